From an optimization exercise on the open Yosys and OpenROAD flow, aimed at small area and a short achievable clock period; shortcuts taken in it are not production practice.
RTL that was checked went through simulation tests only; none was proved equivalent to the original.
The runs stand in the order in which they began. Some may have run side by side, so a run need not build on the results above it, and the first need not be the original design.
Not every run is shown, and edits may drop behaviour that the tests do not exercise.
No functional check of the RTL was part of runs 2 to 4, 7, 8, 10, 11, 14 to 17, 20, 25 to 27, 34 and 36.
Power is estimated from default activity; no workload was simulated.

==> design.v <==
module softplus8_pla #(
    parameter WIDTH = 16,
    parameter SLICES = 8,
    parameter FP = 8
) (
    input wire clk,
    input wire rst,
    input wire signed [WIDTH - 1:0] x,
    output wire [WIDTH - 1:0] y
);
    localparam signed [(WIDTH * SLICES - 1):0] SLOPES = {
        16'sd255,
        16'sd250,
        16'sd230,
        16'sd172,
        16'sd84,
        16'sd26,
        16'sd6,
        16'sd1
    };
    localparam signed [(WIDTH * SLICES - 1):0] INTERCEPTS = {
        16'sd9,
        16'sd32,
        16'sd91,
        16'sd177,
        16'sd177,
        16'sd91,
        16'sd32,
        16'sd9
    };
    localparam signed [(WIDTH * (SLICES + 1) - 1):0] BREAKPOINTS = {
        16'sd1536,
        16'sd1152,
        16'sd768,
        16'sd384,
        16'sd0,
        -16'sd384,
        -16'sd768,
        -16'sd1152,
        -16'sd1536
    };
    reg [SLICES:0] sel;  
    reg signed [(2 * WIDTH - 1):0] segmult [SLICES - 1:0];  
    reg [WIDTH - 1:0] segres [SLICES - 1:0];  
    reg [WIDTH - 1:0] mux;  
    integer i;
    always @(*) begin
        for (i = 0; i < SLICES + 1; i = i + 1) begin
            sel[i] = (x_reg > $signed(BREAKPOINTS[WIDTH * i +: WIDTH]));
        end
        for (i = 0; i < SLICES; i = i + 1) begin
            segmult[i] = x_reg * $signed(SLOPES[WIDTH * i +: WIDTH]);
        end
        for (i = 0; i < SLICES; i = i + 1) begin
            segres[i] = (segmult_reg[i] >> FP) + $signed(INTERCEPTS[WIDTH * i +: WIDTH]);
        end
        mux = {WIDTH{1'b0}};
        if (sel_reg2 == {(SLICES+1){1'b0}}) begin
            mux = {WIDTH{1'b0}};
        end else if (sel_reg2 == {(SLICES+1){1'b1}}) begin
            mux = segres_reg[SLICES - 1];
        end else begin
            for (i = 0; i < SLICES; i = i + 1) begin
                if (sel_reg2 == ((1 << (i + 1)) - 1)) begin
                    mux = segres_reg[i];
                end
            end
        end
    end
    reg signed [WIDTH - 1:0] x_reg;
    reg [SLICES:0] sel_reg1;
    reg signed [2 * WIDTH - 1:0] segmult_reg [SLICES - 1:0];
    reg [SLICES:0] sel_reg2;
    reg [WIDTH - 1:0] segres_reg [SLICES - 1:0];
    reg [WIDTH - 1:0] mux_reg;
    always @(posedge clk or posedge rst) begin
        if (rst) begin
            x_reg <= {WIDTH{1'b0}};
            sel_reg1 <= {(SLICES + 1){1'b0}};
            for (i = 0; i < SLICES; i = i + 1) begin
                segmult_reg[i] <= {(WIDTH * 2){1'b0}};
            end
            sel_reg2 <= {(SLICES + 1){1'b0}};
            for (i = 0; i < SLICES; i = i + 1) begin
                segres_reg[i] <= {WIDTH{1'b0}};
            end
            mux_reg <= {WIDTH{1'b0}};
        end else begin
            x_reg <= x;
            sel_reg1 <= sel;
            for (i = 0; i < SLICES; i = i + 1) begin
                segmult_reg[i] <= segmult[i];
            end
            sel_reg2 <= sel_reg1;
            for (i = 0; i < SLICES; i = i + 1) begin
                segres_reg[i] <= segres[i];
            end
            mux_reg <= mux;
        end
    end
    assign y = mux_reg;
endmodule
==> run.sh <==
#!/bin/bash
# synth_recipe.tcl (not shown) runs the flow's synth.tcl, then flattens the netlist and writes it again
# the make line also repeats each setting of config.mk as NAME=value (left out here)
make -C /OpenROAD-flow-scripts/flow DESIGN_CONFIG=/design/flow/config.mk WORK_HOME=/design/flow/orfs CLKGATE_MAP_FILE= SYNTH_SCRIPT=/design/flow/synth_recipe.tcl finish
==> config.mk <==
export PLATFORM = sky130hd
export DESIGN_NAME = softplus8_pla
export DESIGN_NICKNAME = softplus8_pla
export VERILOG_FILES = /design/flow/design.v
export SDC_FILE = /design/flow/constraint.sdc
export NUM_CORES = 4
export LEC_CHECK = 0
export CAP_MARGIN = 20
export CORE_MARGIN = 2
export CORE_UTILIZATION = 40
export SLEW_MARGIN = 20
==> constraint.sdc <==
create_clock -name core_clock -period 5.5 [get_ports {clk}]
set_input_delay 1.1000 -clock core_clock [delete_from_list [all_inputs] [get_ports {clk}]]
set_output_delay 1.1000 -clock core_clock [all_outputs]
set_load 0.01 [all_outputs]
==> results.py, run 1 <==
metrics = {
    "clocking": {
        "insertion_delay_ps": 560,
        "cts_tree": "done",
        "hold_buffers": 0,
        "path_clk_slew_ps": 60,
        "clk_root_buffer_cell": "clkbuf_16",
        "post_cts_buffers": 0,
        "clk_path_buf_depth": 3,
        "cts_inserted_buffers": 35,
        "cts_num_sinks": 292,
        "htreeDepth": 2,
    },
    "final_layout": {
        "final_cell_area_um2": 23800,
        "nNetsFinal": 2519,
        "area_growth_pct": 13.0,
        "largest_register_ffs": 128,
        "drive_gt1_frac": 0.0622,
        "num_antenna_cells": 0,
        "fill_cells": 4919,
        "utilization": 0.455,
    },
    "worst_setup_path": {
        "r2r_cells": 15,
        "crit_family": "adder cells",
        "cpPeakStageDelay_ps": 550,
        "start_kind": "flop",
        "required_ps": 5970,
        "worstReg2RegStart": "x_reg[7]$_DFF_PP0_",
        "slowest_stage": "fa_1",
        "critPathBufInv": 2,
        "rrSetupSlack_ps": 380,
        "rr_endpoint": "segmult_reg[6][22]$_DFF_PP0_",
        "worstPathMaxFanout": 6,
        "end_kind": "flop",
        "worstPathCellList": "inv_1 > fa_1 > fa_1 > fa_1 > fa_1 > inv_1 > ha_1 > a21o_1 > a2111oi_0 > o21ai_1 > a41o_1 > o221a_2 > o21a_1 > nor2_1 > xnor2_1",
        "cp.arrival_ps": 5600,
        "crit_type": "flop to flop",
        "critPathMostFrequentCell": "fa_1",
    },
    "pwr": {
        "pwr-share-comb": 0.508,
        "p_int_mw": 7.33,
        "switchingPower_mw": 5.09,
        "peakVddDrop_v": 0.000282,
        "p_sw_frac": 0.410,
        "powerDensity_nw_per_um2": 522,
        "p_clk_frac": 0.208,
        "power_frac_seq": 0.285,
        "leakagePower_nw": 11.8,
    },
    "routing": {
        "final_antenna_net_count": 0,
        "num_vias": 13900,
        "wl_per_cell_um": 19.7,
        "drcViolationCount": 0,
        "vias_per_cell": 5.00,
        "first_pass_iters": 6,
        "drtIter0Drc": 1085,
        "wl_um": 54700,
    },
    "global_route": {
        "grt_pass1_vias": 14800,
        "grt_use_total": 0.211,
        "grt_max_degree": 133,
        "grt_pass1_wl_um": 86200,
        "antenna_found_initial": 4,
        "grt_overflow": 0,
    },
    "synth": {
        "ys_ff_latch": 292,
        "synth_area_leaders": "dfrtp_1, fa_1, ha_1",
        "synth_xor_area_frac": 0.0836,
        "synth.distinct_cells": 70,
        "syn-num-nets": 2430,
        "synth_edf_count": 0,
        "synth.most_common_cell": "inv_1",
        "synth_top_area_frac": 0.347,
        "ys_async_sr_fraction": 1.00,
        "synthFlopType": "dfrtp_1",
        "syn_inst": 1976,
        "muxShareOfSynthArea": 0.00196,
        "synth-compound-area-share": 0.0785,
        "yosysWarnings": 5,
        "synth-simple-area-share": 0.0932,
        "yosysTopAreaCell": "dfrtp_1",
        "synth-seq-area-share": 0.347,
        "synthTopCellsByCount": "inv_1, dfrtp_1, ha_1",
        "synth_adder_area_share": 0.321,
        "synth.cell_area_um2": 21100,
        "synth.avg_cell_area_um2": 10.7,
        "synth_top_family_by_area": "adder cells",
    },
    "timing": {
        "setup_tns_ps": 0,
        "fmax_ghz": 0.195,
        "setup_viol": 0,
        "drv_slew": 0,
        "rsz0062_at_grt": "false",
        "setup_slack_ps": 376,
        "worstMarginPinSlew_ps": 1060,
        "fin_skew_ps": 13.8,
        "hold_viol": 0,
        "slew_headroom": 0.288,
        "post-route-min-period_ps": 5120,
        "period_share": 0.932,
    },
    "place": {
        "io_buffers": 33,
        "globalplace.congestion": 0.938,
        "post-place-ws_ps": 360,
        "dpl-instance-area_um2": 22500,
        "dp_hpwl_um": 43700,
    },
    "status": {
        "outcome": "timing/DRC/antenna clean",
    },
    "min_path": {
        "worstHoldPathCells": 0,
        "hp-class": "flop to flop",
        "hp-start": "sel_reg1[7]$_DFF_PP0_",
        "hold_end": "sel_reg2[7]$_DFF_PP0_",
    },
    "floorplan": {
        "core_um2": 52300,
        "die_height_um": 233,
        "dieArea_um2": 54500,
        "initial_core_util": 0.402,
        "die_width_um": 233,
        "io_pins": 34,
        "row_count": 84,
    },
    "run": {
        "maxCapViolations": 0,
    },
}
kinds of logic after synthesis:
| kind of cell | Yosys count |
|---|---|
| adders and majority gates | 437 |
| buffers and inverters | 419 |
| and+or+nand+nor | 393 |
| DFF | 292 |
| AOI/OAI and AO/OA | 230 |
| xor gates and xnor gates | 201 |
| muxes | 4 |
metrics by stage:
step / hold WS, ps / cells / power, mW
final: 344 / 2778 / 12.4
after global routing: 348 / 2778 / 13.5
after CTS: 347 / 2778 / 12.5
after detailed placement: 336 / 2716 / 9.79
after global placement: 334 / 2716 / 9.63
after floorplan: 331 / 1976 / 8.07
cells in the final DEF (no fill, tap or decap), types with 10 or more instances in the layout:
| master | Yosys | routed |
|---|---|---|
| a21o_1 | 14 | 14 |
| a21oi_1 | 61 | 61 |
| a222oi_1 | 31 | 31 |
| a31oi_1 | 13 | 13 |
| and2_1 | 10 | 10 |
| and3_1 | 19 | 19 |
| and4_1 | 11 | 11 |
| buf_4 | 0 | 34 |
| clkbuf_16 | 0 | 36 |
| clkdlybuf4s50_1 | 0 | 33 |
| dfrtp_1 | 292 | 290 |
| fa_1 | 173 | 173 |
| ha_1 | 263 | 263 |
| inv_1 | 401 | 399 |
| nand2_1 | 111 | 111 |
| nand2b_1 | 18 | 18 |
| nand3_1 | 35 | 35 |
| nand4_1 | 29 | 29 |
| nor2_1 | 85 | 84 |
| nor2b_1 | 15 | 15 |
| nor3_1 | 25 | 23 |
| o21a_1 | 23 | 23 |
| o21ai_0 | 27 | 27 |
| or2_2 | 10 | 10 |
| xnor2_1 | 129 | 129 |
| xor2_1 | 72 | 72 |
final cells by class:
type / count / area [um^2] / area share
multi-input cells: 1265 / 12200 / 0.513
inverters: 402 / 1520 / 0.0637
well taps: 688 / 861 / 0.0362
clock buffers: 45 / 985 / 0.0414
clock inverters: 17 / 300 / 0.0126
repair buffers: 69 / 626 / 0.0263
flip-flops and latches: 292 / 7310 / 0.307
layer usage:
metal	part of all wire	up-vias	global-route usage
li1	-	6589	-
met1	0.45	6968	0.283
met2	0.48	274	0.354
met3	0.037	71	0.0210
met4	0.034	0	0.0785
met5	0	-	0
timing repair:
item / in CTS / in global routing
endpoints found under the setup margin: 0 / 2
hold endpoints to repair: 0 / 0
resized for setup: 0 / 3
power by group through the flow:
stage	registers (mW)	logic, mW	clock network [mW]
final	3.54	6.31	2.58
after global placement	3.54	6.09	0
after floorplan	3.39	4.68	0
after detailed placement	3.56	6.23	0
after global routing	3.62	7.15	2.72
after CTS	3.53	6.30	2.62
worst max path at each step:
stage,from,end,slack (ps),cells past startpoint
6_report,x_reg[7]$_DFF_PP0_,segmult_reg[6][22]$_DFF_PP0_,380,15
5_1_grt,x_reg[7]$_DFF_PP0_,segmult_reg[6][22]$_DFF_PP0_,30,15
4_1_cts,x_reg[9]$_DFF_PP0_,segmult_reg[7][22]$_DFF_PP0_,330,17
3_5_place_dp,x_reg[7]$_DFF_PP0_,segmult_reg[6][22]$_DFF_PP0_,360,15
3_3_place_gp,x_reg[6]$_DFF_PP0_,segmult_reg[6][22]$_DFF_PP0_,500,15
2_1_floorplan,x_reg[15]$_DFF_PP0_,segmult_reg[7][23]$_DFF_PP0_,70,16
==> run 2: changes to the inputs <==
==> design.v (replaced) <==
module softplus8_pla (input wire clk, input wire rst, input wire signed [15:0] x, output wire [15:0] y);
  reg [15:0] x1;
  wire neg = x1[15];
  wire pos = ~neg;
  wire [14:0] m = x1[14:0] ^ {15{neg}};
  wire [7:0] a7 = m[14:7];
  wire [6:0] t = m[6:0];
  wire hi = |m[14:11];
  wire [10:0] ml = m[10:0];
  wire j3 = ~hi & (neg ? ml <= 11'd382 : ml <= 11'd384);
  wire j2 = ~hi & (neg ? ml <= 11'd766 : ml <= 11'd768);
  wire j1 = ~hi & (neg ? ml <= 11'd1150 : ml <= 11'd1152);
  wire zero = neg & ~(~hi & (ml <= 11'd1534));
  wire seg7 = pos & ~j1;
  wire jn0 = neg & ~j1;  
  wire [8:0] s = {2'b0, t} + {1'b0, t, 1'b0};
  reg [13:0] X, Y, K;
  reg [10:0] L;
  always @(*) begin
    if (j3) begin X = {s, 5'b0}; Y = {3'b0, s, 2'b0}; K = neg ? 14'd339 : 14'd255; end
    else if (j2) begin X = {2'b0, t, 5'b0}; Y = {4'b0, s, 1'b0}; K = neg ? 14'd281 : 14'd255; end
    else begin X = {4'b0, s, 1'b0}; Y = 14'd0; K = neg ? 14'd261 : 14'd255; end
  end
  wire [13:0] N = X - Y + K;
  wire [5:0] E = N[13:8];
  always @(*) begin
    if (jn0) L = 11'd8 - {7'd0, a7[3:1]};
    else if (j3) L = pos ? 11'd177 + 11'd86 * a7[3:0] : 11'd177 - 11'd42 * a7[3:0];
    else if (j2) L = pos ? 11'd91 + 11'd115 * a7[3:0] : 11'd91 - 11'd13 * a7[3:0];
    else L = pos ? 11'd32 + 11'd125 * a7[3:0] : 11'd32 - 11'd3 * a7[3:0];
  end
  wire [6:0] U = seg7 ? 7'd9 - {6'd0, |x1[7:0]} : (jn0 ? 7'd0 : (pos ? t : 7'd0));
  wire [6:0] V = seg7 ? x1[14:8] : (jn0 ? 7'd0 : {1'b0, E});
  wire [7:0] Q = {1'b0, U} - {1'b0, V};
  wire [14:0] P = seg7 ? x1[14:0] : {4'd0, L};
  wire [14:0] f = zero ? 15'd0 : P + {{7{Q[7]}}, Q};
  reg [14:0] f2, f3, f4;
  always @(posedge clk) begin x1 <= x; f2 <= f; f3 <= f2; end
  always @(posedge clk or posedge rst) if (rst) f4 <= 15'd0; else f4 <= f3;
  assign y = {1'b0, f4};
endmodule
==> results.py, run 2 <==
metrics = {
    "final_layout": {
        "final_cell_mix": "buf_4, ha_1, inv_1",
        "largest_register_ffs": 16,
        "nNetsFinal": 1109,
        "area_growth_pct": 40.8,
        "mostFrequentLayoutCell": "buf_4",
        "final_cell_area_um2": 9410,
        "utilization": 0.571,
        "final_cells": 1189,
        "drive_gt1_frac": 0.320,
        "num_antenna_cells": 0,
        "fill_cells": 1438,
    },
    "routing": {
        "first_pass_iters": 4,
        "vias_per_cell": 5.30,
        "wl_um": 20000,
        "final_antenna_net_count": 0,
        "wl_per_cell_um": 16.9,
        "num_vias": 6298,
        "drcViolationCount": 0,
        "drtIter0Drc": 422,
    },
    "worst_setup_path": {
        "crit_type": "flop to flop",
        "cp.arrival_ps": 7000,
        "required_ps": 5760,
        "cpPeakStageDelay_ps": 530,
        "slowest_stage": "fa_1",
        "start_kind": "flop",
        "worstPathMaxFanout": 6,
        "end_kind": "flop",
    },
    "synth": {
        "synth_top_area_frac": 0.197,
        "synth-seq-area-share": 0.194,
        "synth_top_family_by_area": "adder cells",
        "synth.most_common_cell": "ha_1",
        "synth-compound-area-share": 0.203,
        "synth_edf_count": 0,
        "yosysTopAreaCell": "ha_1",
        "synth_xor_area_frac": 0.0985,
        "syn_inst": 793,
        "muxShareOfSynthArea": 0.0169,
        "synth.cell_area_um2": 6680,
        "yosysWarnings": 1,
        "syn-num-nets": 938,
        "synth_area_leaders": "ha_1, dfxtp_1, fa_1",
        "synth-simple-area-share": 0.157,
        "synth_adder_area_share": 0.263,
        "synthTopCellsByCount": "ha_1, inv_1, a21oi_1",
        "synth.avg_cell_area_um2": 8.42,
        "ys_async_sr_fraction": 0.246,
        "ys_ff_latch": 61,
        "synth.distinct_cells": 79,
        "synthFlopType": "dfxtp_1",
    },
    "timing": {
        "drv_slew": 0,
        "hold_viol": 0,
        "setup_slack_ps": -1240,
        "fin_skew_ps": 21.8,
        "fmax_ghz": 0.148,
        "setup_tns_ps": -12180,
        "period_share": 1.23,
        "rsz0062_at_grt": "true",
        "worstMarginPinSlew_ps": 891,
        "setup_viol": 14,
        "slew_headroom": 0.404,
        "post-route-min-period_ps": 6740,
        "hold-worst-slack_ps": 308,
    },
    "clocking": {
        "cts_tree": "done",
        "cts_inserted_buffers": 9,
        "cts_num_sinks": 61,
        "htreeDepth": 3,
        "hold_buffers": 0,
        "insertion_delay_ps": 340,
        "clk_root_buffer_cell": "clkbuf_16",
        "clk_path_buf_depth": 2,
        "path_clk_slew_ps": 70,
    },
    "floorplan": {
        "core_um2": 16500,
        "io_pins": 34,
        "die_height_um": 133,
        "initial_core_util": 0.406,
        "row_count": 47,
        "die_width_um": 133,
        "dieArea_um2": 17800,
    },
    "status": {
        "outcome": "complete, but fails checks",
        "so_faults": "setup timing",
    },
    "place": {
        "dpl-instance-area_um2": 8320,
        "dp_cells": 1152,
        "globalplace.congestion": 0.914,
        "io_buffers": 32,
        "dp_hpwl_um": 14900,
    },
    "global_route": {
        "grt_overflow": 0,
        "antenna_found_initial": 0,
        "grt_use_total": 0.222,
        "grtUsageMet3": 0.0285,
        "busiest_layer": "met2",
        "grt_pass1_wl_um": 31300,
        "use_met2": 0.377,
        "met1_usage": 0.301,
        "grt_max_degree": 29,
        "grt_pass1_vias": 6121,
    },
    "pwr": {
        "leakagePower_nw": 4.21,
        "peakVddDrop_v": 0.000188,
        "powerDensity_nw_per_um2": 355,
    },
    "min_path": {
        "hp-class": "flop to flop",
    },
    "run": {
        "maxCapViolations": 0,
    },
}
## run 2: per-layer routing
layer | up-vias | wire (um)
met5 | - | 0
met4 | 0 | 367
met3 | 30 | 953
met2 | 175 | 9710
met1 | 2977 | 9010
li1 | 3116 | -
## run 2: final timing paths
check | startpoint | endpoint | slack [ps] | cells after the start
max | x1[15]$_DFF_P_ | f2[14]$_SDFF_PP0_ | -1240 | 34
min | f2[9]$_SDFF_PP0_ | f3[9]$_DFF_P_ | 310 | 0
max reg2reg | x1[15]$_DFF_P_ | f2[14]$_SDFF_PP0_ | -1240 | 34
min reg2reg | f2[9]$_SDFF_PP0_ | f3[9]$_DFF_P_ | 310 | 0
max in group asynchronous | rst | f4[7]$_DFF_PP0_ | 4020 | 2
min in group asynchronous | rst | f4[6]$_DFF_PP0_ | 1120 | 2
## run 2: through the flow
stage,setup slack [ps],power (mW)
floorplan,-1570,1.87
global placement,-1520,2.48
detailed placement,-1560,2.50
CTS,-1340,3.19
global route,-1570,3.61
finish,-1240,3.34
## run 2: final cells by class
cell class,instances,area [um^2],share of cell area
timing repair buffer,197,1600,0.170
tap,220,275,0.0293
clock inverter,3,17.5,0.00186
multi-input combinational,625,5670,0.603
inverter,70,263,0.0279
sequential,61,1300,0.138
clock buffer,13,282,0.0299
## run 2: cells by family after synthesis
group / after synthesis
flops: 61
buf+inv: 107
simple gates: 210
xor+xnor: 73
fa+ha+maj: 127
mux: 11
other cells: 1
compound gates: 203
## run 2: repair_timing
action                     in CTS  in global routing
hold endpoints to repair        0                  0
pin swaps                      39                 41
setup endpoints to repair      14                 14
setup buffers                   9                 12
resized for setup              52                 71
## run 2: power by group
part / switching [mW] / internal [mW]
Combinational: 1.11 / 1.04
Sequential: 0.0374 / 0.577
Clock: 0.221 / 0.356
## run 2: worst max-delay path, delay by kind of cell (launching register included)
kind / cells / cell delay, ps
XOR/XNOR: 2 / 270
AND/OR/NAND/NOR: 6 / 1050
adder cells (fa/ha/maj): 5 / 1650
flip-flops: 1 / 340
buffers and inverters: 5 / 480
AO/OA/AOI/OAI: 16 / 2860
==> run 3: changes to the inputs <==
==> design.v (replaced) <==
module softplus8_pla (input wire clk, input wire rst, input wire signed [15:0] x, output wire [15:0] y);
  wire x0tz = ~|x[6:0];
  wire big0 = x[15] ? ~&x[14:11] : |x[14:11];
  wire [5:0] li0 = {x[15], x[10:7], x0tz};
  wire [4:0] cl0;
  assign cl0[0] = (li0 == 6'd0) | (li0 == 6'd1) | (li0 == 6'd2) | (li0 == 6'd3) | (li0 == 6'd4) | (li0 == 6'd5) | (li0 == 6'd7) | (li0 == 6'd12) | (li0 == 6'd14) | (li0 == 6'd15) | (li0 == 6'd16) | (li0 == 6'd17) | (li0 == 6'd19) | (li0 == 6'd46) | (li0 == 6'd48) | (li0 == 6'd49) | (li0 == 6'd50) | (li0 == 6'd51) | (li0 == 6'd53) | (li0 == 6'd58) | (li0 == 6'd60) | (li0 == 6'd61) | (li0 == 6'd62) | (li0 == 6'd63);
  assign cl0[1] = (li0 == 6'd0) | (li0 == 6'd1) | (li0 == 6'd2) | (li0 == 6'd3) | (li0 == 6'd4) | (li0 == 6'd5) | (li0 == 6'd6) | (li0 == 6'd7) | (li0 == 6'd8) | (li0 == 6'd9) | (li0 == 6'd10) | (li0 == 6'd11) | (li0 == 6'd13) | (li0 == 6'd52) | (li0 == 6'd54) | (li0 == 6'd55) | (li0 == 6'd56) | (li0 == 6'd57) | (li0 == 6'd58) | (li0 == 6'd59) | (li0 == 6'd60) | (li0 == 6'd61) | (li0 == 6'd62) | (li0 == 6'd63);
  assign cl0[2] = (li0 == 6'd0) | (li0 == 6'd2) | (li0 == 6'd3) | (li0 == 6'd4) | (li0 == 6'd5) | (li0 == 6'd6) | (li0 == 6'd7) | (li0 == 6'd8) | (li0 == 6'd9) | (li0 == 6'd10) | (li0 == 6'd11) | (li0 == 6'd12) | (li0 == 6'd13) | (li0 == 6'd14) | (li0 == 6'd15) | (li0 == 6'd16) | (li0 == 6'd17) | (li0 == 6'd18) | (li0 == 6'd19) | (li0 == 6'd20) | (li0 == 6'd21) | (li0 == 6'd22) | (li0 == 6'd23) | (li0 == 6'd24) | (li0 == 6'd25) | (li0 == 6'd26) | (li0 == 6'd27) | (li0 == 6'd28) | (li0 == 6'd29) | (li0 == 6'd30) | (li0 == 6'd31);
  assign cl0[3] = (li0 == 6'd18) | (li0 == 6'd20) | (li0 == 6'd21) | (li0 == 6'd22) | (li0 == 6'd23) | (li0 == 6'd24) | (li0 == 6'd25) | (li0 == 6'd26) | (li0 == 6'd27) | (li0 == 6'd28) | (li0 == 6'd29) | (li0 == 6'd30) | (li0 == 6'd31);
  assign cl0[4] = (li0 == 6'd32) | (li0 == 6'd33) | (li0 == 6'd34) | (li0 == 6'd35) | (li0 == 6'd36) | (li0 == 6'd37) | (li0 == 6'd38) | (li0 == 6'd39) | (li0 == 6'd41);
  wire zero0 = big0 ? x[15] : cl0[4];
  wire seg70 = big0 ? ~x[15] : cl0[3];
  wire pos0 = ~big0 & cl0[2];
  reg [15:0] x1; reg [1:0] j1; reg pos1, zero1, seg71;
  wire [6:0] t = x1[6:0];
  wire [6:0] v = t ^ {7{pos1}};
  wire [11:0] r1 = j1[1] ? {3'd0, v, 2'b0} : 12'd0;
  wire [11:0] r2 = (j1 == 2'd3) ? {1'b0, v, 4'b0} : (j1 == 2'd2) ? {2'b0, v, 3'b0} : (j1 == 2'd1) ? {4'b0, v, 1'b0} : 12'd0;
  wire [11:0] kl = pos1 ? ((j1 == 2'd3) ? 12'd21 : (j1 == 2'd2) ? 12'd13 : 12'd3) : 12'd0;
  wire [11:0] sm = {5'd0, v} + r1 + r2 + kl;
  wire [5:0] E = (j1 == 2'd3) ? sm[11:6] : {1'b0, sm[11:7]};
  wire [7:0] q7 = 8'd9 - ({1'b0, x1[14:8]} + {7'd0, |x1[7:0]});
  wire [7:0] Ew = zero1 ? 8'd0 : seg71 ? q7 : (j1 == 2'd0 ? 8'd0 : {2'd0, E});
  reg [15:0] x2; reg [7:0] E2; reg pos2, seg72, zero2;
  wire [5:0] li2 = {x2[15], x2[10:7], ~|x2[6:0]};
  wire [7:0] K2;
  assign K2[0] = (li2 == 6'd0) | (li2 == 6'd1) | (li2 == 6'd2) | (li2 == 6'd3) | (li2 == 6'd4) | (li2 == 6'd5) | (li2 == 6'd6) | (li2 == 6'd7) | (li2 == 6'd10) | (li2 == 6'd11) | (li2 == 6'd12) | (li2 == 6'd16) | (li2 == 6'd17) | (li2 == 6'd40) | (li2 == 6'd42) | (li2 == 6'd43) | (li2 == 6'd46) | (li2 == 6'd50) | (li2 == 6'd51) | (li2 == 6'd52) | (li2 == 6'd56) | (li2 == 6'd57) | (li2 == 6'd58) | (li2 == 6'd60) | (li2 == 6'd61) | (li2 == 6'd62) | (li2 == 6'd63);
  assign K2[1] = (li2 == 6'd0) | (li2 == 6'd4) | (li2 == 6'd5) | (li2 == 6'd6) | (li2 == 6'd8) | (li2 == 6'd9) | (li2 == 6'd12) | (li2 == 6'd19) | (li2 == 6'd40) | (li2 == 6'd42) | (li2 == 6'd43) | (li2 == 6'd50) | (li2 == 6'd51) | (li2 == 6'd53) | (li2 == 6'd54) | (li2 == 6'd55) | (li2 == 6'd56) | (li2 == 6'd57) | (li2 == 6'd58) | (li2 == 6'd62) | (li2 == 6'd63);
  assign K2[2] = (li2 == 6'd0) | (li2 == 6'd2) | (li2 == 6'd3) | (li2 == 6'd6) | (li2 == 6'd10) | (li2 == 6'd11) | (li2 == 6'd16) | (li2 == 6'd17) | (li2 == 6'd44) | (li2 == 6'd45) | (li2 == 6'd46) | (li2 == 6'd47) | (li2 == 6'd52) | (li2 == 6'd53) | (li2 == 6'd56) | (li2 == 6'd57) | (li2 == 6'd59) | (li2 == 6'd60) | (li2 == 6'd61) | (li2 == 6'd62) | (li2 == 6'd63);
  assign K2[3] = (li2 == 6'd2) | (li2 == 6'd3) | (li2 == 6'd7) | (li2 == 6'd8) | (li2 == 6'd9) | (li2 == 6'd10) | (li2 == 6'd11) | (li2 == 6'd12) | (li2 == 6'd14) | (li2 == 6'd15) | (li2 == 6'd48) | (li2 == 6'd49) | (li2 == 6'd50) | (li2 == 6'd51) | (li2 == 6'd52) | (li2 == 6'd53) | (li2 == 6'd54) | (li2 == 6'd55) | (li2 == 6'd60) | (li2 == 6'd61);
  assign K2[4] = (li2 == 6'd1) | (li2 == 6'd2) | (li2 == 6'd3) | (li2 == 6'd4) | (li2 == 6'd5) | (li2 == 6'd8) | (li2 == 6'd9) | (li2 == 6'd54) | (li2 == 6'd55) | (li2 == 6'd58) | (li2 == 6'd59) | (li2 == 6'd60) | (li2 == 6'd61);
  assign K2[5] = (li2 == 6'd1) | (li2 == 6'd4) | (li2 == 6'd5) | (li2 == 6'd6) | (li2 == 6'd56) | (li2 == 6'd57) | (li2 == 6'd58) | (li2 == 6'd59);
  assign K2[6] = (li2 == 6'd2) | (li2 == 6'd3) | (li2 == 6'd60) | (li2 == 6'd61);
  assign K2[7] = (li2 == 6'd0) | (li2 == 6'd1) | (li2 == 6'd62) | (li2 == 6'd63);
  wire [7:0] Kw = (seg72 | zero2) ? 8'd0 : K2;
  wire [7:0] Pl = (pos2 | seg72) ? x2[7:0] : 8'd0;
  wire [9:0] sl = {2'b0, Pl} + {2'b0, Kw} + {{2{E2[7] & seg72}}, E2};
  reg [7:0] fl3; reg [6:0] ph3; reg [1:0] d3;
  wire [6:0] fh = ph3 + {{5{d3[1]}}, d3};
  reg [14:0] f4;
  always @(posedge clk) begin
    x1 <= x; j1 <= cl0[1:0]; pos1 <= pos0; zero1 <= zero0; seg71 <= seg70;
    x2 <= x1; E2 <= Ew; pos2 <= pos1; seg72 <= seg71; zero2 <= zero1;
    fl3 <= sl[7:0]; ph3 <= (pos2 | seg72) ? x2[14:8] : 7'd0; d3 <= sl[9:8];
  end
  always @(posedge clk or posedge rst) if (rst) f4 <= 15'd0; else f4 <= {fh, fl3};
  assign y = {1'b0, f4};
endmodule
--- a/config.mk
+++ b/config.mk
@@ -7,5 +7,5 @@
 export LEC_CHECK = 0
 export CAP_MARGIN = 20
 export CORE_MARGIN = 2
-export CORE_UTILIZATION = 40
+export CORE_UTILIZATION = 65
 export SLEW_MARGIN = 20
==> results.py, run 3 <==
metrics = {
    "pwr": {
        "peakVddDrop_v": 0.000157,
        "p_clk_frac": 0.323,
        "power_frac_seq": 0.449,
        "p_int_mw": 1.12,
        "power_mw": 1.54,
        "leakagePower_nw": 2.25,
        "switchingPower_uw": 415,
        "p_sw_frac": 0.270,
        "pwr-share-comb": 0.228,
        "powerDensity_nw_per_um2": 310,
    },
    "timing": {
        "fmax_ghz": 0.253,
        "fin_skew_ps": 10.3,
        "worstMarginPinSlew_ps": 955,
        "setup_tns_ps": 0,
        "hold_viol": 0,
        "rsz0062_at_grt": "false",
        "drv_slew": 0,
        "setup_viol": 0,
        "post-route-min-period_ps": 3950,
        "period_share": 0.718,
        "hold-worst-slack_ps": 323,
        "slew_headroom": 0.361,
    },
    "routing": {
        "num_vias": 3096,
        "vias_per_cell": 5.61,
        "first_pass_iters": 4,
        "met2WireLength_um": 3960,
        "dr.max_layer_used": "met4",
        "wl_um": 7810,
        "drtIter0Drc": 153,
        "drcViolationCount": 0,
        "final_antenna_net_count": 0,
        "route.met3.wl_um": 306,
        "m1WireLength_um": 3370,
        "wl_per_cell_um": 14.1,
    },
    "clocking": {
        "cts_tree": "done",
        "post_cts_resized": 0,
        "post_cts_buffers": 0,
        "htreeDepth": 3,
        "cts_inserted_buffers": 9,
        "insertion_delay_ps": 340,
        "cts_num_sinks": 80,
        "hold_buffers": 0,
        "path_clk_slew_ps": 80,
        "clk_root_buffer_cell": "clkbuf_8",
        "clk_path_buf_depth": 2,
    },
    "place": {
        "dpl-instance-area_um2": 4720,
        "io_buffers": 32,
        "globalplace.congestion": 0.914,
        "dp_hpwl_um": 6200,
    },
    "floorplan": {
        "row_count": 30,
        "die_height_um": 86.4,
        "die_width_um": 86.4,
        "core_um2": 6680,
        "dieArea_um2": 7470,
        "initial_core_util": 0.661,
        "io_pins": 34,
    },
    "global_route": {
        "grt_pass1_wl_um": 13300,
        "grt_pass1_vias": 2987,
        "grt_overflow": 0,
        "grt_use_total": 0.227,
        "antenna_found_initial": 0,
        "grt_max_degree": 23,
    },
    "worst_setup_path": {
        "end_kind": "flop",
        "cp.arrival_ps": 4160,
        "crit_type": "flop to flop",
        "worstPathMaxFanout": 11,
        "required_ps": 5710,
        "start_kind": "flop",
    },
    "synth": {
        "ys_async_sr_fraction": 0.188,
        "synthFlopType": "dfxtp_1",
        "synth.avg_cell_area_um2": 9.88,
        "syn_inst": 447,
        "syn-num-nets": 524,
        "synth_edf_count": 0,
        "synth.distinct_cells": 61,
        "ys_ff_latch": 80,
        "synth-seq-area-share": 0.380,
        "synthTopCellsByCount": "dfxtp_1, ha_1, inv_1",
        "synth_top_area_frac": 0.295,
        "synth_area_leaders": "dfxtp_1, ha_1, fa_1",
        "synth.most_common_cell": "dfxtp_1",
        "yosysWarnings": 1,
        "synth.cell_area_um2": 4420,
        "yosysTopAreaCell": "dfxtp_1",
    },
    "final_layout": {
        "area_growth_pct": 12.2,
        "fill_cells": 499,
        "multi_input_area_um2": 2490,
        "seq_area_um2": 1680,
        "final_cell_area_um2": 4950,
        "drive_gt1_frac": 0.0508,
        "mostFrequentLayoutCell": "dfxtp_1",
        "num_antenna_cells": 0,
        "final_cell_mix": "dfxtp_1, ha_1, inv_1",
        "nNetsFinal": 544,
    },
    "status": {
        "outcome": "timing/DRC/antenna clean",
    },
    "run": {
        "maxCapViolations": 0,
    },
    "min_path": {
        "hp-class": "flop to flop",
    },
}
## run 3: cell types whose count changed in the layout (fill, tap and decap cells not counted), sizes merged, moves of 12 or more
cell,before,now
ha,105,40
buf,165,0
xnor2,50,19
nand2,61,22
nand3,20,2
a21oi,65,27
inv,70,35
a21o,19,7
nor2,51,28
o21ai,37,15
xor2,23,10
dfxtp,46,65
## run 3: cells by family after synthesis
kind of cell | share of synthesized area
xor gates and xnor gates | 0.0575
buffers and inverters | 0.0564
muxes | 0.00907
other | 0.000849
adders and majority gates | 0.204
and+or+nand+nor | 0.137
DFF | 0.380
AOI/OAI and AO/OA | 0.156
## run 3: power groups by stage
stage	registers, mW	clock network, mW	logic [mW]
after detailed placement	0.704	0	0.350
after global routing	0.697	0.531	0.395
after global placement	0.700	0	0.342
after CTS	0.691	0.506	0.353
after floorplan	0.696	0	0.247
final	0.689	0.496	0.350
## run 3: critical path, cell delays in order (launching register included)
cell and delay (ps):
dfxtp_1 590, ha_1 330, nand2b_1 190, nor2_1 120
a21oi_1 60, fa_1 500, inv_1 50, fa_1 470
ha_1 200, nor3_1 300, a22oi_4 140, a221oi_4 350
xnor2_1 130, a221oi_2 250, o22ai_1 120
## run 3: routing by layer
| metal | up-vias | track usage |
|---|---|---|
| li1 | 1574 | - |
| met1 | 1424 | 0.274 |
| met2 | 82 | 0.395 |
| met3 | 16 | 0.0562 |
| met4 | 0 | 0.0810 |
| met5 | - | 0 |
## run 3: layout make-up
type                    instances  area share
repair buffers                 32      0.0646
multi-input cells             309       0.503
well taps                      80      0.0202
clock inverters                 6      0.0217
clock buffers                  10      0.0258
inverters                      35      0.0265
flip-flops and latches         80       0.338
## run 3: worst paths after layout
kind                           startpoint          endpoint  slack [ps]  depth (start not counted)
max reg2reg                  pos1$_DFF_P_  E2[4]$_SDFF_PP0_        1550                         14
min reg2reg                fl3[5]$_DFF_P_   f4[5]$_DFF_PP0_         320                          0
max in group asynchronous             rst   f4[7]$_DFF_PP0_        4050                          2
min                        fl3[5]$_DFF_P_   f4[5]$_DFF_PP0_         320                          0
max                          pos1$_DFF_P_  E2[4]$_SDFF_PP0_        1550                         14
min in group asynchronous             rst   f4[4]$_DFF_PP0_        1090                          2
## run 3: through the flow
step	util	instances	setup WS, ps
after floorplan	-	447	1890
after global placement	0.706	536	1670
after detailed placement	0.706	536	1510
after CTS	0.742	552	1550
after global routing	0.742	552	1240
final	0.742	552	1550
==> run 4: changes to the inputs <==
--- a/config.mk
+++ b/config.mk
@@ -8,4 +8,5 @@
 export CAP_MARGIN = 20
 export CORE_MARGIN = 2
 export CORE_UTILIZATION = 65
+export SETUP_SLACK_MARGIN = 3.2
 export SLEW_MARGIN = 20
==> results.py, run 4 <==
metrics = {
    "timing": {
        "setup_viol": 0,
        "setup_tns_ps": 0,
        "period_share": 0.649,
        "post-route-min-period_ps": 3570,
        "hold_viol": 0,
        "rsz0062_at_grt": "true",
        "drv_slew": 0,
        "fin_skew_ps": 7.73,
        "slew_headroom": 0.405,
        "fmax_ghz": 0.280,
        "hold-worst-slack_ps": 326,
        "worstMarginPinSlew_ps": 889,
    },
    "routing": {
        "drcViolationCount": 0,
        "wl_um": 10300,
        "drtIter0Drc": 252,
        "vias_per_cell": 5.88,
        "num_vias": 3413,
        "first_pass_iters": 6,
        "wl_per_cell_um": 17.7,
        "final_antenna_net_count": 0,
    },
    "run": {
        "maxCapViolations": 0,
    },
    "global_route": {
        "antenna_found_initial": 0,
        "grt_overflow": 0,
        "grt_use_total": 0.272,
        "grt_pass1_wl_um": 15600,
        "grt_max_degree": 23,
        "grt_pass1_vias": 3374,
    },
    "pwr": {
        "peakVddDrop_v": 0.000211,
        "leakagePower_nw": 2.54,
        "powerDensity_nw_per_um2": 286,
    },
    "synth": {
        "synth_top_area_frac": 0.295,
        "synthTopCellsByCount": "dfxtp_1, ha_1, inv_1",
        "synth-simple-area-share": 0.137,
        "yosysTopAreaCell": "dfxtp_1",
        "synth.distinct_cells": 61,
        "synth_edf_count": 0,
        "syn_inst": 447,
        "synth.cell_area_um2": 4420,
        "synth.avg_cell_area_um2": 9.88,
        "synth_top_family_by_area": "adder cells",
        "syn-num-nets": 524,
        "yosysWarnings": 1,
        "synth_area_leaders": "dfxtp_1, ha_1, fa_1",
        "ys_async_sr_fraction": 0.188,
        "ys_ff_latch": 80,
        "synth_adder_area_share": 0.204,
        "synth.most_common_cell": "dfxtp_1",
        "synthFlopType": "dfxtp_1",
        "muxShareOfSynthArea": 0.00907,
        "synth-seq-area-share": 0.380,
        "synth_xor_area_frac": 0.0575,
        "synth-compound-area-share": 0.156,
    },
    "final_layout": {
        "final_cell_mix": "dfxtp_1, inv_1, ha_1",
        "mostFrequentLayoutCell": "dfxtp_1",
        "area_growth_pct": 26.6,
        "drive_gt1_frac": 0.256,
        "num_antenna_cells": 0,
        "nNetsFinal": 572,
    },
    "worst_setup_path": {
        "crit_type": "flop to flop",
        "critPathLaunch": "pos1$_DFF_P_",
        "worstPathMaxFanout": 10,
        "r2r_cells": 15,
        "cp-endpoint": "E2[3]$_SDFF_PP0_",
        "rrSetupSlack_ps": 1930,
        "rr_endpoint": "E2[3]$_SDFF_PP0_",
        "end_kind": "flop",
        "start_kind": "flop",
        "cp.arrival_ps": 3780,
        "worstReg2RegStart": "pos1$_DFF_P_",
        "required_ps": 5720,
    },
    "floorplan": {
        "dieArea_um2": 7470,
        "initial_core_util": 0.661,
        "row_count": 30,
        "io_pins": 34,
        "die_width_um": 86.4,
        "core_um2": 6680,
        "die_height_um": 86.4,
    },
    "place": {
        "dp_hpwl_um": 6520,
        "io_buffers": 32,
        "globalplace.congestion": 0.919,
    },
    "clocking": {
        "cts_num_sinks": 80,
        "cts_inserted_buffers": 9,
        "hold_buffers": 0,
        "insertion_delay_ps": 350,
        "cts_tree": "done",
        "clk_path_buf_depth": 2,
        "path_clk_slew_ps": 80,
        "clk_root_buffer_cell": "clkbuf_8",
        "htreeDepth": 3,
    },
    "min_path": {
        "hp-start": "x1[15]$_DFF_P_",
        "hp-class": "flop to flop",
    },
    "status": {
        "outcome": "timing/DRC/antenna clean",
    },
}
[run 4: cell types whose count changed in the layout (fill, tap and decap cells not counted), sizes merged]
cell	before	now
buf	0	28
bufinv	3	2
clkdlybuf4s15	0	2
clkdlybuf4s50	32	10
clkinv	2	1
dlygate4sd2	0	20
inv	35	37
[run 4: layout make-up]
class                           instances  area, um^2
Clock buffer                           10         128
Clock inverter                          6        91.3
Fill cell                             396        1090
Inverter                               35         131
Multi-Input combinational cell        309        2880
Sequential cell                        80        1710
Tap cell                               80         100
Timing Repair Buffer                   60         552
[run 4: kinds of logic after synthesis]
| kind of cell | Yosys count |
|---|---|
| fa+ha+maj | 61 |
| other cells | 1 |
| xor+xnor | 29 |
| flops | 80 |
| simple gates | 116 |
| mux | 4 |
| compound gates | 98 |
| buf+inv | 58 |
[run 4: per-stage QoR]
step	power [mW]	util	cells	worst slack, ps	cell area, um^2
global route	1.67	0.837	580	1800	5590
detailed placement	1.08	0.723	536	1810	4830
global placement	1.06	0.723	536	1810	4830
finish	1.60	0.837	580	1930	5590
CTS	1.57	0.801	569	2080	5360
floorplan	0.959	-	447	2240	4560
[run 4: routing by layer]
| layer | vias to the layer above | track usage | wire length (um) |
|---|---|---|---|
| li1 | 1632 | - | - |
| met1 | 1625 | 0.299 | 3910 |
| met2 | 119 | 0.493 | 5520 |
| met3 | 37 | 0.0638 | 438 |
| met4 | 0 | 0.129 | 407 |
| met5 | - | 0 | 0 |
[run 4: report_power, final]
group | switching, mW | internal [mW]
combinational | 0.225 | 0.207
sequential | 0.0467 | 0.649
clock | 0.215 | 0.258
total | 0.486 | 1.11
[run 4: worst max-delay path, stage by stage, from the launching register on]
cell	delay, ps
dfxtp_4	410
buf_4	130
xor2_2	260
inv_1	130
a21oi_1	170
a22o_1	160
fa_1	420
ha_2	210
ha_4	280
a21o_1	200
a21o_1	200
a221oi_4	360
buf_4	180
xnor2_2	60
mux2i_1	160
o22ai_1	90
[run 4: worst min path at each step]
stage,end,cells past startpoint
2_1_floorplan,x2[15]$_DFF_P_,0
3_3_place_gp,x2[15]$_DFF_P_,0
3_5_place_dp,x2[15]$_DFF_P_,0
4_1_cts,x2[15]$_DFF_P_,0
5_1_grt,f4[2]$_DFF_PP0_,0
6_report,x2[15]$_DFF_P_,0
[run 4: repair_timing]
action	in CTS	in global routing
pin swaps	30	11
cloned	0	0
endpoints found under the hold margin	0	0
buffers inserted	17	11
resized for setup	67	38
setup endpoints to repair	32	17
==> run 5: changes to the inputs <==
==> design.v (replaced) <==
module softplus8_pla (input wire clk, input wire rst, input wire signed [15:0] x, output wire [15:0] y);
  wire tz0 = ~|x[6:0];
  wire big0 = x[15] ? ~&x[14:11] : |x[14:11];
  wire [5:0] li0 = {x[15], x[10:7], tz0};
  wire [4:0] cl0;
  assign cl0[0] = (li0 == 6'd12) | (li0 == 6'd14) | (li0 == 6'd15) | (li0 == 6'd16) | (li0 == 6'd17) | (li0 == 6'd19) | (li0 == 6'd46) | (li0 == 6'd48) | (li0 == 6'd49) | (li0 == 6'd50) | (li0 == 6'd51) | (li0 == 6'd53);
  assign cl0[1] = (li0 == 6'd6) | (li0 == 6'd8) | (li0 == 6'd9) | (li0 == 6'd10) | (li0 == 6'd11) | (li0 == 6'd13) | (li0 == 6'd52) | (li0 == 6'd54) | (li0 == 6'd55) | (li0 == 6'd56) | (li0 == 6'd57) | (li0 == 6'd59);
  assign cl0[2] = (li0 == 6'd0) | (li0 == 6'd1) | (li0 == 6'd2) | (li0 == 6'd3) | (li0 == 6'd4) | (li0 == 6'd5) | (li0 == 6'd7) | (li0 == 6'd58) | (li0 == 6'd60) | (li0 == 6'd61) | (li0 == 6'd62) | (li0 == 6'd63);
  assign cl0[3] = (li0 == 6'd18) | (li0 == 6'd20) | (li0 == 6'd21) | (li0 == 6'd22) | (li0 == 6'd23) | (li0 == 6'd24) | (li0 == 6'd25) | (li0 == 6'd26) | (li0 == 6'd27) | (li0 == 6'd28) | (li0 == 6'd29) | (li0 == 6'd30) | (li0 == 6'd31);
  assign cl0[4] = (li0 == 6'd32) | (li0 == 6'd33) | (li0 == 6'd34) | (li0 == 6'd35) | (li0 == 6'd36) | (li0 == 6'd37) | (li0 == 6'd38) | (li0 == 6'd39) | (li0 == 6'd41);
  wire pos0 = ~x[15] & ~(tz0 & ~|x[14:7]);        
  wire zero0 = big0 ? x[15] : cl0[4];
  wire seg70 = big0 ? ~x[15] : cl0[3];
  wire [2:0] jh0 = big0 ? 3'd0 : cl0[2:0];          
  reg [15:7] xh1; reg [6:0] v1; reg [2:0] jh1; reg pos1, zero1, seg71;
  wire [6:0] t1 = v1 ^ {7{pos1}};
  wire [12:0] w = {6'd0, v1};
  wire [12:0] rA = jh1[2] ? w << 5 : jh1[1] ? w << 3 : jh1[0] ? w << 1 : 13'd0;
  wire [12:0] rB = jh1[2] ? w << 3 : jh1[1] ? w << 2 : jh1[0] ? w : 13'd0;
  wire [12:0] rC = jh1[2] ? w << 1 : jh1[1] ? w : 13'd0;
  wire [12:0] kc = pos1 ? (jh1[2] ? 13'd42 : jh1[1] ? 13'd13 : jh1[0] ? 13'd3 : 13'd0) : 13'd0;
  wire [12:0] s1 = rA ^ rB ^ rC;
  wire [12:0] c1 = ((rA & rB) | (rA & rC) | (rB & rC)) << 1;
  wire [12:0] s2 = s1 ^ c1 ^ kc;
  wire [12:0] c2 = ((s1 & c1) | (s1 & kc) | (c1 & kc)) << 1;
  wire [7:0] lo = {1'b0, s2[6:0]} + {1'b0, c2[6:0]};
  wire c7 = lo[7];
  wire [5:0] li1 = {xh1[15], xh1[10:7], ~|t1};
  wire [7:0] K1;
  assign K1[0] = (li1 == 6'd0) | (li1 == 6'd1) | (li1 == 6'd2) | (li1 == 6'd3) | (li1 == 6'd4) | (li1 == 6'd5) | (li1 == 6'd6) | (li1 == 6'd7) | (li1 == 6'd10) | (li1 == 6'd11) | (li1 == 6'd12) | (li1 == 6'd16) | (li1 == 6'd17) | (li1 == 6'd40) | (li1 == 6'd42) | (li1 == 6'd43) | (li1 == 6'd46) | (li1 == 6'd50) | (li1 == 6'd51) | (li1 == 6'd52) | (li1 == 6'd56) | (li1 == 6'd57) | (li1 == 6'd58) | (li1 == 6'd60) | (li1 == 6'd61) | (li1 == 6'd62) | (li1 == 6'd63);
  assign K1[1] = (li1 == 6'd0) | (li1 == 6'd4) | (li1 == 6'd5) | (li1 == 6'd6) | (li1 == 6'd8) | (li1 == 6'd9) | (li1 == 6'd12) | (li1 == 6'd19) | (li1 == 6'd40) | (li1 == 6'd42) | (li1 == 6'd43) | (li1 == 6'd50) | (li1 == 6'd51) | (li1 == 6'd53) | (li1 == 6'd54) | (li1 == 6'd55) | (li1 == 6'd56) | (li1 == 6'd57) | (li1 == 6'd58) | (li1 == 6'd62) | (li1 == 6'd63);
  assign K1[2] = (li1 == 6'd0) | (li1 == 6'd2) | (li1 == 6'd3) | (li1 == 6'd6) | (li1 == 6'd10) | (li1 == 6'd11) | (li1 == 6'd16) | (li1 == 6'd17) | (li1 == 6'd44) | (li1 == 6'd45) | (li1 == 6'd46) | (li1 == 6'd47) | (li1 == 6'd52) | (li1 == 6'd53) | (li1 == 6'd56) | (li1 == 6'd57) | (li1 == 6'd59) | (li1 == 6'd60) | (li1 == 6'd61) | (li1 == 6'd62) | (li1 == 6'd63);
  assign K1[3] = (li1 == 6'd2) | (li1 == 6'd3) | (li1 == 6'd7) | (li1 == 6'd8) | (li1 == 6'd9) | (li1 == 6'd10) | (li1 == 6'd11) | (li1 == 6'd12) | (li1 == 6'd14) | (li1 == 6'd15) | (li1 == 6'd48) | (li1 == 6'd49) | (li1 == 6'd50) | (li1 == 6'd51) | (li1 == 6'd52) | (li1 == 6'd53) | (li1 == 6'd54) | (li1 == 6'd55) | (li1 == 6'd60) | (li1 == 6'd61);
  assign K1[4] = (li1 == 6'd1) | (li1 == 6'd2) | (li1 == 6'd3) | (li1 == 6'd4) | (li1 == 6'd5) | (li1 == 6'd8) | (li1 == 6'd9) | (li1 == 6'd54) | (li1 == 6'd55) | (li1 == 6'd58) | (li1 == 6'd59) | (li1 == 6'd60) | (li1 == 6'd61);
  assign K1[5] = (li1 == 6'd1) | (li1 == 6'd4) | (li1 == 6'd5) | (li1 == 6'd6) | (li1 == 6'd56) | (li1 == 6'd57) | (li1 == 6'd58) | (li1 == 6'd59);
  assign K1[6] = (li1 == 6'd2) | (li1 == 6'd3) | (li1 == 6'd60) | (li1 == 6'd61);
  assign K1[7] = (li1 == 6'd0) | (li1 == 6'd1) | (li1 == 6'd62) | (li1 == 6'd63);
  wire [7:0] q7 = 8'd9 - ({1'b0, xh1[14:8]} + {7'd0, xh1[7] | (|t1)});  
  wire [7:0] Kq = zero1 ? 8'd0 : seg71 ? q7 : K1;
  wire [7:0] Pl1 = (pos1 | seg71) ? {xh1[7], t1} : 8'd0;
  wire [9:0] PK = {2'b0, Pl1} + {{2{Kq[7] & seg71}}, Kq};
  reg [6:0] ph2; reg [9:0] PK2; reg [5:0] S2, C2; reg c72;
  wire [9:0] sl = PK2 + {4'd0, S2} + {4'd0, C2} + {9'd0, c72};
  reg [7:0] fl3; reg [6:0] ph3; reg [1:0] d3;
  wire [6:0] fh = ph3 + {{5{d3[1]}}, d3};
  reg [14:0] f4;
  always @(posedge clk) begin
    xh1 <= x[15:7]; v1 <= x[6:0] ^ {7{pos0}}; jh1 <= jh0; pos1 <= pos0; zero1 <= zero0; seg71 <= seg70;
    ph2 <= (pos1 | seg71) ? xh1[14:8] : 7'd0; PK2 <= PK; S2 <= s2[12:7]; C2 <= c2[12:7]; c72 <= c7;
    fl3 <= sl[7:0]; ph3 <= ph2; d3 <= sl[9:8];
  end
  always @(posedge clk or posedge rst) if (rst) f4 <= 15'd0; else f4 <= {fh, fl3};
  assign y = {1'b0, f4};
endmodule
--- a/config.mk
+++ b/config.mk
@@ -8,5 +8,4 @@
 export CAP_MARGIN = 20
 export CORE_MARGIN = 2
 export CORE_UTILIZATION = 65
-export SETUP_SLACK_MARGIN = 3.2
 export SLEW_MARGIN = 20
==> results.py, run 5 <==
metrics = {
    "status": {
        "outcome": "timing/DRC/antenna clean",
    },
    "timing": {
        "fin_skew_ps": 11.6,
        "rsz0062_at_grt": "false",
        "post-route-min-period_ps": 3920,
        "setup_tns_ps": 0,
        "period_share": 0.713,
        "fmax_ghz": 0.255,
        "setup_viol": 0,
        "drv_slew": 0,
        "slew_headroom": 0.484,
        "hold_viol": 0,
        "hold-worst-slack_ps": 327,
        "worstMarginPinSlew_ps": 773,
    },
    "synth": {
        "syn_inst": 515,
        "synth.avg_cell_area_um2": 9.34,
        "syn-num-nets": 596,
        "synth.distinct_cells": 66,
        "synthTopCellsByCount": "dfxtp_1, inv_1, ha_1",
        "yosysWarnings": 1,
        "ys_ff_latch": 82,
        "synth.cell_area_um2": 4810,
        "synthFlopType": "dfxtp_1",
        "synth_top_area_frac": 0.279,
        "ys_async_sr_fraction": 0.183,
        "synth_edf_count": 0,
        "synth.most_common_cell": "dfxtp_1",
        "synth_area_leaders": "dfxtp_1, ha_1, fa_1",
        "yosysTopAreaCell": "dfxtp_1",
        "synth-seq-area-share": 0.357,
    },
    "final_layout": {
        "multi_input_area_um2": 2790,
        "final_cell_mix": "dfxtp_1, inv_1, ha_1",
        "drive_gt1_frac": 0.0649,
        "largest_register_ffs": 15,
        "seq_area_um2": 1720,
        "num_antenna_cells": 0,
        "fill_cells": 560,
        "mostFrequentLayoutCell": "dfxtp_1",
        "nNetsFinal": 615,
        "utilization": 0.740,
        "area_growth_pct": 11.0,
    },
    "place": {
        "globalplace.congestion": 0.872,
        "io_buffers": 32,
        "dp_hpwl_um": 6720,
    },
    "clocking": {
        "htreeDepth": 3,
        "post_cts_resized": 0,
        "cts_inserted_buffers": 9,
        "cts_num_sinks": 82,
        "cts_tree": "done",
        "post_cts_buffers": 0,
        "hold_buffers": 0,
        "clk_root_buffer_cell": "clkbuf_8",
        "insertion_delay_ps": 360,
        "path_clk_slew_ps": 90,
        "clk_path_buf_depth": 2,
    },
    "routing": {
        "num_vias": 3592,
        "wl_um": 8900,
        "drtIter0Drc": 127,
        "final_antenna_net_count": 0,
        "vias_per_cell": 5.63,
        "drcViolationCount": 0,
        "first_pass_iters": 4,
        "wl_per_cell_um": 14.0,
    },
    "pwr": {
        "leakagePower_nw": 2.43,
        "power_mw": 1.50,
        "powerDensity_nw_per_um2": 281,
        "peakVddDrop_v": 0.000172,
    },
    "floorplan": {
        "core_um2": 7210,
        "io_pins": 34,
        "die_width_um": 90.0,
        "dieArea_um2": 8100,
        "row_count": 31,
        "initial_core_util": 0.667,
        "die_height_um": 90.0,
    },
    "min_path": {
        "hp-class": "flop to flop",
    },
    "global_route": {
        "grt_use_total": 0.234,
        "grt_overflow": 0,
        "grt_max_degree": 24,
        "grt_pass1_wl_um": 15600,
        "antenna_found_initial": 0,
        "grt_pass1_vias": 3493,
    },
    "worst_setup_path": {
        "end_kind": "flop",
        "rrSetupSlack_ps": 1580,
        "required_ps": 5740,
        "cp.arrival_ps": 4160,
        "start_kind": "flop",
        "worstPathMaxFanout": 18,
        "crit_type": "flop to flop",
    },
    "run": {
        "maxCapViolations": 0,
    },
}
-- run 5: cell count changes after synthesis, sizes merged, moves of 6 or more --
cell / delta
mux2: +7
xor2: +7
nor2: +10
a211oi: +6
nor2b: -9
inv: +14
nand2: +21
nand3: +6
nor3: -6
o21ai: +9
-- run 5: critical path, stage by stage (launching register included) --
cell	delay, ps
dfxtp_1	470
nor4_1	500
mux2i_4	140
a21oi_4	330
nand2b_1	110
ha_1	190
inv_1	50
ha_1	160
inv_1	50
ha_1	260
a21oi_1	140
o31a_1	160
ha_1	270
a21o_1	200
a21oi_1	230
o21bai_1	120
a21boi_0	200
o21bai_1	100
xnor2_1	120
-- run 5: cells by family (layout without fill, tap and decap cells) --
family | Yosys count | after routing | synth area share
and+or+nand+nor | 141 | 141 | 0.143
AOI/OAI and AO/OA | 113 | 113 | 0.159
DFF | 82 | 82 | 0.357
buffers and inverters | 73 | 97 | 0.0632
adders and majority gates | 63 | 63 | 0.194
xor gates and xnor gates | 32 | 32 | 0.0583
muxes | 10 | 10 | 0.0252
other | 1 | 1 | 0.000780
-- run 5: metal layers --
| layer | wire length (um) | vias to the layer above | GRT usage | part of all wire |
|---|---|---|---|---|
| li1 | - | 1798 | - | - |
| met1 | 3930 | 1700 | 0.294 | 0.44 |
| met2 | 4520 | 83 | 0.413 | 0.51 |
| met3 | 334 | 11 | 0.0461 | 0.038 |
| met4 | 113 | 0 | 0.0628 | 0.013 |
| met5 | 0 | - | 0 | 0 |
-- run 5: worst paths after layout --
check / from / depth (start not counted) / end
setup reg to reg: pos1$_DFF_P_ / 18 / PK2[8]$_DFF_P_
min in group asynchronous: rst / 2 / f4[1]$_DFF_PP0_
max in group asynchronous: rst / 2 / f4[10]$_DFF_PP0_
hold reg to reg: ph2[0]$_SDFF_PP0_ / 0 / ph3[0]$_DFF_P_
hold / removal: ph2[0]$_SDFF_PP0_ / 0 / ph3[0]$_DFF_P_
setup / recovery: pos1$_DFF_P_ / 18 / PK2[8]$_DFF_P_
-- run 5: power by group --
group | total [mW] | switching, mW | internal, mW
Combinational | 0.312 | 0.148 | 0.164
Clock | 0.447 | 0.230 | 0.217
Sequential | 0.742 | 0.0569 | 0.685
Total | 1.50 | 0.435 | 1.07
-- run 5: final cells by class --
class | instances | share of cell area
Timing Repair Buffer | 32 | 0.0600
Sequential cell | 82 | 0.322
Tap cell | 99 | 0.0232
Clock inverter | 7 | 0.0150
Clock buffer | 9 | 0.0232
Multi-Input combinational cell | 360 | 0.523
Inverter | 49 | 0.0345
-- run 5: metrics by stage --
stage	cell area, um^2	std cells	setup slack (ps)
final	5340	638	1580
after global routing	5340	638	1370
after CTS	5340	638	1620
after detailed placement	5130	622	1650
after global placement	5130	622	1790
after floorplan	4810	515	2050
==> run 6: changes to the inputs <==
==> design.v (replaced) <==
module softplus8_pla (
    input  wire clk,
    input  wire rst,
    input  wire signed [15:0] x,
    output wire [15:0] y
);
  wire tz0 = ~|x[6:0];
  wire nz0 = ~tz0 | x[7];
  wire big0 = x[15] ? ~&x[14:11] : |x[14:11];
  wire [4:0] cl0;
  assign cl0[0] = (~tz0 & x[8] & x[9] & ~x[10] & ~x[15]) | (~tz0 & x[7] & x[8] & x[9] & ~x[10]) | (x[7] & x[8] & x[9] & ~x[10] & ~x[15]) | (~x[7] & ~x[8] & ~x[9] & x[10]) | (~x[8] & ~x[9] & x[10] & x[15]) | (tz0 & ~x[8] & ~x[9] & x[10]) | (tz0 & ~x[7] & ~x[9] & x[10] & x[15]);
  assign cl0[1] = (~tz0 & x[7] & x[8] & ~x[9] & ~x[10] & ~x[15]) | (~x[8] & x[9] & ~x[10] & ~x[15]) | (tz0 & ~x[7] & x[9] & ~x[10] & ~x[15]) | (~tz0 & x[8] & ~x[9] & x[10] & x[15]) | (~x[7] & ~x[8] & x[9] & x[10] & x[15]) | (tz0 & ~x[8] & x[9] & x[10] & x[15]) | (x[7] & x[8] & ~x[9] & x[10] & x[15]);
  assign cl0[2] = (~x[8] & ~x[9] & ~x[10] & ~x[15]) | (~x[7] & ~x[9] & ~x[10] & ~x[15]) | (tz0 & ~x[9] & ~x[10] & ~x[15]) | (~tz0 & x[7] & x[9] & x[10] & x[15]) | (x[8] & x[9] & x[10] & x[15]);
  assign cl0[3] = (~tz0 & x[7] & x[10] & ~x[15]) | (x[8] & x[10] & ~x[15]) | (x[9] & x[10] & ~x[15]);
  assign cl0[4] = (~x[9] & ~x[10] & x[15]) | (tz0 & ~x[7] & ~x[8] & ~x[10] & x[15]);
  wire pos0 = ~x[15] & ~(tz0 & ~|x[14:7]);       
  wire zero0 = big0 ? x[15] : cl0[4];
  wire seg70 = big0 ? ~x[15] : cl0[3];
  wire [2:0] jh0 = big0 ? 3'd0 : cl0[2:0];         
  reg [15:7] xh1;
  reg [6:0] v1;
  reg [2:0] jh1;
  reg pos1, zero1, seg71, tz1, nz1;
  wire [6:0] t1 = v1 ^ {7{pos1}};
  wire [12:0] w = {6'd0, v1};
  wire [12:0] rA = jh1[2] ? w << 5 : jh1[1] ? w << 3 : jh1[0] ? w << 1 : 13'd0;
  wire [12:0] rB = jh1[2] ? w << 3 : jh1[1] ? w << 2 : jh1[0] ? w : 13'd0;
  wire [12:0] rC = jh1[2] ? w << 1 : jh1[1] ? w : 13'd0;
  wire [12:0] kc = pos1 ? (jh1[2] ? 13'd42 : jh1[1] ? 13'd13 : jh1[0] ? 13'd3 : 13'd0) : 13'd0;
  wire [12:0] s1 = rA ^ rB ^ rC;
  wire [12:0] c1 = ((rA & rB) | (rA & rC) | (rB & rC)) << 1;
  wire [12:0] s2 = s1 ^ c1 ^ kc;
  wire [12:0] c2 = ((s1 & c1) | (s1 & kc) | (c1 & kc)) << 1;
  wire [7:0] lo = {1'b0, s2[6:0]} + {1'b0, c2[6:0]};
  wire [7:0] K1;
  assign K1[0] = (~tz1 & ~xh1[7] & xh1[8] & ~xh1[15]) | (xh1[7] & ~xh1[8] & ~xh1[9] & xh1[15]) | (xh1[8] & xh1[9] & xh1[10]) | (~xh1[9] & ~xh1[10]) | (xh1[7] & ~xh1[8] & ~xh1[10]) | (~xh1[7] & ~xh1[8] & xh1[9] & xh1[15]) | (~xh1[7] & xh1[10] & ~xh1[15]) | (~tz1 & xh1[7] & xh1[9] & xh1[15]) | (~tz1 & ~xh1[7] & xh1[8] & xh1[10]);
  assign K1[1] = (~xh1[7] & ~xh1[8] & xh1[9]) | (~xh1[8] & ~xh1[10] & xh1[15]) | (xh1[7] & xh1[8] & xh1[10]) | (xh1[7] & ~xh1[9] & xh1[10]) | (~tz1 & ~xh1[7] & ~xh1[10] & ~xh1[15]) | (tz1 & ~xh1[7] & xh1[8] & ~xh1[9]) | (~tz1 & xh1[7] & xh1[10]) | (~tz1 & xh1[8] & ~xh1[9] & ~xh1[15]);
  assign K1[2] = (~xh1[7] & xh1[10] & ~xh1[15]) | (~xh1[7] & xh1[9] & xh1[10]) | (tz1 & xh1[9] & xh1[10]) | (xh1[8] & xh1[9] & xh1[15]) | (xh1[7] & ~xh1[8] & ~xh1[10] & ~xh1[15]) | (~xh1[7] & xh1[8] & xh1[15]) | (~tz1 & xh1[7] & ~xh1[9] & ~xh1[10]) | (~tz1 & ~xh1[8] & ~xh1[9] & ~xh1[10]);
  assign K1[3] = (~tz1 & xh1[9] & ~xh1[15]) | (~xh1[9] & xh1[15]) | (~xh1[7] & xh1[8] & xh1[10]) | (tz1 & xh1[7] & ~xh1[10] & ~xh1[15]) | (~xh1[8] & xh1[9] & ~xh1[15]) | (xh1[7] & ~xh1[8] & ~xh1[9] & ~xh1[10]);
  assign K1[4] = (~xh1[7] & ~xh1[8] & xh1[9] & ~xh1[15]) | (xh1[7] & ~xh1[8] & xh1[9] & xh1[10]) | (~xh1[7] & xh1[8] & xh1[9] & xh1[10]) | (xh1[7] & ~xh1[8] & ~xh1[9] & ~xh1[10]) | (xh1[7] & xh1[8] & ~xh1[9] & xh1[10]) | (tz1 & ~xh1[7] & ~xh1[9] & ~xh1[10]) | (~xh1[7] & xh1[8] & ~xh1[9] & ~xh1[10]);
  assign K1[5] = (tz1 & ~xh1[7] & ~xh1[9] & ~xh1[10]) | (~xh1[8] & xh1[9] & xh1[10]) | (~tz1 & xh1[8] & ~xh1[9] & ~xh1[15]);
  assign K1[6] = (xh1[7] & ~xh1[8] & ~xh1[9] & ~xh1[10]) | (~xh1[7] & xh1[8] & xh1[9] & xh1[10]);
  assign K1[7] = (~xh1[7] & ~xh1[8] & ~xh1[9] & ~xh1[10]) | (xh1[7] & xh1[8] & xh1[9] & xh1[10]);
  wire usep = pos1 | seg71;
  wire [9:0] Pl = usep ? {2'b0, xh1[7], t1} : 10'd0;
  wire [9:0] Kc = zero1 ? 10'd0 : seg71 ? 10'd9 : {2'b0, K1};
  wire [9:0] An = seg71 ? {3'b111, ~xh1[14:8]} : 10'd0;
  wire [9:0] PK = Pl + Kc + An + {9'd0, seg71 & ~nz1};
  reg [6:0] ph2;
  reg [9:0] PK2;
  reg [5:0] S2, C2;
  reg c72;
  wire [9:0] sl = PK2 + {4'd0, S2} + {4'd0, C2} + {9'd0, c72};
  reg [7:0] fl3;
  reg [6:0] ph3;
  reg [1:0] d3;
  wire [6:0] fh = ph3 + {{5{d3[1]}}, d3};
  reg [14:0] f4;
  always @(posedge clk) begin
    xh1 <= x[15:7]; v1 <= x[6:0] ^ {7{pos0}}; jh1 <= jh0;
    pos1 <= pos0; zero1 <= zero0; seg71 <= seg70; tz1 <= tz0; nz1 <= nz0;
    ph2 <= usep ? xh1[14:8] : 7'd0; PK2 <= PK; S2 <= s2[12:7]; C2 <= c2[12:7]; c72 <= lo[7];
    fl3 <= sl[7:0]; ph3 <= ph2; d3 <= sl[9:8];
  end
  always @(posedge clk or posedge rst)
    if (rst) f4 <= 15'd0;
    else f4 <= {fh, fl3};
  assign y = {1'b0, f4};
endmodule
==> results.py, run 6 <==
metrics = {
    "status": {
        "outcome": "timing/DRC/antenna clean",
    },
    "place": {
        "globalplace.congestion": 0.928,
        "dp_cells": 615,
        "dpl-instance-area_um2": 5190,
        "io_buffers": 32,
        "dp_hpwl_um": 6940,
    },
    "final_layout": {
        "final_cell_area_um2": 5410,
        "drive_gt1_frac": 0.0508,
        "nNetsFinal": 607,
        "area_growth_pct": 12.0,
        "mostFrequentLayoutCell": "dfxtp_1",
        "num_antenna_cells": 0,
        "fill_cells": 550,
        "final_cell_mix": "dfxtp_1, inv_1, nand2_1, ha_1, clkdlybuf4s50_1",
        "final_cells": 631,
        "largest_register_ffs": 15,
    },
    "min_path": {
        "hp-class": "flop to flop",
    },
    "worst_setup_path": {
        "end_kind": "flop",
        "cp-endpoint": "PK2[9]$_DFF_P_",
        "crit_type": "flop to flop",
        "cpPeakStageDelay_ps": 830,
        "crit_family": "simple AND/OR/NAND/NOR gates",
        "worstPathMaxFanout": 12,
        "slowest_stage": "a2111oi_0",
        "rrSetupSlack_ps": 1740,
        "cp.arrival_ps": 4010,
        "worstReg2RegStart": "seg71$_DFF_P_",
        "worstPathCellList": "inv_1 > nor2_1 > mux2i_1 > fa_1 > inv_1 > ha_1 > and3_1 > a2111oi_0 > nor4b_1 > nand4b_1",
        "start_kind": "flop",
        "path_depth": 10,
        "rr_endpoint": "PK2[9]$_DFF_P_",
        "required_ps": 5740,
        "r2r_cells": 10,
        "critPathLaunch": "seg71$_DFF_P_",
        "critPathMostFrequentCell": "inv_1",
        "critPathBufInv": 2,
    },
    "synth": {
        "syn_inst": 506,
        "yosysWarnings": 1,
        "synth.cell_area_um2": 4830,
        "synth.avg_cell_area_um2": 9.54,
        "synth_edf_count": 0,
        "synth_top_area_frac": 0.286,
        "syn-num-nets": 586,
        "synth.distinct_cells": 60,
        "yosysTopAreaCell": "dfxtp_1",
        "synth-seq-area-share": 0.364,
        "ys_ff_latch": 84,
        "ys_async_sr_fraction": 0.179,
        "synth_area_leaders": "dfxtp_1, fa_1, ha_1",
        "synthFlopType": "dfxtp_1",
        "synthTopCellsByCount": "dfxtp_1, inv_1, ha_1, nand2_1, fa_1",
        "synth.most_common_cell": "dfxtp_1",
    },
    "pwr": {
        "p_clk_frac": 0.268,
        "p_sw_frac": 0.297,
        "switchingPower_uw": 536,
        "peakVddDrop_v": 0.000146,
        "p_int_mw": 1.27,
        "pwr-share-comb": 0.283,
        "powerDensity_nw_per_um2": 333,
        "leakagePower_nw": 2.45,
        "power_frac_seq": 0.449,
    },
    "clocking": {
        "path_clk_slew_ps": 90,
        "clk_root_buffer_cell": "clkbuf_8",
        "post_cts_resized": 0,
        "insertion_delay_ps": 350,
        "hold_buffers": 0,
        "cts_inserted_buffers": 9,
        "htreeDepth": 3,
        "clk_path_buf_depth": 2,
        "post_cts_buffers": 0,
        "cts_tree": "done",
        "cts_num_sinks": 84,
    },
    "timing": {
        "hold-worst-slack_ps": 331,
        "fmax_ghz": 0.266,
        "slew_headroom": 0.360,
        "post-route-min-period_ps": 3760,
        "setup_viol": 0,
        "setup_tns_ps": 0,
        "worstMarginPinSlew_ps": 935,
        "rsz0062_at_grt": "false",
        "fin_skew_ps": 12.5,
        "drv_slew": 0,
        "hold_viol": 0,
        "period_share": 0.684,
    },
    "routing": {
        "final_antenna_net_count": 0,
        "wl_um": 8840,
        "num_vias": 3546,
        "first_pass_iters": 5,
        "vias_per_cell": 5.62,
        "wl_per_cell_um": 14.0,
        "drcViolationCount": 0,
        "drtIter0Drc": 136,
    },
    "floorplan": {
        "die_width_um": 90.2,
        "io_pins": 34,
        "row_count": 31,
        "dieArea_um2": 8140,
        "initial_core_util": 0.669,
        "core_um2": 7210,
        "die_height_um": 90.2,
    },
    "global_route": {
        "grt_use_total": 0.239,
        "grt_pass1_vias": 3646,
        "grt_pass1_wl_um": 16000,
        "grt_overflow": 0,
        "antenna_found_initial": 0,
        "grt_max_degree": 22,
    },
    "run": {
        "maxCapViolations": 0,
    },
}
## run 6: metrics by stage
| step | util | total power, mW | setup WS [ps] |
|---|---|---|---|
| after global placement | 0.719 | 1.31 | 1940 |
| final | 0.750 | 1.80 | 1740 |
| after CTS | 0.750 | 1.82 | 1760 |
| after detailed placement | 0.719 | 1.34 | 1790 |
| after global routing | 0.750 | 1.92 | 1460 |
| after floorplan | - | 1.14 | 2070 |
## run 6: area by class of cell
class | instances | area [um^2] | share of cell area
inverters | 50 | 188 | 0.0347
repair buffers | 32 | 320 | 0.0592
multi-input cells | 350 | 2800 | 0.517
flip-flops and latches | 84 | 1760 | 0.325
well taps | 99 | 124 | 0.0229
clock inverters | 6 | 95.1 | 0.0176
clock buffers | 10 | 128 | 0.0236
## run 6: power by group through the flow
stage | registers (mW) | clock network [mW] | logic [mW]
after floorplan | 0.831 | 0 | 0.305
after global placement | 0.820 | 0 | 0.494
after detailed placement | 0.827 | 0 | 0.512
after CTS | 0.813 | 0.489 | 0.513
after global routing | 0.830 | 0.522 | 0.572
final | 0.810 | 0.482 | 0.511
## run 6: kinds of logic (layout without fill, tap and decap cells)
family	count (synthesis)	count (layout)	synth area share
AO/OA/AOI/OAI	113	113	0.161
XOR/XNOR	22	22	0.0399
adder cells (fa/ha/maj)	62	62	0.203
buffers and inverters	72	98	0.0567
flip-flops	84	84	0.364
multiplexers	9	9	0.0194
other	1	1	0.000776
AND/OR/NAND/NOR	143	143	0.155
## run 6: how the worst min path moves through the flow
stage                            from         endpoint  slack [ps]  cells past startpoint
global placement    ph2[5]$_SDFF_PP0_   ph3[5]$_DFF_P_         310                      0
global route        ph2[2]$_SDFF_PP0_   ph3[2]$_DFF_P_         340                      0
CTS                    fl3[1]$_DFF_P_  f4[1]$_DFF_PP0_         330                      0
detailed placement  ph2[6]$_SDFF_PP0_   ph3[6]$_DFF_P_         320                      0
finish                 fl3[1]$_DFF_P_  f4[1]$_DFF_PP0_         330                      0
floorplan           ph2[0]$_SDFF_PP0_   ph3[0]$_DFF_P_         310                      0
## run 6: routing by layer
layer  part of all wire  wire length, um  global-route usage
met3              0.034              297              0.0444
met2               0.51             4520               0.426
met4              0.016              140              0.0885
met1               0.44             3880               0.288
met5                  0                0                   0
==> run 7: changes to the inputs <==
==> design.v (replaced) <==
module softplus8_pla (
    input  wire clk,
    input  wire rst,
    input  wire signed [15:0] x,
    output wire [15:0] y
);
  wire tz0 = ~|x[6:0];
  wire big0 = x[15] ? ~&x[14:11] : |x[14:11];
  wire [4:0] cl0;
  assign cl0[0] = (~tz0 & x[8] & x[9] & ~x[10] & ~x[15]) | (~tz0 & x[7] & x[8] & x[9] & ~x[10]) | (x[7] & x[8] & x[9] & ~x[10] & ~x[15]) | (~x[7] & ~x[8] & ~x[9] & x[10]) | (~x[8] & ~x[9] & x[10] & x[15]) | (tz0 & ~x[8] & ~x[9] & x[10]) | (tz0 & ~x[7] & ~x[9] & x[10] & x[15]);
  assign cl0[1] = (~tz0 & x[7] & x[8] & ~x[9] & ~x[10] & ~x[15]) | (~x[8] & x[9] & ~x[10] & ~x[15]) | (tz0 & ~x[7] & x[9] & ~x[10] & ~x[15]) | (~tz0 & x[8] & ~x[9] & x[10] & x[15]) | (~x[7] & ~x[8] & x[9] & x[10] & x[15]) | (tz0 & ~x[8] & x[9] & x[10] & x[15]) | (x[7] & x[8] & ~x[9] & x[10] & x[15]);
  assign cl0[2] = (~x[8] & ~x[9] & ~x[10] & ~x[15]) | (~x[7] & ~x[9] & ~x[10] & ~x[15]) | (tz0 & ~x[9] & ~x[10] & ~x[15]) | (~tz0 & x[7] & x[9] & x[10] & x[15]) | (x[8] & x[9] & x[10] & x[15]);
  assign cl0[3] = (~tz0 & x[7] & x[10] & ~x[15]) | (x[8] & x[10] & ~x[15]) | (x[9] & x[10] & ~x[15]);
  assign cl0[4] = (~x[9] & ~x[10] & x[15]) | (tz0 & ~x[7] & ~x[8] & ~x[10] & x[15]);
  wire [7:0] K0;
  assign K0[0] = (~tz0 & ~x[7] & x[8] & ~x[15]) | (x[7] & ~x[8] & ~x[9] & x[15]) | (x[8] & x[9] & x[10]) | (~x[9] & ~x[10]) | (x[7] & ~x[8] & ~x[10]) | (~x[7] & ~x[8] & x[9] & x[15]) | (~x[7] & x[10] & ~x[15]) | (~tz0 & x[7] & x[9] & x[15]) | (~tz0 & ~x[7] & x[8] & x[10]);
  assign K0[1] = (~x[7] & ~x[8] & x[9]) | (~x[8] & ~x[10] & x[15]) | (x[7] & x[8] & x[10]) | (x[7] & ~x[9] & x[10]) | (~tz0 & ~x[7] & ~x[10] & ~x[15]) | (tz0 & ~x[7] & x[8] & ~x[9]) | (~tz0 & x[7] & x[10]) | (~tz0 & x[8] & ~x[9] & ~x[15]);
  assign K0[2] = (~x[7] & x[10] & ~x[15]) | (~x[7] & x[9] & x[10]) | (tz0 & x[9] & x[10]) | (x[8] & x[9] & x[15]) | (x[7] & ~x[8] & ~x[10] & ~x[15]) | (~x[7] & x[8] & x[15]) | (~tz0 & x[7] & ~x[9] & ~x[10]) | (~tz0 & ~x[8] & ~x[9] & ~x[10]);
  assign K0[3] = (~tz0 & x[9] & ~x[15]) | (~x[9] & x[15]) | (~x[7] & x[8] & x[10]) | (tz0 & x[7] & ~x[10] & ~x[15]) | (~x[8] & x[9] & ~x[15]) | (x[7] & ~x[8] & ~x[9] & ~x[10]);
  assign K0[4] = (~x[7] & ~x[8] & x[9] & ~x[15]) | (x[7] & ~x[8] & x[9] & x[10]) | (~x[7] & x[8] & x[9] & x[10]) | (x[7] & ~x[8] & ~x[9] & ~x[10]) | (x[7] & x[8] & ~x[9] & x[10]) | (tz0 & ~x[7] & ~x[9] & ~x[10]) | (~x[7] & x[8] & ~x[9] & ~x[10]);
  assign K0[5] = (tz0 & ~x[7] & ~x[9] & ~x[10]) | (~x[8] & x[9] & x[10]) | (~tz0 & x[8] & ~x[9] & ~x[15]);
  assign K0[6] = (x[7] & ~x[8] & ~x[9] & ~x[10]) | (~x[7] & x[8] & x[9] & x[10]);
  assign K0[7] = (~x[7] & ~x[8] & ~x[9] & ~x[10]) | (x[7] & x[8] & x[9] & x[10]);
  wire pos0 = ~x[15] & ~(tz0 & ~|x[14:7]);       
  wire zero0 = big0 ? x[15] : cl0[4];
  wire seg70 = big0 ? ~x[15] : cl0[3];
  wire [2:0] jh0 = big0 ? 3'd0 : cl0[2:0];         
  wire [7:0] Ke0 = zero0 ? 8'd0 : seg70 ? 8'd9 : K0;
  reg [14:7] xh1;
  reg [6:0] v1;
  reg [2:0] jh1;
  reg [7:0] K1;
  reg pos1, seg71, ci1;
  wire [6:0] t1 = v1 ^ {7{pos1}};
  wire [12:0] w = {6'd0, v1};
  wire [12:0] rA = jh1[2] ? w << 5 : jh1[1] ? w << 3 : jh1[0] ? w << 1 : 13'd0;
  wire [12:0] rB = jh1[2] ? w << 3 : jh1[1] ? w << 2 : jh1[0] ? w : 13'd0;
  wire [12:0] rC = jh1[2] ? w << 1 : jh1[1] ? w : 13'd0;
  wire [6:0] kc = pos1 ? (jh1[2] ? 7'd42 : jh1[1] ? 7'd13 : jh1[0] ? 7'd3 : 7'd0) : 7'd0;
  wire [12:0] s1 = rA ^ rB ^ rC;
  wire [12:0] c1 = ((rA & rB) | (rA & rC) | (rB & rC)) << 1;
  wire [8:0] lo = {2'b0, s1[6:0]} + {2'b0, c1[6:0]} + {2'b0, kc};
  wire usep = pos1 | seg71;
  wire [9:0] Pl = usep ? {2'b0, xh1[7], t1} : 10'd0;
  wire [9:0] An = seg71 ? {3'b111, ~xh1[14:8]} : 10'd0;
  wire [9:0] PK = Pl + {2'b0, K1} + An + {9'd0, ci1};
  reg [6:0] ph2;
  reg [9:0] PK2;
  reg [5:0] S2, C2;
  reg [1:0] c72;
  wire [9:0] sl = PK2 + {4'd0, S2} + {4'd0, C2} + {8'd0, c72};
  reg [7:0] fl3;
  reg [6:0] ph3;
  reg [1:0] d3;
  wire [6:0] fh = ph3 + {{5{d3[1]}}, d3};
  reg [14:0] f4;
  always @(posedge clk) begin
    xh1 <= x[14:7]; v1 <= x[6:0] ^ {7{pos0}}; jh1 <= jh0; K1 <= Ke0;
    pos1 <= pos0; seg71 <= seg70; ci1 <= seg70 & tz0 & ~x[7];
    ph2 <= usep ? xh1[14:8] : 7'd0; PK2 <= PK; S2 <= s1[12:7]; C2 <= c1[12:7]; c72 <= lo[8:7];
    fl3 <= sl[7:0]; ph3 <= ph2; d3 <= sl[9:8];
  end
  always @(posedge clk or posedge rst)
    if (rst) f4 <= 15'd0;
    else f4 <= {fh, fl3};
  assign y = {1'b0, f4};
endmodule
--- a/config.mk
+++ b/config.mk
@@ -8,4 +8,5 @@
 export CAP_MARGIN = 20
 export CORE_MARGIN = 2
 export CORE_UTILIZATION = 65
+export SETUP_SLACK_MARGIN = 2.9
 export SLEW_MARGIN = 20
==> results.py, run 7 <==
metrics = {
    "worst_setup_path": {
        "start_kind": "flop",
        "critPathMostFrequentCell": "fa_1",
        "end_kind": "flop",
        "cp.arrival_ps": 3170,
        "cpPeakStageDelay_ps": 510,
        "crit_type": "flop to flop",
        "worstReg2RegStart": "jh1[1]$_SDFF_PP0_",
        "worstPathCellList": "nor2b_4 > nand2_2 > a21o_1 > fa_1 > fa_1 > inv_2 > ha_4 > o211ai_1 > o21a_1 > o21ai_2 > a21oi_2 > xnor2_1",
        "slowest_stage": "fa_1",
        "worstPathMaxFanout": 7,
        "rrSetupSlack_ps": 2580,
        "required_ps": 5750,
        "rr_endpoint": "c72[0]$_DFF_P_",
        "r2r_cells": 12,
    },
    "routing": {
        "vias_per_cell": 5.80,
        "drtIter0Drc": 167,
        "num_vias": 3862,
        "final_antenna_net_count": 0,
        "wl_per_cell_um": 16.2,
        "drcViolationCount": 0,
        "first_pass_iters": 4,
        "wl_um": 10800,
    },
    "clocking": {
        "htreeDepth": 3,
        "cts_tree": "done",
        "insertion_delay_ps": 360,
        "clk_root_buffer_cell": "clkbuf_8",
        "clk_path_buf_depth": 2,
        "cts_inserted_buffers": 9,
        "cts_num_sinks": 89,
        "path_clk_slew_ps": 100,
        "hold_buffers": 0,
    },
    "synth": {
        "synth.cell_area_um2": 4970,
        "syn-num-nets": 594,
        "synth.avg_cell_area_um2": 9.67,
        "ys_async_sr_fraction": 0.169,
        "yosysWarnings": 1,
        "syn_inst": 514,
        "synthFlopType": "dfxtp_1",
        "synth_edf_count": 0,
        "synth-seq-area-share": 0.374,
        "yosysTopAreaCell": "dfxtp_1",
        "ys_ff_latch": 89,
        "synth.distinct_cells": 66,
        "synth_area_leaders": "dfxtp_1, fa_1, ha_1",
        "synth_top_area_frac": 0.298,
        "synthTopCellsByCount": "dfxtp_1, inv_1, nor2_1",
        "synth.most_common_cell": "dfxtp_1",
    },
    "pwr": {
        "power_mw": 1.98,
        "leakagePower_nw": 2.61,
        "peakVddDrop_v": 0.000155,
        "powerDensity_nw_per_um2": 334,
    },
    "final_layout": {
        "nNetsFinal": 642,
        "largest_register_ffs": 15,
        "num_antenna_cells": 0,
        "final_cells": 666,
        "utilization": 0.808,
        "drive_gt1_frac": 0.198,
        "final_cell_area_um2": 5920,
        "area_growth_pct": 19.2,
        "mostFrequentLayoutCell": "dfxtp_1",
        "final_cell_mix": "dfxtp_1, inv_1, nor2_1",
    },
    "floorplan": {
        "core_um2": 7330,
        "die_width_um": 91.5,
        "io_pins": 34,
        "dieArea_um2": 8360,
        "die_height_um": 91.5,
        "row_count": 31,
        "initial_core_util": 0.678,
    },
    "place": {
        "globalplace.congestion": 0.874,
        "dpl-instance-area_um2": 5350,
        "dp_hpwl_um": 7160,
        "dp_cells": 624,
        "io_buffers": 32,
    },
    "timing": {
        "fin_skew_ps": 16.7,
        "period_share": 0.531,
        "post-route-min-period_ps": 2920,
        "slew_headroom": 0.542,
        "setup_tns_ps": 0,
        "setup_viol": 0,
        "rsz0062_at_grt": "true",
        "drv_slew": 0,
        "hold_viol": 0,
        "worstMarginPinSlew_ps": 687,
        "fmax_ghz": 0.343,
    },
    "min_path": {
        "hp-start": "ph2[3]$_SDFF_PP0_",
        "worstHoldPathCells": 0,
        "hp-class": "flop to flop",
        "hold_end": "ph3[3]$_DFF_P_",
    },
    "run": {
        "maxCapViolations": 0,
    },
    "global_route": {
        "met1_usage": 0.307,
        "busiest_layer": "met2",
        "grt_use_total": 0.264,
        "grt_pass1_vias": 3865,
        "antenna_found_initial": 0,
        "grtUsageMet3": 0.0556,
        "grt_max_degree": 28,
        "grt_pass1_wl_um": 17800,
        "grt_overflow": 0,
        "use_met2": 0.474,
    },
    "status": {
        "outcome": "timing/DRC/antenna clean",
    },
}
## run 7: final cells by class
type | count | area, um^2
timing repair buffer | 58 | 520
multi-input combinational | 354 | 3000
tap | 99 | 124
clock buffer | 10 | 128
inverter | 50 | 191
fill | 443 | 1410
clock inverter | 6 | 75.1
sequential | 89 | 1890
## run 7: worst max path at each step
stage          slack (ps)              start                 to  cells past startpoint
6_report             2580  jh1[1]$_SDFF_PP0_     c72[0]$_DFF_P_                     12
5_1_grt              2450  jh1[0]$_SDFF_PP0_     c72[0]$_DFF_P_                     11
4_1_cts              2600  jh1[0]$_SDFF_PP0_     c72[0]$_DFF_P_                     13
3_5_place_dp         2160  jh1[2]$_SDFF_PP0_     c72[0]$_DFF_P_                     10
3_3_place_gp         2240               x[7]  jh1[1]$_SDFF_PP0_                      6
2_1_floorplan        2700  jh1[1]$_SDFF_PP0_     c72[0]$_DFF_P_                     12
## run 7: power by group
group          switching (mW)  internal (mW)  total, mW  leakage, nW
Clock                   0.243          0.217      0.460       0.0994
Sequential             0.0645          0.790      0.855        0.794
Combinational           0.334          0.331      0.666         1.72
Total                   0.642           1.34       1.98         2.61
## run 7: what timing repair did
| item | 4_1_cts | 5_1_grt |
|---|---|---|
| gates resized for setup | 38 | 33 |
| buffers inserted | 13 | 13 |
| pin swaps | 11 | 19 |
| setup endpoints to repair | 29 | 20 |
## run 7: per-layer routing
metal  part of all wire  vias to the layer above
met2               0.52                      132
met3              0.046                       38
met1               0.40                     1826
met5                  0                        -
met4              0.032                        0
li1                   -                     1866
## run 7: cells by family after synthesis
logic type      after synthesis  synth area share
fa+ha+maj                    63             0.196
compound gates              119             0.164
xor+xnor                     24            0.0423
other cells                   1          0.000754
buf+inv                      71            0.0569
simple gates                138             0.147
flops                        89             0.374
mux                           9            0.0199
## run 7: through the flow
stage | setup WS [ps] | hold slack, ps
after floorplan | 2700 | 310
after global placement | 2240 | 310
after detailed placement | 2160 | 312
after CTS | 2600 | 321
after global routing | 2450 | 322
final | 2580 | 320
## run 7: critical path: cells and delay by family, from the launching register on
family | cells | cell delay, ps
and+or+nand+nor | 2 | 260
xor gates and xnor gates | 1 | 120
adders and majority gates | 3 | 1270
AOI/OAI and AO/OA | 5 | 720
DFF | 1 | 390
buffers and inverters | 1 | 50
==> run 8: changes to the inputs <==
--- a/config.mk
+++ b/config.mk
@@ -8,5 +8,4 @@
 export CAP_MARGIN = 20
 export CORE_MARGIN = 2
 export CORE_UTILIZATION = 65
-export SETUP_SLACK_MARGIN = 2.9
 export SLEW_MARGIN = 20
==> results.py, run 8 <==
metrics = {
    "run": {
        "maxCapViolations": 0,
    },
    "timing": {
        "period_share": 0.626,
        "setup_slack_ps": 2060,
        "post-route-min-period_ps": 3440,
        "fmax_ghz": 0.291,
        "hold_viol": 0,
        "slew_headroom": 0.371,
        "rsz0062_at_grt": "false",
        "drv_slew": 0,
        "setup_viol": 0,
        "fin_skew_ps": 8.61,
        "worstMarginPinSlew_ps": 940,
        "setup_tns_ps": 0,
    },
    "worst_setup_path": {
        "crit_type": "flop to flop",
        "critPathMostFrequentCell": "fa_1",
        "worstPathCellList": "mux2_2 > fa_1 > fa_1 > inv_1 > ha_1 > o211ai_1 > o21a_1 > o21ai_0 > a21oi_1 > xnor2_1",
        "critPathBufInv": 1,
        "slowest_stage": "dfxtp_1",
        "start_kind": "flop",
        "cp.arrival_ps": 3690,
        "worstPathMaxFanout": 29,
        "cpPeakStageDelay_ps": 860,
        "required_ps": 5750,
        "crit_family": "adder cells",
        "end_kind": "flop",
    },
    "clocking": {
        "cts_tree": "done",
        "post_cts_buffers": 0,
        "cts_inserted_buffers": 9,
        "htreeDepth": 3,
        "hold_buffers": 0,
        "clk_path_buf_depth": 2,
        "insertion_delay_ps": 360,
        "cts_num_sinks": 89,
        "path_clk_slew_ps": 90,
        "post_cts_resized": 0,
        "clk_root_buffer_cell": "clkbuf_8",
    },
    "synth": {
        "synth.most_common_cell": "dfxtp_1",
        "synth_edf_count": 0,
        "synth.avg_cell_area_um2": 9.67,
        "synth-seq-area-share": 0.374,
        "synth_top_area_frac": 0.298,
        "synth.cell_area_um2": 4970,
        "synthFlopType": "dfxtp_1",
        "synthTopCellsByCount": "dfxtp_1, inv_1, nor2_1",
        "syn_inst": 514,
        "yosysWarnings": 1,
        "synth_area_leaders": "dfxtp_1, fa_1, ha_1",
        "ys_async_sr_fraction": 0.169,
        "synth.distinct_cells": 66,
        "yosysTopAreaCell": "dfxtp_1",
        "ys_ff_latch": 89,
        "syn-num-nets": 594,
    },
    "final_layout": {
        "final_cell_mix": "dfxtp_1, inv_1, nor2_1",
        "mostFrequentLayoutCell": "dfxtp_1",
        "area_growth_pct": 11.0,
        "nNetsFinal": 616,
        "num_antenna_cells": 0,
        "largest_register_ffs": 15,
        "drive_gt1_frac": 0.0647,
    },
    "floorplan": {
        "row_count": 31,
        "dieArea_um2": 8360,
        "io_pins": 34,
        "core_um2": 7330,
        "die_height_um": 91.5,
        "die_width_um": 91.5,
        "initial_core_util": 0.678,
    },
    "routing": {
        "drcViolationCount": 0,
        "num_vias": 3634,
        "route.met3.wl_um": 434,
        "drtIter0Drc": 129,
        "wl_per_cell_um": 14.2,
        "dr.max_layer_used": "met4",
        "wl_um": 9060,
        "first_pass_iters": 4,
        "final_antenna_net_count": 0,
        "m1WireLength_um": 4060,
        "vias_per_cell": 5.68,
        "met2WireLength_um": 4340,
    },
    "place": {
        "dp_hpwl_um": 6870,
        "io_buffers": 32,
        "globalplace.congestion": 0.915,
        "post-place-ws_ps": 2090,
    },
    "min_path": {
        "hp-class": "flop to flop",
    },
    "global_route": {
        "grt_pass1_vias": 3516,
        "antenna_found_initial": 0,
        "grt_use_total": 0.239,
        "grt_pass1_wl_um": 16000,
        "grt_max_degree": 30,
        "grt_overflow": 0,
    },
    "status": {
        "outcome": "timing/DRC/antenna clean",
    },
    "pwr": {
        "peakVddDrop_v": 0.000155,
        "leakagePower_nw": 2.46,
        "powerDensity_nw_per_um2": 342,
    },
}
run 8: cell types whose count changed in the layout (fill, tap and decap cells not counted), moves of 4 or more:
cell / change
a21oi_1: +4
a21oi_2: -4
buf_4: -23
clkdlybuf4s50_1: +5
dfxtp_1: +11
dfxtp_2: -4
dfxtp_4: -7
ha_1: +6
inv_1: +4
nor2_1: +5
nor2b_1: +4
o21ai_0: +4
run 8: final cells by class:
cell class	instances	area (um^2)
multi-input cells	354	2830
flip-flops and latches	89	1860
fillers	514	1810
repair buffers	32	320
inverters	50	188
clock buffers	10	128
well taps	99	124
clock inverters	6	72.6
run 8: path summary, 6_finish.rpt:
kind,startpoint,end,slack (ps),cells after the start
max,jh1[2]$_SDFF_PP0_,c72[0]$_DFF_P_,2060,10
min,fl3[4]$_DFF_P_,f4[4]$_DFF_PP0_,330,0
max reg2reg,jh1[2]$_SDFF_PP0_,c72[0]$_DFF_P_,2060,10
min reg2reg,fl3[4]$_DFF_P_,f4[4]$_DFF_PP0_,330,0
max in group asynchronous,rst,f4[5]$_DFF_PP0_,4060,2
min in group asynchronous,rst,f4[1]$_DFF_PP0_,1080,2
run 8: stage by stage:
step / area (um^2) / cells / total power, mW / utilization / hold slack (ps)
global route: 5520 / 640 / 2.02 / 0.753 / 334
global placement: 5320 / 624 / 1.43 / 0.726 / 311
finish: 5520 / 640 / 1.89 / 0.753 / 326
floorplan: 4970 / 514 / 1.25 / - / 310
CTS: 5520 / 640 / 1.90 / 0.753 / 326
detailed placement: 5320 / 624 / 1.45 / 0.726 / 312
run 8: logic make-up after synthesis:
logic type / Yosys count / synth area share
flops: 89 / 0.374
buf+inv: 71 / 0.0569
compound gates: 119 / 0.164
fa+ha+maj: 63 / 0.196
mux: 9 / 0.0199
simple gates: 138 / 0.147
other cells: 1 / 0.000754
xor+xnor: 24 / 0.0423
run 8: report_power, final:
group	switching [mW]	leakage, nW	internal [mW]	total (mW)
clock	0.232	0.0983	0.216	0.449
combinational	0.290	1.57	0.296	0.586
sequential	0.0609	0.790	0.790	0.851
run 8: metal layers:
| layer | GRT usage | up-vias |
|---|---|---|
| met3 | 0.0639 | 22 |
| met1 | 0.298 | 1683 |
| met4 | 0.104 | 0 |
| li1 | - | 1812 |
| met2 | 0.391 | 117 |
| met5 | 0 | - |
==> run 9: changes to the inputs <==
--- a/design.v
+++ b/design.v
@@ -25,39 +25,39 @@
   wire zero0 = big0 ? x[15] : cl0[4];
   wire seg70 = big0 ? ~x[15] : cl0[3];
   wire [2:0] jh0 = big0 ? 3'd0 : cl0[2:0];         
-  wire [7:0] Ke0 = zero0 ? 8'd0 : seg70 ? 8'd9 : K0;
+  wire [7:0] u0 = pos0 ? 8'd128 - {1'b0, x[6:0]} : {1'b0, x[6:0]};
   reg [14:7] xh1;
-  reg [6:0] v1;
+  reg [7:0] u1;
   reg [2:0] jh1;
   reg [7:0] K1;
-  reg pos1, seg71, ci1;
-  wire [6:0] t1 = v1 ^ {7{pos1}};
-  wire [12:0] w = {6'd0, v1};
+  reg pos1, seg71, zero1, ci1;
+  wire [12:0] w = {5'd0, u1};
   wire [12:0] rA = jh1[2] ? w << 5 : jh1[1] ? w << 3 : jh1[0] ? w << 1 : 13'd0;
   wire [12:0] rB = jh1[2] ? w << 3 : jh1[1] ? w << 2 : jh1[0] ? w : 13'd0;
   wire [12:0] rC = jh1[2] ? w << 1 : jh1[1] ? w : 13'd0;
-  wire [6:0] kc = pos1 ? (jh1[2] ? 7'd42 : jh1[1] ? 7'd13 : jh1[0] ? 7'd3 : 7'd0) : 7'd0;
   wire [12:0] s1 = rA ^ rB ^ rC;
   wire [12:0] c1 = ((rA & rB) | (rA & rC) | (rB & rC)) << 1;
-  wire [8:0] lo = {2'b0, s1[6:0]} + {2'b0, c1[6:0]} + {2'b0, kc};
+  wire [7:0] lo = {1'b0, s1[6:0]} + {1'b0, c1[6:0]};
   wire usep = pos1 | seg71;
-  wire [9:0] Pl = usep ? {2'b0, xh1[7], t1} : 10'd0;
+  wire [9:0] Pl = usep ? {2'b0, xh1[7], ~u1[6:0] & {7{~u1[7]}}} : 10'd0;
+  wire [7:0] Ke = zero1 ? 8'd0 : seg71 ? 8'd9 : K1;
   wire [9:0] An = seg71 ? {3'b111, ~xh1[14:8]} : 10'd0;
-  wire [9:0] PK = Pl + {2'b0, K1} + An + {9'd0, ci1};
+  wire [9:0] PK = Pl + {2'b0, Ke} + An + {9'd0, ci1};
   reg [6:0] ph2;
   reg [9:0] PK2;
   reg [5:0] S2, C2;
-  reg [1:0] c72;
-  wire [9:0] sl = PK2 + {4'd0, S2} + {4'd0, C2} + {8'd0, c72};
+  reg c72;
+  wire [9:0] sl = PK2 + {4'd0, S2} + {4'd0, C2} + {9'd0, c72};
   reg [7:0] fl3;
   reg [6:0] ph3;
   reg [1:0] d3;
   wire [6:0] fh = ph3 + {{5{d3[1]}}, d3};
   reg [14:0] f4;
   always @(posedge clk) begin
-    xh1 <= x[14:7]; v1 <= x[6:0] ^ {7{pos0}}; jh1 <= jh0; K1 <= Ke0;
-    pos1 <= pos0; seg71 <= seg70; ci1 <= seg70 & tz0 & ~x[7];
-    ph2 <= usep ? xh1[14:8] : 7'd0; PK2 <= PK; S2 <= s1[12:7]; C2 <= c1[12:7]; c72 <= lo[8:7];
+    xh1 <= x[14:7]; u1 <= u0; jh1 <= jh0; K1 <= K0;
+    pos1 <= pos0; seg71 <= seg70; zero1 <= zero0;
+    ci1 <= tz0 ? (seg70 & ~x[7]) : pos0;
+    ph2 <= usep ? xh1[14:8] : 7'd0; PK2 <= PK; S2 <= s1[12:7]; C2 <= c1[12:7]; c72 <= lo[7];
     fl3 <= sl[7:0]; ph3 <= ph2; d3 <= sl[9:8];
   end
   always @(posedge clk or posedge rst)
--- a/config.mk
+++ b/config.mk
@@ -7,5 +7,6 @@
 export LEC_CHECK = 0
 export CAP_MARGIN = 20
 export CORE_MARGIN = 2
-export CORE_UTILIZATION = 65
+export CORE_UTILIZATION = 75
+export SETUP_SLACK_MARGIN = 3.2
 export SLEW_MARGIN = 20
==> results.py, run 9 <==
metrics = {
    "place": {
        "io_buffers": 32,
        "globalplace.congestion": 0.879,
        "dpl-instance-area_um2": 5160,
        "dp_hpwl_um": 8020,
    },
    "clocking": {
        "post_cts_buffers": 27,
        "cts_num_sinks": 92,
        "htreeDepth": 3,
        "cts_inserted_buffers": 9,
        "clk_root_buffer_cell": "clkbuf_8",
        "post_cts_resized": 123,
        "hold_buffers": 0,
        "clk_path_buf_depth": 2,
    },
    "synth": {
        "syn_inst": 488,
        "synth.avg_cell_area_um2": 9.54,
        "synth_top_area_frac": 0.331,
        "synth.most_common_cell": "dfxtp_1",
        "ys_async_sr_fraction": 0.163,
        "ys_ff_latch": 92,
        "synth-seq-area-share": 0.412,
        "synthTopCellsByCount": "dfxtp_1, inv_1, nand2_1",
        "synth.cell_area_um2": 4650,
        "synth_edf_count": 0,
        "syn-num-nets": 561,
        "synthFlopType": "dfxtp_1",
        "yosysTopAreaCell": "dfxtp_1",
        "synth_area_leaders": "dfxtp_1, fa_1, ha_1",
        "yosysWarnings": 1,
        "synth.distinct_cells": 54,
    },
    "status": {
        "stop_error": "[ERROR DPL-0033] detailed placement checks failed during check placement.",
        "stop_stage": "clock tree synthesis (4_1_cts)",
        "outcome": "aborted with a tool error",
    },
    "floorplan": {
        "initial_core_util": 0.781,
        "io_pins": 34,
        "die_width_um": 82.8,
        "die_height_um": 82.8,
        "row_count": 28,
    },
}
-- run 9: kinds of logic after synthesis --
family,Yosys count,synth area share
adder cells (fa/ha/maj),55,0.187
AO/OA/AOI/OAI,107,0.148
other,1,0.000806
flip-flops,92,0.412
multiplexers,1,0.00215
AND/OR/NAND/NOR,141,0.148
XOR/XNOR,24,0.0452
buffers and inverters,67,0.0565
-- run 9: per-stage QoR --
stage                     cells  setup WS [ps]  hold slack [ps]  utilization
after global placement      576           2190              310        0.867
after floorplan             488           2920              310            -
after detailed placement    576           2140              313        0.867
-- run 9: power groups by stage --
stage	registers [mW]	logic, mW	clock network, mW
floorplan	0.889	0.320	0
global placement	0.870	0.499	0
detailed placement	0.889	0.548	0
-- run 9: how the worst min path moves through the flow --
stage / to / slack (ps) / cells past startpoint
after floorplan: ph3[0]$_DFF_P_ / 310 / 0
after detailed placement: ph3[1]$_DFF_P_ / 310 / 0
after global placement: ph3[6]$_DFF_P_ / 310 / 0
==> run 10: changes to the inputs <==
==> design.v (replaced) <==
module softplus8_pla (
    input  wire clk,
    input  wire rst,
    input  wire signed [15:0] x,
    output wire [15:0] y
);
  wire neg0 = x[15];
  wire tz0 = ~|x[6:0];
  wire [3:0] am0 = x[10:7] ^ {4{neg0}};
  wire big0 = neg0 ? ~&x[14:11] : |x[14:11];
  wire pos0 = ~neg0;                                         
  wire ge9 = am0[3] & (am0[2] | am0[1] | am0[0]);
  wire seg70 = ~neg0 & (big0 | ge9);                         
  wire zero0 = neg0 & (big0 | (am0[3] & am0[2]) | (am0 == 4'd11 & tz0));   
  wire [2:0] jh0 = (big0 | ge9) ? 3'd0 :
                   {am0 <= 4'd2, am0 >= 4'd3 & am0 <= 4'd5, am0 >= 4'd6};    
  wire inc0 = tz0 & ~big0 & (neg0 ? (am0 == 4'd2 | am0 == 4'd5) : am0 == 4'd9);
  wire dec0 = tz0 & ~big0 & (neg0 ? am0 == 4'd8 : (am0 == 4'd3 | am0 == 4'd6));
  wire [7:0] u0 = pos0 ? 8'd128 - {1'b0, x[6:0]} : {1'b0, x[6:0]};
  reg [15:7] xh1;
  reg [7:0] u1;
  reg [2:0] jh1;
  reg pos1, seg71, zero1, ci1, dec1;
  wire [12:0] w = {5'd0, u1};
  wire [12:0] rA = jh1[2] ? w << 5 : jh1[1] ? w << 3 : jh1[0] ? w << 1 : 13'd0;
  wire [12:0] rB = jh1[2] ? w << 3 : jh1[1] ? w << 2 : jh1[0] ? w : 13'd0;
  wire [12:0] rC = jh1[2] ? w << 1 : jh1[1] ? w : 13'd0;
  wire [12:0] s1 = rA ^ rB ^ rC;
  wire [12:0] c1 = ((rA & rB) | (rA & rC) | (rB & rC)) << 1;
  wire [7:0] lo = {1'b0, s1[6:0]} + {1'b0, c1[6:0]};
  wire [5:0] hi = s1[12:7] + c1[12:7];    
  wire [3:0] am1 = xh1[10:7] ^ {4{xh1[15]}};
  wire [7:0] K1;
  assign K1[0] = (~am1[0] & am1[1]) | (~am1[2] & ~am1[3]) | (am1[1] & am1[3]) | (~am1[0] & ~am1[2]) | (am1[0] & ~am1[1] & am1[2]);
  assign K1[1] = (~am1[0] & ~am1[3]) | (am1[1] & ~am1[2]);
  assign K1[2] = (~am1[1] & ~am1[2]) | (am1[0] & ~am1[2] & ~am1[3]) | (am1[0] & ~am1[1]);
  assign K1[3] = (am1[0] & ~am1[1] & ~am1[3]) | (am1[2]);
  assign K1[4] = (am1[0] & ~am1[1] & ~am1[2] & ~am1[3]) | (~am1[0] & am1[1] & ~am1[2] & ~am1[3]) | (~am1[0] & ~am1[1] & am1[2]);
  assign K1[5] = (am1[1] & ~am1[2] & ~am1[3]);
  assign K1[6] = (am1[0] & ~am1[1] & ~am1[2] & ~am1[3]);
  assign K1[7] = (~am1[0] & ~am1[1] & ~am1[2] & ~am1[3]);
  wire usep = pos1 | seg71;
  wire [9:0] Pl = usep ? {2'b0, xh1[7], ~u1[6:0] & {7{~u1[7]}}} : 10'd0;
  wire [7:0] Ke = zero1 ? 8'd0 : seg71 ? 8'd9 : K1;
  wire [9:0] An = seg71 ? {3'b111, ~xh1[14:8]} : {10{dec1}};
  wire [9:0] PK = Pl + {2'b0, Ke} + An + {9'd0, ci1};
  reg [6:0] ph2;
  reg [9:0] PK2;
  reg [5:0] H2;
  reg c72;
  wire [9:0] sl = PK2 + {4'd0, H2} + {9'd0, c72};
  reg [7:0] fl3;
  reg [6:0] ph3;
  reg [1:0] d3;
  wire [6:0] fh = ph3 + {{5{d3[1]}}, d3};
  reg [14:0] f4;
  always @(posedge clk) begin
    xh1 <= x[15:7]; u1 <= u0; jh1 <= jh0;
    pos1 <= pos0; seg71 <= seg70; zero1 <= zero0; dec1 <= dec0;
    ci1 <= tz0 ? ((seg70 & ~x[7]) | inc0) : pos0;
    ph2 <= usep ? xh1[14:8] : 7'd0; PK2 <= PK; H2 <= hi; c72 <= lo[7];
    fl3 <= sl[7:0]; ph3 <= ph2; d3 <= sl[9:8];
  end
  always @(posedge clk or posedge rst)
    if (rst) f4 <= 15'd0;
    else f4 <= {fh, fl3};
  assign y = {1'b0, f4};
endmodule
--- a/config.mk
+++ b/config.mk
@@ -7,6 +7,6 @@
 export LEC_CHECK = 0
 export CAP_MARGIN = 20
 export CORE_MARGIN = 2
-export CORE_UTILIZATION = 75
-export SETUP_SLACK_MARGIN = 3.2
+export CORE_UTILIZATION = 70
+export SETUP_SLACK_MARGIN = 2.9
 export SLEW_MARGIN = 20
==> results.py, run 10 <==
metrics = {
    "status": {
        "outcome": "timing/DRC/antenna clean",
    },
    "place": {
        "io_buffers": 32,
        "post-place-ws_ps": 2270,
        "globalplace.congestion": 0.851,
        "dpl-instance-area_um2": 4900,
        "dp_hpwl_um": 6180,
    },
    "synth": {
        "synth.most_common_cell": "dfxtp_1",
        "syn-num-nets": 547,
        "ys_async_sr_fraction": 0.185,
        "synthFlopType": "dfxtp_1",
        "synth.cell_area_um2": 4490,
        "synth-seq-area-share": 0.378,
        "synth.distinct_cells": 61,
        "yosysWarnings": 1,
        "synth_edf_count": 0,
        "synth_top_area_frac": 0.294,
        "synthTopCellsByCount": "dfxtp_1, inv_1, nand2_1",
        "syn_inst": 475,
        "yosysTopAreaCell": "dfxtp_1",
        "ys_ff_latch": 81,
        "synth.avg_cell_area_um2": 9.46,
        "synth_area_leaders": "dfxtp_1, fa_1, ha_1",
    },
    "timing": {
        "slew_headroom": 0.506,
        "fin_skew_ps": 11.2,
        "worstMarginPinSlew_ps": 741,
        "fmax_ghz": 0.326,
        "drv_slew": 0,
        "hold-worst-slack_ps": 322,
        "setup_tns_ps": 0,
        "rsz0062_at_grt": "true",
        "setup_viol": 0,
        "post-route-min-period_ps": 3060,
        "period_share": 0.557,
        "hold_viol": 0,
        "setup_slack_ps": 2440,
    },
    "final_layout": {
        "fill_cells": 292,
        "multi_input_area_um2": 2740,
        "drive_gt1_frac": 0.202,
        "mostFrequentLayoutCell": "dfxtp_1",
        "nNetsFinal": 598,
        "num_antenna_cells": 0,
        "final_cell_area_um2": 5490,
        "final_cell_mix": "dfxtp_1, inv_1, nand2_1",
        "seq_area_um2": 1730,
        "largest_register_ffs": 15,
        "area_growth_pct": 22.3,
    },
    "floorplan": {
        "io_pins": 34,
        "die_width_um": 84.1,
        "row_count": 29,
        "initial_core_util": 0.716,
        "core_um2": 6280,
        "dieArea_um2": 7080,
        "die_height_um": 84.1,
    },
    "routing": {
        "num_vias": 3626,
        "drcViolationCount": 0,
        "wl_per_cell_um": 17.1,
        "final_antenna_net_count": 0,
        "first_pass_iters": 4,
        "wl_um": 10400,
        "drtIter0Drc": 226,
        "vias_per_cell": 5.96,
    },
    "worst_setup_path": {
        "critPathMostFrequentCell": "nor3_1",
        "worstPathCellList": "or3_4 > buf_4 > nor3_1 > a41oi_1 > nor3_1 > fa_1 > ha_1 > a21oi_1 > o21ai_2 > a21oi_2 > xnor2_1",
        "required_ps": 5780,
        "critPathBufInv": 1,
        "end_kind": "flop",
        "cpPeakStageDelay_ps": 500,
        "r2r_cells": 11,
        "slowest_stage": "fa_1",
        "start_kind": "flop",
        "crit_type": "flop to flop",
        "crit_family": "simple AND/OR/NAND/NOR gates",
        "cp.arrival_ps": 3340,
        "worstPathMaxFanout": 4,
        "path_depth": 11,
    },
    "min_path": {
        "worstHoldPathCells": 0,
        "hp-class": "flop to flop",
    },
    "pwr": {
        "peakVddDrop_v": 0.000347,
        "powerDensity_nw_per_um2": 321,
        "power_mw": 1.76,
        "leakagePower_nw": 2.53,
    },
    "global_route": {
        "grt_max_degree": 21,
        "antenna_found_initial": 0,
        "grt_overflow": 0,
        "grt_use_total": 0.259,
        "grt_pass1_vias": 3269,
        "grt_pass1_wl_um": 14700,
    },
    "clocking": {
        "clk_path_buf_depth": 2,
        "hold_buffers": 0,
        "clk_root_buffer_cell": "clkbuf_8",
        "path_clk_slew_ps": 90,
        "insertion_delay_ps": 370,
        "cts_tree": "done",
        "htreeDepth": 3,
        "cts_num_sinks": 81,
        "cts_inserted_buffers": 9,
    },
    "run": {
        "maxCapViolations": 0,
    },
}
## run 10: changes by cell type after synthesis, sizes merged, moves of 4 or more
cell,change
a21o,+5
a21oi,-4
a221oi,-4
and3,+6
dfxtp,-11
inv,+6
nand2,-4
nand3,-4
nor2,-6
o21ai,-4
o22ai,-4
o31ai,-5
xor2,+8
## run 10: stage by stage
stage | util | instances
2_1_floorplan | - | 475
3_3_place_gp | 0.780 | 565
3_5_place_dp | 0.780 | 565
4_1_cts | 0.832 | 592
5_1_grt | 0.875 | 608
6_report | 0.875 | 608
## run 10: layout make-up
class | instances | share of cell area
Timing Repair Buffer | 59 | 0.0991
Clock inverter | 6 | 0.00911
Multi-Input combinational cell | 322 | 0.498
Tap cell | 77 | 0.0175
Clock buffer | 10 | 0.0251
Inverter | 53 | 0.0362
Sequential cell | 81 | 0.315
## run 10: metal layers
layer | part of all wire | GRT usage | up-vias | wire length [um]
met5 | 0 | 0 | - | 0
met4 | 0.030 | 0.101 | 0 | 308
met3 | 0.053 | 0.0465 | 35 | 549
met2 | 0.53 | 0.469 | 162 | 5450
met1 | 0.39 | 0.303 | 1719 | 4070
li1 | - | - | 1710 | -
## run 10: path summary, 6_finish.rpt
check / slack [ps] / startpoint / to
min reg2reg: 320 / fl3[5]$_DFF_P_ / f4[5]$_DFF_PP0_
max reg2reg: 2440 / xh1[15]$_DFF_P_ / PK2[9]$_DFF_P_
max in group asynchronous: 4070 / rst / f4[7]$_DFF_PP0_
min in group asynchronous: 1070 / rst / f4[5]$_DFF_PP0_
max: 2440 / xh1[15]$_DFF_P_ / PK2[9]$_DFF_P_
min: 320 / fl3[5]$_DFF_P_ / f4[5]$_DFF_PP0_
## run 10: report_power, final
group          total [mW]  switching, mW  internal, mW
Sequential          0.790         0.0669         0.723
Clock               0.405          0.225         0.181
Combinational       0.567          0.266         0.301
## run 10: what timing repair did
action | in CTS | in global routing
buffers inserted | 11 | 16
setup endpoints to repair | 13 | 9
cloned | 0 | 0
gates resized for setup | 25 | 42
pin swaps | 5 | 33
## run 10: kinds of logic (layout without fill, tap and decap cells)
group                    Yosys count  in the layout  synth area share
AO/OA/AOI/OAI                     99             99             0.148
adder cells (fa/ha/maj)           54             54             0.185
buffers and inverters             72            128            0.0613
XOR/XNOR                          29             29            0.0565
flip-flops                        81             81             0.378
other                              1              1          0.000835
AND/OR/NAND/NOR                  133            133             0.152
multiplexers                       6              6            0.0178
## run 10: worst register-to-register path, delay by kind of cell (launching register included)
kind                       cells  cell delay [ps]
AOI/OAI and AO/OA              4              560
xor gates and xnor gates       1              150
adders and majority gates      2              870
buffers and inverters          1              140
DFF                            1              360
and+or+nand+nor                3              900
==> run 11: changes to the inputs <==
==> design.v (replaced) <==
module softplus8_pla (
    input  wire clk,
    input  wire rst,
    input  wire signed [15:0] x,
    output wire [15:0] y
);
  wire neg0 = x[15];
  wire tz0 = ~|x[6:0];
  wire [3:0] am0 = x[10:7] ^ {4{neg0}};
  wire big0 = neg0 ? ~&x[14:11] : |x[14:11];
  wire pos0 = ~neg0;                                         
  wire ge9 = am0[3] & (am0[2] | am0[1] | am0[0]);
  wire seg70 = ~neg0 & (big0 | ge9);                         
  wire zero0 = neg0 & (big0 | (am0[3] & am0[2]) | (am0 == 4'd11 & tz0));   
  wire [2:0] jh0 = (big0 | ge9) ? 3'd0 :
                   {am0 <= 4'd2, am0 >= 4'd3 & am0 <= 4'd5, am0 >= 4'd6};    
  wire inc0 = tz0 & ~big0 & (neg0 ? (am0 == 4'd2 | am0 == 4'd5) : am0 == 4'd9);
  wire dec0 = tz0 & ~big0 & (neg0 ? am0 == 4'd8 : (am0 == 4'd3 | am0 == 4'd6));
  wire [7:0] u0 = pos0 ? 8'd128 - {1'b0, x[6:0]} : {1'b0, x[6:0]};
  wire [7:0] K0;
  assign K0[0] = (~am0[0] & am0[1]) | (~am0[2] & ~am0[3]) | (am0[1] & am0[3]) | (~am0[0] & ~am0[2]) | (am0[0] & ~am0[1] & am0[2]);
  assign K0[1] = (~am0[0] & ~am0[3]) | (am0[1] & ~am0[2]);
  assign K0[2] = (~am0[1] & ~am0[2]) | (am0[0] & ~am0[2] & ~am0[3]) | (am0[0] & ~am0[1]);
  assign K0[3] = (am0[0] & ~am0[1] & ~am0[3]) | (am0[2]);
  assign K0[4] = (am0[0] & ~am0[1] & ~am0[2] & ~am0[3]) | (~am0[0] & am0[1] & ~am0[2] & ~am0[3]) | (~am0[0] & ~am0[1] & am0[2]);
  assign K0[5] = (am0[1] & ~am0[2] & ~am0[3]);
  assign K0[6] = (am0[0] & ~am0[1] & ~am0[2] & ~am0[3]);
  assign K0[7] = (~am0[0] & ~am0[1] & ~am0[2] & ~am0[3]);
  wire [7:0] Ke0 = zero0 ? 8'd0 : seg70 ? 8'd9 : K0;
  reg [14:7] xh1;
  reg [7:0] u1, Ke1;
  reg [2:0] jh1;
  reg pos1, seg71, ci1, dec1;
  wire [12:0] w = {5'd0, u1};
  wire [12:0] rA = jh1[2] ? w << 5 : jh1[1] ? w << 3 : jh1[0] ? w << 1 : 13'd0;
  wire [12:0] rB = jh1[2] ? w << 3 : jh1[1] ? w << 2 : jh1[0] ? w : 13'd0;
  wire [12:0] rC = jh1[2] ? w << 1 : jh1[1] ? w : 13'd0;
  wire [12:0] s1 = rA ^ rB ^ rC;
  wire [12:0] c1 = ((rA & rB) | (rA & rC) | (rB & rC)) << 1;
  wire [7:0] lo = {1'b0, s1[6:0]} + {1'b0, c1[6:0]};
  wire [5:0] hi = s1[12:7] + c1[12:7];    
  wire usep = pos1 | seg71;
  wire [9:0] Pl = usep ? {2'b0, xh1[7], ~u1[6:0] & {7{~u1[7]}}} : 10'd0;
  wire [9:0] An = seg71 ? {3'b111, ~xh1[14:8]} : {10{dec1}};
  wire [9:0] PK = Pl + {2'b0, Ke1} + An + {9'd0, ci1};
  reg [6:0] ph2;
  reg [9:0] PK2;
  reg [5:0] H2;
  reg c72;
  wire [9:0] sl = PK2 + {4'd0, H2} + {9'd0, c72};
  reg [7:0] fl3;
  reg [6:0] ph3;
  reg [1:0] d3;
  wire [6:0] fh = ph3 + {{5{d3[1]}}, d3};
  reg [14:0] f4;
  always @(posedge clk) begin
    xh1 <= x[14:7]; u1 <= u0; jh1 <= jh0; Ke1 <= Ke0;
    pos1 <= pos0; seg71 <= seg70; dec1 <= dec0;
    ci1 <= tz0 ? ((seg70 & ~x[7]) | inc0) : pos0;
    ph2 <= usep ? xh1[14:8] : 7'd0; PK2 <= PK; H2 <= hi; c72 <= lo[7];
    fl3 <= sl[7:0]; ph3 <= ph2; d3 <= sl[9:8];
  end
  always @(posedge clk or posedge rst)
    if (rst) f4 <= 15'd0;
    else f4 <= {fh, fl3};
  assign y = {1'b0, f4};
endmodule
==> results.py, run 11 <==
metrics = {
    "timing": {
        "period_share": 0.500,
        "fin_skew_ps": 12.9,
        "setup_tns_ps": 0,
        "rsz0062_at_grt": "true",
        "post-route-min-period_ps": 2750,
        "fmax_ghz": 0.364,
        "worstMarginPinSlew_ps": 756,
        "slew_headroom": 0.496,
        "setup_slack_ps": 2750,
        "setup_viol": 0,
        "drv_slew": 0,
        "hold_viol": 0,
        "hold-worst-slack_ps": 325,
    },
    "final_layout": {
        "num_antenna_cells": 0,
        "final_cell_mix": "dfxtp_1, inv_1, nand2_1",
        "utilization": 0.865,
        "nNetsFinal": 601,
        "largest_register_ffs": 15,
        "drive_gt1_frac": 0.165,
        "mostFrequentLayoutCell": "dfxtp_1",
        "area_growth_pct": 19.3,
    },
    "routing": {
        "vias_per_cell": 6.00,
        "num_vias": 3669,
        "drcViolationCount": 0,
        "wl_per_cell_um": 17.2,
        "wl_um": 10500,
        "drtIter0Drc": 230,
        "final_antenna_net_count": 0,
        "first_pass_iters": 5,
    },
    "synth": {
        "synth_area_leaders": "dfxtp_1, fa_1, ha_1",
        "synth.most_common_cell": "dfxtp_1",
        "synth_top_family_by_area": "adder cells",
        "synth.cell_area_um2": 4600,
        "synth-compound-area-share": 0.153,
        "yosysWarnings": 1,
        "synth_top_area_frac": 0.313,
        "syn_inst": 481,
        "synthFlopType": "dfxtp_1",
        "synth_adder_area_share": 0.181,
        "synth_edf_count": 0,
        "ys_async_sr_fraction": 0.172,
        "yosysTopAreaCell": "dfxtp_1",
        "synth.distinct_cells": 63,
        "synthTopCellsByCount": "dfxtp_1, inv_1, a21oi_1",
        "ys_ff_latch": 87,
        "muxShareOfSynthArea": 0.00788,
        "synth_xor_area_frac": 0.0552,
        "syn-num-nets": 553,
        "synth-seq-area-share": 0.395,
        "synth.avg_cell_area_um2": 9.57,
        "synth-simple-area-share": 0.154,
    },
    "floorplan": {
        "initial_core_util": 0.725,
        "io_pins": 34,
        "dieArea_um2": 7240,
        "core_um2": 6350,
        "die_width_um": 85.1,
        "die_height_um": 85.1,
        "row_count": 29,
    },
    "global_route": {
        "grt_overflow": 0,
        "grt_pass1_wl_um": 15700,
        "grt_use_total": 0.275,
        "antenna_found_initial": 0,
        "grt_pass1_vias": 3457,
        "grt_max_degree": 36,
    },
    "worst_setup_path": {
        "cp.arrival_ps": 2990,
        "start_kind": "flop",
        "crit_family": "compound AO/OA/AOI/OAI gates",
        "worstPathMaxFanout": 6,
        "worstPathCellList": "or2_4 > nor2_4 > fa_1 > ha_1 > a21o_1 > a2111oi_4 > o21ai_1 > a21oi_1 > xnor2_1",
        "required_ps": 5740,
        "crit_type": "flop to flop",
        "rrSetupSlack_ps": 2750,
        "end_kind": "flop",
        "critPathBufInv": 0,
        "slowest_stage": "fa_1",
        "cpPeakStageDelay_ps": 570,
    },
    "min_path": {
        "hp-class": "flop to flop",
    },
    "clocking": {
        "insertion_delay_ps": 360,
        "cts_num_sinks": 87,
        "htreeDepth": 3,
        "cts_tree": "done",
        "hold_buffers": 0,
        "clk_root_buffer_cell": "clkbuf_8",
        "cts_inserted_buffers": 9,
        "clk_path_buf_depth": 2,
        "path_clk_slew_ps": 90,
    },
    "pwr": {
        "power_mw": 1.77,
        "powerDensity_nw_per_um2": 321,
        "leakagePower_nw": 2.45,
        "peakVddDrop_v": 0.000372,
    },
    "place": {
        "dp_hpwl_um": 6400,
        "globalplace.congestion": 0.946,
        "io_buffers": 32,
        "post-place-ws_ps": 2360,
    },
    "run": {
        "maxCapViolations": 0,
    },
    "status": {
        "outcome": "timing/DRC/antenna clean",
    },
}
run 11: through the flow:
step | cells | instance area (um^2)
after floorplan | 481 | 4700
after global placement | 573 | 5020
after detailed placement | 573 | 5020
after CTS | 600 | 5380
after global routing | 611 | 5500
final | 611 | 5500
run 11: path summary, 6_finish.rpt:
kind,startpoint,end,cells past startpoint
max,u1[7]$_SDFF_PP0_,PK2[9]$_DFF_P_,9
min,ph2[1]$_SDFF_PP0_,ph3[1]$_DFF_P_,0
max reg2reg,u1[7]$_SDFF_PP0_,PK2[9]$_DFF_P_,9
min reg2reg,ph2[1]$_SDFF_PP0_,ph3[1]$_DFF_P_,0
max in group asynchronous,rst,f4[8]$_DFF_PP0_,2
min in group asynchronous,rst,f4[7]$_DFF_PP0_,2
run 11: final cells by class:
type | count | area (um^2)
multi-input combinational | 333 | 2740
inverter | 43 | 161
fill | 328 | 855
clock inverter | 6 | 45.0
tap | 77 | 96.3
sequential | 87 | 1830
clock buffer | 10 | 128
timing repair buffer | 55 | 492
run 11: per-layer routing:
metal,global-route usage,part of all wire,vias to the layer above
li1,-,-,1730
met1,0.310,0.39,1720
met2,0.487,0.51,180
met3,0.0710,0.057,39
met4,0.123,0.044,0
met5,0,0,-
run 11: logic make-up (layout without fill, tap and decap cells):
kind of cell | Yosys count | after routing
and+or+nand+nor | 140 | 140
xor gates and xnor gates | 29 | 29
adders and majority gates | 54 | 54
muxes | 3 | 3
buffers and inverters | 61 | 114
other | 1 | 1
DFF | 87 | 87
AOI/OAI and AO/OA | 106 | 106
run 11: report_power, final:
part	internal, mW	switching (mW)
Sequential	0.765	0.0631
Clock	0.167	0.234
Combinational	0.273	0.264
run 11: worst register-to-register path, stage by stage, from the launching register on:
cell	delay, ps
dfxtp_1	450
or2_4	240
nor2_4	50
fa_1	570
ha_1	250
a21o_1	210
a2111oi_4	430
o21ai_1	130
a21oi_1	210
xnor2_1	90
run 11: what timing repair did:
item / 4_1_cts / 5_1_grt
endpoints found under the setup margin: 19 / 15
gates cloned: 0 / 0
resized for setup: 41 / 15
pin swaps: 21 / 19
setup buffers: 11 / 11
==> run 12: changes to the inputs <==
==> design.v: back to that of run 9 <==
--- a/config.mk
+++ b/config.mk
@@ -7,6 +7,6 @@
 export LEC_CHECK = 0
 export CAP_MARGIN = 20
 export CORE_MARGIN = 2
-export CORE_UTILIZATION = 70
+export CORE_UTILIZATION = 65
 export SETUP_SLACK_MARGIN = 2.9
 export SLEW_MARGIN = 20
==> results.py, run 12 <==
metrics = {
    "place": {
        "io_buffers": 32,
        "globalplace.congestion": 0.839,
        "dp_cells": 597,
        "dp_hpwl_um": 6640,
    },
    "pwr": {
        "peakVddDrop_v": 0.000168,
        "power_mw": 1.93,
        "powerDensity_nw_per_um2": 346,
        "leakagePower_nw": 2.51,
    },
    "synth": {
        "ys_ff_latch": 92,
        "synth.distinct_cells": 54,
        "synth.most_common_cell": "dfxtp_1",
        "synthTopCellsByCount": "dfxtp_1, inv_1, nand2_1",
        "synth.cell_area_um2": 4650,
        "synth_adder_area_share": 0.187,
        "ys_async_sr_fraction": 0.163,
        "synth-compound-area-share": 0.148,
        "syn_inst": 488,
        "yosysWarnings": 1,
        "synthFlopType": "dfxtp_1",
        "synth_top_family_by_area": "adder cells",
        "synth_edf_count": 0,
        "synth-simple-area-share": 0.148,
        "synth.avg_cell_area_um2": 9.54,
        "synth_xor_area_frac": 0.0452,
        "synth_top_area_frac": 0.331,
        "synth-seq-area-share": 0.412,
        "syn-num-nets": 561,
        "yosysTopAreaCell": "dfxtp_1",
        "muxShareOfSynthArea": 0.00215,
        "synth_area_leaders": "dfxtp_1, fa_1, ha_1",
    },
    "timing": {
        "rsz0062_at_grt": "true",
        "fmax_ghz": 0.379,
        "worstMarginPinSlew_ps": 794,
        "slew_headroom": 0.471,
        "post-route-min-period_ps": 2640,
        "setup_tns_ps": 0,
        "period_share": 0.479,
        "hold_viol": 0,
        "setup_viol": 0,
        "drv_slew": 0,
        "fin_skew_ps": 17.7,
    },
    "worst_setup_path": {
        "rrSetupSlack_ps": 2860,
        "path_depth": 10,
        "start_kind": "flop",
        "crit_family": "adder cells",
        "cp.arrival_ps": 2930,
        "worstPathMaxFanout": 8,
        "end_kind": "flop",
        "cpPeakStageDelay_ps": 550,
        "r2r_cells": 10,
        "slowest_stage": "fa_1",
        "worstPathCellList": "nor2_4 > or3_1 > fa_1 > inv_1 > ha_1 > nand3_2 > and2_4 > o21a_1 > o21ai_2 > xnor2_1",
        "crit_type": "flop to flop",
        "worstReg2RegStart": "seg71$_DFF_P_",
        "required_ps": 5790,
        "rr_endpoint": "PK2[7]$_DFF_P_",
        "critPathBufInv": 1,
    },
    "final_layout": {
        "num_antenna_cells": 0,
        "drive_gt1_frac": 0.144,
        "mostFrequentLayoutCell": "dfxtp_1",
        "final_cells": 623,
        "area_growth_pct": 19.8,
        "nNetsFinal": 596,
        "largest_register_ffs": 15,
        "final_cell_mix": "dfxtp_1, inv_1, nand2_1",
    },
    "floorplan": {
        "row_count": 30,
        "dieArea_um2": 7850,
        "io_pins": 34,
        "die_width_um": 88.6,
        "core_um2": 6870,
        "die_height_um": 88.6,
        "initial_core_util": 0.677,
    },
    "routing": {
        "drcViolationCount": 0,
        "first_pass_iters": 5,
        "vias_per_cell": 5.83,
        "drtIter0Drc": 128,
        "wl_um": 10200,
        "num_vias": 3630,
        "wl_per_cell_um": 16.4,
        "final_antenna_net_count": 0,
    },
    "run": {
        "maxCapViolations": 0,
    },
    "clocking": {
        "insertion_delay_ps": 360,
        "cts_num_sinks": 92,
        "clk_root_buffer_cell": "clkbuf_8",
        "htreeDepth": 3,
        "clk_path_buf_depth": 2,
        "cts_tree": "done",
        "path_clk_slew_ps": 100,
        "cts_inserted_buffers": 9,
    },
    "global_route": {
        "grt_pass1_vias": 3411,
        "grt_overflow": 0,
        "grt_use_total": 0.258,
        "antenna_found_initial": 0,
        "grt_pass1_wl_um": 15600,
        "grt_max_degree": 26,
    },
    "min_path": {
        "hp-start": "fl3[7]$_DFF_P_",
        "hp-class": "flop to flop",
        "hold_end": "f4[7]$_DFF_PP0_",
        "worstHoldPathCells": 0,
    },
    "status": {
        "outcome": "timing/DRC/antenna clean",
    },
}
## run 12: changes by cell type after synthesis, moves of 4 or more
cell and delta:
nor2_1 -6, a21oi_1 -7, or3_1 +7, o22ai_1 +5, dfxtp_1 +5, nand2_1 +6, xor2_1 -8, inv_1 +4
o31ai_1 +4
## run 12: how the worst max path moves through the flow
stage,start,to
final,seg71$_DFF_P_,PK2[7]$_DFF_P_
after global routing,seg71$_DFF_P_,PK2[7]$_DFF_P_
after CTS,seg71$_DFF_P_,PK2[7]$_DFF_P_
after detailed placement,x[1],K1[2]$_DFF_P_
after global placement,x[1],K1[2]$_DFF_P_
after floorplan,seg71$_DFF_P_,PK2[9]$_DFF_P_
## run 12: final cells by class
cell class,instances,area (um^2)
multi-input cells,329,2730
flip-flops and latches,92,1930
fillers,437,1300
repair buffers,43,394
inverters,48,183
clock buffers,9,124
well taps,96,120
clock inverters,6,96.3
## run 12: timing repair
action | in CTS | in global routing
hold buffers | 0 | 0
pin swaps | 5 | 18
resized for setup | 33 | 38
endpoints found under the setup margin | 27 | 20
hold endpoints to repair | 0 | 0
buffers inserted | 6 | 5
## run 12: per-layer routing
layer	up-vias	track usage	wire (um)
met1	1734	0.307	4050
li1	1726	-	-
met4	0	0.120	401
met5	-	0	0
met3	38	0.0541	473
met2	132	0.448	5320
## run 12: cell families after synthesis
logic type | after synthesis
AOI/OAI and AO/OA | 107
muxes | 1
other | 1
buffers and inverters | 67
xor gates and xnor gates | 24
adders and majority gates | 55
DFF | 92
and+or+nand+nor | 141
## run 12: per-stage QoR
stage | utilization | hold WS (ps) | setup WS [ps] | cell area, um^2
3_5_place_dp | 0.736 | 312 | 2250 | 5060
3_3_place_gp | 0.736 | 310 | 2310 | 5060
6_report | 0.811 | 324 | 2860 | 5570
2_1_floorplan | - | 310 | 2890 | 4700
4_1_cts | 0.789 | 334 | 2860 | 5420
5_1_grt | 0.811 | 337 | 2770 | 5570
## run 12: report_power, final
| group | leakage (nW) | internal [mW] | switching (mW) |
|---|---|---|---|
| clock network | 0.108 | 0.259 | 0.241 |
| registers | 0.820 | 0.803 | 0.0570 |
| logic | 1.59 | 0.284 | 0.282 |
| total | 2.51 | 1.35 | 0.581 |
==> run 13: changes to the inputs <==
--- a/config.mk
+++ b/config.mk
@@ -7,6 +7,6 @@
 export LEC_CHECK = 0
 export CAP_MARGIN = 20
 export CORE_MARGIN = 2
-export CORE_UTILIZATION = 65
-export SETUP_SLACK_MARGIN = 2.9
+export CORE_UTILIZATION = 70
+export SETUP_SLACK_MARGIN = 3.1
 export SLEW_MARGIN = 20
==> results.py, run 13 <==
metrics = {
    "status": {
        "outcome": "timing/DRC/antenna clean",
    },
    "clocking": {
        "path_clk_slew_ps": 100,
        "clk_root_buffer_cell": "clkbuf_8",
        "hold_buffers": 0,
        "htreeDepth": 3,
        "cts_tree": "done",
        "cts_num_sinks": 92,
        "cts_inserted_buffers": 9,
        "clk_path_buf_depth": 2,
        "insertion_delay_ps": 380,
    },
    "worst_setup_path": {
        "cp.arrival_ps": 2960,
        "worstReg2RegStart": "u1[7]$_SDFF_PN0_",
        "r2r_cells": 9,
        "rrSetupSlack_ps": 2840,
        "crit_type": "flop to flop",
        "required_ps": 5800,
        "slowest_stage": "fa_1",
        "rr_endpoint": "PK2[9]$_DFF_P_",
        "worstPathCellList": "or3_4 > fa_1 > inv_1 > ha_4 > nand2_2 > nor3_4 > a211o_1 > a21oi_2 > xnor2_1",
        "worstPathMaxFanout": 12,
        "end_kind": "flop",
        "start_kind": "flop",
        "cpPeakStageDelay_ps": 580,
    },
    "place": {
        "dp_hpwl_um": 7060,
        "dpl-instance-area_um2": 5110,
        "globalplace.congestion": 0.870,
        "io_buffers": 32,
    },
    "routing": {
        "final_antenna_net_count": 0,
        "wl_per_cell_um": 23.1,
        "drcViolationCount": 0,
        "drtIter0Drc": 355,
        "vias_per_cell": 6.69,
        "wl_um": 14400,
        "num_vias": 4153,
        "first_pass_iters": 8,
    },
    "pwr": {
        "powerDensity_nw_per_um2": 348,
        "peakVddDrop_v": 0.000324,
        "leakagePower_nw": 2.60,
    },
    "final_layout": {
        "final_cell_mix": "dfxtp_1, inv_1, nand2_1",
        "fill_cells": 234,
        "mostFrequentLayoutCell": "dfxtp_1",
        "largest_register_ffs": 15,
        "nNetsFinal": 612,
        "drive_gt1_frac": 0.237,
        "num_antenna_cells": 0,
        "final_cell_area_um2": 5840,
        "area_growth_pct": 25.6,
    },
    "floorplan": {
        "die_height_um": 85.5,
        "io_pins": 34,
        "dieArea_um2": 7320,
        "row_count": 29,
        "die_width_um": 85.5,
        "core_um2": 6390,
        "initial_core_util": 0.729,
    },
    "timing": {
        "setup_tns_ps": 0,
        "drv_slew": 0,
        "fin_skew_ps": 17.3,
        "fmax_ghz": 0.377,
        "worstMarginPinSlew_ps": 563,
        "slew_headroom": 0.625,
        "rsz0062_at_grt": "true",
        "hold_viol": 0,
        "setup_viol": 0,
        "period_share": 0.483,
        "post-route-min-period_ps": 2660,
    },
    "synth": {
        "synthFlopType": "dfxtp_1",
        "synth_top_area_frac": 0.331,
        "synth.most_common_cell": "dfxtp_1",
        "ys_async_sr_fraction": 0.163,
        "syn-num-nets": 561,
        "yosysTopAreaCell": "dfxtp_1",
        "synth_edf_count": 0,
        "yosysWarnings": 1,
        "syn_inst": 488,
        "synth.distinct_cells": 54,
        "ys_ff_latch": 92,
        "synthTopCellsByCount": "dfxtp_1, inv_1, nand2_1",
        "synth.cell_area_um2": 4650,
        "synth_area_leaders": "dfxtp_1, fa_1, ha_1",
        "synth-seq-area-share": 0.412,
        "synth.avg_cell_area_um2": 9.54,
    },
    "min_path": {
        "hp-class": "flop to flop",
        "worstHoldPathCells": 0,
        "hold_end": "ph3[4]$_DFF_P_",
        "hp-start": "ph2[4]$_SDFF_PP0_",
    },
    "run": {
        "maxCapViolations": 0,
    },
    "global_route": {
        "grt_use_total": 0.334,
        "antenna_found_initial": 1,
        "grt_overflow": 0,
        "grt_pass1_vias": 3966,
        "grt_max_degree": 26,
        "grt_pass1_wl_um": 18900,
    },
}
-- run 13: cell counts after synthesis --
Identical to the previous run, type by type.
-- run 13: worst max-delay path by stage --
stage	start	to	slack (ps)	cells after the start
2_1_floorplan	x[1]	K1[0]$_DFF_P_	2920	7
3_3_place_gp	x[1]	K1[2]$_DFF_P_	2190	8
3_5_place_dp	x[1]	K1[2]$_DFF_P_	2120	8
4_1_cts	seg71$_DFF_P_	PK2[8]$_DFF_P_	2970	10
5_1_grt	seg71$_DFF_P_	PK2[9]$_DFF_P_	2790	10
6_report	u1[7]$_SDFF_PN0_	PK2[9]$_DFF_P_	2840	9
-- run 13: routing by layer --
layer | part of all wire | global-route usage
met1 | 0.34 | 0.374
met2 | 0.49 | 0.582
met5 | 0.0011 | 0
met3 | 0.091 | 0.0529
met4 | 0.083 | 0.229
-- run 13: worst max-delay path: cells and delay by family, from the launching register on --
kind | cells | cell delay (ps)
flip-flops | 1 | 410
buffers and inverters | 1 | 80
adder cells (fa/ha/maj) | 2 | 860
XOR/XNOR | 1 | 140
AO/OA/AOI/OAI | 2 | 490
AND/OR/NAND/NOR | 3 | 600
-- run 13: logic make-up (layout without fill, tap and decap cells) --
logic type | Yosys count | count (layout) | synth area share
DFF | 92 | 92 | 0.412
xor gates and xnor gates | 24 | 24 | 0.0452
and+or+nand+nor | 141 | 141 | 0.148
other | 1 | 1 | 0.000806
buffers and inverters | 67 | 123 | 0.0565
adders and majority gates | 55 | 55 | 0.187
AOI/OAI and AO/OA | 107 | 107 | 0.148
muxes | 1 | 1 | 0.00215
-- run 13: report_power, final --
part           leakage (nW)  total, mW  internal, mW  switching (mW)
Sequential            0.821      0.877         0.804          0.0732
Combinational          1.67      0.682         0.322           0.360
Clock                 0.104      0.476         0.191           0.284
-- run 13: stage by stage --
stage / hold slack, ps / power [mW] / cells / utilization / setup WS, ps
floorplan: 310 / 1.19 / 488 / - / 2920
global placement: 310 / 1.36 / 578 / 0.800 / 2190
detailed placement: 312 / 1.40 / 578 / 0.800 / 2120
CTS: 330 / 1.88 / 610 / 0.881 / 2970
global route: 343 / 2.10 / 621 / 0.915 / 2790
finish: 336 / 2.03 / 621 / 0.915 / 2840
-- run 13: final cells by class --
class / count / area (um^2) / area share
multi-input combinational: 329 / 2870 / 0.491
sequential: 92 / 1940 / 0.332
timing repair buffer: 59 / 544 / 0.0931
inverter: 48 / 195 / 0.0334
clock buffer: 10 / 138 / 0.0236
tap: 77 / 96.3 / 0.0165
clock inverter: 6 / 62.6 / 0.0107
-- run 13: timing repair --
item                                   CTS  global route
endpoints found under the hold margin    0             0
pin swaps                               25            23
setup endpoints to repair               29            21
resized for setup                       82            45
setup buffers                           16            11
==> run 14: changes to the inputs <==
==> design.v (replaced) <==
module softplus8_pla (
    input  wire clk,
    input  wire rst,
    input  wire signed [15:0] x,
    output wire [15:0] y
);
  wire neg0 = x[15];
  wire tz0 = ~|x[6:0];
  wire [3:0] am0 = x[10:7] ^ {4{neg0}};
  wire big0 = neg0 ? ~&x[14:11] : |x[14:11];
  wire pos0 = ~neg0;                                         
  wire ge9 = am0[3] & (am0[2] | am0[1] | am0[0]);
  wire seg70 = ~neg0 & (big0 | ge9);                         
  wire zero0 = neg0 & (big0 | (am0[3] & am0[2]) | (am0 == 4'd11 & tz0));   
  wire [2:0] jh0 = (big0 | ge9) ? 3'd0 :
                   {am0 <= 4'd2, am0 >= 4'd3 & am0 <= 4'd5, am0 >= 4'd6};    
  wire inc0 = tz0 & ~big0 & (neg0 ? (am0 == 4'd2 | am0 == 4'd5) : am0 == 4'd9);
  wire dec0 = tz0 & ~big0 & (neg0 ? am0 == 4'd8 : (am0 == 4'd3 | am0 == 4'd6));
  wire [7:0] u0 = pos0 ? 8'd128 - {1'b0, x[6:0]} : {1'b0, x[6:0]};
  wire [7:0] K0;
  assign K0[0] = (~am0[0] & am0[1]) | (~am0[2] & ~am0[3]) | (am0[1] & am0[3]) | (~am0[0] & ~am0[2]) | (am0[0] & ~am0[1] & am0[2]);
  assign K0[1] = (~am0[0] & ~am0[3]) | (am0[1] & ~am0[2]);
  assign K0[2] = (~am0[1] & ~am0[2]) | (am0[0] & ~am0[2] & ~am0[3]) | (am0[0] & ~am0[1]);
  assign K0[3] = (am0[0] & ~am0[1] & ~am0[3]) | (am0[2]);
  assign K0[4] = (am0[0] & ~am0[1] & ~am0[2] & ~am0[3]) | (~am0[0] & am0[1] & ~am0[2] & ~am0[3]) | (~am0[0] & ~am0[1] & am0[2]);
  assign K0[5] = (am0[1] & ~am0[2] & ~am0[3]);
  assign K0[6] = (am0[0] & ~am0[1] & ~am0[2] & ~am0[3]);
  assign K0[7] = (~am0[0] & ~am0[1] & ~am0[2] & ~am0[3]);
  wire [8:0] q70 = {2'b11, ~x[14:8]} + 9'd9 + {8'd0, tz0 & ~x[7]};
  wire [8:0] Ke0 = zero0 ? 9'd0 : seg70 ? q70 : {1'b0, K0};
  reg [14:7] xh1;
  reg [7:0] u1;
  reg [8:0] Ke1;
  reg [2:0] jh1;
  reg pos1, seg71, ci1, dec1;
  wire [12:0] w = {5'd0, u1};
  wire [12:0] rA = jh1[2] ? w << 5 : jh1[1] ? w << 3 : jh1[0] ? w << 1 : 13'd0;
  wire [12:0] rB = jh1[2] ? w << 3 : jh1[1] ? w << 2 : jh1[0] ? w : 13'd0;
  wire [12:0] rC = jh1[2] ? w << 1 : jh1[1] ? w : 13'd0;
  wire [12:0] s1 = rA ^ rB ^ rC;
  wire [12:0] c1 = ((rA & rB) | (rA & rC) | (rB & rC)) << 1;
  wire [7:0] lo = {1'b0, s1[6:0]} + {1'b0, c1[6:0]};
  wire [5:0] hi = s1[12:7] + c1[12:7];    
  wire usep = pos1 | seg71;
  wire [9:0] Pl = dec1 ? {{3{~(usep & xh1[7])}}, 7'h7f} :
                  usep ? {2'b0, xh1[7], ~u1[6:0] & {7{~u1[7]}}} : 10'd0;
  wire [9:0] PK = Pl + {Ke1[8], Ke1} + {9'd0, ci1};
  reg [6:0] ph2;
  reg [9:0] PK2;
  reg [5:0] H2;
  reg c72;
  wire [9:0] sl = PK2 + {4'd0, H2} + {9'd0, c72};
  reg [7:0] fl3;
  reg [6:0] ph3;
  reg [1:0] d3;
  wire [6:0] fh = ph3 + {{5{d3[1]}}, d3};
  reg [14:0] f4;
  always @(posedge clk) begin
    xh1 <= x[14:7]; u1 <= u0; jh1 <= jh0; Ke1 <= Ke0;
    pos1 <= pos0; seg71 <= seg70; dec1 <= dec0;
    ci1 <= tz0 ? inc0 : pos0;
    ph2 <= usep ? xh1[14:8] : 7'd0; PK2 <= PK; H2 <= hi; c72 <= lo[7];
    fl3 <= sl[7:0]; ph3 <= ph2; d3 <= sl[9:8];
  end
  always @(posedge clk or posedge rst)
    if (rst) f4 <= 15'd0;
    else f4 <= {fh, fl3};
  assign y = {1'b0, f4};
endmodule
==> results.py, run 14 <==
metrics = {
    "synth": {
        "synth_area_leaders": "dfxtp_1, ha_1, dfrtp_1",
        "ys_async_sr_fraction": 0.170,
        "synth.most_common_cell": "dfxtp_1",
        "yosysTopAreaCell": "dfxtp_1",
        "synth.cell_area_um2": 4540,
        "synth-seq-area-share": 0.404,
        "syn_inst": 470,
        "synth.distinct_cells": 61,
        "ys_ff_latch": 88,
        "synth_top_area_frac": 0.322,
        "synthFlopType": "dfxtp_1",
        "syn-num-nets": 537,
        "yosysWarnings": 1,
        "synth.avg_cell_area_um2": 9.67,
        "synth_edf_count": 0,
        "synthTopCellsByCount": "dfxtp_1, inv_1, nor2_1",
    },
    "final_layout": {
        "num_antenna_cells": 0,
        "final_cells": 612,
        "largest_register_ffs": 15,
        "final_cell_mix": "dfxtp_1, nor2_1, inv_1",
        "nNetsFinal": 597,
        "mostFrequentLayoutCell": "dfxtp_1",
        "drive_gt1_frac": 0.206,
        "area_growth_pct": 22.4,
    },
    "place": {
        "post-place-ws_ps": 1690,
        "globalplace.congestion": 0.912,
        "io_buffers": 32,
        "dp_cells": 562,
        "dp_hpwl_um": 6220,
    },
    "clocking": {
        "hold_buffers": 0,
        "cts_inserted_buffers": 9,
        "cts_tree": "done",
        "cts_num_sinks": 88,
        "htreeDepth": 3,
        "insertion_delay_ps": 360,
        "clk_root_buffer_cell": "clkbuf_8",
        "path_clk_slew_ps": 100,
        "clk_path_buf_depth": 2,
    },
    "global_route": {
        "grt_overflow": 0,
        "grt_pass1_vias": 3426,
        "grt_use_total": 0.266,
        "grt_pass1_wl_um": 15400,
        "antenna_found_initial": 0,
        "grt_max_degree": 23,
    },
    "worst_setup_path": {
        "crit_type": "primary input to flop",
        "required_ps": 5760,
        "cp.arrival_ps": 3180,
        "worstPathMaxFanout": 3,
        "start_kind": "primary input",
        "end_kind": "flop",
    },
    "timing": {
        "rsz0062_at_grt": "true",
        "setup_slack_ps": 2580,
        "hold_viol": 0,
        "setup_tns_ps": 0,
        "period_share": 0.530,
        "fmax_ghz": 0.343,
        "worstMarginPinSlew_ps": 520,
        "drv_slew": 0,
        "post-route-min-period_ps": 2920,
        "fin_skew_ps": 10.7,
        "slew_headroom": 0.653,
        "setup_viol": 0,
    },
    "floorplan": {
        "die_width_um": 84.6,
        "core_um2": 6310,
        "dieArea_um2": 7150,
        "initial_core_util": 0.720,
        "die_height_um": 84.6,
        "row_count": 29,
        "io_pins": 34,
    },
    "routing": {
        "first_pass_iters": 5,
        "wl_um": 11200,
        "wl_per_cell_um": 18.2,
        "vias_per_cell": 6.17,
        "num_vias": 3774,
        "final_antenna_net_count": 0,
        "drcViolationCount": 0,
        "drtIter0Drc": 303,
    },
    "pwr": {
        "leakagePower_nw": 2.51,
        "powerDensity_nw_per_um2": 295,
        "peakVddDrop_v": 0.000222,
        "power_mw": 1.64,
    },
    "run": {
        "maxCapViolations": 0,
    },
    "min_path": {
        "hp-class": "flop to flop",
    },
    "status": {
        "outcome": "timing/DRC/antenna clean",
    },
}
-- run 14: cell count changes after synthesis, moves of 7 or more --
| cell | before | now |
|---|---|---|
| o21bai_1 | 2 | 10 |
| or3_1 | 8 | 1 |
| xor2_1 | 4 | 13 |
| nand2_1 | 42 | 27 |
| buf_2 | 0 | 7 |
| clkbuf_1 | 16 | 7 |
| inv_1 | 47 | 38 |
| fa_1 | 24 | 13 |
-- run 14: worst max-delay path, cell delays in order --
cell	delay [ps]
buf_12	110
inv_12	40
ha_4	110
or3b_4	400
nor4_4	190
nand2_1	100
ha_2	190
inv_2	70
ha_4	130
inv_2	40
o21ai_2	140
nand2_1	130
xnor2_1	150
a211oi_1	260
-- run 14: logic make-up after synthesis --
group	count (synthesis)	share of synthesized area
AND/OR/NAND/NOR	133	0.159
AO/OA/AOI/OAI	111	0.166
flip-flops	88	0.404
buffers and inverters	55	0.0490
adder cells (fa/ha/maj)	49	0.156
XOR/XNOR	31	0.0597
multiplexers	2	0.00496
other	1	0.000825
-- run 14: through the flow --
stage | util | hold WS (ps) | instance area, um^2
6_report | 0.881 | 321 | 5560
5_1_grt | 0.881 | 323 | 5560
4_1_cts | 0.851 | 328 | 5370
3_5_place_dp | 0.783 | 312 | 4940
3_3_place_gp | 0.783 | 310 | 4940
2_1_floorplan | - | 310 | 4610
-- run 14: repair_timing --
item / CTS / global route
setup buffers: 20 / 14
pin swaps: 25 / 25
gates resized for setup: 60 / 36
endpoints found under the setup margin: 27 / 20
-- run 14: final timing paths --
check	start	endpoint	slack [ps]	depth (start not counted)
setup / recovery	x[0]	Ke1[6]$_SDFF_PP0_	2580	14
hold / removal	fl3[3]$_DFF_P_	f4[3]$_DFF_PP0_	320	0
setup reg to reg	jh1[1]$_SDFF_PN0_	H2[4]$_DFF_P_	2930	11
hold reg to reg	fl3[3]$_DFF_P_	f4[3]$_DFF_PP0_	320	0
max in group asynchronous	rst	f4[7]$_DFF_PP0_	4090	2
min in group asynchronous	rst	f4[0]$_DFF_PP0_	1060	2
-- run 14: final cells by class --
cell class	count	area, um^2
Clock inverter	5	40.0
Timing Repair Buffer	66	609
Sequential cell	88	1850
Multi-Input combinational cell	327	2670
Inverter	38	164
Tap cell	77	96.3
Clock buffer	11	141
Fill cell	304	749
-- run 14: metal layers --
layer  wire length (um)  up-vias  share of wire  GRT usage
met2               5830      208           0.52      0.484
met3                715       34          0.064     0.0501
li1                   -     1742              -          -
met1               4310     1790           0.39      0.313
met5                  0        -              0          0
met4                301        0          0.027     0.0880
-- run 14: power by group --
group | switching [mW] | internal (mW)
Combinational | 0.210 | 0.204
Clock | 0.241 | 0.179
Sequential | 0.0552 | 0.751
==> run 15: changes to the inputs <==
--- a/design.v
+++ b/design.v
@@ -26,30 +26,29 @@
   assign K0[5] = (am0[1] & ~am0[2] & ~am0[3]);
   assign K0[6] = (am0[0] & ~am0[1] & ~am0[2] & ~am0[3]);
   assign K0[7] = (~am0[0] & ~am0[1] & ~am0[2] & ~am0[3]);
-  wire [8:0] q70 = {2'b11, ~x[14:8]} + 9'd9 + {8'd0, tz0 & ~x[7]};
-  wire [8:0] Ke0 = zero0 ? 9'd0 : seg70 ? q70 : {1'b0, K0};
+  wire nz0 = ~tz0 | x[7];
+  wire [8:0] Ke0 = zero0 ? 9'd0 : seg70 ? (nz0 ? -9'sd119 : -9'sd118) : {1'b0, K0};
   reg [14:7] xh1;
   reg [7:0] u1;
   reg [8:0] Ke1;
   reg [2:0] jh1;
   reg pos1, seg71, ci1, dec1;
-  wire [12:0] w = {5'd0, u1};
-  wire [12:0] rA = jh1[2] ? w << 5 : jh1[1] ? w << 3 : jh1[0] ? w << 1 : 13'd0;
-  wire [12:0] rB = jh1[2] ? w << 3 : jh1[1] ? w << 2 : jh1[0] ? w : 13'd0;
-  wire [12:0] rC = jh1[2] ? w << 1 : jh1[1] ? w : 13'd0;
-  wire [12:0] s1 = rA ^ rB ^ rC;
-  wire [12:0] c1 = ((rA & rB) | (rA & rC) | (rB & rC)) << 1;
+  wire [13:0] w = {6'd0, u1};
+  wire [13:0] rA = jh1[2] ? w << 5 : jh1[1] ? w << 3 : jh1[0] ? w << 1 : seg71 ? {~xh1[14:8], 7'd0} : 14'd0;
+  wire [13:0] rB = jh1[2] ? w << 3 : jh1[1] ? w << 2 : jh1[0] ? w : 14'd0;
+  wire [13:0] rC = jh1[2] ? w << 1 : jh1[1] ? w : 14'd0;
+  wire [13:0] s1 = rA ^ rB ^ rC;
+  wire [13:0] c1 = ((rA & rB) | (rA & rC) | (rB & rC)) << 1;
   wire [7:0] lo = {1'b0, s1[6:0]} + {1'b0, c1[6:0]};
-  wire [5:0] hi = s1[12:7] + c1[12:7];    
   wire usep = pos1 | seg71;
   wire [9:0] Pl = dec1 ? {{3{~(usep & xh1[7])}}, 7'h7f} :
                   usep ? {2'b0, xh1[7], ~u1[6:0] & {7{~u1[7]}}} : 10'd0;
   wire [9:0] PK = Pl + {Ke1[8], Ke1} + {9'd0, ci1};
   reg [6:0] ph2;
   reg [9:0] PK2;
-  reg [5:0] H2;
+  reg [6:0] S2, C2;
   reg c72;
-  wire [9:0] sl = PK2 + {4'd0, H2} + {9'd0, c72};
+  wire [9:0] sl = PK2 + {3'd0, S2} + {3'd0, C2} + {9'd0, c72};
   reg [7:0] fl3;
   reg [6:0] ph3;
   reg [1:0] d3;
@@ -59,7 +58,7 @@
     xh1 <= x[14:7]; u1 <= u0; jh1 <= jh0; Ke1 <= Ke0;
     pos1 <= pos0; seg71 <= seg70; dec1 <= dec0;
     ci1 <= tz0 ? inc0 : pos0;
-    ph2 <= usep ? xh1[14:8] : 7'd0; PK2 <= PK; H2 <= hi; c72 <= lo[7];
+    ph2 <= usep ? xh1[14:8] : 7'd0; PK2 <= PK; S2 <= s1[13:7]; C2 <= c1[13:7]; c72 <= lo[7];
     fl3 <= sl[7:0]; ph3 <= ph2; d3 <= sl[9:8];
   end
   always @(posedge clk or posedge rst)
--- a/config.mk
+++ b/config.mk
@@ -8,5 +8,5 @@
 export CAP_MARGIN = 20
 export CORE_MARGIN = 2
 export CORE_UTILIZATION = 70
-export SETUP_SLACK_MARGIN = 3.1
+export SETUP_SLACK_MARGIN = 2.9
 export SLEW_MARGIN = 20
==> results.py, run 15 <==
metrics = {
    "synth": {
        "ys_async_sr_fraction": 0.160,
        "synth_edf_count": 0,
        "synth-seq-area-share": 0.414,
        "yosysWarnings": 1,
        "synth.avg_cell_area_um2": 9.87,
        "syn-num-nets": 547,
        "synth.most_common_cell": "dfxtp_1",
        "synth.cell_area_um2": 4730,
        "ys_ff_latch": 94,
        "synth_top_area_frac": 0.335,
        "syn_inst": 479,
        "synth.distinct_cells": 66,
        "yosysTopAreaCell": "dfxtp_1",
        "synth_area_leaders": "dfxtp_1, ha_1, dfrtp_1",
        "synthFlopType": "dfxtp_1",
        "synthTopCellsByCount": "dfxtp_1, nor2_1, nand2_1",
    },
    "final_layout": {
        "num_antenna_cells": 0,
        "area_growth_pct": 13.2,
        "mostFrequentLayoutCell": "dfxtp_1",
        "drive_gt1_frac": 0.0973,
        "final_cell_area_um2": 5350,
        "largest_register_ffs": 15,
        "nNetsFinal": 577,
        "final_cell_mix": "dfxtp_1, nor2_1, nand2_1",
    },
    "global_route": {
        "grt_overflow": 0,
        "grt_pass1_wl_um": 16200,
        "busiest_layer": "met2",
        "met1_usage": 0.319,
        "grt_max_degree": 34,
        "antenna_found_initial": 0,
        "grt_pass1_vias": 3570,
        "use_met2": 0.491,
        "grt_use_total": 0.276,
        "grtUsageMet3": 0.0495,
    },
    "routing": {
        "drtIter0Drc": 202,
        "first_pass_iters": 7,
        "num_vias": 3616,
        "final_antenna_net_count": 0,
        "drcViolationCount": 0,
        "vias_per_cell": 6.12,
        "wl_um": 9740,
        "wl_per_cell_um": 16.5,
    },
    "worst_setup_path": {
        "required_ps": 5740,
        "end_kind": "flop",
        "cp-endpoint": "Ke1[3]$_SDFF_PP0_",
        "cp.arrival_ps": 2890,
        "worstPathMaxFanout": 5,
        "crit_type": "primary input to flop",
        "rr_endpoint": "PK2[8]$_DFF_P_",
        "worstReg2RegStart": "seg71$_DFF_P_",
        "rrSetupSlack_ps": 2970,
        "critPathLaunch": "x[12]",
        "r2r_cells": 9,
        "start_kind": "primary input",
    },
    "status": {
        "outcome": "timing/DRC/antenna clean",
    },
    "timing": {
        "setup_viol": 0,
        "rsz0062_at_grt": "true",
        "slew_headroom": 0.550,
        "fin_skew_ps": 10.0,
        "fmax_ghz": 0.377,
        "worstMarginPinSlew_ps": 676,
        "hold_viol": 0,
        "post-route-min-period_ps": 2650,
        "setup_tns_ps": 0,
        "drv_slew": 0,
        "period_share": 0.482,
    },
    "min_path": {
        "hp-class": "flop to flop",
        "worstHoldPathCells": 0,
    },
    "clocking": {
        "insertion_delay_ps": 350,
        "cts_num_sinks": 94,
        "cts_tree": "done",
        "hold_buffers": 0,
        "cts_inserted_buffers": 9,
        "htreeDepth": 3,
        "clk_root_buffer_cell": "clkbuf_8",
        "path_clk_slew_ps": 90,
        "clk_path_buf_depth": 2,
    },
    "floorplan": {
        "dieArea_um2": 7430,
        "die_width_um": 86.2,
        "die_height_um": 86.2,
        "core_um2": 6420,
        "io_pins": 34,
        "row_count": 29,
        "initial_core_util": 0.736,
    },
    "pwr": {
        "peakVddDrop_v": 0.000163,
        "leakagePower_nw": 2.43,
        "powerDensity_nw_per_um2": 315,
    },
    "place": {
        "io_buffers": 32,
        "dp_hpwl_um": 6560,
        "dpl-instance-area_um2": 5020,
        "globalplace.congestion": 0.947,
    },
    "run": {
        "maxCapViolations": 0,
    },
}
## run 15: cell count changes after synthesis, moves of 4 or more
| cell | delta |
|---|---|
| a21oi_1 | -5 |
| a2bb2oi_1 | +4 |
| buf_2 | -6 |
| clkbuf_8 | +5 |
| dfxtp_1 | +6 |
| inv_1 | -8 |
| nand2_1 | +8 |
| nor3_1 | +7 |
| nor3b_1 | -4 |
| o41ai_1 | +4 |
| xnor2_1 | -5 |
## run 15: worst min path at each step
| stage | from | end | slack (ps) |
|---|---|---|---|
| 4_1_cts | fl3[4]$_DFF_P_ | f4[4]$_DFF_PP0_ | 320 |
| 2_1_floorplan | ph2[0]$_SDFF_PN0_ | ph3[0]$_DFF_P_ | 310 |
| 3_3_place_gp | ph2[4]$_SDFF_PN0_ | ph3[4]$_DFF_P_ | 310 |
| 5_1_grt | fl3[4]$_DFF_P_ | f4[4]$_DFF_PP0_ | 330 |
| 3_5_place_dp | ph2[1]$_SDFF_PN0_ | ph3[1]$_DFF_P_ | 310 |
| 6_report | fl3[4]$_DFF_P_ | f4[4]$_DFF_PP0_ | 320 |
## run 15: cells by family (layout without fill, tap and decap cells)
family	Yosys count	in the layout	synth area share
xor gates and xnor gates	26	26	0.0482
and+or+nand+nor	140	140	0.152
AOI/OAI and AO/OA	118	118	0.172
buffers and inverters	49	84	0.0521
other	1	1	0.000793
DFF	94	94	0.414
muxes	1	1	0.00238
adders and majority gates	50	50	0.158
## run 15: report_power, final
group / leakage, nW / internal [mW] / switching [mW]
sequential: 0.836 / 0.799 / 0.0492
combinational: 1.51 / 0.223 / 0.219
clock: 0.0835 / 0.166 / 0.230
total: 2.43 / 1.19 / 0.498
## run 15: layout make-up
type / instances / area, um^2
timing repair buffer: 38 / 394
sequential: 94 / 1960
multi-input combinational: 336 / 2620
inverter: 30 / 113
fill: 391 / 1070
clock inverter: 5 / 38.8
clock buffer: 11 / 131
tap: 77 / 96.3
## run 15: worst max-delay path, stage by stage
cell             delay, ps
clkdlybuf4s50_1        490
nor4_4                 370
a2bb2oi_1              220
o31a_2                 430
a311oi_1               280
## run 15: what timing repair did
item	in CTS	in global routing
gates resized for setup	21	19
setup buffers	0	4
setup endpoints to repair	12	14
pin swaps	2	5
endpoints found under the hold margin	0	0
cloned	1	0
## run 15: per-stage QoR
| stage | std cells | hold WS [ps] | total power [mW] | worst slack (ps) | util |
|---|---|---|---|---|---|
| 3_3_place_gp | 570 | 310 | 1.26 | 2170 | 0.782 |
| 6_report | 591 | 320 | 1.69 | 2850 | 0.833 |
| 4_1_cts | 587 | 320 | 1.68 | 2910 | 0.822 |
| 3_5_place_dp | 570 | 312 | 1.29 | 2120 | 0.782 |
| 5_1_grt | 591 | 332 | 1.77 | 2830 | 0.833 |
| 2_1_floorplan | 479 | 310 | 1.11 | 2920 | - |
## run 15: per-layer routing
layer	part of all wire	vias to the layer above
met4	0.051	0
li1	-	1736
met2	0.50	159
met1	0.40	1673
met5	0	-
met3	0.057	48
==> run 16: changes to the inputs <==
--- a/config.mk
+++ b/config.mk
@@ -8,5 +8,7 @@
 export CAP_MARGIN = 20
 export CORE_MARGIN = 2
 export CORE_UTILIZATION = 70
+export CTS_CLUSTER_DIAMETER = 100
+export CTS_CLUSTER_SIZE = 40
 export SETUP_SLACK_MARGIN = 2.9
 export SLEW_MARGIN = 20
==> results.py, run 16 <==
metrics = {
    "place": {
        "io_buffers": 32,
        "globalplace.congestion": 0.947,
        "dp_hpwl_um": 6560,
        "post-place-ws_ps": 2120,
    },
    "final_layout": {
        "mostFrequentLayoutCell": "dfxtp_1",
        "nNetsFinal": 577,
        "largest_register_ffs": 15,
        "final_cell_mix": "dfxtp_1, nor2_1, nand2_1",
        "area_growth_pct": 13.2,
        "drive_gt1_frac": 0.0973,
        "num_antenna_cells": 0,
    },
    "routing": {
        "final_antenna_net_count": 0,
        "wl_per_cell_um": 16.5,
        "num_vias": 3616,
        "first_pass_iters": 7,
        "drcViolationCount": 0,
        "vias_per_cell": 6.12,
        "wl_um": 9740,
        "drtIter0Drc": 202,
    },
    "global_route": {
        "grt_max_degree": 34,
        "grt_overflow": 0,
        "grt_pass1_vias": 3570,
        "grt_use_total": 0.276,
        "grtUsageMet3": 0.0495,
        "grt_pass1_wl_um": 16200,
        "met1_usage": 0.319,
        "use_met2": 0.491,
        "antenna_found_initial": 0,
        "busiest_layer": "met2",
    },
    "pwr": {
        "leakagePower_nw": 2.43,
        "power_frac_seq": 0.503,
        "powerDensity_nw_per_um2": 315,
        "p_sw_frac": 0.295,
        "p_int_mw": 1.19,
        "p_clk_frac": 0.235,
        "switchingPower_uw": 498,
        "pwr-share-comb": 0.262,
        "peakVddDrop_v": 0.000163,
    },
    "synth": {
        "yosysWarnings": 1,
        "synth.most_common_cell": "dfxtp_1",
        "synthTopCellsByCount": "dfxtp_1, nor2_1, nand2_1",
        "syn-num-nets": 547,
        "synthFlopType": "dfxtp_1",
        "yosysTopAreaCell": "dfxtp_1",
        "synth-seq-area-share": 0.414,
        "synth_edf_count": 0,
        "ys_ff_latch": 94,
        "synth_area_leaders": "dfxtp_1, ha_1, dfrtp_1",
        "synth_top_area_frac": 0.335,
        "synth.avg_cell_area_um2": 9.87,
        "syn_inst": 479,
        "synth.distinct_cells": 66,
        "ys_async_sr_fraction": 0.160,
        "synth.cell_area_um2": 4730,
    },
    "floorplan": {
        "row_count": 29,
        "core_um2": 6420,
        "initial_core_util": 0.736,
        "die_width_um": 86.2,
        "die_height_um": 86.2,
        "dieArea_um2": 7430,
        "io_pins": 34,
    },
    "worst_setup_path": {
        "rr_endpoint": "PK2[8]$_DFF_P_",
        "cp-endpoint": "Ke1[3]$_SDFF_PP0_",
        "crit_type": "primary input to flop",
        "worstReg2RegStart": "seg71$_DFF_P_",
        "required_ps": 5740,
        "start_kind": "primary input",
        "worstPathMaxFanout": 5,
        "r2r_cells": 9,
        "cp.arrival_ps": 2890,
        "rrSetupSlack_ps": 2970,
        "critPathLaunch": "x[12]",
        "end_kind": "flop",
    },
    "clocking": {
        "clk_path_buf_depth": 2,
        "cts_tree": "done",
        "hold_buffers": 0,
        "insertion_delay_ps": 350,
        "htreeDepth": 3,
        "path_clk_slew_ps": 90,
        "cts_inserted_buffers": 9,
        "cts_num_sinks": 94,
        "clk_root_buffer_cell": "clkbuf_8",
    },
    "timing": {
        "period_share": 0.482,
        "rsz0062_at_grt": "true",
        "worstMarginPinSlew_ps": 676,
        "fin_skew_ps": 10.0,
        "post-route-min-period_ps": 2650,
        "setup_tns_ps": 0,
        "setup_viol": 0,
        "slew_headroom": 0.550,
        "setup_slack_ps": 2850,
        "hold_viol": 0,
        "drv_slew": 0,
        "fmax_ghz": 0.377,
    },
    "run": {
        "maxCapViolations": 0,
    },
    "min_path": {
        "hp-start": "fl3[4]$_DFF_P_",
        "hp-class": "flop to flop",
    },
    "status": {
        "outcome": "timing/DRC/antenna clean",
    },
}
run 16: cell counts after synthesis:
No cell type changed its count.
run 16: worst min path at each step:
stage	slack, ps	endpoint	depth (start not counted)
2_1_floorplan	310	ph3[0]$_DFF_P_	0
3_3_place_gp	310	ph3[4]$_DFF_P_	0
3_5_place_dp	310	ph3[1]$_DFF_P_	0
4_1_cts	320	f4[4]$_DFF_PP0_	0
5_1_grt	330	f4[4]$_DFF_PP0_	0
6_report	320	f4[4]$_DFF_PP0_	0
run 16: final cells by class:
cell class	instances	area (um^2)
Multi-Input combinational cell	336	2620
Timing Repair Buffer	38	394
Clock inverter	5	38.8
Sequential cell	94	1960
Inverter	30	113
Fill cell	391	1070
Tap cell	77	96.3
Clock buffer	11	131
run 16: power groups by stage:
stage               clock network [mW]  logic (mW)  registers [mW]
global placement                     0       0.403           0.860
finish                           0.396       0.442           0.848
global route                     0.425       0.487           0.861
CTS                              0.399       0.433           0.849
floorplan                            0       0.237           0.878
detailed placement                   0       0.422           0.865
run 16: routing by layer:
metal  vias up  routed length [um]
met5         -                   0
met4         0                 493
met3        48                 553
met2       159                4830
met1      1673                3860
li1       1736                   -
run 16: critical path, cell delays in order:
cell	delay (ps)
clkdlybuf4s50_1	490
nor4_4	370
a2bb2oi_1	220
o31a_2	430
a311oi_1	280
run 16: cell families after synthesis:
logic type	share of synthesized area
buffers and inverters	0.0521
other	0.000793
AOI/OAI and AO/OA	0.172
muxes	0.00238
adders and majority gates	0.158
DFF	0.414
and+or+nand+nor	0.152
xor gates and xnor gates	0.0482
run 16: what timing repair did:
item	in CTS	in global routing
pin swaps	2	5
gates cloned	1	0
gates resized for setup	21	19
setup buffers	0	4
endpoints found under the setup margin	12	14
run 16: through the flow:
step	std cells	power [mW]	hold slack (ps)	util	instance area, um^2
after floorplan	479	1.11	310	-	4730
after global placement	570	1.26	310	0.782	5020
after detailed placement	570	1.29	312	0.782	5020
after CTS	587	1.68	320	0.822	5280
after global routing	591	1.77	332	0.833	5350
final	591	1.69	320	0.833	5350
==> run 17: changes to the inputs <==
--- a/config.mk
+++ b/config.mk
@@ -8,7 +8,5 @@
 export CAP_MARGIN = 20
 export CORE_MARGIN = 2
 export CORE_UTILIZATION = 70
-export CTS_CLUSTER_DIAMETER = 100
-export CTS_CLUSTER_SIZE = 40
-export SETUP_SLACK_MARGIN = 2.9
+export SETUP_SLACK_MARGIN = 2.7
 export SLEW_MARGIN = 20
==> results.py, run 17 <==
metrics = {
    "status": {
        "outcome": "timing/DRC/antenna clean",
    },
    "global_route": {
        "grt_max_degree": 37,
        "grt_pass1_vias": 3486,
        "grt_use_total": 0.267,
        "grt_overflow": 0,
        "antenna_found_initial": 0,
        "grt_pass1_wl_um": 15500,
    },
    "routing": {
        "drtIter0Drc": 185,
        "m1WireLength_um": 3790,
        "wl_per_cell_um": 15.6,
        "route.met3.wl_um": 435,
        "final_antenna_net_count": 0,
        "met2WireLength_um": 4520,
        "vias_per_cell": 6.04,
        "dr.max_layer_used": "met4",
        "drcViolationCount": 0,
        "wl_um": 9150,
        "num_vias": 3553,
        "first_pass_iters": 5,
    },
    "synth": {
        "yosysWarnings": 1,
        "synthTopCellsByCount": "dfxtp_1, nor2_1, nand2_1",
        "ys_async_sr_fraction": 0.160,
        "synth.cell_area_um2": 4730,
        "synth_top_area_frac": 0.335,
        "synth.distinct_cells": 66,
        "synth_edf_count": 0,
        "yosysTopAreaCell": "dfxtp_1",
        "syn-num-nets": 547,
        "synth.avg_cell_area_um2": 9.87,
        "ys_ff_latch": 94,
        "synth-seq-area-share": 0.414,
        "synth.most_common_cell": "dfxtp_1",
        "syn_inst": 479,
        "synth_area_leaders": "dfxtp_1, ha_1, dfrtp_1",
        "synthFlopType": "dfxtp_1",
    },
    "floorplan": {
        "dieArea_um2": 7430,
        "io_pins": 34,
        "core_um2": 6420,
        "die_height_um": 86.2,
        "row_count": 29,
        "initial_core_util": 0.736,
        "die_width_um": 86.2,
    },
    "timing": {
        "rsz0062_at_grt": "true",
        "period_share": 0.498,
        "fin_skew_ps": 5.09,
        "setup_viol": 0,
        "setup_tns_ps": 0,
        "worstMarginPinSlew_ps": 744,
        "hold-worst-slack_ps": 329,
        "slew_headroom": 0.491,
        "hold_viol": 0,
        "fmax_ghz": 0.365,
        "post-route-min-period_ps": 2740,
        "drv_slew": 0,
    },
    "clocking": {
        "cts_tree": "done",
        "htreeDepth": 3,
        "insertion_delay_ps": 370,
        "clk_root_buffer_cell": "clkbuf_8",
        "cts_inserted_buffers": 9,
        "path_clk_slew_ps": 100,
        "clk_path_buf_depth": 2,
        "cts_num_sinks": 94,
        "hold_buffers": 0,
    },
    "worst_setup_path": {
        "start_kind": "primary input",
        "required_ps": 5720,
        "worstPathCellList": "clkdlybuf4s50_1 > buf_12 > or3b_2 > a2111oi_2 > o31a_2 > a311oi_1",
        "critPathBufInv": 2,
        "end_kind": "flop",
        "cpPeakStageDelay_ps": 500,
        "slowest_stage": "clkdlybuf4s50_1",
        "worstPathMaxFanout": 36,
        "cp.arrival_ps": 2960,
        "crit_type": "primary input to flop",
        "crit_family": "buffers and inverters",
    },
    "run": {
        "maxCapViolations": 0,
    },
    "pwr": {
        "p_clk_frac": 0.260,
        "peakVddDrop_v": 0.000142,
        "p_sw_frac": 0.304,
        "p_int_mw": 1.21,
        "power_mw": 1.74,
        "switchingPower_uw": 528,
        "pwr-share-comb": 0.251,
        "powerDensity_nw_per_um2": 329,
        "power_frac_seq": 0.489,
        "leakagePower_nw": 2.37,
    },
    "final_layout": {
        "final_cell_area_um2": 5270,
        "nNetsFinal": 574,
        "final_cell_mix": "dfxtp_1, nor2_1, nand2_1",
        "mostFrequentLayoutCell": "dfxtp_1",
        "area_growth_pct": 11.5,
        "utilization": 0.821,
        "drive_gt1_frac": 0.0802,
        "largest_register_ffs": 15,
        "num_antenna_cells": 0,
    },
    "place": {
        "io_buffers": 32,
        "dp_hpwl_um": 6640,
        "dpl-instance-area_um2": 5020,
        "globalplace.congestion": 0.925,
    },
    "min_path": {
        "hp-class": "flop to flop",
    },
}
run 17: cell counts after synthesis:
No cell type changed its count.
run 17: what timing repair did:
action / in CTS / in global routing
setup buffers: 0 / 2
cloned: 0 / 0
resized for setup: 8 / 8
endpoints found under the setup margin: 6 / 11
pin swaps: 0 / 2
run 17: stage by stage:
stage                     setup WS [ps]  instances
after floorplan                    2850        479
after global placement             2160        570
after detailed placement           2040        570
after CTS                          2700        586
after global routing               2660        588
final                              2760        588
run 17: per-layer routing:
layer	global-route usage	up-vias
li1	-	1730
met2	0.458	130
met3	0.0486	38
met4	0.156	0
met1	0.313	1655
met5	0	-
run 17: logic make-up after synthesis:
logic type	after synthesis	synth area share
xor gates and xnor gates	26	0.0482
DFF	94	0.414
muxes	1	0.00238
buffers and inverters	49	0.0521
and+or+nand+nor	140	0.152
adders and majority gates	50	0.158
AOI/OAI and AO/OA	118	0.172
other	1	0.000793
run 17: area by class of cell:
cell class / instances / area [um^2]
Clock inverter: 6 / 57.6
Timing Repair Buffer: 35 / 355
Fill cell: 424 / 1150
Tap cell: 77 / 96.3
Sequential cell: 94 / 1960
Multi-Input combinational cell: 336 / 2550
Inverter: 30 / 113
Clock buffer: 10 / 138
run 17: path summary, 6_finish.rpt:
kind	startpoint	endpoint	slack, ps	cells past startpoint
worst max-delay path	x[15]	Ke1[3]$_SDFF_PP0_	2760	6
worst min-delay path	fl3[4]$_DFF_P_	f4[4]$_DFF_PP0_	330	0
worst max register to register	jh1[1]$_SDFF_PN0_	c72$_DFF_P_	2820	10
worst min register to register	fl3[4]$_DFF_P_	f4[4]$_DFF_PP0_	330	0
max in group asynchronous	rst	f4[8]$_DFF_PP0_	4100	2
min in group asynchronous	rst	f4[10]$_DFF_PP0_	1060	2
run 17: power by group through the flow:
stage / Sequential (mW) / Clock [mW] / Combinational [mW]
6_report: 0.849 / 0.451 / 0.435
3_5_place_dp: 0.866 / 0 / 0.424
5_1_grt: 0.861 / 0.481 / 0.482
2_1_floorplan: 0.877 / 0 / 0.237
3_3_place_gp: 0.860 / 0 / 0.403
4_1_cts: 0.850 / 0.459 / 0.429
==> run 18: changes to the inputs <==
--- a/design.v
+++ b/design.v
@@ -27,12 +27,11 @@
   assign K0[6] = (am0[0] & ~am0[1] & ~am0[2] & ~am0[3]);
   assign K0[7] = (~am0[0] & ~am0[1] & ~am0[2] & ~am0[3]);
   wire nz0 = ~tz0 | x[7];
-  wire [8:0] Ke0 = zero0 ? 9'd0 : seg70 ? (nz0 ? -9'sd119 : -9'sd118) : {1'b0, K0};
   reg [14:7] xh1;
   reg [7:0] u1;
-  reg [8:0] Ke1;
+  reg [7:0] K1;
   reg [2:0] jh1;
-  reg pos1, seg71, ci1, dec1;
+  reg pos1, seg71, zero1, nz1, ci1, dec1;
   wire [13:0] w = {6'd0, u1};
   wire [13:0] rA = jh1[2] ? w << 5 : jh1[1] ? w << 3 : jh1[0] ? w << 1 : seg71 ? {~xh1[14:8], 7'd0} : 14'd0;
   wire [13:0] rB = jh1[2] ? w << 3 : jh1[1] ? w << 2 : jh1[0] ? w : 14'd0;
@@ -43,7 +42,8 @@
   wire usep = pos1 | seg71;
   wire [9:0] Pl = dec1 ? {{3{~(usep & xh1[7])}}, 7'h7f} :
                   usep ? {2'b0, xh1[7], ~u1[6:0] & {7{~u1[7]}}} : 10'd0;
-  wire [9:0] PK = Pl + {Ke1[8], Ke1} + {9'd0, ci1};
+  wire [9:0] Ke = zero1 ? 10'd0 : seg71 ? (nz1 ? -10'sd119 : -10'sd118) : {2'b0, K1};
+  wire [9:0] PK = Pl + Ke + {9'd0, ci1};
   reg [6:0] ph2;
   reg [9:0] PK2;
   reg [6:0] S2, C2;
@@ -55,8 +55,8 @@
   wire [6:0] fh = ph3 + {{5{d3[1]}}, d3};
   reg [14:0] f4;
   always @(posedge clk) begin
-    xh1 <= x[14:7]; u1 <= u0; jh1 <= jh0; Ke1 <= Ke0;
-    pos1 <= pos0; seg71 <= seg70; dec1 <= dec0;
+    xh1 <= x[14:7]; u1 <= u0; jh1 <= jh0; K1 <= K0;
+    pos1 <= pos0; seg71 <= seg70; zero1 <= zero0; nz1 <= nz0; dec1 <= dec0;
     ci1 <= tz0 ? inc0 : pos0;
     ph2 <= usep ? xh1[14:8] : 7'd0; PK2 <= PK; S2 <= s1[13:7]; C2 <= c1[13:7]; c72 <= lo[7];
     fl3 <= sl[7:0]; ph3 <= ph2; d3 <= sl[9:8];
--- a/config.mk
+++ b/config.mk
@@ -8,5 +8,5 @@
 export CAP_MARGIN = 20
 export CORE_MARGIN = 2
 export CORE_UTILIZATION = 70
-export SETUP_SLACK_MARGIN = 2.7
+export SETUP_SLACK_MARGIN = 2.9
 export SLEW_MARGIN = 20
==> results.py, run 18 <==
metrics = {
    "status": {
        "outcome": "timing/DRC/antenna clean",
    },
    "routing": {
        "wl_per_cell_um": 14.4,
        "num_vias": 3441,
        "first_pass_iters": 5,
        "final_antenna_net_count": 0,
        "drtIter0Drc": 142,
        "vias_per_cell": 5.83,
        "wl_um": 8470,
        "drcViolationCount": 0,
    },
    "final_layout": {
        "final_cell_area_um2": 5270,
        "multi_input_area_um2": 2490,
        "mostFrequentLayoutCell": "dfxtp_1",
        "drive_gt1_frac": 0.0799,
        "largest_register_ffs": 15,
        "nNetsFinal": 576,
        "final_cell_mix": "dfxtp_1, nor2_1, ha_1",
        "num_antenna_cells": 0,
        "fill_cells": 375,
        "seq_area_um2": 1990,
        "area_growth_pct": 13.7,
        "final_cells": 590,
    },
    "synth": {
        "syn_inst": 477,
        "ys_ff_latch": 95,
        "synth_area_leaders": "dfxtp_1, ha_1, dfrtp_1",
        "synth.cell_area_um2": 4640,
        "syn-num-nets": 545,
        "synth-seq-area-share": 0.426,
        "synth.most_common_cell": "dfxtp_1",
        "yosysWarnings": 1,
        "yosysTopAreaCell": "dfxtp_1",
        "synth_edf_count": 0,
        "ys_async_sr_fraction": 0.158,
        "synthTopCellsByCount": "dfxtp_1, nor2_1, ha_1",
        "synth.avg_cell_area_um2": 9.72,
        "synthFlopType": "dfxtp_1",
        "synth.distinct_cells": 61,
        "synth_top_area_frac": 0.345,
    },
    "timing": {
        "slew_headroom": 0.566,
        "rsz0062_at_grt": "false",
        "drv_slew": 0,
        "fmax_ghz": 0.393,
        "setup_viol": 0,
        "setup_tns_ps": 0,
        "worstMarginPinSlew_ps": 649,
        "period_share": 0.463,
        "fin_skew_ps": 6.86,
        "post-route-min-period_ps": 2550,
        "hold_viol": 0,
    },
    "worst_setup_path": {
        "cp.arrival_ps": 2800,
        "critPathLaunch": "x[15]",
        "required_ps": 5750,
        "end_kind": "flop",
        "rrSetupSlack_ps": 2980,
        "worstPathMaxFanout": 31,
        "r2r_cells": 9,
        "worstReg2RegStart": "jh1[1]$_SDFF_PN0_",
        "rr_endpoint": "c72$_DFF_P_",
        "start_kind": "primary input",
        "crit_type": "primary input to flop",
    },
    "min_path": {
        "hp-class": "flop to flop",
        "hold_end": "f4[7]$_DFF_PP0_",
        "worstHoldPathCells": 0,
        "hp-start": "fl3[7]$_DFF_P_",
    },
    "floorplan": {
        "die_width_um": 85.4,
        "core_um2": 6390,
        "die_height_um": 85.4,
        "dieArea_um2": 7290,
        "row_count": 29,
        "initial_core_util": 0.726,
        "io_pins": 34,
    },
    "clocking": {
        "htreeDepth": 3,
        "hold_buffers": 0,
        "cts_num_sinks": 95,
        "path_clk_slew_ps": 90,
        "cts_tree": "done",
        "clk_path_buf_depth": 2,
        "insertion_delay_ps": 350,
        "cts_inserted_buffers": 9,
        "clk_root_buffer_cell": "clkbuf_8",
    },
    "global_route": {
        "antenna_found_initial": 0,
        "grt_pass1_vias": 3374,
        "grt_pass1_wl_um": 14400,
        "grt_max_degree": 32,
        "grt_use_total": 0.249,
        "grt_overflow": 0,
    },
    "run": {
        "maxCapViolations": 0,
    },
    "place": {
        "dp_hpwl_um": 6510,
        "dpl-instance-area_um2": 4990,
        "dp_cells": 570,
        "globalplace.congestion": 0.926,
        "io_buffers": 32,
    },
    "pwr": {
        "powerDensity_nw_per_um2": 335,
        "peakVddDrop_v": 0.000379,
        "power_mw": 1.77,
        "leakagePower_nw": 2.38,
    },
}
## run 18: worst max path at each step
stage,to,cells past startpoint
after global placement,zero1$_DFF_P_,5
after CTS,c72$_DFF_P_,9
after global routing,ci1$_DFF_P_,6
after detailed placement,ci1$_DFF_P_,6
after floorplan,c72$_DFF_P_,10
final,zero1$_DFF_P_,5
## run 18: timing repair
item,CTS,global route
gates resized for setup,4,11
setup endpoints to repair,7,9
pin swaps,0,1
setup buffers,0,4
## run 18: cell type report
cell class / count / area share
repair buffers: 37 / 0.0686
clock buffers: 9 / 0.0235
inverters: 33 / 0.0242
flip-flops and latches: 95 / 0.377
well taps: 77 / 0.0183
clock inverters: 7 / 0.0152
multi-input cells: 332 / 0.473
## run 18: kinds of logic (layout without fill, tap and decap cells)
| group | count (synthesis) | after routing | share of synthesized area |
|---|---|---|---|
| compound gates | 107 | 107 | 0.152 |
| xor+xnor | 25 | 25 | 0.0472 |
| fa+ha+maj | 50 | 50 | 0.161 |
| buf+inv | 50 | 86 | 0.0424 |
| flops | 95 | 95 | 0.426 |
| mux | 5 | 5 | 0.0132 |
| other cells | 1 | 1 | 0.000809 |
| simple gates | 144 | 144 | 0.157 |
## run 18: per-layer routing
metal / track usage / share of wire / routed length [um] / up-vias
met1: 0.280 / 0.41 / 3480 / 1613
met5: 0 / 0 / 0 / -
li1: - / - / - / 1704
met2: 0.452 / 0.51 / 4360 / 101
met3: 0.0399 / 0.047 / 402 / 23
met4: 0.127 / 0.027 / 227 / 0
## run 18: power breakdown
group	total (mW)	internal [mW]	switching [mW]
clock	0.459	0.215	0.244
combinational	0.444	0.228	0.215
sequential	0.863	0.810	0.0526
## run 18: per-stage QoR
step                hold slack, ps  worst slack [ps]   util
finish                         332              2950  0.826
global route                   339              2890  0.826
CTS                            333              2810  0.814
detailed placement             312              2570  0.781
global placement               310              2590  0.781
floorplan                      310              2980      -
## run 18: critical path, cell delays in order
cell             delay (ps)
clkdlybuf4s50_1         410
buf_6                   180
or4_4                   570
mux2_4                  300
a22o_1                  220
==> run 19: changes to the inputs <==
==> flow/run.sh (new file) <==
#!/bin/bash
set -o pipefail
cp standard.sh standard_copy.log
export BUFFER_PORTS_ARGS="-buffer_cell sky130_fd_sc_hd__buf_2"
bash standard.sh > standard.log 2>&1
==> standard.sh (new file) <==
#!/bin/bash
# synth_recipe.tcl (not shown) runs the flow's synth.tcl, then flattens the netlist and writes it again
# the make line also repeats each setting of config.mk as NAME=value (left out here)
make -C /OpenROAD-flow-scripts/flow DESIGN_CONFIG=/design/flow/config.mk WORK_HOME=/design/flow/orfs CLKGATE_MAP_FILE= SYNTH_SCRIPT=/design/flow/synth_recipe.tcl "${@:-finish}"
removed: run.sh
==> results.py, run 19 <==
metrics = {
    "status": {
        "outcome": "timing/DRC/antenna clean",
    },
    "global_route": {
        "grt_max_degree": 32,
        "met1_usage": 0.274,
        "grt_pass1_wl_um": 14300,
        "grtUsageMet3": 0.0379,
        "use_met2": 0.469,
        "grt_overflow": 0,
        "busiest_layer": "met2",
        "grt_use_total": 0.250,
        "antenna_found_initial": 0,
        "grt_pass1_vias": 3285,
    },
    "synth": {
        "synth_edf_count": 0,
        "synthFlopType": "dfxtp_1",
        "ys_async_sr_fraction": 0.158,
        "synth-seq-area-share": 0.426,
        "synth_area_leaders": "dfxtp_1, ha_1, dfrtp_1",
        "synth.cell_area_um2": 4640,
        "synth.distinct_cells": 61,
        "yosysTopAreaCell": "dfxtp_1",
        "syn-num-nets": 545,
        "synth.avg_cell_area_um2": 9.72,
        "syn_inst": 477,
        "synthTopCellsByCount": "dfxtp_1, nor2_1, ha_1",
        "yosysWarnings": 1,
        "synth.most_common_cell": "dfxtp_1",
        "synth_top_area_frac": 0.345,
        "ys_ff_latch": 95,
    },
    "worst_setup_path": {
        "worstPathMaxFanout": 8,
        "end_kind": "flop",
        "required_ps": 5790,
        "crit_type": "flop to flop",
        "start_kind": "flop",
        "cp.arrival_ps": 2740,
        "r2r_cells": 10,
    },
    "final_layout": {
        "nNetsFinal": 579,
        "multi_input_area_um2": 2480,
        "final_cell_mix": "dfxtp_1, nor2_1, ha_1",
        "final_cell_area_um2": 5110,
        "utilization": 0.800,
        "fill_cells": 420,
        "drive_gt1_frac": 0.145,
        "largest_register_ffs": 15,
        "area_growth_pct": 10.1,
        "num_antenna_cells": 0,
        "seq_area_um2": 1990,
        "mostFrequentLayoutCell": "dfxtp_1",
    },
    "clocking": {
        "clk_root_buffer_cell": "clkbuf_8",
        "hold_buffers": 0,
        "insertion_delay_ps": 350,
        "clk_path_buf_depth": 2,
        "path_clk_slew_ps": 80,
        "cts_inserted_buffers": 9,
        "htreeDepth": 3,
        "cts_num_sinks": 95,
        "cts_tree": "done",
    },
    "place": {
        "post-place-ws_ps": 2580,
        "io_buffers": 32,
        "dpl-instance-area_um2": 4820,
        "dp_hpwl_um": 6460,
        "globalplace.congestion": 0.970,
    },
    "timing": {
        "setup_slack_ps": 3040,
        "rsz0062_at_grt": "false",
        "worstMarginPinSlew_ps": 526,
        "period_share": 0.447,
        "fmax_ghz": 0.407,
        "hold_viol": 0,
        "fin_skew_ps": 8.39,
        "setup_tns_ps": 0,
        "slew_headroom": 0.649,
        "setup_viol": 0,
        "drv_slew": 0,
        "post-route-min-period_ps": 2460,
    },
    "routing": {
        "wl_um": 8410,
        "drtIter0Drc": 117,
        "final_antenna_net_count": 0,
        "wl_per_cell_um": 14.2,
        "vias_per_cell": 5.74,
        "drcViolationCount": 0,
        "num_vias": 3404,
        "first_pass_iters": 5,
    },
    "floorplan": {
        "die_height_um": 85.4,
        "core_um2": 6390,
        "row_count": 29,
        "initial_core_util": 0.726,
        "io_pins": 34,
        "dieArea_um2": 7290,
        "die_width_um": 85.4,
    },
    "run": {
        "maxCapViolations": 0,
    },
    "min_path": {
        "hp-class": "flop to flop",
        "worstHoldPathCells": 0,
    },
    "pwr": {
        "leakagePower_nw": 2.39,
        "power_mw": 1.69,
        "peakVddDrop_v": 0.000250,
        "powerDensity_nw_per_um2": 330,
    },
}
[run 19: cell counts after synthesis]
No cell type changed its count.
[run 19: critical path, cell delays in order, from the launching register on]
cell	delay [ps]
dfxtp_4	380
nor2_4	60
or2_1	290
o21bai_1	230
fa_2	250
inv_1	50
fa_1	410
nor2b_2	140
o2111ai_1	160
a31oi_1	260
xor2_1	160
[run 19: metal layers]
layer	share of wire	routed length, um	vias to the layer above
met5	0	0	-
met4	0.025	213	0
met3	0.050	417	24
met2	0.53	4420	124
met1	0.40	3360	1552
li1	-	-	1704
[run 19: per-stage QoR]
step / instances / hold slack (ps)
finish: 593 / 333
global route: 593 / 338
CTS: 585 / 332
global placement: 569 / 310
detailed placement: 569 / 313
floorplan: 477 / 310
[run 19: report_power, final]
group / switching (mW) / internal [mW] / total [mW] / leakage [nW]
clock: 0.226 / 0.212 / 0.438 / 0.0981
sequential: 0.0474 / 0.810 / 0.857 / 0.846
combinational: 0.216 / 0.175 / 0.391 / 1.44
[run 19: layout make-up]
| cell class | count | share of cell area |
|---|---|---|
| Inverter | 33 | 0.0250 |
| Clock inverter | 5 | 0.0113 |
| Sequential cell | 95 | 0.390 |
| Timing Repair Buffer | 40 | 0.0431 |
| Clock buffer | 11 | 0.0257 |
| Multi-Input combinational cell | 332 | 0.487 |
| Tap cell | 77 | 0.0189 |
[run 19: repair_timing]
item | in CTS | in global routing
resized for setup | 6 | 8
setup buffers | 0 | 8
setup endpoints to repair | 4 | 5
gates cloned | 0 | 0
pin swaps | 0 | 2
[run 19: cell families after synthesis]
| group | count (synthesis) | synth area share |
|---|---|---|
| AOI/OAI and AO/OA | 107 | 0.152 |
| xor gates and xnor gates | 25 | 0.0472 |
| adders and majority gates | 50 | 0.161 |
| buffers and inverters | 50 | 0.0424 |
| DFF | 95 | 0.426 |
| muxes | 5 | 0.0132 |
| other | 1 | 0.000809 |
| and+or+nand+nor | 144 | 0.157 |
[run 19: worst paths after layout]
kind | end | startpoint | slack, ps
hold / removal | ph3[0]$_DFF_P_ | ph2[0]$_SDFF_PN0_ | 330
min in group asynchronous | f4[14]$_DFF_PP0_ | rst | 760
setup / recovery | PK2[8]$_DFF_P_ | seg71$_DFF_P_ | 3040
setup reg to reg | PK2[8]$_DFF_P_ | seg71$_DFF_P_ | 3040
max in group asynchronous | f4[8]$_DFF_PP0_ | rst | 4380
hold reg to reg | ph3[0]$_DFF_P_ | ph2[0]$_SDFF_PN0_ | 330
==> run 20: changes to the inputs <==
--- a/design.v
+++ b/design.v
@@ -29,9 +29,13 @@
   wire nz0 = ~tz0 | x[7];
   reg [14:7] xh1;
   reg [7:0] u1;
-  reg [7:0] K1;
+  wire [8:0] Pl0 = dec0 ? (pos0 & x[7] ? 9'd127 : 9'h1ff) :
+                   inc0 ? {1'b0, pos0 & x[7], 7'd1} :
+                   pos0 ? {1'b0, x[7:0]} : 9'd0;
+  wire [8:0] Ke0 = zero0 ? 9'd0 : seg70 ? (nz0 ? -9'sd119 : -9'sd118) : {1'b0, K0};
+  reg [8:0] Pl1, Ke1;
   reg [2:0] jh1;
-  reg pos1, seg71, zero1, nz1, ci1, dec1;
+  reg pos1, seg71;
   wire [13:0] w = {6'd0, u1};
   wire [13:0] rA = jh1[2] ? w << 5 : jh1[1] ? w << 3 : jh1[0] ? w << 1 : seg71 ? {~xh1[14:8], 7'd0} : 14'd0;
   wire [13:0] rB = jh1[2] ? w << 3 : jh1[1] ? w << 2 : jh1[0] ? w : 14'd0;
@@ -40,10 +44,7 @@
   wire [13:0] c1 = ((rA & rB) | (rA & rC) | (rB & rC)) << 1;
   wire [7:0] lo = {1'b0, s1[6:0]} + {1'b0, c1[6:0]};
   wire usep = pos1 | seg71;
-  wire [9:0] Pl = dec1 ? {{3{~(usep & xh1[7])}}, 7'h7f} :
-                  usep ? {2'b0, xh1[7], ~u1[6:0] & {7{~u1[7]}}} : 10'd0;
-  wire [9:0] Ke = zero1 ? 10'd0 : seg71 ? (nz1 ? -10'sd119 : -10'sd118) : {2'b0, K1};
-  wire [9:0] PK = Pl + Ke + {9'd0, ci1};
+  wire [9:0] PK = {Pl1[8], Pl1} + {Ke1[8], Ke1};
   reg [6:0] ph2;
   reg [9:0] PK2;
   reg [6:0] S2, C2;
@@ -55,9 +56,8 @@
   wire [6:0] fh = ph3 + {{5{d3[1]}}, d3};
   reg [14:0] f4;
   always @(posedge clk) begin
-    xh1 <= x[14:7]; u1 <= u0; jh1 <= jh0; K1 <= K0;
-    pos1 <= pos0; seg71 <= seg70; zero1 <= zero0; nz1 <= nz0; dec1 <= dec0;
-    ci1 <= tz0 ? inc0 : pos0;
+    xh1 <= x[14:7]; u1 <= u0; jh1 <= jh0; 
+    pos1 <= pos0; seg71 <= seg70; Pl1 <= Pl0; Ke1 <= Ke0;
     ph2 <= usep ? xh1[14:8] : 7'd0; PK2 <= PK; S2 <= s1[13:7]; C2 <= c1[13:7]; c72 <= lo[7];
     fl3 <= sl[7:0]; ph3 <= ph2; d3 <= sl[9:8];
   end
--- a/config.mk
+++ b/config.mk
@@ -8,5 +8,5 @@
 export CAP_MARGIN = 20
 export CORE_MARGIN = 2
 export CORE_UTILIZATION = 70
-export SETUP_SLACK_MARGIN = 2.9
+export SETUP_SLACK_MARGIN = 3.1
 export SLEW_MARGIN = 20
==> results.py, run 20 <==
metrics = {
    "clocking": {
        "htreeDepth": 3,
        "clk_path_buf_depth": 2,
        "cts_num_sinks": 100,
        "clk_root_buffer_cell": "clkbuf_8",
        "hold_buffers": 0,
        "path_clk_slew_ps": 100,
        "insertion_delay_ps": 370,
        "cts_inserted_buffers": 9,
        "cts_tree": "done",
    },
    "synth": {
        "yosysTopAreaCell": "dfxtp_1",
        "synth_edf_count": 0,
        "yosysWarnings": 1,
        "ys_ff_latch": 100,
        "synth.avg_cell_area_um2": 9.89,
        "synth-seq-area-share": 0.441,
        "synth.most_common_cell": "dfxtp_1",
        "syn_inst": 476,
        "syn-num-nets": 543,
        "synth.distinct_cells": 60,
        "synth_area_leaders": "dfxtp_1, ha_1, dfrtp_1",
        "synthTopCellsByCount": "dfxtp_1, nor2_1, ha_1",
        "synthFlopType": "dfxtp_1",
        "synth.cell_area_um2": 4710,
        "ys_async_sr_fraction": 0.150,
        "synth_top_area_frac": 0.362,
    },
    "timing": {
        "setup_tns_ps": 0,
        "worstMarginPinSlew_ps": 526,
        "drv_slew": 0,
        "rsz0062_at_grt": "true",
        "setup_viol": 0,
        "slew_headroom": 0.649,
        "fin_skew_ps": 14.8,
        "hold_viol": 0,
        "post-route-min-period_ps": 2550,
        "fmax_ghz": 0.393,
        "period_share": 0.463,
        "hold-worst-slack_ps": 333,
        "setup_slack_ps": 2950,
    },
    "global_route": {
        "grt_pass1_wl_um": 16600,
        "grt_use_total": 0.289,
        "use_met2": 0.516,
        "grt_overflow": 0,
        "busiest_layer": "met2",
        "grtUsageMet3": 0.0491,
        "met1_usage": 0.342,
        "antenna_found_initial": 0,
        "grt_pass1_vias": 3620,
        "grt_max_degree": 36,
    },
    "final_layout": {
        "num_antenna_cells": 0,
        "final_cell_mix": "dfxtp_1, nor2_1, ha_1",
        "largest_register_ffs": 15,
        "nNetsFinal": 586,
        "drive_gt1_frac": 0.202,
        "area_growth_pct": 15.8,
        "mostFrequentLayoutCell": "dfxtp_1",
        "utilization": 0.849,
    },
    "status": {
        "outcome": "timing/DRC/antenna clean",
    },
    "worst_setup_path": {
        "critPathLaunch": "x[13]",
        "worstReg2RegStart": "c72$_DFF_P_",
        "rrSetupSlack_ps": 3100,
        "crit_type": "primary input to flop",
        "required_ps": 5810,
        "cp.arrival_ps": 2860,
        "start_kind": "primary input",
        "worstPathMaxFanout": 5,
        "end_kind": "flop",
        "r2r_cells": 7,
        "cp-endpoint": "Pl1[0]$_SDFF_PP1_",
        "rr_endpoint": "d3[0]$_DFF_P_",
    },
    "routing": {
        "wl_um": 10300,
        "drtIter0Drc": 178,
        "final_antenna_net_count": 0,
        "vias_per_cell": 6.12,
        "wl_per_cell_um": 17.2,
        "first_pass_iters": 4,
        "drcViolationCount": 0,
        "num_vias": 3678,
    },
    "floorplan": {
        "row_count": 29,
        "die_width_um": 86,
        "core_um2": 6420,
        "dieArea_um2": 7400,
        "io_pins": 34,
        "die_height_um": 86,
        "initial_core_util": 0.733,
    },
    "place": {
        "io_buffers": 32,
        "dp_hpwl_um": 6910,
        "globalplace.congestion": 0.912,
        "post-place-ws_ps": 2030,
    },
    "pwr": {
        "powerDensity_nw_per_um2": 306,
        "power_mw": 1.67,
        "leakagePower_nw": 2.53,
        "peakVddDrop_v": 0.000183,
    },
    "run": {
        "maxCapViolations": 0,
    },
    "min_path": {
        "hp-class": "flop to flop",
    },
}
## run 20: logic make-up after synthesis
group | count (synthesis) | synth area share
xor gates and xnor gates | 25 | 0.0481
adders and majority gates | 49 | 0.153
and+or+nand+nor | 132 | 0.143
AOI/OAI and AO/OA | 118 | 0.166
other | 1 | 0.000797
buffers and inverters | 48 | 0.0407
muxes | 3 | 0.00771
DFF | 100 | 0.441
## run 20: repair_timing
item                                    CTS  global route
endpoints found under the setup margin   22            16
cloned                                    1             0
setup buffers                            13             6
gates resized for setup                  20            21
pin swaps                                 6            17
## run 20: where the power goes
part           internal [mW]  switching, mW  total, mW
Sequential             0.812         0.0370      0.849
Clock                  0.228          0.279      0.507
Combinational          0.135          0.178      0.313
Total                   1.18          0.494       1.67
## run 20: worst min path at each step
stage / start / endpoint / slack [ps] / depth (start not counted)
detailed placement: ph2[6]$_SDFF_PN0_ / ph3[6]$_DFF_P_ / 310 / 0
global route: ph2[6]$_SDFF_PN0_ / ph3[6]$_DFF_P_ / 340 / 0
finish: fl3[3]$_DFF_P_ / f4[3]$_DFF_PP0_ / 330 / 0
floorplan: ph2[0]$_SDFF_PN0_ / ph3[0]$_DFF_P_ / 310 / 0
global placement: ph2[5]$_SDFF_PN0_ / ph3[5]$_DFF_P_ / 310 / 0
CTS: fl3[5]$_DFF_P_ / f4[5]$_DFF_PP0_ / 330 / 0
## run 20: worst max-delay path, cell delays in order
cell	delay (ps)
buf_6	90
or4_4	560
mux2_4	320
or4b_4	570
a21bo_1	220
## run 20: layout make-up
| type | instances | area (um^2) |
|---|---|---|
| clock buffer | 9 | 124 |
| clock inverter | 7 | 103 |
| fill | 339 | 972 |
| inverter | 28 | 114 |
| multi-input combinational | 329 | 2590 |
| sequential | 100 | 2090 |
| tap | 77 | 96.3 |
| timing repair buffer | 51 | 335 |
## run 20: metal layers
| metal | wire length, um | part of all wire |
|---|---|---|
| met3 | 532 | 0.051 |
| met5 | 0 | 0 |
| met4 | 259 | 0.025 |
| met2 | 5410 | 0.52 |
| met1 | 4150 | 0.40 |
## run 20: through the flow
stage	area (um^2)	std cells
after floorplan	4790	476
after CTS	5320	595
final	5450	601
after global routing	5450	601
after global placement	4920	565
after detailed placement	4920	565
==> run 21: changes to the inputs <==
--- a/design.v
+++ b/design.v
@@ -29,13 +29,9 @@
   wire nz0 = ~tz0 | x[7];
   reg [14:7] xh1;
   reg [7:0] u1;
-  wire [8:0] Pl0 = dec0 ? (pos0 & x[7] ? 9'd127 : 9'h1ff) :
-                   inc0 ? {1'b0, pos0 & x[7], 7'd1} :
-                   pos0 ? {1'b0, x[7:0]} : 9'd0;
-  wire [8:0] Ke0 = zero0 ? 9'd0 : seg70 ? (nz0 ? -9'sd119 : -9'sd118) : {1'b0, K0};
-  reg [8:0] Pl1, Ke1;
+  reg [7:0] K1;
   reg [2:0] jh1;
-  reg pos1, seg71;
+  reg pos1, seg71, zero1, nz1, ci1, dec1;
   wire [13:0] w = {6'd0, u1};
   wire [13:0] rA = jh1[2] ? w << 5 : jh1[1] ? w << 3 : jh1[0] ? w << 1 : seg71 ? {~xh1[14:8], 7'd0} : 14'd0;
   wire [13:0] rB = jh1[2] ? w << 3 : jh1[1] ? w << 2 : jh1[0] ? w : 14'd0;
@@ -44,7 +40,10 @@
   wire [13:0] c1 = ((rA & rB) | (rA & rC) | (rB & rC)) << 1;
   wire [7:0] lo = {1'b0, s1[6:0]} + {1'b0, c1[6:0]};
   wire usep = pos1 | seg71;
-  wire [9:0] PK = {Pl1[8], Pl1} + {Ke1[8], Ke1};
+  wire [9:0] Pl = dec1 ? {{3{~(usep & xh1[7])}}, 7'h7f} :
+                  usep ? {2'b0, xh1[7], ~u1[6:0] & {7{~u1[7]}}} : 10'd0;
+  wire [9:0] Ke = zero1 ? 10'd0 : seg71 ? (nz1 ? -10'sd119 : -10'sd118) : {2'b0, K1};
+  wire [9:0] PK = Pl + Ke + {9'd0, ci1};
   reg [6:0] ph2;
   reg [9:0] PK2;
   reg [6:0] S2, C2;
@@ -56,8 +55,9 @@
   wire [6:0] fh = ph3 + {{5{d3[1]}}, d3};
   reg [14:0] f4;
   always @(posedge clk) begin
-    xh1 <= x[14:7]; u1 <= u0; jh1 <= jh0; 
-    pos1 <= pos0; seg71 <= seg70; Pl1 <= Pl0; Ke1 <= Ke0;
+    xh1 <= x[14:7]; u1 <= u0; jh1 <= jh0; K1 <= K0;
+    pos1 <= pos0; seg71 <= seg70; zero1 <= zero0; nz1 <= nz0; dec1 <= dec0;
+    ci1 <= tz0 ? inc0 : pos0;
     ph2 <= usep ? xh1[14:8] : 7'd0; PK2 <= PK; S2 <= s1[13:7]; C2 <= c1[13:7]; c72 <= lo[7];
     fl3 <= sl[7:0]; ph3 <= ph2; d3 <= sl[9:8];
   end
--- a/config.mk
+++ b/config.mk
@@ -8,5 +8,5 @@
 export CAP_MARGIN = 20
 export CORE_MARGIN = 2
 export CORE_UTILIZATION = 70
-export SETUP_SLACK_MARGIN = 3.1
+export SETUP_SLACK_MARGIN = 3.3
 export SLEW_MARGIN = 20
==> results.py, run 21 <==
metrics = {
    "status": {
        "outcome": "timing/DRC/antenna clean",
    },
    "final_layout": {
        "area_growth_pct": 15.1,
        "largest_register_ffs": 15,
        "final_cell_mix": "dfxtp_1, nor2_1, ha_1, buf_2, inv_1",
        "num_antenna_cells": 0,
        "nNetsFinal": 591,
        "utilization": 0.836,
        "fill_cells": 398,
        "drive_gt1_frac": 0.201,
        "final_cell_area_um2": 5340,
        "mostFrequentLayoutCell": "dfxtp_1",
    },
    "pwr": {
        "leakagePower_nw": 2.48,
        "power_mw": 1.76,
        "powerDensity_nw_per_um2": 330,
        "peakVddDrop_v": 0.000277,
    },
    "timing": {
        "fmax_ghz": 0.422,
        "period_share": 0.431,
        "hold-worst-slack_ps": 331,
        "worstMarginPinSlew_ps": 529,
        "drv_slew": 0,
        "rsz0062_at_grt": "true",
        "hold_viol": 0,
        "setup_viol": 0,
        "fin_skew_ps": 9.41,
        "post-route-min-period_ps": 2370,
        "setup_tns_ps": 0,
        "slew_headroom": 0.647,
    },
    "synth": {
        "synth.avg_cell_area_um2": 9.72,
        "ys_async_sr_fraction": 0.158,
        "synthFlopType": "dfxtp_1",
        "yosysWarnings": 1,
        "yosysTopAreaCell": "dfxtp_1",
        "synth.most_common_cell": "dfxtp_1",
        "synth_area_leaders": "dfxtp_1, ha_1, dfrtp_1",
        "ys_ff_latch": 95,
        "synth_edf_count": 0,
        "synth.distinct_cells": 61,
        "syn-num-nets": 545,
        "synthTopCellsByCount": "dfxtp_1, nor2_1, ha_1",
        "synth_top_area_frac": 0.345,
        "synth-seq-area-share": 0.426,
        "syn_inst": 477,
        "synth.cell_area_um2": 4640,
    },
    "clocking": {
        "htreeDepth": 3,
        "cts_tree": "done",
        "path_clk_slew_ps": 90,
        "cts_inserted_buffers": 9,
        "insertion_delay_ps": 360,
        "clk_path_buf_depth": 2,
        "clk_root_buffer_cell": "clkbuf_8",
        "cts_num_sinks": 95,
    },
    "worst_setup_path": {
        "end_kind": "flop",
        "cpPeakStageDelay_ps": 440,
        "rr_endpoint": "c72$_DFF_P_",
        "start_kind": "flop",
        "required_ps": 5760,
        "worstPathCellList": "nor2b_4 > a22o_1 > mux2_4 > fa_1 > ha_1 > a21o_1 > a21o_1 > a21o_1 > a21o_1",
        "slowest_stage": "fa_1",
        "crit_family": "compound AO/OA/AOI/OAI gates",
        "r2r_cells": 9,
        "critPathBufInv": 0,
        "critPathLaunch": "jh1[0]$_SDFF_PN0_",
        "cp.arrival_ps": 2630,
        "crit_type": "flop to flop",
        "path_depth": 9,
        "worstPathMaxFanout": 8,
        "cp-endpoint": "c72$_DFF_P_",
        "worstReg2RegStart": "jh1[0]$_SDFF_PN0_",
        "critPathMostFrequentCell": "a21o_1",
        "rrSetupSlack_ps": 3130,
    },
    "place": {
        "globalplace.congestion": 0.940,
        "dp_hpwl_um": 6320,
        "io_buffers": 32,
        "dpl-instance-area_um2": 4840,
    },
    "global_route": {
        "antenna_found_initial": 0,
        "grt_pass1_wl_um": 15000,
        "grt_use_total": 0.260,
        "grt_overflow": 0,
        "grt_max_degree": 32,
        "grt_pass1_vias": 3387,
    },
    "floorplan": {
        "row_count": 29,
        "initial_core_util": 0.726,
        "die_height_um": 85.4,
        "die_width_um": 85.4,
        "dieArea_um2": 7290,
        "io_pins": 34,
        "core_um2": 6390,
    },
    "routing": {
        "num_vias": 3560,
        "drtIter0Drc": 142,
        "vias_per_cell": 5.88,
        "first_pass_iters": 5,
        "drcViolationCount": 0,
        "wl_um": 9280,
        "wl_per_cell_um": 15.3,
        "final_antenna_net_count": 0,
    },
    "min_path": {
        "hp-class": "flop to flop",
    },
    "run": {
        "maxCapViolations": 0,
    },
}
==> run 21: per-layer routing <==
metal,global-route usage,share of wire,up-vias,wire [um]
li1,-,-,1723,-
met1,0.306,0.40,1655,3710
met2,0.461,0.50,145,4680
met3,0.0379,0.056,37,520
met4,0.127,0.039,0,366
met5,0,0,-,0
==> run 21: kinds of logic (layout without fill, tap and decap cells) <==
logic type	Yosys count	after routing	synth area share
DFF	95	95	0.426
muxes	5	5	0.0132
xor gates and xnor gates	25	25	0.0472
buffers and inverters	50	101	0.0424
adders and majority gates	50	50	0.161
other	1	1	0.000809
and+or+nand+nor	144	144	0.157
AOI/OAI and AO/OA	107	107	0.152
==> run 21: worst min path at each step <==
stage / from / to / depth (start not counted)
6_report: fl3[0]$_DFF_P_ / f4[0]$_DFF_PP0_ / 0
3_3_place_gp: ph2[2]$_SDFF_PN0_ / ph3[2]$_DFF_P_ / 0
4_1_cts: fl3[0]$_DFF_P_ / f4[0]$_DFF_PP0_ / 0
5_1_grt: fl3[0]$_DFF_P_ / f4[0]$_DFF_PP0_ / 0
3_5_place_dp: ph2[0]$_SDFF_PN0_ / ph3[0]$_DFF_P_ / 0
2_1_floorplan: ph2[0]$_SDFF_PN0_ / ph3[0]$_DFF_P_ / 0
==> run 21: through the flow <==
stage	std cells	setup WS (ps)
4_1_cts	598	3140
3_5_place_dp	569	2630
5_1_grt	605	3050
6_report	605	3130
3_3_place_gp	569	2700
2_1_floorplan	477	3100
==> run 21: cell type report <==
class / instances / area [um^2] / area share
Clock buffer: 9 / 124 / 0.0232
Clock inverter: 7 / 81.3 / 0.0152
Inverter: 33 / 128 / 0.0239
Multi-Input combinational cell: 332 / 2580 / 0.484
Sequential cell: 95 / 1990 / 0.373
Tap cell: 77 / 96.3 / 0.0180
Timing Repair Buffer: 52 / 333 / 0.0623
==> run 21: timing repair <==
item | 4_1_cts | 5_1_grt
setup buffers | 13 | 7
resized for setup | 18 | 20
endpoints found under the setup margin | 12 | 12
pin swaps | 9 | 11
hold buffers | 0 | 0
==> run 21: power breakdown <==
part | switching (mW) | internal (mW) | total (mW) | leakage, nW
clock network | 0.246 | 0.216 | 0.462 | 0.0993
logic | 0.241 | 0.199 | 0.439 | 1.53
registers | 0.0477 | 0.810 | 0.858 | 0.848
==> run 22: changes to the inputs <==
--- a/config.mk
+++ b/config.mk
@@ -8,5 +8,5 @@
 export CAP_MARGIN = 20
 export CORE_MARGIN = 2
 export CORE_UTILIZATION = 70
-export SETUP_SLACK_MARGIN = 3.3
+export SETUP_SLACK_MARGIN = 3.1
 export SLEW_MARGIN = 20
==> results.py, run 22 <==
metrics = {
    "final_layout": {
        "mostFrequentLayoutCell": "dfxtp_1",
        "final_cell_mix": "dfxtp_1, nor2_1, ha_1",
        "nNetsFinal": 580,
        "drive_gt1_frac": 0.159,
        "num_antenna_cells": 0,
        "area_growth_pct": 10.8,
        "largest_register_ffs": 15,
    },
    "status": {
        "outcome": "timing/DRC/antenna clean",
    },
    "routing": {
        "final_antenna_net_count": 0,
        "drcViolationCount": 0,
        "wl_per_cell_um": 14.6,
        "drtIter0Drc": 152,
        "vias_per_cell": 5.78,
        "num_vias": 3433,
        "wl_um": 8700,
        "first_pass_iters": 5,
    },
    "timing": {
        "setup_slack_ps": 3140,
        "slew_headroom": 0.658,
        "hold_viol": 0,
        "worstMarginPinSlew_ps": 512,
        "drv_slew": 0,
        "fmax_ghz": 0.423,
        "fin_skew_ps": 7.74,
        "period_share": 0.430,
        "rsz0062_at_grt": "true",
        "setup_tns_ps": 0,
        "setup_viol": 0,
        "post-route-min-period_ps": 2360,
    },
    "synth": {
        "synth-seq-area-share": 0.426,
        "synth.cell_area_um2": 4640,
        "synthFlopType": "dfxtp_1",
        "synth_top_family_by_area": "adder cells",
        "synth-compound-area-share": 0.152,
        "synth_top_area_frac": 0.345,
        "synth.most_common_cell": "dfxtp_1",
        "syn-num-nets": 545,
        "yosysWarnings": 1,
        "synth.avg_cell_area_um2": 9.72,
        "synth_area_leaders": "dfxtp_1, ha_1, dfrtp_1",
        "ys_async_sr_fraction": 0.158,
        "synthTopCellsByCount": "dfxtp_1, nor2_1, ha_1",
        "synth_edf_count": 0,
        "syn_inst": 477,
        "synth_xor_area_frac": 0.0472,
        "ys_ff_latch": 95,
        "synth_adder_area_share": 0.161,
        "synth-simple-area-share": 0.157,
        "synth.distinct_cells": 61,
        "yosysTopAreaCell": "dfxtp_1",
        "muxShareOfSynthArea": 0.0132,
    },
    "worst_setup_path": {
        "worstPathMaxFanout": 8,
        "critPathMostFrequentCell": "a21o_1",
        "cp.arrival_ps": 2620,
        "start_kind": "flop",
        "crit_family": "compound AO/OA/AOI/OAI gates",
        "end_kind": "flop",
        "required_ps": 5760,
        "slowest_stage": "fa_1",
        "cpPeakStageDelay_ps": 440,
        "crit_type": "flop to flop",
        "worstPathCellList": "nor2b_4 > a22o_1 > mux2_4 > fa_1 > ha_1 > a21o_1 > a21o_1 > a21o_1 > a21o_1",
        "critPathBufInv": 0,
    },
    "clocking": {
        "clk_root_buffer_cell": "clkbuf_8",
        "clk_path_buf_depth": 2,
        "cts_inserted_buffers": 9,
        "path_clk_slew_ps": 90,
        "htreeDepth": 3,
        "insertion_delay_ps": 360,
        "hold_buffers": 0,
        "cts_tree": "done",
        "cts_num_sinks": 95,
    },
    "floorplan": {
        "dieArea_um2": 7290,
        "core_um2": 6390,
        "row_count": 29,
        "die_height_um": 85.4,
        "initial_core_util": 0.726,
        "die_width_um": 85.4,
        "io_pins": 34,
    },
    "global_route": {
        "grt_use_total": 0.253,
        "grt_max_degree": 32,
        "grt_overflow": 0,
        "grt_pass1_vias": 3320,
        "grt_pass1_wl_um": 14400,
        "antenna_found_initial": 0,
    },
    "run": {
        "maxCapViolations": 0,
    },
    "pwr": {
        "peakVddDrop_v": 0.000288,
        "power_mw": 1.70,
        "powerDensity_nw_per_um2": 331,
        "leakagePower_nw": 2.40,
    },
    "min_path": {
        "hp-class": "flop to flop",
    },
    "place": {
        "dp_hpwl_um": 6490,
        "io_buffers": 32,
        "post-place-ws_ps": 2630,
        "globalplace.congestion": 0.962,
    },
}
[run 22: cell type report]
cell class	count	area, um^2
Clock buffer	10	128
Inverter	33	128
Sequential cell	95	1990
Tap cell	77	96.3
Fill cell	413	1250
Timing Repair Buffer	41	225
Clock inverter	6	67.6
Multi-Input combinational cell	332	2500
[run 22: layer usage]
metal,up-vias,track usage,wire length (um)
met4,0,0.104,244
met5,-,0,0
met3,25,0.0506,483
li1,1703,-,-
met1,1592,0.270,3440
met2,113,0.479,4530
[run 22: path summary, 6_finish.rpt]
check | slack, ps | start | to | cells past startpoint
max | 3140 | jh1[0]$_SDFF_PN0_ | c72$_DFF_P_ | 9
min | 330 | fl3[5]$_DFF_P_ | f4[5]$_DFF_PP0_ | 0
max reg2reg | 3140 | jh1[0]$_SDFF_PN0_ | c72$_DFF_P_ | 9
min reg2reg | 330 | fl3[5]$_DFF_P_ | f4[5]$_DFF_PP0_ | 0
max in group asynchronous | 4400 | rst | f4[8]$_DFF_PP0_ | 2
min in group asynchronous | 750 | rst | f4[0]$_DFF_PP0_ | 2
[run 22: metrics by stage]
stage | hold slack (ps) | cell area [um^2] | utilization | cells
6_report | 331 | 5140 | 0.805 | 594
5_1_grt | 335 | 5140 | 0.805 | 594
2_1_floorplan | 310 | 4650 | - | 477
4_1_cts | 332 | 5110 | 0.800 | 591
3_5_place_dp | 313 | 4830 | 0.756 | 569
3_3_place_gp | 311 | 4830 | 0.756 | 569
[run 22: where the power goes]
group | switching (mW) | total, mW | internal (mW)
Sequential | 0.0467 | 0.857 | 0.810
Clock | 0.237 | 0.450 | 0.213
Combinational | 0.219 | 0.395 | 0.176
Total | 0.503 | 1.70 | 1.20
[run 22: logic make-up (layout without fill, tap and decap cells)]
kind of cell | after synthesis | count (layout)
AND/OR/NAND/NOR | 144 | 144
buffers and inverters | 50 | 90
other | 1 | 1
XOR/XNOR | 25 | 25
adder cells (fa/ha/maj) | 50 | 50
multiplexers | 5 | 5
AO/OA/AOI/OAI | 107 | 107
flip-flops | 95 | 95
[run 22: timing repair]
action	CTS	global route
pin swaps	3	5
buffers inserted	6	3
setup endpoints to repair	7	5
resized for setup	14	5
gates cloned	0	0
==> run 23: changes to the inputs <==
==> flow/run.sh (replaced) <==
#!/bin/bash
set -o pipefail
cp standard.sh standard_copy.log
export BUFFER_PORTS_ARGS="-buffer_cell sky130_fd_sc_hd__buf_2"
export RECOVER_POWER=100
bash standard.sh > standard.log 2>&1
==> results.py, run 23 <==
metrics = {
    "worst_setup_path": {
        "end_kind": "flop",
        "start_kind": "flop",
        "required_ps": 5780,
        "cp.arrival_ps": 3140,
        "cpPeakStageDelay_ps": 450,
        "rrSetupSlack_ps": 2640,
        "path_depth": 9,
        "worstPathCellList": "nor2_1 > or2_0 > o21bai_2 > fa_1 > clkbuf_1 > a211oi_1 > o211ai_1 > and3_1 > o22ai_1",
        "slowest_stage": "fa_1",
        "r2r_cells": 9,
        "crit_type": "flop to flop",
        "crit_family": "simple AND/OR/NAND/NOR gates",
        "worstPathMaxFanout": 8,
        "critPathBufInv": 1,
    },
    "clocking": {
        "htreeDepth": 3,
        "hold_buffers": 0,
        "path_clk_slew_ps": 90,
        "clk_path_buf_depth": 2,
        "cts_num_sinks": 95,
        "clk_root_buffer_cell": "clkbuf_8",
        "insertion_delay_ps": 360,
        "cts_tree": "done",
        "cts_inserted_buffers": 9,
    },
    "synth": {
        "synthTopCellsByCount": "dfxtp_1, nor2_1, ha_1",
        "synth.distinct_cells": 61,
        "synth_area_leaders": "dfxtp_1, ha_1, dfrtp_1",
        "ys_ff_latch": 95,
        "yosysTopAreaCell": "dfxtp_1",
        "syn-num-nets": 545,
        "synth.cell_area_um2": 4640,
        "synth.most_common_cell": "dfxtp_1",
        "syn_inst": 477,
        "yosysWarnings": 1,
        "synthFlopType": "dfxtp_1",
        "synth_top_area_frac": 0.345,
        "synth.avg_cell_area_um2": 9.72,
        "ys_async_sr_fraction": 0.158,
        "synth_edf_count": 0,
        "synth-seq-area-share": 0.426,
    },
    "run": {
        "maxCapViolations": 0,
    },
    "place": {
        "globalplace.congestion": 0.962,
        "dp_hpwl_um": 6490,
        "dpl-instance-area_um2": 4830,
        "dp_cells": 569,
        "io_buffers": 32,
    },
    "pwr": {
        "switchingPower_uw": 500,
        "peakVddDrop_v": 0.000283,
        "p_sw_frac": 0.297,
        "powerDensity_nw_per_um2": 333,
        "power_frac_seq": 0.510,
        "p_clk_frac": 0.267,
        "leakagePower_nw": 2.30,
        "p_int_mw": 1.18,
        "pwr-share-comb": 0.223,
    },
    "global_route": {
        "grt_overflow": 0,
        "grt_use_total": 0.253,
        "grt_pass1_vias": 3320,
        "grt_pass1_wl_um": 14400,
        "grt_max_degree": 32,
        "antenna_found_initial": 0,
    },
    "timing": {
        "post-route-min-period_ps": 2860,
        "period_share": 0.520,
        "setup_viol": 0,
        "rsz0062_at_grt": "true",
        "fin_skew_ps": 6.44,
        "slew_headroom": 0.210,
        "setup_tns_ps": 0,
        "hold-worst-slack_ps": 331,
        "drv_slew": 0,
        "hold_viol": 0,
        "worstMarginPinSlew_ps": 1190,
        "fmax_ghz": 0.350,
    },
    "final_layout": {
        "area_growth_pct": 8.88,
        "final_cell_mix": "dfxtp_1, nor2_1, ha_1",
        "mostFrequentLayoutCell": "dfxtp_1",
        "nNetsFinal": 580,
        "largest_register_ffs": 15,
        "num_antenna_cells": 0,
        "final_cells": 594,
        "final_cell_area_um2": 5050,
        "drive_gt1_frac": 0.0812,
    },
    "routing": {
        "first_pass_iters": 5,
        "wl_um": 8690,
        "wl_per_cell_um": 14.6,
        "num_vias": 3444,
        "drcViolationCount": 0,
        "vias_per_cell": 5.80,
        "drtIter0Drc": 164,
        "final_antenna_net_count": 0,
    },
    "min_path": {
        "hp-class": "flop to flop",
        "worstHoldPathCells": 0,
    },
    "floorplan": {
        "initial_core_util": 0.726,
        "die_width_um": 85.4,
        "core_um2": 6390,
        "die_height_um": 85.4,
        "row_count": 29,
        "io_pins": 34,
        "dieArea_um2": 7290,
    },
    "status": {
        "outcome": "timing/DRC/antenna clean",
    },
}
## run 23: power by group through the flow
stage / combinational (mW) / clock (mW) / sequential (mW)
final: 0.375 / 0.448 / 0.858
after global routing: 0.420 / 0.479 / 0.873
after CTS: 0.392 / 0.455 / 0.859
after detailed placement: 0.381 / 0 / 0.875
after global placement: 0.365 / 0 / 0.871
after floorplan: 0.247 / 0 / 0.890
## run 23: routing by layer
layer  vias to the layer above  part of all wire  GRT usage
li1                       1706                 -          -
met1                      1598              0.40      0.270
met2                       112              0.52      0.479
met3                        28             0.054     0.0506
met4                         0             0.031      0.104
met5                         -                 0          0
## run 23: final timing paths
path                                 from          endpoint
min                        fl3[0]$_DFF_P_   f4[0]$_DFF_PP0_
max reg2reg                 seg71$_DFF_P_    PK2[9]$_DFF_P_
max                         seg71$_DFF_P_    PK2[9]$_DFF_P_
max in group asynchronous             rst   f4[8]$_DFF_PP0_
min in group asynchronous             rst  f4[12]$_DFF_PP0_
min reg2reg                fl3[0]$_DFF_P_   f4[0]$_DFF_PP0_
## run 23: layout make-up
type	instances	area [um^2]
Multi-Input combinational cell	332	2460
Sequential cell	95	1980
Fill cell	450	1340
Timing Repair Buffer	41	185
Clock buffer	10	128
Inverter	33	128
Tap cell	77	96.3
Clock inverter	6	67.6
## run 23: repair_timing
action,in CTS,in global routing
buffers inserted,6,3
endpoints found under the setup margin,7,5
pin swaps,3,5
resized for setup,14,5
## run 23: per-stage QoR
step                      power [mW]  setup slack (ps)   util
after floorplan                 1.14              3100      -
after global placement          1.24              2710  0.756
after detailed placement        1.26              2630  0.756
after CTS                       1.71              3090  0.800
after global routing            1.77              2460  0.791
final                           1.68              2640  0.791
## run 23: logic make-up (layout without fill, tap and decap cells)
family          after synthesis  count (layout)  share of synthesized area
mux                           5               5                     0.0132
flops                        95              95                      0.426
xor+xnor                     25              25                     0.0472
fa+ha+maj                    50              50                      0.161
buf+inv                      50              90                     0.0424
simple gates                144             144                      0.157
other cells                   1               1                   0.000809
compound gates              107             107                      0.152
==> run 24: changes to the inputs <==
==> flow/run.sh (replaced) <==
#!/bin/bash
set -o pipefail
cp standard.sh standard_copy.log
export BUFFER_PORTS_ARGS="-buffer_cell sky130_fd_sc_hd__buf_2"
bash standard.sh > standard.log 2>&1
--- a/config.mk
+++ b/config.mk
@@ -8,5 +8,5 @@
 export CAP_MARGIN = 20
 export CORE_MARGIN = 2
 export CORE_UTILIZATION = 70
-export SETUP_SLACK_MARGIN = 3.1
+export SETUP_SLACK_MARGIN = 3.0
 export SLEW_MARGIN = 20
==> results.py, run 24 <==
metrics = {
    "status": {
        "outcome": "timing/DRC/antenna clean",
    },
    "timing": {
        "worstMarginPinSlew_ps": 521,
        "post-route-min-period_ps": 2440,
        "setup_viol": 0,
        "fin_skew_ps": 9.01,
        "hold_viol": 0,
        "rsz0062_at_grt": "true",
        "hold-worst-slack_ps": 333,
        "fmax_ghz": 0.411,
        "drv_slew": 0,
        "period_share": 0.443,
        "slew_headroom": 0.652,
        "setup_tns_ps": 0,
        "setup_slack_ps": 3060,
    },
    "synth": {
        "synth.most_common_cell": "dfxtp_1",
        "ys_ff_latch": 95,
        "synth-seq-area-share": 0.426,
        "yosysTopAreaCell": "dfxtp_1",
        "synth-compound-area-share": 0.152,
        "muxShareOfSynthArea": 0.0132,
        "synth_area_leaders": "dfxtp_1, ha_1, dfrtp_1",
        "synth_top_family_by_area": "adder cells",
        "synth.distinct_cells": 61,
        "syn_inst": 477,
        "synth_adder_area_share": 0.161,
        "synth.avg_cell_area_um2": 9.72,
        "synth_xor_area_frac": 0.0472,
        "synth_top_area_frac": 0.345,
        "syn-num-nets": 545,
        "ys_async_sr_fraction": 0.158,
        "synth_edf_count": 0,
        "synthFlopType": "dfxtp_1",
        "synthTopCellsByCount": "dfxtp_1, nor2_1, ha_1",
        "synth.cell_area_um2": 4640,
        "yosysWarnings": 1,
        "synth-simple-area-share": 0.157,
    },
    "worst_setup_path": {
        "required_ps": 5760,
        "end_kind": "flop",
        "start_kind": "flop",
        "r2r_cells": 9,
        "worstPathMaxFanout": 8,
        "crit_type": "flop to flop",
        "cp.arrival_ps": 2700,
    },
    "routing": {
        "first_pass_iters": 5,
        "vias_per_cell": 5.76,
        "final_antenna_net_count": 0,
        "wl_per_cell_um": 14.3,
        "num_vias": 3404,
        "drtIter0Drc": 147,
        "drcViolationCount": 0,
        "wl_um": 8430,
    },
    "floorplan": {
        "die_width_um": 85.4,
        "core_um2": 6390,
        "row_count": 29,
        "io_pins": 34,
        "initial_core_util": 0.726,
        "dieArea_um2": 7290,
        "die_height_um": 85.4,
    },
    "final_layout": {
        "drive_gt1_frac": 0.150,
        "final_cell_mix": "dfxtp_1, nor2_1, ha_1",
        "seq_area_um2": 1990,
        "multi_input_area_um2": 2490,
        "fill_cells": 439,
        "nNetsFinal": 577,
        "utilization": 0.802,
        "largest_register_ffs": 15,
        "num_antenna_cells": 0,
        "mostFrequentLayoutCell": "dfxtp_1",
        "area_growth_pct": 10.4,
        "final_cell_area_um2": 5120,
        "final_cells": 591,
    },
    "global_route": {
        "grt_pass1_wl_um": 14300,
        "grt_pass1_vias": 3292,
        "grt_overflow": 0,
        "antenna_found_initial": 0,
        "grt_use_total": 0.250,
        "grt_max_degree": 32,
    },
    "clocking": {
        "clk_root_buffer_cell": "clkbuf_8",
        "clk_path_buf_depth": 2,
        "cts_num_sinks": 95,
        "htreeDepth": 3,
        "cts_tree": "done",
        "path_clk_slew_ps": 90,
        "cts_inserted_buffers": 9,
        "insertion_delay_ps": 360,
    },
    "min_path": {
        "worstHoldPathCells": 0,
        "hp-class": "flop to flop",
    },
    "run": {
        "maxCapViolations": 0,
    },
    "pwr": {
        "pwr-share-comb": 0.229,
        "power_mw": 1.71,
        "power_frac_seq": 0.502,
        "leakagePower_nw": 2.39,
        "powerDensity_nw_per_um2": 334,
        "p_sw_frac": 0.297,
        "switchingPower_uw": 507,
        "p_clk_frac": 0.270,
        "peakVddDrop_v": 0.000296,
        "p_int_mw": 1.20,
    },
    "place": {
        "post-place-ws_ps": 2590,
        "globalplace.congestion": 0.956,
        "dp_cells": 569,
        "io_buffers": 32,
        "dp_hpwl_um": 6440,
        "dpl-instance-area_um2": 4820,
    },
}
-- run 24: worst paths after layout --
| kind | startpoint | endpoint | slack (ps) |
|---|---|---|---|
| worst max-delay path | jh1[0]$_SDFF_PN0_ | c72$_DFF_P_ | 3060 |
| worst min-delay path | fl3[1]$_DFF_P_ | f4[1]$_DFF_PP0_ | 330 |
| worst max register to register | jh1[0]$_SDFF_PN0_ | c72$_DFF_P_ | 3060 |
| worst min register to register | fl3[1]$_DFF_P_ | f4[1]$_DFF_PP0_ | 330 |
| max in group asynchronous | rst | f4[8]$_DFF_PP0_ | 4390 |
| min in group asynchronous | rst | f4[12]$_DFF_PP0_ | 750 |
-- run 24: layout make-up --
cell class / instances / area share
Inverter: 33 / 0.0249
Clock buffer: 9 / 0.0242
Tap cell: 77 / 0.0188
Clock inverter: 7 / 0.0159
Sequential cell: 95 / 0.389
Multi-Input combinational cell: 332 / 0.487
Timing Repair Buffer: 38 / 0.0401
-- run 24: routing by layer --
| layer | GRT usage | wire length, um | share of wire |
|---|---|---|---|
| met2 | 0.455 | 4250 | 0.50 |
| met3 | 0.0428 | 463 | 0.055 |
| met5 | 0 | 0 | 0 |
| met1 | 0.273 | 3420 | 0.41 |
| met4 | 0.137 | 297 | 0.035 |
-- run 24: timing repair --
action,4_1_cts,5_1_grt
pin swaps,0,9
setup buffers,3,3
resized for setup,9,8
setup endpoints to repair,7,7
hold buffers,0,0
-- run 24: cell families after synthesis --
group | count (synthesis)
multiplexers | 5
AO/OA/AOI/OAI | 107
AND/OR/NAND/NOR | 144
buffers and inverters | 50
XOR/XNOR | 25
flip-flops | 95
other | 1
adder cells (fa/ha/maj) | 50
-- run 24: power by group through the flow --
stage | clock network (mW) | registers, mW | logic [mW]
floorplan | 0 | 0.890 | 0.246
global placement | 0 | 0.871 | 0.366
detailed placement | 0 | 0.875 | 0.384
CTS | 0.468 | 0.859 | 0.387
global route | 0.492 | 0.871 | 0.438
finish | 0.461 | 0.856 | 0.390
-- run 24: worst max-delay path: stages, from the launching register on --
cell and delay [ps]:
dfxtp_2 340, nor2b_4 140, a22o_1 210, mux2_4 270, fa_1 470, ha_1 300
a21o_1 160, a21o_1 150, a21o_1 150, a21o_1 150
==> run 25: changes to the inputs <==
--- a/design.v
+++ b/design.v
@@ -38,7 +38,7 @@
   wire [13:0] rC = jh1[2] ? w << 1 : jh1[1] ? w : 14'd0;
   wire [13:0] s1 = rA ^ rB ^ rC;
   wire [13:0] c1 = ((rA & rB) | (rA & rC) | (rB & rC)) << 1;
-  wire [7:0] lo = {1'b0, s1[6:0]} + {1'b0, c1[6:0]};
+  wire [13:0] sc = s1 + c1;    
   wire usep = pos1 | seg71;
   wire [9:0] Pl = dec1 ? {{3{~(usep & xh1[7])}}, 7'h7f} :
                   usep ? {2'b0, xh1[7], ~u1[6:0] & {7{~u1[7]}}} : 10'd0;
@@ -46,9 +46,8 @@
   wire [9:0] PK = Pl + Ke + {9'd0, ci1};
   reg [6:0] ph2;
   reg [9:0] PK2;
-  reg [6:0] S2, C2;
-  reg c72;
-  wire [9:0] sl = PK2 + {3'd0, S2} + {3'd0, C2} + {9'd0, c72};
+  reg [6:0] E2;
+  wire [9:0] sl = PK2 + {3'd0, E2};
   reg [7:0] fl3;
   reg [6:0] ph3;
   reg [1:0] d3;
@@ -58,7 +57,7 @@
     xh1 <= x[14:7]; u1 <= u0; jh1 <= jh0; K1 <= K0;
     pos1 <= pos0; seg71 <= seg70; zero1 <= zero0; nz1 <= nz0; dec1 <= dec0;
     ci1 <= tz0 ? inc0 : pos0;
-    ph2 <= usep ? xh1[14:8] : 7'd0; PK2 <= PK; S2 <= s1[13:7]; C2 <= c1[13:7]; c72 <= lo[7];
+    ph2 <= usep ? xh1[14:8] : 7'd0; PK2 <= PK; E2 <= sc[13:7];
     fl3 <= sl[7:0]; ph3 <= ph2; d3 <= sl[9:8];
   end
   always @(posedge clk or posedge rst)
--- a/config.mk
+++ b/config.mk
@@ -8,5 +8,5 @@
 export CAP_MARGIN = 20
 export CORE_MARGIN = 2
 export CORE_UTILIZATION = 70
-export SETUP_SLACK_MARGIN = 3.0
+export SETUP_SLACK_MARGIN = 3.1
 export SLEW_MARGIN = 20
==> results.py, run 25 <==
metrics = {
    "global_route": {
        "grt_use_total": 0.295,
        "grt_overflow": 0,
        "grt_pass1_wl_um": 16500,
        "grt_pass1_vias": 3593,
        "antenna_found_initial": 0,
        "grt_max_degree": 30,
    },
    "status": {
        "outcome": "timing/DRC/antenna clean",
    },
    "final_layout": {
        "mostFrequentLayoutCell": "dfxtp_1",
        "multi_input_area_um2": 2700,
        "seq_area_um2": 1870,
        "fill_cells": 354,
        "num_antenna_cells": 0,
        "area_growth_pct": 19.4,
        "largest_register_ffs": 15,
        "drive_gt1_frac": 0.220,
        "final_cell_mix": "dfxtp_1, nor2_1, nand2_1",
        "nNetsFinal": 600,
    },
    "worst_setup_path": {
        "end_kind": "flop",
        "start_kind": "flop",
        "critPathLaunch": "jh1[1]$_SDFF_PN0_",
        "crit_type": "flop to flop",
        "cp.arrival_ps": 3160,
        "required_ps": 5750,
        "worstPathMaxFanout": 6,
        "rrSetupSlack_ps": 2590,
        "cp-endpoint": "E2[6]$_DFF_P_",
        "rr_endpoint": "E2[6]$_DFF_P_",
        "r2r_cells": 11,
        "worstReg2RegStart": "jh1[1]$_SDFF_PN0_",
    },
    "clocking": {
        "cts_tree": "done",
        "htreeDepth": 3,
        "path_clk_slew_ps": 80,
        "clk_path_buf_depth": 2,
        "cts_num_sinks": 89,
        "clk_root_buffer_cell": "clkbuf_8",
        "cts_inserted_buffers": 9,
        "insertion_delay_ps": 360,
    },
    "run": {
        "maxCapViolations": 0,
    },
    "pwr": {
        "power_mw": 1.68,
        "power_frac_seq": 0.484,
        "peakVddDrop_v": 0.000304,
        "p_int_mw": 1.19,
        "p_sw_frac": 0.292,
        "switchingPower_uw": 490,
        "p_clk_frac": 0.302,
        "powerDensity_nw_per_um2": 312,
        "pwr-share-comb": 0.214,
        "leakagePower_nw": 2.46,
    },
    "timing": {
        "setup_viol": 0,
        "setup_tns_ps": 0,
        "setup_slack_ps": 2590,
        "hold_viol": 0,
        "slew_headroom": 0.479,
        "period_share": 0.529,
        "fmax_ghz": 0.344,
        "rsz0062_at_grt": "true",
        "drv_slew": 0,
        "worstMarginPinSlew_ps": 775,
        "fin_skew_ps": 7.13,
        "post-route-min-period_ps": 2910,
    },
    "synth": {
        "synth_edf_count": 0,
        "ys_ff_latch": 89,
        "ys_async_sr_fraction": 0.169,
        "synth_top_area_frac": 0.329,
        "synth-seq-area-share": 0.413,
        "synth.most_common_cell": "dfxtp_1",
        "synth.cell_area_um2": 4500,
        "synthTopCellsByCount": "dfxtp_1, nor2_1, nand2_1",
        "synth.avg_cell_area_um2": 9.26,
        "syn_inst": 486,
        "syn-num-nets": 551,
        "synth.distinct_cells": 55,
        "yosysTopAreaCell": "dfxtp_1",
        "yosysWarnings": 1,
        "synth_area_leaders": "dfxtp_1, ha_1, dfrtp_1",
        "synthFlopType": "dfxtp_1",
    },
    "floorplan": {
        "dieArea_um2": 7090,
        "die_height_um": 84.2,
        "core_um2": 6280,
        "io_pins": 34,
        "die_width_um": 84.2,
        "initial_core_util": 0.717,
        "row_count": 29,
    },
    "routing": {
        "first_pass_iters": 5,
        "final_antenna_net_count": 0,
        "drcViolationCount": 0,
        "drtIter0Drc": 325,
        "vias_per_cell": 6.21,
        "wl_per_cell_um": 19.0,
        "num_vias": 3834,
        "wl_um": 11700,
    },
    "place": {
        "post-place-ws_ps": 2380,
        "dp_hpwl_um": 6860,
        "io_buffers": 32,
        "globalplace.congestion": 0.906,
    },
    "min_path": {
        "hp-class": "flop to flop",
    },
}
==> run 25: cell families (layout without fill, tap and decap cells) <==
logic type	after synthesis	after routing	share of synthesized area
compound gates	116	116	0.164
xor+xnor	29	29	0.0564
fa+ha+maj	47	47	0.151
buf+inv	47	101	0.0417
flops	89	89	0.413
mux	5	5	0.0117
other cells	1	1	0.000833
simple gates	152	152	0.162
==> run 25: what timing repair did <==
action,4_1_cts,5_1_grt
hold buffers,0,0
gates resized for setup,21,28
pin swaps,14,21
setup endpoints to repair,13,7
setup buffers,11,13
cloned,0,0
==> run 25: routing by layer <==
layer / share of wire / GRT usage / routed length (um) / vias to the layer above
met2: 0.50 / 0.529 / 5900 / 208
met4: 0.058 / 0.120 / 675 / 0
met3: 0.069 / 0.0619 / 812 / 75
met1: 0.37 / 0.341 / 4300 / 1789
li1: - / - / - / 1762
met5: 0 / 0 / 0 / -
==> run 25: cell type report <==
cell class,count,share of cell area
Sequential cell,89,0.349
Multi-Input combinational cell,350,0.502
Inverter,29,0.0203
Tap cell,77,0.0179
Timing Repair Buffer,56,0.0691
Clock buffer,11,0.0263
Clock inverter,5,0.0161
==> run 25: worst min-delay path by stage <==
| stage | start | to | slack [ps] | cells after the start |
|---|---|---|---|---|
| finish | fl3[0]$_DFF_P_ | f4[0]$_DFF_PP0_ | 330 | 0 |
| global route | fl3[5]$_DFF_P_ | f4[5]$_DFF_PP0_ | 330 | 0 |
| CTS | fl3[0]$_DFF_P_ | f4[0]$_DFF_PP0_ | 330 | 0 |
| detailed placement | ph2[2]$_SDFF_PN0_ | ph3[2]$_DFF_P_ | 310 | 0 |
| global placement | ph2[6]$_SDFF_PN0_ | ph3[6]$_DFF_P_ | 310 | 0 |
| floorplan | ph2[0]$_SDFF_PN0_ | ph3[0]$_DFF_P_ | 310 | 0 |
==> run 25: power by group through the flow <==
stage	registers, mW	logic (mW)	clock network (mW)
after global placement	0.819	0.304	0
after CTS	0.809	0.338	0.504
after detailed placement	0.824	0.324	0
after floorplan	0.832	0.206	0
final	0.811	0.359	0.507
after global routing	0.821	0.393	0.531
==> run 25: critical path, stage by stage, from the launching register on <==
cell	delay (ps)
dfxtp_4	390
buf_8	140
buf_4	150
nor3_1	270
a21oi_1	100
o21ai_0	280
ha_1	300
ha_1	380
a21o_1	200
a21oi_1	290
a21oi_1	130
xor2_1	170
==> run 25: through the flow <==
stage                     std cells  hold WS, ps  utilization  area (um^2)
after floorplan                 486          310            -         4630
after global placement          577          310        0.758         4760
final                           617          331        0.856         5380
after detailed placement        577          312        0.758         4760
after global routing            617          333        0.856         5380
after CTS                       604          332        0.818         5130
==> run 26: changes to the inputs <==
--- a/config.mk
+++ b/config.mk
@@ -8,5 +8,5 @@
 export CAP_MARGIN = 20
 export CORE_MARGIN = 2
 export CORE_UTILIZATION = 70
-export SETUP_SLACK_MARGIN = 3.1
+export SETUP_SLACK_MARGIN = 3.2
 export SLEW_MARGIN = 20
==> results.py, run 26 <==
metrics = {
    "synth": {
        "syn-num-nets": 551,
        "synth.most_common_cell": "dfxtp_1",
        "muxShareOfSynthArea": 0.0117,
        "synthFlopType": "dfxtp_1",
        "synth_edf_count": 0,
        "synth_adder_area_share": 0.151,
        "synth.avg_cell_area_um2": 9.26,
        "yosysWarnings": 1,
        "synthTopCellsByCount": "dfxtp_1, nor2_1, nand2_1",
        "synth_xor_area_frac": 0.0564,
        "ys_async_sr_fraction": 0.169,
        "yosysTopAreaCell": "dfxtp_1",
        "synth_top_area_frac": 0.329,
        "synth-seq-area-share": 0.413,
        "synth_top_family_by_area": "compound AO/OA/AOI/OAI gates",
        "ys_ff_latch": 89,
        "syn_inst": 486,
        "synth-simple-area-share": 0.162,
        "synth-compound-area-share": 0.164,
        "synth_area_leaders": "dfxtp_1, ha_1, dfrtp_1",
        "synth.distinct_cells": 55,
        "synth.cell_area_um2": 4500,
    },
    "global_route": {
        "grt_use_total": 0.293,
        "grtUsageMet3": 0.0521,
        "met1_usage": 0.327,
        "grt_max_degree": 29,
        "grt_overflow": 0,
        "use_met2": 0.553,
        "busiest_layer": "met2",
        "antenna_found_initial": 0,
        "grt_pass1_vias": 3688,
        "grt_pass1_wl_um": 16600,
    },
    "clocking": {
        "cts_num_sinks": 89,
        "clk_path_buf_depth": 2,
        "cts_inserted_buffers": 9,
        "insertion_delay_ps": 360,
        "cts_tree": "done",
        "htreeDepth": 3,
        "clk_root_buffer_cell": "clkbuf_8",
        "hold_buffers": 0,
        "path_clk_slew_ps": 90,
    },
    "timing": {
        "fmax_ghz": 0.357,
        "setup_tns_ps": 0,
        "setup_viol": 0,
        "hold-worst-slack_ps": 331,
        "setup_slack_ps": 2700,
        "fin_skew_ps": 13.7,
        "worstMarginPinSlew_ps": 523,
        "drv_slew": 0,
        "rsz0062_at_grt": "true",
        "post-route-min-period_ps": 2800,
        "period_share": 0.510,
        "hold_viol": 0,
        "slew_headroom": 0.651,
    },
    "routing": {
        "first_pass_iters": 5,
        "vias_per_cell": 6.10,
        "drcViolationCount": 0,
        "wl_um": 10900,
        "num_vias": 3768,
        "drtIter0Drc": 256,
        "wl_per_cell_um": 17.7,
        "final_antenna_net_count": 0,
    },
    "run": {
        "maxCapViolations": 0,
    },
    "place": {
        "dpl-instance-area_um2": 4760,
        "globalplace.congestion": 0.897,
        "dp_hpwl_um": 6790,
        "dp_cells": 577,
        "post-place-ws_ps": 2310,
        "io_buffers": 32,
    },
    "floorplan": {
        "core_um2": 6280,
        "die_height_um": 84.2,
        "die_width_um": 84.2,
        "row_count": 29,
        "initial_core_util": 0.717,
        "dieArea_um2": 7090,
        "io_pins": 34,
    },
    "pwr": {
        "leakagePower_nw": 2.46,
        "power_frac_seq": 0.510,
        "powerDensity_nw_per_um2": 294,
        "power_mw": 1.59,
        "switchingPower_uw": 483,
        "pwr-share-comb": 0.230,
        "p_clk_frac": 0.260,
        "peakVddDrop_v": 0.000288,
        "p_sw_frac": 0.304,
        "p_int_mw": 1.10,
    },
    "worst_setup_path": {
        "end_kind": "flop",
        "worstPathMaxFanout": 7,
        "cp.arrival_ps": 3100,
        "rrSetupSlack_ps": 2700,
        "cpPeakStageDelay_ps": 510,
        "critPathMostFrequentCell": "buf_6",
        "rr_endpoint": "E2[4]$_DFF_P_",
        "required_ps": 5790,
        "slowest_stage": "fa_2",
        "crit_type": "flop to flop",
        "start_kind": "flop",
        "worstReg2RegStart": "jh1[1]$_SDFF_PN0_",
        "worstPathCellList": "buf_6 > buf_6 > mux2i_1 > o21ai_1 > fa_2 > ha_4 > a21o_1 > o2bb2ai_2 > or3_4 > a21oi_4 > xnor2_2",
        "r2r_cells": 11,
    },
    "min_path": {
        "worstHoldPathCells": 0,
        "hold_end": "f4[2]$_DFF_PP0_",
        "hp-class": "flop to flop",
        "hp-start": "fl3[2]$_DFF_P_",
    },
    "final_layout": {
        "mostFrequentLayoutCell": "dfxtp_1",
        "num_antenna_cells": 0,
        "area_growth_pct": 19.9,
        "final_cell_mix": "dfxtp_1, nor2_1, nand2_1",
        "drive_gt1_frac": 0.240,
        "final_cells": 618,
        "final_cell_area_um2": 5400,
        "nNetsFinal": 601,
        "largest_register_ffs": 15,
        "utilization": 0.860,
    },
    "status": {
        "outcome": "timing/DRC/antenna clean",
    },
}
==> run 26: power by group through the flow <==
stage | logic (mW) | registers [mW] | clock network, mW
2_1_floorplan | 0.207 | 0.832 | 0
3_3_place_gp | 0.304 | 0.820 | 0
3_5_place_dp | 0.321 | 0.824 | 0
4_1_cts | 0.340 | 0.808 | 0.409
5_1_grt | 0.404 | 0.819 | 0.438
6_report | 0.365 | 0.809 | 0.412
==> run 26: layout make-up <==
class | instances | area [um^2]
Timing Repair Buffer | 57 | 392
Clock buffer | 11 | 141
Fill cell | 343 | 880
Inverter | 29 | 109
Tap cell | 77 | 96.3
Sequential cell | 89 | 1870
Clock inverter | 5 | 38.8
Multi-Input combinational cell | 350 | 2750
==> run 26: timing repair <==
| action | in CTS | in global routing |
|---|---|---|
| hold endpoints to repair | 0 | 0 |
| pin swaps | 15 | 19 |
| setup endpoints to repair | 14 | 13 |
| gates cloned | 1 | 0 |
| setup buffers | 17 | 7 |
| resized for setup | 37 | 22 |
==> run 26: worst max path at each step <==
stage / end / from / slack (ps) / cells after the start
2_1_floorplan: E2[4]$_DFF_P_ / jh1[0]$_SDFF_PN0_ / 2860 / 14
3_3_place_gp: E2[4]$_DFF_P_ / jh1[2]$_SDFF_PN0_ / 2420 / 10
3_5_place_dp: E2[4]$_DFF_P_ / jh1[2]$_SDFF_PN0_ / 2310 / 10
4_1_cts: E2[4]$_DFF_P_ / jh1[1]$_SDFF_PN0_ / 2810 / 10
5_1_grt: E2[6]$_DFF_P_ / jh1[0]$_SDFF_PN0_ / 2590 / 14
6_report: E2[4]$_DFF_P_ / jh1[1]$_SDFF_PN0_ / 2700 / 11
==> run 26: critical path: cells and delay by family (launching register included) <==
kind / cells / cell delay (ps)
buffers and inverters: 2 / 230
AOI/OAI and AO/OA: 4 / 650
xor gates and xnor gates: 1 / 110
and+or+nand+nor: 1 / 400
DFF: 1 / 430
adders and majority gates: 2 / 690
muxes: 1 / 240
==> run 26: cells by family (layout without fill, tap and decap cells) <==
| logic type | Yosys count | count (layout) |
|---|---|---|
| and+or+nand+nor | 152 | 152 |
| AOI/OAI and AO/OA | 116 | 116 |
| DFF | 89 | 89 |
| adders and majority gates | 47 | 47 |
| buffers and inverters | 47 | 102 |
| xor gates and xnor gates | 29 | 29 |
| muxes | 5 | 5 |
| other | 1 | 1 |
==> run 26: routing by layer <==
metal | share of wire | wire length, um
met1 | 0.37 | 4080
met5 | 0 | 0
met3 | 0.060 | 659
met2 | 0.54 | 5860
met4 | 0.031 | 342
==> run 27: changes to the inputs <==
--- a/design.v
+++ b/design.v
@@ -38,7 +38,8 @@
   wire [13:0] rC = jh1[2] ? w << 1 : jh1[1] ? w : 14'd0;
   wire [13:0] s1 = rA ^ rB ^ rC;
   wire [13:0] c1 = ((rA & rB) | (rA & rC) | (rB & rC)) << 1;
-  wire [13:0] sc = s1 + c1;    
+  wire [7:0] lo = {1'b0, s1[6:0]} + {1'b0, c1[6:0]};
+  wire [6:0] hi = s1[13:7] + c1[13:7];    
   wire usep = pos1 | seg71;
   wire [9:0] Pl = dec1 ? {{3{~(usep & xh1[7])}}, 7'h7f} :
                   usep ? {2'b0, xh1[7], ~u1[6:0] & {7{~u1[7]}}} : 10'd0;
@@ -47,7 +48,8 @@
   reg [6:0] ph2;
   reg [9:0] PK2;
   reg [6:0] E2;
-  wire [9:0] sl = PK2 + {3'd0, E2};
+  reg c72;
+  wire [9:0] sl = PK2 + {3'd0, E2} + {9'd0, c72};
   reg [7:0] fl3;
   reg [6:0] ph3;
   reg [1:0] d3;
@@ -57,7 +59,7 @@
     xh1 <= x[14:7]; u1 <= u0; jh1 <= jh0; K1 <= K0;
     pos1 <= pos0; seg71 <= seg70; zero1 <= zero0; nz1 <= nz0; dec1 <= dec0;
     ci1 <= tz0 ? inc0 : pos0;
-    ph2 <= usep ? xh1[14:8] : 7'd0; PK2 <= PK; E2 <= sc[13:7];
+    ph2 <= usep ? xh1[14:8] : 7'd0; PK2 <= PK; E2 <= hi; c72 <= lo[7];
     fl3 <= sl[7:0]; ph3 <= ph2; d3 <= sl[9:8];
   end
   always @(posedge clk or posedge rst)
==> results.py, run 27 <==
metrics = {
    "final_layout": {
        "final_cell_mix": "dfxtp_1, nor2_1, nand2_1",
        "drive_gt1_frac": 0.224,
        "final_cell_area_um2": 5280,
        "num_antenna_cells": 0,
        "nNetsFinal": 596,
        "largest_register_ffs": 15,
        "final_cells": 612,
        "mostFrequentLayoutCell": "dfxtp_1",
        "area_growth_pct": 17.9,
        "fill_cells": 359,
    },
    "clocking": {
        "cts_num_sinks": 90,
        "clk_root_buffer_cell": "clkbuf_8",
        "insertion_delay_ps": 350,
        "cts_inserted_buffers": 9,
        "cts_tree": "done",
        "htreeDepth": 3,
        "clk_path_buf_depth": 2,
        "path_clk_slew_ps": 90,
    },
    "worst_setup_path": {
        "start_kind": "flop",
        "cp-endpoint": "E2[6]$_DFF_P_",
        "cp.arrival_ps": 3130,
        "worstReg2RegStart": "jh1[0]$_SDFF_PN0_",
        "worstPathMaxFanout": 5,
        "end_kind": "flop",
        "critPathBufInv": 1,
        "crit_family": "adder cells",
        "required_ps": 5740,
        "critPathLaunch": "jh1[0]$_SDFF_PN0_",
        "cpPeakStageDelay_ps": 530,
        "path_depth": 12,
        "slowest_stage": "fa_1",
        "r2r_cells": 12,
        "worstPathCellList": "nor2b_4 > a221oi_4 > nor2_1 > fa_1 > ha_2 > inv_2 > fa_2 > nor2b_2 > o21ai_1 > a21boi_1 > o21ai_1 > xnor2_1",
        "rr_endpoint": "E2[6]$_DFF_P_",
        "crit_type": "flop to flop",
        "rrSetupSlack_ps": 2610,
        "critPathMostFrequentCell": "o21ai_1",
    },
    "pwr": {
        "leakagePower_nw": 2.45,
        "powerDensity_nw_per_um2": 308,
        "peakVddDrop_v": 0.000296,
    },
    "routing": {
        "final_antenna_net_count": 0,
        "drcViolationCount": 0,
        "wl_per_cell_um": 15.7,
        "wl_um": 9580,
        "drtIter0Drc": 158,
        "first_pass_iters": 5,
        "num_vias": 3579,
        "vias_per_cell": 5.85,
    },
    "floorplan": {
        "row_count": 29,
        "initial_core_util": 0.714,
        "io_pins": 34,
        "die_height_um": 84.0,
        "die_width_um": 84.0,
        "core_um2": 6280,
        "dieArea_um2": 7060,
    },
    "timing": {
        "drv_slew": 0,
        "setup_slack_ps": 2610,
        "worstMarginPinSlew_ps": 519,
        "slew_headroom": 0.654,
        "setup_viol": 0,
        "rsz0062_at_grt": "true",
        "setup_tns_ps": 0,
        "period_share": 0.526,
        "fmax_ghz": 0.346,
        "fin_skew_ps": 8.34,
        "post-route-min-period_ps": 2890,
        "hold_viol": 0,
    },
    "synth": {
        "syn-num-nets": 551,
        "synthTopCellsByCount": "dfxtp_1, nor2_1, inv_1, nand2_1, o21ai_0",
        "synth.avg_cell_area_um2": 9.24,
        "ys_ff_latch": 90,
        "ys_async_sr_fraction": 0.167,
        "synth.most_common_cell": "dfxtp_1",
        "syn_inst": 485,
        "synth_top_area_frac": 0.335,
        "yosysTopAreaCell": "dfxtp_1",
        "synth.distinct_cells": 48,
        "synthFlopType": "dfxtp_1",
        "synth-seq-area-share": 0.419,
        "synth_area_leaders": "dfxtp_1, ha_1, dfrtp_1",
        "synth_edf_count": 0,
        "synth.cell_area_um2": 4480,
        "yosysWarnings": 1,
    },
    "global_route": {
        "grt_max_degree": 31,
        "grt_use_total": 0.254,
        "grt_pass1_wl_um": 14400,
        "grt_pass1_vias": 3295,
        "antenna_found_initial": 0,
        "grt_overflow": 0,
    },
    "run": {
        "maxCapViolations": 0,
    },
    "place": {
        "dp_cells": 575,
        "post-place-ws_ps": 2390,
        "dpl-instance-area_um2": 4690,
        "io_buffers": 32,
        "dp_hpwl_um": 6300,
        "globalplace.congestion": 0.915,
    },
    "status": {
        "outcome": "timing/DRC/antenna clean",
    },
    "min_path": {
        "hp-class": "flop to flop",
    },
}
-- run 27: cell type report --
cell class / count / area, um^2 / area share
Clock buffer: 10 / 138 / 0.0261
Clock inverter: 6 / 72.6 / 0.0137
Inverter: 38 / 143 / 0.0270
Multi-Input combinational cell: 338 / 2610 / 0.494
Timing Repair Buffer: 53 / 332 / 0.0628
Sequential cell: 90 / 1890 / 0.359
Tap cell: 77 / 96.3 / 0.0182
-- run 27: worst register-to-register path, stage by stage, from the launching register on --
cell and delay [ps]:
dfxtp_4 370, nor2b_4 140, a221oi_4 290, nor2_1 110, fa_1 530, ha_2 190, inv_2 40, fa_2 360
nor2b_2 140, o21ai_1 120, a21boi_1 240, o21ai_1 130, xnor2_1 150
-- run 27: kinds of logic (layout without fill, tap and decap cells) --
group,count (synthesis),after routing,share of synthesized area
compound gates,121,121,0.169
xor+xnor,26,26,0.0508
fa+ha+maj,48,48,0.158
buf+inv,57,107,0.0486
flops,90,90,0.419
mux,2,2,0.00475
other cells,1,1,0.000837
simple gates,140,140,0.149
-- run 27: per-layer routing --
layer  vias up  track usage  routed length, um
met2       156        0.446               4810
li1       1728            -                  -
met1      1652        0.297               3740
met3        43       0.0564                604
met5         -            0                  0
met4         0        0.113                422
-- run 27: worst min-delay path by stage --
stage	startpoint	endpoint	slack, ps	cells after the start
final	ph2[2]$_SDFF_PN0_	ph3[2]$_DFF_P_	330	0
after global routing	fl3[5]$_DFF_P_	f4[5]$_DFF_PP0_	330	0
after CTS	fl3[0]$_DFF_P_	f4[0]$_DFF_PP0_	330	0
after detailed placement	ph2[1]$_SDFF_PN0_	ph3[1]$_DFF_P_	310	0
after global placement	ph2[5]$_SDFF_PN0_	ph3[5]$_DFF_P_	310	0
after floorplan	ph2[0]$_SDFF_PN0_	ph3[0]$_DFF_P_	310	0
-- run 27: what timing repair did --
item | CTS | global route
hold buffers | 0 | 0
endpoints found under the setup margin | 13 | 15
buffers inserted | 11 | 10
resized for setup | 31 | 25
pin swaps | 20 | 16
gates cloned | 0 | 0
-- run 27: per-stage QoR --
step | hold WS [ps] | power (mW) | utilization
6_report | 330 | 1.63 | 0.841
5_1_grt | 334 | 1.70 | 0.841
4_1_cts | 331 | 1.60 | 0.808
3_5_place_dp | 312 | 1.14 | 0.748
3_3_place_gp | 310 | 1.12 | 0.748
2_1_floorplan | 310 | 1.04 | -
-- run 27: power by group --
group	total, mW	internal [mW]	switching [mW]
logic	0.352	0.158	0.194
registers	0.814	0.765	0.0493
clock network	0.462	0.228	0.234
total	1.63	1.15	0.477
==> run 28: changes to the inputs <==
--- a/design.v
+++ b/design.v
@@ -39,7 +39,6 @@
   wire [13:0] s1 = rA ^ rB ^ rC;
   wire [13:0] c1 = ((rA & rB) | (rA & rC) | (rB & rC)) << 1;
   wire [7:0] lo = {1'b0, s1[6:0]} + {1'b0, c1[6:0]};
-  wire [6:0] hi = s1[13:7] + c1[13:7];    
   wire usep = pos1 | seg71;
   wire [9:0] Pl = dec1 ? {{3{~(usep & xh1[7])}}, 7'h7f} :
                   usep ? {2'b0, xh1[7], ~u1[6:0] & {7{~u1[7]}}} : 10'd0;
@@ -47,9 +46,9 @@
   wire [9:0] PK = Pl + Ke + {9'd0, ci1};
   reg [6:0] ph2;
   reg [9:0] PK2;
-  reg [6:0] E2;
+  reg [6:0] S2, C2;
   reg c72;
-  wire [9:0] sl = PK2 + {3'd0, E2} + {9'd0, c72};
+  wire [9:0] sl = PK2 + {3'd0, S2} + {3'd0, C2} + {9'd0, c72};
   reg [7:0] fl3;
   reg [6:0] ph3;
   reg [1:0] d3;
@@ -59,7 +58,7 @@
     xh1 <= x[14:7]; u1 <= u0; jh1 <= jh0; K1 <= K0;
     pos1 <= pos0; seg71 <= seg70; zero1 <= zero0; nz1 <= nz0; dec1 <= dec0;
     ci1 <= tz0 ? inc0 : pos0;
-    ph2 <= usep ? xh1[14:8] : 7'd0; PK2 <= PK; E2 <= hi; c72 <= lo[7];
+    ph2 <= usep ? xh1[14:8] : 7'd0; PK2 <= PK; S2 <= s1[13:7]; C2 <= c1[13:7]; c72 <= lo[7];
     fl3 <= sl[7:0]; ph3 <= ph2; d3 <= sl[9:8];
   end
   always @(posedge clk or posedge rst)
--- a/config.mk
+++ b/config.mk
@@ -8,5 +8,7 @@
 export CAP_MARGIN = 20
 export CORE_MARGIN = 2
 export CORE_UTILIZATION = 70
+export CTS_BUF_LIST = sky130_fd_sc_hd__clkbuf_4 sky130_fd_sc_hd__clkbuf_8
+export CTS_CLUSTER_SIZE = 12
 export SETUP_SLACK_MARGIN = 3.2
 export SLEW_MARGIN = 20
==> results.py, run 28 <==
metrics = {
    "routing": {
        "wl_um": 8930,
        "drtIter0Drc": 182,
        "vias_per_cell": 5.74,
        "first_pass_iters": 5,
        "num_vias": 3427,
        "wl_per_cell_um": 15.0,
        "drcViolationCount": 0,
        "final_antenna_net_count": 0,
    },
    "synth": {
        "synth_edf_count": 0,
        "synth_top_area_frac": 0.345,
        "synth.avg_cell_area_um2": 9.72,
        "synthFlopType": "dfxtp_1",
        "synth-seq-area-share": 0.426,
        "synth.cell_area_um2": 4640,
        "synth.distinct_cells": 61,
        "yosysWarnings": 1,
        "synth.most_common_cell": "dfxtp_1",
        "synthTopCellsByCount": "dfxtp_1, nor2_1, ha_1",
        "ys_async_sr_fraction": 0.158,
        "ys_ff_latch": 95,
        "yosysTopAreaCell": "dfxtp_1",
        "syn_inst": 477,
        "syn-num-nets": 545,
        "synth_area_leaders": "dfxtp_1, ha_1, dfrtp_1",
    },
    "worst_setup_path": {
        "crit_type": "flop to flop",
        "worstReg2RegStart": "u1[1]$_DFF_P_",
        "crit_family": "compound AO/OA/AOI/OAI gates",
        "critPathMostFrequentCell": "a21o_1",
        "slowest_stage": "fa_1",
        "required_ps": 5750,
        "rr_endpoint": "c72$_DFF_P_",
        "start_kind": "flop",
        "worstPathMaxFanout": 6,
        "rrSetupSlack_ps": 3180,
        "end_kind": "flop",
        "cp.arrival_ps": 2580,
        "cpPeakStageDelay_ps": 430,
        "critPathBufInv": 0,
        "worstPathCellList": "a22o_1 > mux2_4 > fa_1 > ha_1 > a21o_1 > a21o_1 > a21o_1 > a21o_1",
        "r2r_cells": 8,
    },
    "min_path": {
        "hp-class": "flop to flop",
        "hp-start": "fl3[0]$_DFF_P_",
        "worstHoldPathCells": 0,
        "hold_end": "f4[0]$_DFF_PP0_",
    },
    "clocking": {
        "cts_inserted_buffers": 9,
        "hold_buffers": 0,
        "cts_num_sinks": 95,
        "htreeDepth": 3,
        "cts_tree": "done",
        "clk_root_buffer_cell": "clkbuf_8",
        "clk_path_buf_depth": 2,
        "insertion_delay_ps": 350,
        "path_clk_slew_ps": 90,
    },
    "global_route": {
        "grt_pass1_vias": 3305,
        "grt_overflow": 0,
        "grt_pass1_wl_um": 14600,
        "grt_max_degree": 32,
        "antenna_found_initial": 0,
        "grt_use_total": 0.255,
    },
    "pwr": {
        "power_mw": 1.67,
        "peakVddDrop_v": 0.000289,
        "powerDensity_nw_per_um2": 322,
        "leakagePower_nw": 2.42,
    },
    "final_layout": {
        "nNetsFinal": 583,
        "largest_register_ffs": 15,
        "seq_area_um2": 1990,
        "drive_gt1_frac": 0.183,
        "final_cell_mix": "dfxtp_1, nor2_1, ha_1",
        "num_antenna_cells": 0,
        "fill_cells": 419,
        "mostFrequentLayoutCell": "dfxtp_1",
        "area_growth_pct": 12.1,
        "final_cell_area_um2": 5200,
        "multi_input_area_um2": 2560,
    },
    "floorplan": {
        "die_width_um": 85.4,
        "core_um2": 6390,
        "io_pins": 34,
        "row_count": 29,
        "die_height_um": 85.4,
        "dieArea_um2": 7290,
        "initial_core_util": 0.726,
    },
    "place": {
        "globalplace.congestion": 0.899,
        "dpl-instance-area_um2": 4830,
        "io_buffers": 32,
        "dp_hpwl_um": 6530,
    },
    "timing": {
        "drv_slew": 0,
        "fmax_ghz": 0.430,
        "slew_headroom": 0.655,
        "setup_tns_ps": 0,
        "period_share": 0.423,
        "worstMarginPinSlew_ps": 518,
        "rsz0062_at_grt": "true",
        "post-route-min-period_ps": 2320,
        "fin_skew_ps": 11.5,
        "setup_viol": 0,
        "hold_viol": 0,
    },
    "run": {
        "maxCapViolations": 0,
    },
    "status": {
        "outcome": "timing/DRC/antenna clean",
    },
}
-- run 28: cell count changes in the layout (fill, tap and decap cells not counted), sizes merged, moves of 5 or more --
cell / delta
dfxtp: +5
inv: -8
nand2: -7
a21oi: -9
o21ai: -11
buf: -10
-- run 28: cell type report --
type / count / area share
clock buffer: 11 / 0.0267
clock inverter: 5 / 0.00674
inverter: 33 / 0.0246
multi-input combinational: 332 / 0.492
sequential: 95 / 0.383
tap: 77 / 0.0185
timing repair buffer: 44 / 0.0481
-- run 28: cells by family (layout without fill, tap and decap cells) --
group                      Yosys count  count (layout)  share of synthesized area
adders and majority gates           50              50                      0.161
and+or+nand+nor                    144             144                      0.157
AOI/OAI and AO/OA                  107             107                      0.152
DFF                                 95              95                      0.426
xor gates and xnor gates            25              25                     0.0472
buffers and inverters               50              93                     0.0424
other                                1               1                   0.000809
muxes                                5               5                     0.0132
-- run 28: stage by stage --
step	hold WS [ps]	setup WS (ps)	instances	utilization
finish	331	3180	597	0.814
global route	334	3110	597	0.814
CTS	331	3180	595	0.805
detailed placement	313	2620	569	0.756
global placement	310	2700	569	0.756
floorplan	310	3100	477	-
-- run 28: timing repair --
item | in CTS | in global routing
pin swaps | 7 | 5
resized for setup | 20 | 10
buffers inserted | 10 | 2
endpoints found under the setup margin | 8 | 8
-- run 28: worst max-delay path by stage --
stage | start | to | slack [ps] | cells after the start
CTS | jh1[0]$_SDFF_PN0_ | c72$_DFF_P_ | 3180 | 9
floorplan | jh1[0]$_SDFF_PN0_ | c72$_DFF_P_ | 3100 | 10
global placement | jh1[2]$_SDFF_PN0_ | c72$_DFF_P_ | 2700 | 8
detailed placement | jh1[2]$_SDFF_PN0_ | c72$_DFF_P_ | 2620 | 8
global route | jh1[0]$_SDFF_PN0_ | c72$_DFF_P_ | 3110 | 9
finish | u1[1]$_DFF_P_ | c72$_DFF_P_ | 3180 | 8
-- run 28: routing by layer --
layer	global-route usage	part of all wire
met2	0.491	0.53
met1	0.275	0.41
met5	0	0
met3	0.0428	0.042
met4	0.0938	0.018
-- run 28: power breakdown --
group          total, mW  leakage (nW)  internal [mW]  switching [mW]
logic              0.410          1.48          0.181           0.229
registers          0.859         0.847          0.810          0.0486
clock network      0.403        0.0905          0.175           0.228
==> run 29: changes to the inputs <==
--- a/config.mk
+++ b/config.mk
@@ -8,7 +8,5 @@
 export CAP_MARGIN = 20
 export CORE_MARGIN = 2
 export CORE_UTILIZATION = 70
-export CTS_BUF_LIST = sky130_fd_sc_hd__clkbuf_4 sky130_fd_sc_hd__clkbuf_8
-export CTS_CLUSTER_SIZE = 12
 export SETUP_SLACK_MARGIN = 3.2
 export SLEW_MARGIN = 20
==> results.py, run 29 <==
metrics = {
    "worst_setup_path": {
        "critPathMostFrequentCell": "a21o_1",
        "slowest_stage": "fa_1",
        "cp.arrival_ps": 2580,
        "required_ps": 5750,
        "r2r_cells": 9,
        "worstPathMaxFanout": 6,
        "start_kind": "flop",
        "rrSetupSlack_ps": 3180,
        "worstPathCellList": "nor2b_4 > a22o_1 > mux2_4 > fa_1 > ha_1 > a21o_1 > a21o_1 > a21o_1 > a21o_1",
        "crit_type": "flop to flop",
        "cpPeakStageDelay_ps": 430,
        "end_kind": "flop",
    },
    "final_layout": {
        "final_cell_mix": "dfxtp_1, nor2_1, ha_1",
        "mostFrequentLayoutCell": "dfxtp_1",
        "nNetsFinal": 583,
        "area_growth_pct": 11.9,
        "drive_gt1_frac": 0.179,
        "num_antenna_cells": 0,
        "utilization": 0.813,
        "largest_register_ffs": 15,
        "final_cell_area_um2": 5190,
        "final_cells": 597,
    },
    "pwr": {
        "peakVddDrop_v": 0.000289,
        "powerDensity_nw_per_um2": 320,
        "leakagePower_nw": 2.41,
        "p_clk_frac": 0.236,
        "pwr-share-comb": 0.247,
        "power_frac_seq": 0.518,
        "power_mw": 1.66,
        "switchingPower_uw": 502,
        "p_sw_frac": 0.303,
        "p_int_mw": 1.16,
    },
    "routing": {
        "vias_per_cell": 5.76,
        "drcViolationCount": 0,
        "final_antenna_net_count": 0,
        "first_pass_iters": 5,
        "num_vias": 3439,
        "drtIter0Drc": 213,
        "wl_per_cell_um": 14.8,
        "wl_um": 8850,
    },
    "synth": {
        "synthFlopType": "dfxtp_1",
        "synth.cell_area_um2": 4640,
        "synth_top_area_frac": 0.345,
        "synth_area_leaders": "dfxtp_1, ha_1, dfrtp_1",
        "synth.avg_cell_area_um2": 9.72,
        "synth-seq-area-share": 0.426,
        "syn_inst": 477,
        "ys_ff_latch": 95,
        "yosysTopAreaCell": "dfxtp_1",
        "synth.distinct_cells": 61,
        "synth.most_common_cell": "dfxtp_1",
        "ys_async_sr_fraction": 0.158,
        "synth_edf_count": 0,
        "synthTopCellsByCount": "dfxtp_1, nor2_1, ha_1",
        "yosysWarnings": 1,
        "syn-num-nets": 545,
    },
    "floorplan": {
        "initial_core_util": 0.726,
        "row_count": 29,
        "io_pins": 34,
        "die_height_um": 85.4,
        "core_um2": 6390,
        "dieArea_um2": 7290,
        "die_width_um": 85.4,
    },
    "clocking": {
        "cts_num_sinks": 95,
        "hold_buffers": 0,
        "cts_tree": "done",
        "path_clk_slew_ps": 90,
        "cts_inserted_buffers": 9,
        "htreeDepth": 3,
        "insertion_delay_ps": 350,
        "clk_root_buffer_cell": "clkbuf_8",
        "clk_path_buf_depth": 2,
    },
    "timing": {
        "slew_headroom": 0.654,
        "fmax_ghz": 0.430,
        "setup_viol": 0,
        "rsz0062_at_grt": "true",
        "worstMarginPinSlew_ps": 519,
        "hold_viol": 0,
        "fin_skew_ps": 10.2,
        "post-route-min-period_ps": 2320,
        "drv_slew": 0,
        "period_share": 0.423,
        "setup_tns_ps": 0,
    },
    "status": {
        "outcome": "timing/DRC/antenna clean",
    },
    "min_path": {
        "hp-class": "flop to flop",
        "worstHoldPathCells": 0,
    },
    "global_route": {
        "grt_pass1_vias": 3303,
        "antenna_found_initial": 0,
        "grt_max_degree": 32,
        "grt_overflow": 0,
        "grt_use_total": 0.254,
        "grt_pass1_wl_um": 14600,
    },
    "run": {
        "maxCapViolations": 0,
    },
    "place": {
        "globalplace.congestion": 0.899,
        "dp_cells": 569,
        "dpl-instance-area_um2": 4830,
        "io_buffers": 32,
        "dp_hpwl_um": 6530,
    },
}
## run 29: cell counts after synthesis
No cell type changed its count.
## run 29: worst paths after layout
check / from / to
worst max-delay path: jh1[0]$_SDFF_PN0_ / c72$_DFF_P_
worst min-delay path: fl3[0]$_DFF_P_ / f4[0]$_DFF_PP0_
worst max register to register: jh1[0]$_SDFF_PN0_ / c72$_DFF_P_
worst min register to register: fl3[0]$_DFF_P_ / f4[0]$_DFF_PP0_
max in group asynchronous: rst / f4[8]$_DFF_PP0_
min in group asynchronous: rst / f4[4]$_DFF_PP0_
## run 29: layout make-up
type                    count  area (um^2)
multi-input cells         332         2560
flip-flops and latches     95         1990
fillers                   418         1200
repair buffers             44          250
clock buffers              11          131
inverters                  33          128
well taps                  77         96.3
clock inverters             5         35.0
## run 29: timing repair
action	in CTS	in global routing
setup buffers	10	2
gates resized for setup	20	10
pin swaps	7	5
setup endpoints to repair	8	8
## run 29: cell families (layout without fill, tap and decap cells)
family,Yosys count,in the layout,share of synthesized area
buf+inv,50,93,0.0424
simple gates,144,144,0.157
flops,95,95,0.426
fa+ha+maj,50,50,0.161
other cells,1,1,0.000809
xor+xnor,25,25,0.0472
compound gates,107,107,0.152
mux,5,5,0.0132
## run 29: worst max-delay path: cells and delay by family (launching register included)
family	cells	cell delay [ps]
and+or+nand+nor	1	140
DFF	1	330
adders and majority gates	2	710
AOI/OAI and AO/OA	5	800
muxes	1	260
## run 29: stage by stage
step / hold WS, ps / setup WS, ps
global placement: 310 / 2700
CTS: 331 / 3180
finish: 331 / 3180
detailed placement: 313 / 2620
global route: 334 / 3110
floorplan: 310 / 3100
## run 29: routing by layer
metal | GRT usage | vias to the layer above | share of wire
met5 | 0 | - | 0
met4 | 0.0938 | 0 | 0.015
met3 | 0.0428 | 12 | 0.050
met2 | 0.491 | 114 | 0.54
met1 | 0.274 | 1602 | 0.40
li1 | - | 1711 | -
## run 29: power groups by stage
stage,clock network [mW],registers [mW],logic (mW)
final,0.391,0.859,0.409
after CTS,0.397,0.859,0.397
after global routing,0.421,0.872,0.456
after global placement,0,0.872,0.365
after detailed placement,0,0.876,0.386
after floorplan,0,0.890,0.247
==> run 30: changes to the inputs <==
--- a/config.mk
+++ b/config.mk
@@ -7,6 +7,6 @@
 export LEC_CHECK = 0
 export CAP_MARGIN = 20
 export CORE_MARGIN = 2
-export CORE_UTILIZATION = 70
+export CORE_UTILIZATION = 75
 export SETUP_SLACK_MARGIN = 3.2
 export SLEW_MARGIN = 20
==> results.py, run 30 <==
metrics = {
    "pwr": {
        "switchingPower_uw": 538,
        "peakVddDrop_v": 0.000286,
        "power_frac_seq": 0.506,
        "power_mw": 1.71,
        "p_sw_frac": 0.315,
        "p_int_mw": 1.17,
        "leakagePower_nw": 2.43,
        "p_clk_frac": 0.249,
        "powerDensity_nw_per_um2": 328,
        "pwr-share-comb": 0.246,
    },
    "final_layout": {
        "final_cell_mix": "dfxtp_1, nor2_1, ha_1",
        "final_cell_area_um2": 5200,
        "largest_register_ffs": 15,
        "seq_area_um2": 1990,
        "num_antenna_cells": 0,
        "fill_cells": 308,
        "final_cells": 598,
        "multi_input_area_um2": 2530,
        "nNetsFinal": 586,
        "area_growth_pct": 12.2,
        "drive_gt1_frac": 0.182,
        "mostFrequentLayoutCell": "dfxtp_1",
    },
    "routing": {
        "vias_per_cell": 5.96,
        "drcViolationCount": 0,
        "num_vias": 3566,
        "drtIter0Drc": 186,
        "wl_um": 9340,
        "first_pass_iters": 7,
        "wl_per_cell_um": 15.6,
        "final_antenna_net_count": 0,
    },
    "floorplan": {
        "core_um2": 5960,
        "initial_core_util": 0.779,
        "dieArea_um2": 6830,
        "die_height_um": 82.6,
        "io_pins": 34,
        "die_width_um": 82.6,
        "row_count": 28,
    },
    "timing": {
        "drv_slew": 0,
        "fmax_ghz": 0.421,
        "period_share": 0.432,
        "setup_viol": 0,
        "slew_headroom": 0.642,
        "setup_tns_ps": 0,
        "rsz0062_at_grt": "true",
        "fin_skew_ps": 12.7,
        "post-route-min-period_ps": 2380,
        "hold_viol": 0,
        "worstMarginPinSlew_ps": 536,
    },
    "min_path": {
        "hold_end": "f4[4]$_DFF_PP0_",
        "worstHoldPathCells": 0,
        "hp-start": "fl3[4]$_DFF_P_",
        "hp-class": "flop to flop",
    },
    "synth": {
        "synth_top_area_frac": 0.345,
        "synth.cell_area_um2": 4640,
        "syn-num-nets": 545,
        "synth.most_common_cell": "dfxtp_1",
        "synth-seq-area-share": 0.426,
        "yosysTopAreaCell": "dfxtp_1",
        "yosysWarnings": 1,
        "synthFlopType": "dfxtp_1",
        "synth_edf_count": 0,
        "synth.avg_cell_area_um2": 9.72,
        "synth.distinct_cells": 61,
        "synth_area_leaders": "dfxtp_1, ha_1, dfrtp_1",
        "synthTopCellsByCount": "dfxtp_1, nor2_1, ha_1",
        "syn_inst": 477,
        "ys_ff_latch": 95,
        "ys_async_sr_fraction": 0.158,
    },
    "clocking": {
        "insertion_delay_ps": 360,
        "hold_buffers": 0,
        "clk_path_buf_depth": 2,
        "htreeDepth": 3,
        "cts_tree": "done",
        "cts_num_sinks": 95,
        "path_clk_slew_ps": 100,
        "cts_inserted_buffers": 9,
        "clk_root_buffer_cell": "clkbuf_8",
    },
    "worst_setup_path": {
        "critPathBufInv": 0,
        "rr_endpoint": "c72$_DFF_P_",
        "worstPathMaxFanout": 7,
        "end_kind": "flop",
        "cpPeakStageDelay_ps": 450,
        "worstPathCellList": "nor2b_4 > a22o_1 > mux2_4 > fa_1 > ha_1 > a21o_1 > a21o_1 > a21o_1 > a21o_1",
        "critPathMostFrequentCell": "a21o_1",
        "start_kind": "flop",
        "slowest_stage": "fa_1",
        "worstReg2RegStart": "jh1[0]$_SDFF_PN0_",
        "crit_type": "flop to flop",
        "cp.arrival_ps": 2640,
        "required_ps": 5760,
        "path_depth": 9,
        "rrSetupSlack_ps": 3120,
        "r2r_cells": 9,
        "crit_family": "compound AO/OA/AOI/OAI gates",
    },
    "global_route": {
        "busiest_layer": "met2",
        "grt_max_degree": 32,
        "antenna_found_initial": 0,
        "grtUsageMet3": 0.0435,
        "use_met2": 0.520,
        "grt_use_total": 0.286,
        "grt_pass1_wl_um": 14700,
        "grt_pass1_vias": 3339,
        "met1_usage": 0.321,
        "grt_overflow": 0,
    },
    "status": {
        "outcome": "timing/DRC/antenna clean",
    },
    "place": {
        "globalplace.congestion": 0.929,
        "dp_hpwl_um": 6760,
        "io_buffers": 32,
        "dpl-instance-area_um2": 4830,
        "dp_cells": 567,
    },
    "run": {
        "maxCapViolations": 0,
    },
}
## run 30: changes by cell type in the layout (fill, tap and decap cells not counted), sizes merged
cell,before,now
inv,33,34
buf,43,46
clkbuf,12,10
clkinv,3,4
## run 30: stage by stage
stage                     worst slack, ps  hold WS [ps]  utilization
after CTS                            3110           334        0.861
after global routing                 3060           336        0.874
after floorplan                      3100           310            -
final                                3120           333        0.874
after global placement               2710           311        0.811
after detailed placement             2600           312        0.811
## run 30: area by class of cell
cell class	count	share of cell area
repair buffers	47	0.0524
clock buffers	9	0.0238
flip-flops and latches	95	0.383
clock inverters	7	0.0125
inverters	33	0.0245
multi-input cells	332	0.486
well taps	75	0.0180
## run 30: how the worst max path moves through the flow
stage	from	to	slack, ps
global placement	jh1[2]$_SDFF_PN0_	c72$_DFF_P_	2710
global route	jh1[0]$_SDFF_PN0_	c72$_DFF_P_	3060
finish	jh1[0]$_SDFF_PN0_	c72$_DFF_P_	3120
detailed placement	jh1[2]$_SDFF_PN0_	c72$_DFF_P_	2600
CTS	jh1[0]$_SDFF_PN0_	c72$_DFF_P_	3110
floorplan	jh1[0]$_SDFF_PN0_	c72$_DFF_P_	3100
## run 30: cells by family after synthesis
| group | count (synthesis) | share of synthesized area |
|---|---|---|
| AND/OR/NAND/NOR | 144 | 0.157 |
| AO/OA/AOI/OAI | 107 | 0.152 |
| flip-flops | 95 | 0.426 |
| adder cells (fa/ha/maj) | 50 | 0.161 |
| buffers and inverters | 50 | 0.0424 |
| XOR/XNOR | 25 | 0.0472 |
| multiplexers | 5 | 0.0132 |
| other | 1 | 0.000809 |
## run 30: per-layer routing
metal	wire (um)	vias up
met4	431	0
met1	3650	1641
li1	-	1719
met3	556	45
met5	0	-
met2	4710	161
## run 30: power by group through the flow
stage                     sequential (mW)  clock, mW  combinational, mW
after floorplan                     0.890          0              0.247
after global placement              0.871          0              0.364
after detailed placement            0.883          0              0.391
after CTS                           0.866      0.428              0.402
after global routing                0.878      0.458              0.469
final                               0.864      0.424              0.419
## run 30: what timing repair did
action / CTS / global route
pin swaps: 6 / 6
setup endpoints to repair: 8 / 10
resized for setup: 17 / 9
setup buffers: 9 / 6
==> run 31: changes to the inputs <==
--- a/config.mk
+++ b/config.mk
@@ -7,6 +7,6 @@
 export LEC_CHECK = 0
 export CAP_MARGIN = 20
 export CORE_MARGIN = 2
-export CORE_UTILIZATION = 75
+export CORE_UTILIZATION = 60
 export SETUP_SLACK_MARGIN = 3.2
 export SLEW_MARGIN = 20
==> results.py, run 31 <==
metrics = {
    "status": {
        "outcome": "timing/DRC/antenna clean",
    },
    "final_layout": {
        "final_cell_mix": "dfxtp_1, nor2_1, ha_1",
        "final_cells": 623,
        "drive_gt1_frac": 0.175,
        "largest_register_ffs": 15,
        "area_growth_pct": 13.0,
        "num_antenna_cells": 0,
        "utilization": 0.689,
        "mostFrequentLayoutCell": "dfxtp_1",
        "nNetsFinal": 584,
    },
    "floorplan": {
        "initial_core_util": 0.610,
        "die_height_um": 91.9,
        "core_um2": 7610,
        "die_width_um": 91.9,
        "dieArea_um2": 8450,
        "row_count": 32,
        "io_pins": 34,
    },
    "routing": {
        "drcViolationCount": 0,
        "wl_um": 8380,
        "final_antenna_net_count": 0,
        "dr.max_layer_used": "met4",
        "vias_per_cell": 5.44,
        "m1WireLength_um": 3680,
        "drtIter0Drc": 105,
        "wl_per_cell_um": 13.4,
        "met2WireLength_um": 4270,
        "num_vias": 3391,
        "route.met3.wl_um": 311,
        "first_pass_iters": 4,
    },
    "synth": {
        "syn-num-nets": 545,
        "synth_top_area_frac": 0.345,
        "synth_edf_count": 0,
        "synthTopCellsByCount": "dfxtp_1, nor2_1, ha_1",
        "synthFlopType": "dfxtp_1",
        "synth.distinct_cells": 61,
        "synth.avg_cell_area_um2": 9.72,
        "synth.most_common_cell": "dfxtp_1",
        "synth.cell_area_um2": 4640,
        "ys_async_sr_fraction": 0.158,
        "ys_ff_latch": 95,
        "yosysWarnings": 1,
        "syn_inst": 477,
        "synth_area_leaders": "dfxtp_1, ha_1, dfrtp_1",
        "synth-seq-area-share": 0.426,
        "yosysTopAreaCell": "dfxtp_1",
    },
    "global_route": {
        "grt_use_total": 0.214,
        "antenna_found_initial": 0,
        "grt_overflow": 0,
        "grt_pass1_vias": 3180,
        "grt_max_degree": 32,
        "grt_pass1_wl_um": 14300,
    },
    "min_path": {
        "hp-class": "flop to flop",
    },
    "clocking": {
        "cts_num_sinks": 95,
        "cts_inserted_buffers": 9,
        "insertion_delay_ps": 350,
        "clk_path_buf_depth": 2,
        "path_clk_slew_ps": 90,
        "clk_root_buffer_cell": "clkbuf_8",
        "cts_tree": "done",
        "htreeDepth": 3,
        "hold_buffers": 0,
    },
    "timing": {
        "hold_viol": 0,
        "setup_tns_ps": 0,
        "fmax_ghz": 0.428,
        "worstMarginPinSlew_ps": 546,
        "post-route-min-period_ps": 2340,
        "setup_viol": 0,
        "fin_skew_ps": 8.16,
        "setup_slack_ps": 3160,
        "slew_headroom": 0.636,
        "period_share": 0.425,
        "rsz0062_at_grt": "true",
        "drv_slew": 0,
    },
    "pwr": {
        "leakagePower_nw": 2.43,
        "powerDensity_nw_per_um2": 328,
        "peakVddDrop_v": 0.000156,
    },
    "place": {
        "post-place-ws_ps": 2620,
        "globalplace.congestion": 0.947,
        "dp_cells": 594,
        "io_buffers": 32,
        "dp_hpwl_um": 6340,
    },
    "worst_setup_path": {
        "crit_type": "flop to flop",
        "required_ps": 5760,
        "worstPathMaxFanout": 8,
        "cp.arrival_ps": 2590,
        "start_kind": "flop",
        "end_kind": "flop",
    },
    "run": {
        "maxCapViolations": 0,
    },
}
-- run 31: cell counts after synthesis --
No cell type changed its count.
-- run 31: logic make-up after synthesis --
family,share of synthesized area
other,0.000809
XOR/XNOR,0.0472
multiplexers,0.0132
buffers and inverters,0.0424
AO/OA/AOI/OAI,0.152
AND/OR/NAND/NOR,0.157
adder cells (fa/ha/maj),0.161
flip-flops,0.426
-- run 31: area by class of cell --
type / instances / area [um^2]
flip-flops and latches: 95 / 1990
well taps: 102 / 128
multi-input cells: 332 / 2520
clock inverters: 6 / 73.8
clock buffers: 10 / 138
repair buffers: 45 / 258
inverters: 33 / 128
fillers: 619 / 2370
-- run 31: worst max-delay path, stage by stage, from the launching register on --
cell and delay, ps:
dfxtp_2 330, nor2b_4 140, a22o_1 190, mux2_4 260
fa_1 440, ha_1 280, a21o_1 150, a21o_1 150
a21o_1 150, a21o_1 140
-- run 31: worst paths after layout --
kind | startpoint | to | slack, ps | cells past startpoint
setup reg to reg | jh1[0]$_SDFF_PN0_ | c72$_DFF_P_ | 3160 | 9
max in group asynchronous | rst | f4[2]$_DFF_PP0_ | 4360 | 2
setup / recovery | jh1[0]$_SDFF_PN0_ | c72$_DFF_P_ | 3160 | 9
hold / removal | fl3[2]$_DFF_P_ | f4[2]$_DFF_PP0_ | 330 | 0
hold reg to reg | fl3[2]$_DFF_P_ | f4[2]$_DFF_PP0_ | 330 | 0
min in group asynchronous | rst | f4[12]$_DFF_PP0_ | 770 | 2
-- run 31: where the power goes --
part           leakage, nW  switching, mW  internal, mW  total [mW]
sequential           0.847         0.0455         0.810       0.855
clock                0.108          0.243         0.229       0.472
combinational         1.48          0.211         0.178       0.389
-- run 31: layer usage --
| layer | track usage | vias to the layer above |
|---|---|---|
| li1 | - | 1715 |
| met1 | 0.258 | 1575 |
| met2 | 0.382 | 88 |
| met3 | 0.0485 | 13 |
| met4 | 0.0622 | 0 |
| met5 | 0 | - |
-- run 31: repair_timing --
item,4_1_cts,5_1_grt
gates resized for setup,15,8
endpoints found under the setup margin,7,8
hold endpoints to repair,0,0
pin swaps,4,5
buffers inserted,9,4
-- run 31: per-stage QoR --
step	hold slack (ps)	area (um^2)	total power [mW]
2_1_floorplan	310	4650	1.14
3_3_place_gp	311	4860	1.24
3_5_place_dp	312	4860	1.25
4_1_cts	333	5180	1.73
5_1_grt	337	5240	1.83
6_report	331	5240	1.72
==> run 32: changes to the inputs <==
--- a/config.mk
+++ b/config.mk
@@ -5,8 +5,9 @@
 export SDC_FILE = /design/flow/constraint.sdc
 export NUM_CORES = 4
 export LEC_CHECK = 0
+export ABC_AREA = 1
 export CAP_MARGIN = 20
 export CORE_MARGIN = 2
-export CORE_UTILIZATION = 60
+export CORE_UTILIZATION = 70
 export SETUP_SLACK_MARGIN = 3.2
 export SLEW_MARGIN = 20
==> results.py, run 32 <==
metrics = {
    "synth": {
        "synthTopCellsByCount": "nand2_1, inv_1, dfxtp_1",
        "synthFlopType": "dfxtp_1",
        "synth.most_common_cell": "nand2_1",
        "syn_inst": 557,
        "synth_top_area_frac": 0.342,
        "synth_edf_count": 0,
        "ys_async_sr_fraction": 0.158,
        "synth_area_leaders": "dfxtp_1, nand2_1, ha_1",
        "synth-seq-area-share": 0.423,
        "synth.cell_area_um2": 4680,
        "yosysTopAreaCell": "dfxtp_1",
        "synth.avg_cell_area_um2": 8.40,
        "synth.distinct_cells": 38,
        "ys_ff_latch": 95,
        "syn-num-nets": 625,
        "yosysWarnings": 1,
    },
    "final_layout": {
        "drive_gt1_frac": 0.137,
        "nNetsFinal": 663,
        "area_growth_pct": 9.90,
        "fill_cells": 432,
        "utilization": 0.800,
        "multi_input_area_um2": 2360,
        "final_cell_area_um2": 5140,
        "mostFrequentLayoutCell": "nand2_1",
        "seq_area_um2": 1980,
        "final_cell_mix": "nand2_1, inv_1, dfxtp_1",
        "largest_register_ffs": 15,
        "num_antenna_cells": 0,
    },
    "global_route": {
        "grt_max_degree": 18,
        "antenna_found_initial": 0,
        "grt_overflow": 0,
        "grt_pass1_wl_um": 14400,
        "grt_pass1_vias": 3394,
        "grt_use_total": 0.249,
    },
    "pwr": {
        "powerDensity_nw_per_um2": 318,
        "leakagePower_nw": 2.72,
        "peakVddDrop_v": 0.000141,
        "power_mw": 1.63,
    },
    "floorplan": {
        "die_height_um": 85.7,
        "row_count": 29,
        "die_width_um": 85.7,
        "initial_core_util": 0.728,
        "core_um2": 6420,
        "io_pins": 34,
        "dieArea_um2": 7350,
    },
    "worst_setup_path": {
        "worstPathCellList": "inv_2 > nand2_1 > inv_2 > a21oi_1 > nor2_1 > fa_1 > ha_1 > nand2_1 > inv_1 > nand4_1 > o211ai_1",
        "slowest_stage": "fa_1",
        "crit_family": "adder cells",
        "rr_endpoint": "c72$_DFF_P_",
        "start_kind": "flop",
        "end_kind": "flop",
        "cpPeakStageDelay_ps": 560,
        "cp-endpoint": "c72$_DFF_P_",
        "worstReg2RegStart": "jh1[1]$_SDFF_PN0_",
        "required_ps": 5740,
        "rrSetupSlack_ps": 3270,
        "path_depth": 11,
        "r2r_cells": 11,
        "cp.arrival_ps": 2480,
        "critPathBufInv": 3,
        "crit_type": "flop to flop",
        "critPathLaunch": "jh1[1]$_SDFF_PN0_",
        "worstPathMaxFanout": 7,
    },
    "routing": {
        "final_antenna_net_count": 0,
        "drtIter0Drc": 151,
        "wl_um": 8930,
        "wl_per_cell_um": 13.2,
        "drcViolationCount": 0,
        "num_vias": 3661,
        "vias_per_cell": 5.41,
        "first_pass_iters": 20,
    },
    "place": {
        "globalplace.congestion": 0.904,
        "dp_hpwl_um": 6680,
        "dpl-instance-area_um2": 4880,
        "io_buffers": 32,
    },
    "timing": {
        "fmax_ghz": 0.448,
        "slew_headroom": 0.656,
        "drv_slew": 0,
        "fin_skew_ps": 8.58,
        "setup_tns_ps": 0,
        "setup_viol": 0,
        "hold_viol": 0,
        "period_share": 0.406,
        "hold-worst-slack_ps": 333,
        "rsz0062_at_grt": "true",
        "worstMarginPinSlew_ps": 516,
        "post-route-min-period_ps": 2230,
    },
    "clocking": {
        "cts_tree": "done",
        "htreeDepth": 3,
        "cts_inserted_buffers": 9,
        "hold_buffers": 0,
        "cts_num_sinks": 95,
        "insertion_delay_ps": 360,
        "clk_root_buffer_cell": "clkbuf_8",
        "clk_path_buf_depth": 2,
        "path_clk_slew_ps": 90,
    },
    "run": {
        "maxCapViolations": 0,
    },
    "min_path": {
        "hp-class": "flop to flop",
    },
    "status": {
        "outcome": "timing/DRC/antenna clean",
    },
}
run 32: cell count changes after synthesis, moves of 11 or more:
cell     before  now
nand2_1      30  116
inv_1        33   81
nor2_1       42   59
nor2b_1      16    0
a21oi_1      19   30
run 32: area by class of cell:
type                            instances  area share
Tap cell                               77      0.0187
Multi-Input combinational cell        366       0.459
Clock inverter                          5     0.00755
Timing Repair Buffer                   36      0.0370
Sequential cell                        95       0.386
Clock buffer                           11      0.0275
Inverter                               87      0.0643
run 32: how the worst min path moves through the flow:
stage / from / cells past startpoint / end
2_1_floorplan: ph2[0]$_SDFF_PN0_ / 0 / ph3[0]$_DFF_P_
3_3_place_gp: ph2[1]$_SDFF_PN0_ / 0 / ph3[1]$_DFF_P_
3_5_place_dp: ph2[6]$_SDFF_PN0_ / 0 / ph3[6]$_DFF_P_
4_1_cts: ph2[6]$_SDFF_PN0_ / 0 / ph3[6]$_DFF_P_
5_1_grt: ph2[3]$_SDFF_PN0_ / 0 / ph3[3]$_DFF_P_
6_report: fl3[6]$_DFF_P_ / 0 / f4[6]$_DFF_PP0_
run 32: cell families (layout without fill, tap and decap cells):
kind of cell | after synthesis | count (layout) | share of synthesized area
AND/OR/NAND/NOR | 214 | 214 | 0.192
XOR/XNOR | 23 | 23 | 0.0471
adder cells (fa/ha/maj) | 50 | 50 | 0.159
other | 1 | 1 | 0.000802
flip-flops | 95 | 95 | 0.423
AO/OA/AOI/OAI | 78 | 78 | 0.0960
buffers and inverters | 96 | 139 | 0.0816
run 32: power breakdown:
group,switching [mW],internal [mW]
Sequential,0.0438,0.805
Clock,0.238,0.181
Combinational,0.218,0.148
run 32: metal layers:
metal,vias up,wire (um),GRT usage
li1,1834,-,-
met1,1672,3550,0.273
met2,134,4740,0.473
met3,21,390,0.0308
met4,0,245,0.117
met5,-,0,0
run 32: worst register-to-register path, delay by kind of cell, from the launching register on:
| kind | cells | cell delay [ps] |
|---|---|---|
| adders and majority gates | 2 | 800 |
| and+or+nand+nor | 4 | 380 |
| AOI/OAI and AO/OA | 2 | 320 |
| buffers and inverters | 3 | 220 |
| DFF | 1 | 420 |
run 32: metrics by stage:
step                cells  worst slack (ps)
floorplan             557              3210
global placement      657              3090
detailed placement    657              3030
CTS                   676              3220
global route          677              3140
finish                677              3270
run 32: what timing repair did:
action	in CTS	in global routing
gates resized for setup	5	12
endpoints found under the setup margin	7	8
gates cloned	0	0
buffers inserted	3	1
pin swaps	0	1
==> run 33: changes to the inputs <==
--- a/config.mk
+++ b/config.mk
@@ -9,5 +9,5 @@
 export CAP_MARGIN = 20
 export CORE_MARGIN = 2
 export CORE_UTILIZATION = 70
-export SETUP_SLACK_MARGIN = 3.2
+export SETUP_SLACK_MARGIN = 3.5
 export SLEW_MARGIN = 20
==> results.py, run 33 <==
metrics = {
    "timing": {
        "fmax_ghz": 0.449,
        "setup_tns_ps": 0,
        "fin_skew_ps": 10.2,
        "period_share": 0.405,
        "hold_viol": 0,
        "slew_headroom": 0.656,
        "setup_viol": 0,
        "rsz0062_at_grt": "true",
        "worstMarginPinSlew_ps": 515,
        "drv_slew": 0,
        "post-route-min-period_ps": 2230,
    },
    "worst_setup_path": {
        "required_ps": 5740,
        "end_kind": "flop",
        "crit_type": "flop to flop",
        "worstPathMaxFanout": 10,
        "worstPathCellList": "buf_4 > nor2_1 > a32oi_2 > inv_1 > fa_1 > ha_1 > a21oi_1 > o211ai_1",
        "cpPeakStageDelay_ps": 440,
        "cp.arrival_ps": 2470,
        "slowest_stage": "fa_1",
        "start_kind": "flop",
    },
    "synth": {
        "yosysWarnings": 1,
        "yosysTopAreaCell": "dfxtp_1",
        "synth.distinct_cells": 38,
        "syn_inst": 557,
        "syn-num-nets": 625,
        "synthTopCellsByCount": "nand2_1, inv_1, dfxtp_1",
        "ys_ff_latch": 95,
        "ys_async_sr_fraction": 0.158,
        "synth.cell_area_um2": 4680,
        "synthFlopType": "dfxtp_1",
        "synth.most_common_cell": "nand2_1",
        "synth_edf_count": 0,
        "synth_area_leaders": "dfxtp_1, nand2_1, ha_1",
        "synth_top_area_frac": 0.342,
        "synth-seq-area-share": 0.423,
        "synth.avg_cell_area_um2": 8.40,
    },
    "clocking": {
        "cts_num_sinks": 95,
        "path_clk_slew_ps": 100,
        "htreeDepth": 3,
        "cts_inserted_buffers": 9,
        "clk_path_buf_depth": 2,
        "hold_buffers": 0,
        "clk_root_buffer_cell": "clkbuf_8",
        "cts_tree": "done",
        "insertion_delay_ps": 370,
    },
    "pwr": {
        "power_frac_seq": 0.477,
        "p_sw_frac": 0.309,
        "p_clk_frac": 0.274,
        "p_int_mw": 1.23,
        "powerDensity_nw_per_um2": 326,
        "leakagePower_nw": 2.85,
        "pwr-share-comb": 0.249,
        "switchingPower_uw": 551,
        "peakVddDrop_v": 0.000147,
    },
    "routing": {
        "num_vias": 3926,
        "wl_um": 10800,
        "drtIter0Drc": 233,
        "wl_per_cell_um": 15.5,
        "vias_per_cell": 5.65,
        "first_pass_iters": 19,
        "final_antenna_net_count": 0,
        "drcViolationCount": 0,
    },
    "final_layout": {
        "drive_gt1_frac": 0.209,
        "final_cell_mix": "nand2_1, inv_1, dfxtp_1",
        "largest_register_ffs": 15,
        "nNetsFinal": 681,
        "mostFrequentLayoutCell": "nand2_1",
        "final_cell_area_um2": 5470,
        "final_cells": 695,
        "utilization": 0.852,
        "num_antenna_cells": 0,
        "area_growth_pct": 17.0,
    },
    "place": {
        "io_buffers": 32,
        "dpl-instance-area_um2": 4910,
        "dp_hpwl_um": 7030,
        "dp_cells": 657,
        "globalplace.congestion": 0.903,
    },
    "floorplan": {
        "row_count": 29,
        "core_um2": 6420,
        "die_height_um": 85.7,
        "io_pins": 34,
        "initial_core_util": 0.728,
        "dieArea_um2": 7350,
        "die_width_um": 85.7,
    },
    "global_route": {
        "grt_pass1_vias": 3669,
        "grt_pass1_wl_um": 15900,
        "grt_overflow": 0,
        "antenna_found_initial": 0,
        "grt_max_degree": 18,
        "grt_use_total": 0.276,
    },
    "run": {
        "maxCapViolations": 0,
    },
    "status": {
        "outcome": "timing/DRC/antenna clean",
    },
    "min_path": {
        "hp-class": "flop to flop",
    },
}
==> run 33: cell types whose count changed in the layout (fill, tap and decap cells not counted), sizes merged <==
cell,previous run,this run
buf,36,54
bufinv,0,1
clkinv,2,4
clkinvlp,2,1
inv,88,86
==> run 33: per-layer routing <==
| layer | track usage | share of wire |
|---|---|---|
| met5 | 0 | 0 |
| met4 | 0.140 | 0.044 |
| met3 | 0.0520 | 0.056 |
| met2 | 0.502 | 0.50 |
| met1 | 0.305 | 0.40 |
==> run 33: final cells by class <==
type | instances | area [um^2]
tap | 77 | 96.3
clock buffer | 11 | 151
fill | 370 | 952
inverter | 87 | 338
clock inverter | 5 | 65.1
timing repair buffer | 54 | 352
sequential | 95 | 1990
multi-input combinational | 366 | 2470
==> run 33: cells by family after synthesis <==
kind of cell | share of synthesized area
simple gates | 0.192
buf+inv | 0.0816
flops | 0.423
compound gates | 0.0960
fa+ha+maj | 0.159
xor+xnor | 0.0471
other cells | 0.000802
==> run 33: power by group through the flow <==
stage / sequential (mW) / clock [mW] / combinational, mW
final: 0.851 / 0.489 / 0.444
after detailed placement: 0.866 / 0 / 0.362
after global placement: 0.861 / 0 / 0.347
after CTS: 0.851 / 0.482 / 0.378
after global routing: 0.862 / 0.514 / 0.486
after floorplan: 0.878 / 0 / 0.234
==> run 33: metrics by stage <==
step / power, mW / hold WS [ps] / setup slack (ps)
after floorplan: 1.11 / 310 / 3510
after global placement: 1.21 / 310 / 3070
after detailed placement: 1.23 / 312 / 3030
after CTS: 1.71 / 333 / 3330
after global routing: 1.86 / 338 / 3200
final: 1.78 / 332 / 3270
==> run 33: final timing paths <==
check	startpoint	endpoint	slack, ps	depth (start not counted)
hold reg to reg	fl3[2]$_DFF_P_	f4[2]$_DFF_PP0_	330	0
max in group asynchronous	rst	f4[6]$_DFF_PP0_	4410	2
setup / recovery	jh1[2]$_SDFF_PN0_	c72$_DFF_P_	3270	8
setup reg to reg	jh1[2]$_SDFF_PN0_	c72$_DFF_P_	3270	8
min in group asynchronous	rst	f4[2]$_DFF_PP0_	740	2
hold / removal	fl3[2]$_DFF_P_	f4[2]$_DFF_PP0_	330	0
==> run 33: repair_timing <==
| action | in CTS | in global routing |
|---|---|---|
| setup endpoints to repair | 16 | 20 |
| gates resized for setup | 19 | 32 |
| endpoints found under the hold margin | 0 | 0 |
| pin swaps | 6 | 12 |
| setup buffers | 12 | 10 |
==> run 33: critical path, delay by kind of cell (launching register included) <==
kind | cells | cell delay, ps
AOI/OAI and AO/OA | 3 | 570
adders and majority gates | 2 | 760
buffers and inverters | 2 | 300
DFF | 1 | 370
and+or+nand+nor | 1 | 100
==> run 34: changes to the inputs <==
--- a/design.v
+++ b/design.v
@@ -39,6 +39,7 @@
   wire [13:0] s1 = rA ^ rB ^ rC;
   wire [13:0] c1 = ((rA & rB) | (rA & rC) | (rB & rC)) << 1;
   wire [7:0] lo = {1'b0, s1[6:0]} + {1'b0, c1[6:0]};
+  wire [6:0] hi = s1[13:7] + c1[13:7];    
   wire usep = pos1 | seg71;
   wire [9:0] Pl = dec1 ? {{3{~(usep & xh1[7])}}, 7'h7f} :
                   usep ? {2'b0, xh1[7], ~u1[6:0] & {7{~u1[7]}}} : 10'd0;
@@ -46,9 +47,9 @@
   wire [9:0] PK = Pl + Ke + {9'd0, ci1};
   reg [6:0] ph2;
   reg [9:0] PK2;
-  reg [6:0] S2, C2;
+  reg [6:0] E2;
   reg c72;
-  wire [9:0] sl = PK2 + {3'd0, S2} + {3'd0, C2} + {9'd0, c72};
+  wire [9:0] sl = PK2 + {3'd0, E2} + {9'd0, c72};
   reg [7:0] fl3;
   reg [6:0] ph3;
   reg [1:0] d3;
@@ -58,7 +59,7 @@
     xh1 <= x[14:7]; u1 <= u0; jh1 <= jh0; K1 <= K0;
     pos1 <= pos0; seg71 <= seg70; zero1 <= zero0; nz1 <= nz0; dec1 <= dec0;
     ci1 <= tz0 ? inc0 : pos0;
-    ph2 <= usep ? xh1[14:8] : 7'd0; PK2 <= PK; S2 <= s1[13:7]; C2 <= c1[13:7]; c72 <= lo[7];
+    ph2 <= usep ? xh1[14:8] : 7'd0; PK2 <= PK; E2 <= hi; c72 <= lo[7];
     fl3 <= sl[7:0]; ph3 <= ph2; d3 <= sl[9:8];
   end
   always @(posedge clk or posedge rst)
--- a/config.mk
+++ b/config.mk
@@ -9,5 +9,5 @@
 export CAP_MARGIN = 20
 export CORE_MARGIN = 2
 export CORE_UTILIZATION = 70
-export SETUP_SLACK_MARGIN = 3.5
+export SETUP_SLACK_MARGIN = 3.3
 export SLEW_MARGIN = 20
==> results.py, run 34 <==
metrics = {
    "status": {
        "outcome": "timing/DRC/antenna clean",
    },
    "pwr": {
        "leakagePower_nw": 2.80,
        "peakVddDrop_v": 0.000313,
        "powerDensity_nw_per_um2": 320,
        "power_mw": 1.72,
    },
    "worst_setup_path": {
        "start_kind": "flop",
        "path_depth": 15,
        "rrSetupSlack_ps": 3060,
        "critPathBufInv": 3,
        "rr_endpoint": "E2[6]$_DFF_P_",
        "crit_type": "flop to flop",
        "cp.arrival_ps": 2690,
        "worstPathCellList": "inv_8 > nand2_4 > inv_4 > a21oi_4 > nor2_2 > fa_1 > ha_2 > inv_2 > fa_2 > o21ai_2 > nand2_1 > nand2_2 > nand2_1 > nand2_1 > nand2_1",
        "worstPathMaxFanout": 5,
        "r2r_cells": 15,
        "cp-endpoint": "E2[6]$_DFF_P_",
        "cpPeakStageDelay_ps": 520,
        "critPathMostFrequentCell": "nand2_1",
        "critPathLaunch": "jh1[1]$_SDFF_PN0_",
        "crit_family": "adder cells",
        "slowest_stage": "fa_1",
        "worstReg2RegStart": "jh1[1]$_SDFF_PN0_",
        "end_kind": "flop",
        "required_ps": 5760,
    },
    "floorplan": {
        "dieArea_um2": 7270,
        "row_count": 29,
        "core_um2": 6390,
        "die_width_um": 85.3,
        "initial_core_util": 0.724,
        "io_pins": 34,
        "die_height_um": 85.3,
    },
    "routing": {
        "wl_um": 9860,
        "first_pass_iters": 5,
        "final_antenna_net_count": 0,
        "drcViolationCount": 0,
        "wl_per_cell_um": 14.2,
        "num_vias": 3926,
        "vias_per_cell": 5.66,
        "drtIter0Drc": 212,
    },
    "clocking": {
        "htreeDepth": 3,
        "clk_path_buf_depth": 2,
        "insertion_delay_ps": 350,
        "hold_buffers": 0,
        "cts_inserted_buffers": 9,
        "path_clk_slew_ps": 80,
        "cts_tree": "done",
        "cts_num_sinks": 90,
        "clk_root_buffer_cell": "clkbuf_8",
    },
    "synth": {
        "ys_async_sr_fraction": 0.167,
        "synth-seq-area-share": 0.406,
        "synth.cell_area_um2": 4620,
        "synth_edf_count": 0,
        "yosysTopAreaCell": "dfxtp_1",
        "synth.distinct_cells": 39,
        "synth.most_common_cell": "nand2_1",
        "syn_inst": 561,
        "synth.avg_cell_area_um2": 8.24,
        "syn-num-nets": 627,
        "ys_ff_latch": 90,
        "synth_area_leaders": "dfxtp_1, nand2_1, ha_1",
        "yosysWarnings": 1,
        "synthTopCellsByCount": "nand2_1, inv_1, dfxtp_1",
        "synth_top_area_frac": 0.325,
        "synthFlopType": "dfxtp_1",
    },
    "timing": {
        "setup_viol": 0,
        "hold_viol": 0,
        "slew_headroom": 0.647,
        "fin_skew_ps": 9.69,
        "hold-worst-slack_ps": 331,
        "rsz0062_at_grt": "true",
        "fmax_ghz": 0.410,
        "drv_slew": 0,
        "post-route-min-period_ps": 2440,
        "worstMarginPinSlew_ps": 528,
        "period_share": 0.443,
        "setup_tns_ps": 0,
    },
    "global_route": {
        "antenna_found_initial": 0,
        "grt_use_total": 0.282,
        "grt_overflow": 0,
        "grt_pass1_vias": 3775,
        "grt_pass1_wl_um": 16300,
        "grt_max_degree": 20,
    },
    "run": {
        "maxCapViolations": 0,
    },
    "final_layout": {
        "largest_register_ffs": 15,
        "final_cell_mix": "nand2_1, inv_1, dfxtp_1",
        "fill_cells": 373,
        "nNetsFinal": 678,
        "area_growth_pct": 16.5,
        "final_cell_area_um2": 5390,
        "drive_gt1_frac": 0.193,
        "num_antenna_cells": 0,
        "mostFrequentLayoutCell": "nand2_1",
    },
    "place": {
        "io_buffers": 32,
        "globalplace.congestion": 0.950,
        "dpl-instance-area_um2": 4860,
        "dp_hpwl_um": 7070,
    },
    "min_path": {
        "hp-class": "flop to flop",
        "hp-start": "ph2[6]$_SDFF_PN0_",
    },
}
==> run 34: changes by cell type after synthesis, moves of 5 or more <==
cell	change
dfxtp_1	-5
nand2_2	-5
nand3_1	+15
nor2_1	-12
xor2_1	+5
==> run 34: worst min-delay path by stage <==
| stage | end | depth (start not counted) |
|---|---|---|
| final | ph3[6]$_DFF_P_ | 0 |
| after global routing | ph3[2]$_DFF_P_ | 0 |
| after CTS | ph3[6]$_DFF_P_ | 0 |
| after detailed placement | ph3[6]$_DFF_P_ | 0 |
| after global placement | ph3[5]$_DFF_P_ | 0 |
| after floorplan | ph3[0]$_DFF_P_ | 0 |
==> run 34: logic make-up after synthesis <==
family          share of synthesized area
other cells                      0.000811
fa+ha+maj                           0.153
xor+xnor                           0.0493
compound gates                      0.105
buf+inv                            0.0853
simple gates                        0.201
flops                               0.406
==> run 34: repair_timing <==
action	4_1_cts	5_1_grt
setup buffers	15	3
pin swaps	11	5
endpoints found under the hold margin	0	0
setup endpoints to repair	10	10
resized for setup	20	21
==> run 34: area by class of cell <==
class / count / area [um^2] / area share
clock buffers: 11 / 131 / 0.0244
inverters: 86 / 345 / 0.0641
flip-flops and latches: 90 / 1900 / 0.352
well taps: 77 / 96.3 / 0.0179
repair buffers: 50 / 295 / 0.0548
multi-input cells: 375 / 2490 / 0.463
clock inverters: 5 / 129 / 0.0239
==> run 34: per-stage QoR <==
step / utilization / instances / setup slack [ps]
2_1_floorplan: - / 561 / 3130
3_3_place_gp: 0.761 / 660 / 2960
3_5_place_dp: 0.761 / 660 / 2850
4_1_cts: 0.827 / 691 / 3110
5_1_grt: 0.844 / 694 / 2930
6_report: 0.844 / 694 / 3060
==> run 34: where the power goes <==
group / internal (mW) / switching, mW
clock: 0.349 / 0.215
sequential: 0.766 / 0.0437
combinational: 0.136 / 0.214
total: 1.25 / 0.473
==> run 34: worst reg2reg max path: stages (launching register included) <==
cell and delay, ps:
dfxtp_4 420, inv_8 50, nand2_4 70, inv_4 50
a21oi_4 150, nor2_2 60, fa_1 520, ha_2 190
inv_2 40, fa_2 350, o21ai_2 150, nand2_1 80
nand2_2 70, nand2_1 50, nand2_1 50, nand2_1 40
==> run 34: layer usage <==
metal  routed length (um)  part of all wire  vias to the layer above  track usage
met2                 4980              0.51                      179        0.510
met3                  481             0.049                       45       0.0554
met1                 3920              0.40                     1797        0.304
met4                  472             0.048                        0        0.165
met5                    0                 0                        -            0
li1                     -                 -                     1905            -
==> run 35: changes to the inputs <==
--- a/design.v
+++ b/design.v
@@ -39,7 +39,6 @@
   wire [13:0] s1 = rA ^ rB ^ rC;
   wire [13:0] c1 = ((rA & rB) | (rA & rC) | (rB & rC)) << 1;
   wire [7:0] lo = {1'b0, s1[6:0]} + {1'b0, c1[6:0]};
-  wire [6:0] hi = s1[13:7] + c1[13:7];    
   wire usep = pos1 | seg71;
   wire [9:0] Pl = dec1 ? {{3{~(usep & xh1[7])}}, 7'h7f} :
                   usep ? {2'b0, xh1[7], ~u1[6:0] & {7{~u1[7]}}} : 10'd0;
@@ -47,9 +46,9 @@
   wire [9:0] PK = Pl + Ke + {9'd0, ci1};
   reg [6:0] ph2;
   reg [9:0] PK2;
-  reg [6:0] E2;
+  reg [6:0] S2, C2;
   reg c72;
-  wire [9:0] sl = PK2 + {3'd0, E2} + {9'd0, c72};
+  wire [9:0] sl = PK2 + {3'd0, S2} + {3'd0, C2} + {9'd0, c72};
   reg [7:0] fl3;
   reg [6:0] ph3;
   reg [1:0] d3;
@@ -59,7 +58,7 @@
     xh1 <= x[14:7]; u1 <= u0; jh1 <= jh0; K1 <= K0;
     pos1 <= pos0; seg71 <= seg70; zero1 <= zero0; nz1 <= nz0; dec1 <= dec0;
     ci1 <= tz0 ? inc0 : pos0;
-    ph2 <= usep ? xh1[14:8] : 7'd0; PK2 <= PK; E2 <= hi; c72 <= lo[7];
+    ph2 <= usep ? xh1[14:8] : 7'd0; PK2 <= PK; S2 <= s1[13:7]; C2 <= c1[13:7]; c72 <= lo[7];
     fl3 <= sl[7:0]; ph3 <= ph2; d3 <= sl[9:8];
   end
   always @(posedge clk or posedge rst)
==> results.py, run 35 <==
metrics = {
    "floorplan": {
        "die_width_um": 85.7,
        "io_pins": 34,
        "row_count": 29,
        "die_height_um": 85.7,
        "initial_core_util": 0.728,
        "core_um2": 6420,
        "dieArea_um2": 7350,
    },
    "synth": {
        "synth.avg_cell_area_um2": 8.40,
        "synthTopCellsByCount": "nand2_1, inv_1, dfxtp_1",
        "yosysWarnings": 1,
        "synth.most_common_cell": "nand2_1",
        "synth_area_leaders": "dfxtp_1, nand2_1, ha_1",
        "synth.distinct_cells": 38,
        "synth.cell_area_um2": 4680,
        "ys_async_sr_fraction": 0.158,
        "synth_edf_count": 0,
        "synth_top_area_frac": 0.342,
        "syn-num-nets": 625,
        "ys_ff_latch": 95,
        "synth-seq-area-share": 0.423,
        "yosysTopAreaCell": "dfxtp_1",
        "synthFlopType": "dfxtp_1",
        "syn_inst": 557,
    },
    "timing": {
        "period_share": 0.390,
        "setup_tns_ps": 0,
        "fmax_ghz": 0.467,
        "slew_headroom": 0.651,
        "rsz0062_at_grt": "true",
        "drv_slew": 0,
        "post-route-min-period_ps": 2140,
        "worstMarginPinSlew_ps": 523,
        "setup_viol": 0,
        "fin_skew_ps": 9.09,
        "hold_viol": 0,
    },
    "routing": {
        "wl_per_cell_um": 13.6,
        "drcViolationCount": 0,
        "first_pass_iters": 19,
        "vias_per_cell": 5.42,
        "wl_um": 9290,
        "num_vias": 3709,
        "drtIter0Drc": 128,
        "final_antenna_net_count": 0,
    },
    "global_route": {
        "antenna_found_initial": 0,
        "grt_use_total": 0.266,
        "grt_pass1_vias": 3502,
        "grt_max_degree": 18,
        "grt_pass1_wl_um": 15200,
        "grt_overflow": 0,
    },
    "min_path": {
        "hp-start": "fl3[0]$_DFF_P_",
        "hp-class": "flop to flop",
    },
    "clocking": {
        "insertion_delay_ps": 360,
        "clk_root_buffer_cell": "clkbuf_8",
        "path_clk_slew_ps": 90,
        "htreeDepth": 3,
        "hold_buffers": 0,
        "cts_num_sinks": 95,
        "cts_tree": "done",
        "clk_path_buf_depth": 2,
        "cts_inserted_buffers": 9,
    },
    "final_layout": {
        "final_cell_mix": "nand2_1, inv_1, dfxtp_1",
        "utilization": 0.817,
        "mostFrequentLayoutCell": "nand2_1",
        "drive_gt1_frac": 0.161,
        "num_antenna_cells": 0,
        "area_growth_pct": 12.3,
        "largest_register_ffs": 15,
        "nNetsFinal": 670,
    },
    "place": {
        "dp_hpwl_um": 6790,
        "io_buffers": 32,
        "globalplace.congestion": 0.934,
    },
    "worst_setup_path": {
        "worstPathMaxFanout": 3,
        "crit_type": "flop to flop",
        "worstReg2RegStart": "C2[0]$_DFF_P_",
        "critPathLaunch": "C2[0]$_DFF_P_",
        "cp.arrival_ps": 2450,
        "rrSetupSlack_ps": 3360,
        "required_ps": 5800,
        "end_kind": "flop",
        "start_kind": "flop",
    },
    "pwr": {
        "powerDensity_nw_per_um2": 325,
        "leakagePower_nw": 2.78,
        "peakVddDrop_v": 0.000155,
    },
    "run": {
        "maxCapViolations": 0,
    },
    "status": {
        "outcome": "timing/DRC/antenna clean",
    },
}
-- run 35: critical path: stages (launching register included) --
cell and delay, ps:
dfxtp_2 330, fa_1 600, ha_4 180, inv_4 40
fa_2 350, nand3b_1 180, nand2_2 100, nand2_2 60
a21o_1 150, nand2_1 80
-- run 35: metal layers --
| metal | track usage | wire, um |
|---|---|---|
| met3 | 0.0433 | 402 |
| met5 | 0 | 0 |
| met4 | 0.152 | 315 |
| met2 | 0.482 | 4830 |
| met1 | 0.294 | 3740 |
-- run 35: cell type report --
| cell class | count | area (um^2) |
|---|---|---|
| Inverter | 87 | 335 |
| Fill cell | 418 | 1170 |
| Clock inverter | 5 | 61.3 |
| Timing Repair Buffer | 43 | 243 |
| Clock buffer | 11 | 151 |
| Sequential cell | 95 | 1990 |
| Multi-Input combinational cell | 366 | 2370 |
| Tap cell | 77 | 96.3 |
-- run 35: power by group --
| part | internal, mW | switching, mW | total, mW |
|---|---|---|---|
| clock network | 0.238 | 0.239 | 0.478 |
| logic | 0.154 | 0.227 | 0.381 |
| registers | 0.805 | 0.0429 | 0.848 |
-- run 35: path summary, 6_finish.rpt --
check	to	cells past startpoint
min reg2reg	f4[0]$_DFF_PP0_	0
max in group asynchronous	f4[4]$_DFF_PP0_	2
max reg2reg	d3[0]$_DFF_P_	9
min in group asynchronous	f4[11]$_DFF_PP0_	2
max	d3[0]$_DFF_P_	9
min	f4[0]$_DFF_PP0_	0
-- run 35: kinds of logic (layout without fill, tap and decap cells) --
family                     after synthesis  in the layout  synth area share
AOI/OAI and AO/OA                       78             78            0.0960
xor gates and xnor gates                23             23            0.0471
adders and majority gates               50             50             0.159
buffers and inverters                   96            146            0.0816
DFF                                     95             95             0.423
other                                    1              1          0.000802
and+or+nand+nor                        214            214             0.192
-- run 35: per-stage QoR --
stage	setup WS [ps]	power, mW	instances	instance area, um^2	hold slack, ps
after global routing	3230	1.80	684	5250	336
after floorplan	3360	1.11	557	4680	310
after detailed placement	3040	1.22	657	4880	313
after global placement	3050	1.20	657	4880	311
after CTS	3260	1.69	676	5140	334
final	3360	1.71	684	5250	332
-- run 35: timing repair --
| item | in CTS | in global routing |
|---|---|---|
| setup endpoints to repair | 11 | 10 |
| gates cloned | 0 | 0 |
| hold endpoints to repair | 0 | 0 |
| resized for setup | 9 | 18 |
| buffers inserted | 3 | 8 |
| pin swaps | 0 | 6 |
==> run 36: changes to the inputs <==
--- a/design.v
+++ b/design.v
@@ -27,11 +27,12 @@
   assign K0[6] = (am0[0] & ~am0[1] & ~am0[2] & ~am0[3]);
   assign K0[7] = (~am0[0] & ~am0[1] & ~am0[2] & ~am0[3]);
   wire nz0 = ~tz0 | x[7];
+  wire [8:0] Ke0 = zero0 ? 9'd0 : seg70 ? (nz0 ? -9'sd119 : -9'sd118) : {1'b0, K0};
   reg [14:7] xh1;
   reg [7:0] u1;
-  reg [7:0] K1;
+  reg [8:0] Ke1;
   reg [2:0] jh1;
-  reg pos1, seg71, zero1, nz1, ci1, dec1;
+  reg pos1, seg71, ci1, dec1;
   wire [13:0] w = {6'd0, u1};
   wire [13:0] rA = jh1[2] ? w << 5 : jh1[1] ? w << 3 : jh1[0] ? w << 1 : seg71 ? {~xh1[14:8], 7'd0} : 14'd0;
   wire [13:0] rB = jh1[2] ? w << 3 : jh1[1] ? w << 2 : jh1[0] ? w : 14'd0;
@@ -42,8 +43,7 @@
   wire usep = pos1 | seg71;
   wire [9:0] Pl = dec1 ? {{3{~(usep & xh1[7])}}, 7'h7f} :
                   usep ? {2'b0, xh1[7], ~u1[6:0] & {7{~u1[7]}}} : 10'd0;
-  wire [9:0] Ke = zero1 ? 10'd0 : seg71 ? (nz1 ? -10'sd119 : -10'sd118) : {2'b0, K1};
-  wire [9:0] PK = Pl + Ke + {9'd0, ci1};
+  wire [9:0] PK = Pl + {Ke1[8], Ke1} + {9'd0, ci1};
   reg [6:0] ph2;
   reg [9:0] PK2;
   reg [6:0] S2, C2;
@@ -55,8 +55,8 @@
   wire [6:0] fh = ph3 + {{5{d3[1]}}, d3};
   reg [14:0] f4;
   always @(posedge clk) begin
-    xh1 <= x[14:7]; u1 <= u0; jh1 <= jh0; K1 <= K0;
-    pos1 <= pos0; seg71 <= seg70; zero1 <= zero0; nz1 <= nz0; dec1 <= dec0;
+    xh1 <= x[14:7]; u1 <= u0; jh1 <= jh0; Ke1 <= Ke0;
+    pos1 <= pos0; seg71 <= seg70; dec1 <= dec0;
     ci1 <= tz0 ? inc0 : pos0;
     ph2 <= usep ? xh1[14:8] : 7'd0; PK2 <= PK; S2 <= s1[13:7]; C2 <= c1[13:7]; c72 <= lo[7];
     fl3 <= sl[7:0]; ph3 <= ph2; d3 <= sl[9:8];
==> results.py, run 36 <==
metrics = {
    "synth": {
        "synth_edf_count": 0,
        "synth.cell_area_um2": 4600,
        "synth.distinct_cells": 42,
        "syn_inst": 524,
        "ys_ff_latch": 94,
        "synth.avg_cell_area_um2": 8.77,
        "synth_area_leaders": "dfxtp_1, ha_1, dfrtp_1",
        "synth.most_common_cell": "nand2_1",
        "synth-seq-area-share": 0.426,
        "syn-num-nets": 592,
        "yosysWarnings": 1,
        "synth_top_area_frac": 0.344,
        "synthFlopType": "dfxtp_1",
        "ys_async_sr_fraction": 0.160,
        "yosysTopAreaCell": "dfxtp_1",
        "synthTopCellsByCount": "nand2_1, dfxtp_1, inv_1",
    },
    "worst_setup_path": {
        "worstReg2RegStart": "jh1[1]$_SDFF_PN0_",
        "cp.arrival_ps": 2480,
        "required_ps": 5740,
        "start_kind": "flop",
        "worstPathMaxFanout": 9,
        "crit_type": "flop to flop",
        "end_kind": "flop",
        "critPathLaunch": "jh1[1]$_SDFF_PN0_",
    },
    "clocking": {
        "clk_root_buffer_cell": "clkbuf_8",
        "htreeDepth": 3,
        "hold_buffers": 0,
        "clk_path_buf_depth": 2,
        "cts_num_sinks": 94,
        "path_clk_slew_ps": 100,
        "cts_inserted_buffers": 9,
        "insertion_delay_ps": 360,
        "cts_tree": "done",
    },
    "routing": {
        "drcViolationCount": 0,
        "first_pass_iters": 6,
        "drtIter0Drc": 186,
        "vias_per_cell": 5.47,
        "wl_per_cell_um": 14.4,
        "wl_um": 9380,
        "num_vias": 3554,
        "final_antenna_net_count": 0,
    },
    "final_layout": {
        "nNetsFinal": 637,
        "final_cell_area_um2": 5180,
        "final_cell_mix": "nand2_1, dfxtp_1, inv_1",
        "utilization": 0.816,
        "area_growth_pct": 12.7,
        "mostFrequentLayoutCell": "nand2_1",
        "drive_gt1_frac": 0.180,
        "fill_cells": 420,
        "num_antenna_cells": 0,
        "final_cells": 650,
        "largest_register_ffs": 15,
    },
    "global_route": {
        "grt_max_degree": 20,
        "antenna_found_initial": 0,
        "use_met2": 0.474,
        "grt_use_total": 0.260,
        "grt_overflow": 0,
        "grtUsageMet3": 0.0545,
        "busiest_layer": "met2",
        "grt_pass1_vias": 3420,
        "grt_pass1_wl_um": 14800,
        "met1_usage": 0.285,
    },
    "floorplan": {
        "io_pins": 34,
        "dieArea_um2": 7230,
        "core_um2": 6350,
        "die_height_um": 85.0,
        "die_width_um": 85.0,
        "initial_core_util": 0.724,
        "row_count": 29,
    },
    "pwr": {
        "leakagePower_nw": 2.71,
        "powerDensity_nw_per_um2": 324,
        "power_mw": 1.68,
        "peakVddDrop_v": 0.000317,
    },
    "place": {
        "post-place-ws_ps": 2950,
        "globalplace.congestion": 0.960,
        "io_buffers": 32,
        "dpl-instance-area_um2": 4800,
        "dp_hpwl_um": 6810,
        "dp_cells": 624,
    },
    "timing": {
        "fmax_ghz": 0.446,
        "post-route-min-period_ps": 2240,
        "hold_viol": 0,
        "setup_tns_ps": 0,
        "setup_viol": 0,
        "fin_skew_ps": 13.8,
        "rsz0062_at_grt": "true",
        "slew_headroom": 0.648,
        "drv_slew": 0,
        "setup_slack_ps": 3260,
        "worstMarginPinSlew_ps": 527,
        "hold-worst-slack_ps": 328,
        "period_share": 0.408,
    },
    "min_path": {
        "hp-class": "flop to flop",
        "hp-start": "ph2[1]$_SDFF_PN0_",
    },
    "status": {
        "outcome": "timing/DRC/antenna clean",
    },
    "run": {
        "maxCapViolations": 0,
    },
}
[run 36: changes by cell type after synthesis, sizes merged, moves of 6 or more]
cell   change
xor2       +8
nand3     +13
xnor2      -6
inv       -11
nor2      -11
nand2     -20
[run 36: cell families (layout without fill, tap and decap cells)]
group	after synthesis	after routing	synth area share
other cells	1	1	0.000816
compound gates	72	72	0.0917
fa+ha+maj	50	50	0.162
buf+inv	85	134	0.0781
xor+xnor	25	25	0.0476
flops	94	94	0.426
simple gates	197	197	0.194
[run 36: metal layers]
layer  up-vias  part of all wire
met1      1619              0.39
met5         -                 0
met2       148              0.53
met3        32             0.056
li1       1755                 -
met4         0             0.030
[run 36: critical path, stage by stage, from the launching register on]
cell and delay (ps):
dfxtp_4 420, inv_2 70, nand2_1 90, inv_2 80, buf_4 150, a21oi_4 150
nor2_2 70, fa_1 440, ha_1 330, nand2_1 110, inv_1 60, nand4_1 70
o211ai_1 90
[run 36: timing repair]
item	4_1_cts	5_1_grt
buffers inserted	3	8
cloned	0	0
pin swaps	0	8
gates resized for setup	8	24
setup endpoints to repair	6	4
[run 36: cell type report]
type | instances | area [um^2] | share of cell area
multi-input cells | 345 | 2370 | 0.457
flip-flops and latches | 94 | 1970 | 0.379
clock buffers | 9 | 124 | 0.0239
repair buffers | 43 | 254 | 0.0490
well taps | 77 | 96.3 | 0.0186
inverters | 76 | 305 | 0.0589
clock inverters | 6 | 71.3 | 0.0138
[run 36: worst paths after layout]
kind	depth (start not counted)	to	slack [ps]
worst max-delay path	12	c72$_DFF_P_	3260
worst min-delay path	0	ph3[1]$_DFF_P_	330
worst max register to register	12	c72$_DFF_P_	3260
worst min register to register	0	ph3[1]$_DFF_P_	330
max in group asynchronous	2	f4[3]$_DFF_PP0_	4380
min in group asynchronous	2	f4[10]$_DFF_PP0_	760
[run 36: power breakdown]
part | switching [mW] | internal (mW) | total [mW]
registers | 0.0463 | 0.800 | 0.847
logic | 0.227 | 0.149 | 0.376
clock network | 0.243 | 0.212 | 0.454
total | 0.516 | 1.16 | 1.68

re-timing with driven ports:
The flow's constraints put no driver on any port. The routed layouts listed below were extracted and timed again, unchanged, in two steps.
Step 1 (the two cells are an assumption about what drives the block):
set clk [get_ports {clk}]
set_driving_cell -lib_cell sky130_fd_sc_hd__clkbuf_16 $clk
set_driving_cell -lib_cell sky130_fd_sc_hd__buf_2 [delete_from_list [all_inputs] $clk]
Step 2 also shifts input and output timing later by t, the mid clock arrival at the registers, as if the neighbouring blocks saw the same clock.
Three values: no drivers, after step 1, after step 2; two values: the first two.
run | t, ns | setup slack, ns | worst data-port slew with drivers (ns)
run 1 | 0.607 | 0.376 / 0.376 / 0.376 | 0.07
run 2 | 0.369 | -1.245 / -1.245 / -1.245 | 0.05
run 3 | 0.368 | 1.551 / 1.551 / 1.551 | 0.03
run 4 | 0.384 | 1.933 / 1.933 / 1.933 | 0.04
run 5 | 0.379 | 1.577 / 1.577 / 1.577 | 0.04
run 6 | 0.378 | 1.739 / 1.739 / 1.739 | 0.04
run 7 | 0.389 | 2.581 / 2.581 / 2.579 | 0.03
run 8 | 0.388 | 2.058 / 2.058 / 2.047 | 0.03
run 10 | 0.397 | 2.437 / 2.437 / 2.437 | 0.04
run 11 | 0.388 | 2.752 / 2.752 / 2.642 | 0.03
run 12 | 0.389 | 2.864 / 2.864 / 2.611 | 0.04
run 13 | 0.408 | 2.844 / 2.844 / 2.666 | 0.06
run 14 | 0.391 | 2.585 / 2.572 / 2.181 | 0.06
run 15 | 0.373 | 2.849 / 2.857 / 2.484 | 0.04
run 16 | 0.373 | 2.849 / 2.857 / 2.484 | 0.04
run 17 | 0.397 | 2.759 / 2.764 / 2.367 | 0.04
run 18 | 0.382 | 2.953 / 2.964 / 2.583 | 0.03
run 19 | 0.381 | 3.042 / 3.042 / 2.827 | 0.03
run 20 | 0.389 | 2.955 / 2.950 / 2.561 | 0.08
run 21 | 0.387 | 3.128 / 3.128 / 2.973 | 0.03
run 22 | 0.385 | 3.137 / 3.137 / 2.862 | 0.03
run 23 | 0.384 | 2.639 / 2.639 / 2.395 | 0.03
run 24 | 0.386 | 3.064 / 3.064 / 2.841 | 0.03
run 25 | 0.391 | 2.591 / 2.591 / 2.591 | 0.04
run 26 | 0.385 | 2.697 / 2.697 / 2.697 | 0.04
run 27 | 0.376 | 2.610 / 2.610 / 2.610 | 0.04
run 28 | 0.379 | 3.175 / 3.175 / 2.895 | 0.03
run 29 | 0.378 | 3.175 / 3.175 / 2.887 | 0.03
run 30 | 0.387 | 3.123 / 3.123 / 2.881 | 0.03
run 31 | 0.377 | 3.162 / 3.162 / 2.899 | 0.03
run 32 | 0.380 | 3.266 / 3.266 / 3.056 | 0.03
run 33 | 0.399 | 3.274 / 3.274 / 3.220 | 0.04
run 34 | 0.377 | 3.062 / 3.062 / 3.062 | 0.03
run 35 | 0.391 | 3.357 / 3.357 / 3.072 | 0.03
run 36 | 0.386 | 3.257 / 3.257 / 3.094 | 0.03
The setup slack of run 14, which loses most, moves by -0.013 ns with the drivers and by -0.404 ns with both steps.
